Source: an optimization exercise on an open RTL-to-GDS flow (aim: small area, a short achievable clock period and few clock cycles per item). Production flows keep margins and buffers that such runs may drop.
Only simulation tests tie the RTL to the original design; equivalence was not proved.
The runs stand in the order in which they began. Some may have run side by side, so a run need not build on the results above it, and the first need not be the original design.
Not every run is shown, and edits may drop behaviour that the tests do not exercise.

==> design/flow/design.v <==
module add_sub(
    input [31:0] A, B,
    output reg [31:0] s
);
    parameter e = 8'b01111111;
    reg [23:0] x, y, z;
    reg [7:0] expa, expb, expc;
    reg [7:0] shift;
    reg [4:0] count;
    wire [1:0] signs;
    integer shift_amount;
    assign signs = {A[31], B[31]};
    always @(*) begin
        x[23] = 1'b1;
        x[22:0] = A[22:0];
        y[23] = 2'b01;
        y[22:0] = B[22:0];
        expa = A[30:23];
        expb = B[30:23];
        count = 5'd0;
        shift_amount = 5'd0;
        if (expa > expb) begin
            shift = expa - expb;
            y = y >> shift;
            expc = expa;
        end 
        else begin
            shift = expb - expa;
            x = x >> shift;
            expc = expb;
        end
        if (signs == 2'b00 || signs == 2'b11) begin
            z = x + y;
            s[31] = A[31];
        end 
        else begin
            if (expa > expb) begin
                z = x - y;
                s[31] = A[31];
            end
            else if (expa < expb) begin
                z = y - x;
                s[31] = B[31];
            end
            else begin
                if (x >= y) begin
                    z = x - y;
                    s[31] = A[31];
                end 
                else begin
                    z = y - x;
                    s[31] = B[31];
                end
            end
        end
        if (z[23]) shift_amount = 0;
        else if (z[22]) shift_amount = 1;
        else if (z[21]) shift_amount = 2;
        else if (z[20]) shift_amount = 3;
        else if (z[19]) shift_amount = 4;
        else if (z[18]) shift_amount = 5;
        else if (z[17]) shift_amount = 6;
        else if (z[16]) shift_amount = 7;
        else if (z[15]) shift_amount = 8;
        else if (z[14]) shift_amount = 9;
        else if (z[13]) shift_amount = 10;
        else if (z[12]) shift_amount = 11;
        else if (z[11]) shift_amount = 12;
        else if (z[10]) shift_amount = 13;
        else if (z[9]) shift_amount = 14;
        else if (z[8]) shift_amount = 15;
        else if (z[7]) shift_amount = 16;
        else if (z[6]) shift_amount = 17;
        else if (z[5]) shift_amount = 18;
        else if (z[4]) shift_amount = 19;
        else if (z[3]) shift_amount = 20;
        else if (z[2]) shift_amount = 21;
        else if (z[1]) shift_amount = 22;
        else if (z[0]) shift_amount = 23;
        else shift_amount = 24;
        z = z << shift_amount;
        expc = expc - shift_amount;
        s[22:0] = z[22:0];
        s[30:23] = expc;
    end
endmodule
module multi(
    input wire [31:0] a,
    input wire [31:0] b,
    output reg [31:0] result
);
    wire sign_a = a[31];
    wire sign_b = b[31];
    wire [7:0] exp_a = a[30:23];
    wire [7:0] exp_b = b[30:23];
    wire [23:0] mantissa_a = {1'b1, a[22:0]};
    wire [23:0] mantissa_b = {1'b1, b[22:0]};
    wire sign_result = sign_a ^ sign_b;
    wire [47:0] mantissa_product = mantissa_a * mantissa_b;
    reg [7:0] exp_result;
    reg [22:0] mantissa_result;
    always @(*) begin
        if (mantissa_product[47] == 1) begin
            mantissa_result = mantissa_product[46:24];
            exp_result = exp_a + exp_b - 127 + 1;
        end 
        else begin
            mantissa_result = mantissa_product[45:23];
            exp_result = exp_a + exp_b - 127;
        end
        if (exp_a == 8'b0 || exp_b == 8'b0) begin
            result = 32'b0;
        end 
        else if (exp_result >= 255) begin
            result = {sign_result, 8'hFF, 23'b0};
        end 
        else begin
            result = {sign_result, exp_result, mantissa_result};
        end
    end
endmodule
module fp_div_restoring_fsm_32bit (
    input  wire        clk,
    input  wire        rst,
    input  wire        start,
    input  wire [31:0] a,
    input  wire [31:0] b,
    output reg  [31:0] result,
    output reg         done
);
    localparam IDLE      = 3'b000,
               UNPACK    = 3'b001,
               DIVIDE_1  = 3'b010,
               DIVIDE_2  = 3'b011,
               NORMALIZE = 3'b100,
               ROUND     = 3'b101,
               PACK      = 3'b110,
               DONE      = 3'b111;
    reg [2:0] current_state, next_state;
    reg sign_a, sign_b, sign_res;
    reg [7:0] exp_a, exp_b, exp_res;
    reg [24:0] mant_a, mant_b;         
    reg signed [47:0] remainder, divisor;
    reg [24:0] quotient;               
    reg [4:0]  count;
    reg [4:0] shift_amount;
    reg [24:0] normalized_mantissa;   
    reg [7:0] normalized_exp;
    reg sticky_bit;
    reg [22:0] mantissa_bits;
    reg guard_bit, round_bit;
    reg round_up;
    reg [23:0] mantissa_rounded;
    reg signed [47:0] temp_remainder;
    reg [22:0] mant_res;
    always @(posedge clk or posedge rst) begin
        if (rst)
            current_state <= IDLE;
        else
            current_state <= next_state;
    end
    always @(posedge clk or posedge rst) begin
        if (rst) begin
            result      <= 0;
            done        <= 0;
            quotient    <= 0;
            remainder   <= 0;
            divisor     <= 0;
            count       <= 0;
            sign_a      <= 0;
            sign_b      <= 0;
            sign_res    <= 0;
            exp_a       <= 0;
            exp_b       <= 0;
            exp_res     <= 0;
            mant_a      <= 0;
            mant_b      <= 0;
            normalized_mantissa <= 0;
            normalized_exp      <= 0;
            shift_amount <= 0;
            sticky_bit <= 0;
            mantissa_bits <= 0;
            guard_bit <= 0;
            round_bit <= 0;
            round_up <= 0;
            mantissa_rounded <= 0;
            mant_res <= 0;
        end else begin
            case (current_state)
                UNPACK: begin
                    sign_a   <= a[31];
                    sign_b   <= b[31];
                    exp_a    <= a[30:23];
                    exp_b    <= b[30:23];
                    mant_a   <= {1'b1, a[22:0], 1'b0};  
                    mant_b   <= {1'b1, b[22:0], 1'b0};
                    quotient <= 0;
                    remainder <= {{1'b1, a[22:0]},24'd0};  
                    divisor  <= {{1'b1, b[22:0]}, 24'd0};   
                    count    <= 0;
                    done     <= 0;
                    sticky_bit <= 0;
                    shift_amount <= 0;
                end
                DIVIDE_1: begin	 
                    temp_remainder <= remainder - divisor;
			end             
                DIVIDE_2: begin
                    if (temp_remainder[47]) begin
                        remainder <= temp_remainder + divisor;
                        quotient  <= quotient << 1;
                    end else begin
			remainder <= temp_remainder;
                        quotient  <= (quotient << 1) | 1'b1;
                    end
                    divisor <= divisor >> 1;
                    count   <= count + 1;
                end
                NORMALIZE: begin
                    if      (quotient[24]) shift_amount <= 0;
                    else if (quotient[23]) shift_amount <= 1;
                    else if (quotient[22]) shift_amount <= 2;
                    else if (quotient[21]) shift_amount <= 3;
                    else if (quotient[20]) shift_amount <= 4;
                    else if (quotient[19]) shift_amount <= 5;
                    else if (quotient[18]) shift_amount <= 6;
                    else if (quotient[17]) shift_amount <= 7;
                    else if (quotient[16]) shift_amount <= 8;
                    else if (quotient[15]) shift_amount <= 9;
                    else if (quotient[14]) shift_amount <= 10;
                    else if (quotient[13]) shift_amount <= 11;
                    else if (quotient[12]) shift_amount <= 12;
                    else if (quotient[11]) shift_amount <= 13;
                    else if (quotient[10]) shift_amount <= 14;
                    else if (quotient[9])  shift_amount <= 15;
                    else if (quotient[8])  shift_amount <= 16;
                    else if (quotient[7])  shift_amount <= 17;
                    else if (quotient[6])  shift_amount <= 18;
                    else if (quotient[5])  shift_amount <= 19;
                    else if (quotient[4])  shift_amount <= 20;
                    else if (quotient[3])  shift_amount <= 21;
                    else if (quotient[2])  shift_amount <= 22;
                    else if (quotient[1])  shift_amount <= 23;
                    else if (quotient[0])  shift_amount <= 24;
                    else                   shift_amount <= 25;
                    sticky_bit <= |(quotient << (25 - shift_amount));
                end
                ROUND: begin
                    normalized_mantissa <= quotient << shift_amount;
                    if (shift_amount == 0)
                        normalized_exp <= exp_a - exp_b + 8'd127;
                    else
                        normalized_exp <= exp_a - exp_b + 8'd127 - shift_amount + 1'b1;
                    sign_res <= sign_a ^ sign_b;
                end
                PACK: begin
                    mantissa_bits = {normalized_mantissa[23:2],1'b0};
                    guard_bit     = normalized_mantissa[1];
                    round_bit     = normalized_mantissa[0];
                    round_up = (guard_bit && (round_bit || sticky_bit || mantissa_bits[0]));
                    mantissa_rounded = {1'b0, mantissa_bits} + round_up;
                    if (mantissa_rounded[23]) begin
                        mant_res <= mantissa_rounded[23:1];
                        exp_res  <= normalized_exp + 1;
                    end else begin
                        mant_res <= mantissa_rounded[22:0];
                        exp_res  <= normalized_exp;
end
end
DONE: begin
    done <= 1;
    result <= {sign_res, exp_res, mant_res};
end
                IDLE: begin
                    done <= 0;
                end
            endcase
        end
    end
    always @(*) begin
        next_state = current_state;
        case (current_state)
            IDLE:      if (start) next_state = UNPACK;
            UNPACK:    next_state = DIVIDE_1;
            DIVIDE_1:  next_state = DIVIDE_2;
            DIVIDE_2:  next_state = ((count == 5'd23 || remainder == 48'd0)) ? NORMALIZE : DIVIDE_1;
            NORMALIZE: next_state = ROUND;
            ROUND:     next_state = PACK;
            PACK:      next_state = DONE;
            DONE:      if (!start) next_state = IDLE;
        endcase
    end
endmodule
module reg2_fsm_case(
input clk, 
input rstn,
input [31:0]IN_FP32,
input start_compute,
output reg [31:0]composition,
output reg[31:0]ex_temp,
output reg seq_done
);
localparam [31:0] exp_val1 = 32'h4b07975f;  
localparam [31:0] exp_val2 = 32'h453a4f54;  
localparam [31:0] exp_val3 = 32'h425a6481;  
localparam [31:0] exp_val4 = 32'b01000000111011000111001100100110;  
localparam [31:0] exp_val5 = 32'b01000000001011011111100001010100;  
localparam [31:0] exp_val6 = 32'b00111111110100110000100101001100;  
localparam [31:0] exp_val7 = 32'h3fa45af2;  
localparam [31:0] exp_val8 = 32'h3f910b02;  
localparam [31:0] exp_val9 = 32'h3f88415b;  
localparam [31:0] exp_val10 = 32'h3f84102b;  
localparam [31:0] exp_val11 = 32'h3f820405;  
localparam [31:0] exp_val12_neg = 32'h3f475f7d;  
localparam [31:0] exp_val13_neg = 32'h3f61eb51;  
localparam [31:0] exp_val14_neg = 32'h3f707d60;  
localparam [31:0] exp_val15_neg = 32'h3f781fab;  
localparam [31:0] exp_val16_neg = 32'h3f7c07f5;  
parameter 
ST_RESET      = 6'd0,  
ST_READY      = 6'd1,  
ST_CMP_1      = 6'd2,  
ST_CMP_2      = 6'd3,  
ST_CMP_3      = 6'd4,  
ST_CMP_4      = 6'd5,  
ST_CMP_5      = 6'd6,  
ST_CMP_6      = 6'd7,  
ST_CMP_7      = 6'd8,  
ST_CMP_8      = 6'd9,  
ST_CMP_9      = 6'd10,  
ST_CMP_10     = 6'd11,  
ST_CMP_11     = 6'd12,  
ST_CMP_12_NEG = 6'd13,  
ST_CMP_13_NEG = 6'd14,  
ST_CMP_14_NEG = 6'd15,  
ST_CMP_15_NEG = 6'd16,  
ST_CMP_16_NEG = 6'd17,  
ST_CMP_END    = 6'd18;
reg [5:0] ps,ns;
reg [31:0]A,B,FP32_temp,C,D;
wire [31:0]OUT,PRD;
reg update_FP32_temp;
always@(posedge clk, negedge rstn)begin
	if(!rstn)	ps <= ST_RESET;
	else			ps <= ns;		
end
always @(*) begin
	 case (ps)
        ST_RESET: begin
            if (seq_done) begin
                ns = ST_RESET;  
            end 
	    else if (start_compute) begin 	
                case (FP32_temp[30:23])
                    8'd131: ns = ST_CMP_1;
                    8'd130: ns = ST_CMP_2;
                    8'd129: ns = ST_CMP_3;
                    8'd128: ns = ST_CMP_4;
                    8'd127: ns = ST_CMP_5;
                    8'd126: ns = ST_CMP_6;
                    8'd125: ns = (FP32_temp[31]) ? ST_CMP_12_NEG : ST_CMP_7;
                    8'd124: ns = (FP32_temp[31]) ? ST_CMP_13_NEG : ST_CMP_8;
                    8'd123: ns = (FP32_temp[31]) ? ST_CMP_14_NEG : ST_CMP_9;
                    8'd122: ns = (FP32_temp[31]) ? ST_CMP_15_NEG : ST_CMP_10;
                    8'd121: ns = (FP32_temp[31]) ? ST_CMP_16_NEG : ST_CMP_11;
                    8'd120, 8'd119, 8'd118, 8'd117,
8'd116, 8'd115, 8'd114, 8'd113, 8'd112, 8'd111, 8'd110,
8'd109, 8'd108, 8'd107, 8'd106, 8'd105, 8'd104, 8'd103,
8'd102, 8'd101, 8'd100, 8'd99,  8'd98,  8'd97,  8'd96,
8'd95,  8'd94,  8'd93,  8'd92,  8'd91,  8'd90,  8'd89,
8'd88,  8'd87,  8'd86,  8'd85,  8'd84,  8'd83,  8'd82,
8'd81,  8'd80,  8'd79,  8'd78,  8'd77,  8'd76,  8'd75,
8'd74,  8'd73,  8'd72,  8'd71,  8'd70,  8'd69,  8'd68,
8'd67,  8'd66,  8'd65,  8'd64,  8'd63,  8'd62,  8'd61,
8'd60,  8'd59,  8'd58,  8'd57,  8'd56,  8'd55,  8'd54,
8'd53,  8'd52,  8'd51,  8'd50: begin
                        ns = ST_CMP_END;
                    end
        default: begin
			     ns = ps; 
				  end
        endcase
            end else begin
                ns = ST_RESET;
            end
        end
		ST_CMP_END: ns = ST_RESET;
        default: begin
            if (seq_done) begin
                ns = ST_RESET;  
end
         else begin
                case (OUT[30:23])
                    8'd131: ns = ST_CMP_1;
                    8'd130: ns = ST_CMP_2;
                    8'd129: ns = ST_CMP_3;
                    8'd128: ns = ST_CMP_4;
                    8'd127: ns = ST_CMP_5;
                    8'd126: ns = ST_CMP_6;
                    8'd125: ns = (FP32_temp[31]) ? ST_CMP_15_NEG : ST_CMP_7;
                    8'd124: ns = (FP32_temp[31]) ? ST_CMP_13_NEG : ST_CMP_8;
                    8'd123: ns = (FP32_temp[31]) ? ST_CMP_14_NEG : ST_CMP_9;
                    8'd122: ns = (FP32_temp[31]) ? ST_CMP_15_NEG : ST_CMP_10;
                    8'd121: ns = (FP32_temp[31]) ? ST_CMP_16_NEG : ST_CMP_11;
                    8'd120, 8'd119, 8'd118, 8'd117,
8'd116, 8'd115, 8'd114, 8'd113, 8'd112, 8'd111, 8'd110,
8'd109, 8'd108, 8'd107, 8'd106, 8'd105, 8'd104, 8'd103,
8'd102, 8'd101, 8'd100, 8'd99,  8'd98,  8'd97,  8'd96,
8'd95,  8'd94,  8'd93,  8'd92,  8'd91,  8'd90,  8'd89,
8'd88,  8'd87,  8'd86,  8'd85,  8'd84,  8'd83,  8'd82,
8'd81,  8'd80,  8'd79,  8'd78,  8'd77,  8'd76,  8'd75,
8'd74,  8'd73,  8'd72,  8'd71,  8'd70,  8'd69,  8'd68,
8'd67,  8'd66,  8'd65,  8'd64,  8'd63,  8'd62,  8'd61,
8'd60,  8'd59,  8'd58,  8'd57,  8'd56,  8'd55,  8'd54,
8'd53,  8'd52,  8'd51,  8'd50: begin
                        ns = ST_CMP_END;
                    end
                    default: begin 
									ns = ps;
									end
                endcase
            end
        end
    endcase
    end
always@(*)begin
	case(ps)
		ST_RESET:	
				begin	
				A				   = 32'd0;
				B 				   = 32'd0;
				C 				   = 32'd1;
				D 				   = 32'd1;
				composition 	= 32'd0;	
				update_FP32_temp                   = 1'b0;
				seq_done                           = 1'd0;
				end
	ST_CMP_1:
            begin
                A                  = FP32_temp;
                B                  = 32'h41800000; 
                C                  = ex_temp;
                D                  = exp_val1;
                composition        = 32'h41800000;
                update_FP32_temp   = 1'b1;
		seq_done        			     = 1'd0;
            end
        ST_CMP_2:
            begin
                A                  = FP32_temp;
                B                  = 32'h41000000;
                C                  = ex_temp;
                D                  = exp_val2;
                composition        = 32'h41000000;
                update_FP32_temp   = 1'b1;
		seq_done           = 1'd0;
            end
        ST_CMP_3:
            begin
                A                  = FP32_temp;
                B                  = 32'h40800000; 
                C                  = ex_temp;
                D                  = exp_val3;
                composition        = 32'h40800000;
                update_FP32_temp   = 1'b1;
		seq_done           = 1'd0;
            end
        ST_CMP_4:
            begin
                A                  = FP32_temp;
                B                  = 32'h40000000;
                C                  = ex_temp;
                D                  = exp_val4;
                composition        = 32'h40000000;
                update_FP32_temp   = 1'b1;
		seq_done           = 1'd0;
            end
        ST_CMP_5:
            begin
                A                  = FP32_temp;
                B                  = 32'h3f800000;
                C                  = ex_temp;
                D                  = exp_val5;
                composition        = 32'h3f800000;
                update_FP32_temp   = 1'b1;
		seq_done           = 1'd0;
            end
        ST_CMP_6:
            begin
                A                  = FP32_temp;
                B                  = 32'h3f000000;
                C                  = ex_temp;
                D                  = exp_val6;
                composition        = 32'h3f000000;
                update_FP32_temp   = 1'b1;
		seq_done           = 1'd0;
            end
        ST_CMP_7:
            begin
                A                  = FP32_temp;
                B                  = 32'h3e800000;
                C                  = ex_temp;
                D                  = exp_val7;
                composition        = 32'h3e800000;
                update_FP32_temp   = 1'b1;
		seq_done           = 1'd0;
            end
        ST_CMP_8:
            begin
                A                  = FP32_temp;
                B                  = 32'h3e000000;
                C                  = ex_temp;
                D                  = exp_val8;
                composition        = 32'h3e000000;
                update_FP32_temp   = 1'b1;
		seq_done           = 1'd0;
            end
        ST_CMP_9:
            begin
                A                  = FP32_temp;
                B                  = 32'h3d800000;
                C                  = ex_temp;
                D                  = exp_val9;
                composition        = 32'h3d800000;
                update_FP32_temp   = 1'b1;
		seq_done           = 1'd0;
            end
        ST_CMP_10:
            begin
                A                  = FP32_temp;
                B                  = 32'h3d000000;
                C                  = ex_temp;
                D                  = exp_val10;
                composition        = 32'h3d000000;
                update_FP32_temp   = 1'b1;
		seq_done           = 1'd0;
            end
        ST_CMP_11:
            begin
                A                  = FP32_temp;
                B                  = 32'h3c800000;
                C                  = ex_temp;
                D                  = exp_val11;
                composition        = 32'h3c800000;
                update_FP32_temp   = 1'b1;
		seq_done           = 1'd0;
            end
       ST_CMP_12_NEG:
            begin
                A                  = FP32_temp;
                B                  = 32'hbe800000;
                C                  = ex_temp;
                D                  = exp_val12_neg;
                composition        = 32'hbe800000;
                update_FP32_temp   = 1'b1; 
		seq_done           = 1'd0;
            end
	ST_CMP_13_NEG:
            begin
                A                  = FP32_temp;
                B                  = 32'hbe000000;
                C                  = ex_temp;
                D                  = exp_val13_neg;
                composition        = 32'hbe000000;
                update_FP32_temp   = 1'b1; 
		seq_done           = 1'd0;
            end
	ST_CMP_14_NEG:
            begin
                A                  = FP32_temp;
                B                  = 32'hbd800000;
                C                  = ex_temp;
                D                  = exp_val14_neg;
                composition        = 32'hbd800000;
                update_FP32_temp   = 1'b1; 
		seq_done           = 1'd0;
            end
	ST_CMP_15_NEG:
            begin
                A                  = FP32_temp;
                B                  = 32'hbd000000;
                C                  = ex_temp;
                D                  = exp_val15_neg;
                composition        = 32'hbd000000;
                update_FP32_temp   = 1'b1; 
		seq_done           = 1'd0;
            end
	ST_CMP_16_NEG:
            begin
                A                  = FP32_temp;
                B                  = 32'hbc800000;
                C                  = ex_temp;
                D                  = exp_val15_neg;
                composition        = 32'hbc800000;
                update_FP32_temp   = 1'b1; 
		seq_done           = 1'd0;
            end
	ST_CMP_END:
				begin
					A                  = 32'd0;
                B                  = 32'd0;
                C                  = 32'd0;
                D                  = 32'd0;
                composition        = 32'd0;
                update_FP32_temp   = 1'b0;
                seq_done       	  = 1'b1;
					 end
		default: begin
					 A                  = 32'd0;
                B                  = 32'd0;
                C                  = 32'd0;
                D                  = 32'd0;
                composition        = 32'd0;
                update_FP32_temp   = 1'b0;
                seq_done       	  = 1'b1;
					end
	endcase
	end
always@(posedge clk, negedge rstn)begin
	if(!rstn)	begin
		FP32_temp <= 32'd0;
		end
	else if(update_FP32_temp) begin
		FP32_temp <= OUT; 
		end
	else if (start_compute)	begin
		FP32_temp <= IN_FP32; 
		end
	else if(seq_done) begin
		FP32_temp <= 32'd0;
		end
end
always@(posedge clk, negedge rstn)begin
	if(!rstn)	begin
		ex_temp<=32'd0; 
		end
	else if(update_FP32_temp) begin
		ex_temp<=PRD;	
		end
	else if (start_compute)	begin
		ex_temp<=32'h3f800000;
		end
end
add_sub xadd_sub_gpt0( .A(A), .B({!B[31],B[30:0]}), .s(OUT));
multi xexponent(.a(C),.b(D),.result(PRD));
endmodule
module softmax #(
    parameter N = 8
) (
    input  wire        clk,
    input  wire        rst_n,
    input  wire        in_valid,
    input  wire [31:0] in_data,
    output wire        in_ready,
    output wire        out_valid,
    output wire [31:0] out_data,
    output wire        out_last
);
    localparam T_IN     = 3'd0,
               T_EXP_S1 = 3'd1,
               T_EXP_S2 = 3'd2,
               T_EXP_W  = 3'd3,
               T_DIV_S  = 3'd4,
               T_DIV_W  = 3'd5;
    reg  [2:0]  state;
    reg  [2:0]  idx;
    reg  [31:0] x_reg;
    reg  [31:0] sum_exp;
    reg  [31:0] exps [0:N-1];
    wire [31:0] y_exp, y_div, sum_next;
    wire        done_exp, done_div;
    wire        start_exp = (state == T_EXP_S1) || (state == T_EXP_S2);
    wire        start_div = (state == T_DIV_S);
    assign in_ready  = (state == T_IN);
    assign out_valid = (state == T_DIV_W) && done_div;
    assign out_data  = y_div;
    assign out_last  = (idx == N - 1);
    reg2_fsm_case u_exp (
        .clk(clk),
        .rstn(rst_n),
        .IN_FP32(x_reg),
        .start_compute(start_exp),
        .composition(),
        .ex_temp(y_exp),
        .seq_done(done_exp)
    );
    fp_div_restoring_fsm_32bit u_div (
        .clk(clk),
        .rst(~rst_n),
        .start(start_div),
        .a(exps[idx]),
        .b(sum_exp),
        .result(y_div),
        .done(done_div)
    );
    add_sub sum_exponents (
        .A(y_exp),
        .B(sum_exp),
        .s(sum_next)
    );
    integer k;
    always @(posedge clk or negedge rst_n) begin
        if (!rst_n) begin
            state   <= T_IN;
            idx     <= 3'd0;
            x_reg   <= 32'd0;
            sum_exp <= 32'd0;
            for (k = 0; k < N; k = k + 1)
                exps[k] <= 32'd0;
        end else begin
            case (state)
                T_IN: if (in_valid) begin
                    x_reg <= in_data;
                    state <= T_EXP_S1;
                end
                T_EXP_S1: state <= T_EXP_S2;
                T_EXP_S2: state <= T_EXP_W;
                T_EXP_W: if (done_exp) begin
                    exps[idx] <= y_exp;
                    sum_exp   <= sum_next;
                    if (idx == N - 1) begin
                        idx   <= 3'd0;
                        state <= T_DIV_S;
                    end else begin
                        idx   <= idx + 3'd1;
                        state <= T_IN;
                    end
                end
                T_DIV_S: state <= T_DIV_W;
                T_DIV_W: if (done_div) begin
                    if (idx == N - 1) begin
                        idx     <= 3'd0;
                        sum_exp <= 32'd0;
                        state   <= T_IN;
                    end else begin
                        idx   <= idx + 3'd1;
                        state <= T_DIV_S;
                    end
                end
                default: state <= T_IN;
            endcase
        end
    end
endmodule
==> design/flow/run.sh <==
#!/bin/bash
# synth_recipe.tcl (not shown) runs the flow's synth.tcl, then flattens the netlist and writes it again
# the make line also repeats each setting of config.mk as NAME=value (left out here)
make -C /OpenROAD-flow-scripts/flow DESIGN_CONFIG=/design/flow/config.mk WORK_HOME=/design/flow/orfs CLKGATE_MAP_FILE= SYNTH_SCRIPT=/design/flow/synth_recipe.tcl finish
==> design/flow/config.mk <==
export PLATFORM = sky130hd
export DESIGN_NAME = softmax
export DESIGN_NICKNAME = softmax
export VERILOG_FILES = /design/flow/design.v
export SDC_FILE = /design/flow/constraint.sdc
export NUM_CORES = 4
export LEC_CHECK = 0
export CAP_MARGIN = 20
export CORE_MARGIN = 2
export CORE_UTILIZATION = 40
export SLEW_MARGIN = 20
==> design/flow/constraint.sdc <==
create_clock -name core_clock -period 16.0 [get_ports {clk}]
set_input_delay 3.2000 -clock core_clock [delete_from_list [all_inputs] [get_ports {clk}]]
set_output_delay 3.2000 -clock core_clock [all_outputs]
set_load 0.01 [all_outputs]
==> results of run 1 <==
-- routing by layer --
metal | track usage | up-vias | part of all wire
met2 | 0.403 | 2037 | 0.46
met1 | 0.353 | 28800 | 0.44
met5 | 0 | - | 0.00015
met3 | 0.0390 | 359 | 0.071
li1 | - | 26200 | -
met4 | 0.0721 | 4 | 0.029
-- worst register-to-register path, delay by kind of cell (launching register included) --
| family | cells | cell delay (ns) |
|---|---|---|
| xor gates and xnor gates | 2 | 0.82 |
| DFF | 1 | 0.88 |
| adders and majority gates | 5 | 1.99 |
| and+or+nand+nor | 10 | 2.82 |
| AOI/OAI and AO/OA | 25 | 6.36 |
| buffers and inverters | 6 | 1.27 |
-- through the flow --
stage	instances	hold slack, ns	util	instance area (sq um)
3_5_place_dp	9642	0.461	0.419	70800
2_1_floorplan	7698	0.442	-	67900
3_3_place_gp	9642	0.457	0.419	70800
6_report	9789	0.474	0.435	73500
4_1_cts	9787	0.475	0.435	73500
5_1_grt	9788	0.496	0.435	73500
-- worst min-delay path by stage --
| stage | slack, ns | to | depth (start not counted) | start |
|---|---|---|---|---|
| 5_1_grt | 0.50 | u_div.normalized_mantissa[0] | 2 | u_div.normalized_mantissa[0] |
| 2_1_floorplan | 0.44 | u_div.normalized_mantissa[1] | 2 | u_div.normalized_mantissa[1] |
| 3_5_place_dp | 0.46 | u_div.normalized_mantissa[0] | 2 | u_div.normalized_mantissa[0] |
| 4_1_cts | 0.47 | u_div.normalized_mantissa[0] | 2 | u_div.normalized_mantissa[0] |
| 6_report | 0.47 | u_div.normalized_mantissa[17] | 2 | u_div.normalized_mantissa[17] |
| 3_3_place_gp | 0.46 | u_div.normalized_mantissa[0] | 2 | u_div.normalized_mantissa[0] |
-- layout make-up --
type	instances	area (sq um)
inverters	783	2940
clock inverters	39	528
multi-input cells	5755	46100
clock buffers	106	2180
fillers	16500	95500
well taps	2218	2780
repair buffers	208	1780
flip-flops and latches	679	17200
diodes	1	2.50
-- cell usage after synthesis, types with 70 or more instances --
master and instances:
clkbuf_1 384, nand3_1 103, inv_1 766, nor2_1 571, nand2_1 976, nor3_1 116, o22ai_1 82, dfrtp_1 631
fa_1 495, and2_1 79, a21oi_1 380, mux2i_1 201, a22oi_1 76, ha_1 441, o21ai_0 486, xnor2_1 155
buf_1 70, mux2_2 373, a21o_1 121
-- logic make-up (layout without fill, tap and decap cells) --
family / count (synthesis) / count (layout) / synth area share
and+or+nand+nor: 2212 / 2212 / 0.145
AOI/OAI and AO/OA: 1783 / 1783 / 0.173
buffers and inverters: 1264 / 1136 / 0.0707
adders and majority gates: 936 / 936 / 0.227
DFF: 679 / 679 / 0.254
muxes: 608 / 608 / 0.103
xor gates and xnor gates: 215 / 215 / 0.0278
other: 1 / 2 / 0.0000552
==> impl_metrics.toml, run 1 <==
[critical_path]
crit_path_end_kind = "register"
cp.depth = 48
r2r_cells = 48
r2r_slack_ns = 1.69
worstPathArrival_ns = 14.83
cp-endpoint = "u_exp.ps[0]"
cp_common_cell = "a21oi_1"
r2r-end = "u_exp.ps[0]"
cp-start-kind = "register"
crit_required_ns = 16.53
critPathLaunch = "u_exp.ps[4]"
cpLargestDelayFamily = "compound AO/OA/AOI/OAI gates"
r2r-start = "u_exp.ps[4]"
critPathSlowestCell = "dfrtp_1"
max_stage_delay_ns = 0.88
crit_fanout = 25
path_class = "register to register"
cp.buffers_inverters = 6

[routing]
postRouteAntennaNets = 0
routed_wl_microns = 220000
wl_per_cell_microns = 22.5
drc_errors = 0
first_pass_iters = 8
viasPerCell = 5.86
drtIter0Drc = 5135
vias = 57400

[timing]
worst_pin_slew_ns = 1.18
rsz0062_at_grt = "false"
slew_viol_final = 0
slew_headroom = 0.204
setup_violations = 0
final_hold_viol_count = 0
period_minus_slack_ns = 14.31
fmax_mhz = 69.9
min_period_over_period = 0.894
setup_tns_ns = 0
fin_worst_skew_ns = 0.0667
timing.final.ws_setup_ns = 1.69

[global_routing]
grt_max_degree = 187
grt_first_pass_wirelength_microns = 344000
overflow = 0
track_usage = 0.252
grt_pass1_vias = 57200
antenna_found_initial = 6

[place]
post-place-ws_ns = 2.00
place.gp.congestion = 0.947
io_buffers = 68
dp.final_hpwl_microns = 164000

[final_layout]
largest_reg_flops = 248
layout_commonest_cell = "nand2_1"
nets = 8476
drive_above_1_share = 0.103
area_delta_synth_final_pct = 8.26
final_cell_mix = "nand2_1, inv_1, dfrtp_1"
top_register = "exps"

[synth]
synth_cell_types = 112
yosysSeqAreaShare = 0.254
synth-edff-count = 48
yosys.area.top_type = "dfrtp_1"
ys_top_cells_by_area = "dfrtp_1, fa_1, ha_1, mux2_2, nand2_1"
synth_async_sr_flop_share = 0.929
netlist_instances = 7698
syn_area_per_cell_sq_um = 8.83
synth_top_area_frac = 0.232
synth_seq_cells = 679
yosysWarningCount = 7
synth_ff_type = "dfrtp_1"
synth_area_sq_um = 67900

[floorplan]
io_pins = 70
die_y_microns = 416
die_area_sq_um = 173000
initial_core_util = 0.402
fp.dieW_microns = 416
num_rows = 151
coreArea_sq_um = 169000

[clocking]
clk_latency_ns = 0.71
cts_setup_buffers = 0
cts-buffers-inserted = 78
ctsResizeCount = 0
htreeDepth = 3
clk_path_buf_depth = 3
cts_sinks = 679
clockRootBuffer = "clkbuf_16"
cts-hold-fix-buffers = 0
cts_tree = "yes"
clk_pin_slew_worst_paths_ns = 0.06

[job]
cap_violations = 0

[outcome]
run_status = "timing/DRC/antenna clean"

[worst_hold_path]
hold_class = "register to register"
Testbench counts, summed over its fixed seeds: cycles 94,021, vectors 192.
Power of run 1 is not shown: the default activity estimate is doubtful for this run.
==> inputs of run 2 (changes only) <==
==> design/flow/design.v (replaced) <==
module add_sub(
    input [31:0] A, B,
    output reg [31:0] s
);
    parameter e = 8'b01111111;
    reg [23:0] x, y, z;
    reg [7:0] expa, expb, expc;
    reg [7:0] shift;
    reg [4:0] count;
    wire [1:0] signs;
    integer shift_amount;
    assign signs = {A[31], B[31]};
    always @(*) begin
        x[23] = 1'b1;
        x[22:0] = A[22:0];
        y[23] = 2'b01;
        y[22:0] = B[22:0];
        expa = A[30:23];
        expb = B[30:23];
        count = 5'd0;
        shift_amount = 5'd0;
        if (expa > expb) begin
            shift = expa - expb;
            y = y >> shift;
            expc = expa;
        end 
        else begin
            shift = expb - expa;
            x = x >> shift;
            expc = expb;
        end
        if (signs == 2'b00 || signs == 2'b11) begin
            z = x + y;
            s[31] = A[31];
        end 
        else begin
            if (expa > expb) begin
                z = x - y;
                s[31] = A[31];
            end
            else if (expa < expb) begin
                z = y - x;
                s[31] = B[31];
            end
            else begin
                if (x >= y) begin
                    z = x - y;
                    s[31] = A[31];
                end 
                else begin
                    z = y - x;
                    s[31] = B[31];
                end
            end
        end
        if (z[23]) shift_amount = 0;
        else if (z[22]) shift_amount = 1;
        else if (z[21]) shift_amount = 2;
        else if (z[20]) shift_amount = 3;
        else if (z[19]) shift_amount = 4;
        else if (z[18]) shift_amount = 5;
        else if (z[17]) shift_amount = 6;
        else if (z[16]) shift_amount = 7;
        else if (z[15]) shift_amount = 8;
        else if (z[14]) shift_amount = 9;
        else if (z[13]) shift_amount = 10;
        else if (z[12]) shift_amount = 11;
        else if (z[11]) shift_amount = 12;
        else if (z[10]) shift_amount = 13;
        else if (z[9]) shift_amount = 14;
        else if (z[8]) shift_amount = 15;
        else if (z[7]) shift_amount = 16;
        else if (z[6]) shift_amount = 17;
        else if (z[5]) shift_amount = 18;
        else if (z[4]) shift_amount = 19;
        else if (z[3]) shift_amount = 20;
        else if (z[2]) shift_amount = 21;
        else if (z[1]) shift_amount = 22;
        else if (z[0]) shift_amount = 23;
        else shift_amount = 24;
        z = z << shift_amount;
        expc = expc - shift_amount;
        s[22:0] = z[22:0];
        s[30:23] = expc;
    end
endmodule
module multi(
    input wire [31:0] a,
    input wire [31:0] b,
    output reg [31:0] result
);
    wire sign_a = a[31];
    wire sign_b = b[31];
    wire [7:0] exp_a = a[30:23];
    wire [7:0] exp_b = b[30:23];
    wire [23:0] mantissa_a = {1'b1, a[22:0]};
    wire [23:0] mantissa_b = {1'b1, b[22:0]};
    wire sign_result = sign_a ^ sign_b;
    wire [47:0] mantissa_product = mantissa_a * mantissa_b;
    reg [7:0] exp_result;
    reg [22:0] mantissa_result;
    always @(*) begin
        if (mantissa_product[47] == 1) begin
            mantissa_result = mantissa_product[46:24];
            exp_result = exp_a + exp_b - 127 + 1;
        end 
        else begin
            mantissa_result = mantissa_product[45:23];
            exp_result = exp_a + exp_b - 127;
        end
        if (exp_a == 8'b0 || exp_b == 8'b0) begin
            result = 32'b0;
        end 
        else if (exp_result >= 255) begin
            result = {sign_result, 8'hFF, 23'b0};
        end 
        else begin
            result = {sign_result, exp_result, mantissa_result};
        end
    end
endmodule
module fp_div_k #(
    parameter K = 4                  
) (
    input  wire        clk,
    input  wire        rst_n,
    input  wire        start,         
    input  wire [22:0] ma,            
    input  wire [7:0]  ediff,         
    input  wire        last_in,       
    input  wire [22:0] mb,            
    output wire        ready,         
    output reg         out_valid,
    output reg  [30:0] out_data,
    output reg         out_last
);
    localparam NC = 24 / K;
    reg        run;
    reg [4:0]  cyc;
    reg [24:0] r;
    reg [23:0] q;
    reg [7:0]  ed;
    reg        lst;
    wire last_cyc = run && (cyc == NC - 1);
    assign ready = !run;
    reg [24:0] rr;
    reg [23:0] qq;
    reg [25:0] d;
    integer i;
    always @(*) begin
        rr = start ? {2'b01, ma} : r;
        qq = start ? 24'd0 : q;
        for (i = 0; i < K; i = i + 1) begin
            d  = {1'b0, rr} - {2'b01, mb};
            qq = {qq[22:0], ~d[25]};
            rr = d[25] ? {rr[23:0], 1'b0} : {d[23:0], 1'b0};
        end
    end
    reg        f_valid, f_exact, f_last;
    reg [23:0] f_q;
    reg [7:0]  f_ed;
    always @(posedge clk or negedge rst_n) begin
        if (!rst_n) begin
            run     <= 1'b0;
            f_valid <= 1'b0;
            out_valid <= 1'b0;
        end else begin
            run     <= start || (run && !last_cyc);
            f_valid <= last_cyc;
            out_valid <= f_valid;
        end
    end
    always @(posedge clk) begin
        if (start || run) begin
            r   <= rr;
            q   <= qq;
            cyc <= start ? 5'd1 : cyc + 5'd1;
        end
        if (start) begin
            ed  <= ediff;
            lst <= last_in;
        end
        if (last_cyc) begin
            f_q     <= qq;
            f_exact <= (rr == 25'd0);
            f_ed    <= ed;
            f_last  <= lst;
        end
    end
    reg [4:0]  tz;
    reg [7:0]  adj;
    integer j;
    always @(*) begin
        tz = 5'd0;
        for (j = 23; j >= 0; j = j - 1)
            if (f_q[j]) tz = j[4:0];
        adj = (f_exact && tz >= 5'd2) ? {3'd0, tz} - 8'd1 : 8'd0;
    end
    always @(posedge clk) begin
        if (f_valid) begin
            out_data <= f_q[23] ? {f_ed + 8'd127 - adj, f_q[22:1], 1'b0}
                                : {f_ed + 8'd126 - adj, f_q[21:0], 1'b0};
            out_last <= f_last;
        end
    end
endmodule
module exp_step (
    input  wire [31:0] t,       
    input  wire [4:0]  s,       
    output wire [31:0] t_next,  
    output wire [4:0]  s_next   
);
    wire [31:0] negb = (s <= 5'd11) ? {1'b1, 8'd132 - {3'd0, s}, 23'd0}
                                    : {1'b0, 8'd137 - {3'd0, s}, 23'd0};
    add_sub u_sub (.A(t), .B(negb), .s(t_next));
    exp_sel u_sel (.e(t_next[30:23]), .sg(t[31]), .first(1'b0), .cur(s), .s(s_next));
endmodule
module exp_sel (
    input  wire [7:0] e,
    input  wire       sg,
    input  wire       first,
    input  wire [4:0] cur,
    output reg  [4:0] s
);
    always @(*) begin
        if (e >= 8'd50 && e <= 8'd120)       s = 5'd0;
        else if (e >= 8'd126 && e <= 8'd131) s = 5'd4 - e[4:0];
        else if (e >= 8'd121 && e <= 8'd125) s = !sg ? 5'd4 - e[4:0]
                                               : (e == 8'd125 && !first) ? 5'd15
                                               : 5'd9 - e[4:0];
        else                                 s = cur;
    end
endmodule
module exp_const (
    input  wire [4:0]  s,
    output reg  [30:0] d
);
    always @(*) begin
        case (s)
            5'd1:  d = 31'h4b07975f;
            5'd2:  d = 31'h453a4f54;
            5'd3:  d = 31'h425a6481;
            5'd4:  d = 31'h40ec7326;
            5'd5:  d = 31'h402df854;
            5'd6:  d = 31'h3fd3094c;
            5'd7:  d = 31'h3fa45af2;
            5'd8:  d = 31'h3f910b02;
            5'd9:  d = 31'h3f88415b;
            5'd10: d = 31'h3f84102b;
            5'd11: d = 31'h3f820405;
            5'd12: d = 31'h3f475f7d;
            5'd13: d = 31'h3f61eb51;
            5'd14: d = 31'h3f707d60;
            5'd15: d = 31'h3f781fab;
            5'd16: d = 31'h3f781fab;
            default: d = 31'h3f800000;
        endcase
    end
endmodule
module softmax #(
    parameter N = 8
) (
    input  wire        clk,
    input  wire        rst_n,
    input  wire        in_valid,
    input  wire [31:0] in_data,
    output wire        in_ready,
    output wire        out_valid,
    output wire [31:0] out_data,
    output wire        out_last
);
    reg        x_full;
    reg [31:0] x;
    reg [4:0]  x_s0;                  
    wire [4:0] in_s0;
    exp_sel u_sel0 (.e(in_data[30:23]), .sg(in_data[31]), .first(1'b1),
                    .cur(5'd0), .s(in_s0));
    reg        busy;                  
    reg        done;                  
    reg [31:0] t;                     
    reg [30:0] p;                     
    reg [4:0]  s;                     
    reg [30:0] ebuf [0:N-1];
    reg [2:0]  wr_idx;
    reg        pending;               
    reg [30:0] s_acc;                 
    reg [30:0] s_div;                 
    reg [3:0]  rd_cnt;                
    wire slot_ok = !pending && (rd_cnt[3] || (wr_idx < rd_cnt[2:0]));
    wire wb      = done && slot_ok;
    wire free    = (!busy && !done) || wb;
    wire load    = x_full && free;
    assign in_ready = !x_full || load;
    wire take    = in_valid && in_ready;
    wire [31:0] tc = load ? x : t;
    wire [4:0]  sc = load ? x_s0 : s;
    wire [31:0] t_nx;
    wire [4:0]  s_nx;
    exp_step u_step (.t(tc), .s(sc), .t_next(t_nx), .s_next(s_nx));
    wire [30:0] d_cur, d_x;
    exp_const u_dc (.s(s), .d(d_cur));
    exp_const u_dx (.s(x_s0), .d(d_x));
    wire [31:0] prd;
    multi u_mul (.a({1'b0, p}), .b({1'b0, d_cur}), .result(prd));
    wire [31:0] sum_nx;
    add_sub u_sum (.A({1'b0, p}), .B({1'b0, s_acc}), .s(sum_nx));
    wire       dv_ready;
    wire       dv_start = !rd_cnt[3] && dv_ready;
    wire       handoff  = pending && rd_cnt[3] && dv_ready;
    wire [30:0] a_rd = ebuf[rd_cnt[2:0]];
    wire [30:0] dv_out;
    fp_div_k #(.K(4)) u_div (
        .clk(clk), .rst_n(rst_n),
        .start(dv_start),
        .ma(a_rd[22:0]),
        .ediff(a_rd[30:23] - s_div[30:23]),
        .last_in(rd_cnt[2:0] == 3'd7),
        .mb(s_div[22:0]),
        .ready(dv_ready),
        .out_valid(out_valid),
        .out_data(dv_out),
        .out_last(out_last)
    );
    assign out_data = {1'b0, dv_out};
    always @(posedge clk or negedge rst_n) begin
        if (!rst_n) begin
            x_full  <= 1'b0;
            busy    <= 1'b0;
            done    <= 1'b0;
            wr_idx  <= 3'd0;
            pending <= 1'b0;
            rd_cnt  <= 4'd8;
            s_acc   <= 31'd0;
        end else begin
            x_full <= take || (x_full && !load);
            if (load) begin
                busy <= (x_s0 != 5'd0) && (s_nx != 5'd0);
                done <= (x_s0 == 5'd0) || (s_nx == 5'd0);
            end else if (busy) begin
                busy <= (s_nx != 5'd0);
                done <= (s_nx == 5'd0);
            end else if (wb) begin
                done <= 1'b0;
            end
            if (wb) begin
                wr_idx <= wr_idx + 3'd1;
                if (wr_idx == N - 1) pending <= 1'b1;
                s_acc <= sum_nx[30:0];
            end
            if (handoff) begin
                pending <= 1'b0;
                rd_cnt  <= 4'd0;
                s_acc   <= 31'd0;
            end else if (dv_start) begin
                rd_cnt <= rd_cnt + 4'd1;
            end
        end
    end
    always @(posedge clk) begin
        if (take) begin
            x    <= in_data;
            x_s0 <= in_s0;
        end
        if (load || busy) begin
            t <= t_nx;
            s <= s_nx;
        end
        if (load)
            p <= (x_s0 == 5'd0) ? 31'h3f800000 : d_x;
        else if (busy)
            p <= prd[30:0];
        if (wb)
            ebuf[wr_idx] <= p;
        if (handoff)
            s_div <= s_acc;
    end
endmodule
==> run 2 against run 1 <==
Effect of this change:
- first-iteration DRC count decreased by 16%
- cell count decreased by 10%
- synthesized area decreased by 7.4%
- clock skew decreased by 0.030 ns
- flip-flop and latch count decreased by 67
- non-clock buffer count increased by 5
- fmax decreased by 4.7%
- wire length decreased by 14%
- still clean on timing, DRC and antenna
- global-route usage decreased by 1.8 points
- sequential share of layout area increased by 2.2 points
==> impl_metrics.toml, run 2 <==
[outcome]
run_status = "timing/DRC/antenna clean"

[critical_path]
r2r_cells = 58
r2r-end = "d_cur[5]"
cp-start-kind = "register"
worstPathArrival_ns = 15.49
cp-endpoint = "d_cur[5]"
critPathSlowestCell = "dfrtp_1"
r2r_slack_ns = 0.99
crit_path_end_kind = "register"
path_class = "register to register"
crit_required_ns = 16.48
critPathLaunch = "wr_idx[2]"
crit_fanout = 21
max_stage_delay_ns = 0.60
r2r-start = "wr_idx[2]"

[synth]
synth-edff-count = 507
ys_top_cells_by_area = "edfxtp_1, fa_1, ha_1, nand2_1, inv_1"
synth_top_cells_by_count = "nand2_1, inv_1, edfxtp_1, fa_1, ha_1"
yosysWarningCount = 6
synth_cell_types = 97
synth_ff_type = "edfxtp_1"
synth_async_sr_flop_share = 0.0735
synth_top_area_frac = 0.242
syn_area_per_cell_sq_um = 9.41
synth_seq_cells = 612
netlist_instances = 6689
yosys.area.top_type = "edfxtp_1"
synth_area_sq_um = 62900
yosysMostFrequentCell = "nand2_1"
yosysSeqAreaShare = 0.279

[timing]
period_minus_slack_ns = 15.01
rsz0062_at_grt = "false"
setup_violations = 0
fmax_mhz = 66.6
fin_worst_skew_ns = 0.0370
slew_headroom = 0.231
worst_pin_slew_ns = 1.15
min_period_over_period = 0.938
final_hold_viol_count = 0
slew_viol_final = 0
setup_tns_ns = 0

[place]
io_buffers = 67
place.gp.congestion = 0.970
numPlacedInstances = 8652
dp.final_hpwl_microns = 140000
placed_area_sq_um = 66200

[routing]
drc_errors = 0
first_pass_iters = 6
postRouteAntennaNets = 0
drtIter0Drc = 4316
wl_per_cell_microns = 21.6
routed_wl_microns = 190000
vias = 50000
viasPerCell = 5.70

[final_layout]
regArea_sq_um = 17600
largestRegisters = "ebuf: 248 flops, t: 32 flops, x: 32 flops"
area_delta_synth_final_pct = 8.94
postLayoutCellArea_sq_um = 68500
largest_reg_flops = 248
drive_above_1_share = 0.0780
top_register = "ebuf"
nets = 7675
final_cells = 8776
final_cell_mix = "nand2_1, inv_1, edfxtp_1"
layout_commonest_cell = "nand2_1"
fillers = 14900
multi_input_area_sq_um = 41300

[job]
cap_violations = 0

[global_routing]
track_usage = 0.234
grt_pass1_vias = 50800
antenna_found_initial = 0
overflow = 0
grt_first_pass_wirelength_microns = 296000
grt_max_degree = 65

[floorplan]
die_area_sq_um = 160000
num_rows = 145
io_pins = 70
coreArea_sq_um = 156000
die_y_microns = 401
initial_core_util = 0.403
fp.dieW_microns = 401

[clocking]
clk_pin_slew_worst_paths_ns = 0.06
clockRootBuffer = "clkbuf_16"
ctsResizeCount = 0
cts_tree = "yes"
clk_path_buf_depth = 3
htreeDepth = 3
cts_sinks = 612
cts-buffers-inserted = 67
clk_latency_ns = 0.65
cts-hold-fix-buffers = 0
cts_setup_buffers = 0

[worst_hold_path]
hold_class = "register to register"
[run 2: cell families (layout without fill, tap and decap cells)]
group | Yosys count | count (layout) | share of synthesized area
AO/OA/AOI/OAI | 1343 | 1344 | 0.138
XOR/XNOR | 213 | 213 | 0.0302
adder cells (fa/ha/maj) | 976 | 976 | 0.253
buffers and inverters | 1140 | 1166 | 0.0688
flip-flops | 612 | 612 | 0.279
multiplexers | 405 | 405 | 0.0824
other | 1 | 3 | 0.0000596
AND/OR/NAND/NOR | 1999 | 1999 | 0.149
[run 2: how the worst min path moves through the flow]
stage | startpoint | to | slack (ns) | depth (start not counted)
after CTS | u_div.ed[5] | u_div.f_ed[5] | 0.42 | 0
final | u_div.ed[3] | u_div.f_ed[3] | 0.42 | 0
after global routing | u_div.ed[3] | u_div.f_ed[3] | 0.43 | 0
after detailed placement | u_div.ed[6] | u_div.f_ed[6] | 0.41 | 0
after global placement | u_div.ed[5] | u_div.f_ed[5] | 0.40 | 0
after floorplan | u_div.ed[0] | u_div.f_ed[0] | 0.40 | 0
[run 2: worst max-delay path: cells and delay by family, from the launching register on]
| kind | cells | cell delay [ns] |
|---|---|---|
| buffers and inverters | 9 | 1.59 |
| adders and majority gates | 6 | 2.19 |
| muxes | 4 | 1.26 |
| AOI/OAI and AO/OA | 28 | 6.89 |
| DFF | 1 | 0.60 |
| and+or+nand+nor | 11 | 2.27 |
[run 2: stage by stage]
| stage | hold slack (ns) | util | setup slack [ns] |
|---|---|---|---|
| 2_1_floorplan | 0.400 | - | 0.215 |
| 3_3_place_gp | 0.403 | 0.424 | 0.856 |
| 3_5_place_dp | 0.406 | 0.424 | 0.673 |
| 4_1_cts | 0.421 | 0.438 | 0.607 |
| 5_1_grt | 0.426 | 0.439 | 0.0115 |
| 6_report | 0.420 | 0.439 | 0.992 |
[run 2: cell type report]
class,instances,area share
Antenna cell,1,0.0000365
Multi-Input combinational cell,4939,0.602
Clock buffer,84,0.0260
Inverter,831,0.0455
Tap cell,2058,0.0376
Timing Repair Buffer,213,0.0261
Clock inverter,38,0.00657
Sequential cell,612,0.256
[run 2: per-layer routing]
metal  GRT usage  wire length [microns]  up-vias  share of wire
met5           0                      0        -              0
met4      0.0928                   8410        0          0.044
met3      0.0289                  10000      423          0.053
met2       0.398                  91600     1588           0.48
met1       0.303                  79900    24900           0.42
li1            -                      -    23100              -
Testbench counts for the RTL of run 2, summed over its fixed seeds: cycles 9,602, vectors 192.
Power of run 2 is not shown: default switching activity piles up to over one toggle a cycle in this logic, so the estimate is an artifact.
==> inputs of run 3 (changes only) <==
--- a/design/flow/design.v
+++ b/design/flow/design.v
@@ -120,41 +120,86 @@
     end
 endmodule
-module fp_div_k #(
-    parameter K = 4                  
+module div_lane #(
+    parameter K = 4
 ) (
     input  wire        clk,
     input  wire        rst_n,
-    input  wire        start,         
-    input  wire [22:0] ma,            
-    input  wire [7:0]  ediff,         
-    input  wire        last_in,       
-    input  wire [22:0] mb,            
-    output wire        ready,         
-    output reg         out_valid,
-    output reg  [30:0] out_data,
-    output reg         out_last
+    input  wire        start,
+    input  wire [22:0] ma,
+    input  wire [22:0] mb,
+    input  wire [7:0]  ediff,
+    input  wire        last_in,
+    output wire        ready,
+    output wire        fin,           
+    output reg  [23:0] qq,
+    output reg  [24:0] rr,
+    output reg  [7:0]  ed,
+    output reg         lst
 );
     localparam NC = 24 / K;
     reg        run;
-    reg [4:0]  cyc;
+    reg [2:0]  cyc;
     reg [24:0] r;
     reg [23:0] q;
-    reg [7:0]  ed;
-    reg        lst;
-    wire last_cyc = run && (cyc == NC - 1);
-    assign ready = !run;
-    reg [24:0] rr;
-    reg [23:0] qq;
+    reg [22:0] b;
+    assign ready = !run || fin;
+    assign fin   = run && (cyc == NC - 1);
     reg [25:0] d;
     integer i;
     always @(*) begin
-        rr = start ? {2'b01, ma} : r;
-        qq = start ? 24'd0 : q;
+        rr = r;
+        qq = q;
         for (i = 0; i < K; i = i + 1) begin
-            d  = {1'b0, rr} - {2'b01, mb};
+            d  = {1'b0, rr} - {2'b01, b};
             qq = {qq[22:0], ~d[25]};
             rr = d[25] ? {rr[23:0], 1'b0} : {d[23:0], 1'b0};
         end
     end
+    always @(posedge clk or negedge rst_n) begin
+        if (!rst_n) run <= 1'b0;
+        else        run <= start || (run && !fin);
+    end
+    always @(posedge clk) begin
+        if (start) begin
+            r   <= {2'b01, ma};
+            q   <= 24'd0;
+            b   <= mb;
+            ed  <= ediff;
+            lst <= last_in;
+            cyc <= 3'd0;
+        end else if (run) begin
+            r   <= rr;
+            q   <= qq;
+            cyc <= cyc + 3'd1;
+        end
+    end
+endmodule
+module fp_div_k #(
+    parameter K = 4
+) (
+    input  wire        clk,
+    input  wire        rst_n,
+    input  wire        start,         
+    input  wire        lane,
+    input  wire [22:0] ma,
+    input  wire [22:0] mb,
+    input  wire [7:0]  ediff,         
+    input  wire        last_in,       
+    output wire [1:0]  ready,
+    output reg         out_valid,
+    output reg  [30:0] out_data,
+    output reg         out_last
+);
+    wire [1:0]  fin;
+    wire [23:0] qq0, qq1;
+    wire [24:0] rr0, rr1;
+    wire [7:0]  ed0, ed1;
+    wire        l0, l1;
+    div_lane #(.K(K)) u_l0 (.clk(clk), .rst_n(rst_n), .start(start && !lane),
+        .ma(ma), .mb(mb), .ediff(ediff), .last_in(last_in), .ready(ready[0]),
+        .fin(fin[0]), .qq(qq0), .rr(rr0), .ed(ed0), .lst(l0));
+    div_lane #(.K(K)) u_l1 (.clk(clk), .rst_n(rst_n), .start(start && lane),
+        .ma(ma), .mb(mb), .ediff(ediff), .last_in(last_in), .ready(ready[1]),
+        .fin(fin[1]), .qq(qq1), .rr(rr1), .ed(ed1), .lst(l1));
     reg        f_valid, f_exact, f_last;
     reg [23:0] f_q;
@@ -162,28 +207,17 @@
     always @(posedge clk or negedge rst_n) begin
         if (!rst_n) begin
-            run     <= 1'b0;
-            f_valid <= 1'b0;
+            f_valid   <= 1'b0;
             out_valid <= 1'b0;
         end else begin
-            run     <= start || (run && !last_cyc);
-            f_valid <= last_cyc;
+            f_valid   <= |fin;
             out_valid <= f_valid;
         end
     end
     always @(posedge clk) begin
-        if (start || run) begin
-            r   <= rr;
-            q   <= qq;
-            cyc <= start ? 5'd1 : cyc + 5'd1;
-        end
-        if (start) begin
-            ed  <= ediff;
-            lst <= last_in;
-        end
-        if (last_cyc) begin
-            f_q     <= qq;
-            f_exact <= (rr == 25'd0);
-            f_ed    <= ed;
-            f_last  <= lst;
+        if (|fin) begin
+            f_q     <= fin[1] ? qq1 : qq0;
+            f_exact <= fin[1] ? (rr1 == 25'd0) : (rr0 == 25'd0);
+            f_ed    <= fin[1] ? ed1 : ed0;
+            f_last  <= fin[1] ? l1 : l0;
         end
     end
@@ -205,53 +239,73 @@
     end
 endmodule
-module exp_step (
-    input  wire [31:0] t,       
-    input  wire [4:0]  s,       
-    output wire [31:0] t_next,  
-    output wire [4:0]  s_next   
-);
-    wire [31:0] negb = (s <= 5'd11) ? {1'b1, 8'd132 - {3'd0, s}, 23'd0}
-                                    : {1'b0, 8'd137 - {3'd0, s}, 23'd0};
-    add_sub u_sub (.A(t), .B(negb), .s(t_next));
-    exp_sel u_sel (.e(t_next[30:23]), .sg(t[31]), .first(1'b0), .cur(s), .s(s_next));
-endmodule
-module exp_sel (
-    input  wire [7:0] e,
-    input  wire       sg,
-    input  wire       first,
-    input  wire [4:0] cur,
-    output reg  [4:0] s
+module exp_prep (
+    input  wire [31:0] x,
+    output reg  [10:0] w,
+    output reg  [3:0]  lc,
+    output wire        neg
 );
+    wire [7:0]  e  = x[30:23];
+    wire [23:0] mt = {1'b1, x[22:0]};
+    assign neg = x[31];
+    reg [10:0] m;
     always @(*) begin
-        if (e >= 8'd50 && e <= 8'd120)       s = 5'd0;
-        else if (e >= 8'd126 && e <= 8'd131) s = 5'd4 - e[4:0];
-        else if (e >= 8'd121 && e <= 8'd125) s = !sg ? 5'd4 - e[4:0]
-                                               : (e == 8'd125 && !first) ? 5'd15
-                                               : 5'd9 - e[4:0];
-        else                                 s = cur;
+        m  = 11'd0;
+        if (e >= 8'd121 && e <= 8'd131)
+            m = mt >> (8'd144 - e);
+        w  = m;
+        lc = 4'd0;
+        if (neg && e >= 8'd126 && m[4]) begin
+            w  = {m[10:5], 4'b0111, m[0]};
+            lc = {1'b0, m[3:1]} + 4'd1;     
+        end
+    end
+endmodule
+module exp_pick (
+    input  wire [10:0] w,
+    input  wire [3:0]  lc,
+    input  wire        neg,
+    output reg  [3:0]  c,
+    output reg  [10:0] w_n,
+    output reg  [3:0]  lc_n
+);
+    integer i;
+    reg found;
+    always @(*) begin
+        c = 4'd0; w_n = w; lc_n = lc; found = 1'b0;
+        for (i = 10; i >= 5; i = i - 1)
+            if (!found && w[i]) begin
+                found = 1'b1; c = 4'd11 - i[3:0]; w_n[i] = 1'b0;
+            end
+        if (!found && lc != 4'd0) begin
+            found = 1'b1; c = 4'd15; lc_n = lc - 4'd1;
+        end
+        for (i = 4; i >= 0; i = i - 1)
+            if (!found && w[i]) begin
+                found = 1'b1; w_n[i] = 1'b0;
+                c = !neg ? 4'd11 - i[3:0] : (i == 0) ? 4'd15 : 4'd12 + (4'd4 - i[3:0]);
+            end
     end
 endmodule
 module exp_const (
-    input  wire [4:0]  s,
+    input  wire [3:0]  c,
     output reg  [30:0] d
 );
     always @(*) begin
-        case (s)
-            5'd1:  d = 31'h4b07975f;
-            5'd2:  d = 31'h453a4f54;
-            5'd3:  d = 31'h425a6481;
-            5'd4:  d = 31'h40ec7326;
-            5'd5:  d = 31'h402df854;
-            5'd6:  d = 31'h3fd3094c;
-            5'd7:  d = 31'h3fa45af2;
-            5'd8:  d = 31'h3f910b02;
-            5'd9:  d = 31'h3f88415b;
-            5'd10: d = 31'h3f84102b;
-            5'd11: d = 31'h3f820405;
-            5'd12: d = 31'h3f475f7d;
-            5'd13: d = 31'h3f61eb51;
-            5'd14: d = 31'h3f707d60;
-            5'd15: d = 31'h3f781fab;
-            5'd16: d = 31'h3f781fab;
+        case (c)
+            4'd1:  d = 31'h4b07975f;
+            4'd2:  d = 31'h453a4f54;
+            4'd3:  d = 31'h425a6481;
+            4'd4:  d = 31'h40ec7326;
+            4'd5:  d = 31'h402df854;
+            4'd6:  d = 31'h3fd3094c;
+            4'd7:  d = 31'h3fa45af2;
+            4'd8:  d = 31'h3f910b02;
+            4'd9:  d = 31'h3f88415b;
+            4'd10: d = 31'h3f84102b;
+            4'd11: d = 31'h3f820405;
+            4'd12: d = 31'h3f475f7d;
+            4'd13: d = 31'h3f61eb51;
+            4'd14: d = 31'h3f707d60;
+            4'd15: d = 31'h3f781fab;
             default: d = 31'h3f800000;
         endcase
@@ -270,15 +324,23 @@
     output wire        out_last
 );
-    reg        x_full;
-    reg [31:0] x;
-    reg [4:0]  x_s0;                  
-    wire [4:0] in_s0;
-    exp_sel u_sel0 (.e(in_data[30:23]), .sg(in_data[31]), .first(1'b1),
-                    .cur(5'd0), .s(in_s0));
+    reg        x0_full, x1_full;
+    reg [31:0] x0;
+    reg [3:0]  x1_c1, x1_c2;
+    reg [10:0] x1_w;
+    reg [3:0]  x1_lc;
+    reg        x1_neg;
+    wire [10:0] w0, w1, w2;
+    wire [3:0]  lc0, lc1, lc2, c1, c2;
+    wire        neg0;
+    exp_prep u_prep (.x(x0), .w(w0), .lc(lc0), .neg(neg0));
+    exp_pick u_pk1 (.w(w0), .lc(lc0), .neg(neg0), .c(c1), .w_n(w1), .lc_n(lc1));
+    exp_pick u_pk2 (.w(w1), .lc(lc1), .neg(neg0), .c(c2), .w_n(w2), .lc_n(lc2));
     reg        busy;                  
     reg        done;                  
-    reg [31:0] t;                     
     reg [30:0] p;                     
-    reg [4:0]  s;                     
+    reg [3:0]  sc;                    
+    reg [10:0] w;
+    reg [3:0]  lc;
+    reg        neg;
     reg [30:0] ebuf [0:N-1];
     reg [2:0]  wr_idx;
@@ -290,22 +352,25 @@
     wire wb      = done && slot_ok;
     wire free    = (!busy && !done) || wb;
-    wire load    = x_full && free;
-    assign in_ready = !x_full || load;
+    wire load    = x1_full && free;
+    wire mv01    = x0_full && (!x1_full || load);
+    assign in_ready = !x0_full || mv01;
     wire take    = in_valid && in_ready;
-    wire [31:0] tc = load ? x : t;
-    wire [4:0]  sc = load ? x_s0 : s;
-    wire [31:0] t_nx;
-    wire [4:0]  s_nx;
-    exp_step u_step (.t(tc), .s(sc), .t_next(t_nx), .s_next(s_nx));
-    wire [30:0] d_cur, d_x;
-    exp_const u_dc (.s(s), .d(d_cur));
-    exp_const u_dx (.s(x_s0), .d(d_x));
+    wire [30:0] d_c1, d_c2, d_sc;
+    exp_const u_d1 (.c(x1_c1), .d(d_c1));
+    exp_const u_d2 (.c(x1_c2), .d(d_c2));
+    exp_const u_ds (.c(sc), .d(d_sc));
+    wire [30:0] ma = load ? d_c1 : p;
+    wire [30:0] mb = load ? d_c2 : d_sc;
     wire [31:0] prd;
-    multi u_mul (.a({1'b0, p}), .b({1'b0, d_cur}), .result(prd));
+    multi u_mul (.a({1'b0, ma}), .b({1'b0, mb}), .result(prd));
+    wire [3:0]  c3, lc3;
+    wire [10:0] w3;
+    exp_pick u_pk3 (.w(load ? x1_w : w), .lc(load ? x1_lc : lc), .neg(load ? x1_neg : neg),
+                    .c(c3), .w_n(w3), .lc_n(lc3));
     wire [31:0] sum_nx;
     add_sub u_sum (.A({1'b0, p}), .B({1'b0, s_acc}), .s(sum_nx));
-    wire       dv_ready;
-    wire       dv_start = !rd_cnt[3] && dv_ready;
-    wire       handoff  = pending && rd_cnt[3] && dv_ready;
+    wire [1:0]  dv_ready;
+    wire        dv_start = !rd_cnt[3] && dv_ready[rd_cnt[0]];
+    wire        handoff  = pending && rd_cnt[3];
     wire [30:0] a_rd = ebuf[rd_cnt[2:0]];
     wire [30:0] dv_out;
@@ -313,8 +378,9 @@
         .clk(clk), .rst_n(rst_n),
         .start(dv_start),
+        .lane(rd_cnt[0]),
         .ma(a_rd[22:0]),
+        .mb(s_div[22:0]),
         .ediff(a_rd[30:23] - s_div[30:23]),
         .last_in(rd_cnt[2:0] == 3'd7),
-        .mb(s_div[22:0]),
         .ready(dv_ready),
         .out_valid(out_valid),
@@ -325,5 +391,6 @@
     always @(posedge clk or negedge rst_n) begin
         if (!rst_n) begin
-            x_full  <= 1'b0;
+            x0_full <= 1'b0;
+            x1_full <= 1'b0;
             busy    <= 1'b0;
             done    <= 1'b0;
@@ -333,11 +400,12 @@
             s_acc   <= 31'd0;
         end else begin
-            x_full <= take || (x_full && !load);
+            x0_full <= take || (x0_full && !mv01);
+            x1_full <= mv01 || (x1_full && !load);
             if (load) begin
-                busy <= (x_s0 != 5'd0) && (s_nx != 5'd0);
-                done <= (x_s0 == 5'd0) || (s_nx == 5'd0);
+                busy <= (x1_c2 != 4'd0) && (c3 != 4'd0);
+                done <= (x1_c2 == 4'd0) || (c3 == 4'd0);
             end else if (busy) begin
-                busy <= (s_nx != 5'd0);
-                done <= (s_nx == 5'd0);
+                busy <= (c3 != 4'd0);
+                done <= (c3 == 4'd0);
             end else if (wb) begin
                 done <= 1'b0;
@@ -358,14 +426,23 @@
     end
     always @(posedge clk) begin
-        if (take) begin
-            x    <= in_data;
-            x_s0 <= in_s0;
+        if (take)
+            x0 <= in_data;
+        if (mv01) begin
+            x1_c1  <= c1;
+            x1_c2  <= c2;
+            x1_w   <= w2;
+            x1_lc  <= lc2;
+            x1_neg <= neg0;
         end
         if (load || busy) begin
-            t <= t_nx;
-            s <= s_nx;
+            sc  <= c3;
+            w   <= w3;
+            lc  <= lc3;
         end
         if (load)
-            p <= (x_s0 == 5'd0) ? 31'h3f800000 : d_x;
+            neg <= x1_neg;
+        if (load)
+            p <= (x1_c1 == 4'd0) ? 31'h3f800000
+               : (x1_c2 == 4'd0) ? d_c1 : prd[30:0];
         else if (busy)
             p <= prd[30:0];
==> run 3 against run 2 <==
Effect of this change:
- critical path depth down 13
- clock skew up 0.020 ns
- flip-flop and latch count up 73
- cell count up 5.8%
- global-route usage up 1.2 points
- synthesized area up 6.1%
- sequential share of layout area up 1.3 points
- largest cell class unchanged
- highest routed layer is now met5
==> impl_metrics.toml, run 3 <==
[floorplan]
coreArea_sq_um = 165000
io_pins = 70
num_rows = 149
fp.dieW_microns = 413
die_y_microns = 413
die_area_sq_um = 170000
initial_core_util = 0.404

[timing]
fin_hold_ws_ns = 0.473
timing.final.ws_setup_ns = 1.89
rsz0062_at_grt = "false"
worst_pin_slew_ns = 1.23
setup_tns_ns = 0
slew_viol_final = 0
slew_headroom = 0.180
period_minus_slack_ns = 14.11
fmax_mhz = 70.9
min_period_over_period = 0.882
final_hold_viol_count = 0
fin_worst_skew_ns = 0.0572
setup_violations = 0

[critical_path]
crit_fanout = 25
crit_path_end_kind = "register"
cp-start-kind = "register"
worstPathArrival_ns = 14.62
critPathSlowestCell = "a211oi_1"
r2r_cells = 45
path_class = "register to register"
max_stage_delay_ns = 0.64
crit_required_ns = 16.51

[place]
post-place-ws_ns = 2.15
io_buffers = 67
place.gp.congestion = 0.974
dp.final_hpwl_microns = 161000
numPlacedInstances = 9139

[global_routing]
grt_max_degree = 67
track_usage = 0.246
overflow = 0
grt_first_pass_wirelength_microns = 321000
antenna_found_initial = 3
grt_pass1_vias = 53400

[clocking]
clk_pin_slew_worst_paths_ns = 0.07
clk_path_buf_depth = 3
clockRootBuffer = "clkbuf_16"
cts-hold-fix-buffers = 0
clk_latency_ns = 0.69
cts_setup_buffers = 0
ctsResizeCount = 0
cts_tree = "yes"
cts-buffers-inserted = 77
htreeDepth = 3
cts_sinks = 685

[synth]
synth_async_sr_flop_share = 0.0686
synth_top_area_frac = 0.250
synthAdderAreaFrac = 0.237
synth_compound_area_frac = 0.148
synth_cell_types = 121
yosys.area_share.xor_xnor = 0.0341
netlist_instances = 7076
yosys.area.top_type = "edfxtp_1"
synth_area_sq_um = 66800
yosysWarningCount = 8
yosysMostFrequentCell = "nand2_1"
synth_ff_type = "edfxtp_1"
synth_top_family_by_area = "adder cells"
synth_seq_cells = 685
synth_top_cells_by_count = "nand2_1, inv_1, nor2_1, edfxtp_1, fa_1"
yosysSeqAreaShare = 0.292
muxShareOfSynthArea = 0.0800
ys_top_cells_by_area = "edfxtp_1, fa_1, ha_1, nand2_1, inv_1"
syn_area_per_cell_sq_um = 9.44
synth-edff-count = 557
synthSimpleGateAreaFrac = 0.143

[worst_hold_path]
min_path_cells = 0
hold_class = "register to register"

[final_layout]
largestRegisters = "ebuf: 248 flops, x0: 32 flops"
final_cell_mix = "nand2_1, inv_1, nor2_1"
top_register = "ebuf"
largest_reg_flops = 248
area_delta_synth_final_pct = 8.54
fillers = 15900
final_cells = 9286
nets = 8033
drive_above_1_share = 0.0807
layout_commonest_cell = "nand2_1"

[routing]
drc_errors = 0
routed_wl_microns = 210000
postRouteAntennaNets = 0
drtIter0Drc = 4516
vias = 53400
viasPerCell = 5.75
first_pass_iters = 8
wl_per_cell_microns = 22.6

[job]
cap_violations = 0

[outcome]
run_status = "timing/DRC/antenna clean"
[run 3: cell families (layout without fill, tap and decap cells)]
family | count (synthesis) | count (layout)
AO/OA/AOI/OAI | 1511 | 1511
XOR/XNOR | 259 | 259
adder cells (fa/ha/maj) | 972 | 972
buffers and inverters | 1113 | 1126
flip-flops | 685 | 685
multiplexers | 388 | 388
other | 1 | 9
AND/OR/NAND/NOR | 2147 | 2147
[run 3: cell type report]
cell class,count,area (sq um),share of cell area
antenna,6,15.0,0.000207
tap,2189,2740,0.0378
inverter,806,3030,0.0418
timing repair buffer,179,1510,0.0208
multi-input combinational,5280,43200,0.596
clock buffer,99,2040,0.0282
sequential,685,19500,0.269
clock inverter,42,452,0.00623
[run 3: routing by layer]
| metal | track usage | wire length [microns] | vias up |
|---|---|---|---|
| met3 | 0.0361 | 13800 | 399 |
| met5 | 0 | 27 | - |
| li1 | - | - | 24600 |
| met1 | 0.315 | 86200 | 26400 |
| met2 | 0.410 | 98900 | 1997 |
| met4 | 0.112 | 10600 | 4 |
[run 3: through the flow]
stage | util | cell area [sq um]
global placement | 0.423 | 70000
global route | 0.438 | 72500
floorplan | - | 66800
finish | 0.438 | 72500
detailed placement | 0.423 | 70000
CTS | 0.438 | 72500
[run 3: worst paths after layout]
check                                      from              end  slack (ns)
worst max-delay path            u_div.u_l0.b[1]    u_div.f_exact        1.89
max in group asynchronous                 rst_n        rd_cnt[0]       12.66
worst max register to register  u_div.u_l0.b[1]    u_div.f_exact        1.89
min in group asynchronous                 rst_n  u_div.out_valid        2.64
worst min register to register        s_acc[30]        s_div[30]        0.47
worst min-delay path                  s_acc[30]        s_div[30]        0.47
[run 3: critical path: cells and delay by family (launching register included)]
| family | cells | cell delay, ns |
|---|---|---|
| AOI/OAI and AO/OA | 25 | 7.39 |
| adders and majority gates | 4 | 1.19 |
| buffers and inverters | 3 | 0.68 |
| DFF | 1 | 0.45 |
| muxes | 4 | 1.42 |
| and+or+nand+nor | 9 | 2.73 |
Testbench counts for the RTL of run 3, summed over its fixed seeds: cycles 5,200, vectors 192.
Power of run 3 is left out for the same reason.
==> inputs of run 4 (changes only) <==
==> design/flow/design.v (replaced) <==
module add_pos (
    input  wire [30:0] a,
    input  wire [30:0] b,
    output wire [30:0] s
);
    wire [7:0]  ea = a[30:23];
    wire [7:0]  eb = b[30:23];
    wire [23:0] ma = {1'b1, a[22:0]};
    wire [23:0] mb = {1'b1, b[22:0]};
    wire [8:0]  dab = {1'b0, ea} - {1'b0, eb};    
    wire [7:0]  dba = eb - ea;
    wire        gt  = !dab[8] && (dab[7:0] != 8'd0);
    wire [23:0] mbs = mb >> dab[7:0];
    wire [23:0] mas = ma >> dba;
    wire [23:0] x   = gt ? ma : mas;
    wire [23:0] y   = gt ? mbs : mb;
    wire [7:0]  ec  = gt ? ea : eb;
    wire [23:0] z   = x + y;
    reg  [4:0]  lz;
    integer i;
    always @(*) begin
        lz = 5'd24;
        for (i = 0; i < 24; i = i + 1)
            if (z[i]) lz = 5'd23 - i[4:0];
    end
    wire [23:0] zn = z << lz;
    assign s = {ec - {3'd0, lz}, zn[22:0]};
endmodule
module multi(
    input wire [31:0] a,
    input wire [31:0] b,
    output reg [31:0] result
);
    wire sign_a = a[31];
    wire sign_b = b[31];
    wire [7:0] exp_a = a[30:23];
    wire [7:0] exp_b = b[30:23];
    wire [23:0] mantissa_a = {1'b1, a[22:0]};
    wire [23:0] mantissa_b = {1'b1, b[22:0]};
    wire sign_result = sign_a ^ sign_b;
    wire [47:0] mantissa_product = mantissa_a * mantissa_b;
    reg [7:0] exp_result;
    reg [22:0] mantissa_result;
    always @(*) begin
        if (mantissa_product[47] == 1) begin
            mantissa_result = mantissa_product[46:24];
            exp_result = exp_a + exp_b - 127 + 1;
        end 
        else begin
            mantissa_result = mantissa_product[45:23];
            exp_result = exp_a + exp_b - 127;
        end
        if (exp_a == 8'b0 || exp_b == 8'b0) begin
            result = 32'b0;
        end 
        else if (exp_result >= 255) begin
            result = {sign_result, 8'hFF, 23'b0};
        end 
        else begin
            result = {sign_result, exp_result, mantissa_result};
        end
    end
endmodule
module div_lane #(
    parameter K = 2
) (
    input  wire        clk,
    input  wire        rst_n,
    input  wire        start,
    input  wire [22:0] ma,
    input  wire [22:0] mb,
    input  wire [7:0]  ediff,
    input  wire        last_in,
    output wire        ready,
    output wire        fin,           
    output reg  [23:0] qq,
    output reg  [24:0] rr,
    output reg  [7:0]  ed,
    output reg         lst
);
    localparam NC = 24 / K;
    reg        run;
    reg [4:0]  cyc;
    reg [24:0] r;
    reg [23:0] q;
    reg [22:0] b;
    assign ready = !run || fin;
    assign fin   = run && (cyc == NC - 1);
    reg [25:0] d;
    integer i;
    always @(*) begin
        rr = r;
        qq = q;
        for (i = 0; i < K; i = i + 1) begin
            d  = {1'b0, rr} - {2'b01, b};
            qq = {qq[22:0], ~d[25]};
            rr = d[25] ? {rr[23:0], 1'b0} : {d[23:0], 1'b0};
        end
    end
    always @(posedge clk or negedge rst_n) begin
        if (!rst_n) run <= 1'b0;
        else        run <= start || (run && !fin);
    end
    always @(posedge clk) begin
        r   <= start ? {2'b01, ma} : rr;
        q   <= start ? 24'd0 : qq;
        cyc <= start ? 5'd0 : cyc + 5'd1;
        if (start) begin
            b   <= mb;
            ed  <= ediff;
            lst <= last_in;
        end
    end
endmodule
module fp_div_k #(
    parameter K = 2,
    parameter L = 4
) (
    input  wire         clk,
    input  wire         rst_n,
    input  wire [L-1:0] start,        
    input  wire [22:0]  ma,
    input  wire [22:0]  mb,
    input  wire [7:0]   ediff,        
    input  wire         last_in,      
    output wire [L-1:0] ready,
    output reg          out_valid,
    output reg  [30:0]  out_data,
    output reg          out_last
);
    wire [L-1:0]    fin;
    wire [24*L-1:0] qq;
    wire [25*L-1:0] rr;
    wire [8*L-1:0]  ed;
    wire [L-1:0]    lst;
    genvar g;
    generate
        for (g = 0; g < L; g = g + 1) begin : lane
            div_lane #(.K(K)) u (.clk(clk), .rst_n(rst_n), .start(start[g]),
                .ma(ma), .mb(mb), .ediff(ediff), .last_in(last_in),
                .ready(ready[g]), .fin(fin[g]), .qq(qq[24*g +: 24]),
                .rr(rr[25*g +: 25]), .ed(ed[8*g +: 8]), .lst(lst[g]));
        end
    endgenerate
    reg        f_valid, f_exact, f_last;
    reg [23:0] f_q;
    reg [7:0]  f_ed;
    reg [23:0] m_q;
    reg [24:0] m_r;
    reg [7:0]  m_ed;
    reg        m_l;
    integer j;
    always @(*) begin
        m_q = 24'd0; m_r = 25'd0; m_ed = 8'd0; m_l = 1'b0;
        for (j = 0; j < L; j = j + 1)
            if (fin[j]) begin
                m_q  = m_q  | qq[24*j +: 24];
                m_r  = m_r  | rr[25*j +: 25];
                m_ed = m_ed | ed[8*j +: 8];
                m_l  = m_l  | lst[j];
            end
    end
    always @(posedge clk or negedge rst_n) begin
        if (!rst_n) begin
            f_valid   <= 1'b0;
            out_valid <= 1'b0;
        end else begin
            f_valid   <= |fin;
            out_valid <= f_valid;
        end
    end
    always @(posedge clk) begin
        if (|fin) begin
            f_q     <= m_q;
            f_exact <= (m_r == 25'd0);
            f_ed    <= m_ed;
            f_last  <= m_l;
        end
    end
    reg [4:0]  tz;
    reg [7:0]  adj;
    integer k;
    always @(*) begin
        tz = 5'd0;
        for (k = 23; k >= 0; k = k - 1)
            if (f_q[k]) tz = k[4:0];
        adj = (f_exact && tz >= 5'd2) ? {3'd0, tz} - 8'd1 : 8'd0;
    end
    always @(posedge clk) begin
        if (f_valid) begin
            out_data <= f_q[23] ? {f_ed + 8'd127 - adj, f_q[22:1], 1'b0}
                                : {f_ed + 8'd126 - adj, f_q[21:0], 1'b0};
            out_last <= f_last;
        end
    end
endmodule
module exp_prep (
    input  wire [31:0] x,
    output reg  [10:0] w,
    output reg  [3:0]  lc,
    output wire        neg
);
    wire [7:0]  e  = x[30:23];
    wire [23:0] mt = {1'b1, x[22:0]};
    assign neg = x[31];
    reg [10:0] m;
    always @(*) begin
        m  = 11'd0;
        if (e >= 8'd121 && e <= 8'd131)
            m = mt >> (8'd144 - e);
        w  = m;
        lc = 4'd0;
        if (neg && e >= 8'd126 && m[4]) begin
            w  = {m[10:5], 4'b0111, m[0]};
            lc = {1'b0, m[3:1]} + 4'd1;     
        end
    end
endmodule
module exp_pick (
    input  wire [10:0] w,
    input  wire [3:0]  lc,
    input  wire        neg,
    output reg  [3:0]  c,
    output reg  [10:0] w_n,
    output reg  [3:0]  lc_n
);
    integer i;
    reg found;
    always @(*) begin
        c = 4'd0; w_n = w; lc_n = lc; found = 1'b0;
        for (i = 10; i >= 5; i = i - 1)
            if (!found && w[i]) begin
                found = 1'b1; c = 4'd11 - i[3:0]; w_n[i] = 1'b0;
            end
        if (!found && lc != 4'd0) begin
            found = 1'b1; c = 4'd15; lc_n = lc - 4'd1;
        end
        for (i = 4; i >= 0; i = i - 1)
            if (!found && w[i]) begin
                found = 1'b1; w_n[i] = 1'b0;
                c = !neg ? 4'd11 - i[3:0] : (i == 0) ? 4'd15 : 4'd12 + (4'd4 - i[3:0]);
            end
    end
endmodule
module exp_const (
    input  wire [3:0]  c,
    output reg  [30:0] d
);
    always @(*) begin
        case (c)
            4'd1:  d = 31'h4b07975f;
            4'd2:  d = 31'h453a4f54;
            4'd3:  d = 31'h425a6481;
            4'd4:  d = 31'h40ec7326;
            4'd5:  d = 31'h402df854;
            4'd6:  d = 31'h3fd3094c;
            4'd7:  d = 31'h3fa45af2;
            4'd8:  d = 31'h3f910b02;
            4'd9:  d = 31'h3f88415b;
            4'd10: d = 31'h3f84102b;
            4'd11: d = 31'h3f820405;
            4'd12: d = 31'h3f475f7d;
            4'd13: d = 31'h3f61eb51;
            4'd14: d = 31'h3f707d60;
            4'd15: d = 31'h3f781fab;
            default: d = 31'h3f800000;
        endcase
    end
endmodule
module softmax #(
    parameter N = 8,
    parameter L = 4                   
) (
    input  wire        clk,
    input  wire        rst_n,
    input  wire        in_valid,
    input  wire [31:0] in_data,
    output wire        in_ready,
    output wire        out_valid,
    output wire [31:0] out_data,
    output wire        out_last
);
    reg        x0_full, x1_full;
    reg [31:0] x0;
    reg [3:0]  x1_c1, x1_c2;
    reg [10:0] x1_w;
    reg [3:0]  x1_lc;
    reg        x1_neg;
    wire [10:0] w0, w1, w2;
    wire [3:0]  lc0, lc1, lc2, c1, c2;
    wire        neg0;
    exp_prep u_prep (.x(x0), .w(w0), .lc(lc0), .neg(neg0));
    exp_pick u_pk1 (.w(w0), .lc(lc0), .neg(neg0), .c(c1), .w_n(w1), .lc_n(lc1));
    exp_pick u_pk2 (.w(w1), .lc(lc1), .neg(neg0), .c(c2), .w_n(w2), .lc_n(lc2));
    reg        busy;                  
    reg [30:0] p;                     
    reg [3:0]  sc;
    reg [10:0] w;
    reg [3:0]  lc;
    reg        neg;
    reg        e_full;
    reg [30:0] e;                     
    reg [30:0] ebuf [0:N-1];
    reg [2:0]  wr_idx;
    reg        pending;               
    reg [30:0] s_acc;                 
    reg [30:0] s_div;                 
    reg [3:0]  rd_cnt;                
    reg [L-1:0] lane;                 
    wire slot_ok = !pending && (rd_cnt[3] || (wr_idx < rd_cnt[2:0]));
    wire wb      = e_full && slot_ok;
    wire e_free  = !e_full || wb;
    wire [3:0]  pc, plc;
    wire [10:0] pw;
    exp_pick u_pk3 (.w(w), .lc(lc), .neg(neg), .c(pc), .w_n(pw), .lc_n(plc));
    wire last   = busy && (pc == 4'd0);
    wire stall  = last && !e_free;
    wire ufree  = !busy || (last && e_free);
    wire x1_big = (x1_c2 != 4'd0);
    wire iss_big   = x1_full && x1_big && ufree;
    wire iss_small = x1_full && !x1_big && !busy && e_free;
    wire x1_go  = iss_big || iss_small;
    wire mv01   = x0_full && (!x1_full || x1_go);
    assign in_ready = !(x0_full && x1_full);
    wire take   = in_valid && in_ready;
    wire [30:0] d_sc, d_c1;
    exp_const u_ds (.c(sc), .d(d_sc));
    exp_const u_d1 (.c(x1_c1), .d(d_c1));
    wire [31:0] prd;
    multi u_mul (.a({1'b0, p}), .b({1'b0, d_sc}), .result(prd));
    wire [30:0] sum_nx;
    add_pos u_sum (.a(e), .b(s_acc), .s(sum_nx));
    wire [L-1:0] dv_ready;
    wire        dv_go    = !rd_cnt[3] && |(dv_ready & lane);
    wire        handoff  = pending && rd_cnt[3];
    wire [30:0] a_rd = ebuf[rd_cnt[2:0]];
    wire [30:0] dv_out;
    fp_div_k #(.K(2), .L(L)) u_div (
        .clk(clk), .rst_n(rst_n),
        .start(dv_go ? lane : {L{1'b0}}),
        .ma(a_rd[22:0]),
        .mb(s_div[22:0]),
        .ediff(a_rd[30:23] - s_div[30:23]),
        .last_in(rd_cnt[2:0] == 3'd7),
        .ready(dv_ready),
        .out_valid(out_valid),
        .out_data(dv_out),
        .out_last(out_last)
    );
    assign out_data = {1'b0, dv_out};
    always @(posedge clk or negedge rst_n) begin
        if (!rst_n) begin
            x0_full <= 1'b0;
            x1_full <= 1'b0;
            busy    <= 1'b0;
            e_full  <= 1'b0;
            wr_idx  <= 3'd0;
            pending <= 1'b0;
            rd_cnt  <= 4'd8;
            lane    <= {{(L-1){1'b0}}, 1'b1};
            s_acc   <= 31'd0;
        end else begin
            x0_full <= take || (x0_full && !mv01);
            x1_full <= mv01 || (x1_full && !x1_go);
            if (!stall)
                busy <= iss_big || (busy && !last);
            e_full <= (last && e_free) || iss_small || (e_full && !wb);
            if (wb) begin
                wr_idx <= wr_idx + 3'd1;
                if (wr_idx == N - 1) pending <= 1'b1;
                s_acc <= sum_nx;
            end
            if (handoff) begin
                pending <= 1'b0;
                rd_cnt  <= 4'd0;
                s_acc   <= 31'd0;
            end else if (dv_go) begin
                rd_cnt <= rd_cnt + 4'd1;
                lane   <= {lane[L-2:0], lane[L-1]};
            end
        end
    end
    always @(posedge clk) begin
        if (take)
            x0 <= in_data;
        if (mv01) begin
            x1_c1  <= c1;
            x1_c2  <= c2;
            x1_w   <= w2;
            x1_lc  <= lc2;
            x1_neg <= neg0;
        end
        if (iss_big) begin
            p   <= d_c1;
            sc  <= x1_c2;
            w   <= x1_w;
            lc  <= x1_lc;
            neg <= x1_neg;
        end else if (busy && !last) begin
            p   <= prd[30:0];
            sc  <= pc;
            w   <= pw;
            lc  <= plc;
        end
        if (last && e_free)
            e <= prd[30:0];
        else if (iss_small)
            e <= (x1_c1 == 4'd0) ? 31'h3f800000 : d_c1;
        if (wb)
            ebuf[wr_idx] <= e;
        if (handoff)
            s_div <= s_acc;
    end
endmodule
==> run 4 against run 3 <==
Effect of this change:
- still clean on timing, DRC and antenna
- first-iteration DRC count down 3.3%
- synthesized cell count up 8.6%
- register-to-register slack better by 4.0 ns
- synthesized area up 11%
- design area up 12%
- worst setup slack better by 4.0 ns
- global-route usage down 1.6 points
- wire length up 5.0%
- critical path type unchanged
- critical endpoint is now s_acc[29]
- largest cell class unchanged
- highest routed layer unchanged
==> impl_metrics.toml, run 4 <==
[floorplan]
die_y_microns = 435
io_pins = 70
num_rows = 158
coreArea_sq_um = 185000
die_area_sq_um = 189000
initial_core_util = 0.402
fp.dieW_microns = 435

[synth]
synth_top_cells_by_count = "nand2_1, inv_1, edfxtp_1, fa_1, ha_1"
synth_top_area_frac = 0.245
synth-edff-count = 606
yosys.area.top_type = "edfxtp_1"
yosysMostFrequentCell = "nand2_1"
synth_seq_cells = 897
synth_cell_types = 112
synth_ff_type = "edfxtp_1"
ys_top_cells_by_area = "edfxtp_1, fa_1, ha_1, dfxtp_1, nand2_1"
netlist_instances = 7684
synth_area_sq_um = 74300
yosysWarningCount = 8
syn_area_per_cell_sq_um = 9.66
yosysSeqAreaShare = 0.327
synth_async_sr_flop_share = 0.0591

[place]
place.gp.congestion = 0.936
io_buffers = 67
dp.final_hpwl_microns = 164000

[job]
cap_violations = 0

[timing]
rsz0062_at_grt = "false"
period_minus_slack_ns = 10.08
setup_tns_ns = 0
final_hold_viol_count = 0
setup_violations = 0
fmax_mhz = 99.2
fin_worst_skew_ns = 0.0646
slew_headroom = 0.168
worst_pin_slew_ns = 1.22
min_period_over_period = 0.630
slew_viol_final = 0

[clocking]
clk_path_buf_depth = 3
ctsResizeCount = 0
cts-hold-fix-buffers = 0
clockRootBuffer = "clkbuf_16"
cts_sinks = 897
htreeDepth = 3
cts_setup_buffers = 0
cts-buffers-inserted = 99
clk_latency_ns = 0.76
clk_pin_slew_worst_paths_ns = 0.06
cts_tree = "yes"

[critical_path]
r2r-end = "s_acc[29]"
cp.buffers_inverters = 4
cp-start-kind = "register"
crit_fanout = 24
worstPathArrival_ns = 10.70
cp_common_cell = "fa_1"
path_class = "register to register"
crit_required_ns = 16.62
r2r_cells = 32
r2r-start = "e[24]"
critPathSlowestCell = "o31ai_4"
max_stage_delay_ns = 0.89
r2r_slack_ns = 5.92
crit_path_end_kind = "register"
cpLargestDelayFamily = "compound AO/OA/AOI/OAI gates"

[final_layout]
area_delta_synth_final_pct = 9.50
largestRegisters = "ebuf: 248 flops, u_div.lane.u.r: 100 flops, u_div.lane.u.b: 92 flops"
final_cell_mix = "nand2_1, inv_1, edfxtp_1"
top_register = "ebuf"
drive_above_1_share = 0.0799
nets = 8640
layout_commonest_cell = "nand2_1"
largest_reg_flops = 248

[routing]
first_pass_iters = 5
drtIter0Drc = 4366
postRouteAntennaNets = 0
drc_errors = 0
routed_wl_microns = 220000
wl_per_cell_microns = 21.6
vias = 57600
viasPerCell = 5.65

[global_routing]
grt_first_pass_wirelength_microns = 342000
grt_pass1_vias = 57600
antenna_found_initial = 4
overflow = 0
grt_max_degree = 69
track_usage = 0.230

[worst_hold_path]
min_path_cells = 0
hold_end = "neg"
hold_class = "register to register"
min-delay-start = "x1_neg"

[outcome]
run_status = "timing/DRC/antenna clean"
run 4: cell types whose count changed in the layout (fill, tap and decap cells not counted), sizes merged, moves of 35 or more:
cell | before | now
a221o | 5 | 40
and2 | 60 | 371
dfxtp | 81 | 238
edfxtp | 557 | 606
inv | 791 | 849
nor2 | 611 | 397
o32ai | 2 | 46
run 4: final cells by class:
class	instances	area, sq um
repair buffers	197	1640
clock buffers	120	2620
clock inverters	68	825
well taps	2480	3100
diodes	4	10.0
flip-flops and latches	897	24300
fillers	17600	104000
inverters	846	3180
multi-input cells	5590	45600
run 4: routing by layer:
layer  vias to the layer above  part of all wire  global-route usage
met5                         -           0.00012                   0
met4                         4             0.048               0.101
met3                       365             0.052              0.0286
met2                      1724              0.48               0.387
met1                     28500              0.42               0.296
li1                      27000                 -                   -
run 4: worst register-to-register path: cells and delay by family, from the launching register on:
kind	cells	cell delay [ns]
fa+ha+maj	5	2.01
compound gates	14	4.48
flops	1	0.58
xor+xnor	2	0.51
simple gates	7	1.45
buf+inv	4	0.92
run 4: cell families (layout without fill, tap and decap cells):
| logic type | after synthesis | after routing | synth area share |
|---|---|---|---|
| fa+ha+maj | 976 | 976 | 0.215 |
| mux | 324 | 324 | 0.0597 |
| simple gates | 2348 | 2348 | 0.154 |
| flops | 897 | 897 | 0.327 |
| xor+xnor | 244 | 244 | 0.0288 |
| compound gates | 1696 | 1696 | 0.154 |
| buf+inv | 1198 | 1231 | 0.0614 |
| other cells | 1 | 6 | 0.0000505 |
run 4: metrics by stage:
stage	utilization	cells	setup WS [ns]	hold WS (ns)	area [sq um]
5_1_grt	0.440	10200	5.02	0.395	81300
3_3_place_gp	0.421	10000	5.88	0.405	77800
3_5_place_dp	0.421	10000	5.70	0.405	77800
4_1_cts	0.440	10200	5.65	0.395	81300
2_1_floorplan	-	7685	7.35	0.400	74300
6_report	0.440	10200	5.92	0.400	81300
run 4: how the worst max path moves through the flow:
stage,start,endpoint,slack (ns),cells past startpoint
global route,e[23],s_acc[29],5.02,34
CTS,e[23],s_acc[29],5.65,34
finish,e[24],s_acc[29],5.92,32
detailed placement,e[23],s_acc[29],5.70,34
floorplan,e[24],s_acc[29],7.35,35
global placement,e[24],s_acc[29],5.88,33
Testbench counts for the RTL of run 4, summed over its fixed seeds: cycles 5,189, vectors 192.
Power of run 4 is left out for the same reason.
==> inputs of run 5 (changes only) <==
==> design/flow/design.v (replaced) <==
module add_pos_a (
    input  wire [30:0] a,
    input  wire [30:0] b,
    output wire [23:0] x,             
    output wire [23:0] y,
    output wire [7:0]  ec             
);
    wire [7:0]  ea = a[30:23];
    wire [7:0]  eb = b[30:23];
    wire [23:0] ma = {1'b1, a[22:0]};
    wire [23:0] mb = {1'b1, b[22:0]};
    wire [8:0]  dab = {1'b0, ea} - {1'b0, eb};    
    wire [7:0]  dba = eb - ea;
    wire        gt  = !dab[8] && (dab[7:0] != 8'd0);
    wire [23:0] mbs = mb >> dab[7:0];
    wire [23:0] mas = ma >> dba;
    assign x  = gt ? ma : mas;
    assign y  = gt ? mbs : mb;
    assign ec = gt ? ea : eb;
endmodule
module add_pos_b (
    input  wire [23:0] x,
    input  wire [23:0] y,
    input  wire [7:0]  ec,
    output wire [30:0] s
);
    wire [23:0] z = x + y;
    reg  [4:0]  lz;
    integer i;
    always @(*) begin
        lz = 5'd24;
        for (i = 0; i < 24; i = i + 1)
            if (z[i]) lz = 5'd23 - i[4:0];
    end
    wire [23:0] zn = z << lz;
    assign s = {ec - {3'd0, lz}, zn[22:0]};
endmodule
module mul_a (
    input  wire [30:0] a,
    input  wire [30:0] b,             
    output wire [35:0] ph,            
    output wire [35:0] pl,            
    output wire [7:0]  e0,            
    output wire [7:0]  e1,            
    output wire        z              
);
    wire [23:0] ma = {1'b1, a[22:0]};
    wire [23:0] mb = {1'b1, b[22:0]};
    assign ph = ma * mb[23:12];
    assign pl = ma * mb[11:0];
    assign e0 = a[30:23] + b[30:23] - 8'd127;
    assign e1 = a[30:23] + b[30:23] - 8'd126;
    assign z  = (a[30:23] == 8'd0);
endmodule
module mul_b (
    input  wire [35:0] ph,
    input  wire [35:0] pl,
    input  wire [7:0]  e0,
    input  wire [7:0]  e1,
    input  wire        z,
    output wire [30:0] r
);
    wire [47:0] p = {ph, 12'd0} + {12'd0, pl};
    wire [7:0]  e = p[47] ? e1 : e0;
    assign r = z ? 31'd0
             : (e == 8'hff) ? {8'hff, 23'd0}
             : {e, p[47] ? p[46:24] : p[45:23]};
endmodule
module div_lane (
    input  wire        clk,
    input  wire        rst_n,
    input  wire        start,
    input  wire [22:0] ma,
    input  wire [22:0] mb,
    input  wire [25:0] mb3,           
    input  wire [7:0]  ediff,
    input  wire        last_in,
    output wire        ready,
    output wire        fin,           
    output reg  [23:0] qq,
    output reg  [24:0] rr,
    output reg  [7:0]  ed,
    output reg         lst
);
    localparam NC = 6;
    reg        run;
    reg [2:0]  cyc;
    reg [24:0] r;                     
    reg [23:0] q;
    reg [23:0] b;
    reg [25:0] b3;
    assign ready = !run || fin;
    assign fin   = run && (cyc == NC - 1);
    reg [25:0] t;
    reg [26:0] d1, d2, d3;
    integer i;
    always @(*) begin
        rr = r;
        qq = q;
        for (i = 0; i < 2; i = i + 1) begin
            t  = {rr, 1'b0};
            d1 = {1'b0, t} - {3'b000, b};
            d2 = {1'b0, t} - {2'b00, b, 1'b0};
            d3 = {1'b0, t} - {1'b0, b3};
            if (!d3[26]) begin
                qq = {qq[21:0], 2'd3}; rr = {d3[23:0], 1'b0};
            end else if (!d2[26]) begin
                qq = {qq[21:0], 2'd2}; rr = {d2[23:0], 1'b0};
            end else if (!d1[26]) begin
                qq = {qq[21:0], 2'd1}; rr = {d1[23:0], 1'b0};
            end else begin
                qq = {qq[21:0], 2'd0}; rr = {t[23:0], 1'b0};
            end
        end
    end
    always @(posedge clk or negedge rst_n) begin
        if (!rst_n) run <= 1'b0;
        else        run <= start || (run && !fin);
    end
    always @(posedge clk) begin
        r   <= start ? {2'b01, ma} : rr;
        q   <= start ? 24'd0 : qq;
        cyc <= start ? 3'd0 : cyc + 3'd1;
        if (start) begin
            b   <= {1'b1, mb};
            b3  <= mb3;
            ed  <= ediff;
            lst <= last_in;
        end
    end
endmodule
module fp_div_r4 #(
    parameter L = 2
) (
    input  wire         clk,
    input  wire         rst_n,
    input  wire [L-1:0] start,        
    input  wire [22:0]  ma,
    input  wire [22:0]  mb,
    input  wire [25:0]  mb3,
    input  wire [7:0]   ediff,        
    input  wire         last_in,      
    output wire [L-1:0] ready,
    output reg          out_valid,
    output reg  [30:0]  out_data,
    output reg          out_last
);
    wire [L-1:0]    fin;
    wire [24*L-1:0] qq;
    wire [25*L-1:0] rr;
    wire [8*L-1:0]  ed;
    wire [L-1:0]    lst;
    genvar g;
    generate
        for (g = 0; g < L; g = g + 1) begin : ln
            div_lane u (.clk(clk), .rst_n(rst_n), .start(start[g]), .ma(ma),
                .mb(mb), .mb3(mb3), .ediff(ediff), .last_in(last_in),
                .ready(ready[g]), .fin(fin[g]), .qq(qq[24*g +: 24]),
                .rr(rr[25*g +: 25]), .ed(ed[8*g +: 8]), .lst(lst[g]));
        end
    endgenerate
    reg        f_valid, f_last;
    reg [23:0] f_q;
    reg [24:0] f_r;
    reg [7:0]  f_ed;
    reg [23:0] m_q;
    reg [24:0] m_r;
    reg [7:0]  m_ed;
    reg        m_l;
    integer j;
    always @(*) begin
        m_q = 24'd0; m_r = 25'd0; m_ed = 8'd0; m_l = 1'b0;
        for (j = 0; j < L; j = j + 1)
            if (fin[j]) begin
                m_q  = m_q  | qq[24*j +: 24];
                m_r  = m_r  | rr[25*j +: 25];
                m_ed = m_ed | ed[8*j +: 8];
                m_l  = m_l  | lst[j];
            end
    end
    always @(posedge clk or negedge rst_n) begin
        if (!rst_n) begin
            f_valid   <= 1'b0;
            out_valid <= 1'b0;
        end else begin
            f_valid   <= |fin;
            out_valid <= f_valid;
        end
    end
    always @(posedge clk) begin
        if (|fin) begin
            f_q     <= m_q;
            f_r     <= m_r;
            f_ed    <= m_ed;
            f_last  <= m_l;
        end
    end
    reg  [4:0]  tz;
    reg         seen;                           
    integer k;
    always @(*) begin
        tz = 5'd0;
        seen = f_q[0];
        for (k = 1; k < 24; k = k + 1) begin
            tz = tz | ((f_q[k] && !seen) ? k[4:0] : 5'd0);
            seen = seen | f_q[k];
        end
    end
    wire        f_exact = (f_r == 25'd0);
    wire [7:0]  adj = (f_exact && tz >= 5'd2) ? {3'd0, tz} - 8'd1 : 8'd0;
    always @(posedge clk) begin
        if (f_valid) begin
            out_data <= f_q[23] ? {f_ed + 8'd127 - adj, f_q[22:1], 1'b0}
                                : {f_ed + 8'd126 - adj, f_q[21:0], 1'b0};
            out_last <= f_last;
        end
    end
endmodule
module exp_prep (
    input  wire [31:0] x,
    output reg  [10:0] w,
    output reg  [3:0]  lc,
    output wire        neg
);
    wire [7:0]  e  = x[30:23];
    wire [23:0] mt = {1'b1, x[22:0]};
    assign neg = x[31];
    reg [10:0] m;
    always @(*) begin
        m  = 11'd0;
        if (e >= 8'd121 && e <= 8'd131)
            m = mt >> (8'd144 - e);
        w  = m;
        lc = 4'd0;
        if (neg && e >= 8'd126 && m[4]) begin
            w  = {m[10:5], 4'b0111, m[0]};
            lc = {1'b0, m[3:1]} + 4'd1;     
        end
    end
endmodule
module exp_pick (
    input  wire [10:0] w,
    input  wire [3:0]  lc,
    input  wire        neg,
    output reg  [3:0]  c,
    output reg  [10:0] w_n,
    output reg  [3:0]  lc_n
);
    integer i;
    reg found;
    always @(*) begin
        c = 4'd0; w_n = w; lc_n = lc; found = 1'b0;
        for (i = 10; i >= 5; i = i - 1)
            if (!found && w[i]) begin
                found = 1'b1; c = 4'd11 - i[3:0]; w_n[i] = 1'b0;
            end
        if (!found && lc != 4'd0) begin
            found = 1'b1; c = 4'd15; lc_n = lc - 4'd1;
        end
        for (i = 4; i >= 0; i = i - 1)
            if (!found && w[i]) begin
                found = 1'b1; w_n[i] = 1'b0;
                c = !neg ? 4'd11 - i[3:0] : (i == 0) ? 4'd15 : 4'd12 + (4'd4 - i[3:0]);
            end
    end
endmodule
module exp_const (
    input  wire [3:0]  c,
    output reg  [30:0] d
);
    always @(*) begin
        case (c)
            4'd1:  d = 31'h4b07975f;
            4'd2:  d = 31'h453a4f54;
            4'd3:  d = 31'h425a6481;
            4'd4:  d = 31'h40ec7326;
            4'd5:  d = 31'h402df854;
            4'd6:  d = 31'h3fd3094c;
            4'd7:  d = 31'h3fa45af2;
            4'd8:  d = 31'h3f910b02;
            4'd9:  d = 31'h3f88415b;
            4'd10: d = 31'h3f84102b;
            4'd11: d = 31'h3f820405;
            4'd12: d = 31'h3f475f7d;
            4'd13: d = 31'h3f61eb51;
            4'd14: d = 31'h3f707d60;
            4'd15: d = 31'h3f781fab;
            default: d = 31'h3f800000;
        endcase
    end
endmodule
module softmax #(
    parameter N  = 8,
    parameter NS = 12,                
    parameter L  = 2                  
) (
    input  wire        clk,
    input  wire        rst_n,
    input  wire        in_valid,
    input  wire [31:0] in_data,
    output wire        in_ready,
    output wire        out_valid,
    output wire [31:0] out_data,
    output wire        out_last
);
    localparam EMPTY = 2'd0, MUL = 2'd1, LAST = 2'd2, DONE = 2'd3;
    function automatic [3:0] inc(input [3:0] v);
        inc = (v == NS - 1) ? 4'd0 : v + 4'd1;
    endfunction
    reg        x0_full, x1_full;
    reg [31:0] x0;
    reg [3:0]  x1_c1, x1_c2;
    reg [10:0] x1_w;
    reg [3:0]  x1_lc;
    reg        x1_neg;
    reg [3:0]  ei;                    
    wire [10:0] w0, w1, w2;
    wire [3:0]  lc0, lc1, lc2, c1, c2;
    wire        neg0;
    exp_prep u_prep (.x(x0), .w(w0), .lc(lc0), .neg(neg0));
    exp_pick u_pk1 (.w(w0), .lc(lc0), .neg(neg0), .c(c1), .w_n(w1), .lc_n(lc1));
    exp_pick u_pk2 (.w(w1), .lc(lc1), .neg(neg0), .c(c2), .w_n(w2), .lc_n(lc2));
    reg [30:0] a1, b1;                
    reg [10:0] w1x;
    reg [3:0]  lc1x;
    reg        neg1x;
    reg [3:0]  id1;                   
    reg [1:0]  st1;                   
    reg [35:0] m_ph, m_pl;
    reg [7:0]  m_e0, m_e1;
    reg        m_z;
    reg [30:0] h2;                    
    reg [3:0]  sc2;                   
    reg [10:0] w2x;
    reg [3:0]  lc2x;
    reg        neg2x;
    reg [3:0]  id2;
    reg [1:0]  st2;                   
    reg [30:0]  ebuf [0:NS-1];
    reg [NS-1:0] full;                
    reg [NS-1:0] nf;                  
    reg [3:0]  sp;                    
    reg        se_v;                  
    reg [30:0] se;
    reg        sb;                    
    reg [23:0] sx, sy;
    reg [7:0]  sec;
    reg [2:0]  scnt;                  
    reg        pending;               
    reg [30:0] s_acc;                 
    reg [30:0] s_div;                 
    reg [25:0] s_div3;                
    reg [3:0]  rp;                    
    reg [3:0]  rd_cnt;                
    reg [L-1:0] lane;                 
    wire        s1 = (st1 == MUL);
    wire [3:0]  pc, plc;
    wire [10:0] pw;
    exp_pick u_pk3 (.w(w1x), .lc(lc1x), .neg(neg1x), .c(pc), .w_n(pw), .lc_n(plc));
    wire [35:0] ph_nx, pl_nx;
    wire [7:0]  e0_nx, e1_nx;
    wire        z_nx;
    mul_a u_ma (.a(a1), .b(b1), .ph(ph_nx), .pl(pl_nx), .e0(e0_nx), .e1(e1_nx), .z(z_nx));
    wire [30:0] prd;
    mul_b u_mb (.ph(m_ph), .pl(m_pl), .e0(m_e0), .e1(m_e1), .z(m_z), .r(prd));
    wire        fin2 = (st2 == LAST) || (st2 == DONE);
    wire [30:0] v2   = (st2 == DONE) ? h2 : prd;
    wire [30:0] d_c1, d_c2, d_s2;
    exp_const u_d1 (.c(x1_c1), .d(d_c1));
    exp_const u_d2 (.c(x1_c2), .d(d_c2));
    exp_const u_ds (.c(sc2), .d(d_s2));
    wire x1_blk = ((st1 != EMPTY) && (id1 == ei)) || ((st2 != EMPTY) && (id2 == ei));
    wire x1_ok  = x1_full && !x1_blk;
    wire x1_big = (x1_c2 != 4'd0);
    wire w_p   = fin2 && !full[id2];
    wire w_x   = x1_ok && !x1_big && !full[ei];
    wire g_p   = w_p;
    wire g_x   = w_x && !w_p;
    wire       wen  = g_p || g_x;
    wire [3:0] widx = g_p ? id2 : ei;
    wire [30:0] wdat = g_p ? v2 : (x1_c1 == 4'd0) ? 31'h3f800000 : d_c1;
    wire fr1   = (st2 == EMPTY) || g_p;
    wire ld    = x1_ok && x1_big && fr1;
    wire x1_go = ld || g_x;
    wire mv01  = x0_full && (!x1_full || x1_go);
    assign in_ready = !(x0_full && x1_full);
    wire take  = in_valid && in_ready;
    wire        fetch = nf[sp] && (!se_v || (sa_go));
    wire        sa_go = se_v && !sb && !pending;
    wire [23:0] sx_nx, sy_nx;
    wire [7:0]  sec_nx;
    add_pos_a u_sa (.a(se), .b(s_acc), .x(sx_nx), .y(sy_nx), .ec(sec_nx));
    wire [30:0] sum_nx;
    add_pos_b u_sb (.x(sx), .y(sy), .ec(sec), .s(sum_nx));
    wire [L-1:0] dv_ready;
    wire        dv_go   = !rd_cnt[3] && |(dv_ready & lane);
    wire        handoff = pending && rd_cnt[3];
    wire [30:0] a_rd = ebuf[rp];
    wire [30:0] dv_out;
    fp_div_r4 #(.L(L)) u_div (
        .clk(clk), .rst_n(rst_n),
        .start(dv_go ? lane : {L{1'b0}}),
        .ma(a_rd[22:0]),
        .mb(s_div[22:0]),
        .mb3(s_div3),
        .ediff(a_rd[30:23] - s_div[30:23]),
        .last_in(rd_cnt[2:0] == 3'd7),
        .ready(dv_ready),
        .out_valid(out_valid),
        .out_data(dv_out),
        .out_last(out_last)
    );
    assign out_data = {1'b0, dv_out};
    integer k;
    always @(posedge clk or negedge rst_n) begin
        if (!rst_n) begin
            x0_full <= 1'b0;
            x1_full <= 1'b0;
            ei      <= 4'd0;
            st1     <= EMPTY;
            st2     <= EMPTY;
            full    <= {NS{1'b0}};
            nf      <= {NS{1'b0}};
            sp      <= 4'd0;
            se_v    <= 1'b0;
            sb      <= 1'b0;
            scnt    <= 3'd0;
            pending <= 1'b0;
            rp      <= 4'd0;
            rd_cnt  <= 4'd8;
            lane    <= {{(L-1){1'b0}}, 1'b1};
            s_acc   <= 31'd0;
        end else begin
            x0_full <= take || (x0_full && !mv01);
            x1_full <= mv01 || (x1_full && !x1_go);
            if (x1_go) ei <= inc(ei);
            st2 <= (st1 == MUL) ? ((pc == 4'd0) ? LAST : MUL) : st1;
            st1 <= (st2 == MUL) ? MUL : (fin2 && !g_p) ? DONE : ld ? MUL : EMPTY;
            for (k = 0; k < NS; k = k + 1) begin
                if (wen && widx == k) begin
                    full[k] <= 1'b1;
                    nf[k]   <= 1'b1;
                end
                if (dv_go && rp == k)    full[k] <= 1'b0;
                if (fetch && sp == k)    nf[k]   <= 1'b0;
            end
            if (fetch) begin
                sp   <= inc(sp);
                se_v <= 1'b1;
            end else if (sa_go) begin
                se_v <= 1'b0;
            end
            sb <= sa_go;
            if (sb) begin
                s_acc <= sum_nx;
                scnt  <= scnt + 3'd1;
                if (scnt == N - 1) pending <= 1'b1;
            end
            if (handoff) begin
                pending <= 1'b0;
                rd_cnt  <= 4'd0;
                s_acc   <= 31'd0;
            end else if (dv_go) begin
                rd_cnt <= rd_cnt + 4'd1;
                rp     <= inc(rp);
                lane   <= {lane[L-2:0], lane[L-1]};
            end
        end
    end
    always @(posedge clk) begin
        if (take)
            x0 <= in_data;
        if (mv01) begin
            x1_c1  <= c1;
            x1_c2  <= c2;
            x1_w   <= w2;
            x1_lc  <= lc2;
            x1_neg <= neg0;
        end
        m_ph  <= ph_nx;
        m_pl  <= pl_nx;
        m_e0  <= e0_nx;
        m_e1  <= e1_nx;
        m_z   <= z_nx;
        h2    <= a1;
        sc2   <= pc;
        w2x   <= pw;
        lc2x  <= plc;
        neg2x <= neg1x;
        id2   <= id1;
        if (st2 == MUL) begin
            a1 <= prd; b1 <= d_s2; w1x <= w2x; lc1x <= lc2x; neg1x <= neg2x; id1 <= id2;
        end else if (fin2 && !g_p) begin
            a1 <= v2; id1 <= id2;
        end else begin
            a1 <= d_c1; b1 <= d_c2; w1x <= x1_w; lc1x <= x1_lc; neg1x <= x1_neg; id1 <= ei;
        end
        if (wen)
            ebuf[widx] <= wdat;
        if (fetch)
            se <= ebuf[sp];
        sx  <= sx_nx;
        sy  <= sy_nx;
        sec <= sec_nx;
        if (handoff) begin
            s_div  <= s_acc;
            s_div3 <= {2'b00, 1'b1, s_acc[22:0]} + {1'b0, 1'b1, s_acc[22:0], 1'b0};
        end
    end
endmodule
==> run 5 against run 4 <==
Effect of this change:
- still clean on timing, DRC and antenna
- fmax rose by 14%
- clock skew fell by 0.0045 ns
- sequential share of layout area rose by 2.1 points
- flip-flop and latch count rose by 296
- critical path depth fell by 7
- synthesized area rose by 22%
- register-to-register slack improved by 1.2 ns
- worst setup slack improved by 1.2 ns
- cell count rose by 19%
- highest routed layer unchanged
==> impl_metrics.toml, run 5 <==
[global_routing]
grt_util_met2 = 0.395
antenna_found_initial = 19
met1_usage = 0.321
grt_most_used_layer = "met2"
grt_pass1_vias = 70200
grt_first_pass_wirelength_microns = 426000
track_usage = 0.238
grtUsageMet3 = 0.0330
overflow = 0
grt_max_degree = 69

[routing]
postRouteAntennaNets = 0
wl_per_cell_microns = 22.8
first_pass_iters = 6
drtIter0Drc = 5721
routed_wl_microns = 278000
viasPerCell = 5.80
drc_errors = 0
vias = 70700

[timing]
fmax_mhz = 113
slew_viol_final = 0
rsz0062_at_grt = "false"
period_minus_slack_ns = 8.88
slew_headroom = 0.191
setup_violations = 0
final_hold_viol_count = 0
worst_pin_slew_ns = 1.21
setup_tns_ns = 0
min_period_over_period = 0.555
fin_worst_skew_ns = 0.0601

[clocking]
htreeDepth = 4
clk_latency_ns = 0.83
cts-hold-fix-buffers = 0
cts_setup_buffers = 0
cts-buffers-inserted = 141
cts_tree = "yes"
clk_path_buf_depth = 3
ctsResizeCount = 0
cts_sinks = 1193
clk_pin_slew_worst_paths_ns = 0.06
clockRootBuffer = "clkbuf_16"

[final_layout]
largestRegisters = "ebuf: 372 flops, u_div.ln.u.b3: 52 flops, u_div.ln.u.r: 50 flops"
fin_util = 0.444
layout_commonest_cell = "nand2_1"
postLayoutCellArea_sq_um = 100000
largest_reg_flops = 372
area_delta_synth_final_pct = 10.1
nets = 10200
drive_above_1_share = 0.0940
final_cell_mix = "nand2_1, inv_1, edfxtp_1"
top_register = "ebuf"

[floorplan]
initial_core_util = 0.403
io_pins = 70
die_area_sq_um = 231000
coreArea_sq_um = 225000
die_y_microns = 480
num_rows = 174
fp.dieW_microns = 480

[synth]
ys_top_cells_by_area = "edfxtp_1, fa_1, ha_1, dfxtp_1, mux4_2"
synth_async_sr_flop_share = 0.0746
netlist_instances = 9100
synth_top_area_frac = 0.251
synth_top_cells_by_count = "nand2_1, inv_1, edfxtp_1, ha_1, nor2_1"
synth_area_sq_um = 90800
synth_seq_cells = 1193
syn_area_per_cell_sq_um = 9.98
yosys.area.top_type = "edfxtp_1"
yosysWarningCount = 7
yosysMostFrequentCell = "nand2_1"
yosysSeqAreaShare = 0.352
synth_ff_type = "edfxtp_1"
synth_cell_types = 123
synth-edff-count = 760

[place]
dp.final_hpwl_microns = 207000
io_buffers = 67
place.gp.congestion = 0.952
placed_area_sq_um = 95200

[job]
cap_violations = 0

[critical_path]
cp-start-kind = "register"
crit_fanout = 26
worstPathArrival_ns = 9.50
crit_path_end_kind = "register"
crit_required_ns = 16.62
r2r_slack_ns = 7.12
path_class = "register to register"

[outcome]
run_status = "timing/DRC/antenna clean"

[worst_hold_path]
hold_class = "register to register"
[run 5: cell count changes in the layout (fill, tap and decap cells not counted), moves of 50 or more]
cell      delta
nor2_1     +186
a21oi_1    +162
edfxtp_1   +154
mux4_2     +141
ha_1       +127
nand2_1    +113
dfxtp_1    +107
and2_1      -97
xnor2_1     +87
inv_1       -70
xor2_1      +56
nand2b_1    +52
a31oi_1     +50
[run 5: cell type report]
type | count | area [sq um]
Fill cell | 21300 | 125000
Multi-Input combinational cell | 6717 | 54600
Sequential cell | 1193 | 32000
Clock buffer | 176 | 3800
Tap cell | 2992 | 3740
Inverter | 778 | 2920
Timing Repair Buffer | 246 | 2010
Clock inverter | 86 | 1000
Antenna cell | 3 | 7.51
[run 5: through the flow]
stage	hold WS [ns]	setup WS (ns)	cells
final	0.360	7.12	12200
after global routing	0.367	6.64	12200
after CTS	0.360	7.14	12200
after detailed placement	0.350	7.28	11900
after global placement	0.341	7.26	11900
after floorplan	0.349	9.26	9102
[run 5: per-layer routing]
metal / vias up / part of all wire / routed length [microns]
li1: 32500 / - / -
met1: 35400 / 0.43 / 121000
met2: 2301 / 0.47 / 132000
met3: 468 / 0.061 / 16800
met4: 14 / 0.031 / 8560
met5: - / 0.00033 / 93
[run 5: final timing paths]
| path | from | end | cells after the start |
|---|---|---|---|
| setup / recovery | u_div.ln[0].u.b3[0] | u_div.ln[0].u.r[4] | 25 |
| hold / removal | a1[5] | h2[5] | 0 |
| setup reg to reg | u_div.ln[0].u.b3[0] | u_div.ln[0].u.r[4] | 25 |
| hold reg to reg | a1[5] | h2[5] | 0 |
| max in group asynchronous | rst_n | rp[0] | 2 |
| min in group asynchronous | rst_n | u_div.out_valid | 1 |
[run 5: logic make-up (layout without fill, tap and decap cells)]
kind of cell               Yosys count  in the layout  share of synthesized area
other                                1              6                  0.0000413
and+or+nand+nor                   2675           2675                      0.138
buffers and inverters             1192           1286                     0.0501
muxes                              480            480                     0.0853
DFF                               1193           1193                      0.352
xor gates and xnor gates           388            388                     0.0375
adders and majority gates         1058           1058                      0.183
AOI/OAI and AO/OA                 2113           2113                      0.154
[run 5: worst max-delay path, cell delays in order (launching register included)]
cell,delay [ns]
edfxtp_1,0.69
fa_1,0.30
nand2b_1,0.16
a21oi_1,0.13
o211ai_1,0.50
o211ai_1,0.27
o21ai_0,0.40
o21ai_2,0.10
buf_4,0.23
a21oi_1,0.75
nor2_1,0.30
ha_1,0.43
a211oi_1,0.37
o211ai_1,0.20
o2111ai_1,0.22
a31oi_1,0.26
nand4_1,0.15
and3_1,0.17
a21oi_1,0.12
a211o_1,0.32
o211ai_1,0.28
and3_1,0.61
buf_4,0.37
mux2_2,0.37
a21oi_1,0.60
mux2i_1,0.29
Testbench counts for the RTL of run 5, summed over its fixed seeds: cycles 5,195, vectors 192.
Power of run 5 is left out for the same reason.
==> inputs of run 6 (changes only) <==
--- a/design/flow/design.v
+++ b/design/flow/design.v
@@ -22,9 +22,8 @@
     input  wire [23:0] x,
     input  wire [23:0] y,
-    input  wire [7:0]  ec,
-    output wire [30:0] s
+    output wire [23:0] z,
+    output reg  [4:0]  lz             
 );
-    wire [23:0] z = x + y;
-    reg  [4:0]  lz;
+    assign z = x + y;
     integer i;
     always @(*) begin
@@ -33,38 +32,968 @@
             if (z[i]) lz = 5'd23 - i[4:0];
     end
+endmodule
+module add_norm (
+    input  wire [23:0] z,
+    input  wire [7:0]  ec,
+    input  wire [4:0]  lz,
+    output wire [30:0] s
+);
     wire [23:0] zn = z << lz;
     assign s = {ec - {3'd0, lz}, zn[22:0]};
 endmodule
-module mul_a (
-    input  wire [30:0] a,
-    input  wire [30:0] b,             
-    output wire [35:0] ph,            
-    output wire [35:0] pl,            
-    output wire [7:0]  e0,            
-    output wire [7:0]  e1,            
-    output wire        z              
-);
-    wire [23:0] ma = {1'b1, a[22:0]};
-    wire [23:0] mb = {1'b1, b[22:0]};
-    assign ph = ma * mb[23:12];
-    assign pl = ma * mb[11:0];
-    assign e0 = a[30:23] + b[30:23] - 8'd127;
-    assign e1 = a[30:23] + b[30:23] - 8'd126;
-    assign z  = (a[30:23] == 8'd0);
+module exp_booth (
+    input  wire [3:0]  c,
+    output wire [11:0] neg,
+    output wire [11:0] one,
+    output wire [11:0] two,
+    output wire [7:0]  e
+);
+    wire [30:0] d;
+    exp_const u_d (.c(c), .d(d));
+    wire [26:0] bx = {2'b00, 1'b1, d[22:0], 1'b0};
+    assign e = d[30:23];
+    genvar k;
+    generate
+        for (k = 0; k < 12; k = k + 1) begin : dg
+            assign neg[k] = bx[2*k+2];
+            assign one[k] = bx[2*k+1] ^ bx[2*k];
+            assign two[k] = (bx[2*k+2] & ~bx[2*k+1] & ~bx[2*k]) |
+                            (~bx[2*k+2] & bx[2*k+1] & bx[2*k]);
+        end
+    endgenerate
 endmodule
-module mul_b (
-    input  wire [35:0] ph,
-    input  wire [35:0] pl,
-    input  wire [7:0]  e0,
-    input  wire [7:0]  e1,
-    input  wire        z,
+module mul_fin (
+    input  wire [47:0] s,
+    input  wire [47:0] c,
+    input  wire [7:0]  e0,            
+    input  wire        z,             
     output wire [30:0] r
 );
-    wire [47:0] p = {ph, 12'd0} + {12'd0, pl};
-    wire [7:0]  e = p[47] ? e1 : e0;
+    wire [47:0] p  = s + c;
+    wire [7:0]  e1 = e0 + 8'd1;
+    wire [7:0]  e  = p[47] ? e1 : e0;
     assign r = z ? 31'd0
              : (e == 8'hff) ? {8'hff, 23'd0}
              : {e, p[47] ? p[46:24] : p[45:23]};
 endmodule
+module mul_pp (
+    input  wire [23:0] a,
+    input  wire [11:0] neg,
+    input  wire [11:0] one,
+    input  wire [11:0] two,
+    output wire [47:0] s,
+    output wire [47:0] c
+);
+    wire pp1 = ((one[0] & a[0]) | (two[0] & 1'b0)) ^ neg[0];
+    wire pp2 = ((one[0] & a[1]) | (two[0] & a[0])) ^ neg[0];
+    wire pp3 = ((one[0] & a[2]) | (two[0] & a[1])) ^ neg[0];
+    wire pp4 = ((one[0] & a[3]) | (two[0] & a[2])) ^ neg[0];
+    wire pp5 = ((one[0] & a[4]) | (two[0] & a[3])) ^ neg[0];
+    wire pp6 = ((one[0] & a[5]) | (two[0] & a[4])) ^ neg[0];
+    wire pp7 = ((one[0] & a[6]) | (two[0] & a[5])) ^ neg[0];
+    wire pp8 = ((one[0] & a[7]) | (two[0] & a[6])) ^ neg[0];
+    wire pp9 = ((one[0] & a[8]) | (two[0] & a[7])) ^ neg[0];
+    wire pp10 = ((one[0] & a[9]) | (two[0] & a[8])) ^ neg[0];
+    wire pp11 = ((one[0] & a[10]) | (two[0] & a[9])) ^ neg[0];
+    wire pp12 = ((one[0] & a[11]) | (two[0] & a[10])) ^ neg[0];
+    wire pp13 = ((one[0] & a[12]) | (two[0] & a[11])) ^ neg[0];
+    wire pp14 = ((one[0] & a[13]) | (two[0] & a[12])) ^ neg[0];
+    wire pp15 = ((one[0] & a[14]) | (two[0] & a[13])) ^ neg[0];
+    wire pp16 = ((one[0] & a[15]) | (two[0] & a[14])) ^ neg[0];
+    wire pp17 = ((one[0] & a[16]) | (two[0] & a[15])) ^ neg[0];
+    wire pp18 = ((one[0] & a[17]) | (two[0] & a[16])) ^ neg[0];
+    wire pp19 = ((one[0] & a[18]) | (two[0] & a[17])) ^ neg[0];
+    wire pp20 = ((one[0] & a[19]) | (two[0] & a[18])) ^ neg[0];
+    wire pp21 = ((one[0] & a[20]) | (two[0] & a[19])) ^ neg[0];
+    wire pp22 = ((one[0] & a[21]) | (two[0] & a[20])) ^ neg[0];
+    wire pp23 = ((one[0] & a[22]) | (two[0] & a[21])) ^ neg[0];
+    wire pp24 = ((one[0] & a[23]) | (two[0] & a[22])) ^ neg[0];
+    wire pp25 = ((one[0] & 1'b0) | (two[0] & a[23])) ^ neg[0];
+    wire nn26 = ~neg[0];
+    wire pp27 = ((one[1] & a[0]) | (two[1] & 1'b0)) ^ neg[1];
+    wire pp28 = ((one[1] & a[1]) | (two[1] & a[0])) ^ neg[1];
+    wire pp29 = ((one[1] & a[2]) | (two[1] & a[1])) ^ neg[1];
+    wire pp30 = ((one[1] & a[3]) | (two[1] & a[2])) ^ neg[1];
+    wire pp31 = ((one[1] & a[4]) | (two[1] & a[3])) ^ neg[1];
+    wire pp32 = ((one[1] & a[5]) | (two[1] & a[4])) ^ neg[1];
+    wire pp33 = ((one[1] & a[6]) | (two[1] & a[5])) ^ neg[1];
+    wire pp34 = ((one[1] & a[7]) | (two[1] & a[6])) ^ neg[1];
+    wire pp35 = ((one[1] & a[8]) | (two[1] & a[7])) ^ neg[1];
+    wire pp36 = ((one[1] & a[9]) | (two[1] & a[8])) ^ neg[1];
+    wire pp37 = ((one[1] & a[10]) | (two[1] & a[9])) ^ neg[1];
+    wire pp38 = ((one[1] & a[11]) | (two[1] & a[10])) ^ neg[1];
+    wire pp39 = ((one[1] & a[12]) | (two[1] & a[11])) ^ neg[1];
+    wire pp40 = ((one[1] & a[13]) | (two[1] & a[12])) ^ neg[1];
+    wire pp41 = ((one[1] & a[14]) | (two[1] & a[13])) ^ neg[1];
+    wire pp42 = ((one[1] & a[15]) | (two[1] & a[14])) ^ neg[1];
+    wire pp43 = ((one[1] & a[16]) | (two[1] & a[15])) ^ neg[1];
+    wire pp44 = ((one[1] & a[17]) | (two[1] & a[16])) ^ neg[1];
+    wire pp45 = ((one[1] & a[18]) | (two[1] & a[17])) ^ neg[1];
+    wire pp46 = ((one[1] & a[19]) | (two[1] & a[18])) ^ neg[1];
+    wire pp47 = ((one[1] & a[20]) | (two[1] & a[19])) ^ neg[1];
+    wire pp48 = ((one[1] & a[21]) | (two[1] & a[20])) ^ neg[1];
+    wire pp49 = ((one[1] & a[22]) | (two[1] & a[21])) ^ neg[1];
+    wire pp50 = ((one[1] & a[23]) | (two[1] & a[22])) ^ neg[1];
+    wire pp51 = ((one[1] & 1'b0) | (two[1] & a[23])) ^ neg[1];
+    wire nn52 = ~neg[1];
+    wire pp53 = ((one[2] & a[0]) | (two[2] & 1'b0)) ^ neg[2];
+    wire pp54 = ((one[2] & a[1]) | (two[2] & a[0])) ^ neg[2];
+    wire pp55 = ((one[2] & a[2]) | (two[2] & a[1])) ^ neg[2];
+    wire pp56 = ((one[2] & a[3]) | (two[2] & a[2])) ^ neg[2];
+    wire pp57 = ((one[2] & a[4]) | (two[2] & a[3])) ^ neg[2];
+    wire pp58 = ((one[2] & a[5]) | (two[2] & a[4])) ^ neg[2];
+    wire pp59 = ((one[2] & a[6]) | (two[2] & a[5])) ^ neg[2];
+    wire pp60 = ((one[2] & a[7]) | (two[2] & a[6])) ^ neg[2];
+    wire pp61 = ((one[2] & a[8]) | (two[2] & a[7])) ^ neg[2];
+    wire pp62 = ((one[2] & a[9]) | (two[2] & a[8])) ^ neg[2];
+    wire pp63 = ((one[2] & a[10]) | (two[2] & a[9])) ^ neg[2];
+    wire pp64 = ((one[2] & a[11]) | (two[2] & a[10])) ^ neg[2];
+    wire pp65 = ((one[2] & a[12]) | (two[2] & a[11])) ^ neg[2];
+    wire pp66 = ((one[2] & a[13]) | (two[2] & a[12])) ^ neg[2];
+    wire pp67 = ((one[2] & a[14]) | (two[2] & a[13])) ^ neg[2];
+    wire pp68 = ((one[2] & a[15]) | (two[2] & a[14])) ^ neg[2];
+    wire pp69 = ((one[2] & a[16]) | (two[2] & a[15])) ^ neg[2];
+    wire pp70 = ((one[2] & a[17]) | (two[2] & a[16])) ^ neg[2];
+    wire pp71 = ((one[2] & a[18]) | (two[2] & a[17])) ^ neg[2];
+    wire pp72 = ((one[2] & a[19]) | (two[2] & a[18])) ^ neg[2];
+    wire pp73 = ((one[2] & a[20]) | (two[2] & a[19])) ^ neg[2];
+    wire pp74 = ((one[2] & a[21]) | (two[2] & a[20])) ^ neg[2];
+    wire pp75 = ((one[2] & a[22]) | (two[2] & a[21])) ^ neg[2];
+    wire pp76 = ((one[2] & a[23]) | (two[2] & a[22])) ^ neg[2];
+    wire pp77 = ((one[2] & 1'b0) | (two[2] & a[23])) ^ neg[2];
+    wire nn78 = ~neg[2];
+    wire pp79 = ((one[3] & a[0]) | (two[3] & 1'b0)) ^ neg[3];
+    wire pp80 = ((one[3] & a[1]) | (two[3] & a[0])) ^ neg[3];
+    wire pp81 = ((one[3] & a[2]) | (two[3] & a[1])) ^ neg[3];
+    wire pp82 = ((one[3] & a[3]) | (two[3] & a[2])) ^ neg[3];
+    wire pp83 = ((one[3] & a[4]) | (two[3] & a[3])) ^ neg[3];
+    wire pp84 = ((one[3] & a[5]) | (two[3] & a[4])) ^ neg[3];
+    wire pp85 = ((one[3] & a[6]) | (two[3] & a[5])) ^ neg[3];
+    wire pp86 = ((one[3] & a[7]) | (two[3] & a[6])) ^ neg[3];
+    wire pp87 = ((one[3] & a[8]) | (two[3] & a[7])) ^ neg[3];
+    wire pp88 = ((one[3] & a[9]) | (two[3] & a[8])) ^ neg[3];
+    wire pp89 = ((one[3] & a[10]) | (two[3] & a[9])) ^ neg[3];
+    wire pp90 = ((one[3] & a[11]) | (two[3] & a[10])) ^ neg[3];
+    wire pp91 = ((one[3] & a[12]) | (two[3] & a[11])) ^ neg[3];
+    wire pp92 = ((one[3] & a[13]) | (two[3] & a[12])) ^ neg[3];
+    wire pp93 = ((one[3] & a[14]) | (two[3] & a[13])) ^ neg[3];
+    wire pp94 = ((one[3] & a[15]) | (two[3] & a[14])) ^ neg[3];
+    wire pp95 = ((one[3] & a[16]) | (two[3] & a[15])) ^ neg[3];
+    wire pp96 = ((one[3] & a[17]) | (two[3] & a[16])) ^ neg[3];
+    wire pp97 = ((one[3] & a[18]) | (two[3] & a[17])) ^ neg[3];
+    wire pp98 = ((one[3] & a[19]) | (two[3] & a[18])) ^ neg[3];
+    wire pp99 = ((one[3] & a[20]) | (two[3] & a[19])) ^ neg[3];
+    wire pp100 = ((one[3] & a[21]) | (two[3] & a[20])) ^ neg[3];
+    wire pp101 = ((one[3] & a[22]) | (two[3] & a[21])) ^ neg[3];
+    wire pp102 = ((one[3] & a[23]) | (two[3] & a[22])) ^ neg[3];
+    wire pp103 = ((one[3] & 1'b0) | (two[3] & a[23])) ^ neg[3];
+    wire nn104 = ~neg[3];
+    wire pp105 = ((one[4] & a[0]) | (two[4] & 1'b0)) ^ neg[4];
+    wire pp106 = ((one[4] & a[1]) | (two[4] & a[0])) ^ neg[4];
+    wire pp107 = ((one[4] & a[2]) | (two[4] & a[1])) ^ neg[4];
+    wire pp108 = ((one[4] & a[3]) | (two[4] & a[2])) ^ neg[4];
+    wire pp109 = ((one[4] & a[4]) | (two[4] & a[3])) ^ neg[4];
+    wire pp110 = ((one[4] & a[5]) | (two[4] & a[4])) ^ neg[4];
+    wire pp111 = ((one[4] & a[6]) | (two[4] & a[5])) ^ neg[4];
+    wire pp112 = ((one[4] & a[7]) | (two[4] & a[6])) ^ neg[4];
+    wire pp113 = ((one[4] & a[8]) | (two[4] & a[7])) ^ neg[4];
+    wire pp114 = ((one[4] & a[9]) | (two[4] & a[8])) ^ neg[4];
+    wire pp115 = ((one[4] & a[10]) | (two[4] & a[9])) ^ neg[4];
+    wire pp116 = ((one[4] & a[11]) | (two[4] & a[10])) ^ neg[4];
+    wire pp117 = ((one[4] & a[12]) | (two[4] & a[11])) ^ neg[4];
+    wire pp118 = ((one[4] & a[13]) | (two[4] & a[12])) ^ neg[4];
+    wire pp119 = ((one[4] & a[14]) | (two[4] & a[13])) ^ neg[4];
+    wire pp120 = ((one[4] & a[15]) | (two[4] & a[14])) ^ neg[4];
+    wire pp121 = ((one[4] & a[16]) | (two[4] & a[15])) ^ neg[4];
+    wire pp122 = ((one[4] & a[17]) | (two[4] & a[16])) ^ neg[4];
+    wire pp123 = ((one[4] & a[18]) | (two[4] & a[17])) ^ neg[4];
+    wire pp124 = ((one[4] & a[19]) | (two[4] & a[18])) ^ neg[4];
+    wire pp125 = ((one[4] & a[20]) | (two[4] & a[19])) ^ neg[4];
+    wire pp126 = ((one[4] & a[21]) | (two[4] & a[20])) ^ neg[4];
+    wire pp127 = ((one[4] & a[22]) | (two[4] & a[21])) ^ neg[4];
+    wire pp128 = ((one[4] & a[23]) | (two[4] & a[22])) ^ neg[4];
+    wire pp129 = ((one[4] & 1'b0) | (two[4] & a[23])) ^ neg[4];
+    wire nn130 = ~neg[4];
+    wire pp131 = ((one[5] & a[0]) | (two[5] & 1'b0)) ^ neg[5];
+    wire pp132 = ((one[5] & a[1]) | (two[5] & a[0])) ^ neg[5];
+    wire pp133 = ((one[5] & a[2]) | (two[5] & a[1])) ^ neg[5];
+    wire pp134 = ((one[5] & a[3]) | (two[5] & a[2])) ^ neg[5];
+    wire pp135 = ((one[5] & a[4]) | (two[5] & a[3])) ^ neg[5];
+    wire pp136 = ((one[5] & a[5]) | (two[5] & a[4])) ^ neg[5];
+    wire pp137 = ((one[5] & a[6]) | (two[5] & a[5])) ^ neg[5];
+    wire pp138 = ((one[5] & a[7]) | (two[5] & a[6])) ^ neg[5];
+    wire pp139 = ((one[5] & a[8]) | (two[5] & a[7])) ^ neg[5];
+    wire pp140 = ((one[5] & a[9]) | (two[5] & a[8])) ^ neg[5];
+    wire pp141 = ((one[5] & a[10]) | (two[5] & a[9])) ^ neg[5];
+    wire pp142 = ((one[5] & a[11]) | (two[5] & a[10])) ^ neg[5];
+    wire pp143 = ((one[5] & a[12]) | (two[5] & a[11])) ^ neg[5];
+    wire pp144 = ((one[5] & a[13]) | (two[5] & a[12])) ^ neg[5];
+    wire pp145 = ((one[5] & a[14]) | (two[5] & a[13])) ^ neg[5];
+    wire pp146 = ((one[5] & a[15]) | (two[5] & a[14])) ^ neg[5];
+    wire pp147 = ((one[5] & a[16]) | (two[5] & a[15])) ^ neg[5];
+    wire pp148 = ((one[5] & a[17]) | (two[5] & a[16])) ^ neg[5];
+    wire pp149 = ((one[5] & a[18]) | (two[5] & a[17])) ^ neg[5];
+    wire pp150 = ((one[5] & a[19]) | (two[5] & a[18])) ^ neg[5];
+    wire pp151 = ((one[5] & a[20]) | (two[5] & a[19])) ^ neg[5];
+    wire pp152 = ((one[5] & a[21]) | (two[5] & a[20])) ^ neg[5];
+    wire pp153 = ((one[5] & a[22]) | (two[5] & a[21])) ^ neg[5];
+    wire pp154 = ((one[5] & a[23]) | (two[5] & a[22])) ^ neg[5];
+    wire pp155 = ((one[5] & 1'b0) | (two[5] & a[23])) ^ neg[5];
+    wire nn156 = ~neg[5];
+    wire pp157 = ((one[6] & a[0]) | (two[6] & 1'b0)) ^ neg[6];
+    wire pp158 = ((one[6] & a[1]) | (two[6] & a[0])) ^ neg[6];
+    wire pp159 = ((one[6] & a[2]) | (two[6] & a[1])) ^ neg[6];
+    wire pp160 = ((one[6] & a[3]) | (two[6] & a[2])) ^ neg[6];
+    wire pp161 = ((one[6] & a[4]) | (two[6] & a[3])) ^ neg[6];
+    wire pp162 = ((one[6] & a[5]) | (two[6] & a[4])) ^ neg[6];
+    wire pp163 = ((one[6] & a[6]) | (two[6] & a[5])) ^ neg[6];
+    wire pp164 = ((one[6] & a[7]) | (two[6] & a[6])) ^ neg[6];
+    wire pp165 = ((one[6] & a[8]) | (two[6] & a[7])) ^ neg[6];
+    wire pp166 = ((one[6] & a[9]) | (two[6] & a[8])) ^ neg[6];
+    wire pp167 = ((one[6] & a[10]) | (two[6] & a[9])) ^ neg[6];
+    wire pp168 = ((one[6] & a[11]) | (two[6] & a[10])) ^ neg[6];
+    wire pp169 = ((one[6] & a[12]) | (two[6] & a[11])) ^ neg[6];
+    wire pp170 = ((one[6] & a[13]) | (two[6] & a[12])) ^ neg[6];
+    wire pp171 = ((one[6] & a[14]) | (two[6] & a[13])) ^ neg[6];
+    wire pp172 = ((one[6] & a[15]) | (two[6] & a[14])) ^ neg[6];
+    wire pp173 = ((one[6] & a[16]) | (two[6] & a[15])) ^ neg[6];
+    wire pp174 = ((one[6] & a[17]) | (two[6] & a[16])) ^ neg[6];
+    wire pp175 = ((one[6] & a[18]) | (two[6] & a[17])) ^ neg[6];
+    wire pp176 = ((one[6] & a[19]) | (two[6] & a[18])) ^ neg[6];
+    wire pp177 = ((one[6] & a[20]) | (two[6] & a[19])) ^ neg[6];
+    wire pp178 = ((one[6] & a[21]) | (two[6] & a[20])) ^ neg[6];
+    wire pp179 = ((one[6] & a[22]) | (two[6] & a[21])) ^ neg[6];
+    wire pp180 = ((one[6] & a[23]) | (two[6] & a[22])) ^ neg[6];
+    wire pp181 = ((one[6] & 1'b0) | (two[6] & a[23])) ^ neg[6];
+    wire nn182 = ~neg[6];
+    wire pp183 = ((one[7] & a[0]) | (two[7] & 1'b0)) ^ neg[7];
+    wire pp184 = ((one[7] & a[1]) | (two[7] & a[0])) ^ neg[7];
+    wire pp185 = ((one[7] & a[2]) | (two[7] & a[1])) ^ neg[7];
+    wire pp186 = ((one[7] & a[3]) | (two[7] & a[2])) ^ neg[7];
+    wire pp187 = ((one[7] & a[4]) | (two[7] & a[3])) ^ neg[7];
+    wire pp188 = ((one[7] & a[5]) | (two[7] & a[4])) ^ neg[7];
+    wire pp189 = ((one[7] & a[6]) | (two[7] & a[5])) ^ neg[7];
+    wire pp190 = ((one[7] & a[7]) | (two[7] & a[6])) ^ neg[7];
+    wire pp191 = ((one[7] & a[8]) | (two[7] & a[7])) ^ neg[7];
+    wire pp192 = ((one[7] & a[9]) | (two[7] & a[8])) ^ neg[7];
+    wire pp193 = ((one[7] & a[10]) | (two[7] & a[9])) ^ neg[7];
+    wire pp194 = ((one[7] & a[11]) | (two[7] & a[10])) ^ neg[7];
+    wire pp195 = ((one[7] & a[12]) | (two[7] & a[11])) ^ neg[7];
+    wire pp196 = ((one[7] & a[13]) | (two[7] & a[12])) ^ neg[7];
+    wire pp197 = ((one[7] & a[14]) | (two[7] & a[13])) ^ neg[7];
+    wire pp198 = ((one[7] & a[15]) | (two[7] & a[14])) ^ neg[7];
+    wire pp199 = ((one[7] & a[16]) | (two[7] & a[15])) ^ neg[7];
+    wire pp200 = ((one[7] & a[17]) | (two[7] & a[16])) ^ neg[7];
+    wire pp201 = ((one[7] & a[18]) | (two[7] & a[17])) ^ neg[7];
+    wire pp202 = ((one[7] & a[19]) | (two[7] & a[18])) ^ neg[7];
+    wire pp203 = ((one[7] & a[20]) | (two[7] & a[19])) ^ neg[7];
+    wire pp204 = ((one[7] & a[21]) | (two[7] & a[20])) ^ neg[7];
+    wire pp205 = ((one[7] & a[22]) | (two[7] & a[21])) ^ neg[7];
+    wire pp206 = ((one[7] & a[23]) | (two[7] & a[22])) ^ neg[7];
+    wire pp207 = ((one[7] & 1'b0) | (two[7] & a[23])) ^ neg[7];
+    wire nn208 = ~neg[7];
+    wire pp209 = ((one[8] & a[0]) | (two[8] & 1'b0)) ^ neg[8];
+    wire pp210 = ((one[8] & a[1]) | (two[8] & a[0])) ^ neg[8];
+    wire pp211 = ((one[8] & a[2]) | (two[8] & a[1])) ^ neg[8];
+    wire pp212 = ((one[8] & a[3]) | (two[8] & a[2])) ^ neg[8];
+    wire pp213 = ((one[8] & a[4]) | (two[8] & a[3])) ^ neg[8];
+    wire pp214 = ((one[8] & a[5]) | (two[8] & a[4])) ^ neg[8];
+    wire pp215 = ((one[8] & a[6]) | (two[8] & a[5])) ^ neg[8];
+    wire pp216 = ((one[8] & a[7]) | (two[8] & a[6])) ^ neg[8];
+    wire pp217 = ((one[8] & a[8]) | (two[8] & a[7])) ^ neg[8];
+    wire pp218 = ((one[8] & a[9]) | (two[8] & a[8])) ^ neg[8];
+    wire pp219 = ((one[8] & a[10]) | (two[8] & a[9])) ^ neg[8];
+    wire pp220 = ((one[8] & a[11]) | (two[8] & a[10])) ^ neg[8];
+    wire pp221 = ((one[8] & a[12]) | (two[8] & a[11])) ^ neg[8];
+    wire pp222 = ((one[8] & a[13]) | (two[8] & a[12])) ^ neg[8];
+    wire pp223 = ((one[8] & a[14]) | (two[8] & a[13])) ^ neg[8];
+    wire pp224 = ((one[8] & a[15]) | (two[8] & a[14])) ^ neg[8];
+    wire pp225 = ((one[8] & a[16]) | (two[8] & a[15])) ^ neg[8];
+    wire pp226 = ((one[8] & a[17]) | (two[8] & a[16])) ^ neg[8];
+    wire pp227 = ((one[8] & a[18]) | (two[8] & a[17])) ^ neg[8];
+    wire pp228 = ((one[8] & a[19]) | (two[8] & a[18])) ^ neg[8];
+    wire pp229 = ((one[8] & a[20]) | (two[8] & a[19])) ^ neg[8];
+    wire pp230 = ((one[8] & a[21]) | (two[8] & a[20])) ^ neg[8];
+    wire pp231 = ((one[8] & a[22]) | (two[8] & a[21])) ^ neg[8];
+    wire pp232 = ((one[8] & a[23]) | (two[8] & a[22])) ^ neg[8];
+    wire pp233 = ((one[8] & 1'b0) | (two[8] & a[23])) ^ neg[8];
+    wire nn234 = ~neg[8];
+    wire pp235 = ((one[9] & a[0]) | (two[9] & 1'b0)) ^ neg[9];
+    wire pp236 = ((one[9] & a[1]) | (two[9] & a[0])) ^ neg[9];
+    wire pp237 = ((one[9] & a[2]) | (two[9] & a[1])) ^ neg[9];
+    wire pp238 = ((one[9] & a[3]) | (two[9] & a[2])) ^ neg[9];
+    wire pp239 = ((one[9] & a[4]) | (two[9] & a[3])) ^ neg[9];
+    wire pp240 = ((one[9] & a[5]) | (two[9] & a[4])) ^ neg[9];
+    wire pp241 = ((one[9] & a[6]) | (two[9] & a[5])) ^ neg[9];
+    wire pp242 = ((one[9] & a[7]) | (two[9] & a[6])) ^ neg[9];
+    wire pp243 = ((one[9] & a[8]) | (two[9] & a[7])) ^ neg[9];
+    wire pp244 = ((one[9] & a[9]) | (two[9] & a[8])) ^ neg[9];
+    wire pp245 = ((one[9] & a[10]) | (two[9] & a[9])) ^ neg[9];
+    wire pp246 = ((one[9] & a[11]) | (two[9] & a[10])) ^ neg[9];
+    wire pp247 = ((one[9] & a[12]) | (two[9] & a[11])) ^ neg[9];
+    wire pp248 = ((one[9] & a[13]) | (two[9] & a[12])) ^ neg[9];
+    wire pp249 = ((one[9] & a[14]) | (two[9] & a[13])) ^ neg[9];
+    wire pp250 = ((one[9] & a[15]) | (two[9] & a[14])) ^ neg[9];
+    wire pp251 = ((one[9] & a[16]) | (two[9] & a[15])) ^ neg[9];
+    wire pp252 = ((one[9] & a[17]) | (two[9] & a[16])) ^ neg[9];
+    wire pp253 = ((one[9] & a[18]) | (two[9] & a[17])) ^ neg[9];
+    wire pp254 = ((one[9] & a[19]) | (two[9] & a[18])) ^ neg[9];
+    wire pp255 = ((one[9] & a[20]) | (two[9] & a[19])) ^ neg[9];
+    wire pp256 = ((one[9] & a[21]) | (two[9] & a[20])) ^ neg[9];
+    wire pp257 = ((one[9] & a[22]) | (two[9] & a[21])) ^ neg[9];
+    wire pp258 = ((one[9] & a[23]) | (two[9] & a[22])) ^ neg[9];
+    wire pp259 = ((one[9] & 1'b0) | (two[9] & a[23])) ^ neg[9];
+    wire nn260 = ~neg[9];
+    wire pp261 = ((one[10] & a[0]) | (two[10] & 1'b0)) ^ neg[10];
+    wire pp262 = ((one[10] & a[1]) | (two[10] & a[0])) ^ neg[10];
+    wire pp263 = ((one[10] & a[2]) | (two[10] & a[1])) ^ neg[10];
+    wire pp264 = ((one[10] & a[3]) | (two[10] & a[2])) ^ neg[10];
+    wire pp265 = ((one[10] & a[4]) | (two[10] & a[3])) ^ neg[10];
+    wire pp266 = ((one[10] & a[5]) | (two[10] & a[4])) ^ neg[10];
+    wire pp267 = ((one[10] & a[6]) | (two[10] & a[5])) ^ neg[10];
+    wire pp268 = ((one[10] & a[7]) | (two[10] & a[6])) ^ neg[10];
+    wire pp269 = ((one[10] & a[8]) | (two[10] & a[7])) ^ neg[10];
+    wire pp270 = ((one[10] & a[9]) | (two[10] & a[8])) ^ neg[10];
+    wire pp271 = ((one[10] & a[10]) | (two[10] & a[9])) ^ neg[10];
+    wire pp272 = ((one[10] & a[11]) | (two[10] & a[10])) ^ neg[10];
+    wire pp273 = ((one[10] & a[12]) | (two[10] & a[11])) ^ neg[10];
+    wire pp274 = ((one[10] & a[13]) | (two[10] & a[12])) ^ neg[10];
+    wire pp275 = ((one[10] & a[14]) | (two[10] & a[13])) ^ neg[10];
+    wire pp276 = ((one[10] & a[15]) | (two[10] & a[14])) ^ neg[10];
+    wire pp277 = ((one[10] & a[16]) | (two[10] & a[15])) ^ neg[10];
+    wire pp278 = ((one[10] & a[17]) | (two[10] & a[16])) ^ neg[10];
+    wire pp279 = ((one[10] & a[18]) | (two[10] & a[17])) ^ neg[10];
+    wire pp280 = ((one[10] & a[19]) | (two[10] & a[18])) ^ neg[10];
+    wire pp281 = ((one[10] & a[20]) | (two[10] & a[19])) ^ neg[10];
+    wire pp282 = ((one[10] & a[21]) | (two[10] & a[20])) ^ neg[10];
+    wire pp283 = ((one[10] & a[22]) | (two[10] & a[21])) ^ neg[10];
+    wire pp284 = ((one[10] & a[23]) | (two[10] & a[22])) ^ neg[10];
+    wire pp285 = ((one[10] & 1'b0) | (two[10] & a[23])) ^ neg[10];
+    wire nn286 = ~neg[10];
+    wire pp287 = ((one[11] & a[0]) | (two[11] & 1'b0)) ^ neg[11];
+    wire pp288 = ((one[11] & a[1]) | (two[11] & a[0])) ^ neg[11];
+    wire pp289 = ((one[11] & a[2]) | (two[11] & a[1])) ^ neg[11];
+    wire pp290 = ((one[11] & a[3]) | (two[11] & a[2])) ^ neg[11];
+    wire pp291 = ((one[11] & a[4]) | (two[11] & a[3])) ^ neg[11];
+    wire pp292 = ((one[11] & a[5]) | (two[11] & a[4])) ^ neg[11];
+    wire pp293 = ((one[11] & a[6]) | (two[11] & a[5])) ^ neg[11];
+    wire pp294 = ((one[11] & a[7]) | (two[11] & a[6])) ^ neg[11];
+    wire pp295 = ((one[11] & a[8]) | (two[11] & a[7])) ^ neg[11];
+    wire pp296 = ((one[11] & a[9]) | (two[11] & a[8])) ^ neg[11];
+    wire pp297 = ((one[11] & a[10]) | (two[11] & a[9])) ^ neg[11];
+    wire pp298 = ((one[11] & a[11]) | (two[11] & a[10])) ^ neg[11];
+    wire pp299 = ((one[11] & a[12]) | (two[11] & a[11])) ^ neg[11];
+    wire pp300 = ((one[11] & a[13]) | (two[11] & a[12])) ^ neg[11];
+    wire pp301 = ((one[11] & a[14]) | (two[11] & a[13])) ^ neg[11];
+    wire pp302 = ((one[11] & a[15]) | (two[11] & a[14])) ^ neg[11];
+    wire pp303 = ((one[11] & a[16]) | (two[11] & a[15])) ^ neg[11];
+    wire pp304 = ((one[11] & a[17]) | (two[11] & a[16])) ^ neg[11];
+    wire pp305 = ((one[11] & a[18]) | (two[11] & a[17])) ^ neg[11];
+    wire pp306 = ((one[11] & a[19]) | (two[11] & a[18])) ^ neg[11];
+    wire pp307 = ((one[11] & a[20]) | (two[11] & a[19])) ^ neg[11];
+    wire pp308 = ((one[11] & a[21]) | (two[11] & a[20])) ^ neg[11];
+    wire pp309 = ((one[11] & a[22]) | (two[11] & a[21])) ^ neg[11];
+    wire pp310 = ((one[11] & a[23]) | (two[11] & a[22])) ^ neg[11];
+    wire pp311 = ((one[11] & 1'b0) | (two[11] & a[23])) ^ neg[11];
+    wire nn312 = ~neg[11];
+    wire s313 = 1'b1 ^ a[1];
+    wire c314 = 1'b1 & a[1];
+    wire s315 = 1'b1 ^ a[2];
+    wire c316 = 1'b1 & a[2];
+    wire s317 = neg[8] ^ pp209;
+    wire c318 = neg[8] & pp209;
+    wire s319 = pp210 ^ pp186;
+    wire c320 = pp210 & pp186;
+    wire s321 = neg[9] ^ pp235 ^ pp211;
+    wire c322 = (neg[9] & pp235) | (neg[9] & pp211) | (pp235 & pp211);
+    wire s323 = pp187 ^ pp163;
+    wire c324 = pp187 & pp163;
+    wire s325 = pp236 ^ pp212 ^ pp188;
+    wire c326 = (pp236 & pp212) | (pp236 & pp188) | (pp212 & pp188);
+    wire s327 = pp164 ^ pp140;
+    wire c328 = pp164 & pp140;
+    wire s329 = neg[10] ^ pp261 ^ pp237;
+    wire c330 = (neg[10] & pp261) | (neg[10] & pp237) | (pp261 & pp237);
+    wire s331 = pp213 ^ pp189 ^ pp165;
+    wire c332 = (pp213 & pp189) | (pp213 & pp165) | (pp189 & pp165);
+    wire s333 = pp141 ^ pp117;
+    wire c334 = pp141 & pp117;
+    wire s335 = pp262 ^ pp238 ^ pp214;
+    wire c336 = (pp262 & pp238) | (pp262 & pp214) | (pp238 & pp214);
+    wire s337 = pp190 ^ pp166 ^ pp142;
+    wire c338 = (pp190 & pp166) | (pp190 & pp142) | (pp166 & pp142);
+    wire s339 = pp118 ^ pp94;
+    wire c340 = pp118 & pp94;
+    wire s341 = neg[11] ^ pp287 ^ pp263;
+    wire c342 = (neg[11] & pp287) | (neg[11] & pp263) | (pp287 & pp263);
+    wire s343 = pp239 ^ pp215 ^ pp191;
+    wire c344 = (pp239 & pp215) | (pp239 & pp191) | (pp215 & pp191);
+    wire s345 = pp167 ^ pp143 ^ pp119;
+    wire c346 = (pp167 & pp143) | (pp167 & pp119) | (pp143 & pp119);
+    wire s347 = pp95 ^ pp71;
+    wire c348 = pp95 & pp71;
+    wire s349 = pp288 ^ pp264 ^ pp240;
+    wire c350 = (pp288 & pp264) | (pp288 & pp240) | (pp264 & pp240);
+    wire s351 = pp216 ^ pp192 ^ pp168;
+    wire c352 = (pp216 & pp192) | (pp216 & pp168) | (pp192 & pp168);
+    wire s353 = pp144 ^ pp120 ^ pp96;
+    wire c354 = (pp144 & pp120) | (pp144 & pp96) | (pp120 & pp96);
+    wire s355 = pp72 ^ pp48;
+    wire c356 = pp72 & pp48;
+    wire s357 = a[0] ^ pp289 ^ pp265;
+    wire c358 = (a[0] & pp289) | (a[0] & pp265) | (pp289 & pp265);
+    wire s359 = pp241 ^ pp217 ^ pp193;
+    wire c360 = (pp241 & pp217) | (pp241 & pp193) | (pp217 & pp193);
+    wire s361 = pp169 ^ pp145 ^ pp121;
+    wire c362 = (pp169 & pp145) | (pp169 & pp121) | (pp145 & pp121);
+    wire s363 = pp97 ^ pp73 ^ pp49;
+    wire c364 = (pp97 & pp73) | (pp97 & pp49) | (pp73 & pp49);
+    wire s365 = pp290 ^ pp266 ^ pp242;
+    wire c366 = (pp290 & pp266) | (pp290 & pp242) | (pp266 & pp242);
+    wire s367 = pp218 ^ pp194 ^ pp170;
+    wire c368 = (pp218 & pp194) | (pp218 & pp170) | (pp194 & pp170);
+    wire s369 = pp146 ^ pp122 ^ pp98;
+    wire c370 = (pp146 & pp122) | (pp146 & pp98) | (pp122 & pp98);
+    wire s371 = pp74 ^ pp50 ^ nn26;
+    wire c372 = (pp74 & pp50) | (pp74 & nn26) | (pp50 & nn26);
+    wire s373 = pp291 ^ pp267 ^ pp243;
+    wire c374 = (pp291 & pp267) | (pp291 & pp243) | (pp267 & pp243);
+    wire s375 = pp219 ^ pp195 ^ pp171;
+    wire c376 = (pp219 & pp195) | (pp219 & pp171) | (pp195 & pp171);
+    wire s377 = pp147 ^ pp123 ^ pp99;
+    wire c378 = (pp147 & pp123) | (pp147 & pp99) | (pp123 & pp99);
+    wire s379 = pp75 ^ pp51 ^ s315;
+    wire c380 = (pp75 & pp51) | (pp75 & s315) | (pp51 & s315);
+    wire s381 = a[3] ^ pp292 ^ pp268;
+    wire c382 = (a[3] & pp292) | (a[3] & pp268) | (pp292 & pp268);
+    wire s383 = pp244 ^ pp220 ^ pp196;
+    wire c384 = (pp244 & pp220) | (pp244 & pp196) | (pp220 & pp196);
+    wire s385 = pp172 ^ pp148 ^ pp124;
+    wire c386 = (pp172 & pp148) | (pp172 & pp124) | (pp148 & pp124);
+    wire s387 = pp100 ^ pp76 ^ nn52;
+    wire c388 = (pp100 & pp76) | (pp100 & nn52) | (pp76 & nn52);
+    wire s389 = 1'b1 ^ a[4] ^ pp293;
+    wire c390 = (1'b1 & a[4]) | (1'b1 & pp293) | (a[4] & pp293);
+    wire s391 = pp269 ^ pp245 ^ pp221;
+    wire c392 = (pp269 & pp245) | (pp269 & pp221) | (pp245 & pp221);
+    wire s393 = pp197 ^ pp173 ^ pp149;
+    wire c394 = (pp197 & pp173) | (pp197 & pp149) | (pp173 & pp149);
+    wire s395 = pp125 ^ pp101;
+    wire c396 = pp125 & pp101;
+    wire s397 = a[5] ^ pp294 ^ pp270;
+    wire c398 = (a[5] & pp294) | (a[5] & pp270) | (pp294 & pp270);
+    wire s399 = pp246 ^ pp222 ^ pp198;
+    wire c400 = (pp246 & pp222) | (pp246 & pp198) | (pp222 & pp198);
+    wire s401 = pp174 ^ pp150 ^ pp126;
+    wire c402 = (pp174 & pp150) | (pp174 & pp126) | (pp150 & pp126);
+    wire s403 = 1'b1 ^ a[6] ^ pp295;
+    wire c404 = (1'b1 & a[6]) | (1'b1 & pp295) | (a[6] & pp295);
+    wire s405 = pp271 ^ pp247 ^ pp223;
+    wire c406 = (pp271 & pp247) | (pp271 & pp223) | (pp247 & pp223);
+    wire s407 = pp199 ^ pp175;
+    wire c408 = pp199 & pp175;
+    wire s409 = a[7] ^ pp296 ^ pp272;
+    wire c410 = (a[7] & pp296) | (a[7] & pp272) | (pp296 & pp272);
+    wire s411 = pp248 ^ pp224 ^ pp200;
+    wire c412 = (pp248 & pp224) | (pp248 & pp200) | (pp224 & pp200);
+    wire s413 = 1'b1 ^ a[8] ^ pp297;
+    wire c414 = (1'b1 & a[8]) | (1'b1 & pp297) | (a[8] & pp297);
+    wire s415 = pp273 ^ pp249;
+    wire c416 = pp273 & pp249;
+    wire s417 = a[9] ^ pp298 ^ pp274;
+    wire c418 = (a[9] & pp298) | (a[9] & pp274) | (pp298 & pp274);
+    wire s419 = 1'b1 ^ a[10];
+    wire c420 = 1'b1 & a[10];
+    wire s421 = neg[5] ^ pp131;
+    wire c422 = neg[5] & pp131;
+    wire s423 = pp132 ^ pp108;
+    wire c424 = pp132 & pp108;
+    wire s425 = neg[6] ^ pp157 ^ pp133;
+    wire c426 = (neg[6] & pp157) | (neg[6] & pp133) | (pp157 & pp133);
+    wire s427 = pp109 ^ pp85;
+    wire c428 = pp109 & pp85;
+    wire s429 = pp158 ^ pp134 ^ pp110;
+    wire c430 = (pp158 & pp134) | (pp158 & pp110) | (pp134 & pp110);
+    wire s431 = pp86 ^ pp62;
+    wire c432 = pp86 & pp62;
+    wire s433 = neg[7] ^ pp183 ^ pp159;
+    wire c434 = (neg[7] & pp183) | (neg[7] & pp159) | (pp183 & pp159);
+    wire s435 = pp135 ^ pp111 ^ pp87;
+    wire c436 = (pp135 & pp111) | (pp135 & pp87) | (pp111 & pp87);
+    wire s437 = pp63 ^ pp39;
+    wire c438 = pp63 & pp39;
+    wire s439 = pp184 ^ pp160 ^ pp136;
+    wire c440 = (pp184 & pp160) | (pp184 & pp136) | (pp160 & pp136);
+    wire s441 = pp112 ^ pp88 ^ pp64;
+    wire c442 = (pp112 & pp88) | (pp112 & pp64) | (pp88 & pp64);
+    wire s443 = pp40 ^ pp16;
+    wire c444 = pp40 & pp16;
+    wire s445 = pp185 ^ pp161 ^ pp137;
+    wire c446 = (pp185 & pp161) | (pp185 & pp137) | (pp161 & pp137);
+    wire s447 = pp113 ^ pp89 ^ pp65;
+    wire c448 = (pp113 & pp89) | (pp113 & pp65) | (pp89 & pp65);
+    wire s449 = pp41 ^ pp17 ^ s317;
+    wire c450 = (pp41 & pp17) | (pp41 & s317) | (pp17 & s317);
+    wire s451 = pp162 ^ pp138 ^ pp114;
+    wire c452 = (pp162 & pp138) | (pp162 & pp114) | (pp138 & pp114);
+    wire s453 = pp90 ^ pp66 ^ pp42;
+    wire c454 = (pp90 & pp66) | (pp90 & pp42) | (pp66 & pp42);
+    wire s455 = pp18 ^ s319 ^ c318;
+    wire c456 = (pp18 & s319) | (pp18 & c318) | (s319 & c318);
+    wire s457 = pp139 ^ pp115 ^ pp91;
+    wire c458 = (pp139 & pp115) | (pp139 & pp91) | (pp115 & pp91);
+    wire s459 = pp67 ^ pp43 ^ pp19;
+    wire c460 = (pp67 & pp43) | (pp67 & pp19) | (pp43 & pp19);
+    wire s461 = s323 ^ s321 ^ c320;
+    wire c462 = (s323 & s321) | (s323 & c320) | (s321 & c320);
+    wire s463 = pp116 ^ pp92 ^ pp68;
+    wire c464 = (pp116 & pp92) | (pp116 & pp68) | (pp92 & pp68);
+    wire s465 = pp44 ^ pp20 ^ s327;
+    wire c466 = (pp44 & pp20) | (pp44 & s327) | (pp20 & s327);
+    wire s467 = s325 ^ c324 ^ c322;
+    wire c468 = (s325 & c324) | (s325 & c322) | (c324 & c322);
+    wire s469 = pp93 ^ pp69 ^ pp45;
+    wire c470 = (pp93 & pp69) | (pp93 & pp45) | (pp69 & pp45);
+    wire s471 = pp21 ^ s333 ^ s331;
+    wire c472 = (pp21 & s333) | (pp21 & s331) | (s333 & s331);
+    wire s473 = s329 ^ c328 ^ c326;
+    wire c474 = (s329 & c328) | (s329 & c326) | (c328 & c326);
+    wire s475 = pp70 ^ pp46 ^ pp22;
+    wire c476 = (pp70 & pp46) | (pp70 & pp22) | (pp46 & pp22);
+    wire s477 = s339 ^ s337 ^ s335;
+    wire c478 = (s339 & s337) | (s339 & s335) | (s337 & s335);
+    wire s479 = c334 ^ c332 ^ c330;
+    wire c480 = (c334 & c332) | (c334 & c330) | (c332 & c330);
+    wire s481 = pp47 ^ pp23 ^ s347;
+    wire c482 = (pp47 & pp23) | (pp47 & s347) | (pp23 & s347);
+    wire s483 = s345 ^ s343 ^ s341;
+    wire c484 = (s345 & s343) | (s345 & s341) | (s343 & s341);
+    wire s485 = c340 ^ c338 ^ c336;
+    wire c486 = (c340 & c338) | (c340 & c336) | (c338 & c336);
+    wire s487 = pp24 ^ s355 ^ s353;
+    wire c488 = (pp24 & s355) | (pp24 & s353) | (s355 & s353);
+    wire s489 = s351 ^ s349 ^ c348;
+    wire c490 = (s351 & s349) | (s351 & c348) | (s349 & c348);
+    wire s491 = c346 ^ c344 ^ c342;
+    wire c492 = (c346 & c344) | (c346 & c342) | (c344 & c342);
+    wire s493 = pp25 ^ s363 ^ s361;
+    wire c494 = (pp25 & s363) | (pp25 & s361) | (s363 & s361);
+    wire s495 = s359 ^ s357 ^ c356;
+    wire c496 = (s359 & s357) | (s359 & c356) | (s357 & c356);
+    wire s497 = c354 ^ c352 ^ c350;
+    wire c498 = (c354 & c352) | (c354 & c350) | (c352 & c350);
+    wire s499 = s313 ^ s371 ^ s369;
+    wire c500 = (s313 & s371) | (s313 & s369) | (s371 & s369);
+    wire s501 = s367 ^ s365 ^ c364;
+    wire c502 = (s367 & s365) | (s367 & c364) | (s365 & c364);
+    wire s503 = c362 ^ c360 ^ c358;
+    wire c504 = (c362 & c360) | (c362 & c358) | (c360 & c358);
+    wire s505 = c314 ^ s379 ^ s377;
+    wire c506 = (c314 & s379) | (c314 & s377) | (s379 & s377);
+    wire s507 = s375 ^ s373 ^ c372;
+    wire c508 = (s375 & s373) | (s375 & c372) | (s373 & c372);
+    wire s509 = c370 ^ c368 ^ c366;
+    wire c510 = (c370 & c368) | (c370 & c366) | (c368 & c366);
+    wire s511 = c316 ^ s387 ^ s385;
+    wire c512 = (c316 & s387) | (c316 & s385) | (s387 & s385);
+    wire s513 = s383 ^ s381 ^ c380;
+    wire c514 = (s383 & s381) | (s383 & c380) | (s381 & c380);
+    wire s515 = c378 ^ c376 ^ c374;
+    wire c516 = (c378 & c376) | (c378 & c374) | (c376 & c374);
+    wire s517 = pp77 ^ s395 ^ s393;
+    wire c518 = (pp77 & s395) | (pp77 & s393) | (s395 & s393);
+    wire s519 = s391 ^ s389 ^ c388;
+    wire c520 = (s391 & s389) | (s391 & c388) | (s389 & c388);
+    wire s521 = c386 ^ c384 ^ c382;
+    wire c522 = (c386 & c384) | (c386 & c382) | (c384 & c382);
+    wire s523 = pp102 ^ nn78 ^ s401;
+    wire c524 = (pp102 & nn78) | (pp102 & s401) | (nn78 & s401);
+    wire s525 = s399 ^ s397 ^ c396;
+    wire c526 = (s399 & s397) | (s399 & c396) | (s397 & c396);
+    wire s527 = c394 ^ c392 ^ c390;
+    wire c528 = (c394 & c392) | (c394 & c390) | (c392 & c390);
+    wire s529 = pp151 ^ pp127 ^ pp103;
+    wire c530 = (pp151 & pp127) | (pp151 & pp103) | (pp127 & pp103);
+    wire s531 = s407 ^ s405 ^ s403;
+    wire c532 = (s407 & s405) | (s407 & s403) | (s405 & s403);
+    wire s533 = c402 ^ c400 ^ c398;
+    wire c534 = (c402 & c400) | (c402 & c398) | (c400 & c398);
+    wire s535 = pp176 ^ pp152 ^ pp128;
+    wire c536 = (pp176 & pp152) | (pp176 & pp128) | (pp152 & pp128);
+    wire s537 = nn104 ^ s411 ^ s409;
+    wire c538 = (nn104 & s411) | (nn104 & s409) | (s411 & s409);
+    wire s539 = c408 ^ c406 ^ c404;
+    wire c540 = (c408 & c406) | (c408 & c404) | (c406 & c404);
+    wire s541 = pp225 ^ pp201 ^ pp177;
+    wire c542 = (pp225 & pp201) | (pp225 & pp177) | (pp201 & pp177);
+    wire s543 = pp153 ^ pp129 ^ s415;
+    wire c544 = (pp153 & pp129) | (pp153 & s415) | (pp129 & s415);
+    wire s545 = s413 ^ c412 ^ c410;
+    wire c546 = (s413 & c412) | (s413 & c410) | (c412 & c410);
+    wire s547 = pp250 ^ pp226 ^ pp202;
+    wire c548 = (pp250 & pp226) | (pp250 & pp202) | (pp226 & pp202);
+    wire s549 = pp178 ^ pp154 ^ nn130;
+    wire c550 = (pp178 & pp154) | (pp178 & nn130) | (pp154 & nn130);
+    wire s551 = s417 ^ c416 ^ c414;
+    wire c552 = (s417 & c416) | (s417 & c414) | (c416 & c414);
+    wire s553 = pp299 ^ pp275 ^ pp251;
+    wire c554 = (pp299 & pp275) | (pp299 & pp251) | (pp275 & pp251);
+    wire s555 = pp227 ^ pp203 ^ pp179;
+    wire c556 = (pp227 & pp203) | (pp227 & pp179) | (pp203 & pp179);
+    wire s557 = pp155 ^ s419 ^ c418;
+    wire c558 = (pp155 & s419) | (pp155 & c418) | (s419 & c418);
+    wire s559 = a[11] ^ pp300 ^ pp276;
+    wire c560 = (a[11] & pp300) | (a[11] & pp276) | (pp300 & pp276);
+    wire s561 = pp252 ^ pp228 ^ pp204;
+    wire c562 = (pp252 & pp228) | (pp252 & pp204) | (pp228 & pp204);
+    wire s563 = pp180 ^ nn156 ^ c420;
+    wire c564 = (pp180 & nn156) | (pp180 & c420) | (nn156 & c420);
+    wire s565 = 1'b1 ^ a[12] ^ pp301;
+    wire c566 = (1'b1 & a[12]) | (1'b1 & pp301) | (a[12] & pp301);
+    wire s567 = pp277 ^ pp253 ^ pp229;
+    wire c568 = (pp277 & pp253) | (pp277 & pp229) | (pp253 & pp229);
+    wire s569 = pp205 ^ pp181;
+    wire c570 = pp205 & pp181;
+    wire s571 = a[13] ^ pp302 ^ pp278;
+    wire c572 = (a[13] & pp302) | (a[13] & pp278) | (pp302 & pp278);
+    wire s573 = pp254 ^ pp230 ^ pp206;
+    wire c574 = (pp254 & pp230) | (pp254 & pp206) | (pp230 & pp206);
+    wire s575 = 1'b1 ^ a[14] ^ pp303;
+    wire c576 = (1'b1 & a[14]) | (1'b1 & pp303) | (a[14] & pp303);
+    wire s577 = pp279 ^ pp255;
+    wire c578 = pp279 & pp255;
+    wire s579 = a[15] ^ pp304 ^ pp280;
+    wire c580 = (a[15] & pp304) | (a[15] & pp280) | (pp304 & pp280);
+    wire s581 = 1'b1 ^ a[16];
+    wire c582 = 1'b1 & a[16];
+    wire s583 = neg[3] ^ pp79;
+    wire c584 = neg[3] & pp79;
+    wire s585 = pp80 ^ pp56;
+    wire c586 = pp80 & pp56;
+    wire s587 = neg[4] ^ pp105 ^ pp81;
+    wire c588 = (neg[4] & pp105) | (neg[4] & pp81) | (pp105 & pp81);
+    wire s589 = pp57 ^ pp33;
+    wire c590 = pp57 & pp33;
+    wire s591 = pp106 ^ pp82 ^ pp58;
+    wire c592 = (pp106 & pp82) | (pp106 & pp58) | (pp82 & pp58);
+    wire s593 = pp34 ^ pp10;
+    wire c594 = pp34 & pp10;
+    wire s595 = pp107 ^ pp83 ^ pp59;
+    wire c596 = (pp107 & pp83) | (pp107 & pp59) | (pp83 & pp59);
+    wire s597 = pp35 ^ pp11 ^ s421;
+    wire c598 = (pp35 & pp11) | (pp35 & s421) | (pp11 & s421);
+    wire s599 = pp84 ^ pp60 ^ pp36;
+    wire c600 = (pp84 & pp60) | (pp84 & pp36) | (pp60 & pp36);
+    wire s601 = pp12 ^ s423 ^ c422;
+    wire c602 = (pp12 & s423) | (pp12 & c422) | (s423 & c422);
+    wire s603 = pp61 ^ pp37 ^ pp13;
+    wire c604 = (pp61 & pp37) | (pp61 & pp13) | (pp37 & pp13);
+    wire s605 = s427 ^ s425 ^ c424;
+    wire c606 = (s427 & s425) | (s427 & c424) | (s425 & c424);
+    wire s607 = pp38 ^ pp14 ^ s431;
+    wire c608 = (pp38 & pp14) | (pp38 & s431) | (pp14 & s431);
+    wire s609 = s429 ^ c428 ^ c426;
+    wire c610 = (s429 & c428) | (s429 & c426) | (c428 & c426);
+    wire s611 = pp15 ^ s437 ^ s435;
+    wire c612 = (pp15 & s437) | (pp15 & s435) | (s437 & s435);
+    wire s613 = s433 ^ c432 ^ c430;
+    wire c614 = (s433 & c432) | (s433 & c430) | (c432 & c430);
+    wire s615 = s443 ^ s441 ^ s439;
+    wire c616 = (s443 & s441) | (s443 & s439) | (s441 & s439);
+    wire s617 = c438 ^ c436 ^ c434;
+    wire c618 = (c438 & c436) | (c438 & c434) | (c436 & c434);
+    wire s619 = s449 ^ s447 ^ s445;
+    wire c620 = (s449 & s447) | (s449 & s445) | (s447 & s445);
+    wire s621 = c444 ^ c442 ^ c440;
+    wire c622 = (c444 & c442) | (c444 & c440) | (c442 & c440);
+    wire s623 = s455 ^ s453 ^ s451;
+    wire c624 = (s455 & s453) | (s455 & s451) | (s453 & s451);
+    wire s625 = c450 ^ c448 ^ c446;
+    wire c626 = (c450 & c448) | (c450 & c446) | (c448 & c446);
+    wire s627 = s461 ^ s459 ^ s457;
+    wire c628 = (s461 & s459) | (s461 & s457) | (s459 & s457);
+    wire s629 = c456 ^ c454 ^ c452;
+    wire c630 = (c456 & c454) | (c456 & c452) | (c454 & c452);
+    wire s631 = s467 ^ s465 ^ s463;
+    wire c632 = (s467 & s465) | (s467 & s463) | (s465 & s463);
+    wire s633 = c462 ^ c460 ^ c458;
+    wire c634 = (c462 & c460) | (c462 & c458) | (c460 & c458);
+    wire s635 = s473 ^ s471 ^ s469;
+    wire c636 = (s473 & s471) | (s473 & s469) | (s471 & s469);
+    wire s637 = c468 ^ c466 ^ c464;
+    wire c638 = (c468 & c466) | (c468 & c464) | (c466 & c464);
+    wire s639 = s479 ^ s477 ^ s475;
+    wire c640 = (s479 & s477) | (s479 & s475) | (s477 & s475);
+    wire s641 = c474 ^ c472 ^ c470;
+    wire c642 = (c474 & c472) | (c474 & c470) | (c472 & c470);
+    wire s643 = s485 ^ s483 ^ s481;
+    wire c644 = (s485 & s483) | (s485 & s481) | (s483 & s481);
+    wire s645 = c480 ^ c478 ^ c476;
+    wire c646 = (c480 & c478) | (c480 & c476) | (c478 & c476);
+    wire s647 = s491 ^ s489 ^ s487;
+    wire c648 = (s491 & s489) | (s491 & s487) | (s489 & s487);
+    wire s649 = c486 ^ c484 ^ c482;
+    wire c650 = (c486 & c484) | (c486 & c482) | (c484 & c482);
+    wire s651 = s497 ^ s495 ^ s493;
+    wire c652 = (s497 & s495) | (s497 & s493) | (s495 & s493);
+    wire s653 = c492 ^ c490 ^ c488;
+    wire c654 = (c492 & c490) | (c492 & c488) | (c490 & c488);
+    wire s655 = s503 ^ s501 ^ s499;
+    wire c656 = (s503 & s501) | (s503 & s499) | (s501 & s499);
+    wire s657 = c498 ^ c496 ^ c494;
+    wire c658 = (c498 & c496) | (c498 & c494) | (c496 & c494);
+    wire s659 = s509 ^ s507 ^ s505;
+    wire c660 = (s509 & s507) | (s509 & s505) | (s507 & s505);
+    wire s661 = c504 ^ c502 ^ c500;
+    wire c662 = (c504 & c502) | (c504 & c500) | (c502 & c500);
+    wire s663 = s515 ^ s513 ^ s511;
+    wire c664 = (s515 & s513) | (s515 & s511) | (s513 & s511);
+    wire s665 = c510 ^ c508 ^ c506;
+    wire c666 = (c510 & c508) | (c510 & c506) | (c508 & c506);
+    wire s667 = s521 ^ s519 ^ s517;
+    wire c668 = (s521 & s519) | (s521 & s517) | (s519 & s517);
+    wire s669 = c516 ^ c514 ^ c512;
+    wire c670 = (c516 & c514) | (c516 & c512) | (c514 & c512);
+    wire s671 = s527 ^ s525 ^ s523;
+    wire c672 = (s527 & s525) | (s527 & s523) | (s525 & s523);
+    wire s673 = c522 ^ c520 ^ c518;
+    wire c674 = (c522 & c520) | (c522 & c518) | (c520 & c518);
+    wire s675 = s533 ^ s531 ^ s529;
+    wire c676 = (s533 & s531) | (s533 & s529) | (s531 & s529);
+    wire s677 = c528 ^ c526 ^ c524;
+    wire c678 = (c528 & c526) | (c528 & c524) | (c526 & c524);
+    wire s679 = s539 ^ s537 ^ s535;
+    wire c680 = (s539 & s537) | (s539 & s535) | (s537 & s535);
+    wire s681 = c534 ^ c532 ^ c530;
+    wire c682 = (c534 & c532) | (c534 & c530) | (c532 & c530);
+    wire s683 = s545 ^ s543 ^ s541;
+    wire c684 = (s545 & s543) | (s545 & s541) | (s543 & s541);
+    wire s685 = c540 ^ c538 ^ c536;
+    wire c686 = (c540 & c538) | (c540 & c536) | (c538 & c536);
+    wire s687 = s551 ^ s549 ^ s547;
+    wire c688 = (s551 & s549) | (s551 & s547) | (s549 & s547);
+    wire s689 = c546 ^ c544 ^ c542;
+    wire c690 = (c546 & c544) | (c546 & c542) | (c544 & c542);
+    wire s691 = s557 ^ s555 ^ s553;
+    wire c692 = (s557 & s555) | (s557 & s553) | (s555 & s553);
+    wire s693 = c552 ^ c550 ^ c548;
+    wire c694 = (c552 & c550) | (c552 & c548) | (c550 & c548);
+    wire s695 = s563 ^ s561 ^ s559;
+    wire c696 = (s563 & s561) | (s563 & s559) | (s561 & s559);
+    wire s697 = c558 ^ c556 ^ c554;
+    wire c698 = (c558 & c556) | (c558 & c554) | (c556 & c554);
+    wire s699 = s569 ^ s567 ^ s565;
+    wire c700 = (s569 & s567) | (s569 & s565) | (s567 & s565);
+    wire s701 = c564 ^ c562 ^ c560;
+    wire c702 = (c564 & c562) | (c564 & c560) | (c562 & c560);
+    wire s703 = nn182 ^ s573 ^ s571;
+    wire c704 = (nn182 & s573) | (nn182 & s571) | (s573 & s571);
+    wire s705 = c570 ^ c568 ^ c566;
+    wire c706 = (c570 & c568) | (c570 & c566) | (c568 & c566);
+    wire s707 = pp231 ^ pp207 ^ s577;
+    wire c708 = (pp231 & pp207) | (pp231 & s577) | (pp207 & s577);
+    wire s709 = s575 ^ c574 ^ c572;
+    wire c710 = (s575 & c574) | (s575 & c572) | (c574 & c572);
+    wire s711 = pp256 ^ pp232 ^ nn208;
+    wire c712 = (pp256 & pp232) | (pp256 & nn208) | (pp232 & nn208);
+    wire s713 = s579 ^ c578 ^ c576;
+    wire c714 = (s579 & c578) | (s579 & c576) | (c578 & c576);
+    wire s715 = pp305 ^ pp281 ^ pp257;
+    wire c716 = (pp305 & pp281) | (pp305 & pp257) | (pp281 & pp257);
+    wire s717 = pp233 ^ s581 ^ c580;
+    wire c718 = (pp233 & s581) | (pp233 & c580) | (s581 & c580);
+    wire s719 = a[17] ^ pp306 ^ pp282;
+    wire c720 = (a[17] & pp306) | (a[17] & pp282) | (pp306 & pp282);
+    wire s721 = pp258 ^ nn234 ^ c582;
+    wire c722 = (pp258 & nn234) | (pp258 & c582) | (nn234 & c582);
+    wire s723 = 1'b1 ^ a[18] ^ pp307;
+    wire c724 = (1'b1 & a[18]) | (1'b1 & pp307) | (a[18] & pp307);
+    wire s725 = pp283 ^ pp259;
+    wire c726 = pp283 & pp259;
+    wire s727 = a[19] ^ pp308 ^ pp284;
+    wire c728 = (a[19] & pp308) | (a[19] & pp284) | (pp308 & pp284);
+    wire s729 = 1'b1 ^ a[20];
+    wire c730 = 1'b1 & a[20];
+    wire s731 = neg[2] ^ pp53;
+    wire c732 = neg[2] & pp53;
+    wire s733 = pp54 ^ pp30;
+    wire c734 = pp54 & pp30;
+    wire s735 = pp55 ^ pp31 ^ pp7;
+    wire c736 = (pp55 & pp31) | (pp55 & pp7) | (pp31 & pp7);
+    wire s737 = pp32 ^ pp8 ^ s585;
+    wire c738 = (pp32 & pp8) | (pp32 & s585) | (pp8 & s585);
+    wire s739 = pp9 ^ s589 ^ s587;
+    wire c740 = (pp9 & s589) | (pp9 & s587) | (s589 & s587);
+    wire s741 = s593 ^ s591 ^ c590;
+    wire c742 = (s593 & s591) | (s593 & c590) | (s591 & c590);
+    wire s743 = s597 ^ s595 ^ c594;
+    wire c744 = (s597 & s595) | (s597 & c594) | (s595 & c594);
+    wire s745 = s601 ^ s599 ^ c598;
+    wire c746 = (s601 & s599) | (s601 & c598) | (s599 & c598);
+    wire s747 = s605 ^ s603 ^ c602;
+    wire c748 = (s605 & s603) | (s605 & c602) | (s603 & c602);
+    wire s749 = s609 ^ s607 ^ c606;
+    wire c750 = (s609 & s607) | (s609 & c606) | (s607 & c606);
+    wire s751 = s613 ^ s611 ^ c610;
+    wire c752 = (s613 & s611) | (s613 & c610) | (s611 & c610);
+    wire s753 = s617 ^ s615 ^ c614;
+    wire c754 = (s617 & s615) | (s617 & c614) | (s615 & c614);
+    wire s755 = s621 ^ s619 ^ c618;
+    wire c756 = (s621 & s619) | (s621 & c618) | (s619 & c618);
+    wire s757 = s625 ^ s623 ^ c622;
+    wire c758 = (s625 & s623) | (s625 & c622) | (s623 & c622);
+    wire s759 = s629 ^ s627 ^ c626;
+    wire c760 = (s629 & s627) | (s629 & c626) | (s627 & c626);
+    wire s761 = s633 ^ s631 ^ c630;
+    wire c762 = (s633 & s631) | (s633 & c630) | (s631 & c630);
+    wire s763 = s637 ^ s635 ^ c634;
+    wire c764 = (s637 & s635) | (s637 & c634) | (s635 & c634);
+    wire s765 = s641 ^ s639 ^ c638;
+    wire c766 = (s641 & s639) | (s641 & c638) | (s639 & c638);
+    wire s767 = s645 ^ s643 ^ c642;
+    wire c768 = (s645 & s643) | (s645 & c642) | (s643 & c642);
+    wire s769 = s649 ^ s647 ^ c646;
+    wire c770 = (s649 & s647) | (s649 & c646) | (s647 & c646);
+    wire s771 = s653 ^ s651 ^ c650;
+    wire c772 = (s653 & s651) | (s653 & c650) | (s651 & c650);
+    wire s773 = s657 ^ s655 ^ c654;
+    wire c774 = (s657 & s655) | (s657 & c654) | (s655 & c654);
+    wire s775 = s661 ^ s659 ^ c658;
+    wire c776 = (s661 & s659) | (s661 & c658) | (s659 & c658);
+    wire s777 = s665 ^ s663 ^ c662;
+    wire c778 = (s665 & s663) | (s665 & c662) | (s663 & c662);
+    wire s779 = s669 ^ s667 ^ c666;
+    wire c780 = (s669 & s667) | (s669 & c666) | (s667 & c666);
+    wire s781 = s673 ^ s671 ^ c670;
+    wire c782 = (s673 & s671) | (s673 & c670) | (s671 & c670);
+    wire s783 = s677 ^ s675 ^ c674;
+    wire c784 = (s677 & s675) | (s677 & c674) | (s675 & c674);
+    wire s785 = s681 ^ s679 ^ c678;
+    wire c786 = (s681 & s679) | (s681 & c678) | (s679 & c678);
+    wire s787 = s685 ^ s683 ^ c682;
+    wire c788 = (s685 & s683) | (s685 & c682) | (s683 & c682);
+    wire s789 = s689 ^ s687 ^ c686;
+    wire c790 = (s689 & s687) | (s689 & c686) | (s687 & c686);
+    wire s791 = s693 ^ s691 ^ c690;
+    wire c792 = (s693 & s691) | (s693 & c690) | (s691 & c690);
+    wire s793 = s697 ^ s695 ^ c694;
+    wire c794 = (s697 & s695) | (s697 & c694) | (s695 & c694);
+    wire s795 = s701 ^ s699 ^ c698;
+    wire c796 = (s701 & s699) | (s701 & c698) | (s699 & c698);
+    wire s797 = s705 ^ s703 ^ c702;
+    wire c798 = (s705 & s703) | (s705 & c702) | (s703 & c702);
+    wire s799 = s709 ^ s707 ^ c706;
+    wire c800 = (s709 & s707) | (s709 & c706) | (s707 & c706);
+    wire s801 = s713 ^ s711 ^ c710;
+    wire c802 = (s713 & s711) | (s713 & c710) | (s711 & c710);
+    wire s803 = s717 ^ s715 ^ c714;
+    wire c804 = (s717 & s715) | (s717 & c714) | (s715 & c714);
+    wire s805 = s721 ^ s719 ^ c718;
+    wire c806 = (s721 & s719) | (s721 & c718) | (s719 & c718);
+    wire s807 = s725 ^ s723 ^ c722;
+    wire c808 = (s725 & s723) | (s725 & c722) | (s723 & c722);
+    wire s809 = nn260 ^ s727 ^ c726;
+    wire c810 = (nn260 & s727) | (nn260 & c726) | (s727 & c726);
+    wire s811 = pp309 ^ pp285 ^ s729;
+    wire c812 = (pp309 & pp285) | (pp309 & s729) | (pp285 & s729);
+    wire s813 = a[21] ^ pp310 ^ nn286;
+    wire c814 = (a[21] & pp310) | (a[21] & nn286) | (pp310 & nn286);
+    wire s815 = 1'b1 ^ a[22];
+    wire c816 = 1'b1 & a[22];
+    wire s817 = neg[1] ^ pp27;
+    wire c818 = neg[1] & pp27;
+    wire s819 = pp28 ^ pp4;
+    wire c820 = pp28 & pp4;
+    wire s821 = pp29 ^ pp5 ^ s731;
+    wire c822 = (pp29 & pp5) | (pp29 & s731) | (pp5 & s731);
+    wire s823 = pp6 ^ s733 ^ c732;
+    wire c824 = (pp6 & s733) | (pp6 & c732) | (s733 & c732);
+    wire s825 = s583 ^ s735 ^ c734;
+    wire c826 = (s583 & s735) | (s583 & c734) | (s735 & c734);
+    wire s827 = c584 ^ s737 ^ c736;
+    wire c828 = (c584 & s737) | (c584 & c736) | (s737 & c736);
+    wire s829 = c586 ^ s739 ^ c738;
+    wire c830 = (c586 & s739) | (c586 & c738) | (s739 & c738);
+    wire s831 = c588 ^ s741 ^ c740;
+    wire c832 = (c588 & s741) | (c588 & c740) | (s741 & c740);
+    wire s833 = c592 ^ s743 ^ c742;
+    wire c834 = (c592 & s743) | (c592 & c742) | (s743 & c742);
+    wire s835 = c596 ^ s745 ^ c744;
+    wire c836 = (c596 & s745) | (c596 & c744) | (s745 & c744);
+    wire s837 = c600 ^ s747 ^ c746;
+    wire c838 = (c600 & s747) | (c600 & c746) | (s747 & c746);
+    wire s839 = c604 ^ s749 ^ c748;
+    wire c840 = (c604 & s749) | (c604 & c748) | (s749 & c748);
+    wire s841 = c608 ^ s751 ^ c750;
+    wire c842 = (c608 & s751) | (c608 & c750) | (s751 & c750);
+    wire s843 = c612 ^ s753 ^ c752;
+    wire c844 = (c612 & s753) | (c612 & c752) | (s753 & c752);
+    wire s845 = c616 ^ s755 ^ c754;
+    wire c846 = (c616 & s755) | (c616 & c754) | (s755 & c754);
+    wire s847 = c620 ^ s757 ^ c756;
+    wire c848 = (c620 & s757) | (c620 & c756) | (s757 & c756);
+    wire s849 = c624 ^ s759 ^ c758;
+    wire c850 = (c624 & s759) | (c624 & c758) | (s759 & c758);
+    wire s851 = c628 ^ s761 ^ c760;
+    wire c852 = (c628 & s761) | (c628 & c760) | (s761 & c760);
+    wire s853 = c632 ^ s763 ^ c762;
+    wire c854 = (c632 & s763) | (c632 & c762) | (s763 & c762);
+    wire s855 = c636 ^ s765 ^ c764;
+    wire c856 = (c636 & s765) | (c636 & c764) | (s765 & c764);
+    wire s857 = c640 ^ s767 ^ c766;
+    wire c858 = (c640 & s767) | (c640 & c766) | (s767 & c766);
+    wire s859 = c644 ^ s769 ^ c768;
+    wire c860 = (c644 & s769) | (c644 & c768) | (s769 & c768);
+    wire s861 = c648 ^ s771 ^ c770;
+    wire c862 = (c648 & s771) | (c648 & c770) | (s771 & c770);
+    wire s863 = c652 ^ s773 ^ c772;
+    wire c864 = (c652 & s773) | (c652 & c772) | (s773 & c772);
+    wire s865 = c656 ^ s775 ^ c774;
+    wire c866 = (c656 & s775) | (c656 & c774) | (s775 & c774);
+    wire s867 = c660 ^ s777 ^ c776;
+    wire c868 = (c660 & s777) | (c660 & c776) | (s777 & c776);
+    wire s869 = c664 ^ s779 ^ c778;
+    wire c870 = (c664 & s779) | (c664 & c778) | (s779 & c778);
+    wire s871 = c668 ^ s781 ^ c780;
+    wire c872 = (c668 & s781) | (c668 & c780) | (s781 & c780);
+    wire s873 = c672 ^ s783 ^ c782;
+    wire c874 = (c672 & s783) | (c672 & c782) | (s783 & c782);
+    wire s875 = c676 ^ s785 ^ c784;
+    wire c876 = (c676 & s785) | (c676 & c784) | (s785 & c784);
+    wire s877 = c680 ^ s787 ^ c786;
+    wire c878 = (c680 & s787) | (c680 & c786) | (s787 & c786);
+    wire s879 = c684 ^ s789 ^ c788;
+    wire c880 = (c684 & s789) | (c684 & c788) | (s789 & c788);
+    wire s881 = c688 ^ s791 ^ c790;
+    wire c882 = (c688 & s791) | (c688 & c790) | (s791 & c790);
+    wire s883 = c692 ^ s793 ^ c792;
+    wire c884 = (c692 & s793) | (c692 & c792) | (s793 & c792);
+    wire s885 = c696 ^ s795 ^ c794;
+    wire c886 = (c696 & s795) | (c696 & c794) | (s795 & c794);
+    wire s887 = c700 ^ s797 ^ c796;
+    wire c888 = (c700 & s797) | (c700 & c796) | (s797 & c796);
+    wire s889 = c704 ^ s799 ^ c798;
+    wire c890 = (c704 & s799) | (c704 & c798) | (s799 & c798);
+    wire s891 = c708 ^ s801 ^ c800;
+    wire c892 = (c708 & s801) | (c708 & c800) | (s801 & c800);
+    wire s893 = c712 ^ s803 ^ c802;
+    wire c894 = (c712 & s803) | (c712 & c802) | (s803 & c802);
+    wire s895 = c716 ^ s805 ^ c804;
+    wire c896 = (c716 & s805) | (c716 & c804) | (s805 & c804);
+    wire s897 = c720 ^ s807 ^ c806;
+    wire c898 = (c720 & s807) | (c720 & c806) | (s807 & c806);
+    wire s899 = c724 ^ s809 ^ c808;
+    wire c900 = (c724 & s809) | (c724 & c808) | (s809 & c808);
+    wire s901 = c728 ^ s811 ^ c810;
+    wire c902 = (c728 & s811) | (c728 & c810) | (s811 & c810);
+    wire s903 = c730 ^ s813 ^ c812;
+    wire c904 = (c730 & s813) | (c730 & c812) | (s813 & c812);
+    wire s905 = pp311 ^ s815 ^ c814;
+    wire c906 = (pp311 & s815) | (pp311 & c814) | (s815 & c814);
+    wire s907 = a[23] ^ nn312 ^ c816;
+    wire c908 = (a[23] & nn312) | (a[23] & c816) | (nn312 & c816);
+    assign s = {c906, c904, c902, c900, c898, c896, c894, c892, c890, c888, c886, c884, c882, c880, c878, c876, c874, c872, c870, c868, c866, c864, c862, c860, c858, c856, c854, c852, c850, c848, c846, c844, c842, c840, c838, c836, c834, c832, c830, c828, c826, c824, c822, c820, c818, s817, pp2, pp1};
+    assign c = {s907, s905, s903, s901, s899, s897, s895, s893, s891, s889, s887, s885, s883, s881, s879, s877, s875, s873, s871, s869, s867, s865, s863, s861, s859, s857, s855, s853, s851, s849, s847, s845, s843, s841, s839, s837, s835, s833, s831, s829, s827, s825, s823, s821, s819, pp3, 1'b0, neg[0]};
+endmodule
 module div_lane (
     input  wire        clk,
@@ -83,7 +1012,7 @@
     output reg         lst
 );
-    localparam NC = 6;
+    localparam NC = 12;
     reg        run;
-    reg [2:0]  cyc;
+    reg [3:0]  cyc;
     reg [24:0] r;                     
     reg [23:0] q;
@@ -98,5 +1027,5 @@
         rr = r;
         qq = q;
-        for (i = 0; i < 2; i = i + 1) begin
+        for (i = 0; i < 1; i = i + 1) begin
             t  = {rr, 1'b0};
             d1 = {1'b0, t} - {3'b000, b};
@@ -121,5 +1050,5 @@
         r   <= start ? {2'b01, ma} : rr;
         q   <= start ? 24'd0 : qq;
-        cyc <= start ? 3'd0 : cyc + 3'd1;
+        cyc <= start ? 4'd0 : cyc + 4'd1;
         if (start) begin
             b   <= {1'b1, mb};
@@ -293,5 +1222,5 @@
     parameter N  = 8,
     parameter NS = 12,                
-    parameter L  = 2                  
+    parameter L  = 4                  
 ) (
     input  wire        clk,
@@ -308,6 +1237,9 @@
         inc = (v == NS - 1) ? 4'd0 : v + 4'd1;
     endfunction
-    reg        x0_full, x1_full;
+    reg        x0_full, xa_full, x1_full;
     reg [31:0] x0;
+    reg [10:0] xa_w;
+    reg [3:0]  xa_lc;
+    reg        xa_neg;
     reg [3:0]  x1_c1, x1_c2;
     reg [10:0] x1_w;
@@ -319,7 +1251,9 @@
     wire        neg0;
     exp_prep u_prep (.x(x0), .w(w0), .lc(lc0), .neg(neg0));
-    exp_pick u_pk1 (.w(w0), .lc(lc0), .neg(neg0), .c(c1), .w_n(w1), .lc_n(lc1));
-    exp_pick u_pk2 (.w(w1), .lc(lc1), .neg(neg0), .c(c2), .w_n(w2), .lc_n(lc2));
-    reg [30:0] a1, b1;                
+    exp_pick u_pk1 (.w(xa_w), .lc(xa_lc), .neg(xa_neg), .c(c1), .w_n(w1), .lc_n(lc1));
+    exp_pick u_pk2 (.w(w1), .lc(lc1), .neg(xa_neg), .c(c2), .w_n(w2), .lc_n(lc2));
+    reg [30:0] a1;                    
+    reg [11:0] bn1, bo1, bt1;         
+    reg [7:0]  be1;                   
     reg [10:0] w1x;
     reg [3:0]  lc1x;
@@ -327,6 +1261,6 @@
     reg [3:0]  id1;                   
     reg [1:0]  st1;                   
-    reg [35:0] m_ph, m_pl;
-    reg [7:0]  m_e0, m_e1;
+    reg [47:0] m_s, m_c;
+    reg [7:0]  m_e0;
     reg        m_z;
     reg [30:0] h2;                    
@@ -340,4 +1274,7 @@
     reg [NS-1:0] full;                
     reg [NS-1:0] nf;                  
+    reg        wq_v;                  
+    reg [3:0]  wq_i;
+    reg [30:0] wq;
     reg [3:0]  sp;                    
     reg        se_v;                  
@@ -346,7 +1283,9 @@
     reg [23:0] sx, sy;
     reg [7:0]  sec;
+    reg [23:0] acc_z;                 
+    reg [7:0]  acc_e;
+    reg [4:0]  acc_lz;
     reg [2:0]  scnt;                  
     reg        pending;               
-    reg [30:0] s_acc;                 
     reg [30:0] s_div;                 
     reg [25:0] s_div3;                
@@ -354,43 +1293,45 @@
     reg [3:0]  rd_cnt;                
     reg [L-1:0] lane;                 
-    wire        s1 = (st1 == MUL);
     wire [3:0]  pc, plc;
     wire [10:0] pw;
     exp_pick u_pk3 (.w(w1x), .lc(lc1x), .neg(neg1x), .c(pc), .w_n(pw), .lc_n(plc));
-    wire [35:0] ph_nx, pl_nx;
-    wire [7:0]  e0_nx, e1_nx;
-    wire        z_nx;
-    mul_a u_ma (.a(a1), .b(b1), .ph(ph_nx), .pl(pl_nx), .e0(e0_nx), .e1(e1_nx), .z(z_nx));
+    wire [47:0] s_nx, c_nx;
+    mul_pp u_pp (.a({1'b1, a1[22:0]}), .neg(bn1), .one(bo1), .two(bt1), .s(s_nx), .c(c_nx));
+    wire [7:0]  e0_nx = a1[30:23] + be1 - 8'd127;
+    wire        z_nx  = (a1[30:23] == 8'd0);
     wire [30:0] prd;
-    mul_b u_mb (.ph(m_ph), .pl(m_pl), .e0(m_e0), .e1(m_e1), .z(m_z), .r(prd));
+    mul_fin u_mf (.s(m_s), .c(m_c), .e0(m_e0), .z(m_z), .r(prd));
     wire        fin2 = (st2 == LAST) || (st2 == DONE);
     wire [30:0] v2   = (st2 == DONE) ? h2 : prd;
-    wire [30:0] d_c1, d_c2, d_s2;
+    wire [11:0] bn_s, bo_s, bt_s, bn_x, bo_x, bt_x;
+    wire [7:0]  be_s, be_x;
+    exp_booth u_bs (.c(sc2), .neg(bn_s), .one(bo_s), .two(bt_s), .e(be_s));
+    exp_booth u_bx (.c(x1_c2), .neg(bn_x), .one(bo_x), .two(bt_x), .e(be_x));
+    wire [30:0] d_c1;
     exp_const u_d1 (.c(x1_c1), .d(d_c1));
-    exp_const u_d2 (.c(x1_c2), .d(d_c2));
-    exp_const u_ds (.c(sc2), .d(d_s2));
     wire x1_blk = ((st1 != EMPTY) && (id1 == ei)) || ((st2 != EMPTY) && (id2 == ei));
     wire x1_ok  = x1_full && !x1_blk;
     wire x1_big = (x1_c2 != 4'd0);
-    wire w_p   = fin2 && !full[id2];
-    wire w_x   = x1_ok && !x1_big && !full[ei];
-    wire g_p   = w_p;
-    wire g_x   = w_x && !w_p;
-    wire       wen  = g_p || g_x;
+    wire g_p   = fin2 && !full[id2];
+    wire g_x   = x1_ok && !x1_big && !full[ei] && !g_p;
+    wire       wsel = g_p || g_x;
     wire [3:0] widx = g_p ? id2 : ei;
-    wire [30:0] wdat = g_p ? v2 : (x1_c1 == 4'd0) ? 31'h3f800000 : d_c1;
     wire fr1   = (st2 == EMPTY) || g_p;
     wire ld    = x1_ok && x1_big && fr1;
     wire x1_go = ld || g_x;
-    wire mv01  = x0_full && (!x1_full || x1_go);
-    assign in_ready = !(x0_full && x1_full);
+    wire xa_go = xa_full && (!x1_full || x1_go);
+    wire x0_go = x0_full && (!xa_full || xa_go);
+    assign in_ready = !x0_full || !xa_full;
     wire take  = in_valid && in_ready;
-    wire        fetch = nf[sp] && (!se_v || (sa_go));
     wire        sa_go = se_v && !sb && !pending;
+    wire        fetch = nf[sp] && (!se_v || sa_go);
+    wire [30:0] s_cur;
+    add_norm u_sn (.z(acc_z), .ec(acc_e), .lz(acc_lz), .s(s_cur));
     wire [23:0] sx_nx, sy_nx;
     wire [7:0]  sec_nx;
-    add_pos_a u_sa (.a(se), .b(s_acc), .x(sx_nx), .y(sy_nx), .ec(sec_nx));
-    wire [30:0] sum_nx;
-    add_pos_b u_sb (.x(sx), .y(sy), .ec(sec), .s(sum_nx));
+    add_pos_a u_sa (.a(se), .b(s_cur), .x(sx_nx), .y(sy_nx), .ec(sec_nx));
+    wire [23:0] sz_nx;
+    wire [4:0]  slz_nx;
+    add_pos_b u_sb (.x(sx), .y(sy), .z(sz_nx), .lz(slz_nx));
     wire [L-1:0] dv_ready;
     wire        dv_go   = !rd_cnt[3] && |(dv_ready & lane);
@@ -416,4 +1357,5 @@
         if (!rst_n) begin
             x0_full <= 1'b0;
+            xa_full <= 1'b0;
             x1_full <= 1'b0;
             ei      <= 4'd0;
@@ -422,4 +1364,5 @@
             full    <= {NS{1'b0}};
             nf      <= {NS{1'b0}};
+            wq_v    <= 1'b0;
             sp      <= 4'd0;
             se_v    <= 1'b0;
@@ -430,18 +1373,20 @@
             rd_cnt  <= 4'd8;
             lane    <= {{(L-1){1'b0}}, 1'b1};
-            s_acc   <= 31'd0;
+            acc_z   <= 24'h800000;
+            acc_e   <= 8'd0;
+            acc_lz  <= 5'd0;
         end else begin
-            x0_full <= take || (x0_full && !mv01);
-            x1_full <= mv01 || (x1_full && !x1_go);
+            x0_full <= take || (x0_full && !x0_go);
+            xa_full <= x0_go || (xa_full && !xa_go);
+            x1_full <= xa_go || (x1_full && !x1_go);
             if (x1_go) ei <= inc(ei);
             st2 <= (st1 == MUL) ? ((pc == 4'd0) ? LAST : MUL) : st1;
             st1 <= (st2 == MUL) ? MUL : (fin2 && !g_p) ? DONE : ld ? MUL : EMPTY;
+            wq_v <= wsel;
             for (k = 0; k < NS; k = k + 1) begin
-                if (wen && widx == k) begin
-                    full[k] <= 1'b1;
-                    nf[k]   <= 1'b1;
-                end
-                if (dv_go && rp == k)    full[k] <= 1'b0;
-                if (fetch && sp == k)    nf[k]   <= 1'b0;
+                if (wsel && widx == k)       full[k] <= 1'b1;
+                if (dv_go && rp == k)        full[k] <= 1'b0;
+                if (wq_v && wq_i == k)       nf[k]   <= 1'b1;
+                if (fetch && sp == k)        nf[k]   <= 1'b0;
             end
             if (fetch) begin
@@ -453,6 +1398,8 @@
             sb <= sa_go;
             if (sb) begin
-                s_acc <= sum_nx;
-                scnt  <= scnt + 3'd1;
+                acc_z  <= sz_nx;
+                acc_e  <= sec;
+                acc_lz <= slz_nx;
+                scnt   <= scnt + 3'd1;
                 if (scnt == N - 1) pending <= 1'b1;
             end
@@ -460,5 +1407,7 @@
                 pending <= 1'b0;
                 rd_cnt  <= 4'd0;
-                s_acc   <= 31'd0;
+                acc_z   <= 24'h800000;
+                acc_e   <= 8'd0;
+                acc_lz  <= 5'd0;
             end else if (dv_go) begin
                 rd_cnt <= rd_cnt + 4'd1;
@@ -471,15 +1420,19 @@
         if (take)
             x0 <= in_data;
-        if (mv01) begin
+        if (x0_go) begin
+            xa_w   <= w0;
+            xa_lc  <= lc0;
+            xa_neg <= neg0;
+        end
+        if (xa_go) begin
             x1_c1  <= c1;
             x1_c2  <= c2;
             x1_w   <= w2;
             x1_lc  <= lc2;
-            x1_neg <= neg0;
+            x1_neg <= xa_neg;
         end
-        m_ph  <= ph_nx;
-        m_pl  <= pl_nx;
+        m_s   <= s_nx;
+        m_c   <= c_nx;
         m_e0  <= e0_nx;
-        m_e1  <= e1_nx;
         m_z   <= z_nx;
         h2    <= a1;
@@ -490,12 +1443,16 @@
         id2   <= id1;
         if (st2 == MUL) begin
-            a1 <= prd; b1 <= d_s2; w1x <= w2x; lc1x <= lc2x; neg1x <= neg2x; id1 <= id2;
+            a1 <= prd; bn1 <= bn_s; bo1 <= bo_s; bt1 <= bt_s; be1 <= be_s;
+            w1x <= w2x; lc1x <= lc2x; neg1x <= neg2x; id1 <= id2;
         end else if (fin2 && !g_p) begin
             a1 <= v2; id1 <= id2;
         end else begin
-            a1 <= d_c1; b1 <= d_c2; w1x <= x1_w; lc1x <= x1_lc; neg1x <= x1_neg; id1 <= ei;
+            a1 <= d_c1; bn1 <= bn_x; bo1 <= bo_x; bt1 <= bt_x; be1 <= be_x;
+            w1x <= x1_w; lc1x <= x1_lc; neg1x <= x1_neg; id1 <= ei;
         end
-        if (wen)
-            ebuf[widx] <= wdat;
+        wq   <= g_p ? v2 : (x1_c1 == 4'd0) ? 31'h3f800000 : d_c1;
+        wq_i <= widx;
+        if (wq_v)
+            ebuf[wq_i] <= wq;
         if (fetch)
             se <= ebuf[sp];
@@ -504,6 +1461,6 @@
         sec <= sec_nx;
         if (handoff) begin
-            s_div  <= s_acc;
-            s_div3 <= {2'b00, 1'b1, s_acc[22:0]} + {1'b0, 1'b1, s_acc[22:0], 1'b0};
+            s_div  <= s_cur;
+            s_div3 <= {2'b00, 1'b1, s_cur[22:0]} + {1'b0, 1'b1, s_cur[22:0], 1'b0};
         end
     end
==> run 6 against run 5 <==
Effect of this change:
- design area rose by 7.9%
- synthesized cell count rose by 3.9%
- register-to-register slack improved by 2.5 ns
- via count rose by 5.5%
- sequential share of layout area rose by 5.0 points
- cell count rose by 4.4%
- critical path depth fell by 9
- core utilization rose by 0.061 points
- die area rose by 7.2%
- clock skew rose by 0.012 ns
- still clean
- highest routed layer unchanged
==> impl_metrics.toml, run 6 <==
[floorplan]
num_rows = 181
initial_core_util = 0.401
fp.dieW_microns = 497
io_pins = 70
die_area_sq_um = 247000
coreArea_sq_um = 243000
die_y_microns = 497

[critical_path]
cp-start-kind = "register"
critPathSlowestCell = "clkinv_1"
crit_required_ns = 16.72
crit_fanout = 25
path_cells = "clkinv_1, ha_1, a21o_1, a21o_1, nand2_1, nand3b_1, xnor2_1, inv_1, ha_1, or4b_2, o31a_1, a211oi_2, a41oi_4, inv_2, nand2_1, o41ai_1"
path_class = "register to register"
max_stage_delay_ns = 0.77
crit_path_end_kind = "register"
worstPathArrival_ns = 7.14

[routing]
drc_errors = 0
postRouteAntennaNets = 0
routed_wl_microns = 301000
viasPerCell = 5.86
wl_per_cell_microns = 23.6
vias = 74700
drtIter0Drc = 7323
first_pass_iters = 8

[worst_hold_path]
hold_class = "register to register"

[final_layout]
largest_reg_flops = 372
top_register = "ebuf"
area_delta_synth_final_pct = 10.8
final_cell_mix = "edfxtp_1, nand2_1, inv_1"
final_cells = 12700
layout_commonest_cell = "edfxtp_1"
drive_above_1_share = 0.0978
nets = 10200
largestRegisters = "ebuf: 372 flops, u_div.ln.u.b3: 104 flops, u_div.ln.u.r: 100 flops"

[synth]
synth-edff-count = 902
ys_top_cells_by_area = "edfxtp_1, dfxtp_1, ha_1, fa_1, mux4_2"
yosysMostFrequentCell = "edfxtp_1"
yosysWarningCount = 7
synth_top_cells_by_count = "edfxtp_1, nand2_1, inv_1, nor2_1, a21oi_1"
synth_async_sr_flop_share = 0.0660
yosys.area.top_type = "edfxtp_1"
syn_area_per_cell_sq_um = 10.3
synth_top_area_frac = 0.278
synth_seq_cells = 1516
netlist_instances = 9451
yosysSeqAreaShare = 0.409
synth_area_sq_um = 97400
synth_ff_type = "edfxtp_1"
synth_cell_types = 111

[outcome]
run_status = "timing/DRC/antenna clean"

[global_routing]
antenna_found_initial = 8
grt_max_degree = 71
overflow = 0
grt_pass1_vias = 74400
grt_first_pass_wirelength_microns = 456000
track_usage = 0.237

[clocking]
clk_pin_slew_worst_paths_ns = 0.06
cts-hold-fix-buffers = 0
cts_setup_buffers = 0
htreeDepth = 4
clk_path_buf_depth = 3
ctsResizeCount = 0
cts_tree = "yes"
cts_sinks = 1516
clockRootBuffer = "clkbuf_16"
cts-buffers-inserted = 175
clk_latency_ns = 0.85

[place]
dp.final_hpwl_microns = 216000
io_buffers = 67
numPlacedInstances = 12400
place.gp.congestion = 0.921

[timing]
setup_tns_ns = 0
worst_pin_slew_ns = 1.26
slew_viol_final = 0
period_minus_slack_ns = 6.42
final_hold_viol_count = 0
min_period_over_period = 0.401
fmax_mhz = 156
fin_worst_skew_ns = 0.0724
setup_violations = 0
rsz0062_at_grt = "false"
slew_headroom = 0.156

[job]
cap_violations = 0
run 6: cell count changes after synthesis, sizes merged, moves of 44 or more:
cell | before | now
edfxtp | 760 | 902
inv | 770 | 698
clkbuf | 344 | 391
nand2 | 1021 | 812
fa | 454 | 272
a22oi | 29 | 353
and2 | 274 | 129
xor2 | 141 | 185
buf | 70 | 117
ha | 604 | 519
o21ai | 444 | 489
xnor2 | 247 | 435
mux2i | 161 | 231
dfxtp | 344 | 514
run 6: logic make-up (layout without fill, tap and decap cells):
family,count (synthesis),count (layout),share of synthesized area
buffers and inverters,1216,1288,0.0477
XOR/XNOR,620,620,0.0557
other,1,6,0.0000385
multiplexers,528,528,0.0855
flip-flops,1516,1516,0.409
adder cells (fa/ha/maj),795,795,0.123
AND/OR/NAND/NOR,2288,2288,0.109
AO/OA/AOI/OAI,2487,2487,0.170
run 6: worst max-delay path, delay by kind of cell, from the launching register on:
kind | cells | cell delay (ns)
AOI/OAI and AO/OA | 6 | 1.97
xor gates and xnor gates | 1 | 0.20
adders and majority gates | 2 | 0.98
buffers and inverters | 3 | 1.28
DFF | 1 | 0.59
and+or+nand+nor | 4 | 1.32
run 6: path summary, 6_finish.rpt:
path                           start  slack (ns)  cells after the start         to
setup / recovery           acc_lz[2]        9.58                     16     sx[20]
hold / removal                 a1[2]        0.35                      0      h2[2]
setup reg to reg           acc_lz[2]        9.58                     16     sx[20]
hold reg to reg                a1[2]        0.35                      0      h2[2]
max in group asynchronous      rst_n       12.13                      2      rp[1]
min in group asynchronous      rst_n        2.47                      1  acc_lz[1]
run 6: final cells by class:
cell class / instances / area (sq um)
Fill cell: 22800 / 135000
Clock buffer: 232 / 4950
Clock inverter: 95 / 1140
Tap cell: 3202 / 4010
Sequential cell: 1516 / 39900
Multi-Input combinational cell: 6721 / 53100
Timing Repair Buffer: 253 / 2080
Inverter: 708 / 2660
Antenna cell: 3 / 7.51
run 6: layer usage:
metal	vias to the layer above	global-route usage	wire [microns]	part of all wire
met4	4	0.112	15300	0.051
li1	34300	-	-	-
met1	36900	0.305	125000	0.41
met3	680	0.0333	18800	0.063
met2	2768	0.395	142000	0.47
met5	-	0	36	0.00012
run 6: metrics by stage:
stage                util  setup slack [ns]  hold WS (ns)  cell area [sq um]
floorplan               -             11.26         0.329              97400
global placement    0.419              9.67         0.335             102000
detailed placement  0.419              9.63         0.340             102000
CTS                 0.444              9.64         0.353             108000
global route        0.444              9.06         0.369             108000
finish              0.444              9.58         0.353             108000
Testbench counts for the RTL of run 6, summed over its fixed seeds: cycles 5,182, vectors 192.
Power of run 6 is left out for the same reason.
==> inputs of run 7 (changes only) <==
==> design/flow/flow/run.sh (new file) <==
#!/bin/bash
# The standard layout (standard.sh), with ORFS's repair_timing asked for a
# larger setup margin so that it also works on paths that already meet the
# clock period. The SDC (clock period and I/O delays) is the design's.
set -e
export SETUP_SLACK_MARGIN=${MARGIN:-10.5}
bash standard.sh > standard.log 2>&1
==> design/flow/standard.sh (new file) <==
#!/bin/bash
# synth_recipe.tcl (not shown) runs the flow's synth.tcl, then flattens the netlist and writes it again
# the make line also repeats each setting of config.mk as NAME=value (left out here)
make -C /OpenROAD-flow-scripts/flow DESIGN_CONFIG=/design/flow/config.mk WORK_HOME=/design/flow/orfs CLKGATE_MAP_FILE= SYNTH_SCRIPT=/design/flow/synth_recipe.tcl "${@:-finish}"
removed: design/flow/run.sh
==> run 7 against run 6 <==
Effect of this change:
- first-iteration DRC count grew 1.2%
- synthesized cell count stayed put
- still clean
- global-route usage is essentially flat
- synthesized area stayed put
- register-to-register slack gained 1.2 ns
- critical path depth fell by 1
- via count hardly changed
- highest routed layer unchanged
==> impl_metrics.toml, run 7 <==
[timing]
setup_violations = 0
slew_headroom = 0.168
final_hold_viol_count = 0
min_period_over_period = 0.325
fmax_mhz = 192
timing.final.ws_setup_ns = 10.80
rsz0062_at_grt = "false"
setup_tns_ns = 0
worst_pin_slew_ns = 1.24
fin_worst_skew_ns = 0.0681
slew_viol_final = 0
period_minus_slack_ns = 5.20

[final_layout]
postLayoutCellArea_sq_um = 108000
layout_commonest_cell = "edfxtp_1"
largestRegisters = "ebuf: 372 flops, u_div.ln.u.b3: 104 flops, u_div.ln.u.r: 100 flops"
final_cell_mix = "edfxtp_1, nand2_1, inv_1"
largest_reg_flops = 372
fin_util = 0.445
area_delta_synth_final_pct = 10.9
top_register = "ebuf"
drive_above_1_share = 0.0996
nets = 10200
fillers = 22800

[floorplan]
initial_core_util = 0.401
die_y_microns = 497
fp.dieW_microns = 497
io_pins = 70
coreArea_sq_um = 243000
die_area_sq_um = 247000
num_rows = 181

[critical_path]
worstPathArrival_ns = 5.93
cp_common_cell = "ha_1"
path_class = "register to register"
path_cells = "clkinvlp_4, ha_1, a21o_1, nand2_1, nand3b_1, xnor2_1, inv_1, ha_1, or4b_2, o31a_2, a221oi_1, a22oi_1, mux2_2, mux2i_1, a311o_1"
critPathSlowestCell = "or4b_2"
cp-start-kind = "register"
crit_required_ns = 16.72
max_stage_delay_ns = 0.70
crit_path_end_kind = "register"
crit_fanout = 20

[clocking]
clk_path_buf_depth = 3
clk_latency_ns = 0.85
cts_tree = "yes"
cts-hold-fix-buffers = 0
htreeDepth = 4
cts_sinks = 1516
clockRootBuffer = "clkbuf_16"
clk_pin_slew_worst_paths_ns = 0.06
cts-buffers-inserted = 175

[global_routing]
grt_first_pass_wirelength_microns = 457000
grt_pass1_vias = 74400
track_usage = 0.238
overflow = 0
antenna_found_initial = 8
grt_max_degree = 71

[routing]
routed_wl_microns = 301000
wl_met3_microns = 19500
drtIter0Drc = 7410
wl_met2_microns = 142000
drt-met1-wl_microns = 124000
vias = 74600
postRouteAntennaNets = 0
wl_per_cell_microns = 23.6
routed.top_layer = "met5"
first_pass_iters = 8
drc_errors = 0
viasPerCell = 5.86

[outcome]
run_status = "timing/DRC/antenna clean"

[place]
place.gp.congestion = 0.921
placed_area_sq_um = 102000
post-place-ws_ns = 9.63
dp.final_hpwl_microns = 216000
io_buffers = 67

[synth]
yosysMostFrequentCell = "edfxtp_1"
synth_async_sr_flop_share = 0.0660
yosys.area.top_type = "edfxtp_1"
syn_area_per_cell_sq_um = 10.3
synth-edff-count = 902
ys_top_cells_by_area = "edfxtp_1, dfxtp_1, ha_1, fa_1, mux4_2"
synth_ff_type = "edfxtp_1"
synth_top_cells_by_count = "edfxtp_1, nand2_1, inv_1, nor2_1, a21oi_1"
synth_cell_types = 111
netlist_instances = 9451
synth_area_sq_um = 97400
yosysWarningCount = 7
synth_top_area_frac = 0.278
synth_seq_cells = 1516
yosysSeqAreaShare = 0.409

[worst_hold_path]
hold_class = "register to register"

[job]
cap_violations = 0
run 7: changes by cell type in the layout (fill, tap and decap cells not counted), sizes merged:
cell | previous run | this run
inv | 698 | 696
clkinvlp | 14 | 15
clkinv | 77 | 78
buf | 186 | 188
diode | 3 | 5
run 7: cell type report:
| cell class | instances | area [sq um] | area share |
|---|---|---|---|
| well taps | 3202 | 4010 | 0.0371 |
| repair buffers | 255 | 2110 | 0.0195 |
| clock inverters | 95 | 1140 | 0.0106 |
| clock buffers | 232 | 4950 | 0.0459 |
| diodes | 5 | 12.5 | 0.000116 |
| multi-input cells | 6721 | 53200 | 0.493 |
| flip-flops and latches | 1516 | 39900 | 0.369 |
| inverters | 708 | 2680 | 0.0248 |
run 7: path summary, 6_finish.rpt:
check	from	to	slack (ns)	cells past startpoint
min reg2reg	a1[2]	h2[2]	0.35	0
min in group asynchronous	rst_n	acc_z[21]	2.47	1
max reg2reg	acc_lz[3]	sy[0]	10.80	15
max	acc_lz[3]	sy[0]	10.80	15
max in group asynchronous	rst_n	rp[1]	12.13	2
min	a1[2]	h2[2]	0.35	0
run 7: per-layer routing:
metal / vias up / track usage
li1: 34300 / -
met1: 36800 / 0.305
met2: 2823 / 0.395
met3: 666 / 0.0333
met4: 2 / 0.112
met5: - / 0
run 7: stage by stage:
step	hold WS, ns	cells
2_1_floorplan	0.329	9453
3_3_place_gp	0.335	12400
3_5_place_dp	0.340	12400
4_1_cts	0.353	12700
5_1_grt	0.369	12700
6_report	0.353	12700
run 7: cells by family after synthesis:
group                      Yosys count  synth area share
AOI/OAI and AO/OA                 2487             0.170
xor gates and xnor gates           620            0.0557
adders and majority gates          795             0.123
buffers and inverters             1216            0.0477
DFF                               1516             0.409
muxes                              528            0.0855
other                                1         0.0000385
and+or+nand+nor                   2288             0.109
run 7: worst max-delay path: cells and delay by family (launching register included):
| kind | cells | cell delay [ns] |
|---|---|---|
| AOI/OAI and AO/OA | 5 | 1.57 |
| and+or+nand+nor | 3 | 0.89 |
| adders and majority gates | 2 | 0.82 |
| buffers and inverters | 2 | 0.57 |
| DFF | 1 | 0.56 |
| muxes | 2 | 0.52 |
| xor gates and xnor gates | 1 | 0.21 |
run 7: what timing repair did:
| action | in CTS | in global routing |
|---|---|---|
| setup buffers | 0 | 2 |
| setup endpoints to repair | 56 | 46 |
| pin swaps | 0 | 2 |
| gates resized for setup | 6 | 23 |
Power of run 7 is left out for the same reason.
==> inputs of run 8 (changes only) <==
--- a/design/flow/flow/run.sh
+++ b/design/flow/flow/run.sh
@@ -4,4 +4,4 @@
 # clock period. The SDC (clock period and I/O delays) is the design's.
 set -e
-export SETUP_SLACK_MARGIN=${MARGIN:-10.5}
+export SETUP_SLACK_MARGIN=${MARGIN:-11.5}
 bash standard.sh > standard.log 2>&1
==> run 8 against run 7 <==
Effect of this change:
- still clean
- design area is 1.6% higher
- clock skew up 0.0099 ns
- worst setup slack better by 0.45 ns
- die area did not move
- critical endpoint is now out_last
- highest routed layer unchanged
==> impl_metrics.toml, run 8 <==
[timing]
period_minus_slack_ns = 4.75
slew_headroom = 0.184
fmax_mhz = 210
fin_worst_skew_ns = 0.0780
final_hold_viol_count = 0
rsz0062_at_grt = "true"
worst_pin_slew_ns = 1.21
min_period_over_period = 0.297
setup_violations = 0
slew_viol_final = 0
setup_tns_ns = 0

[clocking]
cts-buffers-inserted = 171
cts-hold-fix-buffers = 0
htreeDepth = 4
cts_sinks = 1516
clk_pin_slew_worst_paths_ns = 0.06
clk_latency_ns = 0.88
clk_path_buf_depth = 3
clockRootBuffer = "clkbuf_16"
cts_tree = "yes"

[global_routing]
grt_pass1_vias = 75000
grt_max_degree = 69
track_usage = 0.237
overflow = 0
grt_first_pass_wirelength_microns = 457000
antenna_found_initial = 10

[critical_path]
critPathSlowestCell = "edfxtp_1"
cp.depth = 1
cp-start-kind = "register"
max_stage_delay_ns = 0.51
worstPathArrival_ns = 1.55
path_class = "register to output port"
cp.buffers_inverters = 1
cpLargestDelayFamily = "flip-flops"
r2r_cells = 24
crit_required_ns = 12.80
path_cells = "buf_6"
crit_path_end_kind = "output port"
crit_fanout = 1

[floorplan]
initial_core_util = 0.401
die_area_sq_um = 247000
num_rows = 181
coreArea_sq_um = 243000
fp.dieW_microns = 497
io_pins = 70
die_y_microns = 497

[routing]
postRouteAntennaNets = 0
routed_wl_microns = 303000
viasPerCell = 5.89
drtIter0Drc = 7184
vias = 75700
wl_per_cell_microns = 23.6
drc_errors = 0
first_pass_iters = 7

[synth]
yosysMostFrequentCell = "edfxtp_1"
synth_top_family_by_area = "compound AO/OA/AOI/OAI gates"
synth_compound_area_frac = 0.170
synth_top_cells_by_count = "edfxtp_1, nand2_1, inv_1, nor2_1, a21oi_1"
synthAdderAreaFrac = 0.123
synthSimpleGateAreaFrac = 0.109
synth_seq_cells = 1516
synth_top_area_frac = 0.278
muxShareOfSynthArea = 0.0855
yosysWarningCount = 7
synth_ff_type = "edfxtp_1"
synth_cell_types = 111
netlist_instances = 9451
ys_top_cells_by_area = "edfxtp_1, dfxtp_1, ha_1, fa_1, mux4_2"
yosys.area.top_type = "edfxtp_1"
synth_area_sq_um = 97400
synth-edff-count = 902
syn_area_per_cell_sq_um = 10.3
synth_async_sr_flop_share = 0.0660
yosysSeqAreaShare = 0.409
yosys.area_share.xor_xnor = 0.0557

[place]
io_buffers = 67
dp.final_hpwl_microns = 213000
place.gp.congestion = 0.914

[final_layout]
layout_commonest_cell = "edfxtp_1"
largestRegisters = "ebuf: 372 flops, u_div.ln.u.b3: 104 flops, u_div.ln.u.r: 100 flops"
nets = 10300
drive_above_1_share = 0.128
area_delta_synth_final_pct = 12.7
top_register = "ebuf"
largest_reg_flops = 372
final_cell_mix = "edfxtp_1, nand2_1, inv_1"

[job]
cap_violations = 0

[outcome]
run_status = "timing/DRC/antenna clean"

[worst_hold_path]
min_path_cells = 0
hold_class = "register to register"
run 8: cells by family after synthesis:
group           count (synthesis)
mux                           528
simple gates                 2288
compound gates               2487
flops                        1516
xor+xnor                      620
buf+inv                      1216
fa+ha+maj                     795
other cells                     1
run 8: path summary, 6_finish.rpt:
path | start | endpoint | slack [ns]
min in group asynchronous | rst_n | scnt[1] | 2.45
min | a1[8] | h2[8] | 0.35
max | u_div.out_last | out_last | 11.25
min reg2reg | a1[8] | h2[8] | 0.35
max in group asynchronous | rst_n | rp[1] | 12.15
max reg2reg | u_div.f_q[9] | u_div.out_data[30] | 11.31
run 8: layout make-up:
type                    instances  area, sq um
fillers                     22600       133000
multi-input cells            6723        54200
flip-flops and latches       1516        39900
clock buffers                 234         4810
well taps                    3202         4010
repair buffers                369         3080
inverters                     708         2710
clock inverters                90         1070
repair inverters                2         13.8
diodes                          3         7.51
run 8: routing by layer:
metal  global-route usage  share of wire  up-vias
met5                    0        0.00011        -
met4                0.110          0.051        4
met3               0.0348          0.067      687
met2                0.395           0.47     2978
met1                0.304           0.41    37400
li1                     -              -    34600
run 8: metrics by stage:
stage               area [sq um]  setup WS (ns)  cells  utilization  hold slack [ns]
floorplan                  97400          11.50   9453            -            0.329
global placement          102000           9.86  12400        0.419            0.341
detailed placement        102000           9.79  12400        0.419            0.350
CTS                       109000          11.17  12800        0.448            0.350
global route              110000          11.07  12800        0.452            0.358
finish                    110000          11.25  12800        0.452            0.351
run 8: what timing repair did:
action	CTS	global route
gates resized for setup	283	125
cloned	7	2
hold endpoints to repair	0	0
pin swaps	44	59
endpoints found under the setup margin	180	192
setup buffers	64	52
Power of run 8 is left out for the same reason.
==> inputs of run 9 (changes only) <==
--- a/design/flow/flow/run.sh
+++ b/design/flow/flow/run.sh
@@ -4,4 +4,4 @@
 # clock period. The SDC (clock period and I/O delays) is the design's.
 set -e
-export SETUP_SLACK_MARGIN=${MARGIN:-11.5}
+export SETUP_SLACK_MARGIN=${MARGIN:-12.5}
 bash standard.sh > standard.log 2>&1
==> run 9 against run 8 <==
Effect of this change:
- still clean on timing, DRC and antenna
- core utilization increased by 4.1 points
- synthesized cell count unchanged
- fmax decreased by 0.42%
- flip-flop and latch count unchanged
- global-route usage increased by 1.4 points
- critical endpoint unchanged
==> impl_metrics.toml, run 9 <==
[synth]
synth_area_sq_um = 97400
synth_seq_cells = 1516
syn_area_per_cell_sq_um = 10.3
netlist_instances = 9451
synth_async_sr_flop_share = 0.0660
yosys.area.top_type = "edfxtp_1"
synth_top_cells_by_count = "edfxtp_1, nand2_1, inv_1, nor2_1, a21oi_1"
synth_cell_types = 111
yosysMostFrequentCell = "edfxtp_1"
muxShareOfSynthArea = 0.0855
synth_ff_type = "edfxtp_1"
synth-edff-count = 902
yosysSeqAreaShare = 0.409
yosysWarningCount = 7
synth_compound_area_frac = 0.170
ys_top_cells_by_area = "edfxtp_1, dfxtp_1, ha_1, fa_1, mux4_2"
synthAdderAreaFrac = 0.123
synthSimpleGateAreaFrac = 0.109
synth_top_family_by_area = "compound AO/OA/AOI/OAI gates"
synth_top_area_frac = 0.278
yosys.area_share.xor_xnor = 0.0557

[place]
place.gp.congestion = 0.934
io_buffers = 67
dp.final_hpwl_microns = 213000

[routing]
viasPerCell = 5.95
drc_errors = 0
first_pass_iters = 6
routed_wl_microns = 328000
wl_met2_microns = 154000
routed.top_layer = "met4"
vias = 79100
wl_met3_microns = 24700
wl_per_cell_microns = 24.7
drtIter0Drc = 7934
drt-met1-wl_microns = 131000
postRouteAntennaNets = 0

[floorplan]
die_y_microns = 497
num_rows = 181
initial_core_util = 0.401
fp.dieW_microns = 497
io_pins = 70
die_area_sq_um = 247000
coreArea_sq_um = 243000

[critical_path]
cp-start-kind = "register"
crit_path_end_kind = "output port"
r2r-start = "u_div.f_q[9]"
crit_fanout = 1
max_stage_delay_ns = 0.53
cp.buffers_inverters = 1
worstPathArrival_ns = 1.57
critPathLaunch = "u_div.out_last"
path_class = "register to output port"
critPathSlowestCell = "edfxtp_1"
crit_required_ns = 12.80
path_cells = "buf_2"
cpLargestDelayFamily = "flip-flops"

[clocking]
cts_sinks = 1516
clk_path_buf_depth = 3
cts-buffers-inserted = 170
htreeDepth = 4
clk_latency_ns = 0.85
cts_tree = "yes"
clockRootBuffer = "clkbuf_16"
clk_pin_slew_worst_paths_ns = 0.06

[final_layout]
multi_input_area_sq_um = 58900
fillers = 21500
top_register = "ebuf"
largestRegisters = "ebuf: 372 flops, u_div.ln.u.b3: 104 flops, u_div.ln.u.r: 100 flops"
drive_above_1_share = 0.237
regArea_sq_um = 40000
area_delta_synth_final_pct = 23.1
nets = 10800
final_cell_mix = "edfxtp_1, nand2_1, inv_1"
largest_reg_flops = 372
layout_commonest_cell = "edfxtp_1"

[global_routing]
grt_pass1_vias = 78000
grt_max_degree = 71
track_usage = 0.251
overflow = 0
antenna_found_initial = 5
grt_first_pass_wirelength_microns = 481000

[timing]
slew_viol_final = 0
setup_violations = 0
period_minus_slack_ns = 4.77
rsz0062_at_grt = "true"
min_period_over_period = 0.298
worst_pin_slew_ns = 1.24
final_hold_viol_count = 0
fmax_mhz = 210
setup_tns_ns = 0
slew_headroom = 0.170
fin_worst_skew_ns = 0.0543

[worst_hold_path]
hold_class = "register to register"
min-delay-start = "id1[2]"

[job]
cap_violations = 0

[outcome]
run_status = "timing/DRC/antenna clean"
[run 9: cell counts after synthesis]
No cell type changed its count.
[run 9: logic make-up (layout without fill, tap and decap cells)]
kind of cell	count (synthesis)	in the layout
AND/OR/NAND/NOR	2288	2301
buffers and inverters	1216	1819
flip-flops	1516	1516
AO/OA/AOI/OAI	2487	2494
adder cells (fa/ha/maj)	795	795
multiplexers	528	529
XOR/XNOR	620	620
other	1	6
[run 9: path summary, 6_finish.rpt]
check	depth (start not counted)	slack, ns	end
worst min-delay path	0	0.36	id2[2]
max in group asynchronous	2	12.77	st2[0]
worst min register to register	0	0.36	id2[2]
worst max-delay path	1	11.23	out_last
min in group asynchronous	1	2.31	acc_e[4]
worst max register to register	24	11.25	u_div.out_data[30]
[run 9: through the flow]
step,instances,utilization,hold slack (ns),worst slack (ns),area (sq um)
after detailed placement,12400,0.422,0.356,10.31,102000
final,13300,0.494,0.357,11.23,120000
after global routing,13300,0.494,0.372,11.05,120000
after global placement,12400,0.422,0.352,10.36,102000
after CTS,13100,0.476,0.363,11.18,116000
after floorplan,9453,-,0.330,11.81,99100
[run 9: what timing repair did]
action,CTS,global route
setup endpoints to repair,654,494
resized for setup,992,563
pin swaps,342,319
buffers inserted,332,184
cloned,39,20
hold buffers,0,0
[run 9: routing by layer]
metal,GRT usage,vias up
li1,-,35500
met1,0.325,39200
met2,0.415,3518
met3,0.0365,861
met4,0.118,0
met5,0,-
[run 9: layout make-up]
| cell class | count | share of cell area |
|---|---|---|
| Antenna cell | 3 | 0.0000626 |
| Tap cell | 3202 | 0.0334 |
| Sequential cell | 1516 | 0.333 |
| Timing Repair Buffer | 789 | 0.0691 |
| Timing Repair inverter | 5 | 0.000449 |
| Clock inverter | 80 | 0.00753 |
| Multi-Input combinational cell | 6742 | 0.491 |
| Clock buffer | 237 | 0.0411 |
| Inverter | 708 | 0.0235 |
Power of run 9 is left out for the same reason.
==> inputs of run 10 (changes only) <==
--- a/design/flow/design.v
+++ b/design/flow/design.v
@@ -22,8 +22,11 @@
     input  wire [23:0] x,
     input  wire [23:0] y,
+    input  wire [7:0]  ec,
     output wire [23:0] z,
-    output reg  [4:0]  lz             
+    output reg  [4:0]  lz,            
+    output wire [7:0]  en             
 );
-    assign z = x + y;
+    assign z  = x + y;
+    assign en = ec - {3'd0, lz};
     integer i;
     always @(*) begin
@@ -35,10 +38,10 @@
 module add_norm (
     input  wire [23:0] z,
-    input  wire [7:0]  ec,
+    input  wire [7:0]  en,
     input  wire [4:0]  lz,
     output wire [30:0] s
 );
     wire [23:0] zn = z << lz;
-    assign s = {ec - {3'd0, lz}, zn[22:0]};
+    assign s = {en, zn[22:0]};
 endmodule
 module exp_booth (
@@ -1114,14 +1117,12 @@
         end else begin
             f_valid   <= |fin;
-            out_valid <= f_valid;
+            out_valid <= g_valid;
         end
     end
     always @(posedge clk) begin
-        if (|fin) begin
-            f_q     <= m_q;
-            f_r     <= m_r;
-            f_ed    <= m_ed;
-            f_last  <= m_l;
-        end
+        f_q     <= m_q;
+        f_r     <= m_r;
+        f_ed    <= m_ed;
+        f_last  <= m_l;
     end
     reg  [4:0]  tz;
@@ -1137,11 +1138,20 @@
     end
     wire        f_exact = (f_r == 25'd0);
-    wire [7:0]  adj = (f_exact && tz >= 5'd2) ? {3'd0, tz} - 8'd1 : 8'd0;
+    reg         g_valid, g_last;
+    reg  [7:0]  g_e, g_adj;
+    reg  [22:0] g_m;
+    always @(posedge clk or negedge rst_n) begin
+        if (!rst_n) g_valid <= 1'b0;
+        else        g_valid <= f_valid;
+    end
     always @(posedge clk) begin
-        if (f_valid) begin
-            out_data <= f_q[23] ? {f_ed + 8'd127 - adj, f_q[22:1], 1'b0}
-                                : {f_ed + 8'd126 - adj, f_q[21:0], 1'b0};
-            out_last <= f_last;
-        end
+        g_adj  <= (f_exact && tz >= 5'd2) ? {3'd0, tz} - 8'd1 : 8'd0;
+        g_e    <= f_q[23] ? f_ed + 8'd127 : f_ed + 8'd126;
+        g_m    <= f_q[23] ? {f_q[22:1], 1'b0} : {f_q[21:0], 1'b0};
+        g_last <= f_last;
+    end
+    always @(posedge clk) begin
+        out_data <= {g_e - g_adj, g_m};
+        out_last <= g_last;
     end
 endmodule
@@ -1284,10 +1294,9 @@
     reg [7:0]  sec;
     reg [23:0] acc_z;                 
-    reg [7:0]  acc_e;
+    reg [7:0]  acc_e;                 
     reg [4:0]  acc_lz;
     reg [2:0]  scnt;                  
     reg        pending;               
     reg [30:0] s_div;                 
-    reg [25:0] s_div3;                
     reg [3:0]  rp;                    
     reg [3:0]  rd_cnt;                
@@ -1322,10 +1331,11 @@
     wire xa_go = xa_full && (!x1_full || x1_go);
     wire x0_go = x0_full && (!xa_full || xa_go);
-    assign in_ready = !x0_full || !xa_full;
-    wire take  = in_valid && in_ready;
+    reg  rdy;                         
+    assign in_ready = rdy;
+    wire take  = in_valid && rdy;
     wire        sa_go = se_v && !sb && !pending;
     wire        fetch = nf[sp] && (!se_v || sa_go);
     wire [30:0] s_cur;
-    add_norm u_sn (.z(acc_z), .ec(acc_e), .lz(acc_lz), .s(s_cur));
+    add_norm u_sn (.z(acc_z), .en(acc_e), .lz(acc_lz), .s(s_cur));
     wire [23:0] sx_nx, sy_nx;
     wire [7:0]  sec_nx;
@@ -1333,5 +1343,6 @@
     wire [23:0] sz_nx;
     wire [4:0]  slz_nx;
-    add_pos_b u_sb (.x(sx), .y(sy), .z(sz_nx), .lz(slz_nx));
+    wire [7:0]  sen_nx;
+    add_pos_b u_sb (.x(sx), .y(sy), .ec(sec), .z(sz_nx), .lz(slz_nx), .en(sen_nx));
     wire [L-1:0] dv_ready;
     wire        dv_go   = !rd_cnt[3] && |(dv_ready & lane);
@@ -1344,5 +1355,5 @@
         .ma(a_rd[22:0]),
         .mb(s_div[22:0]),
-        .mb3(s_div3),
+        .mb3({2'b00, 1'b1, s_div[22:0]} + {1'b0, 1'b1, s_div[22:0], 1'b0}),
         .ediff(a_rd[30:23] - s_div[30:23]),
         .last_in(rd_cnt[2:0] == 3'd7),
@@ -1358,4 +1369,5 @@
             x0_full <= 1'b0;
             xa_full <= 1'b0;
+            rdy     <= 1'b1;
             x1_full <= 1'b0;
             ei      <= 4'd0;
@@ -1379,4 +1391,5 @@
             x0_full <= take || (x0_full && !x0_go);
             xa_full <= x0_go || (xa_full && !xa_go);
+            rdy     <= !(take || (x0_full && !x0_go)) || !(x0_go || (xa_full && !xa_go));
             x1_full <= xa_go || (x1_full && !x1_go);
             if (x1_go) ei <= inc(ei);
@@ -1399,5 +1412,5 @@
             if (sb) begin
                 acc_z  <= sz_nx;
-                acc_e  <= sec;
+                acc_e  <= sen_nx;
                 acc_lz <= slz_nx;
                 scnt   <= scnt + 3'd1;
@@ -1447,4 +1460,6 @@
         end else if (fin2 && !g_p) begin
             a1 <= v2; id1 <= id2;
+            bn1 <= bn_x; bo1 <= bo_x; bt1 <= bt_x; be1 <= be_x;
+            w1x <= x1_w; lc1x <= x1_lc; neg1x <= x1_neg;
         end else begin
             a1 <= d_c1; bn1 <= bn_x; bo1 <= bo_x; bt1 <= bt_x; be1 <= be_x;
@@ -1460,8 +1475,6 @@
         sy  <= sy_nx;
         sec <= sec_nx;
-        if (handoff) begin
-            s_div  <= s_cur;
-            s_div3 <= {2'b00, 1'b1, s_cur[22:0]} + {1'b0, 1'b1, s_cur[22:0], 1'b0};
-        end
+        if (handoff)
+            s_div <= s_cur;
     end
 endmodule
--- a/design/flow/flow/run.sh
+++ b/design/flow/flow/run.sh
@@ -4,4 +4,4 @@
 # clock period. The SDC (clock period and I/O delays) is the design's.
 set -e
-export SETUP_SLACK_MARGIN=${MARGIN:-12.5}
+export SETUP_SLACK_MARGIN=${MARGIN:-11.5}
 bash standard.sh > standard.log 2>&1
==> run 10 against run 9 <==
Effect of this change:
- fmax down 1.4%
- non-clock buffer count fell by 492
- worst setup slack lost 0.067 ns
- wire length fell by 12%
- clock skew decreased by 0.019 ns
- critical path type unchanged
- critical endpoint is now in_ready
==> impl_metrics.toml, run 10 <==
[outcome]
run_status = "timing/DRC/antenna clean"

[global_routing]
antenna_found_initial = 11
track_usage = 0.234
grt_first_pass_wirelength_microns = 438000
overflow = 0
grt_pass1_vias = 72100
grt_max_degree = 76

[critical_path]
worstPathArrival_ns = 1.64
max_stage_delay_ns = 0.68
cpLargestDelayFamily = "flip-flops"
r2r_slack_ns = 11.36
cp.buffers_inverters = 1
crit_fanout = 2
crit_path_end_kind = "output port"
path_cells = "buf_6"
crit_required_ns = 12.80
critPathSlowestCell = "dfstp_2"
path_class = "register to output port"
cp-start-kind = "register"

[timing]
fin_worst_skew_ns = 0.0351
min_period_over_period = 0.302
slew_viol_final = 0
final_hold_viol_count = 0
timing.final.ws_setup_ns = 11.16
setup_tns_ns = 0
setup_violations = 0
slew_headroom = 0.128
worst_pin_slew_ns = 1.30
period_minus_slack_ns = 4.84
rsz0062_at_grt = "true"
fmax_mhz = 207

[synth]
synth_area_sq_um = 94600
synth_top_cells_by_count = "nand2_1, edfxtp_1, dfxtp_1, inv_1, nor2_1"
synth_ff_type = "edfxtp_1"
yosysWarningCount = 7
synth_async_sr_flop_share = 0.0667
yosysSeqAreaShare = 0.407
synth_cell_types = 103
synth-edff-count = 732
syn_area_per_cell_sq_um = 10.2
netlist_instances = 9299
ys_top_cells_by_area = "edfxtp_1, dfxtp_1, ha_1, fa_1, mux4_2"
yosysMostFrequentCell = "nand2_1"
yosys.area.top_type = "edfxtp_1"
synth_top_area_frac = 0.232
synth_seq_cells = 1530

[floorplan]
initial_core_util = 0.402
coreArea_sq_um = 235000
die_area_sq_um = 240000
io_pins = 70
fp.dieW_microns = 490
die_y_microns = 490
num_rows = 178

[place]
post-place-ws_ns = 10.86
io_buffers = 67
numPlacedInstances = 12200
dp.final_hpwl_microns = 202000
place.gp.congestion = 0.923

[routing]
viasPerCell = 5.82
wl_per_cell_microns = 23.1
first_pass_iters = 6
postRouteAntennaNets = 0
vias = 73100
drtIter0Drc = 6621
drc_errors = 0
routed_wl_microns = 290000

[clocking]
cts_tree = "yes"
clk_pin_slew_worst_paths_ns = 0.06
cts_sinks = 1530
cts-buffers-inserted = 171
clk_latency_ns = 0.83
htreeDepth = 4
clk_path_buf_depth = 3
clockRootBuffer = "clkbuf_16"

[final_layout]
fillers = 22000
final_cells = 12600
drive_above_1_share = 0.119
largest_reg_flops = 372
area_delta_synth_final_pct = 11.9
layout_commonest_cell = "nand2_1"
nets = 10100
final_cell_mix = "nand2_1, edfxtp_1, inv_1"
largestRegisters = "ebuf: 372 flops, u_div.ln.u.b3: 104 flops, u_div.ln.u.r: 100 flops"
top_register = "ebuf"

[job]
cap_violations = 0

[worst_hold_path]
hold_class = "register to register"
[run 10: cell types whose count changed after synthesis, moves of 27 or more]
cell,delta
dfxtp_1,+182
edfxtp_1,-170
nand2_1,-55
nand3_1,-27
nor2_1,+33
o21a_1,-30
[run 10: cell families (layout without fill, tap and decap cells)]
| group | after synthesis | in the layout | synth area share |
|---|---|---|---|
| AO/OA/AOI/OAI | 2368 | 2368 | 0.165 |
| AND/OR/NAND/NOR | 2264 | 2265 | 0.111 |
| flip-flops | 1530 | 1530 | 0.407 |
| buffers and inverters | 1196 | 1307 | 0.0480 |
| adder cells (fa/ha/maj) | 778 | 778 | 0.124 |
| XOR/XNOR | 635 | 635 | 0.0588 |
| multiplexers | 527 | 527 | 0.0861 |
| other | 1 | 5 | 0.0000396 |
[run 10: path summary, 6_finish.rpt]
| kind | from | to | cells past startpoint |
|---|---|---|---|
| max reg2reg | sx[1] | acc_e[7] | 20 |
| min reg2reg | u_div.g_m[3] | u_div.out_data[3] | 0 |
| max in group asynchronous | rst_n | rp[1] | 2 |
| max | rdy | in_ready | 1 |
| min in group asynchronous | rst_n | scnt[1] | 1 |
| min | u_div.g_m[3] | u_div.out_data[3] | 0 |
[run 10: per-layer routing]
layer,part of all wire,global-route usage,wire length [microns]
met1,0.42,0.305,122000
met2,0.47,0.384,135000
met3,0.065,0.0340,18800
met4,0.048,0.106,14000
met5,0.000079,0,23
[run 10: worst register-to-register path: stages (launching register included)]
cell and delay [ns]:
dfxtp_2 0.33, ha_1 0.26, a21o_1 0.16, a21o_1 0.17, a21o_1 0.20, a21oi_4 0.18
o311ai_4 0.12, o31a_1 0.36, o21ai_2 0.15, a31oi_1 0.13, nor3_1 0.21, mux2i_1 0.10
o22a_1 0.24, or4_4 0.60, ha_4 0.27, o21ai_1 0.07, nand2b_1 0.09, a21o_1 0.20
a2111o_1 0.38, xor2_1 0.15, a211oi_1 0.18
[run 10: per-stage QoR]
step	utilization	area, sq um	hold WS [ns]
after floorplan	-	94600	0.310
after global placement	0.420	98800	0.316
after detailed placement	0.420	98800	0.312
after CTS	0.447	105000	0.325
after global routing	0.450	106000	0.329
final	0.450	106000	0.325
[run 10: area by class of cell]
| class | instances | area (sq um) | area share |
|---|---|---|---|
| inverter | 690 | 2610 | 0.0246 |
| multi-input combinational | 6576 | 52500 | 0.496 |
| tap | 3150 | 3940 | 0.0373 |
| antenna | 2 | 5.00 | 0.0000473 |
| sequential | 1530 | 38500 | 0.364 |
| clock inverter | 102 | 983 | 0.00930 |
| clock buffer | 218 | 4830 | 0.0456 |
| timing repair buffer | 297 | 2430 | 0.0230 |
[run 10: timing repair]
| item | in CTS | in global routing |
|---|---|---|
| setup buffers | 38 | 28 |
| pin swaps | 50 | 26 |
| hold buffers | 0 | 0 |
| setup endpoints to repair | 201 | 249 |
| gates resized for setup | 232 | 110 |
| cloned | 1 | 1 |
Testbench counts for the RTL of run 10, summed over its fixed seeds: cycles 5,190, vectors 192.
Power of run 10 is left out for the same reason.
==> inputs of run 11 (changes only) <==
--- a/design/flow/flow/run.sh
+++ b/design/flow/flow/run.sh
@@ -4,4 +4,4 @@
 # clock period. The SDC (clock period and I/O delays) is the design's.
 set -e
-export SETUP_SLACK_MARGIN=${MARGIN:-11.5}
+export SETUP_SLACK_MARGIN=${MARGIN:-11.8}
 bash standard.sh > standard.log 2>&1
==> run 11 against run 10 <==
Effect of this change:
- still clean
- critical endpoint unchanged
- first-iteration DRC count fell by 2.5%
- die area did not move
- fmax rose by 1.4%
- design area rose by 1.9%
==> impl_metrics.toml, run 11 <==
[clocking]
clk_pin_slew_worst_paths_ns = 0.06
clk_path_buf_depth = 3
htreeDepth = 4
cts-buffers-inserted = 172
cts_tree = "yes"
clk_latency_ns = 0.85
cts-hold-fix-buffers = 0
clockRootBuffer = "clkbuf_16"
cts_sinks = 1530

[synth]
synth_ff_type = "edfxtp_1"
synth_cell_types = 103
synth-edff-count = 732
netlist_instances = 9299
yosysWarningCount = 7
yosysMostFrequentCell = "nand2_1"
synth_async_sr_flop_share = 0.0667
ys_top_cells_by_area = "edfxtp_1, dfxtp_1, ha_1, fa_1, mux4_2"
synth_seq_cells = 1530
synth_area_sq_um = 94600
yosysSeqAreaShare = 0.407
synth_top_area_frac = 0.232
syn_area_per_cell_sq_um = 10.2
synth_top_cells_by_count = "nand2_1, edfxtp_1, dfxtp_1, inv_1, nor2_1"
yosys.area.top_type = "edfxtp_1"

[global_routing]
grt_max_degree = 76
grt_first_pass_wirelength_microns = 447000
antenna_found_initial = 12
grt_pass1_vias = 73300
overflow = 0
track_usage = 0.239

[routing]
postRouteAntennaNets = 0
first_pass_iters = 9
viasPerCell = 5.82
drtIter0Drc = 6457
wl_per_cell_microns = 23.5
vias = 73700
routed_wl_microns = 297000
drc_errors = 0

[timing]
fin_worst_skew_ns = 0.0471
rsz0062_at_grt = "true"
setup_violations = 0
final_hold_viol_count = 0
slew_headroom = 0.148
setup_tns_ns = 0
slew_viol_final = 0
fmax_mhz = 209
period_minus_slack_ns = 4.77
min_period_over_period = 0.298
worst_pin_slew_ns = 1.27
timing.final.ws_setup_ns = 11.23

[final_layout]
drive_above_1_share = 0.142
largest_reg_flops = 372
final_cell_mix = "nand2_1, edfxtp_1, inv_1"
nets = 10200
largestRegisters = "ebuf: 372 flops, u_div.ln.u.b3: 104 flops, u_div.ln.u.r: 100 flops"
layout_commonest_cell = "nand2_1"
regArea_sq_um = 38600
top_register = "ebuf"
fillers = 21800
area_delta_synth_final_pct = 14.0
postLayoutCellArea_sq_um = 108000
multi_input_area_sq_um = 53400

[critical_path]
worstPathArrival_ns = 1.57
cpLargestDelayFamily = "flip-flops"
path_cells = "buf_6"
crit_fanout = 2
r2r_slack_ns = 11.42
critPathSlowestCell = "dfstp_2"
cp-start-kind = "register"
r2r_cells = 18
crit_path_end_kind = "output port"
crit_required_ns = 12.80
r2r-end = "acc_e[7]"
max_stage_delay_ns = 0.63
cp.buffers_inverters = 1
r2r-start = "sx[1]"
path_class = "register to output port"

[worst_hold_path]
hold_end = "u_div.out_data[19]"
min_path_cells = 0
min-delay-start = "u_div.g_m[19]"
hold_class = "register to register"

[floorplan]
die_area_sq_um = 240000
coreArea_sq_um = 235000
die_y_microns = 490
io_pins = 70
fp.dieW_microns = 490
initial_core_util = 0.402
num_rows = 178

[place]
dp.final_hpwl_microns = 204000
post-place-ws_ns = 10.53
io_buffers = 67
place.gp.congestion = 0.934
placed_area_sq_um = 98800

[job]
cap_violations = 0

[outcome]
run_status = "timing/DRC/antenna clean"
==> run 11: cell counts after synthesis <==
No cell type changed its count.
==> run 11: kinds of logic (layout without fill, tap and decap cells) <==
family / count (synthesis) / in the layout / share of synthesized area
AOI/OAI and AO/OA: 2368 / 2371 / 0.165
and+or+nand+nor: 2264 / 2267 / 0.111
DFF: 1530 / 1530 / 0.407
buffers and inverters: 1196 / 1381 / 0.0480
adders and majority gates: 778 / 778 / 0.124
xor gates and xnor gates: 635 / 635 / 0.0588
muxes: 527 / 527 / 0.0861
other: 1 / 8 / 0.0000396
==> run 11: what timing repair did <==
action,in CTS,in global routing
cloned,8,7
endpoints found under the setup margin,462,316
pin swaps,65,134
gates resized for setup,304,291
setup buffers,65,67
==> run 11: worst max-delay path by stage <==
stage | start | end | slack (ns) | cells past startpoint
3_5_place_dp | m_c[17] | wq[5] | 10.53 | 15
3_3_place_gp | m_s[18] | wq[12] | 10.53 | 15
6_report | rdy | in_ready | 11.23 | 1
5_1_grt | rdy | in_ready | 11.18 | 1
4_1_cts | rdy | in_ready | 11.19 | 1
2_1_floorplan | sx[0] | acc_e[7] | 11.64 | 22
==> run 11: per-layer routing <==
layer  global-route usage  wire (microns)  part of all wire
met2                0.396          140000              0.47
met4                0.104           13400             0.045
met3               0.0395           21600             0.073
met5                    0              92           0.00031
met1                0.307          122000              0.41
==> run 11: layout make-up <==
type / instances / area share
inverters: 690 / 0.0244
flip-flops and latches: 1530 / 0.358
multi-input cells: 6581 / 0.495
diodes: 5 / 0.000116
repair buffers: 368 / 0.0310
well taps: 3150 / 0.0365
clock inverters: 90 / 0.00880
clock buffers: 233 / 0.0462
==> run 11: per-stage QoR <==
stage	utilization	hold slack, ns	cells
2_1_floorplan	-	0.310	9301
3_3_place_gp	0.420	0.311	12200
3_5_place_dp	0.420	0.312	12200
4_1_cts	0.450	0.319	12600
5_1_grt	0.459	0.329	12600
6_report	0.459	0.323	12600
Power of run 11 is left out for the same reason.
==> inputs of run 12 (changes only) <==
--- a/design/flow/design.v
+++ b/design/flow/design.v
@@ -1229,8 +1229,103 @@
     end
 endmodule
+module exp_pair (
+    input  wire [3:0]  c1,
+    input  wire [3:0]  c2,
+    output reg  [30:0] v
+);
+    wire [30:0] d1;
+    exp_const u1 (.c(c1), .d(d1));
+    wire [7:0]  k = {c1, c2};
+    wire [30:0] pr =
+        ({31{k == 8'h12}} & 31'h50c55bfe) |
+        ({31{k == 8'h13}} & 31'h4de75844) |
+        ({31{k == 8'h14}} & 31'h4c7a7911) |
+        ({31{k == 8'h15}} & 31'h4bb849a4) |
+        ({31{k == 8'h16}} & 31'h4b5f8d5f) |
+        ({31{k == 8'h17}} & 31'h4b2e1a48) |
+        ({31{k == 8'h18}} & 31'h4b19a522) |
+        ({31{k == 8'h19}} & 31'h4b105610) |
+        ({31{k == 8'h1a}} & 31'h4b0be53a) |
+        ({31{k == 8'h1b}} & 31'h4b09b9fe) |
+        ({31{k == 8'h1d}} & 31'h4aef515a) |
+        ({31{k == 8'h1e}} & 31'h4afec0a1) |
+        ({31{k == 8'h1f}} & 31'h4b036b69) |
+        ({31{k == 8'h23}} & 31'h481ef0b2) |
+        ({31{k == 8'h24}} & 31'h46ac14ee) |
+        ({31{k == 8'h25}} & 31'h45fd38ab) |
+        ({31{k == 8'h26}} & 31'h45999626) |
+        ({31{k == 8'h27}} & 31'h456f3a03) |
+        ({31{k == 8'h28}} & 31'h45531de2) |
+        ({31{k == 8'h29}} & 31'h45465369) |
+        ({31{k == 8'h2a}} & 31'h45403957) |
+        ({31{k == 8'h2b}} & 31'h453d3e6b) |
+        ({31{k == 8'h2d}} & 31'h45246afa) |
+        ({31{k == 8'h2e}} & 31'h452f059d) |
+        ({31{k == 8'h2f}} & 31'h453493e5) |
+        ({31{k == 8'h34}} & 31'h43c9b6e2) |
+        ({31{k == 8'h35}} & 31'h431469c4) |
+        ({31{k == 8'h36}} & 31'h42b408c4) |
+        ({31{k == 8'h37}} & 31'h428c35f8) |
+        ({31{k == 8'h38}} & 31'h427778a2) |
+        ({31{k == 8'h39}} & 31'h42687a4b) |
+        ({31{k == 8'h3a}} & 31'h4261533a) |
+        ({31{k == 8'h3b}} & 31'h425dd4ee) |
+        ({31{k == 8'h3d}} & 31'h4240bb14) |
+        ({31{k == 8'h3e}} & 31'h424d292d) |
+        ({31{k == 8'h3f}} & 31'h4253ac61) |
+        ({31{k == 8'h45}} & 31'h41a0af2d) |
+        ({31{k == 8'h46}} & 31'h4142eb7e) |
+        ({31{k == 8'h47}} & 31'h4117cdc4) |
+        ({31{k == 8'h48}} & 31'h4105f763) |
+        ({31{k == 8'h49}} & 31'h40fbb312) |
+        ({31{k == 8'h4a}} & 31'h40f3f49d) |
+        ({31{k == 8'h4b}} & 31'h40f02c5f) |
+        ({31{k == 8'h4d}} & 31'h40d0aa8c) |
+        ({31{k == 8'h4e}} & 31'h40de1fc0) |
+        ({31{k == 8'h4f}} & 31'h40e52ccc) |
+        ({31{k == 8'h56}} & 31'h408f69fe) |
+        ({31{k == 8'h57}} & 31'h405f61c7) |
+        ({31{k == 8'h58}} & 31'h40452245) |
+        ({31{k == 8'h59}} & 31'h403930ad) |
+        ({31{k == 8'h5a}} & 31'h40337e10) |
+        ({31{k == 8'h5b}} & 31'h4030b5ab) |
+        ({31{k == 8'h5d}} & 31'h4019872b) |
+        ({31{k == 8'h5e}} & 31'h40236e02) |
+        ({31{k == 8'h5f}} & 31'h40289e16) |
+        ({31{k == 8'h67}} & 31'h40077ced) |
+        ({31{k == 8'h68}} & 31'h3fef22ae) |
+        ({31{k == 8'h69}} & 31'h3fe0a5a1) |
+        ({31{k == 8'h6a}} & 31'h3fd9bc3e) |
+        ({31{k == 8'h6b}} & 31'h3fd65c11) |
+        ({31{k == 8'h6d}} & 31'h3fba3d28) |
+        ({31{k == 8'h6e}} & 31'h3fc64011) |
+        ({31{k == 8'h6f}} & 31'h3fcc8b1c) |
+        ({31{k == 8'h78}} & 31'h3fba3d28) |
+        ({31{k == 8'h79}} & 31'h3faef48c) |
+        ({31{k == 8'h7a}} & 31'h3fa9928c) |
+        ({31{k == 8'h7b}} & 31'h3fa6f187) |
+        ({31{k == 8'h89}} & 31'h3f9a65c0) |
+        ({31{k == 8'h8a}} & 31'h3f95a5ac) |
+        ({31{k == 8'h8b}} & 31'h3f9353bc) |
+        ({31{k == 8'h9a}} & 31'h3f8c949b) |
+        ({31{k == 8'h9b}} & 31'h3f8a66a7) |
+        ({31{k == 8'hab}} & 31'h3f862491) |
+        ({31{k == 8'hcd}} & 31'h3f2ff230) |
+        ({31{k == 8'hce}} & 31'h3f3b4b29) |
+        ({31{k == 8'hcf}} & 31'h3f413d2a) |
+        ({31{k == 8'hde}} & 31'h3f543b40) |
+        ({31{k == 8'hdf}} & 31'h3f5af7e8) |
+        ({31{k == 8'hef}} & 31'h3f691734) |
+        ({31{k == 8'hff}} & 31'h3f707d5f);
+    always @(*) begin
+        if (c1 == 4'd0)      v = 31'h3f800000;
+        else if (c2 == 4'd0) v = d1;
+        else                 v = pr;
+    end
+endmodule
 module softmax #(
     parameter N  = 8,
-    parameter NS = 12,                
-    parameter L  = 4                  
+    parameter NS = 16,                
+    parameter L  = 5                  
 ) (
     input  wire        clk,
@@ -1252,15 +1347,16 @@
     reg [3:0]  xa_lc;
     reg        xa_neg;
-    reg [3:0]  x1_c1, x1_c2;
+    reg [3:0]  x1_c1, x1_c2, x1_c3;
     reg [10:0] x1_w;
     reg [3:0]  x1_lc;
     reg        x1_neg;
     reg [3:0]  ei;                    
-    wire [10:0] w0, w1, w2;
-    wire [3:0]  lc0, lc1, lc2, c1, c2;
+    wire [10:0] w0, w1, w2, w3;
+    wire [3:0]  lc0, lc1, lc2, lc3, c1, c2, c3;
     wire        neg0;
     exp_prep u_prep (.x(x0), .w(w0), .lc(lc0), .neg(neg0));
     exp_pick u_pk1 (.w(xa_w), .lc(xa_lc), .neg(xa_neg), .c(c1), .w_n(w1), .lc_n(lc1));
     exp_pick u_pk2 (.w(w1), .lc(lc1), .neg(xa_neg), .c(c2), .w_n(w2), .lc_n(lc2));
+    exp_pick u_pk4 (.w(w2), .lc(lc2), .neg(xa_neg), .c(c3), .w_n(w3), .lc_n(lc3));
     reg [30:0] a1;                    
     reg [11:0] bn1, bo1, bt1;         
@@ -1316,10 +1412,10 @@
     wire [7:0]  be_s, be_x;
     exp_booth u_bs (.c(sc2), .neg(bn_s), .one(bo_s), .two(bt_s), .e(be_s));
-    exp_booth u_bx (.c(x1_c2), .neg(bn_x), .one(bo_x), .two(bt_x), .e(be_x));
-    wire [30:0] d_c1;
-    exp_const u_d1 (.c(x1_c1), .d(d_c1));
+    exp_booth u_bx (.c(x1_c3), .neg(bn_x), .one(bo_x), .two(bt_x), .e(be_x));
+    wire [30:0] pv;
+    exp_pair u_pv (.c1(x1_c1), .c2(x1_c2), .v(pv));
     wire x1_blk = ((st1 != EMPTY) && (id1 == ei)) || ((st2 != EMPTY) && (id2 == ei));
     wire x1_ok  = x1_full && !x1_blk;
-    wire x1_big = (x1_c2 != 4'd0);
+    wire x1_big = (x1_c3 != 4'd0);
     wire g_p   = fin2 && !full[id2];
     wire g_x   = x1_ok && !x1_big && !full[ei] && !g_p;
@@ -1331,7 +1427,7 @@
     wire xa_go = xa_full && (!x1_full || x1_go);
     wire x0_go = x0_full && (!xa_full || xa_go);
-    reg  rdy;                         
-    assign in_ready = rdy;
-    wire take  = in_valid && rdy;
+    reg  nrdy;                        
+    assign in_ready = !nrdy;
+    wire take  = in_valid && !nrdy;
     wire        sa_go = se_v && !sb && !pending;
     wire        fetch = nf[sp] && (!se_v || sa_go);
@@ -1369,5 +1465,5 @@
             x0_full <= 1'b0;
             xa_full <= 1'b0;
-            rdy     <= 1'b1;
+            nrdy    <= 1'b0;
             x1_full <= 1'b0;
             ei      <= 4'd0;
@@ -1391,5 +1487,5 @@
             x0_full <= take || (x0_full && !x0_go);
             xa_full <= x0_go || (xa_full && !xa_go);
-            rdy     <= !(take || (x0_full && !x0_go)) || !(x0_go || (xa_full && !xa_go));
+            nrdy    <= (take || (x0_full && !x0_go)) && (x0_go || (xa_full && !xa_go));
             x1_full <= xa_go || (x1_full && !x1_go);
             if (x1_go) ei <= inc(ei);
@@ -1441,6 +1537,7 @@
             x1_c1  <= c1;
             x1_c2  <= c2;
-            x1_w   <= w2;
-            x1_lc  <= lc2;
+            x1_c3  <= c3;
+            x1_w   <= w3;
+            x1_lc  <= lc3;
             x1_neg <= xa_neg;
         end
@@ -1463,8 +1560,8 @@
             w1x <= x1_w; lc1x <= x1_lc; neg1x <= x1_neg;
         end else begin
-            a1 <= d_c1; bn1 <= bn_x; bo1 <= bo_x; bt1 <= bt_x; be1 <= be_x;
+            a1 <= pv; bn1 <= bn_x; bo1 <= bo_x; bt1 <= bt_x; be1 <= be_x;
             w1x <= x1_w; lc1x <= x1_lc; neg1x <= x1_neg; id1 <= ei;
         end
-        wq   <= g_p ? v2 : (x1_c1 == 4'd0) ? 31'h3f800000 : d_c1;
+        wq   <= g_p ? v2 : pv;
         wq_i <= widx;
         if (wq_v)
--- a/design/flow/flow/run.sh
+++ b/design/flow/flow/run.sh
@@ -4,4 +4,4 @@
 # clock period. The SDC (clock period and I/O delays) is the design's.
 set -e
-export SETUP_SLACK_MARGIN=${MARGIN:-11.8}
+export SETUP_SLACK_MARGIN=${MARGIN:-11.5}
 bash standard.sh > standard.log 2>&1
==> run 12 against run 11 <==
Effect of this change:
- flip-flop and latch count increased by 245
- worst setup slack improved by 0.040 ns
- register-to-register slack got worse by 0.15 ns
- critical endpoint is now acc_e[7]
- via count increased by 22%
- critical path depth increased by 19
- wire length increased by 28%
- core utilization decreased by 0.92 points
- count of clock-buffer cells in the layout increased by 30
- first-iteration DRC count increased by 43%
- design area increased by 17%
==> impl_metrics.toml, run 12 <==
[global_routing]
grt_pass1_vias = 89500
track_usage = 0.258
grt_first_pass_wirelength_microns = 567000
grt_max_degree = 96
antenna_found_initial = 9
overflow = 0

[floorplan]
num_rows = 194
initial_core_util = 0.403
io_pins = 70
die_y_microns = 535
fp.dieW_microns = 535
coreArea_sq_um = 280000
die_area_sq_um = 286000

[routing]
drtIter0Drc = 9231
postRouteAntennaNets = 0
first_pass_iters = 9
drc_errors = 0
viasPerCell = 6.03
wl_per_cell_microns = 25.4
routed_wl_microns = 379000
vias = 90100

[clocking]
clockRootBuffer = "clkbuf_16"
cts_tree = "yes"
clk_latency_ns = 0.90
clk_pin_slew_worst_paths_ns = 0.06
cts-hold-fix-buffers = 0
cts-buffers-inserted = 200
clk_path_buf_depth = 4
htreeDepth = 4
cts_sinks = 1775

[final_layout]
fillers = 26100
nets = 11900
largestRegisters = "ebuf: 496 flops, u_div.ln.u.b3: 130 flops, u_div.ln.u.r: 125 flops"
drive_above_1_share = 0.125
final_cell_mix = "edfxtp_1, nand2_1, nor2_1"
area_delta_synth_final_pct = 11.6
top_register = "ebuf"
fin_util = 0.449
largest_reg_flops = 496
layout_commonest_cell = "edfxtp_1"

[timing]
period_minus_slack_ns = 4.73
slew_headroom = 0.221
timing.final.ws_setup_ns = 11.27
min_period_over_period = 0.296
slew_viol_final = 0
fmax_mhz = 211
setup_tns_ns = 0
fin_worst_skew_ns = 0.0676
rsz0062_at_grt = "true"
setup_violations = 0
worst_pin_slew_ns = 1.16
final_hold_viol_count = 0

[critical_path]
crit_required_ns = 16.75
path_class = "register to register"
crit_path_end_kind = "register"
critPathLaunch = "sy[1]"
r2r_slack_ns = 11.27
r2r_cells = 20
crit_fanout = 3
r2r-start = "sy[1]"
r2r-end = "acc_e[7]"
cp-start-kind = "register"
worstPathArrival_ns = 5.48

[synth]
synth-edff-count = 916
synth_cell_types = 112
synth_top_area_frac = 0.244
yosysSeqAreaShare = 0.402
synth_top_cells_by_count = "edfxtp_1, nand2_1, nor2_1, dfxtp_1, inv_1"
yosysMostFrequentCell = "edfxtp_1"
synth_seq_cells = 1775
netlist_instances = 11100
synth_async_sr_flop_share = 0.0631
ys_top_cells_by_area = "edfxtp_1, dfxtp_1, mux4_2, ha_1, fa_1"
yosysWarningCount = 8
syn_area_per_cell_sq_um = 10.2
synth_area_sq_um = 113000
yosys.area.top_type = "edfxtp_1"
synth_ff_type = "edfxtp_1"

[place]
place.gp.congestion = 0.946
io_buffers = 67
post-place-ws_ns = 10.83
dp.final_hpwl_microns = 267000

[worst_hold_path]
min_path_cells = 0
min-delay-start = "u_div.g_m[2]"
hold_end = "u_div.out_data[2]"
hold_class = "register to register"

[job]
cap_violations = 0

[outcome]
run_status = "timing/DRC/antenna clean"
## run 12: final cells by class
| type | instances | area, sq um | area share |
|---|---|---|---|
| multi-input cells | 7954 | 63200 | 0.503 |
| flip-flops and latches | 1775 | 45300 | 0.361 |
| clock buffers | 263 | 5520 | 0.0439 |
| well taps | 3724 | 4660 | 0.0371 |
| repair buffers | 376 | 3040 | 0.0242 |
| inverters | 751 | 2840 | 0.0226 |
| clock inverters | 100 | 1110 | 0.00883 |
| diodes | 6 | 15.0 | 0.000119 |
## run 12: worst max path at each step
stage                         endpoint  cells past startpoint
after floorplan                  x0[0]                      1
after global placement    u_div.f_q[0]                     12
after detailed placement  u_div.f_r[5]                     13
after CTS                     in_ready                      2
after global routing          acc_e[7]                     22
final                         acc_e[7]                     20
## run 12: critical path, stage by stage (launching register included)
cell	delay (ns)
dfxtp_2	0.34
ha_4	0.23
a21o_1	0.16
a211o_1	0.28
a21bo_2	0.23
and4_4	0.19
o2111a_2	0.28
or3_4	0.41
a31oi_4	0.22
xnor2_2	0.15
buf_4	0.14
a211oi_2	0.03
o311ai_2	0.30
nand2_1	0.14
ha_1	0.29
a21o_1	0.18
a21o_1	0.17
a21o_1	0.19
a2111o_1	0.37
xor2_1	0.18
a211oi_2	0.17
## run 12: stage by stage
stage	area, sq um	instances	hold WS (ns)
2_1_floorplan	113000	11100	0.310
5_1_grt	126000	14900	0.329
4_1_cts	125000	14900	0.326
3_3_place_gp	118000	14500	0.313
6_report	126000	14900	0.323
3_5_place_dp	118000	14500	0.312
## run 12: kinds of logic (layout without fill, tap and decap cells)
logic type / after synthesis / after routing / share of synthesized area
flip-flops: 1775 / 1775 / 0.402
XOR/XNOR: 679 / 679 / 0.0528
AND/OR/NAND/NOR: 2829 / 2830 / 0.118
buffers and inverters: 1368 / 1490 / 0.0462
adder cells (fa/ha/maj): 857 / 857 / 0.113
other: 1 / 9 / 0.0000333
AO/OA/AOI/OAI: 2962 / 2962 / 0.174
multiplexers: 623 / 623 / 0.0937
## run 12: repair_timing
item	4_1_cts	5_1_grt
endpoints found under the hold margin	0	0
pin swaps	26	39
cloned	1	1
setup buffers	27	45
gates resized for setup	206	137
setup endpoints to repair	209	193
## run 12: metal layers
metal  GRT usage  part of all wire  vias up
met1       0.326              0.40    44600
li1            -                 -    40700
met4       0.124             0.055        2
met3      0.0390             0.068      996
met5           0          0.000032        -
met2       0.433              0.48     3865
Testbench counts for the RTL of run 12, summed over its fixed seeds: cycles 4,123, vectors 192.
Power of run 12 is not shown: the default activity estimate is doubtful for this run.
==> inputs of run 13 (changes only) <==
--- a/design/flow/config.mk
+++ b/design/flow/config.mk
@@ -8,4 +8,5 @@
 export CAP_MARGIN = 20
 export CORE_MARGIN = 2
-export CORE_UTILIZATION = 40
+export CORE_UTILIZATION = 55
+export PLACE_DENSITY = 0.65
 export SLEW_MARGIN = 20
==> run 13 against run 12 <==
Effect of this change:
- design area is 0.71% lower
- highest routed layer unchanged
- synthesized area stayed put
- still clean
- largest cell class unchanged
- worst hold slack worse by 0.0017 ns
- critical endpoint is now in_ready
- critical path type is now register to output port
- sequential share of layout area grew 0.26 points
==> impl_metrics.toml, run 13 <==
[routing]
drtIter0Drc = 11300
first_pass_iters = 7
vias = 92500
drc_errors = 0
routed_wl_microns = 411000
viasPerCell = 6.64
postRouteAntennaNets = 0
wl_per_cell_microns = 29.5

[critical_path]
cp-start-kind = "register"
crit_required_ns = 12.80
path_class = "register to output port"
r2r-start = "sx[1]"
worstPathArrival_ns = 1.51
critPathLaunch = "nrdy"
r2r_cells = 22
crit_path_end_kind = "output port"
crit_fanout = 2

[worst_hold_path]
min-delay-start = "u_div.g_m[18]"
hold_class = "register to register"
min_path_cells = 0

[synth]
yosysSeqAreaShare = 0.402
synth_seq_cells = 1775
netlist_instances = 11100
yosys.area.top_type = "edfxtp_1"
yosysWarningCount = 8
synth_top_area_frac = 0.244
synth_top_cells_by_count = "edfxtp_1, nand2_1, nor2_1, dfxtp_1, inv_1"
yosysMostFrequentCell = "edfxtp_1"
synth_cell_types = 112
synth_area_sq_um = 113000
syn_area_per_cell_sq_um = 10.2
ys_top_cells_by_area = "edfxtp_1, dfxtp_1, mux4_2, ha_1, fa_1"
synth_async_sr_flop_share = 0.0631
synth_ff_type = "edfxtp_1"
synth-edff-count = 916

[global_routing]
grt_max_degree = 75
grt_first_pass_wirelength_microns = 597000
antenna_found_initial = 43
track_usage = 0.385
overflow = 0
grt_pass1_vias = 89300

[clocking]
cts-buffers-inserted = 190
clockRootBuffer = "clkbuf_16"
cts_tree = "yes"
clk_pin_slew_worst_paths_ns = 0.06
htreeDepth = 4
clk_path_buf_depth = 3
cts_sinks = 1775
clk_latency_ns = 0.91

[final_layout]
drive_above_1_share = 0.127
largestRegisters = "ebuf: 496 flops, u_div.ln.u.b3: 130 flops, u_div.ln.u.r: 125 flops"
area_delta_synth_final_pct = 10.8
layout_commonest_cell = "edfxtp_1"
nets = 11900
largest_reg_flops = 496
final_cell_mix = "edfxtp_1, nand2_1, nor2_1"
top_register = "ebuf"

[timing]
fmax_mhz = 212
slew_headroom = 0.145
setup_tns_ns = 0
setup_violations = 0
timing.final.ws_setup_ns = 11.29
worst_pin_slew_ns = 1.28
min_period_over_period = 0.294
rsz0062_at_grt = "true"
final_hold_viol_count = 0
slew_viol_final = 0
fin_worst_skew_ns = 0.0949
period_minus_slack_ns = 4.71

[outcome]
run_status = "timing/DRC/antenna clean"

[floorplan]
coreArea_sq_um = 204000
io_pins = 70
initial_core_util = 0.552
die_y_microns = 457
fp.dieW_microns = 457
num_rows = 166
die_area_sq_um = 208000

[place]
io_buffers = 67
dp.final_hpwl_microns = 296000
post-place-ws_ns = 10.67
place.gp.congestion = 1.15

[job]
cap_violations = 0
[run 13: cell counts after synthesis]
No cell type changed its count.
[run 13: worst max-delay path: stages, from the launching register on]
cell	delay, ns
dfrtp_2	0.45
inv_2	0.08
buf_6	0.10
[run 13: final timing paths]
check	endpoint	slack, ns
worst max-delay path	in_ready	11.29
worst min-delay path	u_div.out_data[18]	0.32
worst max register to register	acc_e[6]	11.30
worst min register to register	u_div.out_data[18]	0.32
max in group asynchronous	sp[0]	12.35
min in group asynchronous	acc_z[1]	2.41
[run 13: timing repair]
item | 4_1_cts | 5_1_grt
setup endpoints to repair | 205 | 195
cloned | 2 | 2
hold buffers | 0 | 0
pin swaps | 32 | 28
setup buffers | 21 | 36
gates resized for setup | 235 | 128
[run 13: final cells by class]
| type | instances | area (sq um) |
|---|---|---|
| Multi-Input combinational cell | 7956 | 63400 |
| Sequential cell | 1775 | 45300 |
| Clock buffer | 269 | 5440 |
| Clock inverter | 92 | 1200 |
| Antenna cell | 31 | 77.6 |
| Tap cell | 2688 | 3360 |
| Inverter | 751 | 2840 |
| Fill cell | 16900 | 79400 |
| Timing Repair Buffer | 373 | 3100 |
[run 13: stage by stage]
stage / cells / util / instance area, sq um / hold slack (ns)
6_report: 13900 / 0.611 / 125000 / 0.322
5_1_grt: 13900 / 0.611 / 125000 / 0.329
4_1_cts: 13900 / 0.606 / 124000 / 0.326
3_5_place_dp: 13500 / 0.571 / 117000 / 0.312
3_3_place_gp: 13500 / 0.571 / 117000 / 0.312
2_1_floorplan: 11100 / - / 113000 / 0.310
[run 13: cells by family after synthesis]
family	Yosys count	share of synthesized area
AOI/OAI and AO/OA	2962	0.174
xor gates and xnor gates	679	0.0528
adders and majority gates	857	0.113
buffers and inverters	1368	0.0462
DFF	1775	0.402
muxes	623	0.0937
other	1	0.0000333
and+or+nand+nor	2829	0.118
[run 13: layer usage]
layer	vias up	track usage	wire, microns
li1	40700	-	-
met1	45600	0.482	154000
met2	5035	0.598	185000
met3	1213	0.0790	38500
met4	22	0.270	33300
met5	-	0	150
Power of run 13 is not shown: the default activity estimate is doubtful for this run.
==> inputs of run 14 (changes only) <==
--- a/design/flow/design.v
+++ b/design/flow/design.v
@@ -22,11 +22,10 @@
     input  wire [23:0] x,
     input  wire [23:0] y,
-    input  wire [7:0]  ec,
     output wire [23:0] z,
     output reg  [4:0]  lz,            
-    output wire [7:0]  en             
+    output wire [7:0]  nlz            
 );
-    assign z  = x + y;
-    assign en = ec - {3'd0, lz};
+    assign z   = x + y;
+    assign nlz = 8'd0 - {3'd0, lz};
     integer i;
     always @(*) begin
@@ -38,10 +37,11 @@
 module add_norm (
     input  wire [23:0] z,
-    input  wire [7:0]  en,
+    input  wire [7:0]  ec,
     input  wire [4:0]  lz,
+    input  wire [7:0]  nlz,           
     output wire [30:0] s
 );
     wire [23:0] zn = z << lz;
-    assign s = {en, zn[22:0]};
+    assign s = {ec + nlz, zn[22:0]};
 endmodule
 module exp_booth (
@@ -1390,6 +1390,7 @@
     reg [7:0]  sec;
     reg [23:0] acc_z;                 
-    reg [7:0]  acc_e;                 
-    reg [4:0]  acc_lz;
+    reg [7:0]  acc_e;
+    reg [4:0]  acc_lz;                
+    reg [7:0]  acc_nlz;               
     reg [2:0]  scnt;                  
     reg        pending;               
@@ -1433,5 +1434,5 @@
     wire        fetch = nf[sp] && (!se_v || sa_go);
     wire [30:0] s_cur;
-    add_norm u_sn (.z(acc_z), .en(acc_e), .lz(acc_lz), .s(s_cur));
+    add_norm u_sn (.z(acc_z), .ec(acc_e), .lz(acc_lz), .nlz(acc_nlz), .s(s_cur));
     wire [23:0] sx_nx, sy_nx;
     wire [7:0]  sec_nx;
@@ -1439,6 +1440,6 @@
     wire [23:0] sz_nx;
     wire [4:0]  slz_nx;
-    wire [7:0]  sen_nx;
-    add_pos_b u_sb (.x(sx), .y(sy), .ec(sec), .z(sz_nx), .lz(slz_nx), .en(sen_nx));
+    wire [7:0]  snlz_nx;
+    add_pos_b u_sb (.x(sx), .y(sy), .z(sz_nx), .lz(slz_nx), .nlz(snlz_nx));
     wire [L-1:0] dv_ready;
     wire        dv_go   = !rd_cnt[3] && |(dv_ready & lane);
@@ -1484,4 +1485,5 @@
             acc_e   <= 8'd0;
             acc_lz  <= 5'd0;
+            acc_nlz <= 8'd0;
         end else begin
             x0_full <= take || (x0_full && !x0_go);
@@ -1507,7 +1509,8 @@
             sb <= sa_go;
             if (sb) begin
-                acc_z  <= sz_nx;
-                acc_e  <= sen_nx;
-                acc_lz <= slz_nx;
+                acc_z   <= sz_nx;
+                acc_e   <= sec;
+                acc_lz  <= slz_nx;
+                acc_nlz <= snlz_nx;
                 scnt   <= scnt + 3'd1;
                 if (scnt == N - 1) pending <= 1'b1;
@@ -1519,4 +1522,5 @@
                 acc_e   <= 8'd0;
                 acc_lz  <= 5'd0;
+                acc_nlz <= 8'd0;
             end else if (dv_go) begin
                 rd_cnt <= rd_cnt + 4'd1;
--- a/design/flow/config.mk
+++ b/design/flow/config.mk
@@ -8,5 +8,4 @@
 export CAP_MARGIN = 20
 export CORE_MARGIN = 2
-export CORE_UTILIZATION = 55
-export PLACE_DENSITY = 0.65
+export CORE_UTILIZATION = 40
 export SLEW_MARGIN = 20
==> run 14 against run 13 <==
Effect of this change:
- synthesized area up 1.7%
- fmax hardly changed
- design area grew 2.4%
- worst hold slack improved by 0.0011 ns
- flip-flop and latch count up 5
- global-route usage decreased by 11 points
- clock skew is 0.0095 ns lower
- largest cell class unchanged
- die area rose by 39%
- wire length shrank 0.13%
- sequential share of layout area decreased by 0.77 points
==> impl_metrics.toml, run 14 <==
[final_layout]
final_cell_mix = "nand2_1, edfxtp_1, nor2_1"
top_register = "ebuf"
largestRegisters = "ebuf: 496 flops, u_div.ln.u.b3: 130 flops, u_div.ln.u.r: 125 flops"
nets = 12200
drive_above_1_share = 0.124
area_delta_synth_final_pct = 11.6
layout_commonest_cell = "nand2_1"
largest_reg_flops = 496
fillers = 26700

[synth]
synth_top_area_frac = 0.240
synth_async_sr_flop_share = 0.0657
syn_area_per_cell_sq_um = 10.1
netlist_instances = 11400
yosysMostFrequentCell = "nand2_1"
yosysWarningCount = 8
synth_area_sq_um = 115000
synth_cell_types = 103
synth-edff-count = 916
yosys.area.top_type = "edfxtp_1"
synth_top_cells_by_count = "nand2_1, edfxtp_1, nor2_1, a21oi_1, inv_1"
synth_ff_type = "edfxtp_1"
ys_top_cells_by_area = "edfxtp_1, dfxtp_1, mux4_2, ha_1, fa_1"
yosysSeqAreaShare = 0.396
synth_seq_cells = 1780

[worst_hold_path]
min_path_cells = 0
hold_class = "register to register"
hold_end = "u_div.out_data[18]"
min-delay-start = "u_div.g_m[18]"

[outcome]
run_status = "timing/DRC/antenna clean"

[critical_path]
r2r-end = "a1[23]"
path_cells = "buf_6"
r2r_slack_ns = 11.48
cp.buffers_inverters = 1
cpLargestDelayFamily = "flip-flops"
critPathSlowestCell = "dfrtp_2"
crit_fanout = 1
crit_required_ns = 12.80
cp-start-kind = "register"
path_class = "register to output port"
worstPathArrival_ns = 1.51
r2r-start = "x1_c2[0]"
r2r_cells = 12
crit_path_end_kind = "output port"
max_stage_delay_ns = 0.45

[routing]
routed_wl_microns = 411000
first_pass_iters = 9
drtIter0Drc = 9313
wl_per_cell_microns = 26.9
viasPerCell = 6.14
drc_errors = 0
postRouteAntennaNets = 0
vias = 93800

[floorplan]
fp.dieW_microns = 539
die_area_sq_um = 291000
io_pins = 70
die_y_microns = 539
initial_core_util = 0.402
coreArea_sq_um = 285000
num_rows = 196

[global_routing]
overflow = 0
grt_most_used_layer = "met2"
grtUsageMet3 = 0.0431
grt_util_met2 = 0.449
antenna_found_initial = 22
track_usage = 0.273
grt_first_pass_wirelength_microns = 603000
grt_max_degree = 104
grt_pass1_vias = 92700
met1_usage = 0.335

[timing]
slew_headroom = 0.194
min_period_over_period = 0.294
fin_worst_skew_ns = 0.0854
setup_tns_ns = 0
fmax_mhz = 212
setup_violations = 0
period_minus_slack_ns = 4.71
rsz0062_at_grt = "true"
final_hold_viol_count = 0
worst_pin_slew_ns = 1.18
slew_viol_final = 0

[clocking]
cts-hold-fix-buffers = 0
cts-buffers-inserted = 205
cts_sinks = 1780
htreeDepth = 4
cts_tree = "yes"
clk_latency_ns = 0.92
clk_pin_slew_worst_paths_ns = 0.06
clk_path_buf_depth = 4
clockRootBuffer = "clkbuf_16"

[place]
place.gp.congestion = 1.03
dp.final_hpwl_microns = 291000
io_buffers = 67

[job]
cap_violations = 0
run 14: metal layers:
metal  vias to the layer above  part of all wire  wire, microns
met5                         -           0.00022             90
met4                        12             0.072          29600
met3                      1195             0.078          31800
met2                      4514              0.47         191000
met1                     46300              0.38         158000
li1                      41700                 -              -
run 14: final cells by class:
class                           instances  area (sq um)  area share
Multi-Input combinational cell       8199         65000       0.508
Timing Repair Buffer                  367          3060      0.0239
Sequential cell                      1780         45400       0.355
Tap cell                             3762          4710      0.0368
Clock buffer                          265          5590      0.0437
Clock inverter                        115          1150     0.00899
Inverter                              766          2890      0.0226
Antenna cell                            6          15.0    0.000117
run 14: logic make-up (layout without fill, tap and decap cells):
group	after synthesis	in the layout	share of synthesized area
buffers and inverters	1417	1513	0.0469
flip-flops	1780	1780	0.396
AND/OR/NAND/NOR	2889	2889	0.118
XOR/XNOR	708	708	0.0543
adder cells (fa/ha/maj)	858	858	0.112
AO/OA/AOI/OAI	3132	3132	0.181
other	1	9	0.0000327
multiplexers	609	609	0.0921
run 14: through the flow:
stage	hold slack (ns)	utilization	setup slack (ns)	area, sq um	cells
global placement	0.312	0.420	10.68	120000	14800
global route	0.328	0.449	11.25	128000	15300
CTS	0.327	0.445	11.18	127000	15200
finish	0.323	0.449	11.29	128000	15300
floorplan	0.310	-	11.53	115000	11400
detailed placement	0.312	0.420	10.71	120000	14800
run 14: how the worst max path moves through the flow:
stage	start	to	slack, ns	cells after the start
2_1_floorplan	acc_e[1]	sy[3]	11.53	20
3_3_place_gp	acc_e[0]	sy[11]	10.68	20
3_5_place_dp	bn1[6]	m_c[23]	10.71	10
4_1_cts	u_div.out_valid	out_valid	11.18	1
5_1_grt	u_div.out_valid	out_valid	11.25	1
6_report	u_div.out_valid	out_valid	11.29	1
run 14: what timing repair did:
item,4_1_cts,5_1_grt
pin swaps,9,37
cloned,2,1
setup endpoints to repair,280,236
gates resized for setup,231,167
setup buffers,10,44
endpoints found under the hold margin,0,0
Testbench counts for the RTL of run 14, summed over its fixed seeds: cycles 4,123, vectors 192.
Power of run 14 is not shown: the default activity estimate is doubtful for this run.
==> inputs of run 15 (changes only) <==
--- a/design/flow/design.v
+++ b/design/flow/design.v
@@ -1428,6 +1428,7 @@
     wire xa_go = xa_full && (!x1_full || x1_go);
     wire x0_go = x0_full && (!xa_full || xa_go);
-    reg  nrdy;                        
-    assign in_ready = !nrdy;
+    reg  nrdy;
+    reg  rdy_o;
+    assign in_ready = rdy_o;
     wire take  = in_valid && !nrdy;
     wire        sa_go = se_v && !sb && !pending;
@@ -1531,4 +1532,5 @@
     end
     always @(posedge clk) begin
+        rdy_o <= !((take || (x0_full && !x0_go)) && (x0_go || (xa_full && !xa_go)));
         if (take)
             x0 <= in_data;
==> run 15 against run 14 <==
Effect of this change:
- register-to-register slack worse by 0.13 ns
- clock skew is 0.0029 ns lower
- fmax is 0.40% higher
- non-clock buffer count is 27 higher
- worst hold slack better by 0.0033 ns
- sequential share of layout area is 0.20 points lower
- die area is 0.66% lower
- wire length is 2.4% higher
- critical path depth stayed put
- worst setup slack better by 0.019 ns
- global-route usage is 1.1 points higher
- critical path type unchanged
- highest routed layer unchanged
==> impl_metrics.toml, run 15 <==
[floorplan]
die_y_microns = 537
die_area_sq_um = 289000
num_rows = 195
coreArea_sq_um = 283000
io_pins = 70
fp.dieW_microns = 537
initial_core_util = 0.403

[synth]
syn_area_per_cell_sq_um = 10.1
synth_seq_cells = 1781
synth-edff-count = 916
ys_top_cells_by_area = "edfxtp_1, dfxtp_1, mux4_2, ha_1, fa_1"
synth_cell_types = 109
yosysSeqAreaShare = 0.399
synth_async_sr_flop_share = 0.0657
yosysWarningCount = 8
netlist_instances = 11300
yosysMostFrequentCell = "edfxtp_1"
synth_ff_type = "edfxtp_1"
synth_top_area_frac = 0.242
synth_top_cells_by_count = "edfxtp_1, nand2_1, nor2_1, a21oi_1, inv_1"
synth_area_sq_um = 114000
yosys.area.top_type = "edfxtp_1"

[routing]
routed.top_layer = "met5"
vias = 92900
wl_met2_microns = 197000
wl_met3_microns = 31800
postRouteAntennaNets = 0
wl_per_cell_microns = 27.6
drt-met1-wl_microns = 162000
routed_wl_microns = 420000
viasPerCell = 6.11
drtIter0Drc = 9681
drc_errors = 0
first_pass_iters = 8

[clocking]
cts_sinks = 1781
htreeDepth = 4
cts-buffers-inserted = 205
clk_pin_slew_worst_paths_ns = 0.06
clockRootBuffer = "clkbuf_16"
clk_path_buf_depth = 4
cts_tree = "yes"
clk_latency_ns = 0.92

[critical_path]
worstPathArrival_ns = 1.49
r2r_slack_ns = 11.35
r2r-start = "acc_lz[0]"
path_cells = "buf_6"
r2r_cells = 25
r2r-end = "sy[7]"
cp-start-kind = "register"
crit_fanout = 1
crit_path_end_kind = "output port"
cpLargestDelayFamily = "flip-flops"
critPathSlowestCell = "dfrtp_2"
crit_required_ns = 12.80
max_stage_delay_ns = 0.48
cp.buffers_inverters = 1
path_class = "register to output port"
cp.depth = 1

[timing]
slew_viol_final = 0
slew_headroom = 0.240
setup_tns_ns = 0
rsz0062_at_grt = "true"
period_minus_slack_ns = 4.69
worst_pin_slew_ns = 1.14
fmax_mhz = 213
min_period_over_period = 0.293
fin_worst_skew_ns = 0.0825
setup_violations = 0
final_hold_viol_count = 0

[worst_hold_path]
min_path_cells = 0
hold_end = "u_div.out_data[21]"
min-delay-start = "u_div.g_m[21]"
hold_class = "register to register"

[job]
cap_violations = 0

[global_routing]
overflow = 0
grt_first_pass_wirelength_microns = 613000
grt_max_degree = 75
antenna_found_initial = 36
track_usage = 0.284
grt_pass1_vias = 92400

[place]
place.gp.congestion = 0.980
io_buffers = 67
numPlacedInstances = 14700
dp.final_hpwl_microns = 295000

[final_layout]
layout_commonest_cell = "edfxtp_1"
final_cells = 15200
final_cell_mix = "edfxtp_1, nand2_1, nor2_1"
fillers = 26300
nets = 12200
largestRegisters = "ebuf: 496 flops, u_div.ln.u.b3: 130 flops, u_div.ln.u.r: 125 flops"
largest_reg_flops = 496
top_register = "ebuf"
drive_above_1_share = 0.138
area_delta_synth_final_pct = 13.2

[outcome]
run_status = "timing/DRC/antenna clean"
[run 15: cell count changes in the layout (fill, tap and decap cells not counted), moves of 25 or more]
| cell | before | now |
|---|---|---|
| o211ai_1 | 140 | 91 |
| buf_6 | 22 | 55 |
| nand2_1 | 923 | 854 |
| nand2_4 | 2 | 27 |
| nor3_1 | 169 | 206 |
| nor2_1 | 764 | 790 |
| xnor2_1 | 475 | 449 |
[run 15: final cells by class]
type / count / area [sq um] / area share
multi-input cells: 8135 / 65000 / 0.505
clock buffers: 275 / 5810 / 0.0452
diodes: 17 / 42.5 / 0.000330
clock inverters: 107 / 1220 / 0.00951
flip-flops and latches: 1781 / 45500 / 0.353
repair buffers: 394 / 3580 / 0.0278
repair inverters: 2 / 12.5 / 0.0000972
inverters: 767 / 2900 / 0.0225
well taps: 3743 / 4680 / 0.0364
[run 15: cells by family (layout without fill, tap and decap cells)]
family                     after synthesis  in the layout  synth area share
buffers and inverters                 1401           1545            0.0468
AOI/OAI and AO/OA                     3034           3034             0.175
other                                    1             20         0.0000330
and+or+nand+nor                       2934           2936             0.121
adders and majority gates              858            858             0.112
xor gates and xnor gates               692            692            0.0533
muxes                                  611            612            0.0926
DFF                                   1781           1781             0.399
[run 15: worst max path at each step]
stage | start | endpoint
after CTS | u_div.out_valid | out_valid
after floorplan | rp[0] | u_div.ln[0].u.ed[7]
after global routing | acc_lz[0] | sy[4]
final | u_div.out_valid | out_valid
after detailed placement | acc_lz[0] | sy[6]
after global placement | acc_lz[0] | sy[6]
[run 15: what timing repair did]
item / in CTS / in global routing
gates resized for setup: 463 / 164
pin swaps: 40 / 29
hold buffers: 0 / 0
setup endpoints to repair: 328 / 248
cloned: 14 / 1
buffers inserted: 49 / 28
[run 15: per-stage QoR]
step / instance area [sq um] / setup WS, ns / util / hold slack [ns]
6_report: 129000 / 11.31 / 0.456 / 0.326
5_1_grt: 129000 / 11.13 / 0.455 / 0.329
4_1_cts: 128000 / 11.27 / 0.452 / 0.327
3_5_place_dp: 119000 / 10.06 / 0.421 / 0.315
3_3_place_gp: 119000 / 9.98 / 0.421 / 0.314
2_1_floorplan: 114000 / 11.51 / - / 0.310
[run 15: layer usage]
layer | up-vias | track usage
li1 | 41400 | -
met1 | 46200 | 0.351
met2 | 4175 | 0.471
met3 | 1176 | 0.0431
met4 | 16 | 0.170
met5 | - | 0
Testbench counts for the RTL of run 15, summed over its fixed seeds: cycles 4,123, vectors 192.
Power of run 15 is not shown: the default activity estimate is doubtful for this run.
==> inputs of run 16 (changes only) <==
--- a/design/flow/flow/run.sh
+++ b/design/flow/flow/run.sh
@@ -4,4 +4,4 @@
 # clock period. The SDC (clock period and I/O delays) is the design's.
 set -e
-export SETUP_SLACK_MARGIN=${MARGIN:-11.5}
+export SETUP_SLACK_MARGIN=${MARGIN:-11.3}
 bash standard.sh > standard.log 2>&1
==> run 16 against run 15 <==
Effect of this change:
- fmax down 0.47%
- highest routed layer unchanged
- first-iteration DRC count up 4.5%
- clock skew up 0.0053 ns
- cell count up 0.14%
- design area down 0.69%
- wire length down 6.4%
- flip-flop and latch count unchanged
- sequential share of layout area up 0.21 points
- worst hold slack worse by 0.0014 ns
- largest cell class unchanged
==> impl_metrics.toml, run 16 <==
[timing]
timing.final.ws_setup_ns = 11.29
fmax_mhz = 212
slew_headroom = 0.229
setup_violations = 0
min_period_over_period = 0.295
final_hold_viol_count = 0
fin_worst_skew_ns = 0.0878
worst_pin_slew_ns = 1.16
slew_viol_final = 0
setup_tns_ns = 0
period_minus_slack_ns = 4.71
rsz0062_at_grt = "true"

[synth]
yosys.area.top_type = "edfxtp_1"
netlist_instances = 11300
ys_top_cells_by_area = "edfxtp_1, dfxtp_1, mux4_2, ha_1, fa_1"
yosysWarningCount = 8
synth-edff-count = 916
yosysMostFrequentCell = "edfxtp_1"
synth_seq_cells = 1781
synth_async_sr_flop_share = 0.0657
synth_area_sq_um = 114000
synth_top_area_frac = 0.242
yosysSeqAreaShare = 0.399
syn_area_per_cell_sq_um = 10.1
synth_ff_type = "edfxtp_1"
synth_top_cells_by_count = "edfxtp_1, nand2_1, nor2_1, a21oi_1, inv_1"
synth_cell_types = 109

[clocking]
clk_latency_ns = 0.92
htreeDepth = 4
clockRootBuffer = "clkbuf_16"
clk_pin_slew_worst_paths_ns = 0.06
cts_tree = "yes"
cts_sinks = 1781
cts-buffers-inserted = 204
clk_path_buf_depth = 4
cts-hold-fix-buffers = 0

[worst_hold_path]
hold_end = "id2[2]"
hold_class = "register to register"
min-delay-start = "id1[2]"
min_path_cells = 0

[floorplan]
die_y_microns = 537
fp.dieW_microns = 537
num_rows = 195
coreArea_sq_um = 283000
io_pins = 70
die_area_sq_um = 289000
initial_core_util = 0.403

[place]
post-place-ws_ns = 9.68
placed_area_sq_um = 119000
numPlacedInstances = 14700
io_buffers = 67
place.gp.congestion = 1.00
dp.final_hpwl_microns = 272000

[final_layout]
final_cell_mix = "edfxtp_1, nand2_1, nor2_1"
largest_reg_flops = 496
area_delta_synth_final_pct = 12.4
largestRegisters = "ebuf: 496 flops, u_div.ln.u.b3: 130 flops, u_div.ln.u.r: 125 flops"
drive_above_1_share = 0.122
top_register = "ebuf"
layout_commonest_cell = "edfxtp_1"
regArea_sq_um = 45400
fillers = 26400
multi_input_area_sq_um = 64400
nets = 12200
final_cells = 15200
postLayoutCellArea_sq_um = 128000

[routing]
viasPerCell = 6.07
postRouteAntennaNets = 0
first_pass_iters = 7
drtIter0Drc = 10100
wl_per_cell_microns = 25.8
drc_errors = 0
routed_wl_microns = 393000
vias = 92500

[global_routing]
antenna_found_initial = 39
track_usage = 0.264
grt_first_pass_wirelength_microns = 580000
grt_pass1_vias = 89700
grt_max_degree = 75
overflow = 0

[critical_path]
max_stage_delay_ns = 0.50
path_class = "register to output port"
path_cells = "buf_6"
cp.buffers_inverters = 1
worstPathArrival_ns = 1.51
crit_required_ns = 12.80
critPathSlowestCell = "dfrtp_2"
cpLargestDelayFamily = "flip-flops"
cp-start-kind = "register"
crit_path_end_kind = "output port"
r2r-end = "sx[21]"
r2r_cells = 24
crit_fanout = 1
r2r-start = "acc_lz[0]"
r2r_slack_ns = 11.31

[job]
cap_violations = 0

[outcome]
run_status = "timing/DRC/antenna clean"
[run 16: cell count changes in the layout (fill, tap and decap cells not counted), moves of 15 or more]
cell	previous run	this run
dfxtp_2	24	9
nand2_1	854	881
diode_2	17	65
buf_6	55	13
dfxtp_1	716	739
nand2_4	27	11
[run 16: logic make-up (layout without fill, tap and decap cells)]
kind of cell	after synthesis	count (layout)	synth area share
flip-flops	1781	1781	0.399
XOR/XNOR	692	692	0.0533
other	1	68	0.0000330
buffers and inverters	1401	1520	0.0468
AND/OR/NAND/NOR	2934	2935	0.121
adder cells (fa/ha/maj)	858	858	0.112
AO/OA/AOI/OAI	3034	3035	0.175
multiplexers	611	611	0.0926
[run 16: metal layers]
layer	GRT usage	vias up	share of wire
li1	-	41400	-
met1	0.353	45900	0.41
met2	0.416	4287	0.45
met3	0.0441	906	0.085
met4	0.127	14	0.052
met5	0	-	0.00023
[run 16: repair_timing]
| action | in CTS | in global routing |
|---|---|---|
| pin swaps | 18 | 44 |
| gates resized for setup | 171 | 141 |
| cloned | 6 | 7 |
| endpoints found under the setup margin | 235 | 244 |
| buffers inserted | 29 | 26 |
[run 16: per-stage QoR]
step | hold WS, ns | util
after floorplan | 0.310 | -
after detailed placement | 0.312 | 0.421
final | 0.325 | 0.452
after global placement | 0.312 | 0.421
after global routing | 0.336 | 0.452
after CTS | 0.320 | 0.448
[run 16: worst max path at each step]
stage	startpoint	to	slack [ns]	cells past startpoint
2_1_floorplan	acc_e[0]	sy[19]	11.31	22
3_3_place_gp	acc_lz[0]	sy[6]	9.61	23
3_5_place_dp	acc_lz[0]	sy[20]	9.68	23
4_1_cts	u_div.out_valid	out_valid	11.25	1
5_1_grt	acc_lz[0]	sx[21]	11.07	23
6_report	u_div.out_valid	out_valid	11.29	1
[run 16: cell type report]
class                   count  area share
multi-input cells        8134       0.503
clock buffers             278      0.0454
well taps                3743      0.0366
inverters                 767      0.0227
repair buffers            373      0.0256
flip-flops and latches   1781       0.356
repair inverters            2   0.0000979
clock inverters           100     0.00936
diodes                     65     0.00127
Power of run 16 is not shown: the default activity estimate is doubtful for this run.

## port drivers added, routing unchanged
The results above use ideal ports. As a check the final layouts listed here were re-extracted and re-timed, cells and wires unchanged.
Step 1 (the two cells are an assumption about what drives the block):
set clk [get_ports {clk}]
set_driving_cell -lib_cell sky130_fd_sc_hd__clkbuf_16 $clk
set_driving_cell -lib_cell sky130_fd_sc_hd__buf_2 [delete_from_list [all_inputs] $clk]
Step 2, shift: input delay + t, output delay - t, t = (earliest + latest rising clock arrival at the registers) / 2. This alone moves slack from input paths to output paths.
Three values: ideal ports, drivers, drivers and shift; two values: the first two.
| run | shift t [ns] | setup WS [ns] | worst register clock-pin slew, ns | worst slew at a driven data input, ns |
|---|---|---|---|---|
| run 1 | 0.754 | 1.692 / 1.692 / 1.692 | 0.07 / 0.07 | 0.05 |
| run 2 | 0.698 | 0.992 / 0.992 / 0.992 | 0.07 / 0.07 | 0.05 |
| run 3 | 0.747 | 1.887 / 1.887 / 1.887 | 0.07 / 0.07 | 0.08 |
| run 4 | 0.819 | 5.919 / 5.919 / 5.919 | 0.07 / 0.07 | 0.05 |
| run 5 | 0.893 | 7.122 / 7.122 / 7.122 | 0.07 / 0.07 | 0.05 |
| run 6 | 0.899 | 9.582 / 9.582 / 9.582 | 0.07 / 0.07 | 0.07 |
| run 7 | 0.901 | 10.795 / 10.716 / 10.795 | 0.07 / 0.07 | 0.07 |
| run 8 | 0.927 | 11.248 / 11.164 / 11.282 | 0.07 / 0.07 | 0.06 |
| run 9 | 0.907 | 11.228 / 11.143 / 11.254 | 0.07 / 0.07 | 0.08 |
| run 10 | 0.900 | 11.161 / 11.072 / 11.356 | 0.07 / 0.07 | 0.07 |
| run 11 | 0.914 | 11.226 / 11.133 / 11.208 | 0.07 / 0.07 | 0.09 |
| run 12 | 0.962 | 11.266 / 11.209 / 11.266 | 0.08 / 0.08 | 0.04 |
| run 13 | 0.958 | 11.291 / 11.193 / 11.224 | 0.07 / 0.07 | 0.04 |
| run 14 | 0.978 | 11.289 / 11.192 / 11.174 | 0.07 / 0.07 | 0.04 |
| run 15 | 0.973 | 11.308 / 11.212 / 11.331 | 0.07 / 0.07 | 0.05 |
| run 16 | 0.981 | 11.286 / 11.181 / 11.186 | 0.07 / 0.07 | 0.05 |
After both steps every run listed still meets setup and hold. The setup slack of run 14, which loses most, moves by -0.097 ns with the drivers and by -0.115 ns with both steps. Setup slack includes reset recovery checks.
